This design comes from an exercise in tuning for small area and a short achievable clock period on the open sky130 flow, not from production work.
RTL that was checked went through simulation tests only; none was proved equivalent to the original.
Runs are listed by start time; runs that overlapped did not see each other's results, and the first one shown may already differ from the original design.
Not every run is shown, and edits may drop behaviour that the tests do not exercise.
Only the layout flow was run in runs 5 to 8; the RTL was not checked for function there.
No activity file was given, so power comes from the tool's default toggle rates.

===== config.mk =====
export PLATFORM = sky130hd
export DESIGN_NAME = rr_arbiter
export DESIGN_NICKNAME = rr_arbiter
export VERILOG_FILES = /design/flow/design.v
export SDC_FILE = /design/flow/constraint.sdc
export NUM_CORES = 4
export LEC_CHECK = 0
export CAP_MARGIN = 20
export CORE_MARGIN = 2
export CORE_UTILIZATION = 40
export SLEW_MARGIN = 20

===== constraint.sdc =====
create_clock -name core_clock -period 8.0 [get_ports {clk}]
set_input_delay 1.6000 -clock core_clock [delete_from_list [all_inputs] [get_ports {clk}]]
set_output_delay 1.6000 -clock core_clock [all_outputs]
set_load 0.01 [all_outputs]

===== design.v =====
module rotator
#( 
    parameter WIDTH = 4
)
(
    input  [WIDTH - 1:0] x,
    output [WIDTH - 1:0] z
);
    wire [2 * WIDTH - 1:0] temp;
    assign temp = {x, x} << 1'b1;
    assign z = temp[2 * WIDTH - 1: WIDTH];
endmodule
module register
# (
    parameter WIDTH = 4
)
(
    input                      clk,
    input                      rst,
    input                      load,
    input                      ack,
    input 	   [WIDTH - 1:0] in,
    output reg [WIDTH - 1:0] out
);
    always @ (posedge clk, negedge rst)
        if (~rst)
            out <= {{(WIDTH - 1){ 1'b0 }}, 1'b1};
        else if (load & ack)
            out <= in;
endmodule
module arbiter (
	req, grant, base
);
parameter WIDTH = 4;
input [WIDTH-1:0] req;
output [WIDTH-1:0] grant;
input [WIDTH-1:0] base;
wire [2*WIDTH-1:0] double_req = {req,req};
wire [2*WIDTH-1:0] double_grant = double_req & ~(double_req-base);
assign grant = double_grant[WIDTH-1:0] | double_grant[2*WIDTH-1:WIDTH];
endmodule
module decoder
# (
    parameter WIDTH = 4,
    parameter OUTPUT_TYPE = 1
)
(
    input                      clk,
    input                      rst,
    input                      ack,
    input                      load,
    input 	   [WIDTH - 1:0] in,
    output reg     [WIDTH - 1:0] out
);
	always @ (posedge clk, negedge rst)
	  if (~rst)
            out <= {WIDTH { 1'b0 }};
          else if (load & ack)
            out <= in;
endmodule
module rr_arbiter(clk, resetb, ack, request, grant);
	parameter integer WIDTH = 64;
	input clk, resetb, ack;
	input [WIDTH - 1:0] request;
	output [WIDTH - 1:0] grant;
	wire [WIDTH - 1:0] next_base;
	wire [WIDTH - 1:0] grant_tmp;
	wire [WIDTH - 1:0] shifted_base;
	rotator #(.WIDTH(WIDTH)) rotator(.x(grant_tmp), .z(shifted_base));
	register #(.WIDTH(WIDTH)) base(.clk(clk), .rst(resetb), .ack(ack), .load(|grant_tmp), .in(shifted_base), .out(next_base));
	arbiter #(.WIDTH(WIDTH)) arbiter(.req(request), .grant(grant_tmp), .base(next_base));
	decoder #(.WIDTH(WIDTH)) final_decoder(.clk(clk), .rst(resetb), .ack(ack), .load(1'b1), .in(grant_tmp), .out(grant));
endmodule

===== run.sh =====
#!/bin/bash
# synth_recipe.tcl (not shown) runs the flow's synth.tcl, then flattens the netlist and writes it again
# the make line also repeats each setting of config.mk as NAME=value (left out here)
make -C /OpenROAD-flow-scripts/flow DESIGN_CONFIG=/design/flow/config.mk WORK_HOME=/design/flow/orfs CLKGATE_MAP_FILE= SYNTH_SCRIPT=/design/flow/synth_recipe.tcl finish

==> results.cfg, run 1 <==
[status]
status = finished clean

[synth]
ys_seq_area_share_pct = 25.59
yosys_warnings = 2
yosysTopAreaCell = dfrtp_1
syn_area_mm2 = 0.01252
synthArstFlopShare_pct = 100.0
dominantRegCellSynth = dfrtp_1
yosysUniqueCellTypes = 102
yosys-top-cells-count = nand2_1, a21oi_1, nor2_1
avgSynthCellArea_um2 = 7.530
synth_edf_count = 0
yosys.area.top_type_share_pct = 25.38
syn_inst = 1663
yosysMostFrequentCell = nand2_1
syn-num-nets = 1794
synth_area_leaders = dfrtp_1, ha_1, a21oi_1
synth_seq_cells = 128

[cells_and_area]
final_layout_size_suffix_gt1_share_pct = 10.80
fill_cells = 3093
area_growth_syn_to_layout_pct = 18.89
multiInputGateArea_mm2 = 0.008354
regArea_mm2 = 0.003204
final_nets = 1923

[setup_path]
worst_ep_arrival_time_ns = 8.17
r2r-start = base.out[0]
startpoint_type = primary input
cp_max_fo = 36
path_class = in2reg
startpoint = request[1]
worst_setup_path_end_kind = flip-flop
worstPathRequired_ns = 8.39

[grt]
grt_util_met1_pct = 58.71
antenna_found_initial = 1
use_met2_pct = 60.70
grt_max_degree = 67
grt_use_met3_pct = 9.857
overflow = 0
grt_busiest_layer = met2
first_global_vias = 14100
grt_pass1_wl_um = 99910
grtUsageTotal_pct = 42.31

[floorplan]
dieArea_mm2 = 0.03274
die_h_um = 180.9
top_level_ports = 131
start_util_pct = 40.83
rows = 64
die_x_um = 180.9
core_mm2 = 0.03067

[cts]
cts_tree = built
numCtsBuffers = 17
hold_buffers = 0
insertion_delay_ns = 0.48
ctsLongestPathBuffers = 2
numClockSinks = 128
cts_setup_buffers = 0
cts-htree-levels = 4
post_cts_resized = 0
cts-root-buf = clkbuf_16
clkSlewWorstSetupHoldPaths_ns = 0.07

[detailed_routing]
ant_nets = 0
wl_per_cell_um = 31.92
dr.pass1.iters = 6
num_vias = 14960
drt_iter0_markers = 2354
viasPerCell = 6.795
drc = 0
finalWirelength_um = 70290

[power]
ir_drop_mv = 0.2393
power_w = 0.005610
swShare_pct = 53.01
combPwrFrac_pct = 66.9
p_clk_share_pct = 14.9
powerDensity_mw_per_mm2 = 376.8
power.switching_w = 0.002974
seq_power_share_pct = 18.3
internal-power_w = 0.002636
leakage_nw = 5.892

[placed_design]
gp_routability_congestion = 1.102
dpl.hpwl_um = 57980
port_buffers = 130

[timing]
worstMarginPinSlew_ns = 1.371
drv_slew = 0
finalHoldViolations = 0
max_freq_mhz = 128.6
finalCriticalPeriod_ns = 7.778
fin_skew_ns = 0.01659
rsz0062_at_grt = false
fin_crit_sh_pct = 97.23
tns_ns = 0
holdWs_ns = 0.4805
setup_viol = 0
max_slew_margin_pct = 8.023

[worst_hold_path]
hold_path_class = reg2reg
min-delay-start = base.out[14]

[job]
drv_cap = 0
## worst paths after layout
| check | cells after the start | to | slack [ns] |
|---|---|---|---|
| max reg2reg | 15 | base.out[16] | 1.89 |
| min reg2reg | 1 | base.out[14] | 0.48 |
| max | 16 | base.out[16] | 0.22 |
| min in group asynchronous | 1 | base.out[18] | 1.13 |
| max in group asynchronous | 2 | base.out[51] | 5.58 |
| min | 1 | base.out[14] | 0.48 |
## layer usage
layer  part of all wire, %  wire length, µm
met1                    42            29360
met2                    41            28910
met3                    11             7826
met4                   6.0             4197
met5                     0                0
## final cells by class
type	count	area share [%]
Multi-Input combinational cell	1328	56.12
Clock inverter	13	1.017
Inverter	134	3.379
Tap cell	396	3.328
Clock buffer	19	3.043
Sequential cell	128	21.52
Timing Repair Buffer	183	11.57
Antenna cell	1	0.01681
## power groups by stage
stage               logic (W)  registers (W)  clock network, W
floorplan             0.00209        0.00108                 0
global placement      0.00357        0.00102                 0
detailed placement    0.00356        0.00103                 0
CTS                   0.00359        0.00103          0.000839
global route          0.00392        0.00106          0.000865
finish                0.00375        0.00102          0.000835
## kinds of logic after synthesis
kind of cell             share of synthesized area (%)
multiplexers                                    0.7594
adder cells (fa/ha/maj)                          6.455
XOR/XNOR                                         2.658
buffers and inverters                            8.034
AO/OA/AOI/OAI                                    29.47
flip-flops                                       25.59
AND/OR/NAND/NOR                                  27.04
## cell usage in the layout (no fill, tap or decap), drive strengths merged, types with 9 or more instances in the layout
cell type      Yosys  layout
a31oi             16      16
clkbuf            26      19
nand2            189     189
nor2             146     146
nand4             61      61
and3              14      14
o211ai            11      11
clkdlybuf4s50      0     128
ha                63      63
or2               10      10
nor4              42      42
and2              13      13
o21a              11      11
buf               47      55
a211oi            18      18
xor2              16      16
nor3              57      57
xnor2             22      22
nand2b            12      12
o2111ai            9       9
inv              134     139
nand3             46      46
a2111oi           10      10
a21o              37      37
o21ai            180     180
or3               16      16
a21oi            150     150
o31ai             13      13
o22ai              9       9
or4               19      19
dfrtp            127     127
## worst max-delay path, cell delays in order
cell and delay [ns]:
clkdlybuf4s50_1 0.79, inv_1 0.24, fa_1 0.49, nand2b_1 0.24
a211oi_1 0.41, o211ai_1 0.29, a2111oi_2 0.60, o31ai_1 0.32
a21oi_1 0.84, o32ai_1 0.37, nor4_1 0.73, and4_1 0.33
nand4_1 0.19, o21a_4 0.30, buf_12 0.18, o22ai_2 0.17
## metrics by stage
step	setup slack, ns	instances	instance area, µm²	utilization [%]
floorplan	2.838	1663	12520	-
global placement	0.1461	2169	14270	46.53
detailed placement	0.09127	2169	14280	46.56
CTS	0.5356	2201	14880	48.53
global route	0.2550	2201	14880	48.53
finish	0.2217	2202	14890	48.54
## registers in the layout, summed over array words and instances, names as in the netlist
| signal | cells |
|---|---|
| base.out | 64 |
| final_decoder.out | 64 |
==> run 2: changes to the inputs <==
==> design.v (replaced) <==
module register
# (
    parameter LOGW = 6
)
(
    input                 clk,
    input                 rst,
    input                 ack,
    input                 any,
    input      [LOGW-1:0] idx,
    output reg            valid,
    output reg [LOGW-1:0] last
);
    always @ (posedge clk, negedge rst)
        if (~rst) begin
            valid <= 1'b0;
            last  <= {LOGW{1'b1}};
        end else if (ack) begin
            valid <= any;
            if (any)
                last <= idx;
        end
endmodule
module arbiter (req, last, any, idx);
input  [63:0] req;
input  [5:0] last;
output any;
output [5:0] idx;
wire va_1_0 = req[0] | req[1];
wire vm_1_0 = ~last[0] & req[1];
wire [0:0] ia_1_0 = ~req[0] & req[1];
wire [0:0] im_1_0 = ~last[0] & req[1];
wire va_1_1 = req[2] | req[3];
wire vm_1_1 = ~last[0] & req[3];
wire [0:0] ia_1_1 = ~req[2] & req[3];
wire [0:0] im_1_1 = ~last[0] & req[3];
wire va_1_2 = req[4] | req[5];
wire vm_1_2 = ~last[0] & req[5];
wire [0:0] ia_1_2 = ~req[4] & req[5];
wire [0:0] im_1_2 = ~last[0] & req[5];
wire va_1_3 = req[6] | req[7];
wire vm_1_3 = ~last[0] & req[7];
wire [0:0] ia_1_3 = ~req[6] & req[7];
wire [0:0] im_1_3 = ~last[0] & req[7];
wire va_1_4 = req[8] | req[9];
wire vm_1_4 = ~last[0] & req[9];
wire [0:0] ia_1_4 = ~req[8] & req[9];
wire [0:0] im_1_4 = ~last[0] & req[9];
wire va_1_5 = req[10] | req[11];
wire vm_1_5 = ~last[0] & req[11];
wire [0:0] ia_1_5 = ~req[10] & req[11];
wire [0:0] im_1_5 = ~last[0] & req[11];
wire va_1_6 = req[12] | req[13];
wire vm_1_6 = ~last[0] & req[13];
wire [0:0] ia_1_6 = ~req[12] & req[13];
wire [0:0] im_1_6 = ~last[0] & req[13];
wire va_1_7 = req[14] | req[15];
wire vm_1_7 = ~last[0] & req[15];
wire [0:0] ia_1_7 = ~req[14] & req[15];
wire [0:0] im_1_7 = ~last[0] & req[15];
wire va_1_8 = req[16] | req[17];
wire vm_1_8 = ~last[0] & req[17];
wire [0:0] ia_1_8 = ~req[16] & req[17];
wire [0:0] im_1_8 = ~last[0] & req[17];
wire va_1_9 = req[18] | req[19];
wire vm_1_9 = ~last[0] & req[19];
wire [0:0] ia_1_9 = ~req[18] & req[19];
wire [0:0] im_1_9 = ~last[0] & req[19];
wire va_1_10 = req[20] | req[21];
wire vm_1_10 = ~last[0] & req[21];
wire [0:0] ia_1_10 = ~req[20] & req[21];
wire [0:0] im_1_10 = ~last[0] & req[21];
wire va_1_11 = req[22] | req[23];
wire vm_1_11 = ~last[0] & req[23];
wire [0:0] ia_1_11 = ~req[22] & req[23];
wire [0:0] im_1_11 = ~last[0] & req[23];
wire va_1_12 = req[24] | req[25];
wire vm_1_12 = ~last[0] & req[25];
wire [0:0] ia_1_12 = ~req[24] & req[25];
wire [0:0] im_1_12 = ~last[0] & req[25];
wire va_1_13 = req[26] | req[27];
wire vm_1_13 = ~last[0] & req[27];
wire [0:0] ia_1_13 = ~req[26] & req[27];
wire [0:0] im_1_13 = ~last[0] & req[27];
wire va_1_14 = req[28] | req[29];
wire vm_1_14 = ~last[0] & req[29];
wire [0:0] ia_1_14 = ~req[28] & req[29];
wire [0:0] im_1_14 = ~last[0] & req[29];
wire va_1_15 = req[30] | req[31];
wire vm_1_15 = ~last[0] & req[31];
wire [0:0] ia_1_15 = ~req[30] & req[31];
wire [0:0] im_1_15 = ~last[0] & req[31];
wire va_1_16 = req[32] | req[33];
wire vm_1_16 = ~last[0] & req[33];
wire [0:0] ia_1_16 = ~req[32] & req[33];
wire [0:0] im_1_16 = ~last[0] & req[33];
wire va_1_17 = req[34] | req[35];
wire vm_1_17 = ~last[0] & req[35];
wire [0:0] ia_1_17 = ~req[34] & req[35];
wire [0:0] im_1_17 = ~last[0] & req[35];
wire va_1_18 = req[36] | req[37];
wire vm_1_18 = ~last[0] & req[37];
wire [0:0] ia_1_18 = ~req[36] & req[37];
wire [0:0] im_1_18 = ~last[0] & req[37];
wire va_1_19 = req[38] | req[39];
wire vm_1_19 = ~last[0] & req[39];
wire [0:0] ia_1_19 = ~req[38] & req[39];
wire [0:0] im_1_19 = ~last[0] & req[39];
wire va_1_20 = req[40] | req[41];
wire vm_1_20 = ~last[0] & req[41];
wire [0:0] ia_1_20 = ~req[40] & req[41];
wire [0:0] im_1_20 = ~last[0] & req[41];
wire va_1_21 = req[42] | req[43];
wire vm_1_21 = ~last[0] & req[43];
wire [0:0] ia_1_21 = ~req[42] & req[43];
wire [0:0] im_1_21 = ~last[0] & req[43];
wire va_1_22 = req[44] | req[45];
wire vm_1_22 = ~last[0] & req[45];
wire [0:0] ia_1_22 = ~req[44] & req[45];
wire [0:0] im_1_22 = ~last[0] & req[45];
wire va_1_23 = req[46] | req[47];
wire vm_1_23 = ~last[0] & req[47];
wire [0:0] ia_1_23 = ~req[46] & req[47];
wire [0:0] im_1_23 = ~last[0] & req[47];
wire va_1_24 = req[48] | req[49];
wire vm_1_24 = ~last[0] & req[49];
wire [0:0] ia_1_24 = ~req[48] & req[49];
wire [0:0] im_1_24 = ~last[0] & req[49];
wire va_1_25 = req[50] | req[51];
wire vm_1_25 = ~last[0] & req[51];
wire [0:0] ia_1_25 = ~req[50] & req[51];
wire [0:0] im_1_25 = ~last[0] & req[51];
wire va_1_26 = req[52] | req[53];
wire vm_1_26 = ~last[0] & req[53];
wire [0:0] ia_1_26 = ~req[52] & req[53];
wire [0:0] im_1_26 = ~last[0] & req[53];
wire va_1_27 = req[54] | req[55];
wire vm_1_27 = ~last[0] & req[55];
wire [0:0] ia_1_27 = ~req[54] & req[55];
wire [0:0] im_1_27 = ~last[0] & req[55];
wire va_1_28 = req[56] | req[57];
wire vm_1_28 = ~last[0] & req[57];
wire [0:0] ia_1_28 = ~req[56] & req[57];
wire [0:0] im_1_28 = ~last[0] & req[57];
wire va_1_29 = req[58] | req[59];
wire vm_1_29 = ~last[0] & req[59];
wire [0:0] ia_1_29 = ~req[58] & req[59];
wire [0:0] im_1_29 = ~last[0] & req[59];
wire va_1_30 = req[60] | req[61];
wire vm_1_30 = ~last[0] & req[61];
wire [0:0] ia_1_30 = ~req[60] & req[61];
wire [0:0] im_1_30 = ~last[0] & req[61];
wire va_1_31 = req[62] | req[63];
wire vm_1_31 = ~last[0] & req[63];
wire [0:0] ia_1_31 = ~req[62] & req[63];
wire [0:0] im_1_31 = ~last[0] & req[63];
wire va_2_0 = va_1_0 | va_1_1;
wire vm_2_0 = last[1] ? vm_1_1 : (vm_1_0 | va_1_1);
wire [1:0] ia_2_0 = {~va_1_0 & va_1_1, ia_1_0 | ({1{~va_1_0}} & ia_1_1)};
wire [1:0] im_2_0 = last[1] ? {vm_1_1, im_1_1} : {~vm_1_0 & va_1_1, im_1_0 | ({1{~vm_1_0}} & ia_1_1)};
wire va_2_1 = va_1_2 | va_1_3;
wire vm_2_1 = last[1] ? vm_1_3 : (vm_1_2 | va_1_3);
wire [1:0] ia_2_1 = {~va_1_2 & va_1_3, ia_1_2 | ({1{~va_1_2}} & ia_1_3)};
wire [1:0] im_2_1 = last[1] ? {vm_1_3, im_1_3} : {~vm_1_2 & va_1_3, im_1_2 | ({1{~vm_1_2}} & ia_1_3)};
wire va_2_2 = va_1_4 | va_1_5;
wire vm_2_2 = last[1] ? vm_1_5 : (vm_1_4 | va_1_5);
wire [1:0] ia_2_2 = {~va_1_4 & va_1_5, ia_1_4 | ({1{~va_1_4}} & ia_1_5)};
wire [1:0] im_2_2 = last[1] ? {vm_1_5, im_1_5} : {~vm_1_4 & va_1_5, im_1_4 | ({1{~vm_1_4}} & ia_1_5)};
wire va_2_3 = va_1_6 | va_1_7;
wire vm_2_3 = last[1] ? vm_1_7 : (vm_1_6 | va_1_7);
wire [1:0] ia_2_3 = {~va_1_6 & va_1_7, ia_1_6 | ({1{~va_1_6}} & ia_1_7)};
wire [1:0] im_2_3 = last[1] ? {vm_1_7, im_1_7} : {~vm_1_6 & va_1_7, im_1_6 | ({1{~vm_1_6}} & ia_1_7)};
wire va_2_4 = va_1_8 | va_1_9;
wire vm_2_4 = last[1] ? vm_1_9 : (vm_1_8 | va_1_9);
wire [1:0] ia_2_4 = {~va_1_8 & va_1_9, ia_1_8 | ({1{~va_1_8}} & ia_1_9)};
wire [1:0] im_2_4 = last[1] ? {vm_1_9, im_1_9} : {~vm_1_8 & va_1_9, im_1_8 | ({1{~vm_1_8}} & ia_1_9)};
wire va_2_5 = va_1_10 | va_1_11;
wire vm_2_5 = last[1] ? vm_1_11 : (vm_1_10 | va_1_11);
wire [1:0] ia_2_5 = {~va_1_10 & va_1_11, ia_1_10 | ({1{~va_1_10}} & ia_1_11)};
wire [1:0] im_2_5 = last[1] ? {vm_1_11, im_1_11} : {~vm_1_10 & va_1_11, im_1_10 | ({1{~vm_1_10}} & ia_1_11)};
wire va_2_6 = va_1_12 | va_1_13;
wire vm_2_6 = last[1] ? vm_1_13 : (vm_1_12 | va_1_13);
wire [1:0] ia_2_6 = {~va_1_12 & va_1_13, ia_1_12 | ({1{~va_1_12}} & ia_1_13)};
wire [1:0] im_2_6 = last[1] ? {vm_1_13, im_1_13} : {~vm_1_12 & va_1_13, im_1_12 | ({1{~vm_1_12}} & ia_1_13)};
wire va_2_7 = va_1_14 | va_1_15;
wire vm_2_7 = last[1] ? vm_1_15 : (vm_1_14 | va_1_15);
wire [1:0] ia_2_7 = {~va_1_14 & va_1_15, ia_1_14 | ({1{~va_1_14}} & ia_1_15)};
wire [1:0] im_2_7 = last[1] ? {vm_1_15, im_1_15} : {~vm_1_14 & va_1_15, im_1_14 | ({1{~vm_1_14}} & ia_1_15)};
wire va_2_8 = va_1_16 | va_1_17;
wire vm_2_8 = last[1] ? vm_1_17 : (vm_1_16 | va_1_17);
wire [1:0] ia_2_8 = {~va_1_16 & va_1_17, ia_1_16 | ({1{~va_1_16}} & ia_1_17)};
wire [1:0] im_2_8 = last[1] ? {vm_1_17, im_1_17} : {~vm_1_16 & va_1_17, im_1_16 | ({1{~vm_1_16}} & ia_1_17)};
wire va_2_9 = va_1_18 | va_1_19;
wire vm_2_9 = last[1] ? vm_1_19 : (vm_1_18 | va_1_19);
wire [1:0] ia_2_9 = {~va_1_18 & va_1_19, ia_1_18 | ({1{~va_1_18}} & ia_1_19)};
wire [1:0] im_2_9 = last[1] ? {vm_1_19, im_1_19} : {~vm_1_18 & va_1_19, im_1_18 | ({1{~vm_1_18}} & ia_1_19)};
wire va_2_10 = va_1_20 | va_1_21;
wire vm_2_10 = last[1] ? vm_1_21 : (vm_1_20 | va_1_21);
wire [1:0] ia_2_10 = {~va_1_20 & va_1_21, ia_1_20 | ({1{~va_1_20}} & ia_1_21)};
wire [1:0] im_2_10 = last[1] ? {vm_1_21, im_1_21} : {~vm_1_20 & va_1_21, im_1_20 | ({1{~vm_1_20}} & ia_1_21)};
wire va_2_11 = va_1_22 | va_1_23;
wire vm_2_11 = last[1] ? vm_1_23 : (vm_1_22 | va_1_23);
wire [1:0] ia_2_11 = {~va_1_22 & va_1_23, ia_1_22 | ({1{~va_1_22}} & ia_1_23)};
wire [1:0] im_2_11 = last[1] ? {vm_1_23, im_1_23} : {~vm_1_22 & va_1_23, im_1_22 | ({1{~vm_1_22}} & ia_1_23)};
wire va_2_12 = va_1_24 | va_1_25;
wire vm_2_12 = last[1] ? vm_1_25 : (vm_1_24 | va_1_25);
wire [1:0] ia_2_12 = {~va_1_24 & va_1_25, ia_1_24 | ({1{~va_1_24}} & ia_1_25)};
wire [1:0] im_2_12 = last[1] ? {vm_1_25, im_1_25} : {~vm_1_24 & va_1_25, im_1_24 | ({1{~vm_1_24}} & ia_1_25)};
wire va_2_13 = va_1_26 | va_1_27;
wire vm_2_13 = last[1] ? vm_1_27 : (vm_1_26 | va_1_27);
wire [1:0] ia_2_13 = {~va_1_26 & va_1_27, ia_1_26 | ({1{~va_1_26}} & ia_1_27)};
wire [1:0] im_2_13 = last[1] ? {vm_1_27, im_1_27} : {~vm_1_26 & va_1_27, im_1_26 | ({1{~vm_1_26}} & ia_1_27)};
wire va_2_14 = va_1_28 | va_1_29;
wire vm_2_14 = last[1] ? vm_1_29 : (vm_1_28 | va_1_29);
wire [1:0] ia_2_14 = {~va_1_28 & va_1_29, ia_1_28 | ({1{~va_1_28}} & ia_1_29)};
wire [1:0] im_2_14 = last[1] ? {vm_1_29, im_1_29} : {~vm_1_28 & va_1_29, im_1_28 | ({1{~vm_1_28}} & ia_1_29)};
wire va_2_15 = va_1_30 | va_1_31;
wire vm_2_15 = last[1] ? vm_1_31 : (vm_1_30 | va_1_31);
wire [1:0] ia_2_15 = {~va_1_30 & va_1_31, ia_1_30 | ({1{~va_1_30}} & ia_1_31)};
wire [1:0] im_2_15 = last[1] ? {vm_1_31, im_1_31} : {~vm_1_30 & va_1_31, im_1_30 | ({1{~vm_1_30}} & ia_1_31)};
wire va_3_0 = va_2_0 | va_2_1;
wire vm_3_0 = last[2] ? vm_2_1 : (vm_2_0 | va_2_1);
wire [2:0] ia_3_0 = {~va_2_0 & va_2_1, ia_2_0 | ({2{~va_2_0}} & ia_2_1)};
wire [2:0] im_3_0 = last[2] ? {vm_2_1, im_2_1} : {~vm_2_0 & va_2_1, im_2_0 | ({2{~vm_2_0}} & ia_2_1)};
wire va_3_1 = va_2_2 | va_2_3;
wire vm_3_1 = last[2] ? vm_2_3 : (vm_2_2 | va_2_3);
wire [2:0] ia_3_1 = {~va_2_2 & va_2_3, ia_2_2 | ({2{~va_2_2}} & ia_2_3)};
wire [2:0] im_3_1 = last[2] ? {vm_2_3, im_2_3} : {~vm_2_2 & va_2_3, im_2_2 | ({2{~vm_2_2}} & ia_2_3)};
wire va_3_2 = va_2_4 | va_2_5;
wire vm_3_2 = last[2] ? vm_2_5 : (vm_2_4 | va_2_5);
wire [2:0] ia_3_2 = {~va_2_4 & va_2_5, ia_2_4 | ({2{~va_2_4}} & ia_2_5)};
wire [2:0] im_3_2 = last[2] ? {vm_2_5, im_2_5} : {~vm_2_4 & va_2_5, im_2_4 | ({2{~vm_2_4}} & ia_2_5)};
wire va_3_3 = va_2_6 | va_2_7;
wire vm_3_3 = last[2] ? vm_2_7 : (vm_2_6 | va_2_7);
wire [2:0] ia_3_3 = {~va_2_6 & va_2_7, ia_2_6 | ({2{~va_2_6}} & ia_2_7)};
wire [2:0] im_3_3 = last[2] ? {vm_2_7, im_2_7} : {~vm_2_6 & va_2_7, im_2_6 | ({2{~vm_2_6}} & ia_2_7)};
wire va_3_4 = va_2_8 | va_2_9;
wire vm_3_4 = last[2] ? vm_2_9 : (vm_2_8 | va_2_9);
wire [2:0] ia_3_4 = {~va_2_8 & va_2_9, ia_2_8 | ({2{~va_2_8}} & ia_2_9)};
wire [2:0] im_3_4 = last[2] ? {vm_2_9, im_2_9} : {~vm_2_8 & va_2_9, im_2_8 | ({2{~vm_2_8}} & ia_2_9)};
wire va_3_5 = va_2_10 | va_2_11;
wire vm_3_5 = last[2] ? vm_2_11 : (vm_2_10 | va_2_11);
wire [2:0] ia_3_5 = {~va_2_10 & va_2_11, ia_2_10 | ({2{~va_2_10}} & ia_2_11)};
wire [2:0] im_3_5 = last[2] ? {vm_2_11, im_2_11} : {~vm_2_10 & va_2_11, im_2_10 | ({2{~vm_2_10}} & ia_2_11)};
wire va_3_6 = va_2_12 | va_2_13;
wire vm_3_6 = last[2] ? vm_2_13 : (vm_2_12 | va_2_13);
wire [2:0] ia_3_6 = {~va_2_12 & va_2_13, ia_2_12 | ({2{~va_2_12}} & ia_2_13)};
wire [2:0] im_3_6 = last[2] ? {vm_2_13, im_2_13} : {~vm_2_12 & va_2_13, im_2_12 | ({2{~vm_2_12}} & ia_2_13)};
wire va_3_7 = va_2_14 | va_2_15;
wire vm_3_7 = last[2] ? vm_2_15 : (vm_2_14 | va_2_15);
wire [2:0] ia_3_7 = {~va_2_14 & va_2_15, ia_2_14 | ({2{~va_2_14}} & ia_2_15)};
wire [2:0] im_3_7 = last[2] ? {vm_2_15, im_2_15} : {~vm_2_14 & va_2_15, im_2_14 | ({2{~vm_2_14}} & ia_2_15)};
wire va_4_0 = va_3_0 | va_3_1;
wire vm_4_0 = last[3] ? vm_3_1 : (vm_3_0 | va_3_1);
wire [3:0] ia_4_0 = {~va_3_0 & va_3_1, ia_3_0 | ({3{~va_3_0}} & ia_3_1)};
wire [3:0] im_4_0 = last[3] ? {vm_3_1, im_3_1} : {~vm_3_0 & va_3_1, im_3_0 | ({3{~vm_3_0}} & ia_3_1)};
wire va_4_1 = va_3_2 | va_3_3;
wire vm_4_1 = last[3] ? vm_3_3 : (vm_3_2 | va_3_3);
wire [3:0] ia_4_1 = {~va_3_2 & va_3_3, ia_3_2 | ({3{~va_3_2}} & ia_3_3)};
wire [3:0] im_4_1 = last[3] ? {vm_3_3, im_3_3} : {~vm_3_2 & va_3_3, im_3_2 | ({3{~vm_3_2}} & ia_3_3)};
wire va_4_2 = va_3_4 | va_3_5;
wire vm_4_2 = last[3] ? vm_3_5 : (vm_3_4 | va_3_5);
wire [3:0] ia_4_2 = {~va_3_4 & va_3_5, ia_3_4 | ({3{~va_3_4}} & ia_3_5)};
wire [3:0] im_4_2 = last[3] ? {vm_3_5, im_3_5} : {~vm_3_4 & va_3_5, im_3_4 | ({3{~vm_3_4}} & ia_3_5)};
wire va_4_3 = va_3_6 | va_3_7;
wire vm_4_3 = last[3] ? vm_3_7 : (vm_3_6 | va_3_7);
wire [3:0] ia_4_3 = {~va_3_6 & va_3_7, ia_3_6 | ({3{~va_3_6}} & ia_3_7)};
wire [3:0] im_4_3 = last[3] ? {vm_3_7, im_3_7} : {~vm_3_6 & va_3_7, im_3_6 | ({3{~vm_3_6}} & ia_3_7)};
wire va_5_0 = va_4_0 | va_4_1;
wire vm_5_0 = last[4] ? vm_4_1 : (vm_4_0 | va_4_1);
wire [4:0] ia_5_0 = {~va_4_0 & va_4_1, ia_4_0 | ({4{~va_4_0}} & ia_4_1)};
wire [4:0] im_5_0 = last[4] ? {vm_4_1, im_4_1} : {~vm_4_0 & va_4_1, im_4_0 | ({4{~vm_4_0}} & ia_4_1)};
wire va_5_1 = va_4_2 | va_4_3;
wire vm_5_1 = last[4] ? vm_4_3 : (vm_4_2 | va_4_3);
wire [4:0] ia_5_1 = {~va_4_2 & va_4_3, ia_4_2 | ({4{~va_4_2}} & ia_4_3)};
wire [4:0] im_5_1 = last[4] ? {vm_4_3, im_4_3} : {~vm_4_2 & va_4_3, im_4_2 | ({4{~vm_4_2}} & ia_4_3)};
wire va_6_0 = va_5_0 | va_5_1;
wire vm_6_0 = last[5] ? vm_5_1 : (vm_5_0 | va_5_1);
wire [5:0] ia_6_0 = {~va_5_0 & va_5_1, ia_5_0 | ({5{~va_5_0}} & ia_5_1)};
wire [5:0] im_6_0 = last[5] ? {vm_5_1, im_5_1} : {~vm_5_0 & va_5_1, im_5_0 | ({5{~vm_5_0}} & ia_5_1)};
assign any = va_6_0;
assign idx = im_6_0 | ({6{~vm_6_0}} & ia_6_0);
endmodule
module decoder
# (
    parameter WIDTH = 64,
    parameter LOGW = 6
)
(
    input              valid,
    input  [LOGW-1:0]  in,
    output [WIDTH-1:0] out
);
    genvar i;
    generate
        for (i = 0; i < WIDTH; i = i + 1) begin : dec
            assign out[i] = valid & (in == i);
        end
    endgenerate
endmodule
module rr_arbiter(clk, resetb, ack, request, grant);
	parameter integer WIDTH = 64;
	localparam integer LOGW = 6;
	input clk, resetb, ack;
	input [WIDTH - 1:0] request;
	output [WIDTH - 1:0] grant;
	wire            valid;
	wire [LOGW-1:0] last;
	wire            any;
	wire [LOGW-1:0] idx;
	arbiter arbiter(.req(request), .last(last), .any(any), .idx(idx));
	register #(.LOGW(LOGW)) state(.clk(clk), .rst(resetb), .ack(ack), .any(any), .idx(idx), .valid(valid), .last(last));
	decoder #(.WIDTH(WIDTH), .LOGW(LOGW)) final_decoder(.valid(valid), .in(last), .out(grant));
endmodule
==> run 2 against run 1 <==
Effect of this change: still clean; synthesized area is 71% lower; design area down 67%; total power is 78% lower; core utilization rose by 7.9 points; critical path type is now reg2out; critical endpoint is now grant[33]; largest power group unchanged.
==> results.cfg, run 2 <==
[setup_path]
cpPeakStageDelay_ns = 1.07
path_buf_inv = 2
path_class = reg2out
path_cells = clkinv_1, nor2_1, nand2_1, nor2_1, clkdlybuf4s50_1
slowest_stage = dfstp_2
cp_common_cell = nor2_1
worst_ep_arrival_time_ns = 3.67
cp_max_fo = 41
worst_setup_path_end_kind = output pin
startpoint_type = flip-flop
path_delay_family = buffers and inverters
worstPathRequired_ns = 6.40

[grt]
grt_pass1_wl_um = 23680
grt_max_degree = 56
grtUsageTotal_pct = 28.56
overflow = 0
first_global_vias = 4757
antenna_found_initial = 0

[cts]
cts_setup_buffers = 0
cts-htree-levels = 1
cts-root-buf = clkbuf_8
cts_tree = built
numCtsBuffers = 3
hold_buffers = 0
insertion_delay_ns = 0.23
clkSlewWorstSetupHoldPaths_ns = 0.04
ctsLongestPathBuffers = 2
post_cts_resized = 0
numClockSinks = 7

[cells_and_area]
area_growth_syn_to_layout_pct = 35.67
fin_cells = 814
final_layout_size_suffix_gt1_share_pct = 6.516
layout_common_cells = nor2_1, clkdlybuf4s50_1, a21oi_1
biggestRegsByFlops = state.last (6), state.valid (1)
regMostFlops = state.last
antenna_cells = 0
fin_area_mm2 = 0.004950
largest_reg_flops = 6
final_nets = 774
final_common_cell = nor2_1
utilization_pct = 56.48

[synth]
ys_seq_area_share_pct = 5.007
yosysUniqueCellTypes = 80
yosysMostFrequentCell = nor2_1
yosys-top-cells-count = nor2_1, a21oi_1, nand2_1
syn-num-nets = 674
synth_seq_cells = 7
dominantRegCellSynth = dfstp_2
avgSynthCellArea_um2 = 6.011
syn_inst = 607
synthArstFlopShare_pct = 100.0
syn_area_mm2 = 0.003648
synth_area_leaders = nor2_1, a21oi_1, nand2_1
yosys_warnings = 1
yosys.area.top_type_share_pct = 14.51
synth_edf_count = 0
yosysTopAreaCell = nor2_1

[detailed_routing]
wl_met3_um = 875
wl_met2_um = 7007
drc = 0
dr.pass1.iters = 7
ant_nets = 0
viasPerCell = 6.281
drt_iter0_markers = 482
wl_met1_um = 6583
highest_layer = met4
num_vias = 5113
wl_per_cell_um = 18.16
finalWirelength_um = 14790

[placed_design]
port_buffers = 130
postPlaceCellArea_mm2 = 0.004905
dp_cells = 810
dpl.hpwl_um = 11110
gp_routability_congestion = 0.9104

[job]
drv_cap = 0

[power]
powerDensity_mw_per_mm2 = 244.8
ir_drop_mv = 0.1790
leakage_nw = 1.585
power_w = 0.001212

[timing]
tns_ns = 0
drv_slew = 0
fin_crit_sh_pct = 65.84
finalHoldViolations = 0
max_slew_margin_pct = 39.88
fin_skew_ns = 0.001242
max_freq_mhz = 189.8
finalCriticalPeriod_ns = 5.267
worstMarginPinSlew_ns = 0.8935
setup_viol = 0
rsz0062_at_grt = false

[floorplan]
dieArea_mm2 = 0.009901
core_mm2 = 0.008763
die_h_um = 99.51
rows = 34
top_level_ports = 131
die_x_um = 99.51
start_util_pct = 41.63

[worst_hold_path]
hold_path_class = reg2reg

[status]
status = finished clean
run 2: cell count changes after synthesis, moves of 44 or more:
cell,previous run,this run
a21oi_1,149,66
dfrtp_1,127,1
ha_1,63,0
inv_1,134,23
nand2_1,189,43
nand4_1,59,3
o21ai_0,128,31
o21ai_2,44,0
run 2: cells by family after synthesis:
kind of cell | Yosys count | share of synthesized area (%)
DFF | 7 | 5.007
muxes | 4 | 1.166
AOI/OAI and AO/OA | 236 | 45.95
and+or+nand+nor | 296 | 39.64
buffers and inverters | 64 | 8.230
run 2: layout make-up:
| cell class | count | area (µm²) |
|---|---|---|
| fill | 878 | 3814 |
| timing repair buffer | 133 | 1324 |
| multi-input combinational | 536 | 3166 |
| sequential | 7 | 182.7 |
| clock buffer | 4 | 45.04 |
| tap | 108 | 135.1 |
| inverter | 26 | 97.59 |
run 2: metrics by stage:
stage                     hold WS [ns]  setup WS (ns)
final                           0.5683          2.733
after floorplan                 0.5275          4.646
after global placement          0.5468          3.064
after CTS                       0.5642          2.795
after detailed placement        0.5536          3.045
after global routing            0.5925          2.491
run 2: final timing paths:
path | cells after the start | to | slack, ns | startpoint
min reg2reg | 1 | state.valid | 0.57 | state.valid
max reg2reg | 8 | state.last[1] | 4.28 | state.last[0]
min in group asynchronous | 1 | state.valid | 1.64 | resetb
min | 1 | state.valid | 0.57 | state.valid
max | 5 | grant[33] | 2.73 | state.last[0]
max in group asynchronous | 1 | state.last[4] | 6.07 | resetb
run 2: where the power goes:
| group | internal (W) | switching [W] | total (W) | leakage [nW] |
|---|---|---|---|---|
| logic | 0.000379 | 0.000614 | 0.000992 | 1.49 |
| registers | 0.0000649 | 0.000106 | 0.000171 | 0.0740 |
| clock network | 0.0000344 | 0.0000147 | 0.0000491 | 0.0228 |
run 2: layer usage:
layer | GRT usage [%] | vias to the layer above
li1 | - | 2495
met1 | 39.24 | 2374
met2 | 47.45 | 218
met3 | 3.303 | 26
met4 | 7.587 | 0
met5 | 0 | -
==> run 3: changes to the inputs <==
==> flow/run.sh (new file) <==
#!/bin/bash
# The standard layout, with the port buffers made as plain buf_1 cells.
set -euo pipefail
export BUFFER_PORTS_ARGS="-buffer_cell sky130_fd_sc_hd__buf_1"
bash standard.sh > standard.log 2>&1
==> standard.sh (new file) <==
#!/bin/bash
# synth_recipe.tcl (not shown) runs the flow's synth.tcl, then flattens the netlist and writes it again
# the make line also repeats each setting of config.mk as NAME=value (left out here)
make -C /OpenROAD-flow-scripts/flow DESIGN_CONFIG=/design/flow/config.mk WORK_HOME=/design/flow/orfs CLKGATE_MAP_FILE= SYNTH_SCRIPT=/design/flow/synth_recipe.tcl "${@:-finish}"
--- a/config.mk
+++ b/config.mk
@@ -8,4 +8,5 @@
 export CAP_MARGIN = 20
 export CORE_MARGIN = 2
 export CORE_UTILIZATION = 40
+export SETUP_SLACK_MARGIN = 3.5
 export SLEW_MARGIN = 20
removed: run.sh
==> run 3 against run 2 <==
Effect of this change: still clean on timing, DRC and antenna; core utilization fell by 9.2 points; synthesized area did not move; total power fell by 4.3%; register-to-register slack improved by 0.48 ns; combinational power fell by 5.9%; non-clock buffer count did not move; cell count did not move; hold slack got worse by 0.0022 ns; sequential share of layout area rose by 0.81 points; critical path depth did not move; synthesized cell count did not move; largest cell class unchanged; largest power group unchanged.
==> results.cfg, run 3 <==
[synth]
syn-num-nets = 674
yosysUniqueCellTypes = 80
yosysTopAreaCell = nor2_1
yosys-top-cells-count = nor2_1, a21oi_1, nand2_1
synth_seq_cells = 7
yosysMostFrequentCell = nor2_1
syn_area_mm2 = 0.003648
synth_edf_count = 0
syn_inst = 607
synth_area_leaders = nor2_1, a21oi_1, nand2_1
yosys.area.top_type_share_pct = 14.51
dominantRegCellSynth = dfstp_2
yosys_warnings = 1
synthArstFlopShare_pct = 100.0
avgSynthCellArea_um2 = 6.011
ys_seq_area_share_pct = 5.007

[detailed_routing]
drc = 0
ant_nets = 0
drt_iter0_markers = 436
viasPerCell = 6.367
dr.pass1.iters = 5
finalWirelength_um = 13840
num_vias = 5183
wl_per_cell_um = 17.00

[job]
drv_cap = 0

[timing]
finalCriticalPeriod_ns = 4.333
finalHoldViolations = 0
max_freq_mhz = 230.8
rsz0062_at_grt = false
max_slew_margin_pct = 38.93
fin_skew_ns = 0.001955
tns_ns = 0
fin_crit_sh_pct = 54.16
setup_viol = 0
drv_slew = 0
worstMarginPinSlew_ns = 0.9127

[power]
ir_drop_mv = 0.1910
internal-power_w = 0.0004352
combPwrFrac_pct = 80.5
powerDensity_mw_per_mm2 = 279.8
swShare_pct = 62.46
p_clk_share_pct = 4.2
seq_power_share_pct = 15.3
power.switching_w = 0.0007242
leakage_nw = 1.266

[placed_design]
postPlaceCellArea_mm2 = 0.004091
dpl.hpwl_um = 10370
port_buffers = 130
gp_routability_congestion = 0.9679

[setup_path]
startpoint_type = flip-flop
worst_setup_path_end_kind = output pin
path_buf_inv = 2
path_cells = clkinv_1, nor2_2, nand3_1, nor2_1, buf_1
worst_ep_arrival_time_ns = 2.73
r2r-start = state.last[3]
slowest_stage = dfstp_2
cp_max_fo = 34
path_class = reg2out
r2r_cells = 8
cpPeakStageDelay_ns = 0.96
path_delay_family = flip-flops
worstPathRequired_ns = 6.40
reg2reg_slack_ns = 4.76
r2r-end = state.last[4]

[floorplan]
top_level_ports = 131
core_mm2 = 0.008763
rows = 34
die_x_um = 99.51
dieArea_mm2 = 0.009901
die_h_um = 99.51
start_util_pct = 41.63

[cells_and_area]
antenna_cells = 0
layout_common_cells = nor2_1, buf_1, a21oi_1
largest_reg_flops = 6
final_nets = 774
area_growth_syn_to_layout_pct = 13.58
final_layout_size_suffix_gt1_share_pct = 6.799
fin_area_mm2 = 0.004144
final_common_cell = nor2_1
fill_cells = 939
biggestRegsByFlops = state.last (6), state.valid (1)
regMostFlops = state.last

[grt]
antenna_found_initial = 0
overflow = 0
grt_pass1_wl_um = 21820
first_global_vias = 4509
grt_max_degree = 52
grtUsageTotal_pct = 26.32

[worst_hold_path]
holdPathEnd = state.valid
hold_depth = 1
hold_path_class = reg2reg
min-delay-start = state.valid

[cts]
cts_setup_buffers = 0
cts_tree = built
numCtsBuffers = 3
hold_buffers = 0
clkSlewWorstSetupHoldPaths_ns = 0.04
cts-root-buf = clkbuf_8
insertion_delay_ns = 0.23
ctsLongestPathBuffers = 2
cts-htree-levels = 1
numClockSinks = 7

[status]
status = finished clean
## run 3: how the worst max path moves through the flow
stage | from | end | slack, ns | depth (start not counted)
floorplan | request[36] | state.last[0] | 4.65 | 7
global placement | state.last[0] | grant[45] | 3.55 | 5
detailed placement | state.last[0] | grant[45] | 3.50 | 5
CTS | state.last[3] | grant[59] | 3.56 | 5
global route | state.last[3] | grant[27] | 3.53 | 5
finish | state.last[3] | grant[59] | 3.67 | 5
## run 3: what timing repair did
item                                    CTS  global route
endpoints found under the setup margin   16            28
gates resized for setup                   1             2
pin swaps                                 0             0
## run 3: power groups by stage
stage | logic [W] | registers [W] | clock network, W
6_report | 0.000933 | 0.000178 | 0.0000489
5_1_grt | 0.00102 | 0.000187 | 0.0000544
4_1_cts | 0.000909 | 0.000172 | 0.0000498
3_5_place_dp | 0.000904 | 0.000172 | 0
3_3_place_gp | 0.000896 | 0.000168 | 0
2_1_floorplan | 0.000795 | 0.0000709 | 0
## run 3: kinds of logic after synthesis
group                  share of synthesized area, %
AND/OR/NAND/NOR                               39.64
multiplexers                                  1.166
flip-flops                                    5.007
AO/OA/AOI/OAI                                 45.95
buffers and inverters                         8.230
## run 3: layout make-up
cell class	instances	area, µm²	share of cell area, %
Clock buffer	4	45.04	1.087
Tap cell	108	135.1	3.261
Inverter	26	98.84	2.385
Sequential cell	7	186.4	4.499
Multi-Input combinational cell	536	3168	76.45
Timing Repair Buffer	133	510.5	12.32
## run 3: routing by layer
| metal | wire length, µm | vias to the layer above | GRT usage (%) |
|---|---|---|---|
| met1 | 5929 | 2376 | 35.20 |
| li1 | - | 2508 | - |
| met3 | 1104 | 30 | 2.670 |
| met2 | 6575 | 269 | 45.69 |
| met5 | 0 | - | 0 |
| met4 | 227 | 0 | 5.901 |
## run 3: worst reg2reg max path: cells and delay by family (launching register included)
| kind | cells | cell delay (ns) |
|---|---|---|
| DFF | 1 | 0.96 |
| AOI/OAI and AO/OA | 5 | 0.95 |
| and+or+nand+nor | 2 | 0.71 |
| buffers and inverters | 1 | 0.54 |
## run 3: stage by stage
stage / power (W) / util, % / setup slack (ns) / hold slack [ns] / instances
after floorplan: 0.0008655 / - / 4.646 / 0.5275 / 607
after global placement: 0.001063 / 46.69 / 3.553 / 0.5527 / 810
after detailed placement: 0.001076 / 46.69 / 3.501 / 0.5611 / 810
after CTS: 0.001131 / 47.22 / 3.563 / 0.5692 / 814
after global routing: 0.001265 / 47.29 / 3.528 / 0.6064 / 814
final: 0.001159 / 47.29 / 3.667 / 0.5661 / 814
==> run 4: changes to the inputs <==
--- a/config.mk
+++ b/config.mk
@@ -8,5 +8,4 @@
 export CAP_MARGIN = 20
 export CORE_MARGIN = 2
 export CORE_UTILIZATION = 40
-export SETUP_SLACK_MARGIN = 3.5
 export SLEW_MARGIN = 20
==> run 4 against run 3 <==
Effect of this change: first-iteration DRC count rose by 7.1%; hold slack got worse by 0.00068 ns; total power decreased by 0.28%; via count decreased by 0.89%; wire length is 0.12% higher; critical endpoint is now grant[13]; non-clock buffer count is the same; highest routed layer unchanged; synthesized cell count unchanged; largest cell class unchanged; setup slack got worse by 0.47 ns; clock skew barely moved; core utilization shrank 0.086 points.
==> results.cfg, run 4 <==
[status]
status = finished clean

[cts]
clkSlewWorstSetupHoldPaths_ns = 0.04
cts_setup_buffers = 0
ctsLongestPathBuffers = 2
cts-htree-levels = 1
numCtsBuffers = 3
hold_buffers = 0
insertion_delay_ns = 0.23
cts-root-buf = clkbuf_8
post_cts_resized = 0
cts_tree = built
numClockSinks = 7

[setup_path]
r2r-start = state.last[0]
cp.depth = 5
worst_setup_path_end_kind = output pin
reg2reg_slack_ns = 4.29
path_delay_family = buffers and inverters
startpoint = state.last[0]
path_cells = clkinv_1, nor2_1, nand3_1, nor2_1, buf_1
path_buf_inv = 2
worstPathRequired_ns = 6.40
startpoint_type = flip-flop
r2r_cells = 8
cp_max_fo = 41
worst_ep_arrival_time_ns = 3.21
cpPeakStageDelay_ns = 1.06
r2r-end = state.last[1]
path_class = reg2out
slowest_stage = dfstp_2
cp_common_cell = nor2_1

[floorplan]
rows = 34
die_h_um = 99.51
core_mm2 = 0.008763
top_level_ports = 131
dieArea_mm2 = 0.009901
start_util_pct = 41.63
die_x_um = 99.51

[placed_design]
gp_routability_congestion = 0.9679
postPlaceCellArea_mm2 = 0.004091
port_buffers = 130
dpl.hpwl_um = 10370
place_ws_ns = 3.501

[detailed_routing]
finalWirelength_um = 13850
drc = 0
wl_per_cell_um = 17.02
num_vias = 5137
ant_nets = 0
viasPerCell = 6.311
dr.pass1.iters = 6
drt_iter0_markers = 467

[worst_hold_path]
holdPathEnd = state.valid
min-delay-start = state.valid
hold_path_class = reg2reg
hold_depth = 1

[synth]
yosysTopAreaCell = nor2_1
syn-num-nets = 674
synthArstFlopShare_pct = 100.0
yosys_warnings = 1
syn_area_mm2 = 0.003648
synth_seq_cells = 7
synth_edf_count = 0
avgSynthCellArea_um2 = 6.011
yosysMostFrequentCell = nor2_1
synth_area_leaders = nor2_1, a21oi_1, nand2_1
yosysUniqueCellTypes = 80
yosys.area.top_type_share_pct = 14.51
dominantRegCellSynth = dfstp_2
yosys-top-cells-count = nor2_1, a21oi_1, nand2_1
syn_inst = 607
ys_seq_area_share_pct = 5.007

[job]
drv_cap = 0

[cells_and_area]
largest_reg_flops = 6
multiInputGateArea_mm2 = 0.003166
utilization_pct = 47.20
final_common_cell = nor2_1
area_growth_syn_to_layout_pct = 13.37
final_layout_size_suffix_gt1_share_pct = 6.516
biggestRegsByFlops = state.last (6), state.valid (1)
layout_common_cells = nor2_1, buf_1, a21oi_1
antenna_cells = 0
fin_area_mm2 = 0.004136
regArea_um2 = 182.7
fill_cells = 936
final_nets = 774
regMostFlops = state.last

[timing]
tns_ns = 0
fin_skew_ns = 0.001615
rsz0062_at_grt = false
setup_viol = 0
max_slew_margin_pct = 40.14
finalCriticalPeriod_ns = 4.805
max_freq_mhz = 208.1
setup_ws_ns = 3.195
finalHoldViolations = 0
fin_crit_sh_pct = 60.07
drv_slew = 0
worstMarginPinSlew_ns = 0.8946
holdWs_ns = 0.5654

[power]
powerDensity_mw_per_mm2 = 279.5
leakage_nw = 1.263
ir_drop_mv = 0.1908

[grt]
first_global_vias = 4509
grt_pass1_wl_um = 21820
grtUsageTotal_pct = 26.32
grt_max_degree = 52
antenna_found_initial = 0
overflow = 0
-- run 4: cell types whose count changed in the layout (fill, tap and decap cells not counted) --
| cell | delta |
|---|---|
| nor2_2 | -1 |
| clkinv_1 | +1 |
| clkinv_2 | -1 |
| nor2_1 | +1 |
| dfstp_2 | +1 |
| dfstp_4 | -1 |
-- run 4: cell families after synthesis --
| family | count (synthesis) | share of synthesized area (%) |
|---|---|---|
| buf+inv | 64 | 8.230 |
| simple gates | 296 | 39.64 |
| compound gates | 236 | 45.95 |
| mux | 4 | 1.166 |
| flops | 7 | 5.007 |
-- run 4: through the flow --
stage	power [W]	std cells
2_1_floorplan	0.0008655	607
6_report	0.001156	814
5_1_grt	0.001262	814
3_3_place_gp	0.001063	810
3_5_place_dp	0.001076	810
4_1_cts	0.001131	814
-- run 4: where the power goes --
part	switching, W	internal, W	total [W]
Clock	0.0000148	0.0000344	0.0000492
Sequential	0.000110	0.0000650	0.000175
Combinational	0.000598	0.000334	0.000932
-- run 4: area by class of cell --
cell class | count | area share, %
Tap cell | 108 | 3.267
Clock buffer | 4 | 1.089
Multi-Input combinational cell | 536 | 76.53
Inverter | 26 | 2.359
Sequential cell | 7 | 4.416
Timing Repair Buffer | 133 | 12.34
-- run 4: worst max path at each step --
stage | end | slack, ns
detailed placement | grant[45] | 3.50
global placement | grant[45] | 3.55
floorplan | state.last[0] | 4.65
finish | grant[13] | 3.19
global route | grant[61] | 2.87
CTS | grant[29] | 3.25
-- run 4: layer usage --
| metal | up-vias | share of wire [%] | track usage, % |
|---|---|---|---|
| li1 | 2500 | - | - |
| met4 | 0 | 1.6 | 5.901 |
| met1 | 2367 | 43 | 35.20 |
| met2 | 245 | 48 | 45.69 |
| met3 | 25 | 7.1 | 2.670 |
| met5 | - | 0 | 0 |
==> run 5: changes to the inputs <==
==> design.v (replaced) <==
module register
# (
    parameter LOGW = 6
)
(
    input                 clk,
    input                 rst,
    input                 ack,
    input                 any,
    input      [LOGW-1:0] idx,
    output reg            valid,
    output reg [LOGW-1:0] last
);
    always @ (posedge clk, negedge rst)
        if (~rst) begin
            valid <= 1'b0;
            last  <= {LOGW{1'b1}};
        end else if (ack) begin
            valid <= any;
            if (any)
                last <= idx;
        end
endmodule
module arbiter (req, last, any, idx);
input  [63:0] req;
input  [5:0] last;
output any;
output [5:0] idx;
wire va_1_0 = req[0] | req[1];
wire [0:0] ia_1_0 = ~req[0] & req[1];
wire va_1_1 = req[2] | req[3];
wire [0:0] ia_1_1 = ~req[2] & req[3];
wire va_1_2 = req[4] | req[5];
wire [0:0] ia_1_2 = ~req[4] & req[5];
wire va_1_3 = req[6] | req[7];
wire [0:0] ia_1_3 = ~req[6] & req[7];
wire va_1_4 = req[8] | req[9];
wire [0:0] ia_1_4 = ~req[8] & req[9];
wire va_1_5 = req[10] | req[11];
wire [0:0] ia_1_5 = ~req[10] & req[11];
wire va_1_6 = req[12] | req[13];
wire [0:0] ia_1_6 = ~req[12] & req[13];
wire va_1_7 = req[14] | req[15];
wire [0:0] ia_1_7 = ~req[14] & req[15];
wire va_1_8 = req[16] | req[17];
wire [0:0] ia_1_8 = ~req[16] & req[17];
wire va_1_9 = req[18] | req[19];
wire [0:0] ia_1_9 = ~req[18] & req[19];
wire va_1_10 = req[20] | req[21];
wire [0:0] ia_1_10 = ~req[20] & req[21];
wire va_1_11 = req[22] | req[23];
wire [0:0] ia_1_11 = ~req[22] & req[23];
wire va_1_12 = req[24] | req[25];
wire [0:0] ia_1_12 = ~req[24] & req[25];
wire va_1_13 = req[26] | req[27];
wire [0:0] ia_1_13 = ~req[26] & req[27];
wire va_1_14 = req[28] | req[29];
wire [0:0] ia_1_14 = ~req[28] & req[29];
wire va_1_15 = req[30] | req[31];
wire [0:0] ia_1_15 = ~req[30] & req[31];
wire va_1_16 = req[32] | req[33];
wire [0:0] ia_1_16 = ~req[32] & req[33];
wire va_1_17 = req[34] | req[35];
wire [0:0] ia_1_17 = ~req[34] & req[35];
wire va_1_18 = req[36] | req[37];
wire [0:0] ia_1_18 = ~req[36] & req[37];
wire va_1_19 = req[38] | req[39];
wire [0:0] ia_1_19 = ~req[38] & req[39];
wire va_1_20 = req[40] | req[41];
wire [0:0] ia_1_20 = ~req[40] & req[41];
wire va_1_21 = req[42] | req[43];
wire [0:0] ia_1_21 = ~req[42] & req[43];
wire va_1_22 = req[44] | req[45];
wire [0:0] ia_1_22 = ~req[44] & req[45];
wire va_1_23 = req[46] | req[47];
wire [0:0] ia_1_23 = ~req[46] & req[47];
wire va_1_24 = req[48] | req[49];
wire [0:0] ia_1_24 = ~req[48] & req[49];
wire va_1_25 = req[50] | req[51];
wire [0:0] ia_1_25 = ~req[50] & req[51];
wire va_1_26 = req[52] | req[53];
wire [0:0] ia_1_26 = ~req[52] & req[53];
wire va_1_27 = req[54] | req[55];
wire [0:0] ia_1_27 = ~req[54] & req[55];
wire va_1_28 = req[56] | req[57];
wire [0:0] ia_1_28 = ~req[56] & req[57];
wire va_1_29 = req[58] | req[59];
wire [0:0] ia_1_29 = ~req[58] & req[59];
wire va_1_30 = req[60] | req[61];
wire [0:0] ia_1_30 = ~req[60] & req[61];
wire va_1_31 = req[62] | req[63];
wire [0:0] ia_1_31 = ~req[62] & req[63];
wire va_2_0 = va_1_0 | va_1_1;
wire [1:0] ia_2_0 = {~va_1_0 & va_1_1, ia_1_0 | ({1{~va_1_0}} & ia_1_1)};
wire va_2_1 = va_1_2 | va_1_3;
wire [1:0] ia_2_1 = {~va_1_2 & va_1_3, ia_1_2 | ({1{~va_1_2}} & ia_1_3)};
wire va_2_2 = va_1_4 | va_1_5;
wire [1:0] ia_2_2 = {~va_1_4 & va_1_5, ia_1_4 | ({1{~va_1_4}} & ia_1_5)};
wire va_2_3 = va_1_6 | va_1_7;
wire [1:0] ia_2_3 = {~va_1_6 & va_1_7, ia_1_6 | ({1{~va_1_6}} & ia_1_7)};
wire va_2_4 = va_1_8 | va_1_9;
wire [1:0] ia_2_4 = {~va_1_8 & va_1_9, ia_1_8 | ({1{~va_1_8}} & ia_1_9)};
wire va_2_5 = va_1_10 | va_1_11;
wire [1:0] ia_2_5 = {~va_1_10 & va_1_11, ia_1_10 | ({1{~va_1_10}} & ia_1_11)};
wire va_2_6 = va_1_12 | va_1_13;
wire [1:0] ia_2_6 = {~va_1_12 & va_1_13, ia_1_12 | ({1{~va_1_12}} & ia_1_13)};
wire va_2_7 = va_1_14 | va_1_15;
wire [1:0] ia_2_7 = {~va_1_14 & va_1_15, ia_1_14 | ({1{~va_1_14}} & ia_1_15)};
wire va_2_8 = va_1_16 | va_1_17;
wire [1:0] ia_2_8 = {~va_1_16 & va_1_17, ia_1_16 | ({1{~va_1_16}} & ia_1_17)};
wire va_2_9 = va_1_18 | va_1_19;
wire [1:0] ia_2_9 = {~va_1_18 & va_1_19, ia_1_18 | ({1{~va_1_18}} & ia_1_19)};
wire va_2_10 = va_1_20 | va_1_21;
wire [1:0] ia_2_10 = {~va_1_20 & va_1_21, ia_1_20 | ({1{~va_1_20}} & ia_1_21)};
wire va_2_11 = va_1_22 | va_1_23;
wire [1:0] ia_2_11 = {~va_1_22 & va_1_23, ia_1_22 | ({1{~va_1_22}} & ia_1_23)};
wire va_2_12 = va_1_24 | va_1_25;
wire [1:0] ia_2_12 = {~va_1_24 & va_1_25, ia_1_24 | ({1{~va_1_24}} & ia_1_25)};
wire va_2_13 = va_1_26 | va_1_27;
wire [1:0] ia_2_13 = {~va_1_26 & va_1_27, ia_1_26 | ({1{~va_1_26}} & ia_1_27)};
wire va_2_14 = va_1_28 | va_1_29;
wire [1:0] ia_2_14 = {~va_1_28 & va_1_29, ia_1_28 | ({1{~va_1_28}} & ia_1_29)};
wire va_2_15 = va_1_30 | va_1_31;
wire [1:0] ia_2_15 = {~va_1_30 & va_1_31, ia_1_30 | ({1{~va_1_30}} & ia_1_31)};
wire va_3_0 = va_2_0 | va_2_1;
wire [2:0] ia_3_0 = {~va_2_0 & va_2_1, ia_2_0 | ({2{~va_2_0}} & ia_2_1)};
wire va_3_1 = va_2_2 | va_2_3;
wire [2:0] ia_3_1 = {~va_2_2 & va_2_3, ia_2_2 | ({2{~va_2_2}} & ia_2_3)};
wire va_3_2 = va_2_4 | va_2_5;
wire [2:0] ia_3_2 = {~va_2_4 & va_2_5, ia_2_4 | ({2{~va_2_4}} & ia_2_5)};
wire va_3_3 = va_2_6 | va_2_7;
wire [2:0] ia_3_3 = {~va_2_6 & va_2_7, ia_2_6 | ({2{~va_2_6}} & ia_2_7)};
wire va_3_4 = va_2_8 | va_2_9;
wire [2:0] ia_3_4 = {~va_2_8 & va_2_9, ia_2_8 | ({2{~va_2_8}} & ia_2_9)};
wire va_3_5 = va_2_10 | va_2_11;
wire [2:0] ia_3_5 = {~va_2_10 & va_2_11, ia_2_10 | ({2{~va_2_10}} & ia_2_11)};
wire va_3_6 = va_2_12 | va_2_13;
wire [2:0] ia_3_6 = {~va_2_12 & va_2_13, ia_2_12 | ({2{~va_2_12}} & ia_2_13)};
wire va_3_7 = va_2_14 | va_2_15;
wire [2:0] ia_3_7 = {~va_2_14 & va_2_15, ia_2_14 | ({2{~va_2_14}} & ia_2_15)};
wire va_4_0 = va_3_0 | va_3_1;
wire [3:0] ia_4_0 = {~va_3_0 & va_3_1, ia_3_0 | ({3{~va_3_0}} & ia_3_1)};
wire va_4_1 = va_3_2 | va_3_3;
wire [3:0] ia_4_1 = {~va_3_2 & va_3_3, ia_3_2 | ({3{~va_3_2}} & ia_3_3)};
wire va_4_2 = va_3_4 | va_3_5;
wire [3:0] ia_4_2 = {~va_3_4 & va_3_5, ia_3_4 | ({3{~va_3_4}} & ia_3_5)};
wire va_4_3 = va_3_6 | va_3_7;
wire [3:0] ia_4_3 = {~va_3_6 & va_3_7, ia_3_6 | ({3{~va_3_6}} & ia_3_7)};
wire va_5_0 = va_4_0 | va_4_1;
wire [4:0] ia_5_0 = {~va_4_0 & va_4_1, ia_4_0 | ({4{~va_4_0}} & ia_4_1)};
wire va_5_1 = va_4_2 | va_4_3;
wire [4:0] ia_5_1 = {~va_4_2 & va_4_3, ia_4_2 | ({4{~va_4_2}} & ia_4_3)};
wire va_6_0 = va_5_0 | va_5_1;
wire [5:0] ia_6_0 = {~va_5_0 & va_5_1, ia_5_0 | ({5{~va_5_0}} & ia_5_1)};
wire [15:0] grp;
wire [3:0] col_0 = {req[48], req[32], req[16], req[0]};
assign grp[0] = col_0[last[5:4]];
wire [3:0] col_1 = {req[49], req[33], req[17], req[1]};
assign grp[1] = col_1[last[5:4]];
wire [3:0] col_2 = {req[50], req[34], req[18], req[2]};
assign grp[2] = col_2[last[5:4]];
wire [3:0] col_3 = {req[51], req[35], req[19], req[3]};
assign grp[3] = col_3[last[5:4]];
wire [3:0] col_4 = {req[52], req[36], req[20], req[4]};
assign grp[4] = col_4[last[5:4]];
wire [3:0] col_5 = {req[53], req[37], req[21], req[5]};
assign grp[5] = col_5[last[5:4]];
wire [3:0] col_6 = {req[54], req[38], req[22], req[6]};
assign grp[6] = col_6[last[5:4]];
wire [3:0] col_7 = {req[55], req[39], req[23], req[7]};
assign grp[7] = col_7[last[5:4]];
wire [3:0] col_8 = {req[56], req[40], req[24], req[8]};
assign grp[8] = col_8[last[5:4]];
wire [3:0] col_9 = {req[57], req[41], req[25], req[9]};
assign grp[9] = col_9[last[5:4]];
wire [3:0] col_10 = {req[58], req[42], req[26], req[10]};
assign grp[10] = col_10[last[5:4]];
wire [3:0] col_11 = {req[59], req[43], req[27], req[11]};
assign grp[11] = col_11[last[5:4]];
wire [3:0] col_12 = {req[60], req[44], req[28], req[12]};
assign grp[12] = col_12[last[5:4]];
wire [3:0] col_13 = {req[61], req[45], req[29], req[13]};
assign grp[13] = col_13[last[5:4]];
wire [3:0] col_14 = {req[62], req[46], req[30], req[14]};
assign grp[14] = col_14[last[5:4]];
wire [3:0] col_15 = {req[63], req[47], req[31], req[15]};
assign grp[15] = col_15[last[5:4]];
wire gva_1_0 = grp[0] | grp[1];
wire [0:0] gia_1_0 = ~grp[0] & grp[1];
wire gvm_1_0 = ~last[0] & grp[1];
wire [0:0] gim_1_0 = ~last[0] & grp[1];
wire gva_1_1 = grp[2] | grp[3];
wire [0:0] gia_1_1 = ~grp[2] & grp[3];
wire gvm_1_1 = ~last[0] & grp[3];
wire [0:0] gim_1_1 = ~last[0] & grp[3];
wire gva_1_2 = grp[4] | grp[5];
wire [0:0] gia_1_2 = ~grp[4] & grp[5];
wire gvm_1_2 = ~last[0] & grp[5];
wire [0:0] gim_1_2 = ~last[0] & grp[5];
wire gva_1_3 = grp[6] | grp[7];
wire [0:0] gia_1_3 = ~grp[6] & grp[7];
wire gvm_1_3 = ~last[0] & grp[7];
wire [0:0] gim_1_3 = ~last[0] & grp[7];
wire gva_1_4 = grp[8] | grp[9];
wire [0:0] gia_1_4 = ~grp[8] & grp[9];
wire gvm_1_4 = ~last[0] & grp[9];
wire [0:0] gim_1_4 = ~last[0] & grp[9];
wire gva_1_5 = grp[10] | grp[11];
wire [0:0] gia_1_5 = ~grp[10] & grp[11];
wire gvm_1_5 = ~last[0] & grp[11];
wire [0:0] gim_1_5 = ~last[0] & grp[11];
wire gva_1_6 = grp[12] | grp[13];
wire [0:0] gia_1_6 = ~grp[12] & grp[13];
wire gvm_1_6 = ~last[0] & grp[13];
wire [0:0] gim_1_6 = ~last[0] & grp[13];
wire gva_1_7 = grp[14] | grp[15];
wire [0:0] gia_1_7 = ~grp[14] & grp[15];
wire gvm_1_7 = ~last[0] & grp[15];
wire [0:0] gim_1_7 = ~last[0] & grp[15];
wire gva_2_0 = gva_1_0 | gva_1_1;
wire [1:0] gia_2_0 = {~gva_1_0 & gva_1_1, gia_1_0 | ({1{~gva_1_0}} & gia_1_1)};
wire gvm_2_0 = last[1] ? gvm_1_1 : (gvm_1_0 | gva_1_1);
wire [1:0] gim_2_0 = last[1] ? {gvm_1_1, gim_1_1} : {~gvm_1_0 & gva_1_1, gim_1_0 | ({1{~gvm_1_0}} & gia_1_1)};
wire gva_2_1 = gva_1_2 | gva_1_3;
wire [1:0] gia_2_1 = {~gva_1_2 & gva_1_3, gia_1_2 | ({1{~gva_1_2}} & gia_1_3)};
wire gvm_2_1 = last[1] ? gvm_1_3 : (gvm_1_2 | gva_1_3);
wire [1:0] gim_2_1 = last[1] ? {gvm_1_3, gim_1_3} : {~gvm_1_2 & gva_1_3, gim_1_2 | ({1{~gvm_1_2}} & gia_1_3)};
wire gva_2_2 = gva_1_4 | gva_1_5;
wire [1:0] gia_2_2 = {~gva_1_4 & gva_1_5, gia_1_4 | ({1{~gva_1_4}} & gia_1_5)};
wire gvm_2_2 = last[1] ? gvm_1_5 : (gvm_1_4 | gva_1_5);
wire [1:0] gim_2_2 = last[1] ? {gvm_1_5, gim_1_5} : {~gvm_1_4 & gva_1_5, gim_1_4 | ({1{~gvm_1_4}} & gia_1_5)};
wire gva_2_3 = gva_1_6 | gva_1_7;
wire [1:0] gia_2_3 = {~gva_1_6 & gva_1_7, gia_1_6 | ({1{~gva_1_6}} & gia_1_7)};
wire gvm_2_3 = last[1] ? gvm_1_7 : (gvm_1_6 | gva_1_7);
wire [1:0] gim_2_3 = last[1] ? {gvm_1_7, gim_1_7} : {~gvm_1_6 & gva_1_7, gim_1_6 | ({1{~gvm_1_6}} & gia_1_7)};
wire gva_3_0 = gva_2_0 | gva_2_1;
wire [2:0] gia_3_0 = {~gva_2_0 & gva_2_1, gia_2_0 | ({2{~gva_2_0}} & gia_2_1)};
wire gvm_3_0 = last[2] ? gvm_2_1 : (gvm_2_0 | gva_2_1);
wire [2:0] gim_3_0 = last[2] ? {gvm_2_1, gim_2_1} : {~gvm_2_0 & gva_2_1, gim_2_0 | ({2{~gvm_2_0}} & gia_2_1)};
wire gva_3_1 = gva_2_2 | gva_2_3;
wire [2:0] gia_3_1 = {~gva_2_2 & gva_2_3, gia_2_2 | ({2{~gva_2_2}} & gia_2_3)};
wire gvm_3_1 = last[2] ? gvm_2_3 : (gvm_2_2 | gva_2_3);
wire [2:0] gim_3_1 = last[2] ? {gvm_2_3, gim_2_3} : {~gvm_2_2 & gva_2_3, gim_2_2 | ({2{~gvm_2_2}} & gia_2_3)};
wire gva_4_0 = gva_3_0 | gva_3_1;
wire [3:0] gia_4_0 = {~gva_3_0 & gva_3_1, gia_3_0 | ({3{~gva_3_0}} & gia_3_1)};
wire gvm_4_0 = last[3] ? gvm_3_1 : (gvm_3_0 | gva_3_1);
wire [3:0] gim_4_0 = last[3] ? {gvm_3_1, gim_3_1} : {~gvm_3_0 & gva_3_1, gim_3_0 | ({3{~gvm_3_0}} & gia_3_1)};
wire vm_5_0 = last[4] ? gvm_4_0 : (gvm_4_0 | va_4_1);
wire [4:0] im_5_0 = last[4] ? {gvm_4_0, gim_4_0} : {~gvm_4_0 & va_4_1, gim_4_0 | ({4{~gvm_4_0}} & ia_4_1)};
wire vm_5_1 = last[4] ? gvm_4_0 : (gvm_4_0 | va_4_3);
wire [4:0] im_5_1 = last[4] ? {gvm_4_0, gim_4_0} : {~gvm_4_0 & va_4_3, gim_4_0 | ({4{~gvm_4_0}} & ia_4_3)};
wire vm_6_0 = last[5] ? vm_5_1 : (vm_5_0 | va_5_1);
wire [5:0] im_6_0 = last[5] ? {vm_5_1, im_5_1} : {~vm_5_0 & va_5_1, im_5_0 | ({5{~vm_5_0}} & ia_5_1)};
assign any = va_6_0;
assign idx = im_6_0 | ({6{~vm_6_0}} & ia_6_0);
endmodule
module decoder
# (
    parameter WIDTH = 64,
    parameter LOGW = 6
)
(
    input              valid,
    input  [LOGW-1:0]  in,
    output [WIDTH-1:0] out
);
    genvar i;
    generate
        for (i = 0; i < WIDTH; i = i + 1) begin : dec
            assign out[i] = valid & (in == i);
        end
    endgenerate
endmodule
module rr_arbiter(clk, resetb, ack, request, grant);
	parameter integer WIDTH = 64;
	localparam integer LOGW = 6;
	input clk, resetb, ack;
	input [WIDTH - 1:0] request;
	output [WIDTH - 1:0] grant;
	wire            valid;
	wire [LOGW-1:0] last;
	wire            any;
	wire [LOGW-1:0] idx;
	arbiter arbiter(.req(request), .last(last), .any(any), .idx(idx));
	register #(.LOGW(LOGW)) state(.clk(clk), .rst(resetb), .ack(ack), .any(any), .idx(idx), .valid(valid), .last(last));
	decoder #(.WIDTH(WIDTH), .LOGW(LOGW)) final_decoder(.valid(valid), .in(last), .out(grant));
endmodule
--- a/config.mk
+++ b/config.mk
@@ -8,4 +8,5 @@
 export CAP_MARGIN = 20
 export CORE_MARGIN = 2
 export CORE_UTILIZATION = 40
+export SETUP_SLACK_MARGIN = 4.0
 export SLEW_MARGIN = 20
==> run 5 against run 4 <==
Effect of this change: non-clock buffer count fell by 1; critical path type is now in2reg; die area fell by 25%; global-route usage is 1.8 points higher; clock power barely moved; critical endpoint is now state.last[0]; clock skew about the same; hold slack improved by 0.031 ns.
==> results.cfg, run 5 <==
[floorplan]
die_x_um = 86.03
top_level_ports = 131
core_mm2 = 0.006422
die_h_um = 86.03
start_util_pct = 41.91
rows = 29
dieArea_mm2 = 0.007400

[cells_and_area]
largest_reg_flops = 6
antenna_cells = 0
regMostFlops = state.last
biggestRegsByFlops = state.last (6), state.valid (1)
final_nets = 607
final_layout_size_suffix_gt1_share_pct = 7.792
layout_common_cells = buf_1, nor2_1, a21oi_1
fill_cells = 707
utilization_pct = 50.73
area_growth_syn_to_layout_pct = 21.06
fin_cells = 616
final_common_cell = buf_1

[cts]
cts_tree = built
numClockSinks = 7
cts-htree-levels = 1
clkSlewWorstSetupHoldPaths_ns = 0.04
insertion_delay_ns = 0.23
cts-root-buf = clkbuf_8
ctsLongestPathBuffers = 2
numCtsBuffers = 3

[synth]
synth_seq_cells = 7
yosysTopAreaCell = nor2_1
syn-num-nets = 490
yosys_warnings = 1
synth_edf_count = 0
synthArstFlopShare_pct = 100.0
yosysMostFrequentCell = nor2_1
yosys-top-cells-count = nor2_1, a21oi_1, nand2_1, o21ai_0, inv_1
yosys.area.top_type_share_pct = 16.46
synth_area_leaders = nor2_1, mux4_2, dfstp_2
ys_seq_area_share_pct = 6.788
syn_area_mm2 = 0.002691
yosysUniqueCellTypes = 62
dominantRegCellSynth = dfstp_2
syn_inst = 423
avgSynthCellArea_um2 = 6.362

[power]
combPwrFrac_pct = 74.3
swShare_pct = 58.69
power.switching_w = 0.0005066
ir_drop_mv = 0.1461
seq_power_share_pct = 19.9
powerDensity_mw_per_mm2 = 265.0
internal-power_w = 0.0003566
p_clk_share_pct = 5.7
leakage_nw = 0.9997

[worst_hold_path]
hold_depth = 1
hold_path_class = reg2reg
holdPathEnd = state.last[3]
min-delay-start = state.last[3]

[setup_path]
cp_common_cell = o311ai_1
startpoint_type = primary input
startpoint = request[52]
worst_setup_path_end_kind = flip-flop
reg2reg_slack_ns = 4.79
slowest_stage = o41a_1
worst_ep_arrival_time_ns = 3.95
cpPeakStageDelay_ns = 0.68
cp_max_fo = 12
path_class = in2reg
worstPathRequired_ns = 8.13
r2r-start = state.last[4]
r2r_cells = 7
r2r-end = state.last[5]
path_cells = buf_1, or4_1, nand4b_1, o41a_1, nor2_1, nor2b_1, o311ai_1, o311ai_1

[grt]
overflow = 0
antenna_found_initial = 0
grtUsageTotal_pct = 28.13
grt_pass1_wl_um = 17020
first_global_vias = 3524
grt_max_degree = 34

[detailed_routing]
dr.pass1.iters = 5
wl_per_cell_um = 17.15
drt_iter0_markers = 236
drc = 0
finalWirelength_um = 10570
num_vias = 3845
viasPerCell = 6.242
ant_nets = 0

[timing]
finalCriticalPeriod_ns = 3.816
setup_viol = 0
max_slew_margin_pct = 50.57
holdWs_ns = 0.5968
tns_ns = 0
drv_slew = 0
finalHoldViolations = 0
fin_crit_sh_pct = 47.69
fin_skew_ns = 0.001785
rsz0062_at_grt = false
worstMarginPinSlew_ns = 0.7228
max_freq_mhz = 262.1

[job]
drv_cap = 0

[status]
status = finished clean

[placed_design]
dp_cells = 612
port_buffers = 130
gp_routability_congestion = 0.9946
dpl.hpwl_um = 8754
run 5: critical path, delay by kind of cell:
| family | cells | cell delay, ns |
|---|---|---|
| buffers and inverters | 1 | 0.10 |
| AOI/OAI and AO/OA | 3 | 0.92 |
| and+or+nand+nor | 4 | 1.32 |
run 5: final cells by class:
class / instances / area, µm² / share of cell area, %
Multi-Input combinational cell: 373 / 2345 / 71.97
Timing Repair Buffer: 132 / 503.0 / 15.44
Sequential cell: 7 / 182.7 / 5.607
Tap cell: 77 / 96.34 / 2.957
Inverter: 23 / 86.33 / 2.650
Clock buffer: 4 / 45.04 / 1.382
run 5: what timing repair did:
| item | CTS | global route |
|---|---|---|
| endpoints found under the setup margin | 0 | 49 |
| setup buffers | 0 | 0 |
| hold buffers | 0 | 0 |
| resized for setup | 0 | 4 |
run 5: through the flow:
stage               area, µm²  worst slack, ns   power, W
floorplan                2691            4.398  0.0006412
global placement         3193            4.066  0.0007947
detailed placement       3193            3.991  0.0007946
CTS                      3238            4.115  0.0008471
global route             3258            4.052  0.0009389
finish                   3258            4.185  0.0008632
run 5: how the worst max path moves through the flow:
| stage | depth (start not counted) | end |
|---|---|---|
| 2_1_floorplan | 8 | state.last[0] |
| 6_report | 8 | state.last[0] |
| 5_1_grt | 7 | state.last[1] |
| 3_3_place_gp | 7 | state.last[1] |
| 4_1_cts | 4 | grant[2] |
| 3_5_place_dp | 7 | state.last[1] |
run 5: cells by family (layout without fill, tap and decap cells):
kind of cell	after synthesis	count (layout)	share of synthesized area (%)
flops	7	7	6.787
mux	20	20	14.23
compound gates	133	133	33.99
buf+inv	43	159	6.834
simple gates	220	220	38.17
run 5: per-layer routing:
metal | vias to the layer above | global-route usage (%) | wire, µm
li1 | 1835 | - | -
met1 | 1778 | 35.72 | 4392
met2 | 208 | 51.30 | 5150
met3 | 24 | 2.310 | 816
met4 | 0 | 6.494 | 207
met5 | - | 0 | 0
run 5: power by group through the flow:
stage	clock, W	combinational (W)	sequential [W]
after floorplan	0	0.000569	0.0000724
after global placement	0	0.000624	0.000171
after detailed placement	0	0.000625	0.000169
after CTS	0.0000499	0.000628	0.000169
after global routing	0.0000525	0.000704	0.000183
final	0.0000494	0.000642	0.000172
==> run 6: changes to the inputs <==
--- a/config.mk
+++ b/config.mk
@@ -8,5 +8,5 @@
 export CAP_MARGIN = 20
 export CORE_MARGIN = 2
 export CORE_UTILIZATION = 40
-export SETUP_SLACK_MARGIN = 4.0
+export SETUP_SLACK_MARGIN = 4.8
 export SLEW_MARGIN = 20
==> run 6 against run 5 <==
Effect of this change: still clean; cell count increased by 5.5%; sequential power down 42%; sequential share of layout area down 0.52 points; register-to-register slack better by 0.16 ns; clock-buffer cell count is the same; die area did not move; first-iteration DRC count fell by 5.9%; wire length rose by 14%; critical path type unchanged; largest power group unchanged.
==> results.cfg, run 6 <==
[grt]
grtUsageTotal_pct = 31.05
grt_pass1_wl_um = 18570
overflow = 0
first_global_vias = 3773
grt_max_degree = 17
antenna_found_initial = 0

[synth]
yosys_warnings = 1
avgSynthCellArea_um2 = 6.362
ys_seq_area_share_pct = 6.788
syn_inst = 423
synthArstFlopShare_pct = 100.0
yosysTopAreaCell = nor2_1
yosys.area.top_type_share_pct = 16.46
dominantRegCellSynth = dfstp_2
syn_area_mm2 = 0.002691
yosys-top-cells-count = nor2_1, a21oi_1, nand2_1, o21ai_0, inv_1
syn-num-nets = 490
synth_edf_count = 0
synth_seq_cells = 7
yosysMostFrequentCell = nor2_1
synth_area_leaders = nor2_1, mux4_2, dfstp_2
yosysUniqueCellTypes = 62

[power]
powerDensity_mw_per_mm2 = 288.8
combPwrFrac_pct = 87.0
power.switching_w = 0.0006458
seq_power_share_pct = 8.7
p_clk_share_pct = 4.3
internal-power_w = 0.0004983
leakage_nw = 1.391
ir_drop_mv = 0.1506
swShare_pct = 56.45

[cts]
clkSlewWorstSetupHoldPaths_ns = 0.04
cts-htree-levels = 1
cts_tree = built
ctsLongestPathBuffers = 2
numCtsBuffers = 3
cts-root-buf = clkbuf_8
numClockSinks = 7
insertion_delay_ns = 0.23

[floorplan]
core_mm2 = 0.006422
die_x_um = 86.03
start_util_pct = 41.91
die_h_um = 86.03
rows = 29
top_level_ports = 131
dieArea_mm2 = 0.007400

[setup_path]
path_class = in2reg
worst_ep_arrival_time_ns = 3.67
startpoint_type = primary input
cp_max_fo = 6
worstPathRequired_ns = 8.12
worst_setup_path_end_kind = flip-flop

[cells_and_area]
final_layout_size_suffix_gt1_share_pct = 28.80
biggestRegsByFlops = state.last (6), state.valid (1)
final_common_cell = buf_1
fill_cells = 610
area_growth_syn_to_layout_pct = 47.19
final_nets = 641
antenna_cells = 0
fin_cells = 650
utilization_pct = 61.68
regMostFlops = state.last
largest_reg_flops = 6
layout_common_cells = buf_1, nor2_1, a21oi_1
fin_area_mm2 = 0.003961

[timing]
fin_crit_sh_pct = 44.47
max_freq_mhz = 281.1
tns_ns = 0
fin_skew_ns = 0.005808
setup_ws_ns = 4.442
finalHoldViolations = 0
setup_viol = 0
max_slew_margin_pct = 55.40
rsz0062_at_grt = true
finalCriticalPeriod_ns = 3.558
drv_slew = 0
worstMarginPinSlew_ns = 0.6620

[job]
drv_cap = 0

[placed_design]
gp_routability_congestion = 1.020
dpl.hpwl_um = 8631
dp_cells = 612
postPlaceCellArea_mm2 = 0.003223
place_ws_ns = 3.988
port_buffers = 130

[worst_hold_path]
hold_path_class = reg2reg

[detailed_routing]
ant_nets = 0
drt_iter0_markers = 222
dr.pass1.iters = 5
viasPerCell = 6.420
finalWirelength_um = 12010
drc = 0
num_vias = 4173
wl_per_cell_um = 18.47

[status]
status = finished clean
run 6: worst paths after layout:
| path | cells after the start | slack [ns] | end | from |
|---|---|---|---|---|
| max | 8 | 4.44 | state.last[0] | request[41] |
| min | 2 | 0.72 | state.last[3] | state.last[3] |
| max reg2reg | 8 | 4.95 | state.last[5] | state.last[4] |
| min reg2reg | 2 | 0.72 | state.last[3] | state.last[3] |
| max in group asynchronous | 1 | 6.42 | state.last[3] | resetb |
| min in group asynchronous | 1 | 1.26 | state.valid | resetb |
run 6: final cells by class:
type | instances | area [µm²] | share of cell area [%]
repair buffers | 166 | 880.8 | 22.24
clock buffers | 4 | 45.04 | 1.137
well taps | 77 | 96.34 | 2.432
multi-input cells | 373 | 2644 | 66.74
inverters | 23 | 93.84 | 2.369
flip-flops and latches | 7 | 201.4 | 5.085
run 6: worst max-delay path: stages:
cell      delay (ns)
buf_1           0.14
nor4_1          0.56
nand4_1         0.25
or2_4           0.32
a221oi_4        0.40
nor2b_1         0.19
o311ai_1        0.11
o311ai_1        0.11
run 6: through the flow:
step	hold WS, ns	power (W)
after floorplan	0.5192	0.0006590
after global placement	0.5610	0.0008067
after detailed placement	0.5648	0.0008073
after CTS	0.7328	0.001019
after global routing	0.7300	0.001211
final	0.7150	0.001144
run 6: cells by family (layout without fill, tap and decap cells):
group / Yosys count / count (layout) / synth area share, %
buffers and inverters: 43 / 193 / 6.834
AND/OR/NAND/NOR: 220 / 220 / 38.17
AO/OA/AOI/OAI: 133 / 133 / 33.99
multiplexers: 20 / 20 / 14.23
flip-flops: 7 / 7 / 6.787
run 6: timing repair:
action / in CTS / in global routing
endpoints found under the setup margin: 71 / 60
hold buffers: 0 / 0
gates resized for setup: 74 / 70
pin swaps: 12 / 30
setup buffers: 26 / 8
run 6: metal layers:
layer | track usage, % | vias to the layer above | wire (µm)
met2 | 55.81 | 299 | 5889
met1 | 38.45 | 1914 | 4702
li1 | - | 1913 | -
met3 | 2.887 | 47 | 997
met5 | 0 | - | 0
met4 | 10.82 | 0 | 418
run 6: power by group through the flow:
stage	sequential (W)	clock, W	combinational, W
2_1_floorplan	0.0000724	0	0.000587
3_3_place_gp	0.000170	0	0.000636
3_5_place_dp	0.000171	0	0.000637
4_1_cts	0.0000982	0.0000499	0.000871
5_1_grt	0.000100	0.0000529	0.00106
6_report	0.0000990	0.0000496	0.000995
==> run 7: changes to the inputs <==
--- a/config.mk
+++ b/config.mk
@@ -8,5 +8,5 @@
 export CAP_MARGIN = 20
 export CORE_MARGIN = 2
 export CORE_UTILIZATION = 40
-export SETUP_SLACK_MARGIN = 4.8
+export SETUP_SLACK_MARGIN = 3.6
 export SLEW_MARGIN = 20
==> run 7 against run 6 <==
Effect of this change: still clean; clock-buffer cell count is the same; critical path type is now reg2out; critical path depth shrank 4; non-clock buffer count shrank 34; clock skew shrank 0.0039 ns; total power shrank 25%.
==> results.cfg, run 7 <==
[timing]
max_freq_mhz = 257.1
finalCriticalPeriod_ns = 3.889
tns_ns = 0
drv_slew = 0
fin_skew_ns = 0.001917
max_slew_margin_pct = 51.72
fin_crit_sh_pct = 48.61
rsz0062_at_grt = false
finalHoldViolations = 0
setup_viol = 0
worstMarginPinSlew_ns = 0.7060

[worst_hold_path]
min-delay-start = state.valid
hold_path_class = reg2reg
holdPathEnd = state.valid
hold_depth = 1

[detailed_routing]
viasPerCell = 6.219
dr.pass1.iters = 5
ant_nets = 0
num_vias = 3831
wl_per_cell_um = 17.26
drc = 0
drt_iter0_markers = 267
finalWirelength_um = 10630

[grt]
grtUsageTotal_pct = 28.13
grt_max_degree = 34
grt_pass1_wl_um = 17020
antenna_found_initial = 0
first_global_vias = 3524
overflow = 0

[cells_and_area]
fin_cells = 616
layout_common_cells = buf_1, nor2_1, a21oi_1
largest_reg_flops = 6
antenna_cells = 0
final_layout_size_suffix_gt1_share_pct = 7.050
biggestRegsByFlops = state.last (6), state.valid (1)
final_common_cell = buf_1
regMostFlops = state.last
area_growth_syn_to_layout_pct = 20.32
final_nets = 607
utilization_pct = 50.42

[synth]
yosysTopAreaCell = nor2_1
yosysUniqueCellTypes = 62
yosysMostFrequentCell = nor2_1
yosys-top-cells-count = nor2_1, a21oi_1, nand2_1, o21ai_0, inv_1
synth_edf_count = 0
synth_area_leaders = nor2_1, mux4_2, dfstp_2
dominantRegCellSynth = dfstp_2
yosys_warnings = 1
synth_seq_cells = 7
yosys.area.top_type_share_pct = 16.46
avgSynthCellArea_um2 = 6.362
syn_inst = 423
synthArstFlopShare_pct = 100.0
syn_area_mm2 = 0.002691
syn-num-nets = 490
ys_seq_area_share_pct = 6.788

[power]
ir_drop_mv = 0.1435
seq_power_share_pct = 19.9
power.switching_w = 0.0005058
p_clk_share_pct = 5.7
leakage_nw = 0.9943
powerDensity_mw_per_mm2 = 265.8
swShare_pct = 58.75
combPwrFrac_pct = 74.4
internal-power_w = 0.0003551

[setup_path]
worst_setup_path_end_kind = output pin
startpoint_type = flip-flop
r2r_cells = 7
slowest_stage = dfstp_2
worstPathRequired_ns = 6.40
r2r-start = state.last[4]
path_class = reg2out
reg2reg_slack_ns = 4.79
worst_ep_arrival_time_ns = 2.29
cpPeakStageDelay_ns = 0.93
r2r-end = state.last[5]
path_cells = inv_1, nand3_1, nor2_1, buf_1
cp_max_fo = 33

[placed_design]
dp_cells = 612
dpl.hpwl_um = 8754
gp_routability_congestion = 0.9946
port_buffers = 130

[cts]
numCtsBuffers = 3
insertion_delay_ns = 0.23
cts-root-buf = clkbuf_8
cts_tree = built
cts-htree-levels = 1
clkSlewWorstSetupHoldPaths_ns = 0.04
cts_setup_buffers = 0
post_cts_resized = 0
ctsLongestPathBuffers = 2
hold_buffers = 0
numClockSinks = 7

[job]
drv_cap = 0

[status]
status = finished clean

[floorplan]
die_x_um = 86.03
rows = 29
top_level_ports = 131
die_h_um = 86.03
start_util_pct = 41.91
core_mm2 = 0.006422
dieArea_mm2 = 0.007400
==> run 7: changes by cell type in the layout (fill, tap and decap cells not counted), moves of 9 or more <==
| cell | delta |
|---|---|
| buf_1 | +34 |
| buf_4 | -27 |
| nor2_1 | +23 |
| buf_2 | -19 |
| nor2_2 | -16 |
| buf_6 | -14 |
| nand2_1 | +11 |
| nand3_1 | +9 |
==> run 7: logic make-up after synthesis <==
| kind of cell | synth area share [%] |
|---|---|
| muxes | 14.23 |
| buffers and inverters | 6.834 |
| AOI/OAI and AO/OA | 33.99 |
| DFF | 6.787 |
| and+or+nand+nor | 38.17 |
==> run 7: final cells by class <==
| class | instances | area [µm²] |
|---|---|---|
| fillers | 709 | 3184 |
| multi-input cells | 373 | 2325 |
| repair buffers | 132 | 503.0 |
| flip-flops and latches | 7 | 182.7 |
| well taps | 77 | 96.34 |
| inverters | 23 | 86.33 |
| clock buffers | 4 | 45.04 |
==> run 7: routing by layer <==
metal	GRT usage [%]	wire (µm)
met1	35.72	4453
met2	51.30	5191
met3	2.310	792
met4	6.494	192
met5	0	0
==> run 7: worst max path at each step <==
stage	from	to	slack, ns
2_1_floorplan	request[52]	state.last[0]	4.40
3_3_place_gp	request[52]	state.last[1]	4.07
3_5_place_dp	request[52]	state.last[1]	3.99
4_1_cts	state.last[5]	grant[2]	4.11
5_1_grt	state.last[4]	grant[25]	3.87
6_report	state.last[5]	grant[2]	4.11
==> run 7: power groups by stage <==
| stage | Combinational (W) | Clock, W | Sequential (W) |
|---|---|---|---|
| final | 0.000640 | 0.0000493 | 0.000171 |
| after global routing | 0.000700 | 0.0000525 | 0.000181 |
| after CTS | 0.000628 | 0.0000499 | 0.000169 |
| after detailed placement | 0.000625 | 0 | 0.000169 |
| after global placement | 0.000624 | 0 | 0.000171 |
| after floorplan | 0.000569 | 0 | 0.0000724 |
==> run 7: critical path: cells and delay by family, from the launching register on <==
family,cells,cell delay (ns)
buf+inv,2,0.47
flops,1,0.93
simple gates,2,0.65
==> run 7: through the flow <==
step                hold WS, ns  setup WS, ns  power (W)  instance area, µm²
floorplan                0.5196         4.398  0.0006412                2691
global placement         0.5556         4.066  0.0007947                3193
detailed placement       0.5549         3.991  0.0007946                3193
CTS                      0.5636         4.115  0.0008471                3238
global route             0.6157         3.871  0.0009340                3238
finish                   0.5637         4.111  0.0008608                3238
==> run 8: changes to the inputs <==
--- a/config.mk
+++ b/config.mk
@@ -8,5 +8,5 @@
 export CAP_MARGIN = 20
 export CORE_MARGIN = 2
 export CORE_UTILIZATION = 40
-export SETUP_SLACK_MARGIN = 3.6
+export SETUP_SLACK_MARGIN = 4.3
 export SLEW_MARGIN = 20
==> run 8 against run 7 <==
Effect of this change: still clean on timing, DRC and antenna; core utilization up 1.7 points; die area stayed put; clock skew decreased by 0.00056 ns; global-route usage stayed put; non-clock buffer count grew 3; critical path depth rose by 4; setup slack better by 0.24 ns; combinational power increased by 1%; clock power is essentially flat; synthesized cell count unchanged; critical endpoint is now state.last[0]; largest power group unchanged.
==> results.cfg, run 8 <==
[synth]
ys_seq_area_share_pct = 6.788
yosys-top-cells-count = nor2_1, a21oi_1, nand2_1, o21ai_0, inv_1
syn_area_mm2 = 0.002691
yosysTopAreaCell = nor2_1
yosysMostFrequentCell = nor2_1
dominantRegCellSynth = dfstp_2
syn-num-nets = 490
synth_area_leaders = nor2_1, mux4_2, dfstp_2
syn_inst = 423
avgSynthCellArea_um2 = 6.362
synthArstFlopShare_pct = 100.0
synth_edf_count = 0
synth_seq_cells = 7
yosysUniqueCellTypes = 62
yosys.area.top_type_share_pct = 16.46
yosys_warnings = 1

[cells_and_area]
biggestRegsByFlops = state.last (6), state.valid (1)
final_common_cell = buf_1
final_layout_size_suffix_gt1_share_pct = 9.963
regMostFlops = state.last
fill_cells = 697
layout_common_cells = buf_1, nor2_1, a21oi_1
largest_reg_flops = 6
final_nets = 610
fin_area_mm2 = 0.003346
antenna_cells = 0
regArea_um2 = 190.2
multiInputGateArea_mm2 = 0.002402
area_growth_syn_to_layout_pct = 24.31

[grt]
grt_use_met3_pct = 2.117
overflow = 0
grt_busiest_layer = met2
grtUsageTotal_pct = 28.13
use_met2_pct = 51.37
antenna_found_initial = 0
first_global_vias = 3521
grt_pass1_wl_um = 17020
grt_max_degree = 34
grt_util_met1_pct = 35.78

[floorplan]
top_level_ports = 131
die_h_um = 86.03
rows = 29
core_mm2 = 0.006422
die_x_um = 86.03
dieArea_mm2 = 0.007400
start_util_pct = 41.91

[power]
power_w = 0.0008750
power.switching_w = 0.0005095
seq_power_share_pct = 20.1
powerDensity_mw_per_mm2 = 261.5
p_clk_share_pct = 5.6
ir_drop_mv = 0.1380
leakage_nw = 1.040
combPwrFrac_pct = 74.2
swShare_pct = 58.23
internal-power_w = 0.0003655

[worst_hold_path]
hold_path_class = reg2reg
min-delay-start = state.last[3]

[setup_path]
worst_ep_arrival_time_ns = 3.78
r2r-start = state.last[4]
startpoint_type = primary input
startpoint = request[52]
worstPathRequired_ns = 8.13
path_cells = buf_1, or4_4, nand4b_1, or2_1, a221oi_4, nor2b_1, o311ai_1, o311ai_1
worst_setup_path_end_kind = flip-flop
path_class = in2reg
cp_common_cell = o311ai_1
reg2reg_slack_ns = 5.01
slowest_stage = or4_4
cpPeakStageDelay_ns = 0.59
cp_max_fo = 7

[timing]
rsz0062_at_grt = true
worstMarginPinSlew_ns = 0.6974
drv_slew = 0
fin_crit_sh_pct = 45.63
setup_viol = 0
fin_skew_ns = 0.001352
holdWs_ns = 0.5986
finalCriticalPeriod_ns = 3.651
max_freq_mhz = 273.9
tns_ns = 0
finalHoldViolations = 0
setup_ws_ns = 4.349
max_slew_margin_pct = 53.02

[job]
drv_cap = 0

[detailed_routing]
wl_per_cell_um = 17.16
dr.pass1.iters = 5
drc = 0
num_vias = 3854
drt_iter0_markers = 198
finalWirelength_um = 10620
ant_nets = 0
viasPerCell = 6.226

[placed_design]
dpl.hpwl_um = 8754
port_buffers = 130
postPlaceCellArea_mm2 = 0.003193
gp_routability_congestion = 0.9946
place_ws_ns = 3.991

[status]
status = finished clean

[cts]
clkSlewWorstSetupHoldPaths_ns = 0.04
hold_buffers = 0
cts-root-buf = clkbuf_8
insertion_delay_ns = 0.23
cts-htree-levels = 1
cts_tree = built
numClockSinks = 7
numCtsBuffers = 3
ctsLongestPathBuffers = 2
## run 8: cell count changes in the layout (fill, tap and decap cells not counted), sizes merged
cell,previous run,this run
buf,132,135
## run 8: cell families (layout without fill, tap and decap cells)
logic type | count (synthesis) | after routing | share of synthesized area, %
flops | 7 | 7 | 6.787
simple gates | 220 | 220 | 38.17
compound gates | 133 | 133 | 33.99
buf+inv | 43 | 162 | 6.834
mux | 20 | 20 | 14.23
## run 8: metrics by stage
step                      std cells  utilization (%)
after global placement          612            49.72
after global routing            619            52.09
after detailed placement        612            49.72
after floorplan                 423                -
after CTS                       617            50.54
final                           619            52.09
## run 8: worst max-delay path: cells and delay by family
family	cells	cell delay [ns]
buffers and inverters	1	0.11
and+or+nand+nor	4	1.43
AOI/OAI and AO/OA	3	0.65
## run 8: per-layer routing
metal	wire length (µm)	up-vias
li1	-	1846
met1	4361	1786
met2	5194	197
met3	846	25
met4	218	0
met5	0	-
## run 8: area by class of cell
cell class | count | share of cell area (%)
clock buffers | 4 | 1.346
inverters | 23 | 2.580
multi-input cells | 373 | 71.80
flip-flops and latches | 7 | 5.684
well taps | 77 | 2.880
repair buffers | 135 | 15.71
## run 8: what timing repair did
action	4_1_cts	5_1_grt
pin swaps	1	1
setup buffers	1	2
gates resized for setup	0	18
endpoints found under the setup margin	67	69
## run 8: power groups by stage
| stage | registers, W | logic, W | clock network [W] |
|---|---|---|---|
| after detailed placement | 0.000169 | 0.000625 | 0 |
| after floorplan | 0.0000724 | 0.000569 | 0 |
| after CTS | 0.000169 | 0.000628 | 0.0000499 |
| after global placement | 0.000171 | 0.000624 | 0 |
| final | 0.000176 | 0.000649 | 0.0000494 |
| after global routing | 0.000188 | 0.000712 | 0.0000524 |
## run 8: final timing paths
| kind | cells after the start | to |
|---|---|---|
| max in group asynchronous | 1 | state.last[3] |
| worst max-delay path | 8 | state.last[0] |
| worst min register to register | 1 | state.last[3] |
| worst max register to register | 7 | state.last[5] |
| worst min-delay path | 1 | state.last[3] |
| min in group asynchronous | 1 | state.valid |
==> run 9: changes to the inputs <==
--- a/design.v
+++ b/design.v
@@ -185,66 +185,40 @@
 assign grp[14] = col_14[last[5:4]];
 wire [3:0] col_15 = {req[63], req[47], req[31], req[15]};
 assign grp[15] = col_15[last[5:4]];
-wire gva_1_0 = grp[0] | grp[1];
-wire [0:0] gia_1_0 = ~grp[0] & grp[1];
-wire gvm_1_0 = ~last[0] & grp[1];
-wire [0:0] gim_1_0 = ~last[0] & grp[1];
-wire gva_1_1 = grp[2] | grp[3];
-wire [0:0] gia_1_1 = ~grp[2] & grp[3];
-wire gvm_1_1 = ~last[0] & grp[3];
-wire [0:0] gim_1_1 = ~last[0] & grp[3];
-wire gva_1_2 = grp[4] | grp[5];
-wire [0:0] gia_1_2 = ~grp[4] & grp[5];
-wire gvm_1_2 = ~last[0] & grp[5];
-wire [0:0] gim_1_2 = ~last[0] & grp[5];
-wire gva_1_3 = grp[6] | grp[7];
-wire [0:0] gia_1_3 = ~grp[6] & grp[7];
-wire gvm_1_3 = ~last[0] & grp[7];
-wire [0:0] gim_1_3 = ~last[0] & grp[7];
-wire gva_1_4 = grp[8] | grp[9];
-wire [0:0] gia_1_4 = ~grp[8] & grp[9];
-wire gvm_1_4 = ~last[0] & grp[9];
-wire [0:0] gim_1_4 = ~last[0] & grp[9];
-wire gva_1_5 = grp[10] | grp[11];
-wire [0:0] gia_1_5 = ~grp[10] & grp[11];
-wire gvm_1_5 = ~last[0] & grp[11];
-wire [0:0] gim_1_5 = ~last[0] & grp[11];
-wire gva_1_6 = grp[12] | grp[13];
-wire [0:0] gia_1_6 = ~grp[12] & grp[13];
-wire gvm_1_6 = ~last[0] & grp[13];
-wire [0:0] gim_1_6 = ~last[0] & grp[13];
-wire gva_1_7 = grp[14] | grp[15];
-wire [0:0] gia_1_7 = ~grp[14] & grp[15];
-wire gvm_1_7 = ~last[0] & grp[15];
-wire [0:0] gim_1_7 = ~last[0] & grp[15];
-wire gva_2_0 = gva_1_0 | gva_1_1;
-wire [1:0] gia_2_0 = {~gva_1_0 & gva_1_1, gia_1_0 | ({1{~gva_1_0}} & gia_1_1)};
-wire gvm_2_0 = last[1] ? gvm_1_1 : (gvm_1_0 | gva_1_1);
-wire [1:0] gim_2_0 = last[1] ? {gvm_1_1, gim_1_1} : {~gvm_1_0 & gva_1_1, gim_1_0 | ({1{~gvm_1_0}} & gia_1_1)};
-wire gva_2_1 = gva_1_2 | gva_1_3;
-wire [1:0] gia_2_1 = {~gva_1_2 & gva_1_3, gia_1_2 | ({1{~gva_1_2}} & gia_1_3)};
-wire gvm_2_1 = last[1] ? gvm_1_3 : (gvm_1_2 | gva_1_3);
-wire [1:0] gim_2_1 = last[1] ? {gvm_1_3, gim_1_3} : {~gvm_1_2 & gva_1_3, gim_1_2 | ({1{~gvm_1_2}} & gia_1_3)};
-wire gva_2_2 = gva_1_4 | gva_1_5;
-wire [1:0] gia_2_2 = {~gva_1_4 & gva_1_5, gia_1_4 | ({1{~gva_1_4}} & gia_1_5)};
-wire gvm_2_2 = last[1] ? gvm_1_5 : (gvm_1_4 | gva_1_5);
-wire [1:0] gim_2_2 = last[1] ? {gvm_1_5, gim_1_5} : {~gvm_1_4 & gva_1_5, gim_1_4 | ({1{~gvm_1_4}} & gia_1_5)};
-wire gva_2_3 = gva_1_6 | gva_1_7;
-wire [1:0] gia_2_3 = {~gva_1_6 & gva_1_7, gia_1_6 | ({1{~gva_1_6}} & gia_1_7)};
-wire gvm_2_3 = last[1] ? gvm_1_7 : (gvm_1_6 | gva_1_7);
-wire [1:0] gim_2_3 = last[1] ? {gvm_1_7, gim_1_7} : {~gvm_1_6 & gva_1_7, gim_1_6 | ({1{~gvm_1_6}} & gia_1_7)};
-wire gva_3_0 = gva_2_0 | gva_2_1;
-wire [2:0] gia_3_0 = {~gva_2_0 & gva_2_1, gia_2_0 | ({2{~gva_2_0}} & gia_2_1)};
-wire gvm_3_0 = last[2] ? gvm_2_1 : (gvm_2_0 | gva_2_1);
-wire [2:0] gim_3_0 = last[2] ? {gvm_2_1, gim_2_1} : {~gvm_2_0 & gva_2_1, gim_2_0 | ({2{~gvm_2_0}} & gia_2_1)};
-wire gva_3_1 = gva_2_2 | gva_2_3;
-wire [2:0] gia_3_1 = {~gva_2_2 & gva_2_3, gia_2_2 | ({2{~gva_2_2}} & gia_2_3)};
-wire gvm_3_1 = last[2] ? gvm_2_3 : (gvm_2_2 | gva_2_3);
-wire [2:0] gim_3_1 = last[2] ? {gvm_2_3, gim_2_3} : {~gvm_2_2 & gva_2_3, gim_2_2 | ({2{~gvm_2_2}} & gia_2_3)};
-wire gva_4_0 = gva_3_0 | gva_3_1;
-wire [3:0] gia_4_0 = {~gva_3_0 & gva_3_1, gia_3_0 | ({3{~gva_3_0}} & gia_3_1)};
-wire gvm_4_0 = last[3] ? gvm_3_1 : (gvm_3_0 | gva_3_1);
-wire [3:0] gim_4_0 = last[3] ? {gvm_3_1, gim_3_1} : {~gvm_3_0 & gva_3_1, gim_3_0 | ({3{~gvm_3_0}} & gia_3_1)};
+wire [15:0] above = ~({16{1'b1}} >> (15 - last[3:0]));
+wire [15:0] grpm = grp & above;
+wire mva_1_0 = grpm[0] | grpm[1];
+wire [0:0] mia_1_0 = ~grpm[0] & grpm[1];
+wire mva_1_1 = grpm[2] | grpm[3];
+wire [0:0] mia_1_1 = ~grpm[2] & grpm[3];
+wire mva_1_2 = grpm[4] | grpm[5];
+wire [0:0] mia_1_2 = ~grpm[4] & grpm[5];
+wire mva_1_3 = grpm[6] | grpm[7];
+wire [0:0] mia_1_3 = ~grpm[6] & grpm[7];
+wire mva_1_4 = grpm[8] | grpm[9];
+wire [0:0] mia_1_4 = ~grpm[8] & grpm[9];
+wire mva_1_5 = grpm[10] | grpm[11];
+wire [0:0] mia_1_5 = ~grpm[10] & grpm[11];
+wire mva_1_6 = grpm[12] | grpm[13];
+wire [0:0] mia_1_6 = ~grpm[12] & grpm[13];
+wire mva_1_7 = grpm[14] | grpm[15];
+wire [0:0] mia_1_7 = ~grpm[14] & grpm[15];
+wire mva_2_0 = mva_1_0 | mva_1_1;
+wire [1:0] mia_2_0 = {~mva_1_0 & mva_1_1, mia_1_0 | ({1{~mva_1_0}} & mia_1_1)};
+wire mva_2_1 = mva_1_2 | mva_1_3;
+wire [1:0] mia_2_1 = {~mva_1_2 & mva_1_3, mia_1_2 | ({1{~mva_1_2}} & mia_1_3)};
+wire mva_2_2 = mva_1_4 | mva_1_5;
+wire [1:0] mia_2_2 = {~mva_1_4 & mva_1_5, mia_1_4 | ({1{~mva_1_4}} & mia_1_5)};
+wire mva_2_3 = mva_1_6 | mva_1_7;
+wire [1:0] mia_2_3 = {~mva_1_6 & mva_1_7, mia_1_6 | ({1{~mva_1_6}} & mia_1_7)};
+wire mva_3_0 = mva_2_0 | mva_2_1;
+wire [2:0] mia_3_0 = {~mva_2_0 & mva_2_1, mia_2_0 | ({2{~mva_2_0}} & mia_2_1)};
+wire mva_3_1 = mva_2_2 | mva_2_3;
+wire [2:0] mia_3_1 = {~mva_2_2 & mva_2_3, mia_2_2 | ({2{~mva_2_2}} & mia_2_3)};
+wire mva_4_0 = mva_3_0 | mva_3_1;
+wire [3:0] mia_4_0 = {~mva_3_0 & mva_3_1, mia_3_0 | ({3{~mva_3_0}} & mia_3_1)};
+wire gvm_4_0 = mva_4_0;
+wire [3:0] gim_4_0 = mia_4_0;
 wire vm_5_0 = last[4] ? gvm_4_0 : (gvm_4_0 | va_4_1);
 wire [4:0] im_5_0 = last[4] ? {gvm_4_0, gim_4_0} : {~gvm_4_0 & va_4_1, gim_4_0 | ({4{~gvm_4_0}} & ia_4_1)};
 wire vm_5_1 = last[4] ? gvm_4_0 : (gvm_4_0 | va_4_3);
--- a/config.mk
+++ b/config.mk
@@ -7,6 +7,6 @@
 export LEC_CHECK = 0
 export CAP_MARGIN = 20
 export CORE_MARGIN = 2
-export CORE_UTILIZATION = 40
+export CORE_UTILIZATION = 60
 export SETUP_SLACK_MARGIN = 4.3
 export SLEW_MARGIN = 20
==> run 9 against run 8 <==
Effect of this change: highest routed layer unchanged; critical path depth increased by 2; sequential power down 35%; hold slack gained 0.025 ns; design area fell by 5.9%; wire length fell by 9.4%; still clean on timing, DRC and antenna; largest power group unchanged; critical path type unchanged; via count fell by 4.0%; largest cell class unchanged.
==> results.cfg, run 9 <==
[setup_path]
path_buf_inv = 3
slowest_stage = or4_4
r2r-end = state.last[2]
cp_common_cell = buf_4
startpoint_type = primary input
path_class = in2reg
worst_setup_path_end_kind = flip-flop
worstPathRequired_ns = 8.15
cpPeakStageDelay_ns = 0.60
crit_end = state.last[2]
reg2reg_slack_ns = 4.91
path_cells = buf_1, or4_4, nor4b_4, buf_4, o21ai_0, a22oi_2, nand3_2, buf_4, o31a_1, o21ai_1
worst_ep_arrival_time_ns = 3.84
r2r-start = state.last[4]
cp_max_fo = 5
r2r_cells = 8
path_delay_family = simple AND/OR/NAND/NOR gates
cp.depth = 10
startpoint = request[52]

[cts]
cts_tree = built
hold_buffers = 0
numCtsBuffers = 3
numClockSinks = 7
ctsLongestPathBuffers = 2
clkSlewWorstSetupHoldPaths_ns = 0.04
insertion_delay_ns = 0.24
cts-root-buf = clkbuf_8
cts-htree-levels = 1

[detailed_routing]
drt_iter0_markers = 495
viasPerCell = 6.667
dr.pass1.iters = 5
finalWirelength_um = 9626
drc = 0
ant_nets = 0
num_vias = 3700
wl_per_cell_um = 17.34

[grt]
grt_pass1_wl_um = 14270
grt_max_degree = 33
overflow = 0
first_global_vias = 3035
grtUsageTotal_pct = 39.95
antenna_found_initial = 0

[cells_and_area]
largest_reg_flops = 6
regMostFlops = state.last
final_common_cell = buf_1
biggestRegsByFlops = state.last (6), state.valid (1)
multiInputGateArea_mm2 = 0.002231
final_layout_size_suffix_gt1_share_pct = 11.29
fill_cells = 323
final_nets = 573
regArea_um2 = 190.2
area_growth_syn_to_layout_pct = 25.80
antenna_cells = 0
fin_cells = 555
layout_common_cells = buf_1, nor2_1, a21oi_1

[power]
combPwrFrac_pct = 66.7
leakage_nw = 0.9915
p_clk_share_pct = 10.5
swShare_pct = 57.01
seq_power_share_pct = 22.8
ir_drop_mv = 0.06798
power_w = 0.0005049
internal-power_w = 0.0002171
powerDensity_mw_per_mm2 = 160.4
power.switching_w = 0.0002878

[placed_design]
dpl.hpwl_um = 7276
place_ws_ns = 3.965
dp_cells = 543
port_buffers = 130
gp_routability_congestion = 1.063

[synth]
ys_seq_area_share_pct = 7.300
yosysMostFrequentCell = nor2_1
yosys.area.top_type_share_pct = 15.75
syn_area_mm2 = 0.002502
avgSynthCellArea_um2 = 6.551
syn-num-nets = 449
yosys-top-cells-count = nor2_1, a21oi_1, nand2_1
yosysUniqueCellTypes = 67
synth_edf_count = 0
synth_area_leaders = nor2_1, mux4_2, dfstp_2
dominantRegCellSynth = dfstp_2
yosys_warnings = 1
yosysTopAreaCell = nor2_1
syn_inst = 382
synthArstFlopShare_pct = 100.0
synth_seq_cells = 7

[timing]
tns_ns = 0
max_freq_mhz = 270.8
fin_crit_sh_pct = 46.15
holdWs_ns = 0.6241
setup_viol = 0
setup_ws_ns = 4.308
fin_skew_ns = 0.001911
drv_slew = 0
finalCriticalPeriod_ns = 3.692
max_slew_margin_pct = 52.09
rsz0062_at_grt = false
worstMarginPinSlew_ns = 0.7161
finalHoldViolations = 0

[floorplan]
die_x_um = 68.58
dieArea_mm2 = 0.004703
start_util_pct = 62.56
top_level_ports = 131
rows = 23
core_mm2 = 0.004000
die_h_um = 68.58

[job]
drv_cap = 0

[worst_hold_path]
hold_path_class = reg2reg
hold_depth = 2

[status]
status = finished clean
-- run 9: changes by cell type after synthesis, sizes merged, moves of 3 or more --
cell	delta
a22oi	-3
nor2	-13
a22o	-4
a31oi	-4
o22ai	-5
nor3	+3
o211ai	-4
nor4	-4
o21bai	+3
mux2	-5
a221oi	-4
inv	-4
-- run 9: worst min path at each step --
| stage | from | endpoint | slack, ns |
|---|---|---|---|
| floorplan | state.valid | state.valid | 0.54 |
| global placement | state.valid | state.valid | 0.57 |
| detailed placement | state.valid | state.valid | 0.58 |
| CTS | state.last[1] | state.last[1] | 0.62 |
| global route | state.last[1] | state.last[1] | 0.67 |
| finish | state.last[1] | state.last[1] | 0.62 |
-- run 9: cells by family (layout without fill, tap and decap cells) --
kind of cell / Yosys count / in the layout / synth area share, %
flops: 7 / 7 / 7.300
simple gates: 200 / 200 / 38.70
buf+inv: 38 / 161 / 6.850
mux: 18 / 18 / 15.05
compound gates: 119 / 119 / 32.10
-- run 9: area by class of cell --
| cell class | count | area share, % |
|---|---|---|
| clock buffer | 4 | 1.431 |
| tap | 50 | 1.987 |
| multi-input combinational | 337 | 70.87 |
| sequential | 7 | 6.041 |
| inverter | 19 | 2.266 |
| timing repair buffer | 138 | 17.41 |
-- run 9: what timing repair did --
action                     in CTS  in global routing
buffers inserted                3                  5
pin swaps                       2                  5
cloned                          0                  0
setup endpoints to repair      68                 70
hold endpoints to repair        0                  0
gates resized for setup         4                 15
-- run 9: tightest hold or removal path: cells and delay by family, from the launching register on --
family,cells,cell delay [ns]
AND/OR/NAND/NOR,1,0.08
flip-flops,1,0.43
AO/OA/AOI/OAI,1,0.11
-- run 9: power by group through the flow --
stage / clock (W) / sequential (W) / combinational (W)
2_1_floorplan: 0 / 0.0000587 / 0.000286
3_3_place_gp: 0 / 0.000110 / 0.000315
3_5_place_dp: 0 / 0.000111 / 0.000319
4_1_cts: 0.0000520 / 0.000111 / 0.000322
5_1_grt: 0.0000546 / 0.000120 / 0.000371
6_report: 0.0000532 / 0.000115 / 0.000337
-- run 9: layer usage --
metal	GRT usage, %	wire [µm]	up-vias
met5	0	0	-
met4	19.00	439	0
met3	7.955	1252	63
met2	62.50	4410	330
met1	52.57	3525	1621
li1	-	-	1686
-- run 9: per-stage QoR --
step,instance area [µm²],utilization [%]
3_3_place_gp,2953,73.82
3_5_place_dp,2953,73.82
5_1_grt,3148,78.70
2_1_floorplan,2502,-
6_report,3148,78.70
4_1_cts,3035,75.88
==> run 10: changes to the inputs <==
--- a/config.mk
+++ b/config.mk
@@ -7,6 +7,6 @@
 export LEC_CHECK = 0
 export CAP_MARGIN = 20
 export CORE_MARGIN = 2
-export CORE_UTILIZATION = 60
+export CORE_UTILIZATION = 40
 export SETUP_SLACK_MARGIN = 4.3
 export SLEW_MARGIN = 20
==> run 10 against run 9 <==
Effect of this change: synthesized cell count is the same; flip-flop and latch count is the same; wire length grew 3.6%; global-route usage shrank 13 points; synthesized area is the same; critical path depth shrank 1; clock skew grew 0.0011 ns; cell count grew 4.5%; still clean; hold slack gained 0.013 ns; first-iteration DRC count shrank 46%; register-to-register slack is essentially flat; maximum frequency shrank 0.47%.
==> results.cfg, run 10 <==
[status]
status = finished clean

[power]
powerDensity_mw_per_mm2 = 160.9
leakage_nw = 1.005
ir_drop_mv = 0.08977

[placed_design]
dp_cells = 568
port_buffers = 130
postPlaceCellArea_mm2 = 0.002984
dpl.hpwl_um = 7990
gp_routability_congestion = 0.9910

[setup_path]
startpoint_type = primary input
path_class = in2reg
worst_ep_arrival_time_ns = 3.83
slowest_stage = or4_4
r2r-end = state.last[5]
worst_setup_path_end_kind = flip-flop
cp_max_fo = 5
reg2reg_slack_ns = 4.92
cpPeakStageDelay_ns = 0.57
startpoint = request[53]
r2r_cells = 7
worstPathRequired_ns = 8.12
r2r-start = state.last[4]
path_cells = clkbuf_2, or4_4, nor4b_4, buf_4, nand2_2, a22oi_2, nand3_2, or4_1, o311ai_1
crit_end = state.last[5]

[synth]
yosysTopAreaCell = nor2_1
synth_seq_cells = 7
yosysUniqueCellTypes = 67
yosysMostFrequentCell = nor2_1
syn-num-nets = 449
yosys.area.top_type_share_pct = 15.75
syn_inst = 382
synth_area_leaders = nor2_1, mux4_2, dfstp_2
ys_seq_area_share_pct = 7.300
dominantRegCellSynth = dfstp_2
avgSynthCellArea_um2 = 6.551
synth_edf_count = 0
yosys-top-cells-count = nor2_1, a21oi_1, nand2_1
syn_area_mm2 = 0.002502
yosys_warnings = 1
synthArstFlopShare_pct = 100.0

[timing]
worstMarginPinSlew_ns = 0.6439
fin_crit_sh_pct = 46.37
tns_ns = 0
fin_skew_ns = 0.002962
finalHoldViolations = 0
max_slew_margin_pct = 56.97
drv_slew = 0
rsz0062_at_grt = true
max_freq_mhz = 269.6
setup_viol = 0
holdWs_ns = 0.6371
finalCriticalPeriod_ns = 3.709

[cells_and_area]
antenna_cells = 0
utilization_pct = 53.13
area_growth_syn_to_layout_pct = 27.20
largest_reg_flops = 6
final_common_cell = buf_1
regMostFlops = state.last
fin_area_mm2 = 0.003183
layout_common_cells = buf_1, nor2_1, a21oi_1
final_layout_size_suffix_gt1_share_pct = 11.49
biggestRegsByFlops = state.last (6), state.valid (1)
final_nets = 573
fill_cells = 640
fin_cells = 580

[cts]
cts-htree-levels = 1
hold_buffers = 0
numClockSinks = 7
ctsLongestPathBuffers = 2
insertion_delay_ns = 0.23
cts-root-buf = clkbuf_8
clkSlewWorstSetupHoldPaths_ns = 0.04
cts_tree = built
numCtsBuffers = 3

[floorplan]
rows = 28
top_level_ports = 131
start_util_pct = 41.77
die_x_um = 83.10
core_mm2 = 0.005991
die_h_um = 83.10
dieArea_mm2 = 0.006905

[grt]
antenna_found_initial = 0
grtUsageTotal_pct = 26.51
grt_max_degree = 33
grt_pass1_wl_um = 15320
overflow = 0
first_global_vias = 3105

[detailed_routing]
wl_per_cell_um = 17.19
viasPerCell = 6.083
drt_iter0_markers = 268
finalWirelength_um = 9971
num_vias = 3528
dr.pass1.iters = 5
drc = 0
ant_nets = 0

[job]
drv_cap = 0

[worst_hold_path]
hold_path_class = reg2reg
-- run 10: cell counts after synthesis --
Identical to the previous run, type by type.
-- run 10: layout make-up --
type	count	area, µm²	area share (%)
clock buffer	4	45.04	1.415
inverter	19	71.32	2.241
multi-input combinational	337	2232	70.13
sequential	7	190.2	5.975
tap	75	93.84	2.948
timing repair buffer	138	550.5	17.30
-- run 10: how the worst min path moves through the flow --
stage / slack [ns] / startpoint / endpoint / depth (start not counted)
4_1_cts: 0.59 / state.valid / state.valid / 2
3_5_place_dp: 0.57 / state.valid / state.valid / 2
2_1_floorplan: 0.54 / state.valid / state.valid / 2
3_3_place_gp: 0.58 / state.valid / state.valid / 2
6_report: 0.64 / state.valid / state.valid / 2
5_1_grt: 0.66 / state.valid / state.valid / 2
-- run 10: cell families after synthesis --
kind of cell	share of synthesized area, %
muxes	15.05
AOI/OAI and AO/OA	32.10
DFF	7.300
buffers and inverters	6.850
and+or+nand+nor	38.70
-- run 10: worst max-delay path, delay by kind of cell --
family / cells / cell delay (ns)
AND/OR/NAND/NOR: 5 / 1.61
buffers and inverters: 2 / 0.31
AO/OA/AOI/OAI: 2 / 0.30
-- run 10: repair_timing --
action | 4_1_cts | 5_1_grt
setup endpoints to repair | 69 | 69
gates resized for setup | 3 | 20
endpoints found under the hold margin | 0 | 0
pin swaps | 2 | 7
setup buffers | 3 | 5
-- run 10: routing by layer --
metal  routed length (µm)  GRT usage, %  up-vias
li1                     -             -     1681
met1                 4215         34.90     1610
met2                 4707         45.16      211
met3                  808         3.380       26
met4                  239         8.048        0
met5                    0             0        -
-- run 10: power by group --
part,switching (W),internal (W)
Sequential,0.0000582,0.0000582
Combinational,0.000215,0.000131
Clock,0.0000149,0.0000344
Total,0.000288,0.000224
-- run 10: per-stage QoR --
stage / setup WS [ns] / total power (W)
final: 4.291 / 0.0005121
after global placement: 3.924 / 0.0004357
after global routing: 4.217 / 0.0005541
after floorplan: 4.395 / 0.0003444
after CTS: 4.114 / 0.0004901
after detailed placement: 3.843 / 0.0004377
==> run 11: changes to the inputs <==
==> flow/run.sh (replaced) <==
#!/bin/bash
# The standard layout, with two changes: the port buffers are plain buf_1
# cells, and the slow OR-type cells (an OR is a NOR plus an inverter in one
# cell, with a weak stacked pull-up) are kept out of synthesis and repair.
set -euo pipefail
slow=""
for c in or3 or3b or4 or4b or4bb o41a; do
  for s in 1 2 4; do slow="$slow sky130_fd_sc_hd__${c}_$s"; done
done
cp config.mk flow_config.mk
echo "export DONT_USE_CELLS += $slow" >> flow_config.mk
sed "s#DESIGN_CONFIG=[^ ]*#DESIGN_CONFIG=$PWD/flow_config.mk#" standard.sh > flow_standard.sh
export BUFFER_PORTS_ARGS="-buffer_cell sky130_fd_sc_hd__buf_1"
bash flow_standard.sh > standard.log 2>&1
==> run 11 against run 10 <==
Effect of this change: still clean; global-route usage shrank 0.63 points; non-clock buffer count is 3 lower; synthesized area is 2.8% higher; flip-flop and latch count unchanged; wire length shrank 4.3%; clock skew fell by 0.0018 ns; clock power is essentially flat; design area up 0.79%; via count fell by 2.0%; die area is 2.7% higher; setup slack better by 0.11 ns; core utilization down 2.0 points; critical path type unchanged; largest power group unchanged; highest routed layer unchanged.
==> results.cfg, run 11 <==
[synth]
synth_edf_count = 0
synth_seq_cells = 7
synthArstFlopShare_pct = 100.0
yosysTopAreaCell = nor2_1
dominantRegCellSynth = dfstp_2
yosysMostFrequentCell = nor2_1
yosys-top-cells-count = nor2_1, nand2_1, a21oi_1
synth_area_leaders = nor2_1, mux4_2, dfstp_2
syn_area_mm2 = 0.002574
syn_inst = 389
yosys_warnings = 1
yosysUniqueCellTypes = 63
yosys.area.top_type_share_pct = 15.46
avgSynthCellArea_um2 = 6.616
syn-num-nets = 456
ys_seq_area_share_pct = 7.098

[cts]
numClockSinks = 7
ctsLongestPathBuffers = 2
insertion_delay_ns = 0.23
clkSlewWorstSetupHoldPaths_ns = 0.04
cts_tree = built
cts-htree-levels = 1
hold_buffers = 0
cts-root-buf = clkbuf_8
numCtsBuffers = 3

[setup_path]
worstPathRequired_ns = 8.13
path_class = in2reg
worst_setup_path_end_kind = flip-flop
cp_max_fo = 6
startpoint_type = primary input
worst_ep_arrival_time_ns = 3.73

[detailed_routing]
wl_per_cell_um = 16.29
viasPerCell = 5.898
drt_iter0_markers = 135
num_vias = 3456
finalWirelength_um = 9545
dr.pass1.iters = 8
ant_nets = 0
drc = 0

[job]
drv_cap = 0

[timing]
finalCriticalPeriod_ns = 3.603
fin_crit_sh_pct = 45.04
fin_skew_ns = 0.001143
max_freq_mhz = 277.5
drv_slew = 0
holdWs_ns = 0.6030
max_slew_margin_pct = 56.75
setup_viol = 0
tns_ns = 0
worstMarginPinSlew_ns = 0.6463
finalHoldViolations = 0
rsz0062_at_grt = false

[cells_and_area]
fin_cells = 586
final_common_cell = buf_1
final_nets = 577
biggestRegsByFlops = state.last (6), state.valid (1)
final_layout_size_suffix_gt1_share_pct = 11.59
antenna_cells = 0
regMostFlops = state.last
largest_reg_flops = 6
layout_common_cells = buf_1, nor2_1, nand2_1
area_growth_syn_to_layout_pct = 24.65

[placed_design]
dp_cells = 578
port_buffers = 130
dpl.hpwl_um = 7839
gp_routability_congestion = 0.9030

[floorplan]
top_level_ports = 131
rows = 29
core_mm2 = 0.006277
die_h_um = 84.22
start_util_pct = 41.00
die_x_um = 84.22
dieArea_mm2 = 0.007092

[grt]
grt_pass1_wl_um = 15120
grt_max_degree = 31
grtUsageTotal_pct = 25.89
antenna_found_initial = 0
first_global_vias = 3091
overflow = 0

[worst_hold_path]
hold_path_class = reg2reg

[power]
leakage_nw = 0.9788
powerDensity_mw_per_mm2 = 157.2
ir_drop_mv = 0.1161
power_w = 0.0005042

[status]
status = finished clean
## run 11: path summary, 6_finish.rpt
| path | startpoint | to | slack, ns | cells after the start |
|---|---|---|---|---|
| worst max-delay path | request[59] | state.last[4] | 4.40 | 8 |
| worst min-delay path | state.valid | state.valid | 0.60 | 2 |
| worst max register to register | state.last[5] | state.last[4] | 5.00 | 7 |
| worst min register to register | state.valid | state.valid | 0.60 | 2 |
| max in group asynchronous | resetb | state.last[2] | 6.44 | 1 |
| min in group asynchronous | resetb | state.valid | 1.26 | 1 |
## run 11: timing repair
action | 4_1_cts | 5_1_grt
pin swaps | 0 | 1
setup buffers | 0 | 4
resized for setup | 7 | 15
endpoints found under the setup margin | 54 | 70
## run 11: critical path, stage by stage
cell and delay (ns):
buf_1 0.16, mux4_2 0.56, o21a_1 0.21, o21a_1 0.23
nor3_4 0.27, nand3_2 0.19, a2111o_1 0.43, o311ai_1 0.08
## run 11: power breakdown
group	internal (W)	switching, W	leakage (nW)	total, W
registers	0.0000580	0.0000594	0.0753	0.000117
clock network	0.0000344	0.0000150	0.0228	0.0000495
logic	0.000133	0.000205	0.881	0.000337
total	0.000225	0.000279	0.979	0.000504
## run 11: cells by family after synthesis
kind of cell | synth area share (%)
flip-flops | 7.098
multiplexers | 13.86
AO/OA/AOI/OAI | 32.48
AND/OR/NAND/NOR | 36.90
buffers and inverters | 9.674
## run 11: through the flow
| stage | cell area (µm²) | utilization, % | setup WS, ns |
|---|---|---|---|
| 2_1_floorplan | 2574 | - | 4.607 |
| 3_3_place_gp | 3003 | 47.84 | 3.849 |
| 3_5_place_dp | 3003 | 47.84 | 3.742 |
| 4_1_cts | 3088 | 49.19 | 4.265 |
| 5_1_grt | 3208 | 51.11 | 4.295 |
| 6_report | 3208 | 51.11 | 4.397 |
## run 11: metal layers
layer	up-vias	global-route usage (%)	part of all wire, %
li1	1680	-	-
met2	164	47.91	49
met3	11	1.180	6.6
met4	0	4.399	1.4
met5	-	0	0
met1	1601	33.76	43
## run 11: area by class of cell
cell class | count | area (µm²)
Fill cell | 680 | 3069
Multi-Input combinational cell | 340 | 2265
Timing Repair Buffer | 135 | 525.5
Sequential cell | 7 | 190.2
Tap cell | 77 | 96.34
Inverter | 23 | 86.33
Clock buffer | 4 | 45.04
==> run 12: changes to the inputs <==
--- a/config.mk
+++ b/config.mk
@@ -8,5 +8,5 @@
 export CAP_MARGIN = 20
 export CORE_MARGIN = 2
 export CORE_UTILIZATION = 40
-export SETUP_SLACK_MARGIN = 4.3
+export SETUP_SLACK_MARGIN = 4.6
 export SLEW_MARGIN = 20
==> run 12 against run 11 <==
Effect of this change: still clean; total power grew 20%; die area is the same; combinational power grew 32%; synthesized cell count is the same; critical path depth grew 1; synthesized area is the same; clock power is essentially flat; non-clock buffer count grew 25; core utilization grew 8.9 points; critical endpoint is now state.last[5].
==> results.cfg, run 12 <==
[synth]
syn-num-nets = 456
syn_inst = 389
synth_area_leaders = nor2_1, mux4_2, dfstp_2
yosysMostFrequentCell = nor2_1
synth_edf_count = 0
yosys_warnings = 1
synthArstFlopShare_pct = 100.0
syn_area_mm2 = 0.002574
ys_seq_area_share_pct = 7.098
avgSynthCellArea_um2 = 6.616
yosys-top-cells-count = nor2_1, nand2_1, a21oi_1
dominantRegCellSynth = dfstp_2
yosys.area.top_type_share_pct = 15.46
synth_seq_cells = 7
yosysTopAreaCell = nor2_1
yosysUniqueCellTypes = 63

[placed_design]
gp_routability_congestion = 0.9030
dpl.hpwl_um = 7839
port_buffers = 130
dp_cells = 578

[power]
combPwrFrac_pct = 73.2
leakage_nw = 1.263
internal-power_w = 0.0002915
p_clk_share_pct = 8.2
swShare_pct = 51.97
power_w = 0.0006070
power.switching_w = 0.0003155
powerDensity_mw_per_mm2 = 161.1
seq_power_share_pct = 18.6
ir_drop_mv = 0.1053

[timing]
fin_crit_sh_pct = 42.90
finalHoldViolations = 0
rsz0062_at_grt = true
finalCriticalPeriod_ns = 3.432
tns_ns = 0
setup_viol = 0
max_freq_mhz = 291.4
fin_skew_ns = 0.002828
max_slew_margin_pct = 67.94
drv_slew = 0
worstMarginPinSlew_ns = 0.4759

[cells_and_area]
final_layout_size_suffix_gt1_share_pct = 26.22
area_growth_syn_to_layout_pct = 46.38
fill_cells = 618
layout_common_cells = nor2_1, buf_1, nand2_1
final_common_cell = nor2_1
fin_cells = 611
regMostFlops = state.last
largest_reg_flops = 6
final_nets = 602
biggestRegsByFlops = state.last (6), state.valid (1)
antenna_cells = 0
utilization_pct = 60.02

[floorplan]
die_x_um = 84.22
dieArea_mm2 = 0.007092
start_util_pct = 41.00
die_h_um = 84.22
top_level_ports = 131
rows = 29
core_mm2 = 0.006277

[cts]
cts-root-buf = clkbuf_8
clkSlewWorstSetupHoldPaths_ns = 0.04
ctsLongestPathBuffers = 2
numClockSinks = 7
cts_tree = built
insertion_delay_ns = 0.23
cts-htree-levels = 1
numCtsBuffers = 3

[detailed_routing]
num_vias = 3626
viasPerCell = 5.935
ant_nets = 0
drc = 0
finalWirelength_um = 10500
wl_per_cell_um = 17.18
dr.pass1.iters = 4
drt_iter0_markers = 197

[setup_path]
worst_setup_path_end_kind = flip-flop
worst_ep_arrival_time_ns = 3.57
path_class = in2reg
startpoint_type = primary input
r2r_cells = 9
worstPathRequired_ns = 8.14
cp_max_fo = 5

[grt]
grtUsageTotal_pct = 26.66
overflow = 0
grt_max_degree = 31
first_global_vias = 3205
grt_pass1_wl_um = 15570
antenna_found_initial = 0

[job]
drv_cap = 0

[status]
status = finished clean

[worst_hold_path]
hold_depth = 2
hold_path_class = reg2reg
run 12: cell counts after synthesis:
No cell type changed its count.
run 12: layout make-up:
class                      count  area, µm²  share of cell area (%)
clock buffer                   4      45.04                   1.196
inverter                      23      90.09                   2.391
multi-input combinational    340       2441                   64.80
sequential                     7      201.4                   5.347
tap                           77      96.34                   2.557
timing repair buffer         160      893.4                   23.71
run 12: cell families after synthesis:
kind of cell | synth area share [%]
AND/OR/NAND/NOR | 36.90
AO/OA/AOI/OAI | 32.48
buffers and inverters | 9.674
multiplexers | 13.86
flip-flops | 7.098
run 12: per-stage QoR:
step	cell area (µm²)	setup slack [ns]	hold WS [ns]
6_report	3767	4.568	0.6460
5_1_grt	3767	4.500	0.6817
4_1_cts	3267	4.590	0.6207
3_5_place_dp	3003	3.742	0.5677
3_3_place_gp	3003	3.849	0.5765
2_1_floorplan	2574	4.607	0.5342
run 12: power by group through the flow:
| stage | combinational [W] | clock, W | sequential [W] |
|---|---|---|---|
| after floorplan | 0.000313 | 0 | 0.0000613 |
| after global placement | 0.000324 | 0 | 0.000116 |
| after detailed placement | 0.000327 | 0 | 0.000116 |
| after CTS | 0.000348 | 0.0000498 | 0.000119 |
| after global routing | 0.000480 | 0.0000520 | 0.000118 |
| final | 0.000444 | 0.0000497 | 0.000113 |
run 12: critical path, stage by stage:
cell	delay, ns
buf_1	0.15
mux4_2	0.54
a21o_1	0.22
o2bb2ai_4	0.14
nor3_4	0.23
buf_6	0.14
nand3b_1	0.19
o21ai_1	0.23
o311ai_2	0.12
run 12: per-layer routing:
layer	vias to the layer above	global-route usage, %	wire length (µm)
met4	0	4.985	235
met1	1670	34.31	4305
met2	214	49.71	5248
met5	-	0	0
li1	1720	-	-
met3	22	1.180	709
run 12: worst paths after layout:
kind	from	endpoint	slack, ns
setup / recovery	request[13]	state.last[5]	4.57
hold / removal	state.valid	state.valid	0.65
setup reg to reg	state.last[4]	state.last[5]	5.04
hold reg to reg	state.valid	state.valid	0.65
max in group asynchronous	resetb	state.last[5]	6.44
min in group asynchronous	resetb	state.valid	1.26
run 12: timing repair:
action                                  in CTS  in global routing
hold buffers                                 0                  0
pin swaps                                    7                  4
endpoints found under the setup margin      71                 71
gates resized for setup                     39                126
buffers inserted                             9                 20
endpoints found under the hold margin        0                  0
==> run 13: changes to the inputs <==
--- a/config.mk
+++ b/config.mk
@@ -8,5 +8,5 @@
 export CAP_MARGIN = 20
 export CORE_MARGIN = 2
 export CORE_UTILIZATION = 40
-export SETUP_SLACK_MARGIN = 4.6
+export SETUP_SLACK_MARGIN = 5.0
 export SLEW_MARGIN = 20
==> run 13 against run 12 <==
Effect of this change: synthesized area did not move; first-iteration DRC count rose by 32%; core utilization rose by 17 points; clock skew fell by 0.00069 ns; clock-buffer cell count did not move; sequential power fell by 18%; critical endpoint is now state.last[4]; largest power group unchanged.
==> results.cfg, run 13 <==
[timing]
max_slew_margin_pct = 68.09
setup_viol = 0
rsz0062_at_grt = true
worstMarginPinSlew_ns = 0.4725
finalHoldViolations = 0
setup_ws_ns = 4.543
finalCriticalPeriod_ns = 3.457
fin_skew_ns = 0.002141
tns_ns = 0
fin_crit_sh_pct = 43.22
max_freq_mhz = 289.2
drv_slew = 0

[grt]
overflow = 0
first_global_vias = 3764
grt_max_degree = 17
grtUsageTotal_pct = 32.92
grt_pass1_wl_um = 19180
antenna_found_initial = 0

[placed_design]
port_buffers = 130
dp_cells = 577
place_ws_ns = 3.820
postPlaceCellArea_mm2 = 0.003151
gp_routability_congestion = 0.9371
dpl.hpwl_um = 7810

[cells_and_area]
final_layout_size_suffix_gt1_share_pct = 56.10
largest_reg_flops = 6
fin_area_mm2 = 0.004858
final_nets = 658
fill_cells = 392
antenna_cells = 0
layout_common_cells = buf_4, buf_2, nor2_1
regMostFlops = state.last
area_growth_syn_to_layout_pct = 88.77
biggestRegsByFlops = state.last (6), state.valid (1)
fin_cells = 667

[floorplan]
dieArea_mm2 = 0.007092
die_x_um = 84.22
start_util_pct = 41.00
core_mm2 = 0.006277
top_level_ports = 131
die_h_um = 84.22
rows = 29

[power]
ir_drop_mv = 0.1627
internal-power_w = 0.0004948
p_clk_share_pct = 5.0
power.switching_w = 0.0005136
seq_power_share_pct = 9.2
leakage_nw = 1.930
swShare_pct = 50.93
combPwrFrac_pct = 85.8
powerDensity_mw_per_mm2 = 207.6

[setup_path]
path_cells = clkbuf_2, nor4_4, and4_1, o21ai_0, a2bb2oi_1, nand3_2, a2111o_1, o311ai_2
path_class = in2reg
worst_setup_path_end_kind = flip-flop
slowest_stage = nor4_4
worst_ep_arrival_time_ns = 3.59
worstPathRequired_ns = 8.13
cp_max_fo = 6
startpoint = request[53]
cpPeakStageDelay_ns = 0.43
r2r_cells = 9
startpoint_type = primary input
r2r-start = state.last[4]

[cts]
hold_buffers = 0
insertion_delay_ns = 0.23
numClockSinks = 7
clkSlewWorstSetupHoldPaths_ns = 0.04
ctsLongestPathBuffers = 2
numCtsBuffers = 3
cts-htree-levels = 1
cts-root-buf = clkbuf_8
cts_tree = built

[detailed_routing]
dr.pass1.iters = 7
ant_nets = 0
drt_iter0_markers = 261
wl_per_cell_um = 20.54
num_vias = 4169
drc = 0
finalWirelength_um = 13700
viasPerCell = 6.250

[synth]
avgSynthCellArea_um2 = 6.616
yosysMostFrequentCell = nor2_1
ys_seq_area_share_pct = 7.098
dominantRegCellSynth = dfstp_2
syn-num-nets = 456
yosys_warnings = 1
yosysUniqueCellTypes = 63
syn_area_mm2 = 0.002574
yosys.area.top_type_share_pct = 15.46
syn_inst = 389
synth_edf_count = 0
synth_seq_cells = 7
yosysTopAreaCell = nor2_1
yosys-top-cells-count = nor2_1, nand2_1, a21oi_1
synthArstFlopShare_pct = 100.0
synth_area_leaders = nor2_1, mux4_2, dfstp_2

[worst_hold_path]
min-delay-start = state.valid
hold_path_class = reg2reg
hold_depth = 2

[job]
drv_cap = 0

[status]
status = finished clean
## run 13: changes by cell type in the layout (fill, tap and decap cells not counted), sizes merged
cell and delta:
nand2 +1, buf +59, clkbuf -6, nand3 +2
## run 13: worst paths after layout
check	end	slack, ns
max in group asynchronous	state.last[2]	6.42
hold / removal	state.valid	0.72
hold reg to reg	state.valid	0.72
min in group asynchronous	state.valid	1.26
setup / recovery	state.last[4]	4.54
setup reg to reg	state.last[4]	4.95
## run 13: cell type report
class / count / area (µm²) / area share (%)
timing repair buffer: 213 / 1476 / 30.39
clock buffer: 4 / 45.04 / 0.9271
sequential: 7 / 198.9 / 4.095
multi-input combinational: 343 / 2944 / 60.60
inverter: 23 / 97.59 / 2.009
tap: 77 / 96.34 / 1.983
## run 13: critical path, delay by kind of cell
kind / cells / cell delay (ns)
buffers and inverters: 1 / 0.13
AOI/OAI and AO/OA: 4 / 0.93
and+or+nand+nor: 3 / 0.93
## run 13: metrics by stage
stage               utilization [%]  hold slack (ns)  power [W]
CTS                           69.96           0.5912  0.0008614
global route                  77.40           0.7257   0.001044
floorplan                         -           0.5625  0.0003970
global placement              50.19           0.6053  0.0004597
finish                        77.40           0.7189   0.001008
detailed placement            50.19           0.5962  0.0004638
## run 13: cells by family (layout without fill, tap and decap cells)
| family | after synthesis | in the layout | synth area share, % |
|---|---|---|---|
| and+or+nand+nor | 207 | 210 | 36.90 |
| AOI/OAI and AO/OA | 118 | 118 | 32.48 |
| buffers and inverters | 42 | 240 | 9.674 |
| muxes | 15 | 15 | 13.86 |
| DFF | 7 | 7 | 7.098 |
## run 13: routing by layer
layer | wire [µm] | GRT usage [%] | vias to the layer above
met5 | 0 | 0 | -
met2 | 6800 | 59.31 | 311
li1 | - | - | 1848
met4 | 685 | 13.78 | 0
met1 | 4925 | 39.16 | 1953
met3 | 1289 | 4.326 | 57
## run 13: timing repair
action | CTS | global route
gates resized for setup | 208 | 86
setup buffers | 66 | 17
pin swaps | 72 | 46
endpoints found under the setup margin | 71 | 71
cloned | 3 | 0
## run 13: power groups by stage
| stage | clock, W | sequential (W) | combinational [W] |
|---|---|---|---|
| floorplan | 0 | 0.0000615 | 0.000336 |
| global placement | 0 | 0.000118 | 0.000342 |
| detailed placement | 0 | 0.000118 | 0.000345 |
| CTS | 0.0000485 | 0.0000859 | 0.000727 |
| global route | 0.0000533 | 0.0000933 | 0.000897 |
| finish | 0.0000506 | 0.0000929 | 0.000865 |
==> run 14: changes to the inputs <==
--- a/design.v
+++ b/design.v
@@ -238,10 +238,14 @@
     input  [LOGW-1:0]  in,
     output [WIDTH-1:0] out
 );
+    localparam H = LOGW / 2;
+    localparam N = 1 << H;
+    wire [N-1:0] hi = {{(N-1){1'b0}}, valid} << in[LOGW-1:H];
+    wire [N-1:0] lo = {{(N-1){1'b0}}, 1'b1} << in[H-1:0];
     genvar i;
     generate
         for (i = 0; i < WIDTH; i = i + 1) begin : dec
-            assign out[i] = valid & (in == i);
+            assign out[i] = hi[i / N] & lo[i % N];
         end
     endgenerate
 endmodule
--- a/config.mk
+++ b/config.mk
@@ -8,5 +8,5 @@
 export CAP_MARGIN = 20
 export CORE_MARGIN = 2
 export CORE_UTILIZATION = 40
-export SETUP_SLACK_MARGIN = 5.0
+export SETUP_SLACK_MARGIN = 4.0
 export SLEW_MARGIN = 20
==> run 14 against run 13 <==
Effect of this change: sequential power up 66%; setup slack worse by 0.35 ns; clock skew down 0.00079 ns; global-route usage down 6.6 points; via count down 20%; register-to-register slack worse by 0.36 ns; sequential share of layout area up 2.2 points; clock-buffer cell count unchanged; critical endpoint is now grant[62]; highest routed layer unchanged.
==> results.cfg, run 14 <==
[detailed_routing]
viasPerCell = 5.830
finalWirelength_um = 9144
drt_iter0_markers = 218
drc = 0
dr.pass1.iters = 5
num_vias = 3317
ant_nets = 0
wl_per_cell_um = 16.07

[timing]
finalCriticalPeriod_ns = 3.807
max_slew_margin_pct = 45.46
tns_ns = 0
setup_viol = 0
worstMarginPinSlew_ns = 0.8106
setup_ws_ns = 4.193
max_freq_mhz = 262.7
finalHoldViolations = 0
fin_crit_sh_pct = 47.58
rsz0062_at_grt = false
drv_slew = 0
fin_skew_ns = 0.001351

[grt]
grt_pass1_wl_um = 13330
overflow = 0
first_global_vias = 2708
grtUsageTotal_pct = 26.28
grt_max_degree = 32
antenna_found_initial = 0

[setup_path]
worst_setup_path_end_kind = output pin
startpoint_type = flip-flop
reg2reg_slack_ns = 4.59
r2r_cells = 8
r2r-start = state.last[4]
path_class = reg2out
r2r-end = state.last[3]
cp_max_fo = 31
worst_ep_arrival_time_ns = 2.21
worstPathRequired_ns = 6.40

[synth]
synth_edf_count = 0
yosys_warnings = 1
avgSynthCellArea_um2 = 6.313
yosys-mux-area-fraction_pct = 14.75
synthAdderAreaFrac_pct = 0
yosys.area_share.simple_pct = 41.01
dominantRegCellSynth = dfstp_2
synth_area_leaders = nor2_1, mux4_2, a21oi_1
synth_compound_area_share_pct = 30.29
yosysMostFrequentCell = nor2_1
yosysTopAreaCell = nor2_1
ys_seq_area_share_pct = 7.717
yosys-top-cells-count = nor2_1, a21oi_1, nand2_1
syn_inst = 375
synthArstFlopShare_pct = 100.0
syn-num-nets = 442
synth_xor_area_share_pct = 0
yosys.area.top_type_share_pct = 16.65
syn_area_mm2 = 0.002367
yosysUniqueCellTypes = 61
synth_top_family_by_area = simple AND/OR/NAND/NOR gates
synth_seq_cells = 7

[floorplan]
start_util_pct = 40.71
rows = 28
die_h_um = 80.93
core_mm2 = 0.005816
dieArea_mm2 = 0.006550
top_level_ports = 131
die_x_um = 80.93

[cts]
cts_tree = built
ctsLongestPathBuffers = 2
clkSlewWorstSetupHoldPaths_ns = 0.04
numClockSinks = 7
cts-htree-levels = 1
cts-root-buf = clkbuf_8
cts_setup_buffers = 0
hold_buffers = 0
numCtsBuffers = 3
insertion_delay_ns = 0.22
post_cts_resized = 0

[worst_hold_path]
hold_path_class = reg2reg
hold_depth = 2
min-delay-start = state.valid
holdPathEnd = state.valid

[cells_and_area]
antenna_cells = 0
final_common_cell = buf_1
final_layout_size_suffix_gt1_share_pct = 5.870
area_growth_syn_to_layout_pct = 23.26
fill_cells = 642
regMostFlops = state.last
biggestRegsByFlops = state.last (6), state.valid (1)
final_nets = 562
fin_cells = 569
layout_common_cells = buf_1, nor2_1, a21oi_1
largest_reg_flops = 6

[placed_design]
port_buffers = 130
gp_routability_congestion = 0.9179
dp_cells = 565
dpl.hpwl_um = 7481
place_ws_ns = 4.067

[power]
leakage_nw = 0.9377
powerDensity_mw_per_mm2 = 235.3
ir_drop_mv = 0.1089

[status]
status = finished clean

[job]
drv_cap = 0
[run 14: changes by cell type in the layout (fill, tap and decap cells not counted), sizes merged, moves of 4 or more]
cell	change
buf	-77
a21oi	+9
o21ai	-8
nand2	-7
nor3	+7
clkbuf	-6
inv	-4
[run 14: cell families after synthesis]
logic type / count (synthesis)
DFF: 7
AOI/OAI and AO/OA: 109
buffers and inverters: 34
and+or+nand+nor: 210
muxes: 15
[run 14: stage by stage]
stage	cell area [µm²]	util [%]	hold slack, ns	total power (W)
finish	2918	50.17	0.6135	0.0006865
global route	2918	50.17	0.6505	0.0007457
CTS	2918	50.17	0.6173	0.0006818
detailed placement	2873	49.40	0.6124	0.0006311
global placement	2873	49.40	0.5982	0.0006260
floorplan	2367	-	0.5659	0.0005044
[run 14: worst max-delay path by stage]
stage | start | to | slack (ns)
floorplan | state.last[5] | grant[56] | 4.49
global placement | request[63] | state.last[3] | 4.06
detailed placement | request[63] | state.last[3] | 4.07
CTS | state.last[4] | grant[62] | 4.21
global route | state.last[4] | grant[52] | 4.00
finish | state.last[4] | grant[62] | 4.19
[run 14: critical path, stage by stage, from the launching register on]
cell     delay (ns)
dfstp_2        1.05
nand4_1        0.54
nor2_1         0.23
buf_1          0.17
[run 14: area by class of cell]
class                   count  area [µm²]  area share (%)
multi-input cells         334        2037           69.81
repair buffers            130       488.0           16.72
flip-flops and latches      7       182.7           6.261
well taps                  75       93.84           3.216
inverters                  19       71.32           2.444
clock buffers               4       45.04           1.544
[run 14: where the power goes]
group / total [W] / switching (W) / internal [W] / leakage, nW
logic: 0.000483 / 0.000279 / 0.000204 / 0.841
registers: 0.000154 / 0.0000905 / 0.0000640 / 0.0738
clock network: 0.0000489 / 0.0000145 / 0.0000344 / 0.0228
total: 0.000686 / 0.000384 / 0.000302 / 0.938
[run 14: metal layers]
layer / up-vias / track usage (%) / share of wire [%]
li1: 1636 / - / -
met1: 1505 / 34.47 / 43
met2: 164 / 47.60 / 49
met3: 12 / 0.7778 / 6.5
met4: 0 / 6.441 / 1.6
met5: - / 0 / 0
==> run 15: changes to the inputs <==
--- a/config.mk
+++ b/config.mk
@@ -8,5 +8,6 @@
 export CAP_MARGIN = 20
 export CORE_MARGIN = 2
 export CORE_UTILIZATION = 40
-export SETUP_SLACK_MARGIN = 4.0
+export GPL_TIMING_DRIVEN = 1
+export SETUP_SLACK_MARGIN = 4.3
 export SLEW_MARGIN = 20
==> run 15 against run 14 <==
Effect of this change: hold slack improved by 0.016 ns; critical path depth grew 6; clock skew shrank 0.00092 ns; non-clock buffer count rose by 2; flip-flop and latch count is the same; core utilization increased by 1.4 points; register-to-register slack improved by 0.45 ns; maximum frequency rose by 5.2%; synthesized area did not move; die area unchanged; largest power group unchanged.
==> results.cfg, run 15 <==
[timing]
fin_crit_sh_pct = 45.23
tns_ns = 0
rsz0062_at_grt = true
max_freq_mhz = 276.4
setup_viol = 0
worstMarginPinSlew_ns = 0.6307
finalHoldViolations = 0
finalCriticalPeriod_ns = 3.618
fin_skew_ns = 0.0004262
drv_slew = 0
max_slew_margin_pct = 57.57

[synth]
yosysMostFrequentCell = nor2_1
syn_area_mm2 = 0.002367
syn-num-nets = 442
yosys_warnings = 1
synthArstFlopShare_pct = 100.0
synth_edf_count = 0
dominantRegCellSynth = dfstp_2
avgSynthCellArea_um2 = 6.313
yosys-top-cells-count = nor2_1, a21oi_1, nand2_1
ys_seq_area_share_pct = 7.717
synth_area_leaders = nor2_1, mux4_2, a21oi_1
synth_seq_cells = 7
syn_inst = 375
yosysTopAreaCell = nor2_1
yosysUniqueCellTypes = 61
yosys.area.top_type_share_pct = 16.65

[power]
internal-power_w = 0.0003159
combPwrFrac_pct = 72.2
seq_power_share_pct = 21.0
powerDensity_mw_per_mm2 = 236.9
swShare_pct = 55.54
ir_drop_mv = 0.1577
p_clk_share_pct = 6.8
power.switching_w = 0.0003947
leakage_nw = 0.9568

[grt]
grt_pass1_wl_um = 13350
antenna_found_initial = 0
first_global_vias = 2718
overflow = 0
grtUsageTotal_pct = 26.32
grt_max_degree = 32

[cells_and_area]
largest_reg_flops = 6
final_layout_size_suffix_gt1_share_pct = 7.661
final_nets = 564
regArea_um2 = 190.2
area_growth_syn_to_layout_pct = 26.69
multiInputGateArea_mm2 = 0.002088
antenna_cells = 0
regMostFlops = state.last
final_common_cell = buf_1
fill_cells = 637
biggestRegsByFlops = state.last (6), state.valid (1)
layout_common_cells = buf_1, nor2_1, a21oi_1
fin_cells = 571

[job]
drv_cap = 0

[floorplan]
die_h_um = 80.93
dieArea_mm2 = 0.006550
top_level_ports = 131
rows = 28
die_x_um = 80.93
core_mm2 = 0.005816
start_util_pct = 40.71

[cts]
cts-root-buf = clkbuf_8
numCtsBuffers = 3
cts-htree-levels = 1
cts_tree = built
insertion_delay_ns = 0.22
hold_buffers = 0
ctsLongestPathBuffers = 2
numClockSinks = 7
clkSlewWorstSetupHoldPaths_ns = 0.04

[setup_path]
path_cells = buf_1, mux4_2, o21a_1, nor4_4, nor3b_2, and2_4, o221a_4, o2111ai_1, a31oi_1
path_class = in2reg
worst_setup_path_end_kind = flip-flop
cpPeakStageDelay_ns = 0.53
worst_ep_arrival_time_ns = 3.76
worstPathRequired_ns = 8.14
startpoint_type = primary input
slowest_stage = mux4_2
cp_max_fo = 5
path_delay_family = compound AO/OA/AOI/OAI gates
path_buf_inv = 1

[detailed_routing]
viasPerCell = 5.848
wl_per_cell_um = 16.19
ant_nets = 0
drc = 0
num_vias = 3339
drt_iter0_markers = 215
dr.pass1.iters = 6
finalWirelength_um = 9247

[placed_design]
dp_cells = 565
port_buffers = 130
dpl.hpwl_um = 7481
gp_routability_congestion = 0.9179

[worst_hold_path]
hold_path_class = reg2reg

[status]
status = finished clean
[run 15: cell counts after synthesis]
Identical to the previous run, type by type.
[run 15: path summary, 6_finish.rpt]
kind / start / to / slack [ns] / cells after the start
max: request[62] / state.last[3] / 4.38 / 9
min: state.last[3] / state.last[3] / 0.63 / 2
max reg2reg: state.last[4] / state.last[3] / 5.04 / 8
min reg2reg: state.last[3] / state.last[3] / 0.63 / 2
max in group asynchronous: resetb / state.last[2] / 6.45 / 1
min in group asynchronous: resetb / state.valid / 1.25 / 1
[run 15: worst reg2reg max path, stage by stage, from the launching register on]
cell and delay [ns]:
dfstp_4 0.78, mux4_1 0.66, and2_1 0.22, nor4_4 0.24, nor3b_2 0.22, and2_4 0.20
o221a_4 0.21, o2111ai_1 0.14, a31oi_1 0.22
[run 15: per-stage QoR]
stage                     hold WS [ns]  worst slack [ns]  power [W]  instance area (µm²)  utilization (%)
after floorplan                 0.5659             4.488  0.0005044                 2367                -
after global placement          0.5982             4.060  0.0006260                 2873            49.40
after detailed placement        0.6124             4.067  0.0006311                 2873            49.40
after CTS                       0.6173             4.342  0.0006894                 2937            50.49
after global routing            0.6530             4.266  0.0007734                 2999            51.57
final                           0.6298             4.382  0.0007106                 2999            51.57
[run 15: power groups by stage]
stage | sequential [W] | clock [W] | combinational [W]
after CTS | 0.000155 | 0.0000489 | 0.000485
after global routing | 0.000158 | 0.0000506 | 0.000564
after detailed placement | 0.000154 | 0 | 0.000477
final | 0.000149 | 0.0000486 | 0.000513
after floorplan | 0.0000720 | 0 | 0.000432
after global placement | 0.000154 | 0 | 0.000472
[run 15: logic make-up after synthesis]
family | Yosys count | synth area share (%)
simple gates | 210 | 41.02
compound gates | 109 | 30.29
buf+inv | 34 | 6.236
mux | 15 | 14.75
flops | 7 | 7.716
[run 15: layer usage]
metal | share of wire, % | global-route usage (%) | vias up
met5 | 0 | 0 | -
met4 | 1.8 | 6.441 | 0
met1 | 43 | 34.47 | 1522
met3 | 5.6 | 0.7778 | 12
li1 | - | - | 1640
met2 | 49 | 47.77 | 165
[run 15: area by class of cell]
cell class	instances	area share (%)
sequential	7	6.341
tap	75	3.129
multi-input combinational	334	69.63
clock buffer	4	1.502
timing repair buffer	132	17.02
inverter	19	2.378
[run 15: what timing repair did]
action / 4_1_cts / 5_1_grt
gates cloned: 0 / 0
resized for setup: 3 / 7
endpoints found under the setup margin: 25 / 38
endpoints found under the hold margin: 0 / 0
setup buffers: 0 / 2
==> run 16: changes to the inputs <==
--- a/config.mk
+++ b/config.mk
@@ -8,6 +8,5 @@
 export CAP_MARGIN = 20
 export CORE_MARGIN = 2
 export CORE_UTILIZATION = 40
-export GPL_TIMING_DRIVEN = 1
-export SETUP_SLACK_MARGIN = 4.3
+export SETUP_SLACK_MARGIN = 4.5
 export SLEW_MARGIN = 20
==> run 16 against run 15 <==
Effect of this change: first-iteration DRC count increased by 61%; highest routed layer unchanged; sequential power decreased by 5%; still clean on timing, DRC and antenna; hold slack improved by 0.012 ns; via count increased by 3.5%; sequential share of layout area decreased by 0.63 points; synthesized cell count unchanged; critical path depth unchanged; critical endpoint unchanged; register-to-register slack about the same; synthesized area unchanged.
==> results.cfg, run 16 <==
[power]
internal-power_w = 0.0003518
combPwrFrac_pct = 75.2
leakage_nw = 1.121
power.switching_w = 0.0004166
ir_drop_mv = 0.1387
seq_power_share_pct = 18.5
p_clk_share_pct = 6.4
swShare_pct = 54.22
powerDensity_mw_per_mm2 = 230.6

[grt]
grt_max_degree = 32
antenna_found_initial = 0
grt_pass1_wl_um = 14480
grtUsageTotal_pct = 28.74
first_global_vias = 2830
overflow = 0

[setup_path]
startpoint = request[62]
r2r_cells = 8
path_class = in2reg
worstPathRequired_ns = 8.14
path_delay_family = compound AO/OA/AOI/OAI gates
worst_setup_path_end_kind = flip-flop
path_cells = buf_6, mux4_2, o21a_1, nor4_4, nor3b_2, and2_4, o221a_4, o2111ai_2, a31oi_1
cp_max_fo = 4
r2r-start = state.last[4]
slowest_stage = mux4_2
reg2reg_slack_ns = 5.05
startpoint_type = primary input
cpPeakStageDelay_ns = 0.48
worst_ep_arrival_time_ns = 3.69
path_buf_inv = 1
r2r-end = state.last[3]

[synth]
yosys-top-cells-count = nor2_1, a21oi_1, nand2_1
synth_seq_cells = 7
avgSynthCellArea_um2 = 6.313
yosysTopAreaCell = nor2_1
ys_seq_area_share_pct = 7.717
syn_area_mm2 = 0.002367
dominantRegCellSynth = dfstp_2
syn_inst = 375
yosys_warnings = 1
yosys.area.top_type_share_pct = 16.65
synthArstFlopShare_pct = 100.0
synth_area_leaders = nor2_1, mux4_2, a21oi_1
yosysMostFrequentCell = nor2_1
synth_edf_count = 0
yosysUniqueCellTypes = 61
syn-num-nets = 442

[timing]
tns_ns = 0
drv_slew = 0
finalHoldViolations = 0
fin_crit_sh_pct = 44.41
setup_viol = 0
max_slew_margin_pct = 63.04
max_freq_mhz = 281.5
rsz0062_at_grt = true
holdWs_ns = 0.6415
finalCriticalPeriod_ns = 3.553
fin_skew_ns = 0.001258
worstMarginPinSlew_ns = 0.5494

[cells_and_area]
biggestRegsByFlops = state.last (6), state.valid (1)
layout_common_cells = buf_1, nor2_1, a21oi_1
area_growth_syn_to_layout_pct = 40.75
largest_reg_flops = 6
antenna_cells = 0
final_layout_size_suffix_gt1_share_pct = 16.83
regMostFlops = state.last
utilization_pct = 57.29
final_common_cell = buf_1
final_nets = 579

[worst_hold_path]
min-delay-start = state.valid
hold_path_class = reg2reg
hold_depth = 2
holdPathEnd = state.valid

[floorplan]
top_level_ports = 131
rows = 28
core_mm2 = 0.005816
die_h_um = 80.93
die_x_um = 80.93
start_util_pct = 40.71
dieArea_mm2 = 0.006550

[detailed_routing]
ant_nets = 0
drc = 0
finalWirelength_um = 9811
wl_per_cell_um = 16.74
drt_iter0_markers = 347
num_vias = 3455
viasPerCell = 5.896
dr.pass1.iters = 6

[cts]
numCtsBuffers = 3
cts-root-buf = clkbuf_8
numClockSinks = 7
clkSlewWorstSetupHoldPaths_ns = 0.04
cts-htree-levels = 1
insertion_delay_ns = 0.23
cts_tree = built
ctsLongestPathBuffers = 2

[status]
status = finished clean

[job]
drv_cap = 0

[placed_design]
dpl.hpwl_um = 7473
port_buffers = 130
gp_routability_congestion = 0.9319
run 16: metal layers:
metal	share of wire [%]	up-vias	track usage [%]
met5	0	-	0
met4	2.9	0	9.322
met3	6.6	24	1.556
met2	48	177	50.25
met1	42	1593	37.87
li1	-	1661	-
run 16: how the worst max path moves through the flow:
stage                         end  slack [ns]  cells past startpoint
detailed placement  state.last[2]        4.02                      9
global placement    state.last[3]        4.01                      9
finish              state.last[3]        4.45                      9
global route        state.last[0]        4.33                     10
CTS                 state.last[3]        4.48                      9
floorplan           state.last[3]        4.52                      8
run 16: per-stage QoR:
step / total power [W] / cell area [µm²] / setup slack [ns] / cells
after floorplan: 0.0005048 / 2369 / 4.521 / 375
after global placement: 0.0006284 / 2873 / 4.014 / 565
after detailed placement: 0.0006316 / 2873 / 4.021 / 565
after CTS: 0.0007310 / 3098 / 4.477 / 578
after global routing: 0.0008288 / 3332 / 4.331 / 586
final: 0.0007684 / 3332 / 4.447 / 586
run 16: cells by family after synthesis:
kind of cell           Yosys count  synth area share [%]
AND/OR/NAND/NOR                210                 41.02
AO/OA/AOI/OAI                  109                 30.29
buffers and inverters           34                 6.236
multiplexers                    15                 14.75
flip-flops                       7                 7.716
run 16: power by group through the flow:
| stage | registers (W) | clock network, W | logic [W] |
|---|---|---|---|
| final | 0.000142 | 0.0000489 | 0.000578 |
| after global placement | 0.000154 | 0 | 0.000474 |
| after global routing | 0.000149 | 0.0000523 | 0.000627 |
| after CTS | 0.000139 | 0.0000500 | 0.000542 |
| after floorplan | 0.0000719 | 0 | 0.000433 |
| after detailed placement | 0.000155 | 0 | 0.000477 |
run 16: layout make-up:
cell class | instances | area (µm²)
clock buffer | 4 | 45.04
fill | 603 | 2484
inverter | 19 | 71.32
multi-input combinational | 334 | 2181
sequential | 7 | 190.2
tap | 75 | 93.84
timing repair buffer | 147 | 750.7
run 16: timing repair:
item                       4_1_cts  5_1_grt
hold buffers                     0        0
buffers inserted                 9        8
setup endpoints to repair       65       37
pin swaps                        4       11
resized for setup               31       58
gates cloned                     0        0
run 16: worst min-delay path, stage by stage (launching register included):
cell	delay, ns
dfrtp_1	0.43
inv_1	0.10
o21ai_0	0.07
==> run 17: changes to the inputs <==
--- a/config.mk
+++ b/config.mk
@@ -8,5 +8,5 @@
 export CAP_MARGIN = 20
 export CORE_MARGIN = 2
 export CORE_UTILIZATION = 40
-export SETUP_SLACK_MARGIN = 4.5
+export SETUP_SLACK_MARGIN = 4.3
 export SLEW_MARGIN = 20
==> run 17 against run 16 <==
Effect of this change: still clean; clock-buffer cell count unchanged; synthesized cell count did not move; setup slack worse by 0.066 ns; design area fell by 10%; register-to-register slack about the same; combinational power fell by 11%; hold slack got worse by 0.012 ns; via count decreased by 3.4%; critical endpoint unchanged.
==> results.cfg, run 17 <==
[status]
status = finished clean

[grt]
grt_pass1_wl_um = 13350
first_global_vias = 2718
antenna_found_initial = 0
grt_max_degree = 32
overflow = 0
grtUsageTotal_pct = 26.32

[detailed_routing]
drt_iter0_markers = 215
ant_nets = 0
dr.pass1.iters = 6
num_vias = 3339
finalWirelength_um = 9247
viasPerCell = 5.848
wl_per_cell_um = 16.19
drc = 0

[timing]
rsz0062_at_grt = true
setup_viol = 0
tns_ns = 0
fin_crit_sh_pct = 45.23
drv_slew = 0
setup_ws_ns = 4.382
max_freq_mhz = 276.4
finalCriticalPeriod_ns = 3.618
fin_skew_ns = 0.0004262
worstMarginPinSlew_ns = 0.6307
finalHoldViolations = 0
max_slew_margin_pct = 57.57

[job]
drv_cap = 0

[cells_and_area]
utilization_pct = 51.57
regMostFlops = state.last
largest_reg_flops = 6
final_layout_size_suffix_gt1_share_pct = 7.661
layout_common_cells = buf_1, nor2_1, a21oi_1
biggestRegsByFlops = state.last (6), state.valid (1)
final_common_cell = buf_1
area_growth_syn_to_layout_pct = 26.69
fill_cells = 637
fin_area_mm2 = 0.002999
final_nets = 564
antenna_cells = 0

[synth]
syn-num-nets = 442
syn_area_mm2 = 0.002367
yosysTopAreaCell = nor2_1
synth_edf_count = 0
synthArstFlopShare_pct = 100.0
yosys-top-cells-count = nor2_1, a21oi_1, nand2_1
dominantRegCellSynth = dfstp_2
avgSynthCellArea_um2 = 6.313
yosysMostFrequentCell = nor2_1
yosysUniqueCellTypes = 61
synth_seq_cells = 7
ys_seq_area_share_pct = 7.717
yosys.area.top_type_share_pct = 16.65
syn_inst = 375
synth_area_leaders = nor2_1, mux4_2, a21oi_1
yosys_warnings = 1

[power]
leakage_nw = 0.9568
powerDensity_mw_per_mm2 = 236.9
ir_drop_mv = 0.1577
power_w = 0.0007106

[setup_path]
path_buf_inv = 1
worstPathRequired_ns = 8.14
slowest_stage = mux4_2
cp_max_fo = 5
startpoint_type = primary input
r2r-start = state.last[4]
startpoint = request[62]
path_delay_family = compound AO/OA/AOI/OAI gates
path_cells = buf_1, mux4_2, o21a_1, nor4_4, nor3b_2, and2_4, o221a_4, o2111ai_1, a31oi_1
worst_setup_path_end_kind = flip-flop
worst_ep_arrival_time_ns = 3.76
cpPeakStageDelay_ns = 0.53
path_class = in2reg

[floorplan]
die_h_um = 80.93
die_x_um = 80.93
dieArea_mm2 = 0.006550
top_level_ports = 131
start_util_pct = 40.71
rows = 28
core_mm2 = 0.005816

[placed_design]
gp_routability_congestion = 0.9179
port_buffers = 130
place_ws_ns = 4.067
postPlaceCellArea_mm2 = 0.002873
dpl.hpwl_um = 7481

[cts]
cts-root-buf = clkbuf_8
ctsLongestPathBuffers = 2
cts_tree = built
insertion_delay_ns = 0.22
numCtsBuffers = 3
numClockSinks = 7
cts-htree-levels = 1
clkSlewWorstSetupHoldPaths_ns = 0.04

[worst_hold_path]
min-delay-start = state.last[3]
hold_path_class = reg2reg
[run 17: metrics by stage]
step           cells  hold slack [ns]
2_1_floorplan    375           0.5659
3_3_place_gp     565           0.5982
3_5_place_dp     565           0.6124
4_1_cts          569           0.6173
5_1_grt          571           0.6530
6_report         571           0.6298
[run 17: what timing repair did]
item                                    in CTS  in global routing
endpoints found under the setup margin      25                 38
gates resized for setup                      3                  7
setup buffers                                0                  2
hold buffers                                 0                  0
[run 17: path summary, 6_finish.rpt]
check	endpoint	slack [ns]	cells after the start
hold reg to reg	state.last[3]	0.63	2
hold / removal	state.last[3]	0.63	2
setup reg to reg	state.last[3]	5.04	8
setup / recovery	state.last[3]	4.38	9
max in group asynchronous	state.last[2]	6.45	1
min in group asynchronous	state.valid	1.25	1
[run 17: routing by layer]
| layer | routed length, µm | vias to the layer above | track usage (%) |
|---|---|---|---|
| li1 | - | 1640 | - |
| met1 | 4016 | 1522 | 34.47 |
| met2 | 4540 | 165 | 47.77 |
| met3 | 520 | 12 | 0.7778 |
| met4 | 170 | 0 | 6.441 |
| met5 | 0 | - | 0 |
[run 17: cell type report]
class	instances	area [µm²]	area share (%)
flip-flops and latches	7	190.2	6.341
repair buffers	132	510.5	17.02
inverters	19	71.32	2.378
clock buffers	4	45.04	1.502
multi-input cells	334	2088	69.63
well taps	75	93.84	3.129
[run 17: where the power goes]
| group | internal, W | switching, W | leakage (nW) | total (W) |
|---|---|---|---|---|
| Sequential | 0.0000667 | 0.0000824 | 0.0744 | 0.000149 |
| Combinational | 0.000215 | 0.000298 | 0.860 | 0.000513 |
| Clock | 0.0000344 | 0.0000142 | 0.0228 | 0.0000486 |
| Total | 0.000316 | 0.000395 | 0.957 | 0.000711 |
[run 17: worst register-to-register path: stages (launching register included)]
cell	delay, ns
dfstp_4	0.78
mux4_1	0.66
and2_1	0.22
nor4_4	0.24
nor3b_2	0.22
and2_4	0.20
o221a_4	0.21
o2111ai_1	0.14
a31oi_1	0.22
[run 17: cells by family after synthesis]
| family | after synthesis | synth area share (%) |
|---|---|---|
| flops | 7 | 7.716 |
| simple gates | 210 | 41.02 |
| buf+inv | 34 | 6.236 |
| compound gates | 109 | 30.29 |
| mux | 15 | 14.75 |
==> run 18: changes to the inputs <==
--- a/config.mk
+++ b/config.mk
@@ -8,5 +8,5 @@
 export CAP_MARGIN = 20
 export CORE_MARGIN = 2
 export CORE_UTILIZATION = 40
-export SETUP_SLACK_MARGIN = 4.3
+export SETUP_SLACK_MARGIN = 4.4
 export SLEW_MARGIN = 20
==> run 18 against run 17 <==
Effect of this change: core utilization grew 2.6 points; maximum frequency is 2.4% higher; sequential power about the same; setup slack better by 0.083 ns; clock skew is essentially flat; critical endpoint unchanged.
==> results.cfg, run 18 <==
[status]
status = finished clean

[floorplan]
top_level_ports = 131
dieArea_mm2 = 0.006550
die_x_um = 80.93
die_h_um = 80.93
start_util_pct = 40.71
core_mm2 = 0.005816
rows = 28

[cts]
clkSlewWorstSetupHoldPaths_ns = 0.04
cts-root-buf = clkbuf_8
numCtsBuffers = 3
ctsLongestPathBuffers = 2
numClockSinks = 7
hold_buffers = 0
cts-htree-levels = 1
cts_tree = built
insertion_delay_ns = 0.22

[power]
power_w = 0.0007307
powerDensity_mw_per_mm2 = 231.8
ir_drop_mv = 0.1587
leakage_nw = 1.027

[detailed_routing]
ant_nets = 0
finalWirelength_um = 9475
drc = 0
viasPerCell = 5.842
dr.pass1.iters = 5
drt_iter0_markers = 162
wl_per_cell_um = 16.45
num_vias = 3365

[synth]
synth_seq_cells = 7
syn_inst = 375
synthArstFlopShare_pct = 100.0
yosys.area_share.simple_pct = 41.01
synth_top_family_by_area = simple AND/OR/NAND/NOR gates
yosys-mux-area-fraction_pct = 14.75
yosys-top-cells-count = nor2_1, a21oi_1, nand2_1
synth_area_leaders = nor2_1, mux4_2, a21oi_1
syn-num-nets = 442
synth_compound_area_share_pct = 30.29
syn_area_mm2 = 0.002367
synth_edf_count = 0
yosys.area.top_type_share_pct = 16.65
avgSynthCellArea_um2 = 6.313
synthAdderAreaFrac_pct = 0
dominantRegCellSynth = dfstp_2
yosys_warnings = 1
yosysMostFrequentCell = nor2_1
ys_seq_area_share_pct = 7.717
synth_xor_area_share_pct = 0
yosysUniqueCellTypes = 61
yosysTopAreaCell = nor2_1

[placed_design]
gp_routability_congestion = 0.9179
port_buffers = 130
dpl.hpwl_um = 7481
postPlaceCellArea_mm2 = 0.002873

[cells_and_area]
biggestRegsByFlops = state.last (6), state.valid (1)
fill_cells = 613
final_nets = 569
antenna_cells = 0
largest_reg_flops = 6
final_common_cell = buf_1
final_layout_size_suffix_gt1_share_pct = 12.38
fin_area_mm2 = 0.003153
utilization_pct = 54.22
area_growth_syn_to_layout_pct = 33.19
layout_common_cells = buf_1, nor2_1, a21oi_1
regMostFlops = state.last

[timing]
fin_skew_ns = 0.0004078
rsz0062_at_grt = true
tns_ns = 0
setup_viol = 0
holdWs_ns = 0.6296
drv_slew = 0
finalCriticalPeriod_ns = 3.535
fin_crit_sh_pct = 44.18
max_freq_mhz = 282.9
finalHoldViolations = 0
max_slew_margin_pct = 61.13
worstMarginPinSlew_ns = 0.5778

[setup_path]
r2r-start = state.last[4]
path_class = in2reg
r2r_cells = 8
startpoint_type = primary input
reg2reg_slack_ns = 5.05
r2r-end = state.last[3]
worst_setup_path_end_kind = flip-flop
cp_max_fo = 5
worst_ep_arrival_time_ns = 3.68
crit_end = state.last[3]
worstPathRequired_ns = 8.15
startpoint = request[63]

[grt]
grt_max_degree = 32
overflow = 0
grt_pass1_wl_um = 13440
first_global_vias = 2725
antenna_found_initial = 0
grtUsageTotal_pct = 26.46

[job]
drv_cap = 0

[worst_hold_path]
hold_path_class = reg2reg
## run 18: cell counts after synthesis
Identical to the previous run, type by type.
## run 18: cell families (layout without fill, tap and decap cells)
logic type | Yosys count | after routing
buffers and inverters | 34 | 160
multiplexers | 15 | 15
flip-flops | 7 | 7
AND/OR/NAND/NOR | 210 | 210
AO/OA/AOI/OAI | 109 | 109
## run 18: report_power, final
part / leakage (nW) / internal [W] / switching [W]
clock network: 0.0228 / 0.0000344 / 0.0000145
logic: 0.930 / 0.000228 / 0.000303
registers: 0.0744 / 0.0000667 / 0.0000841
total: 1.03 / 0.000329 / 0.000401
## run 18: area by class of cell
type	instances	area, µm²	area share (%)
multi-input cells	334	2133	67.66
repair buffers	137	619.3	19.64
flip-flops and latches	7	190.2	6.032
well taps	75	93.84	2.976
inverters	19	71.32	2.262
clock buffers	4	45.04	1.429
## run 18: through the flow
step,setup slack (ns),instances
finish,4.465,576
floorplan,4.488,375
global route,4.369,576
CTS,4.407,570
detailed placement,4.067,565
global placement,4.060,565
## run 18: worst min path at each step
stage	startpoint	endpoint	slack, ns	depth (start not counted)
finish	state.last[3]	state.last[3]	0.63	2
global route	state.last[3]	state.last[3]	0.65	2
CTS	state.valid	state.valid	0.62	2
floorplan	state.valid	state.valid	0.57	2
global placement	state.valid	state.valid	0.60	2
detailed placement	state.valid	state.valid	0.61	2
## run 18: what timing repair did
action                                  CTS  global route
pin swaps                                 3             5
cloned                                    0             0
buffers inserted                          1             6
gates resized for setup                   6            50
endpoints found under the setup margin   47            41
## run 18: worst max-delay path: stages
cell and delay, ns:
buf_8 0.10, mux4_2 0.51, o21a_1 0.23, nor4_4 0.28
nor3b_2 0.22, and2_4 0.20, o221a_4 0.21, o2111ai_2 0.13
a31oi_1 0.21
## run 18: metal layers
| layer | global-route usage (%) | routed length [µm] | vias up |
|---|---|---|---|
| met1 | 34.99 | 4108 | 1537 |
| met2 | 47.60 | 4672 | 172 |
| met4 | 6.441 | 150 | 0 |
| li1 | - | - | 1644 |
| met5 | 0 | 0 | - |
| met3 | 0.7778 | 543 | 12 |
==> run 19: changes to the inputs <==
==> flow/run.sh (replaced) <==
#!/bin/bash
# The standard layout, with two changes: the port buffers are plain buf_1
# cells, and slow cells are kept out of synthesis and repair: the OR types
# (a NOR plus an inverter in one cell) and the cells with four stacked
# transistors in one network.
set -euo pipefail
slow=""
for c in or3 or3b or4 or4b or4bb o41a o41ai a41o a41oi a2111o a2111oi o2111a o2111ai nor4b nor4bb and4b and4bb; do
  for s in 1 2 4; do slow="$slow sky130_fd_sc_hd__${c}_$s"; done
done
cp config.mk flow_config.mk
echo "export DONT_USE_CELLS += $slow" >> flow_config.mk
sed "s#DESIGN_CONFIG=[^ ]*#DESIGN_CONFIG=$PWD/flow_config.mk#" standard.sh > flow_standard.sh
export BUFFER_PORTS_ARGS="-buffer_cell sky130_fd_sc_hd__buf_1"
bash flow_standard.sh > standard.log 2>&1
--- a/config.mk
+++ b/config.mk
@@ -8,5 +8,5 @@
 export CAP_MARGIN = 20
 export CORE_MARGIN = 2
 export CORE_UTILIZATION = 40
-export SETUP_SLACK_MARGIN = 4.4
+export SETUP_SLACK_MARGIN = 4.0
 export SLEW_MARGIN = 20
==> run 19 against run 18 <==
Effect of this change: still clean on timing, DRC and antenna; die area barely moved; register-to-register slack got worse by 0.40 ns; flip-flop and latch count did not move.
==> results.cfg, run 19 <==
[detailed_routing]
finalWirelength_um = 9507
wl_met1_um = 3869
highest_layer = met4
viasPerCell = 5.940
num_vias = 3380
ant_nets = 0
wl_met2_um = 4665
drt_iter0_markers = 260
wl_per_cell_um = 16.71
wl_met3_um = 824
drc = 0
dr.pass1.iters = 5

[cells_and_area]
regMostFlops = state.last
final_nets = 562
final_layout_size_suffix_gt1_share_pct = 7.692
area_growth_syn_to_layout_pct = 23.80
fin_cells = 569
layout_common_cells = buf_1, nor2_1, a21oi_1
antenna_cells = 0
biggestRegsByFlops = state.last (6), state.valid (1)
largest_reg_flops = 6
final_common_cell = buf_1

[worst_hold_path]
hold_path_class = reg2reg

[timing]
fin_crit_sh_pct = 48.79
rsz0062_at_grt = false
holdWs_ns = 0.6211
max_freq_mhz = 256.2
drv_slew = 0
worstMarginPinSlew_ns = 0.7332
finalCriticalPeriod_ns = 3.903
setup_viol = 0
max_slew_margin_pct = 50.67
tns_ns = 0
finalHoldViolations = 0
fin_skew_ns = 0.0003712

[cts]
cts_setup_buffers = 0
cts-htree-levels = 1
numCtsBuffers = 3
cts_tree = built
cts-root-buf = clkbuf_8
insertion_delay_ns = 0.22
numClockSinks = 7
ctsLongestPathBuffers = 2
clkSlewWorstSetupHoldPaths_ns = 0.04

[setup_path]
startpoint_type = primary input
cp_max_fo = 6
path_class = in2reg
worst_setup_path_end_kind = flip-flop
worstPathRequired_ns = 8.16
worst_ep_arrival_time_ns = 4.06

[synth]
yosysUniqueCellTypes = 53
syn_area_mm2 = 0.002366
yosys.area.top_type_share_pct = 16.34
dominantRegCellSynth = dfstp_2
synth_compound_area_share_pct = 30.25
synthArstFlopShare_pct = 100.0
synth_area_leaders = nor2_1, mux4_2, a21oi_1
synthAdderAreaFrac_pct = 0
synth_top_family_by_area = simple AND/OR/NAND/NOR gates
yosys-mux-area-fraction_pct = 15.34
syn_inst = 376
ys_seq_area_share_pct = 7.721
synth_xor_area_share_pct = 0
synth_seq_cells = 7
yosys.area_share.simple_pct = 40.08
yosys-top-cells-count = nor2_1, a21oi_1, nand2_1
yosysMostFrequentCell = nor2_1
avgSynthCellArea_um2 = 6.293
syn-num-nets = 443
yosysTopAreaCell = nor2_1
synth_edf_count = 0
yosys_warnings = 1

[floorplan]
rows = 28
dieArea_mm2 = 0.006546
start_util_pct = 40.68
core_mm2 = 0.005816
top_level_ports = 131
die_x_um = 80.91
die_h_um = 80.91

[power]
powerDensity_mw_per_mm2 = 251.9
leakage_nw = 0.9435
ir_drop_mv = 0.1201
power_w = 0.0007379

[placed_design]
dpl.hpwl_um = 7710
gp_routability_congestion = 1.025
port_buffers = 130
dp_cells = 565

[job]
drv_cap = 0

[grt]
overflow = 0
first_global_vias = 2818
grtUsageTotal_pct = 27.80
antenna_found_initial = 0
grt_max_degree = 36
grt_pass1_wl_um = 14060

[status]
status = finished clean
==> run 19: cell types whose count changed after synthesis, moves of 4 or more <==
| cell | before | now |
|---|---|---|
| a211oi_1 | 5 | 1 |
| inv_1 | 17 | 21 |
| nor3_1 | 13 | 9 |
| o21ai_0 | 14 | 18 |
| o31ai_1 | 6 | 13 |
| or2_2 | 1 | 6 |
==> run 19: cells by family after synthesis <==
family                 count (synthesis)
AND/OR/NAND/NOR                      205
AO/OA/AOI/OAI                        110
buffers and inverters                 37
multiplexers                          17
flip-flops                             7
==> run 19: routing by layer <==
layer  global-route usage [%]  up-vias
li1                         -     1622
met3                    2.222       16
met4                    5.254        0
met1                    33.47     1522
met2                    53.72      220
met5                        0        -
==> run 19: worst paths after layout <==
check                               from       endpoint  slack (ns)  cells past startpoint
min                          state.valid    state.valid        0.62                      2
max reg2reg                state.last[4]  state.last[3]        4.65                      8
max in group asynchronous         resetb  state.last[2]        6.44                      1
max                          request[63]  state.last[3]        4.10                      9
min reg2reg                  state.valid    state.valid        0.62                      2
min in group asynchronous         resetb    state.valid        1.26                      1
==> run 19: where the power goes <==
| part | total (W) | switching (W) | internal, W |
|---|---|---|---|
| clock network | 0.0000497 | 0.0000152 | 0.0000345 |
| logic | 0.000526 | 0.000305 | 0.000221 |
| registers | 0.000162 | 0.0000949 | 0.0000672 |
==> run 19: worst max-delay path, stage by stage <==
cell and delay, ns:
buf_1 0.12, mux4_2 0.55, o21a_1 0.23, nor4_2 0.29, nor3b_2 0.31, nand2_2 0.14, a211o_1 0.33, o311a_1 0.37
a21oi_2 0.11
==> run 19: timing repair <==
item,4_1_cts,5_1_grt
setup endpoints to repair,1,4
hold endpoints to repair,0,0
hold buffers,0,0
resized for setup,1,2
==> run 19: per-stage QoR <==
stage	cell area [µm²]	util, %	setup slack [ns]
detailed placement	2870	49.35	3.909
CTS	2919	50.19	4.131
floorplan	2366	-	4.295
finish	2929	50.37	4.097
global route	2929	50.37	4.005
global placement	2870	49.35	3.922
==> run 19: final cells by class <==
cell class,instances,area (µm²)
Timing Repair Buffer,130,488.0
Sequential cell,7,186.4
Fill cell,590,2887
Clock buffer,4,45.04
Tap cell,75,93.84
Multi-Input combinational cell,332,2037
Inverter,21,78.83
==> run 20: changes to the inputs <==
--- a/config.mk
+++ b/config.mk
@@ -8,5 +8,5 @@
 export CAP_MARGIN = 20
 export CORE_MARGIN = 2
 export CORE_UTILIZATION = 40
-export SETUP_SLACK_MARGIN = 4.0
+export SETUP_SLACK_MARGIN = 4.3
 export SLEW_MARGIN = 20
==> run 20 against run 19 <==
Effect of this change: register-to-register slack improved by 0.08 ns; still clean; synthesized area unchanged; core utilization increased by 3.3 points; design area increased by 6.5%; non-clock buffer count increased by 8; via count about the same; total power increased by 6.9%.
==> results.cfg, run 20 <==
[synth]
synthArstFlopShare_pct = 100.0
syn-num-nets = 443
synth_edf_count = 0
syn_area_mm2 = 0.002366
dominantRegCellSynth = dfstp_2
synth_area_leaders = nor2_1, mux4_2, a21oi_1
avgSynthCellArea_um2 = 6.293
yosys_warnings = 1
yosysMostFrequentCell = nor2_1
ys_seq_area_share_pct = 7.721
yosysTopAreaCell = nor2_1
yosys.area.top_type_share_pct = 16.34
synth_seq_cells = 7
syn_inst = 376
yosys-top-cells-count = nor2_1, a21oi_1, nand2_1
yosysUniqueCellTypes = 53

[detailed_routing]
viasPerCell = 5.854
ant_nets = 0
num_vias = 3378
drt_iter0_markers = 310
wl_per_cell_um = 16.85
finalWirelength_um = 9720
dr.pass1.iters = 6
drc = 0

[setup_path]
reg2reg_slack_ns = 4.73
worst_ep_arrival_time_ns = 3.91
r2r_cells = 7
cp_max_fo = 5
worst_setup_path_end_kind = flip-flop
worstPathRequired_ns = 8.17
r2r-start = state.last[5]
startpoint_type = primary input
r2r-end = state.last[3]
path_class = in2reg

[timing]
finalCriticalPeriod_ns = 3.741
tns_ns = 0
finalHoldViolations = 0
fin_skew_ns = 0.002670
worstMarginPinSlew_ns = 0.7044
max_slew_margin_pct = 52.60
setup_viol = 0
drv_slew = 0
max_freq_mhz = 267.3
rsz0062_at_grt = true
fin_crit_sh_pct = 46.76

[worst_hold_path]
hold_depth = 2
holdPathEnd = state.last[2]
hold_path_class = reg2reg
min-delay-start = state.last[2]

[floorplan]
top_level_ports = 131
dieArea_mm2 = 0.006546
rows = 28
die_h_um = 80.91
die_x_um = 80.91
core_mm2 = 0.005816
start_util_pct = 40.68

[grt]
antenna_found_initial = 0
grtUsageTotal_pct = 28.63
first_global_vias = 2864
grt_pass1_wl_um = 14290
grt_max_degree = 36
overflow = 0

[cells_and_area]
final_layout_size_suffix_gt1_share_pct = 12.35
antenna_cells = 0
final_common_cell = buf_1
largest_reg_flops = 6
area_growth_syn_to_layout_pct = 31.89
biggestRegsByFlops = state.last (6), state.valid (1)
regMostFlops = state.last
layout_common_cells = buf_1, nor2_1, a21oi_1
final_nets = 570
fin_cells = 577

[cts]
cts-htree-levels = 1
cts-root-buf = clkbuf_8
numCtsBuffers = 3
ctsLongestPathBuffers = 2
cts_tree = built
numClockSinks = 7
clkSlewWorstSetupHoldPaths_ns = 0.04
insertion_delay_ns = 0.23

[placed_design]
gp_routability_congestion = 0.9824
dpl.hpwl_um = 7626
port_buffers = 130
dp_cells = 565

[power]
powerDensity_mw_per_mm2 = 252.8
leakage_nw = 1.045
ir_drop_mv = 0.09511

[job]
drv_cap = 0

[status]
status = finished clean
==> run 20: critical path, cell delays in order <==
cell     delay [ns]
buf_8          0.10
mux4_2         0.51
o21a_1         0.25
nor4_4         0.29
nor3b_4        0.26
nand2_2        0.11
a211o_4        0.32
o311a_1        0.36
a21oi_2        0.10
==> run 20: stage by stage <==
step	instance area [µm²]	utilization (%)	worst slack (ns)	power, W	hold slack, ns
finish	3120	53.66	4.259	0.0007890	0.6233
global placement	2870	49.35	3.945	0.0006661	0.6008
global route	3120	53.66	4.144	0.0008470	0.6469
floorplan	2367	-	4.349	0.0005384	0.5464
CTS	3004	51.66	4.302	0.0007542	0.6179
detailed placement	2870	49.35	3.936	0.0006709	0.6114
==> run 20: worst max path at each step <==
stage | start | endpoint | slack [ns] | depth (start not counted)
after floorplan | request[63] | state.last[3] | 4.35 | 8
after global placement | request[63] | state.last[3] | 3.95 | 9
after detailed placement | request[63] | state.last[3] | 3.94 | 9
after CTS | request[13] | state.last[3] | 4.30 | 9
after global routing | request[50] | state.last[3] | 4.14 | 8
final | request[62] | state.last[3] | 4.26 | 9
==> run 20: final cells by class <==
cell class / count / area, µm²
multi-input combinational: 332 / 2081
clock buffer: 4 / 45.04
fill: 577 / 2695
tap: 75 / 93.84
sequential: 7 / 186.4
timing repair buffer: 138 / 635.6
inverter: 21 / 78.83
==> run 20: power breakdown <==
group          internal [W]   total, W  leakage [nW]  switching [W]
clock network     0.0000346  0.0000512        0.0228      0.0000166
logic              0.000253   0.000585         0.948       0.000332
registers         0.0000670   0.000153        0.0741      0.0000860
total              0.000355   0.000789          1.04       0.000434
==> run 20: logic make-up after synthesis <==
kind of cell | Yosys count | share of synthesized area (%)
flip-flops | 7 | 7.721
AND/OR/NAND/NOR | 205 | 40.08
buffers and inverters | 37 | 6.611
multiplexers | 17 | 15.34
AO/OA/AOI/OAI | 110 | 30.25
==> run 20: per-layer routing <==
layer  track usage (%)  vias to the layer above  share of wire [%]
li1                  -                     1635                  -
met1             32.69                     1523                 40
met2             54.46                      204                 50
met3             2.778                       16                7.8
met4             10.85                        0                2.1
met5                 0                        -                  0
==> run 20: what timing repair did <==
item | 4_1_cts | 5_1_grt
setup buffers | 5 | 3
pin swaps | 5 | 6
setup endpoints to repair | 20 | 34
gates resized for setup | 14 | 34
hold buffers | 0 | 0
==> run 21: changes to the inputs <==
==> flow/run.sh (replaced) <==
#!/bin/bash
# The standard layout with three changes:
# - Yosys's ABC maps the logic with flow/abc.script (one area-recovering
#   mapping after choice computation) instead of ORFS's speed script; the
#   rest of the synthesis, synth_recipe.tcl included, is unchanged.
# - Slow cells are kept out of synthesis and repair: the OR types (a NOR plus
#   an inverter in one cell) and the cells with four stacked transistors.
# - The port buffers are plain buf_1 cells.
set -euo pipefail
here=$PWD
slow=""
for c in or3 or3b or4 or4b or4bb o41a o41ai a41o a41oi a2111o a2111oi o2111a o2111ai nor4b nor4bb and4b and4bb; do
  for s in 1 2 4; do slow="$slow sky130_fd_sc_hd__${c}_$s"; done
done
cp config.mk flow_config.mk
echo "export DONT_USE_CELLS += $slow" >> flow_config.mk
cat > flow_synth.tcl <<EOT
proc abc {args} {
  set i [lsearch -exact \$args -script]
  if {\$i >= 0} { set args [lreplace \$args \$i [expr {\$i + 1}] -script $here/flow/abc.script] }
  yosys abc {*}\$args
}
source $here/synth_recipe.tcl
EOT
sed -e "s#DESIGN_CONFIG=[^ ]*#DESIGN_CONFIG=$here/flow_config.mk#" \
    -e "s#SYNTH_SCRIPT=[^ ]*#SYNTH_SCRIPT=$here/flow_synth.tcl#" standard.sh > flow_standard.sh
export BUFFER_PORTS_ARGS="-buffer_cell sky130_fd_sc_hd__buf_1"
bash flow_standard.sh > standard.log 2>&1
==> flow/abc.script (new file) <==
&get -n
&st
&syn2
&dch -f
&nf -a
&put
==> run 21 against run 20 <==
Effect of this change: still clean on timing, DRC and antenna; die area fell by 5.5%; cell count fell by 1.0%; register-to-register slack improved by 0.33 ns; clock power barely moved; synthesized cell count fell by 3.7%; sequential share of layout area rose by 0.35 points; non-clock buffer count fell by 5; core utilization rose by 1.6 points; combinational power fell by 22%; wire length rose by 1.7%; synthesized area fell by 5.8%; sequential power fell by 16%; largest power group unchanged; highest routed layer unchanged.
==> results.cfg, run 21 <==
[floorplan]
start_util_pct = 40.99
die_h_um = 78.66
die_x_um = 78.66
core_mm2 = 0.005439
top_level_ports = 131
dieArea_mm2 = 0.006187
rows = 27

[placed_design]
postPlaceCellArea_mm2 = 0.002815
port_buffers = 130
gp_routability_congestion = 0.9917
dpl.hpwl_um = 7848

[detailed_routing]
num_vias = 3452
viasPerCell = 6.046
drt_iter0_markers = 240
wl_per_cell_um = 17.31
dr.pass1.iters = 5
ant_nets = 0
finalWirelength_um = 9883
drc = 0

[synth]
yosys_warnings = 1
yosysUniqueCellTypes = 41
synth_area_leaders = nor2_1, mux4_2, dfstp_2
synth_seq_cells = 7
yosysMostFrequentCell = nor2_1
syn_area_mm2 = 0.002230
yosysTopAreaCell = nor2_1
yosys.area.top_type_share_pct = 17.68
avgSynthCellArea_um2 = 6.159
synth_edf_count = 0
syn-num-nets = 429
syn_inst = 362
synthArstFlopShare_pct = 100.0
dominantRegCellSynth = dfstp_2
ys_seq_area_share_pct = 8.193
yosys-top-cells-count = nor2_1, nand2_1, a21oi_1

[setup_path]
worst_setup_path_end_kind = flip-flop
worst_ep_arrival_time_ns = 3.75
path_class = in2reg
worstPathRequired_ns = 8.15
cp_max_fo = 5
startpoint_type = primary input

[timing]
finalCriticalPeriod_ns = 3.597
max_slew_margin_pct = 63.02
fin_crit_sh_pct = 44.96
rsz0062_at_grt = true
drv_slew = 0
setup_viol = 0
tns_ns = 0
finalHoldViolations = 0
fin_skew_ns = 0.001266
max_freq_mhz = 278.0
worstMarginPinSlew_ns = 0.5497

[cts]
numClockSinks = 7
cts-root-buf = clkbuf_8
clkSlewWorstSetupHoldPaths_ns = 0.04
cts-htree-levels = 1
cts_tree = built
insertion_delay_ns = 0.24
numCtsBuffers = 3
hold_buffers = 0
ctsLongestPathBuffers = 2

[cells_and_area]
layout_common_cells = buf_1, nor2_1, nand2_1
final_common_cell = buf_1
area_growth_syn_to_layout_pct = 34.79
regMostFlops = state.last
final_nets = 567
fin_area_mm2 = 0.003005
biggestRegsByFlops = state.last (6), state.valid (1)
final_layout_size_suffix_gt1_share_pct = 8.617
antenna_cells = 0
largest_reg_flops = 6

[grt]
overflow = 0
antenna_found_initial = 0
grt_max_degree = 33
first_global_vias = 3004
grtUsageTotal_pct = 30.79
grt_pass1_wl_um = 14960

[power]
powerDensity_mw_per_mm2 = 212.1
leakage_nw = 0.8974
combPwrFrac_pct = 71.6
p_clk_share_pct = 8.1
swShare_pct = 57.08
seq_power_share_pct = 20.3
power.switching_w = 0.0003639
ir_drop_mv = 0.09931
internal-power_w = 0.0002736

[status]
status = finished clean

[job]
drv_cap = 0

[worst_hold_path]
hold_path_class = reg2reg
## run 21: cell types whose count changed after synthesis, sizes merged, moves of 4 or more
cell / change
a21oi: -6
o21bai: +9
clkinv: +21
nor3: +4
nand2b: +6
buf: -6
o31ai: -7
clkbuf: -10
inv: -21
or2: -6
nand4: +5
## run 21: kinds of logic after synthesis
logic type      Yosys count  synth area share, %
simple gates            214                43.04
buf+inv                  21                3.536
flops                     7                8.193
compound gates          106                31.09
mux                      14                14.14
## run 21: stage by stage
stage | utilization (%) | total power [W] | hold WS [ns] | setup slack [ns] | std cells
2_1_floorplan | - | 0.0004123 | 0.5417 | 4.478 | 362
3_3_place_gp | 51.76 | 0.0005446 | 0.5914 | 3.919 | 565
3_5_place_dp | 51.76 | 0.0005497 | 0.5974 | 3.905 | 565
4_1_cts | 53.09 | 0.0006115 | 0.6029 | 4.331 | 569
5_1_grt | 55.26 | 0.0006934 | 0.6383 | 4.292 | 571
6_report | 55.26 | 0.0006376 | 0.6017 | 4.403 | 571
## run 21: repair_timing
| action | in CTS | in global routing |
|---|---|---|
| setup buffers | 0 | 2 |
| setup endpoints to repair | 41 | 23 |
| resized for setup | 6 | 17 |
## run 21: cell type report
class | count | area (µm²)
Multi-Input combinational cell | 334 | 2083
Fill cell | 596 | 2434
Timing Repair Buffer | 133 | 518.0
Tap cell | 72 | 90.09
Sequential cell | 7 | 190.2
Inverter | 21 | 78.83
Clock buffer | 4 | 45.04
## run 21: final timing paths
| path | cells past startpoint | slack, ns | to | start |
|---|---|---|---|---|
| worst max-delay path | 9 | 4.40 | state.last[1] | request[63] |
| worst min-delay path | 2 | 0.60 | state.last[2] | state.last[2] |
| worst max register to register | 8 | 5.06 | state.last[1] | state.last[4] |
| worst min register to register | 2 | 0.60 | state.last[2] | state.last[2] |
| max in group asynchronous | 1 | 6.44 | state.last[2] | resetb |
| min in group asynchronous | 1 | 1.25 | state.valid | resetb |
## run 21: layer usage
layer  up-vias  share of wire, %  track usage (%)
met3        18               8.4            4.253
li1       1631                 -                -
met5         -                 0                0
met2       214                50            56.84
met1      1589                40            37.22
met4         0               2.1            7.895
## run 21: power by group through the flow
stage	clock network [W]	logic [W]	registers (W)
2_1_floorplan	0	0.000300	0.000112
6_report	0.0000515	0.000457	0.000129
3_3_place_gp	0	0.000408	0.000137
4_1_cts	0.0000517	0.000420	0.000139
5_1_grt	0.0000540	0.000501	0.000138
3_5_place_dp	0	0.000412	0.000137
## run 21: worst max-delay path, cell delays in order
cell and delay [ns]:
buf_1 0.14, mux4_2 0.53, nor2b_1 0.16, o22a_1 0.23
nor4_2 0.38, nand2_2 0.18, nor2_1 0.17, o21ai_0 0.14
a31oi_1 0.21
==> run 22: changes to the inputs <==
--- a/flow/run.sh
+++ b/flow/run.sh
@@ -3,13 +3,13 @@
 # - Yosys's ABC maps the logic with flow/abc.script (one area-recovering
 #   mapping after choice computation) instead of ORFS's speed script; the
 #   rest of the synthesis, synth_recipe.tcl included, is unchanged.
-# - Slow cells are kept out of synthesis and repair: the OR types (a NOR plus
-#   an inverter in one cell) and the cells with four stacked transistors.
+# - The slow OR-type cells (a NOR plus an inverter in one cell, with a weak
+#   stacked pull-up) are kept out of synthesis and repair.
 # - The port buffers are plain buf_1 cells.
 set -euo pipefail
 here=$PWD
 slow=""
-for c in or3 or3b or4 or4b or4bb o41a o41ai a41o a41oi a2111o a2111oi o2111a o2111ai nor4b nor4bb and4b and4bb; do
+for c in or3 or3b or4 or4b or4bb o41a; do
   for s in 1 2 4; do slow="$slow sky130_fd_sc_hd__${c}_$s"; done
 done
 cp config.mk flow_config.mk
--- a/config.mk
+++ b/config.mk
@@ -8,5 +8,5 @@
 export CAP_MARGIN = 20
 export CORE_MARGIN = 2
 export CORE_UTILIZATION = 40
-export SETUP_SLACK_MARGIN = 4.3
+export SETUP_SLACK_MARGIN = 4.0
 export SLEW_MARGIN = 20
==> run 22 against run 21 <==
Effect of this change: hold slack worse by 0.0016 ns; combinational power is 3% higher; first-iteration DRC count is 49% higher; register-to-register slack worse by 0.35 ns; sequential share of layout area is 0.10 points higher; non-clock buffer count is 3 lower.
==> results.cfg, run 22 <==
[status]
status = finished clean

[setup_path]
reg2reg_slack_ns = 4.71
r2r_cells = 8
slowest_stage = mux4_2
r2r-start = state.last[5]
r2r-end = state.last[4]
startpoint = request[51]
cpPeakStageDelay_ns = 0.53
cp.depth = 9
path_buf_inv = 1
crit_end = state.last[4]
worstPathRequired_ns = 8.15
path_class = in2reg
path_cells = buf_1, mux4_2, and3_1, a311o_1, or2_0, nor2_1, nand2_1, a21o_1, a22o_1
cp_max_fo = 7
worst_setup_path_end_kind = flip-flop
path_delay_family = simple AND/OR/NAND/NOR gates
worst_ep_arrival_time_ns = 3.99
startpoint_type = primary input

[timing]
rsz0062_at_grt = true
setup_viol = 0
max_slew_margin_pct = 49.16
fin_crit_sh_pct = 48.04
worstMarginPinSlew_ns = 0.7556
finalCriticalPeriod_ns = 3.843
fin_skew_ns = 0.003052
setup_ws_ns = 4.157
drv_slew = 0
finalHoldViolations = 0
max_freq_mhz = 260.2
tns_ns = 0

[synth]
synth_edf_count = 0
synthArstFlopShare_pct = 100.0
yosys-top-cells-count = nor2_1, nand2_1, a21oi_1
synth_area_leaders = nor2_1, mux4_2, dfstp_2
yosysTopAreaCell = nor2_1
syn-num-nets = 422
syn_area_mm2 = 0.002228
dominantRegCellSynth = dfstp_2
yosysMostFrequentCell = nor2_1
avgSynthCellArea_um2 = 6.277
yosys.area.top_type_share_pct = 16.84
syn_inst = 355
yosysUniqueCellTypes = 44
ys_seq_area_share_pct = 8.198
yosys_warnings = 1
synth_seq_cells = 7

[cells_and_area]
utilization_pct = 53.30
antenna_cells = 0
area_growth_syn_to_layout_pct = 30.10
fill_cells = 567
regMostFlops = state.last
layout_common_cells = buf_1, nor2_1, nand2_1
largest_reg_flops = 6
fin_area_mm2 = 0.002899
final_common_cell = buf_1
final_layout_size_suffix_gt1_share_pct = 5.930
fin_cells = 561
biggestRegsByFlops = state.last (6), state.valid (1)
final_nets = 557

[cts]
hold_buffers = 0
ctsLongestPathBuffers = 2
numClockSinks = 7
cts-htree-levels = 1
cts-root-buf = clkbuf_8
insertion_delay_ns = 0.22
numCtsBuffers = 3
cts_tree = built
clkSlewWorstSetupHoldPaths_ns = 0.04

[floorplan]
die_x_um = 78.64
rows = 27
top_level_ports = 131
die_h_um = 78.64
core_mm2 = 0.005439
dieArea_mm2 = 0.006184
start_util_pct = 40.97

[detailed_routing]
ant_nets = 0
dr.pass1.iters = 5
num_vias = 3446
wl_per_cell_um = 17.16
finalWirelength_um = 9624
drt_iter0_markers = 358
viasPerCell = 6.143
drc = 0

[grt]
antenna_found_initial = 0
overflow = 0
grtUsageTotal_pct = 30.29
first_global_vias = 3027
grt_pass1_wl_um = 15110
grt_max_degree = 32

[placed_design]
postPlaceCellArea_mm2 = 0.002806
port_buffers = 130
gp_routability_congestion = 0.9838
dp_cells = 557
place_ws_ns = 3.933
dpl.hpwl_um = 7756

[worst_hold_path]
hold_path_class = reg2reg

[power]
ir_drop_mv = 0.1622
leakage_nw = 0.8951
powerDensity_mw_per_mm2 = 231.4

[job]
drv_cap = 0
[run 22: cell count changes in the layout (fill, tap and decap cells not counted), sizes merged, moves of 2 or more]
cell / change
nand2b: -3
o2bb2ai: +4
a22oi: +3
o21ai: -6
buf: -3
a211oi: -2
nor4: -2
nor2: -5
o2111a: +2
nand2: -4
nand4: -2
o21bai: -2
[run 22: what timing repair did]
| item | 4_1_cts | 5_1_grt |
|---|---|---|
| buffers inserted | 0 | 0 |
| gates resized for setup | 0 | 8 |
| setup endpoints to repair | 0 | 18 |
[run 22: worst reg2reg max path, cell delays in order (launching register included)]
cell,delay [ns]
dfstp_2,0.92
mux4_2,0.62
and3_1,0.24
a311o_1,0.31
or2_0,0.25
nor2_1,0.37
nand2_1,0.15
a21o_1,0.19
a22o_1,0.17
[run 22: worst min-delay path by stage]
stage | depth (start not counted) | slack (ns) | start | to
after floorplan | 2 | 0.52 | state.last[2] | state.last[2]
after global placement | 2 | 0.58 | state.last[2] | state.last[2]
after detailed placement | 2 | 0.59 | state.last[2] | state.last[2]
after CTS | 2 | 0.60 | state.last[2] | state.last[2]
after global routing | 2 | 0.62 | state.last[2] | state.last[2]
final | 2 | 0.60 | state.last[2] | state.last[2]
[run 22: per-layer routing]
layer | GRT usage [%] | up-vias | wire, µm
li1 | - | 1609 | -
met1 | 40.01 | 1593 | 4022
met2 | 51.45 | 215 | 4475
met3 | 4.483 | 29 | 873
met4 | 7.895 | 0 | 252
met5 | 0 | - | 0
[run 22: through the flow]
step           hold WS [ns]  total power [W]
6_report             0.6001        0.0006708
3_5_place_dp         0.5903        0.0006018
2_1_floorplan        0.5238        0.0004471
4_1_cts              0.5975        0.0006543
3_3_place_gp         0.5802        0.0006027
5_1_grt              0.6233        0.0007217
[run 22: power breakdown]
part	switching (W)	total, W	leakage, nW	internal [W]
Combinational	0.000286	0.000472	0.798	0.000186
Sequential	0.0000858	0.000151	0.0745	0.0000648
Clock	0.0000140	0.0000483	0.0228	0.0000344
Total	0.000385	0.000671	0.895	0.000285
[run 22: logic make-up after synthesis]
logic type      Yosys count  share of synthesized area [%]
compound gates          109                          33.52
buf+inv                  22                          3.706
flops                     7                          8.197
mux                      13                          13.14
simple gates            204                          41.44
[run 22: final cells by class]
class,count,area [µm²],share of cell area (%)
inverter,22,82.58,2.849
sequential,7,186.4,6.431
timing repair buffer,130,488.0,16.83
clock buffer,4,45.04,1.554
multi-input combinational,326,2007,69.23
tap,72,90.09,3.107
==> run 23: changes to the inputs <==
--- a/config.mk
+++ b/config.mk
@@ -8,5 +8,5 @@
 export CAP_MARGIN = 20
 export CORE_MARGIN = 2
 export CORE_UTILIZATION = 40
-export SETUP_SLACK_MARGIN = 4.0
+export SETUP_SLACK_MARGIN = 4.3
 export SLEW_MARGIN = 20
==> run 23 against run 22 <==
Effect of this change: first-iteration DRC count decreased by 8.7%; clock-buffer cell count is the same; clock skew rose by 0.0012 ns; die area unchanged; non-clock buffer count is 2 higher; combinational power increased by 8.5%; critical path depth shrank 1; design area grew 3.1%; critical path type unchanged; largest cell class unchanged; largest power group unchanged.
==> results.cfg, run 23 <==
[synth]
ys_seq_area_share_pct = 8.198
syn-num-nets = 422
syn_inst = 355
synth_area_leaders = nor2_1, mux4_2, dfstp_2
synthArstFlopShare_pct = 100.0
yosys_warnings = 1
syn_area_mm2 = 0.002228
dominantRegCellSynth = dfstp_2
avgSynthCellArea_um2 = 6.277
yosysTopAreaCell = nor2_1
yosysUniqueCellTypes = 44
yosys-top-cells-count = nor2_1, nand2_1, a21oi_1
yosys.area.top_type_share_pct = 16.84
yosysMostFrequentCell = nor2_1
synth_seq_cells = 7
synth_edf_count = 0

[grt]
grtUsageTotal_pct = 30.65
overflow = 0
grt_max_degree = 32
first_global_vias = 3080
grt_pass1_wl_um = 15300
antenna_found_initial = 0

[detailed_routing]
num_vias = 3495
ant_nets = 0
viasPerCell = 6.208
drt_iter0_markers = 327
drc = 0
wl_per_cell_um = 17.34
dr.pass1.iters = 5
finalWirelength_um = 9762

[setup_path]
r2r-start = state.last[4]
cp_max_fo = 5
r2r-end = state.last[0]
r2r_cells = 7
path_cells = buf_1, mux4_2, and3_1, a311o_1, or2_4, nor3_4, a21boi_0, o32a_1
worst_ep_arrival_time_ns = 3.82
cpPeakStageDelay_ns = 0.52
worstPathRequired_ns = 8.17
reg2reg_slack_ns = 5.01
startpoint_type = primary input
path_class = in2reg
slowest_stage = mux4_2
path_buf_inv = 1
worst_setup_path_end_kind = flip-flop
path_delay_family = simple AND/OR/NAND/NOR gates

[worst_hold_path]
min-delay-start = state.last[2]
holdPathEnd = state.last[2]
hold_depth = 2
hold_path_class = reg2reg

[floorplan]
core_mm2 = 0.005439
die_h_um = 78.64
top_level_ports = 131
die_x_um = 78.64
rows = 27
dieArea_mm2 = 0.006184
start_util_pct = 40.97

[timing]
fin_crit_sh_pct = 45.69
fin_skew_ns = 0.004253
setup_viol = 0
finalCriticalPeriod_ns = 3.655
rsz0062_at_grt = true
finalHoldViolations = 0
drv_slew = 0
setup_ws_ns = 4.345
max_freq_mhz = 273.6
worstMarginPinSlew_ns = 0.6274
max_slew_margin_pct = 57.80
tns_ns = 0

[cts]
cts-htree-levels = 1
numCtsBuffers = 3
cts_tree = built
ctsLongestPathBuffers = 2
clkSlewWorstSetupHoldPaths_ns = 0.04
numClockSinks = 7
hold_buffers = 0
cts-root-buf = clkbuf_8
insertion_delay_ns = 0.23

[placed_design]
dp_cells = 557
postPlaceCellArea_mm2 = 0.002806
place_ws_ns = 3.933
dpl.hpwl_um = 7756
port_buffers = 130
gp_routability_congestion = 0.9838

[job]
drv_cap = 0

[cells_and_area]
final_nets = 559
layout_common_cells = buf_1, nor2_1, nand2_1
multiInputGateArea_mm2 = 0.002074
largest_reg_flops = 6
fin_cells = 563
fill_cells = 569
fin_area_mm2 = 0.002989
regArea_um2 = 190.2
area_growth_syn_to_layout_pct = 34.14
regMostFlops = state.last
biggestRegsByFlops = state.last (6), state.valid (1)
final_common_cell = buf_1
final_layout_size_suffix_gt1_share_pct = 8.147
antenna_cells = 0

[power]
ir_drop_mv = 0.1781
leakage_nw = 0.9204
power_w = 0.0007020
powerDensity_mw_per_mm2 = 234.8

[status]
status = finished clean
run 23: metrics by stage:
step	utilization, %	hold slack (ns)
floorplan	-	0.5238
global placement	51.60	0.5802
detailed placement	51.60	0.5903
CTS	53.03	0.5975
global route	54.96	0.6233
finish	54.96	0.5973
run 23: how the worst max path moves through the flow:
stage | from | endpoint | slack, ns | depth (start not counted)
floorplan | request[51] | state.last[4] | 4.39 | 8
global placement | request[8] | state.last[1] | 3.94 | 8
detailed placement | request[28] | state.last[0] | 3.93 | 8
CTS | request[51] | state.last[4] | 4.31 | 9
global route | request[52] | state.last[0] | 4.26 | 9
finish | request[51] | state.last[0] | 4.34 | 8
run 23: metal layers:
metal	GRT usage (%)	share of wire, %	vias to the layer above	wire (µm)
li1	-	-	1614	-
met1	39.52	41	1615	3978
met2	52.74	47	238	4632
met3	5.517	9.6	28	942
met4	7.544	2.1	0	208
met5	0	0	-	0
run 23: worst reg2reg max path, delay by kind of cell, from the launching register on:
family	cells	cell delay [ns]
AND/OR/NAND/NOR	3	0.78
flip-flops	1	0.79
AO/OA/AOI/OAI	3	0.78
multiplexers	1	0.59
run 23: logic make-up (layout without fill, tap and decap cells):
| kind of cell | Yosys count | in the layout | synth area share (%) |
|---|---|---|---|
| muxes | 13 | 13 | 13.14 |
| AOI/OAI and AO/OA | 109 | 109 | 33.52 |
| buffers and inverters | 22 | 158 | 3.706 |
| DFF | 7 | 7 | 8.197 |
| and+or+nand+nor | 204 | 204 | 41.44 |
run 23: layout make-up:
class                           count  share of cell area, %
Multi-Input combinational cell    326                  69.40
Timing Repair Buffer              132                  16.95
Sequential cell                     7                  6.362
Tap cell                           72                  3.014
Inverter                           22                  2.763
Clock buffer                        4                  1.507
run 23: report_power, final:
group	internal, W	switching, W
Sequential	0.0000654	0.0000757
Combinational	0.000199	0.000313
Clock	0.0000344	0.0000148
run 23: repair_timing:
action | CTS | global route
setup endpoints to repair | 22 | 32
buffers inserted | 0 | 2
gates resized for setup | 7 | 16
gates cloned | 0 | 0
pin swaps | 0 | 1
==> run 24: changes to the inputs <==
==> flow/abc.script (replaced) <==
&get -n
&st
&syn2
&dch -f
&nf -a -R 1000
&put
==> run 24 against run 23 <==
Effect of this change: still clean on timing, DRC and antenna; clock skew fell by 0.0029 ns; die area is 7.4% lower; synthesized cell count rose by 7.6%; cell count grew 4.6%; synthesized area decreased by 7.8%; global-route usage increased by 0.69 points; clock power shrank 2%; sequential share of layout area is 0.24 points higher; critical path depth is 5 higher; largest power group unchanged.
==> results.cfg, run 24 <==
[timing]
fin_skew_ns = 0.001341
worstMarginPinSlew_ns = 0.7225
setup_viol = 0
max_slew_margin_pct = 51.84
finalHoldViolations = 0
fin_crit_sh_pct = 44.88
max_freq_mhz = 278.5
finalCriticalPeriod_ns = 3.590
tns_ns = 0
setup_ws_ns = 4.410
rsz0062_at_grt = false
drv_slew = 0

[cts]
ctsLongestPathBuffers = 2
cts_tree = built
cts-htree-levels = 1
hold_buffers = 0
numClockSinks = 7
clkSlewWorstSetupHoldPaths_ns = 0.04
insertion_delay_ns = 0.22
numCtsBuffers = 3
cts-root-buf = clkbuf_8

[detailed_routing]
viasPerCell = 6.141
dr.pass1.iters = 7
finalWirelength_um = 9962
ant_nets = 0
num_vias = 3617
drc = 0
wl_per_cell_um = 16.91
drt_iter0_markers = 469

[grt]
antenna_found_initial = 0
overflow = 0
grtUsageTotal_pct = 31.34
grt_pass1_wl_um = 13810
grt_max_degree = 22
first_global_vias = 2867

[synth]
syn_area_mm2 = 0.002054
yosys.area.top_type_share_pct = 26.49
synthArstFlopShare_pct = 100.0
yosys-top-cells-count = nor2_1, nand2_1, o21ai_0
yosysUniqueCellTypes = 40
avgSynthCellArea_um2 = 5.378
synth_area_leaders = nor2_1, dfstp_2, nand2_1
syn_inst = 382
yosysTopAreaCell = nor2_1
synth_seq_cells = 7
yosysMostFrequentCell = nor2_1
ys_seq_area_share_pct = 8.892
yosys_warnings = 1
syn-num-nets = 449
dominantRegCellSynth = dfstp_2
synth_edf_count = 0

[placed_design]
place_ws_ns = 3.719
dpl.hpwl_um = 7631
gp_routability_congestion = 1.031
port_buffers = 130
dp_cells = 583

[power]
ir_drop_mv = 0.1886
powerDensity_mw_per_mm2 = 239.8
power_w = 0.0006908
leakage_nw = 0.8327

[worst_hold_path]
min-delay-start = state.last[2]
hold_path_class = reg2reg
holdPathEnd = state.last[2]
hold_depth = 2

[setup_path]
worstPathRequired_ns = 8.16
r2r-start = state.last[4]
worst_ep_arrival_time_ns = 3.75
path_class = in2reg
reg2reg_slack_ns = 4.67
r2r_cells = 11
startpoint_type = primary input
cp_max_fo = 4
r2r-end = state.last[0]
path_cells = buf_4, nor4_4, o211ai_1, o311ai_2, nand3_1, o31ai_4, o31ai_4, a2111oi_4, nor2_2, o22ai_1, nand2_1, nor2_2, o22a_1
cpPeakStageDelay_ns = 0.45
worst_setup_path_end_kind = flip-flop
slowest_stage = a2111oi_4

[cells_and_area]
final_common_cell = nor2_1
fill_cells = 553
layout_common_cells = nor2_1, buf_1, nand2_1
area_growth_syn_to_layout_pct = 40.19
biggestRegsByFlops = state.last (6), state.valid (1)
final_nets = 587
antenna_cells = 0
largest_reg_flops = 6
final_layout_size_suffix_gt1_share_pct = 6.936
fin_cells = 589
utilization_pct = 57.12
regMostFlops = state.last

[floorplan]
die_h_um = 75.67
start_util_pct = 40.74
die_x_um = 75.67
rows = 26
core_mm2 = 0.005042
dieArea_mm2 = 0.005725
top_level_ports = 131

[status]
status = finished clean

[job]
drv_cap = 0
## run 24: cell count changes after synthesis, sizes merged, moves of 6 or more
cell / previous run / this run
a21oi: 29 / 20
clkinv: 22 / 15
mux4: 13 / 1
nand2: 31 / 39
nor2: 100 / 145
nor2b: 10 / 4
o21ai: 13 / 22
o21bai: 11 / 0
o22ai: 4 / 18
o2bb2ai: 6 / 0
## run 24: worst max path at each step
stage / startpoint / endpoint / slack [ns] / cells after the start
after floorplan: request[56] / state.last[1] / 4.57 / 12
after detailed placement: request[56] / state.last[1] / 3.72 / 13
after global placement: request[56] / state.last[1] / 3.70 / 13
after global routing: request[24] / state.last[1] / 4.31 / 11
final: request[57] / state.last[1] / 4.41 / 13
after CTS: request[56] / state.last[1] / 4.29 / 13
## run 24: kinds of logic (layout without fill, tap and decap cells)
group,count (synthesis),count (layout),share of synthesized area (%)
flip-flops,7,7,8.891
multiplexers,1,1,1.096
AND/OR/NAND/NOR,253,253,53.04
AO/OA/AOI/OAI,106,106,34.23
buffers and inverters,15,152,2.740
## run 24: routing by layer
layer / global-route usage, % / vias up / part of all wire [%]
li1: - / 1682 / -
met1: 44.71 / 1660 / 41
met2: 50.63 / 239 / 46
met3: 6.481 / 36 / 11
met4: 3.119 / 0 / 2.0
met5: 0 / - / 0
## run 24: worst max-delay path, delay by kind of cell
kind,cells,cell delay [ns]
buffers and inverters,1,0.14
and+or+nand+nor,5,0.75
AOI/OAI and AO/OA,7,1.26
## run 24: report_power, final
part / switching (W) / internal, W
Sequential: 0.0000655 / 0.0000658
Clock: 0.0000138 / 0.0000343
Combinational: 0.000330 / 0.000181
## run 24: layout make-up
| cell class | count | area [µm²] | area share, % |
|---|---|---|---|
| Clock buffer | 4 | 45.04 | 1.564 |
| Sequential cell | 7 | 190.2 | 6.603 |
| Inverter | 15 | 56.30 | 1.955 |
| Multi-Input combinational cell | 360 | 1979 | 68.72 |
| Tap cell | 70 | 87.58 | 3.041 |
| Timing Repair Buffer | 133 | 521.8 | 18.11 |
## run 24: timing repair
| item | in CTS | in global routing |
|---|---|---|
| setup endpoints to repair | 2 | 33 |
| pin swaps | 1 | 9 |
| gates cloned | 0 | 0 |
| gates resized for setup | 4 | 35 |
| setup buffers | 0 | 2 |
## run 24: through the flow
stage	cell area, µm²	hold slack (ns)
floorplan	2054	0.5231
global placement	2638	0.5887
detailed placement	2638	0.5873
CTS	2701	0.5878
global route	2880	0.6188
finish	2880	0.5973
==> run 25: changes to the inputs <==
==> flow/abc.script (replaced) <==
&get -n
&st
&syn2
&dch -f
&nf -a
&put
--- a/config.mk
+++ b/config.mk
@@ -7,6 +7,6 @@
 export LEC_CHECK = 0
 export CAP_MARGIN = 20
 export CORE_MARGIN = 2
-export CORE_UTILIZATION = 40
+export CORE_UTILIZATION = 55
 export SETUP_SLACK_MARGIN = 4.3
 export SLEW_MARGIN = 20
==> run 25 against run 24 <==
Effect of this change: die area down 20%; via count rose by 1.2%; non-clock buffer count unchanged; flip-flop and latch count unchanged; design area up 4.7%; highest routed layer unchanged.
==> results.cfg, run 25 <==
[power]
ir_drop_mv = 0.2847
internal-power_w = 0.0002986
combPwrFrac_pct = 73.0
powerDensity_mw_per_mm2 = 234.3
swShare_pct = 57.74
seq_power_share_pct = 19.8
leakage_nw = 0.9333
power.switching_w = 0.0004080
p_clk_share_pct = 7.2

[floorplan]
die_h_um = 67.65
rows = 23
top_level_ports = 131
die_x_um = 67.65
start_util_pct = 56.52
dieArea_mm2 = 0.004577
core_mm2 = 0.003943

[timing]
worstMarginPinSlew_ns = 0.5985
fin_skew_ns = 0.001415
max_slew_margin_pct = 59.74
setup_ws_ns = 4.295
tns_ns = 0
max_freq_mhz = 269.9
setup_viol = 0
rsz0062_at_grt = true
fin_crit_sh_pct = 46.31
finalCriticalPeriod_ns = 3.705
finalHoldViolations = 0
drv_slew = 0

[synth]
synth_seq_cells = 7
yosysUniqueCellTypes = 44
yosys.area_share.simple_pct = 41.44
synth_compound_area_share_pct = 33.52
synth_xor_area_share_pct = 0
yosysMostFrequentCell = nor2_1
ys_seq_area_share_pct = 8.198
syn_inst = 355
yosys-mux-area-fraction_pct = 13.14
synth_top_family_by_area = simple AND/OR/NAND/NOR gates
yosysTopAreaCell = nor2_1
dominantRegCellSynth = dfstp_2
syn-num-nets = 422
avgSynthCellArea_um2 = 6.277
yosys.area.top_type_share_pct = 16.84
synthArstFlopShare_pct = 100.0
synth_edf_count = 0
yosys_warnings = 1
yosys-top-cells-count = nor2_1, nand2_1, a21oi_1
syn_area_mm2 = 0.002228
synthAdderAreaFrac_pct = 0
synth_area_leaders = nor2_1, mux4_2, dfstp_2

[cells_and_area]
biggestRegsByFlops = state.last (6), state.valid (1)
final_common_cell = buf_1
final_layout_size_suffix_gt1_share_pct = 9.350
fin_cells = 542
layout_common_cells = buf_1, nor2_1, nand2_1
regMostFlops = state.last
area_growth_syn_to_layout_pct = 35.32
final_nets = 560
antenna_cells = 0
largest_reg_flops = 6
fill_cells = 319

[detailed_routing]
ant_nets = 0
dr.pass1.iters = 5
viasPerCell = 6.753
finalWirelength_um = 9977
num_vias = 3660
drc = 0
wl_per_cell_um = 18.41
drt_iter0_markers = 656

[setup_path]
path_delay_family = simple AND/OR/NAND/NOR gates
cp.depth = 9
reg2reg_slack_ns = 4.95
r2r_cells = 8
startpoint = request[51]
path_class = in2reg
startpoint_type = primary input
worst_ep_arrival_time_ns = 3.86
r2r-end = state.last[4]
path_buf_inv = 1
slowest_stage = mux4_2
cp_max_fo = 7
worstPathRequired_ns = 8.16
crit_end = state.last[4]
worst_setup_path_end_kind = flip-flop
path_cells = buf_1, mux4_2, and3_1, a311o_1, or2_1, nor2_4, nand2_1, a21o_1, a22o_1
r2r-start = state.last[4]
cpPeakStageDelay_ns = 0.51

[cts]
hold_buffers = 0
cts-htree-levels = 1
ctsLongestPathBuffers = 2
insertion_delay_ns = 0.23
cts-root-buf = clkbuf_8
cts_tree = built
clkSlewWorstSetupHoldPaths_ns = 0.04
numClockSinks = 7
numCtsBuffers = 3

[worst_hold_path]
hold_path_class = reg2reg
hold_depth = 1

[grt]
grt_pass1_wl_um = 14010
overflow = 0
grtUsageTotal_pct = 40.50
grt_max_degree = 32
antenna_found_initial = 0
first_global_vias = 2830

[placed_design]
dp_cells = 535
gp_routability_congestion = 0.9940
port_buffers = 130
place_ws_ns = 3.923
dpl.hpwl_um = 7366

[status]
status = finished clean

[job]
drv_cap = 0
[run 25: cell count changes in the layout (fill, tap and decap cells not counted), sizes merged, moves of 6 or more]
cell	before	now
nor2	145	100
o22ai	18	4
mux4	1	13
o21bai	0	11
a21oi	20	29
o21ai	22	13
nand2	39	31
clkinv	15	22
nor2b	4	10
o2bb2ai	0	6
[run 25: what timing repair did]
item                       4_1_cts  5_1_grt
setup endpoints to repair       21       38
gates resized for setup          7       23
setup buffers                    0        3
pin swaps                        0        2
[run 25: worst min-delay path by stage]
stage / start / endpoint / slack (ns)
3_3_place_gp: state.last[0] / state.last[0] / 0.59
6_report: state.last[0] / state.last[0] / 0.61
3_5_place_dp: state.last[2] / state.last[2] / 0.59
2_1_floorplan: state.last[2] / state.last[2] / 0.52
4_1_cts: state.last[2] / state.last[2] / 0.60
5_1_grt: state.last[0] / state.last[0] / 0.62
[run 25: cell families (layout without fill, tap and decap cells)]
logic type	count (synthesis)	after routing
buffers and inverters	22	159
AO/OA/AOI/OAI	109	109
multiplexers	13	13
AND/OR/NAND/NOR	204	204
flip-flops	7	7
[run 25: per-stage QoR]
step	instance area [µm²]	util, %	hold slack [ns]	power (W)
final	3015	76.48	0.6143	0.0007066
after global routing	3015	76.48	0.6219	0.0007521
after CTS	2861	72.58	0.5981	0.0006481
after detailed placement	2779	70.49	0.5904	0.0005913
after global placement	2779	70.49	0.5912	0.0005851
after floorplan	2228	-	0.5238	0.0004471
[run 25: power groups by stage]
| stage | Clock (W) | Sequential [W] | Combinational (W) |
|---|---|---|---|
| floorplan | 0 | 0.000118 | 0.000329 |
| global placement | 0 | 0.000141 | 0.000444 |
| detailed placement | 0 | 0.000143 | 0.000449 |
| CTS | 0.0000500 | 0.000145 | 0.000453 |
| global route | 0.0000534 | 0.000146 | 0.000553 |
| finish | 0.0000505 | 0.000140 | 0.000516 |
[run 25: cell type report]
class	count	area [µm²]	area share, %
Multi-Input combinational cell	326	2121	70.33
Timing Repair Buffer	133	514.2	17.05
Sequential cell	7	190.2	6.307
Inverter	22	82.58	2.739
Tap cell	50	62.56	2.075
Clock buffer	4	45.04	1.494
[run 25: routing by layer]
metal / up-vias / track usage (%) / wire length, µm
met3: 55 / 8.000 / 1377
met1: 1616 / 57.79 / 3713
met2: 366 / 61.03 / 4488
li1: 1623 / - / -
met5: - / 0 / 0
met4: 0 / 12.76 / 397
==> run 26: changes to the inputs <==
==> flow/abc.script (replaced) <==
&get -n
&st
&syn2
&dch -f
&nf -a -R 1000
&put
--- a/config.mk
+++ b/config.mk
@@ -7,6 +7,6 @@
 export LEC_CHECK = 0
 export CAP_MARGIN = 20
 export CORE_MARGIN = 2
-export CORE_UTILIZATION = 55
-export SETUP_SLACK_MARGIN = 4.3
+export CORE_UTILIZATION = 40
+export SETUP_SLACK_MARGIN = 4.5
 export SLEW_MARGIN = 20
==> run 26 against run 25 <==
Effect of this change: clock power fell by 4.6%; cell count rose by 9.8%; hold slack got worse by 0.017 ns.
==> results.cfg, run 26 <==
[synth]
yosys.area.top_type_share_pct = 26.49
synthArstFlopShare_pct = 100.0
synth_area_leaders = nor2_1, dfstp_2, nand2_1
avgSynthCellArea_um2 = 5.378
syn_inst = 382
syn-num-nets = 449
yosysTopAreaCell = nor2_1
yosysUniqueCellTypes = 40
dominantRegCellSynth = dfstp_2
yosys_warnings = 1
yosys-top-cells-count = nor2_1, nand2_1, o21ai_0
synth_seq_cells = 7
ys_seq_area_share_pct = 8.892
yosysMostFrequentCell = nor2_1
syn_area_mm2 = 0.002054
synth_edf_count = 0

[grt]
grtUsageTotal_pct = 31.95
grt_max_degree = 22
overflow = 0
first_global_vias = 2939
antenna_found_initial = 0
grt_pass1_wl_um = 14030

[cts]
numClockSinks = 7
numCtsBuffers = 3
cts-root-buf = clkbuf_8
insertion_delay_ns = 0.22
cts-htree-levels = 1
ctsLongestPathBuffers = 2
hold_buffers = 0
cts_tree = built
clkSlewWorstSetupHoldPaths_ns = 0.04

[power]
internal-power_w = 0.0002951
p_clk_share_pct = 6.7
power.switching_w = 0.0004276
ir_drop_mv = 0.1886
combPwrFrac_pct = 74.8
powerDensity_mw_per_mm2 = 235.3
seq_power_share_pct = 18.5
swShare_pct = 59.17
leakage_nw = 0.9242

[timing]
worstMarginPinSlew_ns = 0.7076
setup_viol = 0
max_freq_mhz = 273.7
fin_skew_ns = 0.001808
max_slew_margin_pct = 52.82
rsz0062_at_grt = true
holdWs_ns = 0.5970
finalHoldViolations = 0
fin_crit_sh_pct = 45.68
drv_slew = 0
tns_ns = 0
finalCriticalPeriod_ns = 3.654

[worst_hold_path]
min-delay-start = state.last[2]
hold_path_class = reg2reg
hold_depth = 2
holdPathEnd = state.last[2]

[setup_path]
slowest_stage = a2111oi_4
worst_setup_path_end_kind = flip-flop
path_delay_family = compound AO/OA/AOI/OAI gates
worst_ep_arrival_time_ns = 3.82
cpPeakStageDelay_ns = 0.46
r2r_cells = 11
path_buf_inv = 1
worstPathRequired_ns = 8.16
path_cells = buf_8, nor4_4, o211ai_1, o311ai_2, nand3_1, o31ai_4, o31ai_4, a2111oi_4, nor2_2, o22ai_1, nand2_1, nor2_2, o22a_1
cp_max_fo = 3
path_class = in2reg
startpoint_type = primary input
reg2reg_slack_ns = 4.79
r2r-start = state.last[4]
r2r-end = state.last[0]

[floorplan]
die_x_um = 75.67
rows = 26
dieArea_mm2 = 0.005725
core_mm2 = 0.005042
die_h_um = 75.67
top_level_ports = 131
start_util_pct = 40.74

[cells_and_area]
final_common_cell = nor2_1
layout_common_cells = nor2_1, buf_1, nand2_1
final_layout_size_suffix_gt1_share_pct = 12.38
final_nets = 593
antenna_cells = 0
largest_reg_flops = 6
regMostFlops = state.last
biggestRegsByFlops = state.last (6), state.valid (1)
area_growth_syn_to_layout_pct = 49.51

[detailed_routing]
drt_iter0_markers = 492
ant_nets = 0
finalWirelength_um = 10270
drc = 0
viasPerCell = 6.161
wl_per_cell_um = 17.26
num_vias = 3666
dr.pass1.iters = 5

[placed_design]
gp_routability_congestion = 1.031
dpl.hpwl_um = 7631
port_buffers = 130

[status]
status = finished clean

[job]
drv_cap = 0
==> run 26: logic make-up (layout without fill, tap and decap cells) <==
kind of cell / count (synthesis) / count (layout) / share of synthesized area (%)
AND/OR/NAND/NOR: 253 / 253 / 53.04
buffers and inverters: 15 / 158 / 2.740
AO/OA/AOI/OAI: 106 / 106 / 34.23
flip-flops: 7 / 7 / 8.891
multiplexers: 1 / 1 / 1.096
==> run 26: worst max-delay path by stage <==
stage | from | depth (start not counted) | to | slack [ns]
after detailed placement | request[56] | 13 | state.last[1] | 3.72
after CTS | request[59] | 13 | state.last[1] | 4.47
after floorplan | request[56] | 12 | state.last[1] | 4.57
after global placement | request[56] | 13 | state.last[1] | 3.70
after global routing | request[56] | 13 | state.last[1] | 4.33
final | request[56] | 13 | state.last[1] | 4.35
==> run 26: final cells by class <==
cell class | count | area, µm²
repair buffers | 139 | 579.3
inverters | 15 | 56.30
fillers | 527 | 1971
well taps | 70 | 87.58
multi-input cells | 360 | 2113
clock buffers | 4 | 45.04
flip-flops and latches | 7 | 190.2
==> run 26: timing repair <==
item,CTS,global route
pin swaps,3,20
gates resized for setup,19,57
gates cloned,0,0
endpoints found under the setup margin,38,40
endpoints found under the hold margin,0,0
buffers inserted,3,5
==> run 26: tightest hold or removal path: stages (launching register included) <==
cell and delay, ns:
dfstp_2 0.43, nand2_1 0.08, o31ai_1 0.07
==> run 26: power groups by stage <==
stage | Combinational (W) | Sequential (W) | Clock, W
detailed placement | 0.000473 | 0.000124 | 0
global route | 0.000585 | 0.000140 | 0.0000523
CTS | 0.000482 | 0.000127 | 0.0000489
floorplan | 0.000345 | 0.000102 | 0
finish | 0.000541 | 0.000134 | 0.0000482
global placement | 0.000472 | 0.000123 | 0
==> run 26: metrics by stage <==
step	util, %	cells	worst slack (ns)	power [W]	cell area (µm²)
detailed placement	52.31	583	3.719	0.0005968	2638
global placement	52.31	583	3.698	0.0005951	2638
global route	60.92	595	4.329	0.0007769	3072
finish	60.92	595	4.346	0.0007226	3072
floorplan	-	382	4.568	0.0004474	2054
CTS	55.51	590	4.473	0.0006583	2799
==> run 26: metal layers <==
metal	part of all wire, %	up-vias	global-route usage (%)
li1	-	1696	-
met1	40	1702	45.07
met2	47	237	51.40
met3	11	31	7.011
met4	1.8	0	4.288
met5	0	-	0
==> run 27: changes to the inputs <==
--- a/config.mk
+++ b/config.mk
@@ -8,5 +8,5 @@
 export CAP_MARGIN = 20
 export CORE_MARGIN = 2
 export CORE_UTILIZATION = 40
-export SETUP_SLACK_MARGIN = 4.5
+export SETUP_SLACK_MARGIN = 3.8
 export SLEW_MARGIN = 20
==> run 27 against run 26 <==
Effect of this change: core utilization fell by 7.5 points; total power down 7.8%; design area shrank 12%; hold slack lost 0.0043 ns; maximum frequency is 8.2% lower; die area unchanged; largest cell class unchanged; largest power group unchanged.
==> results.cfg, run 27 <==
[placed_design]
dpl.hpwl_um = 7631
port_buffers = 130
postPlaceCellArea_mm2 = 0.002638
gp_routability_congestion = 1.031

[synth]
ys_seq_area_share_pct = 8.892
synthArstFlopShare_pct = 100.0
synth_edf_count = 0
yosys_warnings = 1
syn-num-nets = 449
synth_top_family_by_area = simple AND/OR/NAND/NOR gates
yosys-top-cells-count = nor2_1, nand2_1, o21ai_0
synthAdderAreaFrac_pct = 0
syn_inst = 382
yosysMostFrequentCell = nor2_1
yosys.area_share.simple_pct = 53.05
yosys-mux-area-fraction_pct = 1.096
yosys.area.top_type_share_pct = 26.49
synth_area_leaders = nor2_1, dfstp_2, nand2_1
synth_seq_cells = 7
yosysUniqueCellTypes = 40
synth_compound_area_share_pct = 34.23
avgSynthCellArea_um2 = 5.378
synth_xor_area_share_pct = 0
dominantRegCellSynth = dfstp_2
syn_area_mm2 = 0.002054
yosysTopAreaCell = nor2_1

[cts]
cts-root-buf = clkbuf_8
cts_setup_buffers = 0
numClockSinks = 7
clkSlewWorstSetupHoldPaths_ns = 0.04
insertion_delay_ns = 0.22
cts-htree-levels = 1
ctsLongestPathBuffers = 2
cts_tree = built
numCtsBuffers = 3

[cells_and_area]
final_common_cell = nor2_1
fin_area_mm2 = 0.002695
largest_reg_flops = 6
area_growth_syn_to_layout_pct = 31.18
antenna_cells = 0
utilization_pct = 53.45
regMostFlops = state.last
final_nets = 585
final_layout_size_suffix_gt1_share_pct = 2.515
biggestRegsByFlops = state.last (6), state.valid (1)
layout_common_cells = nor2_1, buf_1, nand2_1

[power]
seq_power_share_pct = 19.1
p_clk_share_pct = 7.2
leakage_nw = 0.7929
internal-power_w = 0.0002704
powerDensity_mw_per_mm2 = 247.3
power.switching_w = 0.0003960
combPwrFrac_pct = 73.8
ir_drop_mv = 0.2141
swShare_pct = 59.42

[grt]
grt_pass1_wl_um = 13740
antenna_found_initial = 0
grt_busiest_layer = met2
grt_use_met3_pct = 5.423
overflow = 0
grt_util_met1_pct = 45.35
first_global_vias = 2840
grt_max_degree = 22
use_met2_pct = 50.24
grtUsageTotal_pct = 31.23

[timing]
finalCriticalPeriod_ns = 3.982
max_slew_margin_pct = 40.79
worstMarginPinSlew_ns = 0.8801
max_freq_mhz = 251.1
fin_crit_sh_pct = 49.78
finalHoldViolations = 0
tns_ns = 0
rsz0062_at_grt = false
drv_slew = 0
setup_viol = 0
fin_skew_ns = 0.0004188

[floorplan]
rows = 26
die_x_um = 75.67
top_level_ports = 131
core_mm2 = 0.005042
die_h_um = 75.67
start_util_pct = 40.74
dieArea_mm2 = 0.005725

[setup_path]
worst_setup_path_end_kind = flip-flop
startpoint_type = primary input
worstPathRequired_ns = 8.16
cp_max_fo = 4
worst_ep_arrival_time_ns = 4.15
path_class = in2reg
r2r-end = state.last[3]
reg2reg_slack_ns = 4.41
r2r-start = state.last[5]
r2r_cells = 11

[detailed_routing]
num_vias = 3589
ant_nets = 0
viasPerCell = 6.114
drt_iter0_markers = 525
drc = 0
wl_per_cell_um = 16.62
finalWirelength_um = 9757
dr.pass1.iters = 5

[worst_hold_path]
hold_depth = 2
hold_path_class = reg2reg
min-delay-start = state.last[2]
holdPathEnd = state.last[2]

[status]
status = finished clean

[job]
drv_cap = 0
==> run 27: worst max-delay path by stage <==
stage / from / end / slack (ns) / cells after the start
2_1_floorplan: request[56] / state.last[1] / 4.57 / 12
3_3_place_gp: request[56] / state.last[1] / 3.70 / 13
3_5_place_dp: request[56] / state.last[1] / 3.72 / 13
4_1_cts: request[56] / state.last[1] / 3.91 / 13
5_1_grt: request[62] / state.last[4] / 3.87 / 11
6_report: request[56] / state.last[1] / 4.02 / 13
==> run 27: metrics by stage <==
stage                     hold slack [ns]  instances  worst slack, ns  total power [W]
after floorplan                    0.5231        382            4.568        0.0004474
after global placement             0.5887        583            3.698        0.0005951
after detailed placement           0.5873        583            3.719        0.0005968
after CTS                          0.5878        587            3.911        0.0006482
after global routing               0.6197        587            3.868        0.0007221
final                              0.5927        587            4.018        0.0006664
==> run 27: what timing repair did <==
item / 4_1_cts / 5_1_grt
hold buffers: 0 / 0
gates resized for setup: 0 / 3
endpoints found under the setup margin: 0 / 1
==> run 27: metal layers <==
metal	vias up	wire length (µm)
met2	247	4562
met5	-	0
met4	0	80
met3	16	1040
met1	1648	4074
li1	1678	-
==> run 27: cell families after synthesis <==
logic type / Yosys count
flip-flops: 7
buffers and inverters: 15
multiplexers: 1
AO/OA/AOI/OAI: 106
AND/OR/NAND/NOR: 253
==> run 27: power groups by stage <==
stage	Combinational [W]	Sequential, W	Clock [W]
2_1_floorplan	0.000345	0.000102	0
3_3_place_gp	0.000472	0.000123	0
3_5_place_dp	0.000473	0.000124	0
4_1_cts	0.000476	0.000124	0.0000489
5_1_grt	0.000537	0.000133	0.0000525
6_report	0.000492	0.000127	0.0000479
==> run 27: layout make-up <==
cell class | count | area (µm²)
clock buffer | 4 | 45.04
multi-input combinational | 360 | 1828
sequential | 7 | 182.7
timing repair buffer | 131 | 495.5
fill | 568 | 2347
tap | 70 | 87.58
inverter | 15 | 56.30
==> run 27: worst max-delay path: stages <==
cell and delay (ns):
buf_1 0.16, nor4_2 0.40, o211ai_1 0.16, o311ai_0 0.18, nand3_1 0.16, o31ai_1 0.20, o31ai_1 0.16, a2111oi_2 0.51
nor2_1 0.12, o22ai_1 0.18, nand2_1 0.07, nor2_1 0.11, o22a_1 0.14
==> run 28: changes to the inputs <==
--- a/config.mk
+++ b/config.mk
@@ -8,5 +8,4 @@
 export CAP_MARGIN = 20
 export CORE_MARGIN = 2
 export CORE_UTILIZATION = 40
-export SETUP_SLACK_MARGIN = 3.8
 export SLEW_MARGIN = 20
==> run 28 against run 27 <==
Effect of this change: register-to-register slack got worse by 0.02 ns; highest routed layer unchanged; global-route usage unchanged; flip-flop and latch count unchanged; core utilization decreased by 0.25 points; largest power group unchanged; setup slack got worse by 0.33 ns; non-clock buffer count unchanged.
==> results.cfg, run 28 <==
[status]
status = finished clean

[placed_design]
dpl.hpwl_um = 7631
gp_routability_congestion = 1.031
port_buffers = 130

[timing]
rsz0062_at_grt = false
worstMarginPinSlew_ns = 0.8485
setup_viol = 0
max_freq_mhz = 231.7
finalCriticalPeriod_ns = 4.316
tns_ns = 0
fin_skew_ns = 0.0001711
max_slew_margin_pct = 42.91
drv_slew = 0
finalHoldViolations = 0
fin_crit_sh_pct = 53.95

[worst_hold_path]
hold_depth = 2
hold_path_class = reg2reg

[floorplan]
core_mm2 = 0.005042
die_x_um = 75.67
die_h_um = 75.67
start_util_pct = 40.74
dieArea_mm2 = 0.005725
top_level_ports = 131
rows = 26

[synth]
syn_inst = 382
synth_seq_cells = 7
synthArstFlopShare_pct = 100.0
yosys.area.top_type_share_pct = 26.49
ys_seq_area_share_pct = 8.892
avgSynthCellArea_um2 = 5.378
yosys_warnings = 1
yosysUniqueCellTypes = 40
syn-num-nets = 449
yosysTopAreaCell = nor2_1
yosysMostFrequentCell = nor2_1
synth_area_leaders = nor2_1, dfstp_2, nand2_1
yosys-top-cells-count = nor2_1, nand2_1, o21ai_0
synth_edf_count = 0
dominantRegCellSynth = dfstp_2
syn_area_mm2 = 0.002054

[power]
leakage_nw = 0.7923
powerDensity_mw_per_mm2 = 247.2
ir_drop_mv = 0.2128

[detailed_routing]
num_vias = 3568
drt_iter0_markers = 486
finalWirelength_um = 9659
viasPerCell = 6.078
wl_met1_um = 3983
wl_per_cell_um = 16.45
wl_met3_um = 1065
wl_met2_um = 4503
highest_layer = met4
dr.pass1.iters = 5
ant_nets = 0
drc = 0

[cts]
clkSlewWorstSetupHoldPaths_ns = 0.04
cts_tree = built
numCtsBuffers = 3
cts-root-buf = clkbuf_8
hold_buffers = 0
post_cts_resized = 0
cts_setup_buffers = 0
cts-htree-levels = 1
ctsLongestPathBuffers = 2
numClockSinks = 7
insertion_delay_ns = 0.22

[cells_and_area]
largest_reg_flops = 6
final_layout_size_suffix_gt1_share_pct = 2.128
regMostFlops = state.last
regArea_um2 = 182.7
biggestRegsByFlops = state.last (6), state.valid (1)
layout_common_cells = nor2_1, buf_1, nand2_1
final_nets = 585
area_growth_syn_to_layout_pct = 30.57
utilization_pct = 53.20
multiInputGateArea_mm2 = 0.001815
fill_cells = 569
antenna_cells = 0
final_common_cell = nor2_1

[setup_path]
path_cells = buf_1, nor4_1, o211ai_1, o311ai_0, nand3_1, o31ai_1, o31ai_1, a2111oi_0, nor2_1, o22ai_1, nand2_1, nor2_1, o22a_1
startpoint_type = primary input
worst_setup_path_end_kind = flip-flop
path_buf_inv = 1
cp.depth = 13
r2r_cells = 11
reg2reg_slack_ns = 4.39
worst_ep_arrival_time_ns = 4.48
slowest_stage = a2111oi_0
worstPathRequired_ns = 8.16
cp_max_fo = 4
path_class = in2reg
cpPeakStageDelay_ns = 0.77
path_delay_family = compound AO/OA/AOI/OAI gates

[grt]
overflow = 0
grt_max_degree = 22
grt_pass1_wl_um = 13740
antenna_found_initial = 0
first_global_vias = 2840
grtUsageTotal_pct = 31.23

[job]
drv_cap = 0
[run 28: changes by cell type in the layout (fill, tap and decap cells not counted)]
| cell | previous run | this run |
|---|---|---|
| a2111oi_2 | 1 | 0 |
| nor4_1 | 14 | 15 |
| a2111oi_0 | 1 | 2 |
| nor4_2 | 1 | 0 |
[run 28: cell type report]
type	count	share of cell area [%]
sequential	7	6.810
multi-input combinational	360	67.68
clock buffer	4	1.679
timing repair buffer	131	18.47
inverter	15	2.099
tap	70	3.265
[run 28: stage by stage]
step / setup WS (ns) / hold slack (ns) / power (W) / instance area (µm²) / cells
2_1_floorplan: 4.568 / 0.5231 / 0.0004474 / 2054 / 382
3_3_place_gp: 3.698 / 0.5887 / 0.0005951 / 2638 / 583
3_5_place_dp: 3.719 / 0.5873 / 0.0005968 / 2638 / 583
4_1_cts: 3.911 / 0.5878 / 0.0006482 / 2683 / 587
5_1_grt: 3.493 / 0.6197 / 0.0007217 / 2683 / 587
6_report: 3.684 / 0.5881 / 0.0006632 / 2683 / 587
[run 28: worst paths after layout]
kind | start | end
setup / recovery | request[56] | state.last[1]
setup reg to reg | state.last[5] | state.last[4]
min in group asynchronous | resetb | state.valid
max in group asynchronous | resetb | state.last[3]
hold reg to reg | state.last[2] | state.last[2]
hold / removal | state.last[2] | state.last[2]
[run 28: worst register-to-register path: stages (launching register included)]
cell,delay [ns]
dfstp_2,0.76
nand2_1,0.46
nor2_1,0.27
a221oi_1,0.07
o211ai_1,0.14
o21ai_0,0.17
nor3b_1,0.34
nand2b_1,0.15
nor3_1,0.51
and2_0,0.36
a22oi_1,0.13
o21ai_0,0.17
[run 28: cells by family after synthesis]
family	after synthesis	share of synthesized area, %
compound gates	106	34.23
buf+inv	15	2.740
flops	7	8.891
mux	1	1.096
simple gates	253	53.04
[run 28: layer usage]
| layer | vias to the layer above | GRT usage, % |
|---|---|---|
| met1 | 1659 | 45.35 |
| met4 | 0 | 3.119 |
| met3 | 14 | 5.423 |
| met5 | - | 0 |
| met2 | 219 | 50.24 |
| li1 | 1676 | - |
[run 28: power by group]
part / leakage [nW] / internal (W) / switching (W) / total (W)
Sequential: 0.0738 / 0.0000630 / 0.0000638 / 0.000127
Clock: 0.0228 / 0.0000343 / 0.0000134 / 0.0000477
Combinational: 0.696 / 0.000173 / 0.000316 / 0.000489
==> run 29: changes to the inputs <==
--- a/config.mk
+++ b/config.mk
@@ -8,4 +8,5 @@
 export CAP_MARGIN = 20
 export CORE_MARGIN = 2
 export CORE_UTILIZATION = 40
+export SETUP_SLACK_MARGIN = 4.1
 export SLEW_MARGIN = 20
==> run 29 against run 28 <==
Effect of this change: still clean on timing, DRC and antenna; hold slack improved by 0.0083 ns; clock power barely moved; global-route usage hardly changed; setup slack improved by 0.50 ns; via count shrank 0.22%; design area grew 1.2%; critical endpoint unchanged.
==> results.cfg, run 29 <==
[timing]
drv_slew = 0
fin_skew_ns = 0.0002956
setup_ws_ns = 4.181
finalCriticalPeriod_ns = 3.819
fin_crit_sh_pct = 47.73
max_freq_mhz = 261.9
rsz0062_at_grt = true
setup_viol = 0
max_slew_margin_pct = 53.56
worstMarginPinSlew_ns = 0.6876
tns_ns = 0
finalHoldViolations = 0

[synth]
yosys_warnings = 1
yosys.area_share.simple_pct = 53.05
yosys-top-cells-count = nor2_1, nand2_1, o21ai_0
yosys.area.top_type_share_pct = 26.49
synth_seq_cells = 7
syn-num-nets = 449
syn_area_mm2 = 0.002054
synth_xor_area_share_pct = 0
synth_edf_count = 0
synth_top_family_by_area = simple AND/OR/NAND/NOR gates
ys_seq_area_share_pct = 8.892
syn_inst = 382
yosysTopAreaCell = nor2_1
yosysUniqueCellTypes = 40
synth_area_leaders = nor2_1, dfstp_2, nand2_1
yosys-mux-area-fraction_pct = 1.096
synthAdderAreaFrac_pct = 0
synthArstFlopShare_pct = 100.0
avgSynthCellArea_um2 = 5.378
yosysMostFrequentCell = nor2_1
dominantRegCellSynth = dfstp_2
synth_compound_area_share_pct = 34.23

[cells_and_area]
final_layout_size_suffix_gt1_share_pct = 2.901
regMostFlops = state.last
largest_reg_flops = 6
regArea_um2 = 182.7
area_growth_syn_to_layout_pct = 32.16
final_nets = 585
final_common_cell = nor2_1
biggestRegsByFlops = state.last (6), state.valid (1)
fin_cells = 587
multiInputGateArea_mm2 = 0.001848
layout_common_cells = nor2_1, buf_1, nand2_1
fill_cells = 567
antenna_cells = 0

[floorplan]
top_level_ports = 131
core_mm2 = 0.005042
start_util_pct = 40.74
die_h_um = 75.67
dieArea_mm2 = 0.005725
die_x_um = 75.67
rows = 26

[cts]
cts_setup_buffers = 0
cts-root-buf = clkbuf_8
clkSlewWorstSetupHoldPaths_ns = 0.04
ctsLongestPathBuffers = 2
numCtsBuffers = 3
cts-htree-levels = 1
insertion_delay_ns = 0.22
cts_tree = built
hold_buffers = 0
numClockSinks = 7

[job]
drv_cap = 0

[setup_path]
path_class = in2reg
worst_setup_path_end_kind = flip-flop
worst_ep_arrival_time_ns = 3.98
cp_max_fo = 4
worstPathRequired_ns = 8.16
startpoint_type = primary input
startpoint = request[56]
r2r-start = state.last[5]

[placed_design]
dpl.hpwl_um = 7631
place_ws_ns = 3.719
dp_cells = 583
port_buffers = 130
gp_routability_congestion = 1.031

[detailed_routing]
dr.pass1.iters = 5
drt_iter0_markers = 443
num_vias = 3560
ant_nets = 0
viasPerCell = 6.065
drc = 0
wl_per_cell_um = 16.51
finalWirelength_um = 9693

[grt]
grtUsageTotal_pct = 31.26
grt_max_degree = 22
overflow = 0
grt_pass1_wl_um = 13750
antenna_found_initial = 0
first_global_vias = 2846

[power]
leakage_nw = 0.7978
power_w = 0.0006684
powerDensity_mw_per_mm2 = 246.2
ir_drop_mv = 0.2145

[worst_hold_path]
min-delay-start = state.last[2]
hold_path_class = reg2reg

[status]
status = finished clean
-- run 29: cell counts after synthesis --
No cell type changed its count.
-- run 29: layout make-up --
type | instances | area share [%]
repair buffers | 131 | 18.25
flip-flops and latches | 7 | 6.728
clock buffers | 4 | 1.659
multi-input cells | 360 | 68.06
inverters | 15 | 2.074
well taps | 70 | 3.226
-- run 29: metal layers --
metal	vias to the layer above	routed length [µm]	GRT usage (%)	part of all wire, %
met5	-	0	0	0
met4	0	95	3.119	0.98
met3	15	1028	5.423	11
met2	231	4506	50.34	46
met1	1639	4063	45.35	42
li1	1675	-	-	-
-- run 29: path summary, 6_finish.rpt --
check,cells after the start,slack (ns),end
setup / recovery,13,4.18,state.last[1]
hold / removal,2,0.60,state.last[2]
setup reg to reg,11,4.61,state.last[3]
hold reg to reg,2,0.60,state.last[2]
max in group asynchronous,1,6.43,state.last[3]
min in group asynchronous,1,1.27,state.valid
-- run 29: kinds of logic (layout without fill, tap and decap cells) --
kind of cell           Yosys count  in the layout
buffers and inverters           15            150
muxes                            1              1
DFF                              7              7
AOI/OAI and AO/OA              106            106
and+or+nand+nor                253            253
-- run 29: power by group --
group | total [W] | leakage (nW) | internal (W) | switching, W
clock network | 0.0000477 | 0.0228 | 0.0000343 | 0.0000134
registers | 0.000128 | 0.0738 | 0.0000630 | 0.0000648
logic | 0.000493 | 0.701 | 0.000173 | 0.000320
-- run 29: stage by stage --
step | hold slack (ns) | util [%] | instance area (µm²)
2_1_floorplan | 0.5231 | - | 2054
3_3_place_gp | 0.5887 | 52.31 | 2638
3_5_place_dp | 0.5873 | 52.31 | 2638
4_1_cts | 0.5878 | 53.33 | 2689
5_1_grt | 0.6197 | 53.85 | 2715
6_report | 0.5964 | 53.85 | 2715
-- run 29: what timing repair did --
action                                  CTS  global route
gates resized for setup                   2             4
pin swaps                                 0             1
endpoints found under the hold margin     0             0
endpoints found under the setup margin    1             6
-- run 29: critical path: stages --
cell	delay (ns)
buf_1	0.17
nor4_4	0.35
o211ai_1	0.15
o311ai_0	0.16
nand3_1	0.14
o31ai_1	0.19
o31ai_1	0.16
a2111oi_2	0.44
nor2_1	0.12
o22ai_1	0.18
nand2_1	0.07
nor2_1	0.10
o22a_1	0.14
==> run 30: changes to the inputs <==
--- a/config.mk
+++ b/config.mk
@@ -8,5 +8,5 @@
 export CAP_MARGIN = 20
 export CORE_MARGIN = 2
 export CORE_UTILIZATION = 40
-export SETUP_SLACK_MARGIN = 4.1
+export SETUP_SLACK_MARGIN = 4.2
 export SLEW_MARGIN = 20
==> run 30 against run 29 <==
Effect of this change: still clean on timing, DRC and antenna; critical path depth is the same; clock skew is essentially flat; synthesized cell count is the same; non-clock buffer count grew 2; die area is the same; first-iteration DRC count grew 8.6%; sequential share of layout area shrank 0.14 points; cell count grew 0.34%; wire length grew 0.50%; total power grew 0.41%; flip-flop and latch count is the same; clock power is essentially flat; critical endpoint unchanged; largest cell class unchanged; highest routed layer unchanged.
==> results.cfg, run 30 <==
[setup_path]
r2r_cells = 11
cp_max_fo = 4
r2r-start = state.last[5]
startpoint_type = primary input
reg2reg_slack_ns = 4.61
worst_ep_arrival_time_ns = 3.87
cpPeakStageDelay_ns = 0.48
r2r-end = state.last[0]
startpoint = request[57]
worst_setup_path_end_kind = flip-flop
worstPathRequired_ns = 8.16
path_class = in2reg
path_cells = buf_1, nor4_4, o211ai_1, o311ai_2, nand3_1, o31ai_4, o31ai_1, a2111oi_2, nor2_1, o22ai_1, nand2_1, nor2_2, o22a_1
slowest_stage = a2111oi_2

[timing]
max_freq_mhz = 269.6
fin_skew_ns = 0.0002377
fin_crit_sh_pct = 46.37
finalHoldViolations = 0
tns_ns = 0
max_slew_margin_pct = 50.10
rsz0062_at_grt = true
setup_viol = 0
drv_slew = 0
finalCriticalPeriod_ns = 3.709
worstMarginPinSlew_ns = 0.7485

[placed_design]
dp_cells = 583
port_buffers = 130
dpl.hpwl_um = 7631
postPlaceCellArea_mm2 = 0.002638
gp_routability_congestion = 1.031

[cts]
clkSlewWorstSetupHoldPaths_ns = 0.04
numCtsBuffers = 3
cts-htree-levels = 1
cts-root-buf = clkbuf_8
ctsLongestPathBuffers = 2
numClockSinks = 7
cts_tree = built
hold_buffers = 0
insertion_delay_ns = 0.22

[cells_and_area]
multiInputGateArea_mm2 = 0.001891
utilization_pct = 55.01
final_nets = 587
area_growth_syn_to_layout_pct = 35.02
layout_common_cells = nor2_1, buf_1, nand2_1
antenna_cells = 0
fill_cells = 560
fin_area_mm2 = 0.002774
largest_reg_flops = 6
regMostFlops = state.last
fin_cells = 589
biggestRegsByFlops = state.last (6), state.valid (1)
final_layout_size_suffix_gt1_share_pct = 4.624
regArea_um2 = 182.7
final_common_cell = nor2_1

[detailed_routing]
num_vias = 3552
dr.pass1.iters = 5
wl_per_cell_um = 16.54
drc = 0
ant_nets = 0
finalWirelength_um = 9741
drt_iter0_markers = 481
viasPerCell = 6.031

[synth]
ys_seq_area_share_pct = 8.892
yosysMostFrequentCell = nor2_1
synth_edf_count = 0
synth_area_leaders = nor2_1, dfstp_2, nand2_1
dominantRegCellSynth = dfstp_2
yosys.area.top_type_share_pct = 26.49
synthArstFlopShare_pct = 100.0
synth_seq_cells = 7
syn-num-nets = 449
yosys_warnings = 1
avgSynthCellArea_um2 = 5.378
syn_area_mm2 = 0.002054
syn_inst = 382
yosysUniqueCellTypes = 40
yosysTopAreaCell = nor2_1
yosys-top-cells-count = nor2_1, nand2_1, o21ai_0

[grt]
grtUsageTotal_pct = 31.26
grt_pass1_wl_um = 13750
grt_max_degree = 22
overflow = 0
antenna_found_initial = 0
first_global_vias = 2846

[worst_hold_path]
holdPathEnd = state.last[2]
min-delay-start = state.last[2]
hold_depth = 2
hold_path_class = reg2reg

[floorplan]
rows = 26
start_util_pct = 40.74
core_mm2 = 0.005042
die_h_um = 75.67
top_level_ports = 131
dieArea_mm2 = 0.005725
die_x_um = 75.67

[job]
drv_cap = 0

[power]
powerDensity_mw_per_mm2 = 242.0
leakage_nw = 0.8157
ir_drop_mv = 0.2138
power_w = 0.0006712

[status]
status = finished clean
run 30: area by class of cell:
| class | instances | share of cell area [%] |
|---|---|---|
| multi-input cells | 360 | 68.16 |
| repair buffers | 133 | 18.45 |
| flip-flops and latches | 7 | 6.585 |
| well taps | 70 | 3.157 |
| inverters | 15 | 2.030 |
| clock buffers | 4 | 1.624 |
run 30: logic make-up (layout without fill, tap and decap cells):
group / Yosys count / after routing / share of synthesized area (%)
muxes: 1 / 1 / 1.096
DFF: 7 / 7 / 8.891
and+or+nand+nor: 253 / 253 / 53.04
buffers and inverters: 15 / 152 / 2.740
AOI/OAI and AO/OA: 106 / 106 / 34.23
run 30: worst max-delay path by stage:
| stage | depth (start not counted) | endpoint | slack [ns] |
|---|---|---|---|
| 6_report | 13 | state.last[1] | 4.29 |
| 3_3_place_gp | 13 | state.last[1] | 3.70 |
| 2_1_floorplan | 12 | state.last[1] | 4.57 |
| 5_1_grt | 4 | grant[44] | 4.18 |
| 4_1_cts | 13 | state.last[1] | 4.24 |
| 3_5_place_dp | 13 | state.last[1] | 3.72 |
run 30: layer usage:
layer	part of all wire (%)	track usage, %	vias to the layer above
li1	-	-	1688
met1	42	45.35	1626
met2	46	50.34	221
met3	10	5.423	17
met4	1.1	3.119	0
met5	0	0	-
run 30: repair_timing:
| item | in CTS | in global routing |
|---|---|---|
| setup endpoints to repair | 1 | 7 |
| gates resized for setup | 3 | 13 |
| pin swaps | 0 | 6 |
| buffers inserted | 0 | 2 |
run 30: per-stage QoR:
step | hold WS (ns) | worst slack, ns
3_3_place_gp | 0.5887 | 3.698
5_1_grt | 0.6197 | 4.182
6_report | 0.5915 | 4.291
4_1_cts | 0.5878 | 4.238
3_5_place_dp | 0.5873 | 3.719
2_1_floorplan | 0.5231 | 4.568
run 30: critical path, delay by kind of cell:
family / cells / cell delay [ns]
AND/OR/NAND/NOR: 5 / 0.79
buffers and inverters: 1 / 0.15
AO/OA/AOI/OAI: 7 / 1.32
run 30: power by group:
part           internal, W  switching [W]  leakage [nW]
Combinational     0.000175       0.000322         0.719
Sequential       0.0000630      0.0000633        0.0738
Clock            0.0000343      0.0000134        0.0228
Total             0.000273       0.000399         0.816
==> run 31: changes to the inputs <==
--- a/config.mk
+++ b/config.mk
@@ -8,5 +8,7 @@
 export CAP_MARGIN = 20
 export CORE_MARGIN = 2
 export CORE_UTILIZATION = 40
+export CTS_BUF_LIST = sky130_fd_sc_hd__clkbuf_2
+export CTS_CLUSTER_SIZE = 30
 export SETUP_SLACK_MARGIN = 4.2
 export SLEW_MARGIN = 20
==> run 31 against run 30 <==
Effect of this change: still clean on timing, DRC and antenna; die area unchanged; clock power fell by 48%; clock skew rose by 0.00052 ns; design area is 1.4% lower; flip-flop and latch count unchanged; maximum frequency is 1.1% higher; total power shrank 3.1%; synthesized cell count did not move; global-route usage fell by 0.082 points; register-to-register slack about the same; critical path type unchanged.
==> results.cfg, run 31 <==
[power]
ir_drop_mv = 0.1838
combPwrFrac_pct = 76.6
p_clk_share_pct = 3.8
internal-power_w = 0.0002519
seq_power_share_pct = 19.6
power.switching_w = 0.0003985
leakage_nw = 0.8080
swShare_pct = 61.27
powerDensity_mw_per_mm2 = 237.8

[synth]
ys_seq_area_share_pct = 8.892
syn_area_mm2 = 0.002054
dominantRegCellSynth = dfstp_2
syn-num-nets = 449
yosysMostFrequentCell = nor2_1
synth_edf_count = 0
synth_xor_area_share_pct = 0
yosys-top-cells-count = nor2_1, nand2_1, o21ai_0
yosys-mux-area-fraction_pct = 1.096
avgSynthCellArea_um2 = 5.378
synth_seq_cells = 7
yosysTopAreaCell = nor2_1
syn_inst = 382
synth_top_family_by_area = simple AND/OR/NAND/NOR gates
yosys.area_share.simple_pct = 53.05
synthArstFlopShare_pct = 100.0
yosys.area.top_type_share_pct = 26.49
yosys_warnings = 1
synthAdderAreaFrac_pct = 0
synth_area_leaders = nor2_1, dfstp_2, nand2_1
yosysUniqueCellTypes = 40
synth_compound_area_share_pct = 34.23

[cells_and_area]
biggestRegsByFlops = state.last (6), state.valid (1)
final_common_cell = nor2_1
final_nets = 587
regMostFlops = state.last
largest_reg_flops = 6
final_layout_size_suffix_gt1_share_pct = 4.239
fin_area_mm2 = 0.002735
antenna_cells = 0
layout_common_cells = nor2_1, buf_1, nand2_1
area_growth_syn_to_layout_pct = 33.13

[floorplan]
core_mm2 = 0.005042
start_util_pct = 40.74
rows = 26
die_x_um = 75.67
top_level_ports = 131
dieArea_mm2 = 0.005725
die_h_um = 75.67

[placed_design]
dpl.hpwl_um = 7631
port_buffers = 130
postPlaceCellArea_mm2 = 0.002638
gp_routability_congestion = 1.031

[detailed_routing]
drt_iter0_markers = 494
ant_nets = 0
num_vias = 3576
drc = 0
viasPerCell = 6.071
wl_per_cell_um = 16.56
finalWirelength_um = 9752
dr.pass1.iters = 5

[grt]
grt_pass1_wl_um = 13720
grt_use_met3_pct = 5.423
overflow = 0
antenna_found_initial = 0
grt_busiest_layer = met2
grtUsageTotal_pct = 31.17
first_global_vias = 2843
use_met2_pct = 50.14
grt_max_degree = 22
grt_util_met1_pct = 45.27

[timing]
max_slew_margin_pct = 52.62
max_freq_mhz = 272.5
tns_ns = 0
finalCriticalPeriod_ns = 3.670
setup_viol = 0
rsz0062_at_grt = false
finalHoldViolations = 0
drv_slew = 0
fin_skew_ns = 0.0007602
worstMarginPinSlew_ns = 0.7108
fin_crit_sh_pct = 45.87

[cts]
ctsLongestPathBuffers = 2
cts_tree = built
numClockSinks = 7
cts-htree-levels = 1
cts-root-buf = clkbuf_2
clkSlewWorstSetupHoldPaths_ns = 0.07
insertion_delay_ns = 0.22
numCtsBuffers = 3

[setup_path]
worstPathRequired_ns = 8.17
startpoint_type = primary input
worst_setup_path_end_kind = flip-flop
worst_ep_arrival_time_ns = 3.84
path_class = in2reg
cp_max_fo = 4

[worst_hold_path]
hold_path_class = reg2reg

[status]
status = finished clean

[job]
drv_cap = 0
[run 31: cell counts after synthesis]
Identical to the previous run, type by type.
[run 31: path summary, 6_finish.rpt]
kind / from / endpoint / slack (ns) / cells past startpoint
worst max-delay path: request[59] / state.last[1] / 4.33 / 13
worst min-delay path: state.last[2] / state.last[2] / 0.60 / 2
worst max register to register: state.last[5] / state.last[0] / 4.62 / 11
worst min register to register: state.last[2] / state.last[2] / 0.60 / 2
max in group asynchronous: resetb / state.last[4] / 6.43 / 1
min in group asynchronous: resetb / state.valid / 1.26 / 1
[run 31: power by group through the flow]
stage               Combinational (W)  Sequential (W)  Clock [W]
global route                 0.000546        0.000134  0.0000291
finish                       0.000498        0.000127  0.0000249
global placement             0.000472        0.000123          0
detailed placement           0.000473        0.000124          0
CTS                          0.000476        0.000123  0.0000261
floorplan                    0.000345        0.000102          0
[run 31: cell families (layout without fill, tap and decap cells)]
group,Yosys count,count (layout)
buffers and inverters,15,152
multiplexers,1,1
flip-flops,7,7
AO/OA/AOI/OAI,106,106
AND/OR/NAND/NOR,253,253
[run 31: per-layer routing]
metal	part of all wire [%]	vias to the layer above
met3	11	19
met5	0	-
met1	41	1658
li1	-	1682
met4	1.4	0
met2	46	217
[run 31: repair_timing]
| action | in CTS | in global routing |
|---|---|---|
| setup endpoints to repair | 1 | 17 |
| pin swaps | 0 | 4 |
| gates resized for setup | 3 | 10 |
| hold buffers | 0 | 0 |
| setup buffers | 0 | 2 |
[run 31: cell type report]
cell class / count / area, µm²
clock buffer: 4 / 20.02
fill: 566 / 2307
inverter: 15 / 56.30
multi-input combinational: 360 / 1878
sequential: 7 / 182.7
tap: 70 / 87.58
timing repair buffer: 133 / 510.5
[run 31: stage by stage]
stage / worst slack (ns) / util (%) / instances / power, W / hold WS (ns)
floorplan: 4.568 / - / 382 / 0.0004474 / 0.5231
global placement: 3.698 / 52.31 / 583 / 0.0005951 / 0.5887
detailed placement: 3.719 / 52.31 / 583 / 0.0005968 / 0.5873
CTS: 4.247 / 52.95 / 587 / 0.0006257 / 0.5955
global route: 4.210 / 54.24 / 589 / 0.0007084 / 0.6294
finish: 4.330 / 54.24 / 589 / 0.0006504 / 0.6012
[run 31: worst max-delay path: stages]
cell       delay, ns
buf_1           0.13
nor4_4          0.30
o211ai_1        0.14
o311ai_1        0.13
nand3_1         0.19
o31ai_4         0.12
o31ai_1         0.12
a2111oi_2       0.46
nor2_1          0.15
o21ai_0         0.20
nand2_1         0.08
nand4_1         0.09
o22a_1          0.12
==> run 32: changes to the inputs <==
--- a/config.mk
+++ b/config.mk
@@ -10,5 +10,5 @@
 export CORE_UTILIZATION = 40
 export CTS_BUF_LIST = sky130_fd_sc_hd__clkbuf_2
 export CTS_CLUSTER_SIZE = 30
-export SETUP_SLACK_MARGIN = 4.2
+export SETUP_SLACK_MARGIN = 4.1
 export SLEW_MARGIN = 20
==> run 32 against run 31 <==
Effect of this change: still clean; total power down 0.97%; synthesized area unchanged; core utilization shrank 1.1 points; clock power grew 2%; clock skew hardly changed; clock-buffer cell count stayed put; cell count decreased by 0.34%; via count grew 0.50%; design area shrank 2.0%; maximum frequency is 5.7% lower.
==> results.cfg, run 32 <==
[timing]
max_slew_margin_pct = 51.29
holdWs_ns = 0.6093
finalHoldViolations = 0
worstMarginPinSlew_ns = 0.7306
drv_slew = 0
rsz0062_at_grt = true
tns_ns = 0
max_freq_mhz = 257.0
finalCriticalPeriod_ns = 3.891
setup_viol = 0
fin_skew_ns = 0.001223
fin_crit_sh_pct = 48.64
setup_ws_ns = 4.109

[synth]
syn_area_mm2 = 0.002054
ys_seq_area_share_pct = 8.892
yosysMostFrequentCell = nor2_1
yosys.area.top_type_share_pct = 26.49
yosysTopAreaCell = nor2_1
dominantRegCellSynth = dfstp_2
synth_edf_count = 0
synth_seq_cells = 7
avgSynthCellArea_um2 = 5.378
synth_area_leaders = nor2_1, dfstp_2, nand2_1
yosys-top-cells-count = nor2_1, nand2_1, o21ai_0
yosys_warnings = 1
syn-num-nets = 449
synthArstFlopShare_pct = 100.0
syn_inst = 382
yosysUniqueCellTypes = 40

[grt]
grt_pass1_wl_um = 13720
overflow = 0
grt_max_degree = 22
grtUsageTotal_pct = 31.17
first_global_vias = 2843
antenna_found_initial = 0

[floorplan]
core_mm2 = 0.005042
dieArea_mm2 = 0.005725
start_util_pct = 40.74
die_x_um = 75.67
rows = 26
top_level_ports = 131
die_h_um = 75.67

[cts]
cts_tree = built
ctsLongestPathBuffers = 2
clkSlewWorstSetupHoldPaths_ns = 0.07
cts-htree-levels = 1
cts-root-buf = clkbuf_2
insertion_delay_ns = 0.22
numCtsBuffers = 3
numClockSinks = 7
hold_buffers = 0

[detailed_routing]
dr.pass1.iters = 5
drc = 0
wl_met1_um = 4013
highest_layer = met4
ant_nets = 0
wl_per_cell_um = 16.45
wl_met2_um = 4484
viasPerCell = 6.123
drt_iter0_markers = 418
finalWirelength_um = 9655
num_vias = 3594
wl_met3_um = 1035

[cells_and_area]
regArea_um2 = 182.7
layout_common_cells = nor2_1, buf_1, nand2_1
antenna_cells = 0
area_growth_syn_to_layout_pct = 30.51
largest_reg_flops = 6
biggestRegsByFlops = state.last (6), state.valid (1)
regMostFlops = state.last
final_common_cell = nor2_1
fill_cells = 570
final_nets = 585
multiInputGateArea_mm2 = 0.001839
final_layout_size_suffix_gt1_share_pct = 3.095

[power]
powerDensity_mw_per_mm2 = 240.2
ir_drop_mv = 0.1853
leakage_nw = 0.7901

[setup_path]
worst_setup_path_end_kind = flip-flop
startpoint_type = primary input
cp_max_fo = 4
path_class = in2reg
worst_ep_arrival_time_ns = 4.06
worstPathRequired_ns = 8.17

[placed_design]
port_buffers = 130
dpl.hpwl_um = 7631
place_ws_ns = 3.719
gp_routability_congestion = 1.031

[worst_hold_path]
hold_path_class = reg2reg

[status]
status = finished clean

[job]
drv_cap = 0
-- run 32: final timing paths --
kind	start	endpoint	slack [ns]	cells after the start
worst max-delay path	request[56]	state.last[1]	4.11	13
worst min-delay path	state.last[0]	state.last[0]	0.61	2
worst max register to register	state.last[5]	state.last[3]	4.61	11
worst min register to register	state.last[0]	state.last[0]	0.61	2
max in group asynchronous	resetb	state.last[3]	6.44	1
min in group asynchronous	resetb	state.valid	1.25	1
-- run 32: power breakdown --
group / internal, W / switching, W
registers: 0.0000628 / 0.0000645
clock network: 0.0000133 / 0.0000121
logic: 0.000173 / 0.000318
-- run 32: metal layers --
layer	up-vias	track usage, %
met3	20	5.423
met5	-	0
met1	1676	45.27
met2	215	50.14
li1	1683	-
met4	0	3.119
-- run 32: final cells by class --
type                       count  share of cell area (%)
tap                           70                   3.266
sequential                     7                   6.813
inverter                      15                   2.100
timing repair buffer         131                   18.48
multi-input combinational    360                   68.60
clock buffer                   4                  0.7466
-- run 32: through the flow --
stage | total power, W | instance area, µm² | instances | util [%]
after floorplan | 0.0004474 | 2054 | 382 | -
after global placement | 0.0005951 | 2638 | 583 | 52.31
after detailed placement | 0.0005968 | 2638 | 583 | 52.31
after CTS | 0.0006255 | 2664 | 587 | 52.83
after global routing | 0.0007003 | 2681 | 587 | 53.18
final | 0.0006441 | 2681 | 587 | 53.18
-- run 32: worst max-delay path, cell delays in order --
cell and delay [ns]:
buf_1 0.15, nor4_2 0.39, o211ai_1 0.16, o311ai_0 0.16, nand3_1 0.14, o31ai_1 0.18, o31ai_1 0.15, a2111oi_2 0.50
nor2_1 0.13, o21ai_0 0.20, nand2_1 0.08, nand4_1 0.09, o22a_1 0.12
-- run 32: kinds of logic (layout without fill, tap and decap cells) --
family	count (synthesis)	count (layout)	share of synthesized area (%)
buf+inv	15	150	2.740
flops	7	7	8.891
compound gates	106	106	34.23
mux	1	1	1.096
simple gates	253	253	53.04
-- run 32: repair_timing --
| action | CTS | global route |
|---|---|---|
| resized for setup | 2 | 3 |
| pin swaps | 0 | 0 |
| endpoints found under the setup margin | 1 | 6 |
| setup buffers | 0 | 0 |
==> run 33: changes to the inputs <==
--- a/config.mk
+++ b/config.mk
@@ -10,5 +10,5 @@
 export CORE_UTILIZATION = 40
 export CTS_BUF_LIST = sky130_fd_sc_hd__clkbuf_2
 export CTS_CLUSTER_SIZE = 30
-export SETUP_SLACK_MARGIN = 4.1
+export SETUP_SLACK_MARGIN = 4.4
 export SLEW_MARGIN = 20
==> run 33 against run 32 <==
Effect of this change: die area stayed put; global-route usage increased by 0.16 points; hold slack got worse by 0.0097 ns; combinational power rose by 5.1%; clock-buffer cell count did not move; cell count is 0.34% higher; critical path depth fell by 2; core utilization up 4.5 points; design area increased by 8.4%; sequential power is 4% higher; wire length is 4.0% higher; flip-flop and latch count is the same.
==> results.cfg, run 33 <==
[worst_hold_path]
min-delay-start = state.last[2]
hold_depth = 2
hold_path_class = reg2reg
holdPathEnd = state.last[2]

[cts]
insertion_delay_ns = 0.22
cts-root-buf = clkbuf_2
hold_buffers = 0
cts-htree-levels = 1
numClockSinks = 7
clkSlewWorstSetupHoldPaths_ns = 0.07
ctsLongestPathBuffers = 2
cts_tree = built
numCtsBuffers = 3

[detailed_routing]
finalWirelength_um = 10040
ant_nets = 0
drc = 0
wl_per_cell_um = 17.05
num_vias = 3581
drt_iter0_markers = 593
viasPerCell = 6.080
dr.pass1.iters = 6

[synth]
yosys-top-cells-count = nor2_1, nand2_1, o21ai_0
synthAdderAreaFrac_pct = 0
yosysTopAreaCell = nor2_1
synth_area_leaders = nor2_1, dfstp_2, nand2_1
synthArstFlopShare_pct = 100.0
yosys_warnings = 1
synth_xor_area_share_pct = 0
avgSynthCellArea_um2 = 5.378
syn-num-nets = 449
dominantRegCellSynth = dfstp_2
synth_edf_count = 0
yosys-mux-area-fraction_pct = 1.096
syn_area_mm2 = 0.002054
synth_top_family_by_area = simple AND/OR/NAND/NOR gates
yosysMostFrequentCell = nor2_1
yosys.area.top_type_share_pct = 26.49
ys_seq_area_share_pct = 8.892
syn_inst = 382
yosysUniqueCellTypes = 40
yosys.area_share.simple_pct = 53.05
synth_seq_cells = 7
synth_compound_area_share_pct = 34.23

[timing]
max_slew_margin_pct = 52.16
rsz0062_at_grt = true
worstMarginPinSlew_ns = 0.7176
holdWs_ns = 0.5996
max_freq_mhz = 277.6
setup_viol = 0
finalHoldViolations = 0
finalCriticalPeriod_ns = 3.602
fin_skew_ns = 0.0005078
fin_crit_sh_pct = 45.03
tns_ns = 0
drv_slew = 0

[grt]
grtUsageTotal_pct = 31.34
overflow = 0
antenna_found_initial = 0
grt_max_degree = 22
first_global_vias = 2861
grt_pass1_wl_um = 13800

[placed_design]
gp_routability_congestion = 1.031
port_buffers = 130
postPlaceCellArea_mm2 = 0.002638
dpl.hpwl_um = 7631

[cells_and_area]
area_growth_syn_to_layout_pct = 41.53
final_nets = 587
largest_reg_flops = 6
layout_common_cells = nor2_1, buf_1, nand2_1
regMostFlops = state.last
final_common_cell = nor2_1
antenna_cells = 0
final_layout_size_suffix_gt1_share_pct = 9.249
biggestRegsByFlops = state.last (6), state.valid (1)
fin_area_mm2 = 0.002908

[setup_path]
r2r-end = state.last[0]
worstPathRequired_ns = 8.15
cp_max_fo = 4
r2r_cells = 11
worst_setup_path_end_kind = flip-flop
startpoint_type = primary input
path_class = in2reg
r2r-start = state.last[4]
reg2reg_slack_ns = 4.74
worst_ep_arrival_time_ns = 3.76

[power]
combPwrFrac_pct = 76.7
seq_power_share_pct = 19.6
power_w = 0.0006741
ir_drop_mv = 0.1890
p_clk_share_pct = 3.7
leakage_nw = 0.8383
power.switching_w = 0.0004124
swShare_pct = 61.18
powerDensity_mw_per_mm2 = 231.8
internal-power_w = 0.0002617

[floorplan]
rows = 26
dieArea_mm2 = 0.005725
die_h_um = 75.67
core_mm2 = 0.005042
start_util_pct = 40.74
top_level_ports = 131
die_x_um = 75.67

[job]
drv_cap = 0

[status]
status = finished clean
## run 33: cell count changes in the layout (fill, tap and decap cells not counted), moves of 3 or more
cell     previous run  this run
buf_1             130       127
nand3_1            16        13
nand3_2             0         3
nor2_1            145       142
nor2_2              0         3
nor4_1             13         4
nor4_2              2         9
## run 33: layout make-up
| type | instances | area [µm²] |
|---|---|---|
| fill | 552 | 2135 |
| multi-input combinational | 360 | 2033 |
| timing repair buffer | 133 | 520.5 |
| sequential | 7 | 190.2 |
| tap | 70 | 87.58 |
| inverter | 15 | 56.30 |
| clock buffer | 4 | 20.02 |
## run 33: power by group through the flow
| stage | clock network [W] | logic (W) | registers (W) |
|---|---|---|---|
| 6_report | 0.0000253 | 0.000517 | 0.000132 |
| 5_1_grt | 0.0000291 | 0.000560 | 0.000139 |
| 4_1_cts | 0.0000261 | 0.000479 | 0.000124 |
| 3_5_place_dp | 0 | 0.000473 | 0.000124 |
| 3_3_place_gp | 0 | 0.000472 | 0.000123 |
| 2_1_floorplan | 0 | 0.000345 | 0.000102 |
## run 33: worst max-delay path, cell delays in order
cell	delay [ns]
buf_1	0.22
nor4_1	0.10
buf_4	0.17
a2111oi_0	0.48
nor3_1	0.15
o31ai_1	0.41
o32a_1	0.23
o21ai_1	0.07
nand2_1	0.07
nand4_1	0.08
o22a_1	0.19
## run 33: through the flow
stage | std cells | util (%) | setup slack (ns)
2_1_floorplan | 382 | - | 4.568
3_3_place_gp | 583 | 52.31 | 3.698
3_5_place_dp | 583 | 52.31 | 3.719
4_1_cts | 587 | 53.40 | 4.348
5_1_grt | 589 | 57.67 | 4.210
6_report | 589 | 57.67 | 4.398
## run 33: timing repair
action                     4_1_cts  5_1_grt
setup endpoints to repair       22       38
gates resized for setup          8       43
pin swaps                        2        9
setup buffers                    0        2
## run 33: logic make-up after synthesis
kind of cell | count (synthesis)
multiplexers | 1
AO/OA/AOI/OAI | 106
buffers and inverters | 15
AND/OR/NAND/NOR | 253
flip-flops | 7
## run 33: metal layers
| layer | vias up | wire [µm] | track usage [%] |
|---|---|---|---|
| li1 | 1685 | - | - |
| met1 | 1650 | 4189 | 44.79 |
| met2 | 228 | 4727 | 50.53 |
| met3 | 18 | 1029 | 6.481 |
| met4 | 0 | 97 | 3.119 |
| met5 | - | 0 | 0 |
## run 33: how the worst max path moves through the flow
| stage | from | to | slack (ns) | depth (start not counted) |
|---|---|---|---|---|
| floorplan | request[56] | state.last[1] | 4.57 | 12 |
| global placement | request[56] | state.last[1] | 3.70 | 13 |
| detailed placement | request[56] | state.last[1] | 3.72 | 13 |
| CTS | request[59] | state.last[1] | 4.35 | 13 |
| global route | request[24] | state.last[1] | 4.21 | 11 |
| finish | request[24] | state.last[1] | 4.40 | 11 |
==> run 34: changes to the inputs <==
--- a/flow/run.sh
+++ b/flow/run.sh
@@ -1,7 +1,8 @@
 #!/bin/bash
 # The standard layout with three changes:
 # - Yosys's ABC maps the logic with flow/abc.script (one area-recovering
-#   mapping after choice computation) instead of ORFS's speed script; the
+#   mapping after choice computation, then ABC's load-aware buffering and
+#   sizing) instead of ORFS's speed script; the
 #   rest of the synthesis, synth_recipe.tcl included, is unchanged.
 # - The slow OR-type cells (a NOR plus an inverter in one cell, with a weak
 #   stacked pull-up) are kept out of synthesis and repair.
==> flow/abc.script (replaced) <==
&get -n
&st
&syn2
&dch -f
&nf -a -R 1000
&put
buffer -c
topo
stime -c
upsize -c
dnsize -c
--- a/config.mk
+++ b/config.mk
@@ -10,5 +10,5 @@
 export CORE_UTILIZATION = 40
 export CTS_BUF_LIST = sky130_fd_sc_hd__clkbuf_2
 export CTS_CLUSTER_SIZE = 30
-export SETUP_SLACK_MARGIN = 4.4
+export SETUP_SLACK_MARGIN = 4.2
 export SLEW_MARGIN = 20
==> run 34 against run 33 <==
Effect of this change: still clean; cell count down 0.17%; critical path type is now reg2out; sequential share of layout area increased by 0.11 points; clock power up 6%.
==> results.cfg, run 34 <==
[status]
status = finished clean

[setup_path]
worstPathRequired_ns = 6.40
startpoint_type = flip-flop
r2r-start = state.last[4]
worst_ep_arrival_time_ns = 2.02
cp_max_fo = 21
path_class = reg2out
r2r_cells = 11
r2r-end = state.last[0]
reg2reg_slack_ns = 4.89
worst_setup_path_end_kind = output pin

[grt]
antenna_found_initial = 0
grtUsageTotal_pct = 30.75
first_global_vias = 2968
grt_max_degree = 22
grt_pass1_wl_um = 15190
overflow = 0

[timing]
worstMarginPinSlew_ns = 0.7592
finalCriticalPeriod_ns = 3.623
max_freq_mhz = 276.0
tns_ns = 0
max_slew_margin_pct = 48.92
setup_viol = 0
drv_slew = 0
fin_skew_ns = 0.01380
finalHoldViolations = 0
fin_crit_sh_pct = 45.28
rsz0062_at_grt = true
setup_ws_ns = 4.377

[cells_and_area]
final_nets = 584
final_common_cell = nor2_1
regMostFlops = state.last
final_layout_size_suffix_gt1_share_pct = 6.783
area_growth_syn_to_layout_pct = 25.60
layout_common_cells = nor2_1, buf_1, nand2_1
largest_reg_flops = 6
fin_area_mm2 = 0.002805
biggestRegsByFlops = state.last (6), state.valid (1)
utilization_pct = 51.58
antenna_cells = 0

[synth]
synth_area_leaders = nor2_1, dfstp_2, nand2_1
syn-num-nets = 463
yosys-top-cells-count = nor2_1, nand2_1, a21oi_1
synth_edf_count = 0
yosysMostFrequentCell = nor2_1
yosysUniqueCellTypes = 57
dominantRegCellSynth = dfstp_2
syn_inst = 396
avgSynthCellArea_um2 = 5.640
yosysTopAreaCell = nor2_1
yosys.area.top_type_share_pct = 24.37
ys_seq_area_share_pct = 8.179
synthArstFlopShare_pct = 100.0
yosys_warnings = 1
syn_area_mm2 = 0.002233
synth_seq_cells = 7

[cts]
ctsLongestPathBuffers = 2
insertion_delay_ns = 0.24
cts_tree = built
cts_setup_buffers = 0
cts-root-buf = clkbuf_2
cts-htree-levels = 1
clkSlewWorstSetupHoldPaths_ns = 0.08
numClockSinks = 7
numCtsBuffers = 3

[placed_design]
dpl.hpwl_um = 7899
port_buffers = 130
postPlaceCellArea_mm2 = 0.002733
place_ws_ns = 4.108
gp_routability_congestion = 1.080

[detailed_routing]
drt_iter0_markers = 367
finalWirelength_um = 9891
num_vias = 3483
dr.pass1.iters = 5
viasPerCell = 5.923
drc = 0
ant_nets = 0
wl_per_cell_um = 16.82

[power]
powerDensity_mw_per_mm2 = 243.9
ir_drop_mv = 0.2851
leakage_nw = 0.8790

[worst_hold_path]
min-delay-start = state.last[0]
holdPathEnd = state.last[0]
hold_depth = 2
hold_path_class = reg2reg

[floorplan]
top_level_ports = 131
die_h_um = 78.72
rows = 27
dieArea_mm2 = 0.006197
start_util_pct = 41.06
core_mm2 = 0.005439
die_x_um = 78.72

[job]
drv_cap = 0
[run 34: final cells by class]
type	instances	area [µm²]
clock buffer	4	20.02
multi-input combinational	360	1964
fill	627	2634
sequential	7	186.4
inverter	15	56.30
timing repair buffer	130	488.0
tap	72	90.09
[run 34: cell families (layout without fill, tap and decap cells)]
| group | Yosys count | count (layout) | share of synthesized area [%] |
|---|---|---|---|
| DFF | 7 | 7 | 8.179 |
| muxes | 1 | 1 | 1.008 |
| and+or+nand+nor | 253 | 253 | 51.71 |
| AOI/OAI and AO/OA | 106 | 106 | 33.05 |
| buffers and inverters | 29 | 149 | 6.050 |
[run 34: power by group]
| part | total, W | internal [W] | switching [W] |
|---|---|---|---|
| Combinational | 0.000525 | 0.000189 | 0.000336 |
| Sequential | 0.000132 | 0.0000638 | 0.0000681 |
| Clock | 0.0000268 | 0.0000133 | 0.0000135 |
[run 34: worst max path at each step]
stage / startpoint / to / slack [ns] / cells after the start
after global routing: request[18] / state.last[2] / 4.16 / 10
after global placement: request[28] / state.last[2] / 4.08 / 10
after CTS: state.last[5] / grant[43] / 4.24 / 4
after detailed placement: request[24] / state.last[2] / 4.11 / 10
final: state.last[4] / grant[25] / 4.38 / 4
after floorplan: request[56] / state.last[1] / 4.70 / 12
[run 34: timing repair]
action,CTS,global route
resized for setup,0,9
hold buffers,0,0
setup endpoints to repair,0,17
[run 34: metal layers]
layer  wire (µm)  GRT usage, %  part of all wire [%]  up-vias
li1            -             -                     -     1683
met1        4192         43.87                    42     1571
met2        4525         47.44                    46      215
met3        1052         6.932                    11       14
met4         121         6.140                   1.2        0
met5           0             0                     0        -
[run 34: critical path, cell delays in order, from the launching register on]
cell and delay, ns:
dfstp_2 0.83, nor2b_2 0.34, nand3_1 0.28, nor2_1 0.18, buf_1 0.16
[run 34: through the flow]
stage               hold WS (ns)  total power (W)  std cells
global route              0.6515        0.0007421        588
global placement          0.5772        0.0006371        584
finish                    0.6069        0.0006842        588
floorplan                 0.5492        0.0005099        396
CTS                       0.5986        0.0006664        588
detailed placement        0.5884        0.0006377        584
==> run 35: changes to the inputs <==
--- a/flow/run.sh
+++ b/flow/run.sh
@@ -1,8 +1,7 @@
 #!/bin/bash
 # The standard layout with three changes:
 # - Yosys's ABC maps the logic with flow/abc.script (one area-recovering
-#   mapping after choice computation, then ABC's load-aware buffering and
-#   sizing) instead of ORFS's speed script; the
+#   mapping after choice computation) instead of ORFS's speed script; the
 #   rest of the synthesis, synth_recipe.tcl included, is unchanged.
 # - The slow OR-type cells (a NOR plus an inverter in one cell, with a weak
 #   stacked pull-up) are kept out of synthesis and repair.
==> flow/abc.script (replaced) <==
&get -n
&st
&syn2
&dch -f
&nf -a -R 1000
&put
--- a/config.mk
+++ b/config.mk
@@ -10,5 +10,6 @@
 export CORE_UTILIZATION = 40
 export CTS_BUF_LIST = sky130_fd_sc_hd__clkbuf_2
 export CTS_CLUSTER_SIZE = 30
+export PLACE_DENSITY = 0.85
 export SETUP_SLACK_MARGIN = 4.2
 export SLEW_MARGIN = 20
==> run 35 against run 34 <==
Effect of this change: combinational power fell by 3%; flip-flop and latch count unchanged; clock-buffer cell count unchanged; first-iteration DRC count up 3.0%; non-clock buffer count up 1; register-to-register slack got worse by 0.39 ns; critical path type is now in2reg; critical endpoint is now state.last[1].
==> results.cfg, run 35 <==
[status]
status = finished clean

[timing]
rsz0062_at_grt = true
fin_skew_ns = 0.0007235
finalCriticalPeriod_ns = 3.723
fin_crit_sh_pct = 46.53
setup_viol = 0
finalHoldViolations = 0
tns_ns = 0
max_slew_margin_pct = 48.59
holdWs_ns = 0.6019
worstMarginPinSlew_ns = 0.7711
max_freq_mhz = 268.6
drv_slew = 0

[setup_path]
path_buf_inv = 1
cp_max_fo = 4
worst_setup_path_end_kind = flip-flop
cpPeakStageDelay_ns = 0.43
r2r-end = state.last[0]
path_class = in2reg
reg2reg_slack_ns = 4.50
r2r-start = state.last[5]
worst_ep_arrival_time_ns = 3.90
startpoint = request[56]
crit_end = state.last[1]
path_delay_family = compound AO/OA/AOI/OAI gates
cp.depth = 13
worstPathRequired_ns = 8.18
r2r_cells = 11
slowest_stage = a2111oi_2
startpoint_type = primary input
path_cells = buf_1, nor4_2, o211ai_1, o311ai_0, nand3_1, o31ai_1, o31ai_1, a2111oi_2, nor2_1, o22ai_1, nand2_1, nor2_1, o22a_1

[grt]
grtUsageTotal_pct = 32.34
overflow = 0
antenna_found_initial = 0
first_global_vias = 2958
grt_pass1_wl_um = 14110
grt_max_degree = 22

[detailed_routing]
num_vias = 3595
viasPerCell = 6.124
wl_per_cell_um = 16.52
finalWirelength_um = 9698
drc = 0
dr.pass1.iters = 5
ant_nets = 0
drt_iter0_markers = 378

[floorplan]
top_level_ports = 131
die_x_um = 75.67
core_mm2 = 0.005042
start_util_pct = 40.74
rows = 26
dieArea_mm2 = 0.005725
die_h_um = 75.67

[cells_and_area]
multiInputGateArea_mm2 = 0.001841
final_nets = 585
area_growth_syn_to_layout_pct = 30.57
utilization_pct = 53.20
biggestRegsByFlops = state.last (6), state.valid (1)
fill_cells = 526
layout_common_cells = nor2_1, buf_1, nand2_1
final_common_cell = nor2_1
largest_reg_flops = 6
final_layout_size_suffix_gt1_share_pct = 3.288
antenna_cells = 0
regArea_um2 = 182.7
regMostFlops = state.last

[synth]
synth_seq_cells = 7
syn-num-nets = 449
synth_edf_count = 0
yosysUniqueCellTypes = 40
dominantRegCellSynth = dfstp_2
ys_seq_area_share_pct = 8.892
yosys_warnings = 1
yosysTopAreaCell = nor2_1
avgSynthCellArea_um2 = 5.378
yosys.area.top_type_share_pct = 26.49
synth_area_leaders = nor2_1, dfstp_2, nand2_1
syn_area_mm2 = 0.002054
syn_inst = 382
synthArstFlopShare_pct = 100.0
yosys-top-cells-count = nor2_1, nand2_1, o21ai_0
yosysMostFrequentCell = nor2_1

[placed_design]
gp_routability_congestion = 0.9557
port_buffers = 130
dpl.hpwl_um = 7769

[job]
drv_cap = 0

[cts]
cts-root-buf = clkbuf_2
numCtsBuffers = 3
cts_tree = built
cts_setup_buffers = 0
clkSlewWorstSetupHoldPaths_ns = 0.08
numClockSinks = 7
cts-htree-levels = 1
ctsLongestPathBuffers = 2
insertion_delay_ns = 0.23
hold_buffers = 0

[power]
ir_drop_mv = 0.09531
powerDensity_mw_per_mm2 = 247.1
leakage_nw = 0.7905

[worst_hold_path]
hold_path_class = reg2reg
-- run 35: metrics by stage --
stage / area, µm² / worst slack (ns) / cells / total power [W]
final: 2683 / 4.277 / 587 / 0.0006628
after global routing: 2683 / 4.126 / 587 / 0.0007165
after CTS: 2665 / 4.225 / 587 / 0.0006391
after detailed placement: 2638 / 3.785 / 583 / 0.0006103
after global placement: 2638 / 3.859 / 583 / 0.0006049
after floorplan: 2054 / 4.568 / 382 / 0.0004474
-- run 35: worst min path at each step --
stage          slack (ns)       endpoint           from  depth (start not counted)
6_report             0.60  state.last[2]  state.last[2]                          2
5_1_grt              0.64  state.last[0]  state.last[0]                          2
4_1_cts              0.59  state.last[2]  state.last[2]                          2
3_5_place_dp         0.57  state.last[2]  state.last[2]                          2
3_3_place_gp         0.57  state.last[2]  state.last[2]                          2
2_1_floorplan        0.52  state.last[2]  state.last[2]                          2
-- run 35: timing repair --
action	in CTS	in global routing
hold endpoints to repair	0	0
gates cloned	0	0
setup endpoints to repair	1	20
gates resized for setup	2	4
-- run 35: cell families (layout without fill, tap and decap cells) --
| logic type | Yosys count | after routing | share of synthesized area [%] |
|---|---|---|---|
| compound gates | 106 | 106 | 34.23 |
| buf+inv | 15 | 150 | 2.740 |
| flops | 7 | 7 | 8.891 |
| mux | 1 | 1 | 1.096 |
| simple gates | 253 | 253 | 53.04 |
-- run 35: where the power goes --
part	leakage (nW)	internal [W]	switching [W]
Sequential	0.0738	0.0000627	0.0000650
Clock	0.0166	0.0000133	0.0000136
Combinational	0.700	0.000174	0.000335
Total	0.791	0.000250	0.000413
-- run 35: worst reg2reg max path: cells and delay by family, from the launching register on --
| kind | cells | cell delay (ns) |
|---|---|---|
| and+or+nand+nor | 6 | 1.64 |
| DFF | 1 | 0.79 |
| AOI/OAI and AO/OA | 5 | 0.99 |
-- run 35: area by class of cell --
| type | count | area share [%] |
|---|---|---|
| timing repair buffer | 131 | 18.47 |
| clock buffer | 4 | 0.7463 |
| inverter | 15 | 2.099 |
| sequential | 7 | 6.810 |
| multi-input combinational | 360 | 68.61 |
| tap | 70 | 3.265 |
-- run 35: layer usage --
metal,share of wire (%),track usage [%]
met1,38,37.94
met2,45,56.81
met3,12,5.556
met4,4.9,15.59
met5,0,0
==> run 36: changes to the inputs <==
--- a/config.mk
+++ b/config.mk
@@ -10,6 +10,6 @@
 export CORE_UTILIZATION = 40
 export CTS_BUF_LIST = sky130_fd_sc_hd__clkbuf_2
 export CTS_CLUSTER_SIZE = 30
-export PLACE_DENSITY = 0.85
+export PLACE_DENSITY = 0.75
 export SETUP_SLACK_MARGIN = 4.2
 export SLEW_MARGIN = 20
==> run 36 against run 35 <==
Effect of this change: hold slack got worse by 0.0054 ns; clock power increased by 2%; via count increased by 0.33%; first-iteration DRC count decreased by 19%; critical path depth unchanged; maximum frequency increased by 1.9%; synthesized area unchanged; combinational power about the same; clock skew increased by 0.0065 ns; synthesized cell count unchanged; global-route usage decreased by 0.15 points; clock-buffer cell count unchanged; critical path type unchanged; critical endpoint unchanged; largest cell class unchanged.
==> results.cfg, run 36 <==
[timing]
fin_crit_sh_pct = 45.67
worstMarginPinSlew_ns = 0.7581
finalHoldViolations = 0
holdWs_ns = 0.5965
max_freq_mhz = 273.7
setup_viol = 0
fin_skew_ns = 0.007245
rsz0062_at_grt = false
tns_ns = 0
finalCriticalPeriod_ns = 3.654
max_slew_margin_pct = 49.46
drv_slew = 0

[setup_path]
r2r_cells = 11
worstPathRequired_ns = 8.19
r2r-start = state.last[5]
path_class = in2reg
cp_max_fo = 4
worst_ep_arrival_time_ns = 3.84
startpoint = request[59]
reg2reg_slack_ns = 4.52
startpoint_type = primary input
worst_setup_path_end_kind = flip-flop

[grt]
grt_max_degree = 22
antenna_found_initial = 0
overflow = 0
grtUsageTotal_pct = 32.19
first_global_vias = 2969
grt_pass1_wl_um = 14150

[cells_and_area]
final_layout_size_suffix_gt1_share_pct = 5.222
regMostFlops = state.last
fin_cells = 587
biggestRegsByFlops = state.last (6), state.valid (1)
final_nets = 585
antenna_cells = 0
layout_common_cells = nor2_1, buf_1, nand2_1
final_common_cell = nor2_1
area_growth_syn_to_layout_pct = 32.95
largest_reg_flops = 6

[detailed_routing]
ant_nets = 0
num_vias = 3607
dr.pass1.iters = 7
drc = 0
wl_per_cell_um = 16.20
finalWirelength_um = 9509
drt_iter0_markers = 305
viasPerCell = 6.145

[synth]
synth_area_leaders = nor2_1, dfstp_2, nand2_1
yosysUniqueCellTypes = 40
syn_area_mm2 = 0.002054
yosys.area.top_type_share_pct = 26.49
synthArstFlopShare_pct = 100.0
dominantRegCellSynth = dfstp_2
synth_edf_count = 0
ys_seq_area_share_pct = 8.892
yosysMostFrequentCell = nor2_1
synth_seq_cells = 7
yosysTopAreaCell = nor2_1
yosys-top-cells-count = nor2_1, nand2_1, o21ai_0
yosys_warnings = 1
syn-num-nets = 449
avgSynthCellArea_um2 = 5.378
syn_inst = 382

[cts]
ctsLongestPathBuffers = 2
cts-htree-levels = 1
cts_tree = built
cts-root-buf = clkbuf_2
clkSlewWorstSetupHoldPaths_ns = 0.07
numClockSinks = 7
numCtsBuffers = 3
hold_buffers = 0
insertion_delay_ns = 0.25

[worst_hold_path]
hold_path_class = reg2reg
min-delay-start = state.last[2]
hold_depth = 2

[placed_design]
dpl.hpwl_um = 7684
dp_cells = 582
port_buffers = 130
gp_routability_congestion = 1.038

[power]
ir_drop_mv = 0.09644
leakage_nw = 0.7987
powerDensity_mw_per_mm2 = 242.4

[status]
status = finished clean

[floorplan]
start_util_pct = 40.74
core_mm2 = 0.005042
die_x_um = 75.67
die_h_um = 75.67
top_level_ports = 131
dieArea_mm2 = 0.005725
rows = 26

[job]
drv_cap = 0
==> run 36: final cells by class <==
class,instances,area (µm²)
Clock buffer,4,20.02
Multi-Input combinational cell,360,1889
Fill cell,556,2311
Inverter,15,56.30
Sequential cell,7,182.7
Timing Repair Buffer,131,495.5
Tap cell,70,87.58
==> run 36: kinds of logic after synthesis <==
logic type	synth area share [%]
and+or+nand+nor	53.04
AOI/OAI and AO/OA	34.23
buffers and inverters	2.740
DFF	8.891
muxes	1.096
==> run 36: power by group <==
part / total, W / switching (W) / internal [W]
Combinational: 0.000508 / 0.000333 / 0.000176
Clock: 0.0000275 / 0.0000142 / 0.0000133
Sequential: 0.000126 / 0.0000636 / 0.0000627
Total: 0.000662 / 0.000410 / 0.000252
==> run 36: repair_timing <==
| action | in CTS | in global routing |
|---|---|---|
| setup endpoints to repair | 1 | 18 |
| pin swaps | 0 | 2 |
| gates cloned | 0 | 0 |
| resized for setup | 3 | 13 |
| setup buffers | 0 | 1 |
| hold endpoints to repair | 0 | 0 |
==> run 36: worst max-delay path: stages <==
cell	delay, ns
buf_1	0.12
nor4_2	0.31
o211ai_1	0.13
o311ai_0	0.11
nand3_1	0.17
o31ai_2	0.17
o31ai_1	0.16
a2111oi_2	0.40
nor2_1	0.13
o22ai_1	0.19
nand2_1	0.08
nor2_1	0.11
o22a_1	0.14
==> run 36: worst paths after layout <==
check                           endpoint
max                        state.last[1]
min                        state.last[2]
max reg2reg                state.last[0]
min reg2reg                state.last[2]
max in group asynchronous  state.last[3]
min in group asynchronous    state.valid
==> run 36: metrics by stage <==
| stage | util [%] | worst slack (ns) | total power (W) | area, µm² |
|---|---|---|---|---|
| 3_5_place_dp | 52.16 | 3.725 | 0.0006029 | 2630 |
| 2_1_floorplan | - | 4.568 | 0.0004474 | 2054 |
| 6_report | 54.17 | 4.346 | 0.0006620 | 2731 |
| 5_1_grt | 54.17 | 4.226 | 0.0007196 | 2731 |
| 3_3_place_gp | 52.16 | 3.638 | 0.0006005 | 2630 |
| 4_1_cts | 52.80 | 4.224 | 0.0006327 | 2663 |
==> run 36: metal layers <==
layer  vias to the layer above  share of wire [%]  routed length (µm)  global-route usage [%]
met5                         -                  0                   0                       0
met4                         0                4.8                 454                   14.62
met3                        43                9.0                 853                   3.968
met2                       273                 46                4365                   57.29
met1                      1603                 40                3834                   38.45
li1                       1688                  -                   -                       -
==> run 37: changes to the inputs <==
--- a/config.mk
+++ b/config.mk
@@ -11,5 +11,5 @@
 export CTS_BUF_LIST = sky130_fd_sc_hd__clkbuf_2
 export CTS_CLUSTER_SIZE = 30
 export PLACE_DENSITY = 0.75
-export SETUP_SLACK_MARGIN = 4.2
+export SETUP_SLACK_MARGIN = 4.3
 export SLEW_MARGIN = 20
==> run 37 against run 36 <==
Effect of this change: die area unchanged; flip-flop and latch count unchanged; via count decreased by 1.6%; critical endpoint unchanged; highest routed layer unchanged.
==> results.cfg, run 37 <==
[synth]
synth_area_leaders = nor2_1, dfstp_2, nand2_1
yosys_warnings = 1
yosysTopAreaCell = nor2_1
dominantRegCellSynth = dfstp_2
syn_area_mm2 = 0.002054
ys_seq_area_share_pct = 8.892
yosys-top-cells-count = nor2_1, nand2_1, o21ai_0
synth_edf_count = 0
synth_seq_cells = 7
yosysUniqueCellTypes = 40
yosys.area.top_type_share_pct = 26.49
avgSynthCellArea_um2 = 5.378
yosysMostFrequentCell = nor2_1
syn_inst = 382
synthArstFlopShare_pct = 100.0
syn-num-nets = 449

[placed_design]
dpl.hpwl_um = 7684
dp_cells = 582
port_buffers = 130
gp_routability_congestion = 1.038

[floorplan]
core_mm2 = 0.005042
top_level_ports = 131
start_util_pct = 40.74
die_h_um = 75.67
die_x_um = 75.67
dieArea_mm2 = 0.005725
rows = 26

[job]
drv_cap = 0

[cts]
cts-htree-levels = 1
insertion_delay_ns = 0.24
clkSlewWorstSetupHoldPaths_ns = 0.07
numCtsBuffers = 3
cts_tree = built
ctsLongestPathBuffers = 2
cts-root-buf = clkbuf_2
numClockSinks = 7

[cells_and_area]
area_growth_syn_to_layout_pct = 35.02
biggestRegsByFlops = state.last (6), state.valid (1)
final_nets = 585
regMostFlops = state.last
final_common_cell = nor2_1
final_layout_size_suffix_gt1_share_pct = 5.803
antenna_cells = 0
utilization_pct = 55.01
layout_common_cells = nor2_1, buf_1, nand2_1
largest_reg_flops = 6
fin_cells = 587
fill_cells = 549

[grt]
grt_max_degree = 22
first_global_vias = 2963
grtUsageTotal_pct = 32.38
grt_pass1_wl_um = 14200
overflow = 0
antenna_found_initial = 0

[timing]
holdWs_ns = 0.5975
setup_viol = 0
finalCriticalPeriod_ns = 3.648
max_freq_mhz = 274.2
drv_slew = 0
max_slew_margin_pct = 49.28
fin_crit_sh_pct = 45.59
worstMarginPinSlew_ns = 0.7608
tns_ns = 0
finalHoldViolations = 0
rsz0062_at_grt = true
fin_skew_ns = 0.006773

[detailed_routing]
drt_iter0_markers = 362
finalWirelength_um = 9586
viasPerCell = 6.048
ant_nets = 0
wl_per_cell_um = 16.33
num_vias = 3550
dr.pass1.iters = 5
drc = 0

[power]
powerDensity_mw_per_mm2 = 243.7
leakage_nw = 0.8048
internal-power_w = 0.0002583
ir_drop_mv = 0.09649
power.switching_w = 0.0004176
swShare_pct = 61.78
combPwrFrac_pct = 76.7
seq_power_share_pct = 19.3
p_clk_share_pct = 4.0

[setup_path]
startpoint = request[59]
crit_end = state.last[1]
cp_max_fo = 4
worstPathRequired_ns = 8.18
cp_common_cell = nor2_1
worst_ep_arrival_time_ns = 3.83
worst_setup_path_end_kind = flip-flop
r2r_cells = 11
slowest_stage = a2111oi_2
reg2reg_slack_ns = 4.58
path_class = in2reg
r2r-start = state.last[5]
r2r-end = state.last[0]
cpPeakStageDelay_ns = 0.39
startpoint_type = primary input
path_cells = buf_1, nor4_2, o211ai_1, o311ai_0, nand3_1, o31ai_4, o31ai_1, a2111oi_2, nor2_1, o22ai_1, nand2_1, nor2_1, o22a_1

[worst_hold_path]
hold_path_class = reg2reg
hold_depth = 2

[status]
status = finished clean
-- run 37: area by class of cell --
| class | instances | area [µm²] | share of cell area [%] |
|---|---|---|---|
| clock buffer | 4 | 20.02 | 0.7217 |
| timing repair buffer | 131 | 495.5 | 17.86 |
| multi-input combinational | 360 | 1924 | 69.37 |
| tap | 70 | 87.58 | 3.157 |
| inverter | 15 | 56.30 | 2.030 |
| sequential | 7 | 190.2 | 6.856 |
-- run 37: worst max-delay path, delay by kind of cell --
family | cells | cell delay, ns
and+or+nand+nor | 5 | 0.85
AOI/OAI and AO/OA | 7 | 1.24
buffers and inverters | 1 | 0.12
-- run 37: metrics by stage --
| stage | setup WS [ns] | total power [W] | cell area, µm² |
|---|---|---|---|
| 2_1_floorplan | 4.568 | 0.0004474 | 2054 |
| 3_3_place_gp | 3.638 | 0.0006005 | 2630 |
| 3_5_place_dp | 3.725 | 0.0006029 | 2630 |
| 4_1_cts | 4.320 | 0.0006331 | 2675 |
| 5_1_grt | 4.282 | 0.0007306 | 2774 |
| 6_report | 4.353 | 0.0006759 | 2774 |
-- run 37: logic make-up (layout without fill, tap and decap cells) --
family	count (synthesis)	after routing	synth area share [%]
compound gates	106	106	34.23
buf+inv	15	150	2.740
flops	7	7	8.891
mux	1	1	1.096
simple gates	253	253	53.04
-- run 37: worst min-delay path by stage --
stage | from | end | slack, ns
after floorplan | state.last[2] | state.last[2] | 0.52
after global placement | state.last[2] | state.last[2] | 0.57
after detailed placement | state.last[2] | state.last[2] | 0.58
after CTS | state.last[2] | state.last[2] | 0.59
after global routing | state.last[2] | state.last[2] | 0.66
final | state.last[2] | state.last[2] | 0.60
-- run 37: layer usage --
layer | part of all wire [%] | vias to the layer above | global-route usage [%]
li1 | - | 1681 | -
met2 | 46 | 251 | 57.49
met1 | 39 | 1579 | 38.53
met3 | 9.7 | 39 | 3.836
met4 | 4.8 | 0 | 15.59
met5 | 0 | - | 0
-- run 37: what timing repair did --
action,CTS,global route
buffers inserted,1,0
hold buffers,0,0
setup endpoints to repair,1,38
pin swaps,1,2
resized for setup,4,20
-- run 37: power groups by stage --
stage          sequential (W)  clock (W)  combinational (W)
2_1_floorplan        0.000102          0           0.000345
3_3_place_gp         0.000121          0           0.000479
3_5_place_dp         0.000123          0           0.000480
4_1_cts              0.000122  0.0000269           0.000484
5_1_grt              0.000136  0.0000282           0.000566
6_report             0.000130  0.0000271           0.000518
==> run 38: changes to the inputs <==
==> flow/abc.script (replaced) <==
&get -n
&st
&syn2
&dch -f
&nf -a -R 1000 -F 10 -A 10
&put
--- a/config.mk
+++ b/config.mk
@@ -11,5 +11,5 @@
 export CTS_BUF_LIST = sky130_fd_sc_hd__clkbuf_2
 export CTS_CLUSTER_SIZE = 30
 export PLACE_DENSITY = 0.75
-export SETUP_SLACK_MARGIN = 4.3
+export SETUP_SLACK_MARGIN = 4.2
 export SLEW_MARGIN = 20
==> run 38 against run 37 <==
Effect of this change: design area shrank 2.6%; total power shrank 4.0%; first-iteration DRC count shrank 19%; cell count shrank 0.51%; maximum frequency shrank 1.7%; synthesized area shrank 0.79%; critical path depth shrank 9; wire length grew 0.13%; synthesized cell count is the same; clock-buffer cell count is the same.
==> results.cfg, run 38 <==
[status]
status = finished clean

[synth]
dominantRegCellSynth = dfstp_2
syn_inst = 382
yosysMostFrequentCell = nor2_1
yosysTopAreaCell = nor2_1
syn_area_mm2 = 0.002038
yosysUniqueCellTypes = 37
avgSynthCellArea_um2 = 5.336
synth_edf_count = 0
yosys_warnings = 1
synth_seq_cells = 7
synth_area_leaders = nor2_1, dfstp_2, nand2_1
synthArstFlopShare_pct = 100.0
yosys.area.top_type_share_pct = 27.07
syn-num-nets = 449
ys_seq_area_share_pct = 8.963
yosys-top-cells-count = nor2_1, nand2_1, o21ai_0

[floorplan]
top_level_ports = 131
core_mm2 = 0.004817
dieArea_mm2 = 0.005682
start_util_pct = 42.31
die_x_um = 75.38
rows = 25
die_h_um = 75.38

[power]
combPwrFrac_pct = 76.3
power_w = 0.0006492
powerDensity_mw_per_mm2 = 240.3
seq_power_share_pct = 19.5
swShare_pct = 62.45
power.switching_w = 0.0004054
leakage_nw = 0.7908
p_clk_share_pct = 4.2
ir_drop_mv = 0.1012
internal-power_w = 0.0002437

[setup_path]
path_class = reg2out
reg2reg_slack_ns = 4.63
worstPathRequired_ns = 6.40
r2r_cells = 10
worst_ep_arrival_time_ns = 2.11
startpoint_type = flip-flop
worst_setup_path_end_kind = output pin
cp_max_fo = 20

[grt]
overflow = 0
first_global_vias = 2963
grtUsageTotal_pct = 32.20
grt_pass1_wl_um = 14030
antenna_found_initial = 0
grt_max_degree = 21

[cells_and_area]
regMostFlops = state.last
fin_cells = 584
final_layout_size_suffix_gt1_share_pct = 4.062
biggestRegsByFlops = state.last (6), state.valid (1)
antenna_cells = 0
largest_reg_flops = 6
utilization_pct = 56.08
layout_common_cells = nor2_1, buf_1, nand2_1
final_common_cell = nor2_1
final_nets = 585
area_growth_syn_to_layout_pct = 32.54

[placed_design]
port_buffers = 130
dp_cells = 580
dpl.hpwl_um = 7722
gp_routability_congestion = 1.022

[timing]
max_freq_mhz = 269.5
tns_ns = 0
holdWs_ns = 0.5997
rsz0062_at_grt = true
drv_slew = 0
setup_viol = 0
max_slew_margin_pct = 49.41
fin_crit_sh_pct = 46.39
finalHoldViolations = 0
finalCriticalPeriod_ns = 3.711
fin_skew_ns = 0.005192
worstMarginPinSlew_ns = 0.7588

[detailed_routing]
num_vias = 3554
wl_met3_um = 967
ant_nets = 0
viasPerCell = 6.086
highest_layer = met4
wl_met1_um = 3752
wl_met2_um = 4486
finalWirelength_um = 9598
dr.pass1.iters = 5
wl_per_cell_um = 16.43
drc = 0
drt_iter0_markers = 294

[cts]
insertion_delay_ns = 0.24
cts-root-buf = clkbuf_2
cts_tree = built
clkSlewWorstSetupHoldPaths_ns = 0.08
numClockSinks = 7
ctsLongestPathBuffers = 2
cts-htree-levels = 1
numCtsBuffers = 3
cts_setup_buffers = 0

[worst_hold_path]
hold_path_class = reg2reg
hold_depth = 2

[job]
drv_cap = 0
[run 38: per-stage QoR]
| step | worst slack [ns] | instance area [µm²] |
|---|---|---|
| 2_1_floorplan | 4.584 | 2038 |
| 3_3_place_gp | 3.669 | 2618 |
| 3_5_place_dp | 3.666 | 2618 |
| 4_1_cts | 4.231 | 2650 |
| 5_1_grt | 4.172 | 2701 |
| 6_report | 4.289 | 2701 |
[run 38: kinds of logic (layout without fill, tap and decap cells)]
family | after synthesis | in the layout | synth area share, %
simple gates | 253 | 253 | 53.47
buf+inv | 13 | 148 | 2.394
compound gates | 109 | 109 | 35.18
flops | 7 | 7 | 8.962
[run 38: cell type report]
type | count | area, µm²
clock buffers | 4 | 20.02
fillers | 530 | 2116
inverters | 13 | 48.80
multi-input cells | 362 | 1871
flip-flops and latches | 7 | 182.7
well taps | 67 | 83.83
repair buffers | 131 | 495.5
[run 38: layer usage]
metal,vias to the layer above,GRT usage [%]
met5,-,0
met4,0,13.45
met3,29,2.646
met2,272,57.39
met1,1571,39.66
li1,1682,-
[run 38: what timing repair did]
item,4_1_cts,5_1_grt
gates resized for setup,3,9
endpoints found under the setup margin,1,8
hold buffers,0,0
pin swaps,0,1
[run 38: worst paths after layout]
path                          startpoint            end
max                        state.last[4]      grant[25]
min                          state.valid    state.valid
max reg2reg                state.last[4]  state.last[4]
min reg2reg                  state.valid    state.valid
max in group asynchronous         resetb  state.last[2]
min in group asynchronous         resetb    state.valid
[run 38: power by group through the flow]
stage / clock network (W) / logic [W] / registers [W]
2_1_floorplan: 0 / 0.000339 / 0.000103
3_3_place_gp: 0 / 0.000472 / 0.000123
3_5_place_dp: 0 / 0.000473 / 0.000125
4_1_cts: 0.0000264 / 0.000476 / 0.000125
5_1_grt: 0.0000282 / 0.000546 / 0.000135
6_report: 0.0000271 / 0.000495 / 0.000127
[run 38: critical path, cell delays in order (launching register included)]
cell and delay, ns:
dfstp_2 0.76, nor2b_1 0.39, nand3_1 0.35, nor2_1 0.19, buf_1 0.17
==> run 39: changes to the inputs <==
==> flow/abc.script (replaced) <==
&get -n
&st
&syn2
&syn2
&dch -f
&nf -a -R 1000
&put
==> run 39 against run 38 <==
Effect of this change: combinational power is 11% lower; synthesized area is 0.86% lower; die area is 0.81% lower; first-iteration DRC count is 22% higher; cell count is 0.17% higher; hold slack better by 0.012 ns; flip-flop and latch count stayed put; highest routed layer unchanged; largest power group unchanged; sequential share of layout area is 0.10 points higher; sequential power is 12% lower.
==> results.cfg, run 39 <==
[setup_path]
path_class = reg2out
reg2reg_slack_ns = 4.53
path_cells = nor2b_1, nand3_1, nor2_1, buf_1
worst_setup_path_end_kind = output pin
worst_ep_arrival_time_ns = 2.08
worstPathRequired_ns = 6.40
startpoint_type = flip-flop
slowest_stage = dfstp_2
cpPeakStageDelay_ns = 0.70
cp_max_fo = 17

[synth]
ys_seq_area_share_pct = 9.040
syn_area_mm2 = 0.002021
yosysMostFrequentCell = nor2_1
synth_edf_count = 0
synth_seq_cells = 7
yosys_warnings = 1
yosysUniqueCellTypes = 35
synth_area_leaders = nor2_1, dfstp_2, nand2_1
dominantRegCellSynth = dfstp_2
avgSynthCellArea_um2 = 5.262
synthArstFlopShare_pct = 100.0
yosysTopAreaCell = nor2_1
yosys.area.top_type_share_pct = 28.61
syn-num-nets = 451
yosys-top-cells-count = nor2_1, nand2_1, a21oi_1
syn_inst = 384

[placed_design]
dpl.hpwl_um = 7612
port_buffers = 130
gp_routability_congestion = 1.094
place_ws_ns = 3.961
dp_cells = 581

[grt]
antenna_found_initial = 0
first_global_vias = 2875
grt_max_degree = 18
grtUsageTotal_pct = 32.41
grt_pass1_wl_um = 14080
overflow = 0

[power]
power.switching_w = 0.0003595
swShare_pct = 61.85
internal-power_w = 0.0002218
leakage_nw = 0.7892
ir_drop_mv = 0.1864
powerDensity_mw_per_mm2 = 218.5
seq_power_share_pct = 19.3
combPwrFrac_pct = 76.2
p_clk_share_pct = 4.4

[detailed_routing]
viasPerCell = 6.050
num_vias = 3539
finalWirelength_um = 9606
drt_iter0_markers = 360
wl_per_cell_um = 16.42
dr.pass1.iters = 5
ant_nets = 0
drc = 0

[cts]
cts_tree = built
numCtsBuffers = 3
insertion_delay_ns = 0.22
cts-root-buf = clkbuf_2
numClockSinks = 7
ctsLongestPathBuffers = 2
clkSlewWorstSetupHoldPaths_ns = 0.07
cts-htree-levels = 1

[floorplan]
dieArea_mm2 = 0.005636
rows = 25
top_level_ports = 131
die_x_um = 75.08
core_mm2 = 0.004786
start_util_pct = 42.22
die_h_um = 75.08

[timing]
rsz0062_at_grt = true
drv_slew = 0
fin_skew_ns = 0.0007926
setup_ws_ns = 4.322
finalCriticalPeriod_ns = 3.678
fin_crit_sh_pct = 45.98
worstMarginPinSlew_ns = 1.037
tns_ns = 0
finalHoldViolations = 0
max_freq_mhz = 271.9
setup_viol = 0
max_slew_margin_pct = 30.89

[cells_and_area]
antenna_cells = 0
largest_reg_flops = 6
area_growth_syn_to_layout_pct = 31.64
final_layout_size_suffix_gt1_share_pct = 3.282
final_common_cell = nor2_1
final_nets = 586
biggestRegsByFlops = state.last (6), state.valid (1)
regMostFlops = state.last
layout_common_cells = nor2_1, buf_1, nand2_1
fin_cells = 585

[worst_hold_path]
hold_path_class = reg2reg

[status]
status = finished clean

[job]
drv_cap = 0
-- run 39: changes by cell type in the layout (fill, tap and decap cells not counted), moves of 3 or more --
cell / change
a21oi_1: +4
and2_0: -3
clkinv_1: +3
nand3_1: -5
nor2_1: +7
nor4_1: +3
o211ai_1: -4
o22ai_1: +4
-- run 39: critical path, delay by kind of cell, from the launching register on --
family	cells	cell delay [ns]
DFF	1	0.70
and+or+nand+nor	3	0.98
buffers and inverters	1	0.17
-- run 39: cells by family after synthesis --
group / Yosys count / share of synthesized area, %
AOI/OAI and AO/OA: 109 / 34.92
and+or+nand+nor: 252 / 53.06
DFF: 7 / 9.040
buffers and inverters: 16 / 2.972
-- run 39: final cells by class --
type	instances	area (µm²)
tap	67	83.83
fill	513	2126
clock buffer	4	20.02
multi-input combinational	361	1826
timing repair buffer	130	488.0
sequential	7	182.7
inverter	16	60.06
-- run 39: final timing paths --
kind | startpoint | cells after the start | endpoint
max in group asynchronous | resetb | 1 | state.last[3]
min | state.last[2] | 2 | state.last[2]
max reg2reg | state.last[5] | 12 | state.last[5]
min reg2reg | state.last[2] | 2 | state.last[2]
min in group asynchronous | resetb | 1 | state.valid
max | state.last[5] | 4 | grant[41]
-- run 39: repair_timing --
item / CTS / global route
endpoints found under the setup margin: 0 / 6
resized for setup: 0 / 8
hold buffers: 0 / 0
buffers inserted: 0 / 0
-- run 39: layer usage --
metal  wire (µm)  vias to the layer above  track usage [%]
li1            -                     1675                -
met1        3970                     1553            46.42
met2        4367                      274            51.46
met3         970                       37            3.882
met4         297                        0            8.333
met5           0                        -                0
-- run 39: stage by stage --
step | hold slack (ns) | cell area, µm² | total power (W) | util, %
floorplan | 0.5367 | 2021 | 0.0003974 | -
global placement | 0.5916 | 2592 | 0.0005358 | 54.17
detailed placement | 0.6012 | 2592 | 0.0005355 | 54.17
CTS | 0.6109 | 2613 | 0.0005640 | 54.59
global route | 0.6664 | 2660 | 0.0006351 | 55.58
finish | 0.6117 | 2660 | 0.0005813 | 55.58
-- run 39: power groups by stage --
stage | combinational (W) | sequential (W) | clock, W
after floorplan | 0.000302 | 0.0000953 | 0
after CTS | 0.000426 | 0.000112 | 0.0000265
after global routing | 0.000485 | 0.000120 | 0.0000298
after detailed placement | 0.000424 | 0.000112 | 0
after global placement | 0.000424 | 0.000112 | 0
final | 0.000443 | 0.000112 | 0.0000258

[re-timing with driven ports]
The flow's constraints put no driver on any port. The routed layouts listed below were extracted and timed again, unchanged, in two steps. Step 1 (the two cells are an assumption about what drives the block):
set clk [get_ports {clk}]
set_driving_cell -lib_cell sky130_fd_sc_hd__clkbuf_16 $clk
set_driving_cell -lib_cell sky130_fd_sc_hd__buf_2 [delete_from_list [all_inputs] $clk]
Step 2 moves the port delays by t, midway between the first and last clock arrival at a register: inputs arrive t later, outputs are due t later. That takes back most of the time a late clock gives input paths. Three values: ideal, step 1, step 2; two values: the first two.
run	shift t [ns]	setup slack, ns	worst register clock-pin slew, ns	worst data-port slew with drivers (ns)
run 1	0.523	0.222 / 0.235 / -0.288	0.07 / 0.07	0.05
run 2	0.249	2.733 / 2.708 / 2.957	0.04 / 0.04	0.04
run 3	0.248	3.667 / 3.643 / 3.891	0.04 / 0.04	0.04
run 4	0.249	3.195 / 3.171 / 3.420	0.04 / 0.04	0.04
run 5	0.246	4.185 / 4.185 / 3.939	0.04 / 0.04	0.04
run 6	0.243	4.442 / 4.440 / 4.197	0.04 / 0.04	0.06
run 7	0.245	4.111 / 4.091 / 3.950	0.04 / 0.04	0.04
run 8	0.245	4.349 / 4.350 / 4.104	0.04 / 0.04	0.04
run 9	0.259	4.308 / 4.311 / 4.052	0.04 / 0.04	0.04
run 10	0.246	4.291 / 4.291 / 4.045	0.04 / 0.04	0.04
run 11	0.243	4.397 / 4.394 / 4.151	0.04 / 0.04	0.04
run 12	0.246	4.568 / 4.566 / 4.320	0.04 / 0.04	0.06
run 13	0.243	4.543 / 4.525 / 4.282	0.04 / 0.04	0.06
run 14	0.245	4.193 / 4.171 / 3.983	0.04 / 0.04	0.04
run 15	0.244	4.382 / 4.382 / 4.138	0.04 / 0.04	0.04
run 16	0.248	4.447 / 4.432 / 4.183	0.04 / 0.04	0.07
run 17	0.244	4.382 / 4.382 / 4.138	0.04 / 0.04	0.04
run 18	0.247	4.465 / 4.435 / 4.188	0.04 / 0.04	0.07
run 19	0.244	4.097 / 4.096 / 3.851	0.04 / 0.04	0.04
run 20	0.268	4.259 / 4.251 / 3.983	0.04 / 0.04	0.06
run 21	0.259	4.403 / 4.407 / 4.149	0.04 / 0.04	0.03
run 22	0.239	4.157 / 4.154 / 3.914	0.04 / 0.04	0.03
run 23	0.243	4.345 / 4.342 / 4.099	0.04 / 0.04	0.03
run 24	0.238	4.410 / 4.407 / 4.168	0.04 / 0.04	0.04
run 25	0.248	4.295 / 4.292 / 4.044	0.04 / 0.04	0.04
run 26	0.238	4.346 / 4.326 / 4.088	0.04 / 0.04	0.05
run 27	0.238	4.018 / 4.016 / 3.778	0.04 / 0.04	0.03
run 28	0.238	3.684 / 3.682 / 3.444	0.04 / 0.04	0.03
run 29	0.238	4.181 / 4.180 / 3.942	0.04 / 0.04	0.03
run 30	0.238	4.291 / 4.289 / 4.051	0.04 / 0.04	0.03
run 31	0.233	4.330 / 4.322 / 4.090	0.07 / 0.07	0.03
run 32	0.237	4.109 / 4.105 / 3.867	0.07 / 0.07	0.04
run 33	0.234	4.398 / 4.391 / 4.157	0.07 / 0.07	0.04
run 34	0.247	4.377 / 4.361 / 4.127	0.08 / 0.08	0.04
run 35	0.248	4.277 / 4.276 / 4.028	0.08 / 0.08	0.04
run 36	0.264	4.346 / 4.336 / 4.079	0.08 / 0.08	0.04
run 37	0.259	4.353 / 4.349 / 4.090	0.08 / 0.08	0.04
run 38	0.257	4.289 / 4.270 / 4.108	0.08 / 0.08	0.04
run 39	0.236	4.322 / 4.305 / 4.089	0.07 / 0.07	0.04
Met with ideal ports but missed after step 2: setup timing in run 1. For run 1, which loses most, drivers alone change the setup slack by +0.013 ns; drivers and shift together by -0.510 ns.
